What follows belongs to an exercise in optimizing a design on an open flow for a short achievable clock period and few clock cycles; a production flow would make more cautious choices.
Only simulation tests tie the RTL to the original design; equivalence was not proved.
Order is by start time. A run may have started before the one above it ended, and the first run may already hold edits.
Some runs may be left out. An edit can pass the tests and still lose a function that they never use.
Power and IR drop assume default switching activity.

<file path="run.sh">
#!/bin/bash
# synth_recipe.tcl (not shown) runs the flow's synth.tcl, then flattens the netlist and writes it again
# the make line also repeats each setting of config.mk as NAME=value (left out here)
make -C /OpenROAD-flow-scripts/flow DESIGN_CONFIG=/design/flow/config.mk WORK_HOME=/design/flow/orfs CLKGATE_MAP_FILE= SYNTH_SCRIPT=/design/flow/synth_recipe.tcl finish
</file>
<file path="config.mk">
export PLATFORM = sky130hd
export DESIGN_NAME = z80
export DESIGN_NICKNAME = z80
export VERILOG_FILES = /design/flow/design.v
export SDC_FILE = /design/flow/constraint.sdc
export NUM_CORES = 4
export LEC_CHECK = 0
export CAP_MARGIN = 20
export CORE_MARGIN = 2
export CORE_UTILIZATION = 30
export GPL_ROUTABILITY_DRIVEN = 1
export SLEW_MARGIN = 20
export SYNTH_MEMORY_MAX_BITS = 1048576
</file>
<file path="constraint.sdc">
create_clock -name core_clock -period 16.0 [get_ports {clk}]
set_input_delay 3.2000 -clock core_clock [delete_from_list [all_inputs] [get_ports {clk}]]
set_output_delay 3.2000 -clock core_clock [all_outputs]
set_load 0.01 [all_outputs]
</file>
<file path="design.v">
`timescale 1ns / 1ps
module alu16(
    input wire [15:0] alu16_arg1,
    input wire [15:0] alu16_arg2,
    output reg [15:0] alu16_out,
    input wire [2:0]  alu16_op,
    input wire [7:0]  alu16_flags_in,
    output reg [7:0]  alu16_flags_out
    );
parameter UCODE_LENGTH = 80;
parameter UCODE_ADDR_LENGTH = 12;
parameter UC_RD = 4096;
parameter [79:0] UC_HALT = 1 << 13;
parameter VAL_HALT = 1;
parameter [79:0] UC_BDOS = 2 << 13;
parameter VAL_BDOS = 2;
parameter [79:0] UC_DECODE1 = 1 << 15;
parameter VAL_DECODE1 = 1;
parameter [79:0] UC_DECODE_CB = 2 << 15;
parameter VAL_DECODE_CB = 2;
parameter [79:0] UC_DECODE_XY = 3 << 15;
parameter VAL_DECODE_XY = 3;
parameter [79:0] UC_DECODE_XYBITS = 4 << 15;
parameter VAL_DECODE_XYBITS = 4;
parameter [79:0] UC_DECODE_ED = 5 << 15;
parameter VAL_DECODE_ED = 5;
parameter [79:0] UC_GOTO_NOW = 6 << 15;
parameter VAL_GOTO_NOW = 6;
parameter [79:0] UC_GOTO_NCC = 7 << 15;
parameter VAL_GOTO_NCC = 7;
parameter [79:0] UC_GOTO_NCCR = 8 << 15;
parameter VAL_GOTO_NCCR = 8;
parameter [79:0] UC_GOTO_Z = 9 << 15;
parameter VAL_GOTO_Z = 9;
parameter [79:0] UC_GOTO_LOOP = 10 << 15;
parameter VAL_GOTO_LOOP = 10;
parameter [79:0] UC_ADDR_SEL_IP = 1 << 19;
parameter VAL_ADDR_SEL_IP = 1;
parameter [79:0] UC_ADDR_SEL_DOUT16 = 2 << 19;
parameter VAL_ADDR_SEL_DOUT16 = 2;
parameter [79:0] UC_ADDR_SEL_ALU16 = 3 << 19;
parameter VAL_ADDR_SEL_ALU16 = 3;
parameter [79:0] UC_ADDR_SEL_TMP = 4 << 19;
parameter VAL_ADDR_SEL_TMP = 4;
parameter [79:0] UC_ADDR_SEL_TMP_P1 = 5 << 19;
parameter VAL_ADDR_SEL_TMP_P1 = 5;
parameter [79:0] UC_IO_ADDR_SEL_DOUT8 = 6 << 19;
parameter VAL_IO_ADDR_SEL_DOUT8 = 6;
parameter [79:0] UC_IO_ADDR_SEL_TMP_LO = 7 << 19;
parameter VAL_IO_ADDR_SEL_TMP_LO = 7;
parameter [79:0] UC_RD_IR = 1 << 22;
parameter VAL_RD_IR = 1;
parameter [79:0] UC_RD_TMP_LO = 2 << 22;
parameter VAL_RD_TMP_LO = 2;
parameter [79:0] UC_RD_TMP_HI = 3 << 22;
parameter VAL_RD_TMP_HI = 3;
parameter [79:0] UC_RD_TMP2_LO = 4 << 22;
parameter VAL_RD_TMP2_LO = 4;
parameter [79:0] UC_RD_TMP2_HI = 5 << 22;
parameter VAL_RD_TMP2_HI = 5;
parameter [79:0] UC_RD_TMP_FROM_DOUT16 = 6 << 22;
parameter VAL_RD_TMP_FROM_DOUT16 = 6;
parameter [79:0] UC_RD_TMP2_FROM_DOUT16 = 7 << 22;
parameter VAL_RD_TMP2_FROM_DOUT16 = 7;
parameter [79:0] UC_RD_XY_OFF = 8 << 22;
parameter VAL_RD_XY_OFF = 8;
parameter [79:0] UC_RD_TMP_LO_FROM_IO = 9 << 22;
parameter VAL_RD_TMP_LO_FROM_IO = 9;
parameter [79:0] UC_RAM_WR_DOUT8 = 1 << 26;
parameter VAL_RAM_WR_DOUT8 = 1;
parameter [79:0] UC_RAM_WR_TMP_LO = 2 << 26;
parameter VAL_RAM_WR_TMP_LO = 2;
parameter [79:0] UC_RAM_WR_TMP_HI = 3 << 26;
parameter VAL_RAM_WR_TMP_HI = 3;
parameter [79:0] UC_RAM_WR_TMP2_LO = 4 << 26;
parameter VAL_RAM_WR_TMP2_LO = 4;
parameter [79:0] UC_RAM_WR_TMP2_HI = 5 << 26;
parameter VAL_RAM_WR_TMP2_HI = 5;
parameter [79:0] UC_RAM_WR_IP_HI = 6 << 26;
parameter VAL_RAM_WR_IP_HI = 6;
parameter [79:0] UC_RAM_WR_IP_LO = 7 << 26;
parameter VAL_RAM_WR_IP_LO = 7;
parameter [79:0] UC_IO_WR_DOUT8 = 8 << 26;
parameter VAL_IO_WR_DOUT8 = 8;
parameter [79:0] UC_IO_WR_TMP_LO = 9 << 26;
parameter VAL_IO_WR_TMP_LO = 9;
parameter [79:0] UC_IO_WR_0 = 10 << 26;
parameter VAL_IO_WR_0 = 10;
parameter [79:0] UC_RAM_WR_ALU8 = 11 << 26;
parameter VAL_RAM_WR_ALU8 = 11;
parameter [79:0] UC_DIN8_DST_IR210 = 1 << 30;
parameter VAL_DIN8_DST_IR210 = 1;
parameter [79:0] UC_DIN8_DST_IR543 = 2 << 30;
parameter VAL_DIN8_DST_IR543 = 2;
parameter [79:0] UC_DIN8_DST_IR543_NO_XY = 3 << 30;
parameter VAL_DIN8_DST_IR543_NO_XY = 3;
parameter [79:0] UC_DIN8_DST_A = 4 << 30;
parameter VAL_DIN8_DST_A = 4;
parameter [79:0] UC_DIN8_DST_B = 5 << 30;
parameter VAL_DIN8_DST_B = 5;
parameter [79:0] UC_DIN8_DST_H = 6 << 30;
parameter VAL_DIN8_DST_H = 6;
parameter [79:0] UC_DIN8_DST_L = 7 << 30;
parameter VAL_DIN8_DST_L = 7;
parameter [79:0] UC_DIN8_DST_R = 8 << 30;
parameter VAL_DIN8_DST_R = 8;
parameter [79:0] UC_DIN8_DST_I = 9 << 30;
parameter VAL_DIN8_DST_I = 9;
parameter [79:0] UC_DIN8_SRC_DOUT8 = 1 << 34;
parameter VAL_DIN8_SRC_DOUT8 = 1;
parameter [79:0] UC_DIN8_SRC_RAM = 2 << 34;
parameter VAL_DIN8_SRC_RAM = 2;
parameter [79:0] UC_DIN8_SRC_ALU8 = 3 << 34;
parameter VAL_DIN8_SRC_ALU8 = 3;
parameter [79:0] UC_DIN8_SRC_IO = 4 << 34;
parameter VAL_DIN8_SRC_IO = 4;
parameter [79:0] UC_DOUT8_SEL_IR543 = 1 << 37;
parameter VAL_DOUT8_SEL_IR543 = 1;
parameter [79:0] UC_DOUT8_SEL_IR210_NO_XY = 2 << 37;
parameter VAL_DOUT8_SEL_IR210_NO_XY = 2;
parameter [79:0] UC_DOUT8_SEL_IR210 = 3 << 37;
parameter VAL_DOUT8_SEL_IR210 = 3;
parameter [79:0] UC_DOUT8_SEL_REGA = 4 << 37;
parameter VAL_DOUT8_SEL_REGA = 4;
parameter [79:0] UC_DOUT8_SEL_REGB = 5 << 37;
parameter VAL_DOUT8_SEL_REGB = 5;
parameter [79:0] UC_DOUT8_SEL_REGC = 6 << 37;
parameter VAL_DOUT8_SEL_REGC = 6;
parameter [79:0] UC_DOUT8_SEL_REG_H = 7 << 37;
parameter VAL_DOUT8_SEL_REG_H = 7;
parameter [79:0] UC_DOUT8_SEL_REG_L = 8 << 37;
parameter VAL_DOUT8_SEL_REG_L = 8;
parameter [79:0] UC_DOUT8_SEL_REG_R = 9 << 37;
parameter VAL_DOUT8_SEL_REG_R = 9;
parameter [79:0] UC_DOUT8_SEL_REG_I = 10 << 37;
parameter VAL_DOUT8_SEL_REG_I = 10;
parameter [79:0] UC_DIN16_SRC_TMP = 1 << 41;
parameter VAL_DIN16_SRC_TMP = 1;
parameter [79:0] UC_DIN16_SRC_TMP2 = 2 << 41;
parameter VAL_DIN16_SRC_TMP2 = 2;
parameter [79:0] UC_DIN16_SRC_DOUT16 = 3 << 41;
parameter VAL_DIN16_SRC_DOUT16 = 3;
parameter [79:0] UC_DIN16_SRC_ALU16 = 4 << 41;
parameter VAL_DIN16_SRC_ALU16 = 4;
parameter [79:0] UC_DIN16_SEL_IR54RP1 = 1 << 44;
parameter VAL_DIN16_SEL_IR54RP1 = 1;
parameter [79:0] UC_DIN16_SEL_IR54RP2 = 2 << 44;
parameter VAL_DIN16_SEL_IR54RP2 = 2;
parameter [79:0] UC_DIN16_SEL_SP = 3 << 44;
parameter VAL_DIN16_SEL_SP = 3;
parameter [79:0] UC_DIN16_SEL_HL = 4 << 44;
parameter VAL_DIN16_SEL_HL = 4;
parameter [79:0] UC_DIN16_SEL_DE = 5 << 44;
parameter VAL_DIN16_SEL_DE = 5;
parameter [79:0] UC_DIN16_SEL_BC = 6 << 44;
parameter VAL_DIN16_SEL_BC = 6;
parameter [79:0] UC_DOUT16_SEL_BC = 1 << 47;
parameter VAL_DOUT16_SEL_BC = 1;
parameter [79:0] UC_DOUT16_SEL_HL = 2 << 47;
parameter VAL_DOUT16_SEL_HL = 2;
parameter [79:0] UC_DOUT16_SEL_SP = 3 << 47;
parameter VAL_DOUT16_SEL_SP = 3;
parameter [79:0] UC_DOUT16_SEL_DE = 4 << 47;
parameter VAL_DOUT16_SEL_DE = 4;
parameter [79:0] UC_DOUT16_SEL_IR54RP = 5 << 47;
parameter VAL_DOUT16_SEL_IR54RP = 5;
parameter [79:0] UC_DOUT16_SEL_IR54RP2 = 6 << 47;
parameter VAL_DOUT16_SEL_IR54RP2 = 6;
parameter [79:0] UC_FLAGS_SOURCE_ALU8 = 1 << 50;
parameter VAL_FLAGS_SOURCE_ALU8 = 1;
parameter [79:0] UC_FLAGS_SOURCE_ALU16 = 2 << 50;
parameter VAL_FLAGS_SOURCE_ALU16 = 2;
parameter [79:0] UC_FLAGS_SOURCE_ALU_BLK = 3 << 50;
parameter VAL_FLAGS_SOURCE_ALU_BLK = 3;
parameter [79:0] UC_ALU8_SRC_RAM = 1 << 52;
parameter VAL_ALU8_SRC_RAM = 1;
parameter [79:0] UC_ALU8_SRC_DOUT8 = 2 << 52;
parameter VAL_ALU8_SRC_DOUT8 = 2;
parameter [79:0] UC_ALU8_SRC_TMP_LO = 3 << 52;
parameter VAL_ALU8_SRC_TMP_LO = 3;
parameter [79:0] UC_ALU8_SRC_IO = 4 << 52;
parameter VAL_ALU8_SRC_IO = 4;
parameter [79:0] UC_ALU8_SRC_RAM_ADDR = 5 << 52;
parameter VAL_ALU8_SRC_RAM_ADDR = 5;
parameter [79:0] UC_ALU8_OP_IP543 = 1 << 55;
parameter VAL_ALU8_OP_IP543 = 1;
parameter [79:0] UC_ALU8_OP_IP543B = 2 << 55;
parameter VAL_ALU8_OP_IP543B = 2;
parameter [79:0] UC_ALU8_OP_IP543_CBROT = 3 << 55;
parameter VAL_ALU8_OP_IP543_CBROT = 3;
parameter [79:0] UC_ALU8_OP_INC = 4 << 55;
parameter VAL_ALU8_OP_INC = 4;
parameter [79:0] UC_ALU8_OP_DEC = 5 << 55;
parameter VAL_ALU8_OP_DEC = 5;
parameter [79:0] UC_ALU8_OP_BIT = 6 << 55;
parameter VAL_ALU8_OP_BIT = 6;
parameter [79:0] UC_ALU8_OP_RES = 7 << 55;
parameter VAL_ALU8_OP_RES = 7;
parameter [79:0] UC_ALU8_OP_SET = 8 << 55;
parameter VAL_ALU8_OP_SET = 8;
parameter [79:0] UC_ALU8_OP_IN = 9 << 55;
parameter VAL_ALU8_OP_IN = 9;
parameter [79:0] UC_ALU8_OP_NEG = 10 << 55;
parameter VAL_ALU8_OP_NEG = 10;
parameter [79:0] UC_ALU8_OP_RRD_1 = 11 << 55;
parameter VAL_ALU8_OP_RRD_1 = 11;
parameter [79:0] UC_ALU8_OP_RRD_2 = 12 << 55;
parameter VAL_ALU8_OP_RRD_2 = 12;
parameter [79:0] UC_ALU8_OP_RLD_1 = 13 << 55;
parameter VAL_ALU8_OP_RLD_1 = 13;
parameter [79:0] UC_ALU8_OP_RLD_2 = 14 << 55;
parameter VAL_ALU8_OP_RLD_2 = 14;
parameter [79:0] UC_ALU8_OP_BIT_FIXUP = 15 << 55;
parameter VAL_ALU8_OP_BIT_FIXUP = 15;
parameter [79:0] UC_INC_IP = 1 << 59;
parameter VAL_INC_IP = 1;
parameter [79:0] UC_IP_FROM_TMP = 2 << 59;
parameter VAL_IP_FROM_TMP = 2;
parameter [79:0] UC_IP_FROM_REL_TMP = 3 << 59;
parameter VAL_IP_FROM_REL_TMP = 3;
parameter [79:0] UC_IP_FROM_RST = 4 << 59;
parameter VAL_IP_FROM_RST = 4;
parameter [79:0] UC_ALU16_OP_INC = 1 << 62;
parameter VAL_ALU16_OP_INC = 1;
parameter [79:0] UC_ALU16_OP_DEC = 2 << 62;
parameter VAL_ALU16_OP_DEC = 2;
parameter [79:0] UC_ALU16_OP_DEC_LD = 3 << 62;
parameter VAL_ALU16_OP_DEC_LD = 3;
parameter [79:0] UC_ALU16_OP_ADD = 4 << 62;
parameter VAL_ALU16_OP_ADD = 4;
parameter [79:0] UC_ALU16_OP_SBC = 5 << 62;
parameter VAL_ALU16_OP_SBC = 5;
parameter [79:0] UC_ALU16_OP_ADC = 6 << 62;
parameter VAL_ALU16_OP_ADC = 6;
parameter [79:0] UC_XY_SEL_CLEAR = 1 << 65;
parameter VAL_XY_SEL_CLEAR = 1;
parameter [79:0] UC_XY_SEL_IX = 2 << 65;
parameter VAL_XY_SEL_IX = 2;
parameter [79:0] UC_XY_SEL_IY = 3 << 65;
parameter VAL_XY_SEL_IY = 3;
parameter [79:0] UC_BLK_LATCH_DATA = 1 << 67;
parameter VAL_BLK_LATCH_DATA = 1;
parameter [79:0] UC_BLK_LATCH_IO = 2 << 67;
parameter VAL_BLK_LATCH_IO = 2;
parameter [79:0] UC_BLK_OP_LD = 1 << 69;
parameter VAL_BLK_OP_LD = 1;
parameter [79:0] UC_BLK_OP_CP = 2 << 69;
parameter VAL_BLK_OP_CP = 2;
parameter [79:0] UC_BLK_OP_OUT = 3 << 69;
parameter VAL_BLK_OP_OUT = 3;
parameter [79:0] UC_BLK_OP_INI = 4 << 69;
parameter VAL_BLK_OP_INI = 4;
parameter [79:0] UC_BLK_OP_IND = 5 << 69;
parameter VAL_BLK_OP_IND = 5;
parameter FLAG_S = 7;  
parameter FLAG_Z = 6;  
parameter FLAG_F5 = 5;  
parameter FLAG_H = 4;  
parameter FLAG_F3 = 3;  
parameter FLAG_PV = 2;  
parameter FLAG_N = 1;   
parameter FLAG_C = 0;  
wire flag_s, flag_z, flag_f5, flag_h, flag_f3, flag_pv, flag_n, flag_c;
assign flag_s = alu16_flags_in[FLAG_S];
assign flag_z = alu16_flags_in[FLAG_Z];
assign flag_f5 = alu16_flags_in[FLAG_F5];
assign flag_h = alu16_flags_in[FLAG_H];
assign flag_f3 = alu16_flags_in[FLAG_F3];
assign flag_pv = alu16_flags_in[FLAG_PV];
assign flag_n = alu16_flags_in[FLAG_N];
assign flag_c = alu16_flags_in[FLAG_C];
reg [12:0] tmp13;
reg [16:0] tmp17;
always @(*)
begin
  tmp13 = 0;
  tmp17 = 0;
  case (alu16_op)
    VAL_ALU16_OP_INC:  
      begin
        alu16_out = alu16_arg1 + 1;
        alu16_flags_out = alu16_flags_in;
      end
    VAL_ALU16_OP_DEC:  
      begin
        alu16_out = alu16_arg1 - 1;
        alu16_flags_out = alu16_flags_in;
      end    
    VAL_ALU16_OP_ADD:  
      begin 
        tmp17 = alu16_arg1 + alu16_arg2;
        tmp13 = alu16_arg1[11:0] + alu16_arg2[11:0];
        alu16_out = tmp17[15:0];
        alu16_flags_out = {flag_s, flag_z, alu16_out[8+5], tmp13[12], alu16_out[8+3], flag_pv, 1'b0, tmp17[16]};
      end
    VAL_ALU16_OP_DEC_LD:  
      begin
        alu16_out = alu16_arg1 - 1;
        alu16_flags_out = {flag_s, flag_z, flag_f5, 1'b0, flag_f3, alu16_out != 0, 1'b0, flag_c};
      end    
    VAL_ALU16_OP_SBC:  
      begin 
        tmp17 = alu16_arg1 - alu16_arg2 - flag_c;
        tmp13 = alu16_arg1[11:0] - alu16_arg2[11:0] - flag_c;
        alu16_out = tmp17[15:0];
        alu16_flags_out = {
          alu16_out[15], alu16_out == 0, alu16_out[13], tmp13[12], 
          alu16_out[11], (alu16_arg1[15] != alu16_arg2[15]) && (alu16_arg1[15] != alu16_out[15]) , 1'b1, tmp17[16]};
      end
    VAL_ALU16_OP_ADC:  
      begin 
        tmp17 = alu16_arg1 + alu16_arg2 + flag_c;
        tmp13 = alu16_arg1[11:0] + alu16_arg2[11:0] + flag_c;
        alu16_out = tmp17[15:0]; 
        alu16_flags_out = {
          alu16_out[15], alu16_out == 0, alu16_out[13], tmp13[12], 
          alu16_out[11], (alu16_arg1[15] == alu16_arg2[15]) && (alu16_arg1[15] != alu16_out[15]), 1'b0, tmp17[16]};
      end
    default:
      begin
        alu16_out = 16'bX;
        alu16_flags_out = 8'bX;
      end
  endcase
end
endmodule
`timescale 1ns / 1ps
module alu8(
    input wire [7:0] alu8_ain,
    output reg [7:0] alu8_out,
    input wire [5:0] alu8_op,
    input wire [7:0] alu8_arg,
    input wire [7:0] alu8_flags_in,
    output reg [7:0] alu8_flags_out,
    input wire [2:0] alu8_bit_sel
    );
parameter FLAG_S = 7;  
parameter FLAG_Z = 6;  
parameter FLAG_F5 = 5;  
parameter FLAG_H = 4;  
parameter FLAG_F3 = 3;  
parameter FLAG_PV = 2;  
parameter FLAG_N = 1;   
parameter FLAG_C = 0;  
wire flag_s, flag_z, flag_f5, flag_h, flag_f3, flag_pv, flag_n, flag_c;
assign flag_s = alu8_flags_in[FLAG_S];
assign flag_z = alu8_flags_in[FLAG_Z];
assign flag_f5 = alu8_flags_in[FLAG_F5];
assign flag_h = alu8_flags_in[FLAG_H];
assign flag_f3 = alu8_flags_in[FLAG_F3];
assign flag_pv = alu8_flags_in[FLAG_PV];
assign flag_n = alu8_flags_in[FLAG_N];
assign flag_c = alu8_flags_in[FLAG_C];
reg [4:0] tmp5;
reg [7:0] tmp8;
reg [8:0] tmp9;
reg cf_out, hf_out;
reg bit_set;
task daa_diff;
  input [7:0]a;
  input cf, hf, nf;
  output [7:0] daa_diff;
  output cf_out, hf_out;
  reg [3:0] hi;
  reg [3:0] lo;
  begin
    hi = a[7:4];
    lo = a[3:0];
    if (lo < 10) 
      begin
        if (cf)
          begin
            if (hf)
              begin
                cf_out = 1;
                daa_diff = 8'h66;
              end
            else
              begin
                cf_out = 1;
                daa_diff = 8'h60;
              end
          end
        else
          begin
            if (hf)
              begin
                if (hi < 10)
                  begin
                    cf_out = 0;
                    daa_diff = 8'h06;
                  end
                else 
                  begin
                    cf_out = 1;
                    daa_diff = 8'h66;
                  end
              end
            else
              begin
                if (hi < 10)
                  begin
                    cf_out = 0;
                    daa_diff = 8'h00;
                  end
                else 
                  begin
                    cf_out = 1;
                    daa_diff = 8'h60;
                  end
              end
          end
      end
    else
      begin
        if (cf)
          begin
            cf_out = 1;
            daa_diff = 8'h66;
          end
        else
          begin
            if (hi < 9)
              begin
                cf_out = 0;
                daa_diff = 8'h06;
              end  
            else
              begin
                cf_out = 1;
                daa_diff = 8'h66;
              end
          end
      end
    if (nf) 
        hf_out = hf && (lo < 6); 
    else
        hf_out = lo >= 10;
  end
endtask
always @(*)
begin
  tmp5 = 0;
  tmp8 = 0;
  tmp9 = 0;
  cf_out = 0;
  hf_out = 0;
  bit_set = 0;
  alu8_out = 8'bX;
  case (alu8_op)
  0:  
    begin
      tmp9 = alu8_ain + alu8_arg;
      tmp8 = alu8_ain[6:0] + alu8_arg[6:0];
      tmp5 = alu8_ain[3:0] + alu8_arg[3:0];
      alu8_out = tmp9[7:0];
      alu8_flags_out = {alu8_out[7], alu8_out == 0, alu8_out[5], tmp5[4], alu8_out[3], tmp9[8] ^ tmp8[7], 1'b0, tmp9[8]};
    end
  1:  
    begin
      tmp9 = alu8_ain + alu8_arg + flag_c;
      tmp8 = alu8_ain[6:0] + alu8_arg[6:0] + flag_c;
      tmp5 = alu8_ain[3:0] + alu8_arg[3:0] + flag_c;
      alu8_out = tmp9[7:0];
      alu8_flags_out = {alu8_out[7], alu8_out == 0, alu8_out[5], tmp5[4], alu8_out[3], tmp9[8] ^ tmp8[7], 1'b0, tmp9[8]};
    end
  2:  
    begin
      tmp9 = alu8_ain - alu8_arg;
      tmp8 = alu8_ain[6:0] - alu8_arg[6:0];
      tmp5 = alu8_ain[3:0] - alu8_arg[3:0];
      alu8_out = tmp9[7:0];
      alu8_flags_out = {alu8_out[7], alu8_out == 0, alu8_out[5], tmp5[4], alu8_out[3], tmp9[8] ^ tmp8[7], 1'b1, tmp9[8]};
    end
   3:  
    begin
      tmp9 = alu8_ain - alu8_arg - flag_c;
      tmp8 = alu8_ain[6:0] - alu8_arg[6:0] - flag_c;
      tmp5 = alu8_ain[3:0] - alu8_arg[3:0] - flag_c;
      alu8_out = tmp9[7:0];
      alu8_flags_out = {alu8_out[7], alu8_out == 0, alu8_out[5], tmp5[4], alu8_out[3], tmp9[8] ^ tmp8[7], 1'b1, tmp9[8]};
    end
   4:  
    begin
      alu8_out = alu8_ain & alu8_arg;
      alu8_flags_out = {alu8_out[7], alu8_out == 0, alu8_out[5], 1'b1, alu8_out[3], !(^alu8_out), 1'b0, 1'b0};
    end
   5:  
    begin
      alu8_out = alu8_ain ^ alu8_arg;
      alu8_flags_out = {alu8_out[7], alu8_out == 0, alu8_out[5], 1'b0, alu8_out[3], !(^alu8_out), 1'b0, 1'b0};
    end
   6:  
    begin
      alu8_out = alu8_ain | alu8_arg;
      alu8_flags_out = {alu8_out[7], alu8_out == 0, alu8_out[5], 1'b0, alu8_out[3], !(^alu8_out), 1'b0, 1'b0};
    end
  7:  
    begin
      tmp9 = alu8_ain - alu8_arg;
      tmp8 = alu8_ain[6:0] - alu8_arg[6:0];
      tmp5 = alu8_ain[3:0] - alu8_arg[3:0];
      alu8_out = alu8_ain;
      alu8_flags_out = {tmp9[7], tmp9[7:0] == 0, alu8_arg[5], tmp5[4], alu8_arg[3], tmp9[8] ^ tmp8[7], 1'b1, tmp9[8]};
    end
  8:  
    begin
      alu8_out = {alu8_ain[6:0], alu8_ain[7]};
      alu8_flags_out = {flag_s, flag_z, alu8_out[5], 1'b0, alu8_out[3], flag_pv, 1'b0, alu8_ain[7]};
    end
  9:  
    begin
      alu8_out = {alu8_ain[0], alu8_ain[7:1]};
      alu8_flags_out = {flag_s, flag_z, alu8_out[5], 1'b0, alu8_out[3], flag_pv, 1'b0, alu8_ain[0]};
    end
  10:  
    begin
      alu8_out = {alu8_ain[6:0], flag_c};
      alu8_flags_out = {flag_s, flag_z, alu8_out[5], 1'b0, alu8_out[3], flag_pv, 1'b0, alu8_ain[7]};
    end
  11:  
    begin
      alu8_out = {flag_c, alu8_ain[7:1]};
      alu8_flags_out = {flag_s, flag_z, alu8_out[5], 1'b0, alu8_out[3], flag_pv, 1'b0, alu8_ain[0]};
    end
  12:  
    begin
      daa_diff(alu8_ain, flag_c, flag_h, flag_n, tmp8, cf_out, hf_out);
      if (flag_n)
        alu8_out = alu8_ain - tmp8;
      else
        alu8_out = alu8_ain + tmp8;
      alu8_flags_out = {alu8_out[7], alu8_out == 0, alu8_out[5], hf_out, alu8_out[3], !(^alu8_out), flag_n, cf_out};
    end
  13:  
    begin
      alu8_out = ~alu8_ain;
      alu8_flags_out = {flag_s, flag_z, alu8_out[5], 1'b1, alu8_out[3], flag_pv, 1'b1, flag_c};
    end
  14:  
    begin
      alu8_out = alu8_ain;
      alu8_flags_out = {flag_s, flag_z, alu8_ain[5], 1'b0, alu8_ain[3], flag_pv, 1'b0, 1'b1};
    end
  15:  
    begin
      alu8_out = alu8_ain;
      alu8_flags_out = {flag_s, flag_z, alu8_ain[5], flag_c, alu8_ain[3], flag_pv, 1'b0, !flag_c};
    end
  16:  
    begin
      alu8_out = {alu8_arg[6:0], alu8_arg[7]};
      alu8_flags_out = {alu8_out[7], alu8_out == 0, alu8_out[5], 1'b0, alu8_out[3], !(^alu8_out), 1'b0, alu8_arg[7]};
    end
  17:  
    begin
      alu8_out = {alu8_arg[0], alu8_arg[7:1]};
      alu8_flags_out = {alu8_out[7], alu8_out == 0, alu8_out[5], 1'b0, alu8_out[3], !(^alu8_out), 1'b0, alu8_arg[0]};
    end
  18:  
    begin
      alu8_out = {alu8_arg[6:0], flag_c};
      alu8_flags_out = {alu8_out[7], alu8_out == 0, alu8_out[5], 1'b0, alu8_out[3], !(^alu8_out), 1'b0, alu8_arg[7]};
    end
  19:  
    begin
      alu8_out = {flag_c, alu8_arg[7:1]};
      alu8_flags_out = {alu8_out[7], alu8_out == 0, alu8_out[5], 1'b0, alu8_out[3], !(^alu8_out), 1'b0, alu8_arg[0]};
    end    
  20:  
    begin
      alu8_out = {alu8_arg[6:0], 1'b0};
      alu8_flags_out = {alu8_out[7], alu8_out == 0, alu8_out[5], 1'b0, alu8_out[3], !(^alu8_out), 1'b0, alu8_arg[7]};
    end
  21:  
    begin
      alu8_out = {alu8_arg[7], alu8_arg[7:1]};
      alu8_flags_out = {alu8_out[7], alu8_out == 0, alu8_out[5], 1'b0, alu8_out[3], !(^alu8_out), 1'b0, alu8_arg[0]};
    end
  22:  
    begin
      alu8_out = {alu8_arg[6:0], 1'b1};
      alu8_flags_out = {alu8_out[7], alu8_out == 0, alu8_out[5], 1'b0, alu8_out[3], !(^alu8_out), 1'b0, alu8_arg[7]};
    end
  23:  
    begin
      alu8_out = {1'b0, alu8_arg[7:1]};
      alu8_flags_out = {alu8_out[7], alu8_out == 0, alu8_out[5], 1'b0, alu8_out[3], !(^alu8_out), 1'b0, alu8_arg[0]};
    end
  24:  
    begin
      tmp9 = alu8_arg + 1;
      tmp8 = alu8_arg[6:0] + 1;
      tmp5 = alu8_arg[3:0] + 1;
      alu8_out = tmp9[7:0];
      alu8_flags_out = {alu8_out[7], alu8_out == 0, alu8_out[5], tmp5[4], alu8_out[3], alu8_arg == 8'h7f, 1'b0, flag_c};
    end
  25:  
    begin
      tmp9 = alu8_arg - 1;
      tmp8 = alu8_arg[6:0] - 1;
      tmp5 = alu8_arg[3:0] - 1;
      alu8_out = tmp9[7:0];
      alu8_flags_out = {alu8_out[7], alu8_out == 0, alu8_out[5], tmp5[4], alu8_out[3], alu8_arg == 8'h80, 1'b1, flag_c};
    end
  26:  
    begin
      bit_set = (alu8_arg & (1 << alu8_bit_sel)) != 0;
      alu8_out = alu8_arg;
      alu8_flags_out = {
        (alu8_bit_sel == 7) && bit_set,      
        !bit_set,                            
        alu8_arg[5],                         
        1'b1,                                
        alu8_arg[3],                         
        !bit_set,                            
        1'b0,                                
        flag_c                               
        };                            
    end
  27:  
    begin
      alu8_out = alu8_arg & ~(1 << alu8_bit_sel);
      alu8_flags_out = alu8_flags_in; 
    end
  28:  
    begin
      alu8_out = alu8_arg | (1 << alu8_bit_sel);
      alu8_flags_out = alu8_flags_in; 
    end
  29:  
    begin
      alu8_flags_out = {alu8_arg[7], alu8_arg == 0, alu8_arg[5], 1'b0, alu8_arg[3],!(^alu8_arg), 1'b0, flag_c};
    end
  30:  
    begin
      tmp9 = 0 - alu8_ain;
      tmp8 = 0 - alu8_ain[6:0];
      tmp5 = 0 - alu8_ain[3:0];
      alu8_out = tmp9[7:0];
      alu8_flags_out = {alu8_out[7], alu8_out == 0, alu8_out[5], tmp5[4], alu8_out[3], tmp9[8] ^ tmp8[7], 1'b1, tmp9[8]};
    end
  31:  
    begin
      alu8_out = {alu8_ain[3:0], alu8_arg[7:4]};
      alu8_flags_out = alu8_flags_in;
    end
  32:  
    begin
      alu8_out = {alu8_ain[7:4], alu8_arg[3:0]};
      alu8_flags_out = {alu8_out[7], alu8_out == 0, alu8_out[5], 1'b0, alu8_out[3], !(^alu8_out), 1'b0, flag_c};
    end
  33:  
    begin
      alu8_out = {alu8_arg[3:0], alu8_ain[3:0]};
      alu8_flags_out = alu8_flags_in;
    end
  34:  
    begin
      alu8_out = {alu8_ain[7:4], alu8_arg[7:4]};
      alu8_flags_out = {alu8_out[7], alu8_out == 0, alu8_out[5], 1'b0, alu8_out[3], !(^alu8_out), 1'b0, flag_c};
    end
  35:  
    begin
      alu8_out = 8'bX;
      alu8_flags_out = {flag_s, flag_z, alu8_arg[5], flag_h, alu8_arg[3], flag_pv, flag_n, flag_c};
    end
  default:
    begin
      alu8_out = 8'bX;
      alu8_flags_out = 8'bX;
    end
  endcase  
end
endmodule
`timescale 1ns / 1ps
module alu_blk(
    input wire clk,
    input wire reset,
    input wire [15:0] reg16,
    input wire [7:0] reg8,
    input wire [7:0] mem8,
    input wire [7:0] io8,
    input wire [2:0] op,
    input wire [1:0] latch_op,
    input wire [7:0] flags_in,
    output reg [7:0] flags_out,
    output reg do_loop
    );
parameter FLAG_S = 7;  
parameter FLAG_Z = 6;  
parameter FLAG_F5 = 5;  
parameter FLAG_H = 4;  
parameter FLAG_F3 = 3;  
parameter FLAG_PV = 2;  
parameter FLAG_N = 1;   
parameter FLAG_C = 0;  
wire flag_s, flag_z, flag_f5, flag_h, flag_f3, flag_pv, flag_n, flag_c;
assign flag_s = flags_in[FLAG_S];
assign flag_z = flags_in[FLAG_Z];
assign flag_f5 = flags_in[FLAG_F5];
assign flag_h = flags_in[FLAG_H];
assign flag_f3 = flags_in[FLAG_F3];
assign flag_pv = flags_in[FLAG_PV];
assign flag_n = flags_in[FLAG_N];
assign flag_c = flags_in[FLAG_C];
reg [7:0] data; 
reg [4:0] tmp5;
reg [7:0] tmp8;
reg [8:0] tmp9;
reg HF;
parameter UCODE_LENGTH = 80;
parameter UCODE_ADDR_LENGTH = 12;
parameter UC_RD = 4096;
parameter [79:0] UC_HALT = 1 << 13;
parameter VAL_HALT = 1;
parameter [79:0] UC_BDOS = 2 << 13;
parameter VAL_BDOS = 2;
parameter [79:0] UC_DECODE1 = 1 << 15;
parameter VAL_DECODE1 = 1;
parameter [79:0] UC_DECODE_CB = 2 << 15;
parameter VAL_DECODE_CB = 2;
parameter [79:0] UC_DECODE_XY = 3 << 15;
parameter VAL_DECODE_XY = 3;
parameter [79:0] UC_DECODE_XYBITS = 4 << 15;
parameter VAL_DECODE_XYBITS = 4;
parameter [79:0] UC_DECODE_ED = 5 << 15;
parameter VAL_DECODE_ED = 5;
parameter [79:0] UC_GOTO_NOW = 6 << 15;
parameter VAL_GOTO_NOW = 6;
parameter [79:0] UC_GOTO_NCC = 7 << 15;
parameter VAL_GOTO_NCC = 7;
parameter [79:0] UC_GOTO_NCCR = 8 << 15;
parameter VAL_GOTO_NCCR = 8;
parameter [79:0] UC_GOTO_Z = 9 << 15;
parameter VAL_GOTO_Z = 9;
parameter [79:0] UC_GOTO_LOOP = 10 << 15;
parameter VAL_GOTO_LOOP = 10;
parameter [79:0] UC_ADDR_SEL_IP = 1 << 19;
parameter VAL_ADDR_SEL_IP = 1;
parameter [79:0] UC_ADDR_SEL_DOUT16 = 2 << 19;
parameter VAL_ADDR_SEL_DOUT16 = 2;
parameter [79:0] UC_ADDR_SEL_ALU16 = 3 << 19;
parameter VAL_ADDR_SEL_ALU16 = 3;
parameter [79:0] UC_ADDR_SEL_TMP = 4 << 19;
parameter VAL_ADDR_SEL_TMP = 4;
parameter [79:0] UC_ADDR_SEL_TMP_P1 = 5 << 19;
parameter VAL_ADDR_SEL_TMP_P1 = 5;
parameter [79:0] UC_IO_ADDR_SEL_DOUT8 = 6 << 19;
parameter VAL_IO_ADDR_SEL_DOUT8 = 6;
parameter [79:0] UC_IO_ADDR_SEL_TMP_LO = 7 << 19;
parameter VAL_IO_ADDR_SEL_TMP_LO = 7;
parameter [79:0] UC_RD_IR = 1 << 22;
parameter VAL_RD_IR = 1;
parameter [79:0] UC_RD_TMP_LO = 2 << 22;
parameter VAL_RD_TMP_LO = 2;
parameter [79:0] UC_RD_TMP_HI = 3 << 22;
parameter VAL_RD_TMP_HI = 3;
parameter [79:0] UC_RD_TMP2_LO = 4 << 22;
parameter VAL_RD_TMP2_LO = 4;
parameter [79:0] UC_RD_TMP2_HI = 5 << 22;
parameter VAL_RD_TMP2_HI = 5;
parameter [79:0] UC_RD_TMP_FROM_DOUT16 = 6 << 22;
parameter VAL_RD_TMP_FROM_DOUT16 = 6;
parameter [79:0] UC_RD_TMP2_FROM_DOUT16 = 7 << 22;
parameter VAL_RD_TMP2_FROM_DOUT16 = 7;
parameter [79:0] UC_RD_XY_OFF = 8 << 22;
parameter VAL_RD_XY_OFF = 8;
parameter [79:0] UC_RD_TMP_LO_FROM_IO = 9 << 22;
parameter VAL_RD_TMP_LO_FROM_IO = 9;
parameter [79:0] UC_RAM_WR_DOUT8 = 1 << 26;
parameter VAL_RAM_WR_DOUT8 = 1;
parameter [79:0] UC_RAM_WR_TMP_LO = 2 << 26;
parameter VAL_RAM_WR_TMP_LO = 2;
parameter [79:0] UC_RAM_WR_TMP_HI = 3 << 26;
parameter VAL_RAM_WR_TMP_HI = 3;
parameter [79:0] UC_RAM_WR_TMP2_LO = 4 << 26;
parameter VAL_RAM_WR_TMP2_LO = 4;
parameter [79:0] UC_RAM_WR_TMP2_HI = 5 << 26;
parameter VAL_RAM_WR_TMP2_HI = 5;
parameter [79:0] UC_RAM_WR_IP_HI = 6 << 26;
parameter VAL_RAM_WR_IP_HI = 6;
parameter [79:0] UC_RAM_WR_IP_LO = 7 << 26;
parameter VAL_RAM_WR_IP_LO = 7;
parameter [79:0] UC_IO_WR_DOUT8 = 8 << 26;
parameter VAL_IO_WR_DOUT8 = 8;
parameter [79:0] UC_IO_WR_TMP_LO = 9 << 26;
parameter VAL_IO_WR_TMP_LO = 9;
parameter [79:0] UC_IO_WR_0 = 10 << 26;
parameter VAL_IO_WR_0 = 10;
parameter [79:0] UC_RAM_WR_ALU8 = 11 << 26;
parameter VAL_RAM_WR_ALU8 = 11;
parameter [79:0] UC_DIN8_DST_IR210 = 1 << 30;
parameter VAL_DIN8_DST_IR210 = 1;
parameter [79:0] UC_DIN8_DST_IR543 = 2 << 30;
parameter VAL_DIN8_DST_IR543 = 2;
parameter [79:0] UC_DIN8_DST_IR543_NO_XY = 3 << 30;
parameter VAL_DIN8_DST_IR543_NO_XY = 3;
parameter [79:0] UC_DIN8_DST_A = 4 << 30;
parameter VAL_DIN8_DST_A = 4;
parameter [79:0] UC_DIN8_DST_B = 5 << 30;
parameter VAL_DIN8_DST_B = 5;
parameter [79:0] UC_DIN8_DST_H = 6 << 30;
parameter VAL_DIN8_DST_H = 6;
parameter [79:0] UC_DIN8_DST_L = 7 << 30;
parameter VAL_DIN8_DST_L = 7;
parameter [79:0] UC_DIN8_DST_R = 8 << 30;
parameter VAL_DIN8_DST_R = 8;
parameter [79:0] UC_DIN8_DST_I = 9 << 30;
parameter VAL_DIN8_DST_I = 9;
parameter [79:0] UC_DIN8_SRC_DOUT8 = 1 << 34;
parameter VAL_DIN8_SRC_DOUT8 = 1;
parameter [79:0] UC_DIN8_SRC_RAM = 2 << 34;
parameter VAL_DIN8_SRC_RAM = 2;
parameter [79:0] UC_DIN8_SRC_ALU8 = 3 << 34;
parameter VAL_DIN8_SRC_ALU8 = 3;
parameter [79:0] UC_DIN8_SRC_IO = 4 << 34;
parameter VAL_DIN8_SRC_IO = 4;
parameter [79:0] UC_DOUT8_SEL_IR543 = 1 << 37;
parameter VAL_DOUT8_SEL_IR543 = 1;
parameter [79:0] UC_DOUT8_SEL_IR210_NO_XY = 2 << 37;
parameter VAL_DOUT8_SEL_IR210_NO_XY = 2;
parameter [79:0] UC_DOUT8_SEL_IR210 = 3 << 37;
parameter VAL_DOUT8_SEL_IR210 = 3;
parameter [79:0] UC_DOUT8_SEL_REGA = 4 << 37;
parameter VAL_DOUT8_SEL_REGA = 4;
parameter [79:0] UC_DOUT8_SEL_REGB = 5 << 37;
parameter VAL_DOUT8_SEL_REGB = 5;
parameter [79:0] UC_DOUT8_SEL_REGC = 6 << 37;
parameter VAL_DOUT8_SEL_REGC = 6;
parameter [79:0] UC_DOUT8_SEL_REG_H = 7 << 37;
parameter VAL_DOUT8_SEL_REG_H = 7;
parameter [79:0] UC_DOUT8_SEL_REG_L = 8 << 37;
parameter VAL_DOUT8_SEL_REG_L = 8;
parameter [79:0] UC_DOUT8_SEL_REG_R = 9 << 37;
parameter VAL_DOUT8_SEL_REG_R = 9;
parameter [79:0] UC_DOUT8_SEL_REG_I = 10 << 37;
parameter VAL_DOUT8_SEL_REG_I = 10;
parameter [79:0] UC_DIN16_SRC_TMP = 1 << 41;
parameter VAL_DIN16_SRC_TMP = 1;
parameter [79:0] UC_DIN16_SRC_TMP2 = 2 << 41;
parameter VAL_DIN16_SRC_TMP2 = 2;
parameter [79:0] UC_DIN16_SRC_DOUT16 = 3 << 41;
parameter VAL_DIN16_SRC_DOUT16 = 3;
parameter [79:0] UC_DIN16_SRC_ALU16 = 4 << 41;
parameter VAL_DIN16_SRC_ALU16 = 4;
parameter [79:0] UC_DIN16_SEL_IR54RP1 = 1 << 44;
parameter VAL_DIN16_SEL_IR54RP1 = 1;
parameter [79:0] UC_DIN16_SEL_IR54RP2 = 2 << 44;
parameter VAL_DIN16_SEL_IR54RP2 = 2;
parameter [79:0] UC_DIN16_SEL_SP = 3 << 44;
parameter VAL_DIN16_SEL_SP = 3;
parameter [79:0] UC_DIN16_SEL_HL = 4 << 44;
parameter VAL_DIN16_SEL_HL = 4;
parameter [79:0] UC_DIN16_SEL_DE = 5 << 44;
parameter VAL_DIN16_SEL_DE = 5;
parameter [79:0] UC_DIN16_SEL_BC = 6 << 44;
parameter VAL_DIN16_SEL_BC = 6;
parameter [79:0] UC_DOUT16_SEL_BC = 1 << 47;
parameter VAL_DOUT16_SEL_BC = 1;
parameter [79:0] UC_DOUT16_SEL_HL = 2 << 47;
parameter VAL_DOUT16_SEL_HL = 2;
parameter [79:0] UC_DOUT16_SEL_SP = 3 << 47;
parameter VAL_DOUT16_SEL_SP = 3;
parameter [79:0] UC_DOUT16_SEL_DE = 4 << 47;
parameter VAL_DOUT16_SEL_DE = 4;
parameter [79:0] UC_DOUT16_SEL_IR54RP = 5 << 47;
parameter VAL_DOUT16_SEL_IR54RP = 5;
parameter [79:0] UC_DOUT16_SEL_IR54RP2 = 6 << 47;
parameter VAL_DOUT16_SEL_IR54RP2 = 6;
parameter [79:0] UC_FLAGS_SOURCE_ALU8 = 1 << 50;
parameter VAL_FLAGS_SOURCE_ALU8 = 1;
parameter [79:0] UC_FLAGS_SOURCE_ALU16 = 2 << 50;
parameter VAL_FLAGS_SOURCE_ALU16 = 2;
parameter [79:0] UC_FLAGS_SOURCE_ALU_BLK = 3 << 50;
parameter VAL_FLAGS_SOURCE_ALU_BLK = 3;
parameter [79:0] UC_ALU8_SRC_RAM = 1 << 52;
parameter VAL_ALU8_SRC_RAM = 1;
parameter [79:0] UC_ALU8_SRC_DOUT8 = 2 << 52;
parameter VAL_ALU8_SRC_DOUT8 = 2;
parameter [79:0] UC_ALU8_SRC_TMP_LO = 3 << 52;
parameter VAL_ALU8_SRC_TMP_LO = 3;
parameter [79:0] UC_ALU8_SRC_IO = 4 << 52;
parameter VAL_ALU8_SRC_IO = 4;
parameter [79:0] UC_ALU8_SRC_RAM_ADDR = 5 << 52;
parameter VAL_ALU8_SRC_RAM_ADDR = 5;
parameter [79:0] UC_ALU8_OP_IP543 = 1 << 55;
parameter VAL_ALU8_OP_IP543 = 1;
parameter [79:0] UC_ALU8_OP_IP543B = 2 << 55;
parameter VAL_ALU8_OP_IP543B = 2;
parameter [79:0] UC_ALU8_OP_IP543_CBROT = 3 << 55;
parameter VAL_ALU8_OP_IP543_CBROT = 3;
parameter [79:0] UC_ALU8_OP_INC = 4 << 55;
parameter VAL_ALU8_OP_INC = 4;
parameter [79:0] UC_ALU8_OP_DEC = 5 << 55;
parameter VAL_ALU8_OP_DEC = 5;
parameter [79:0] UC_ALU8_OP_BIT = 6 << 55;
parameter VAL_ALU8_OP_BIT = 6;
parameter [79:0] UC_ALU8_OP_RES = 7 << 55;
parameter VAL_ALU8_OP_RES = 7;
parameter [79:0] UC_ALU8_OP_SET = 8 << 55;
parameter VAL_ALU8_OP_SET = 8;
parameter [79:0] UC_ALU8_OP_IN = 9 << 55;
parameter VAL_ALU8_OP_IN = 9;
parameter [79:0] UC_ALU8_OP_NEG = 10 << 55;
parameter VAL_ALU8_OP_NEG = 10;
parameter [79:0] UC_ALU8_OP_RRD_1 = 11 << 55;
parameter VAL_ALU8_OP_RRD_1 = 11;
parameter [79:0] UC_ALU8_OP_RRD_2 = 12 << 55;
parameter VAL_ALU8_OP_RRD_2 = 12;
parameter [79:0] UC_ALU8_OP_RLD_1 = 13 << 55;
parameter VAL_ALU8_OP_RLD_1 = 13;
parameter [79:0] UC_ALU8_OP_RLD_2 = 14 << 55;
parameter VAL_ALU8_OP_RLD_2 = 14;
parameter [79:0] UC_ALU8_OP_BIT_FIXUP = 15 << 55;
parameter VAL_ALU8_OP_BIT_FIXUP = 15;
parameter [79:0] UC_INC_IP = 1 << 59;
parameter VAL_INC_IP = 1;
parameter [79:0] UC_IP_FROM_TMP = 2 << 59;
parameter VAL_IP_FROM_TMP = 2;
parameter [79:0] UC_IP_FROM_REL_TMP = 3 << 59;
parameter VAL_IP_FROM_REL_TMP = 3;
parameter [79:0] UC_IP_FROM_RST = 4 << 59;
parameter VAL_IP_FROM_RST = 4;
parameter [79:0] UC_ALU16_OP_INC = 1 << 62;
parameter VAL_ALU16_OP_INC = 1;
parameter [79:0] UC_ALU16_OP_DEC = 2 << 62;
parameter VAL_ALU16_OP_DEC = 2;
parameter [79:0] UC_ALU16_OP_DEC_LD = 3 << 62;
parameter VAL_ALU16_OP_DEC_LD = 3;
parameter [79:0] UC_ALU16_OP_ADD = 4 << 62;
parameter VAL_ALU16_OP_ADD = 4;
parameter [79:0] UC_ALU16_OP_SBC = 5 << 62;
parameter VAL_ALU16_OP_SBC = 5;
parameter [79:0] UC_ALU16_OP_ADC = 6 << 62;
parameter VAL_ALU16_OP_ADC = 6;
parameter [79:0] UC_XY_SEL_CLEAR = 1 << 65;
parameter VAL_XY_SEL_CLEAR = 1;
parameter [79:0] UC_XY_SEL_IX = 2 << 65;
parameter VAL_XY_SEL_IX = 2;
parameter [79:0] UC_XY_SEL_IY = 3 << 65;
parameter VAL_XY_SEL_IY = 3;
parameter [79:0] UC_BLK_LATCH_DATA = 1 << 67;
parameter VAL_BLK_LATCH_DATA = 1;
parameter [79:0] UC_BLK_LATCH_IO = 2 << 67;
parameter VAL_BLK_LATCH_IO = 2;
parameter [79:0] UC_BLK_OP_LD = 1 << 69;
parameter VAL_BLK_OP_LD = 1;
parameter [79:0] UC_BLK_OP_CP = 2 << 69;
parameter VAL_BLK_OP_CP = 2;
parameter [79:0] UC_BLK_OP_OUT = 3 << 69;
parameter VAL_BLK_OP_OUT = 3;
parameter [79:0] UC_BLK_OP_INI = 4 << 69;
parameter VAL_BLK_OP_INI = 4;
parameter [79:0] UC_BLK_OP_IND = 5 << 69;
parameter VAL_BLK_OP_IND = 5;
always @(posedge clk)
begin
  if (reset)
      begin
        data <= 8'h00;
      end
  else
    begin     
      case (latch_op)
      VAL_BLK_LATCH_DATA:
        data <= mem8;
      VAL_BLK_LATCH_IO:
        data <= io8;
      endcase
    end
end
reg [7:0] n;    
reg [8:0] k;
reg p;    
always @(*)
begin
  tmp5 = 0;
  tmp8 = 0;
  tmp9 = 0;
  HF = 0;
  n = 0;
  k = 0;
  p = 0;
  do_loop = 1'bX;
  case (op)
  VAL_BLK_OP_LD: 
    begin
      n = data + reg8;
      flags_out = {flag_s, flag_z, n[1], 1'b0, n[3], reg16 != 0, 1'b0, flag_c};
      do_loop = flags_out[FLAG_PV];
    end
  VAL_BLK_OP_CP: 
    begin
      tmp9 = reg8 - data;
      tmp8 = reg8[6:0] - data[6:0];
      tmp5 = reg8[3:0] - data[3:0];
      HF = tmp5[4];
      n = reg8 - data - HF;
      flags_out = {tmp9[7], tmp9[7:0] == 0, n[1], HF, n[3], reg16 != 0, 1'b1, flag_c};
      do_loop = flags_out[FLAG_PV] && !flags_out[FLAG_Z];
    end
  VAL_BLK_OP_OUT: 
    begin
      k = data + reg8;
      p = !(^((k[7:0] & 8'b111) ^ reg16[15:8]));
      flags_out = {flag_s, flag_z, flag_f5, k[8], flag_f3, p, data[7], k[8]};
      do_loop = !flags_out[FLAG_Z];
    end
  VAL_BLK_OP_INI: 
    begin
      k = data + ((reg16[7:0] + 1) & 8'b11111111);
      p = !(^((k[7:0] & 8'b111) ^ reg16[15:8]));
      flags_out = {flag_s, flag_z, flag_f5, k[8], flag_f3, p, data[7], k[8]};
      do_loop = !flags_out[FLAG_Z];
    end
  VAL_BLK_OP_IND: 
    begin
      k = data + ((reg16[7:0] - 1) & 8'b11111111);
      p = !(^((k[7:0] & 8'b111) ^ reg16[15:8]));
      flags_out = {flag_s, flag_z, flag_f5, k[8], flag_f3, p, data[7], k[8]};
      do_loop = !flags_out[FLAG_Z];
    end
  default:
    begin
      flags_out = 8'bX;
    end
  endcase
end
endmodule
`timescale 1ns / 1ps
module registers(
    input wire clk,
    input wire reset,
    input wire [7:0] din8,
    output reg [7:0] dout8,
    input wire [3:0] din8sel,
    input wire [3:0] dout8sel,
    input wire [15:0] din16,
    output reg [15:0] dout16,
    input wire [3:0] din16sel,
    input wire [3:0] dout16sel,
    input wire [7:0] flags_in,
    output reg [7:0] flags_out,
    input wire din8we,
    input wire din16we,
    input wire flags_we,
    output reg [7:0] aout8,
    input wire [1:0] xy_sel
    );
parameter XY_SELECT_HL = 0;
parameter XY_SELECT_IX = 1;
parameter XY_SELECT_IY = 2;
reg [15:0] BC;
reg [15:0] DE;
reg [15:0] HL;
reg [15:0] AF;
reg [15:0] SP;
reg [15:0] IX;
reg [15:0] IY;
reg [15:0] IR;  
always @(*)
begin 
  aout8 = AF[15:8];
  flags_out = AF[7:0];
end    
always @(posedge clk)
begin
  if (reset)
      begin
        BC <= 16'hffff;
        DE <= 16'hffff;
        HL <= 16'hffff;
        AF <= 16'hffff;
        SP <= 16'hffff;
        IX <= 16'hffff;
        IY <= 16'hffff;
      end
  else
    begin 
      if (din8we)
      begin
        case (din8sel)
          0: BC[15:8] <= din8;
          1: BC[7:0] <= din8;
          2: DE[15:8] <= din8;
          3: DE[7:0] <= din8;
          4: 
            case (xy_sel)
              XY_SELECT_HL: HL[15:8] <= din8;
              XY_SELECT_IX: IX[15:8] <= din8;
              XY_SELECT_IY: IY[15:8] <= din8;
            endcase
          5: 
            case (xy_sel)
              XY_SELECT_HL: HL[7:0] <= din8;
              XY_SELECT_IX: IX[7:0] <= din8;
              XY_SELECT_IY: IY[7:0] <= din8;
            endcase
          7: AF[15:8] <= din8;
          8: BC[15:8] <= din8;
          9: BC[7:0] <= din8;
          10: DE[15:8] <= din8;
          11: DE[7:0] <= din8;
          12: HL[15:8] <= din8;
          13: HL[7:0] <= din8;
          15: AF[15:8] <= din8;
          16: IR[15:8] <= din8;
          17: IR[7:0] <= din8;
        endcase
      end
      else if (din16we)
          begin
            case (din16sel)
              0: BC <= din16;
              1: DE <= din16;
              2: 
                case (xy_sel)
                  XY_SELECT_HL: HL <= din16;
                  XY_SELECT_IX: IX <= din16;
                  XY_SELECT_IY: IY <= din16;
                endcase
              3: AF <= din16;
              4: BC <= din16;
              5: DE <= din16;
              6:
                case (xy_sel)
                  XY_SELECT_HL: HL <= din16;
                  XY_SELECT_IX: IX <= din16;
                  XY_SELECT_IY: IY <= din16;
                endcase
              7: SP <= din16;          
              8: IX <= din16;
              9: IY <= din16;
            endcase
          end
      if (flags_we)
        AF[7:0] <= flags_in;
    end  
end
always @(*)
begin
  dout8 = 8'bX;
  case (dout8sel)
    0: dout8 = BC[15:8];
    1: dout8 = BC[7:0];
    2: dout8 = DE[15:8];
    3: dout8 = DE[7:0];
    4: 
      case (xy_sel)
        XY_SELECT_HL: dout8 = HL[15:8];
        XY_SELECT_IX: dout8 = IX[15:8];
        XY_SELECT_IY: dout8 = IY[15:8];
      endcase
    5: 
      case (xy_sel)
        XY_SELECT_HL: dout8 = HL[7:0];    
        XY_SELECT_IX: dout8 = IX[7:0];
        XY_SELECT_IY: dout8 = IY[7:0];
      endcase
    7: dout8 = AF[15:8];
    8: dout8 = BC[15:8];
    9: dout8 = BC[7:0];
    10: dout8 = DE[15:8];
    11: dout8 = DE[7:0];
    12: dout8 = HL[15:8];
    13: dout8 = HL[7:0];    
    15: dout8 = AF[15:8];
    16: dout8 = IR[15:8];    
    17: dout8 = IR[7:0];   
    default: dout8 = 8'bX;
  endcase
end
always @(*)
begin
  dout16 = 16'bX;
  case (dout16sel)
    0: dout16 = BC;
    1: dout16 = DE;
    2: 
      case (xy_sel)
        XY_SELECT_HL: dout16 = HL;   
        XY_SELECT_IX: dout16 = IX;
        XY_SELECT_IY: dout16 = IY;
      endcase
    3: dout16 = AF;
    4: dout16 = BC;
    5: dout16 = DE;
    6: 
      case (xy_sel)
        XY_SELECT_HL: dout16 = HL;   
        XY_SELECT_IX: dout16 = IX;
        XY_SELECT_IY: dout16 = IY;
      endcase
    7: dout16 = SP;
    8: dout16 = IX;
    9: dout16 = IY;
    default: dout16 = 16'bX;
  endcase
end
always @(posedge clk)
begin
end
endmodule
`timescale 1ns / 1ps
module ucode_rom(
    clk,
    reset,
    ucode_addr,
    last_ucode_addr,
    ucode
    );
parameter UCODE_LENGTH = 80;
parameter UCODE_ADDR_LENGTH = 12;
parameter UC_RD = 4096;
parameter [79:0] UC_HALT = 1 << 13;
parameter VAL_HALT = 1;
parameter [79:0] UC_BDOS = 2 << 13;
parameter VAL_BDOS = 2;
parameter [79:0] UC_DECODE1 = 1 << 15;
parameter VAL_DECODE1 = 1;
parameter [79:0] UC_DECODE_CB = 2 << 15;
parameter VAL_DECODE_CB = 2;
parameter [79:0] UC_DECODE_XY = 3 << 15;
parameter VAL_DECODE_XY = 3;
parameter [79:0] UC_DECODE_XYBITS = 4 << 15;
parameter VAL_DECODE_XYBITS = 4;
parameter [79:0] UC_DECODE_ED = 5 << 15;
parameter VAL_DECODE_ED = 5;
parameter [79:0] UC_GOTO_NOW = 6 << 15;
parameter VAL_GOTO_NOW = 6;
parameter [79:0] UC_GOTO_NCC = 7 << 15;
parameter VAL_GOTO_NCC = 7;
parameter [79:0] UC_GOTO_NCCR = 8 << 15;
parameter VAL_GOTO_NCCR = 8;
parameter [79:0] UC_GOTO_Z = 9 << 15;
parameter VAL_GOTO_Z = 9;
parameter [79:0] UC_GOTO_LOOP = 10 << 15;
parameter VAL_GOTO_LOOP = 10;
parameter [79:0] UC_ADDR_SEL_IP = 1 << 19;
parameter VAL_ADDR_SEL_IP = 1;
parameter [79:0] UC_ADDR_SEL_DOUT16 = 2 << 19;
parameter VAL_ADDR_SEL_DOUT16 = 2;
parameter [79:0] UC_ADDR_SEL_ALU16 = 3 << 19;
parameter VAL_ADDR_SEL_ALU16 = 3;
parameter [79:0] UC_ADDR_SEL_TMP = 4 << 19;
parameter VAL_ADDR_SEL_TMP = 4;
parameter [79:0] UC_ADDR_SEL_TMP_P1 = 5 << 19;
parameter VAL_ADDR_SEL_TMP_P1 = 5;
parameter [79:0] UC_IO_ADDR_SEL_DOUT8 = 6 << 19;
parameter VAL_IO_ADDR_SEL_DOUT8 = 6;
parameter [79:0] UC_IO_ADDR_SEL_TMP_LO = 7 << 19;
parameter VAL_IO_ADDR_SEL_TMP_LO = 7;
parameter [79:0] UC_RD_IR = 1 << 22;
parameter VAL_RD_IR = 1;
parameter [79:0] UC_RD_TMP_LO = 2 << 22;
parameter VAL_RD_TMP_LO = 2;
parameter [79:0] UC_RD_TMP_HI = 3 << 22;
parameter VAL_RD_TMP_HI = 3;
parameter [79:0] UC_RD_TMP2_LO = 4 << 22;
parameter VAL_RD_TMP2_LO = 4;
parameter [79:0] UC_RD_TMP2_HI = 5 << 22;
parameter VAL_RD_TMP2_HI = 5;
parameter [79:0] UC_RD_TMP_FROM_DOUT16 = 6 << 22;
parameter VAL_RD_TMP_FROM_DOUT16 = 6;
parameter [79:0] UC_RD_TMP2_FROM_DOUT16 = 7 << 22;
parameter VAL_RD_TMP2_FROM_DOUT16 = 7;
parameter [79:0] UC_RD_XY_OFF = 8 << 22;
parameter VAL_RD_XY_OFF = 8;
parameter [79:0] UC_RD_TMP_LO_FROM_IO = 9 << 22;
parameter VAL_RD_TMP_LO_FROM_IO = 9;
parameter [79:0] UC_RAM_WR_DOUT8 = 1 << 26;
parameter VAL_RAM_WR_DOUT8 = 1;
parameter [79:0] UC_RAM_WR_TMP_LO = 2 << 26;
parameter VAL_RAM_WR_TMP_LO = 2;
parameter [79:0] UC_RAM_WR_TMP_HI = 3 << 26;
parameter VAL_RAM_WR_TMP_HI = 3;
parameter [79:0] UC_RAM_WR_TMP2_LO = 4 << 26;
parameter VAL_RAM_WR_TMP2_LO = 4;
parameter [79:0] UC_RAM_WR_TMP2_HI = 5 << 26;
parameter VAL_RAM_WR_TMP2_HI = 5;
parameter [79:0] UC_RAM_WR_IP_HI = 6 << 26;
parameter VAL_RAM_WR_IP_HI = 6;
parameter [79:0] UC_RAM_WR_IP_LO = 7 << 26;
parameter VAL_RAM_WR_IP_LO = 7;
parameter [79:0] UC_IO_WR_DOUT8 = 8 << 26;
parameter VAL_IO_WR_DOUT8 = 8;
parameter [79:0] UC_IO_WR_TMP_LO = 9 << 26;
parameter VAL_IO_WR_TMP_LO = 9;
parameter [79:0] UC_IO_WR_0 = 10 << 26;
parameter VAL_IO_WR_0 = 10;
parameter [79:0] UC_RAM_WR_ALU8 = 11 << 26;
parameter VAL_RAM_WR_ALU8 = 11;
parameter [79:0] UC_DIN8_DST_IR210 = 1 << 30;
parameter VAL_DIN8_DST_IR210 = 1;
parameter [79:0] UC_DIN8_DST_IR543 = 2 << 30;
parameter VAL_DIN8_DST_IR543 = 2;
parameter [79:0] UC_DIN8_DST_IR543_NO_XY = 3 << 30;
parameter VAL_DIN8_DST_IR543_NO_XY = 3;
parameter [79:0] UC_DIN8_DST_A = 4 << 30;
parameter VAL_DIN8_DST_A = 4;
parameter [79:0] UC_DIN8_DST_B = 5 << 30;
parameter VAL_DIN8_DST_B = 5;
parameter [79:0] UC_DIN8_DST_H = 6 << 30;
parameter VAL_DIN8_DST_H = 6;
parameter [79:0] UC_DIN8_DST_L = 7 << 30;
parameter VAL_DIN8_DST_L = 7;
parameter [79:0] UC_DIN8_DST_R = 8 << 30;
parameter VAL_DIN8_DST_R = 8;
parameter [79:0] UC_DIN8_DST_I = 9 << 30;
parameter VAL_DIN8_DST_I = 9;
parameter [79:0] UC_DIN8_SRC_DOUT8 = 1 << 34;
parameter VAL_DIN8_SRC_DOUT8 = 1;
parameter [79:0] UC_DIN8_SRC_RAM = 2 << 34;
parameter VAL_DIN8_SRC_RAM = 2;
parameter [79:0] UC_DIN8_SRC_ALU8 = 3 << 34;
parameter VAL_DIN8_SRC_ALU8 = 3;
parameter [79:0] UC_DIN8_SRC_IO = 4 << 34;
parameter VAL_DIN8_SRC_IO = 4;
parameter [79:0] UC_DOUT8_SEL_IR543 = 1 << 37;
parameter VAL_DOUT8_SEL_IR543 = 1;
parameter [79:0] UC_DOUT8_SEL_IR210_NO_XY = 2 << 37;
parameter VAL_DOUT8_SEL_IR210_NO_XY = 2;
parameter [79:0] UC_DOUT8_SEL_IR210 = 3 << 37;
parameter VAL_DOUT8_SEL_IR210 = 3;
parameter [79:0] UC_DOUT8_SEL_REGA = 4 << 37;
parameter VAL_DOUT8_SEL_REGA = 4;
parameter [79:0] UC_DOUT8_SEL_REGB = 5 << 37;
parameter VAL_DOUT8_SEL_REGB = 5;
parameter [79:0] UC_DOUT8_SEL_REGC = 6 << 37;
parameter VAL_DOUT8_SEL_REGC = 6;
parameter [79:0] UC_DOUT8_SEL_REG_H = 7 << 37;
parameter VAL_DOUT8_SEL_REG_H = 7;
parameter [79:0] UC_DOUT8_SEL_REG_L = 8 << 37;
parameter VAL_DOUT8_SEL_REG_L = 8;
parameter [79:0] UC_DOUT8_SEL_REG_R = 9 << 37;
parameter VAL_DOUT8_SEL_REG_R = 9;
parameter [79:0] UC_DOUT8_SEL_REG_I = 10 << 37;
parameter VAL_DOUT8_SEL_REG_I = 10;
parameter [79:0] UC_DIN16_SRC_TMP = 1 << 41;
parameter VAL_DIN16_SRC_TMP = 1;
parameter [79:0] UC_DIN16_SRC_TMP2 = 2 << 41;
parameter VAL_DIN16_SRC_TMP2 = 2;
parameter [79:0] UC_DIN16_SRC_DOUT16 = 3 << 41;
parameter VAL_DIN16_SRC_DOUT16 = 3;
parameter [79:0] UC_DIN16_SRC_ALU16 = 4 << 41;
parameter VAL_DIN16_SRC_ALU16 = 4;
parameter [79:0] UC_DIN16_SEL_IR54RP1 = 1 << 44;
parameter VAL_DIN16_SEL_IR54RP1 = 1;
parameter [79:0] UC_DIN16_SEL_IR54RP2 = 2 << 44;
parameter VAL_DIN16_SEL_IR54RP2 = 2;
parameter [79:0] UC_DIN16_SEL_SP = 3 << 44;
parameter VAL_DIN16_SEL_SP = 3;
parameter [79:0] UC_DIN16_SEL_HL = 4 << 44;
parameter VAL_DIN16_SEL_HL = 4;
parameter [79:0] UC_DIN16_SEL_DE = 5 << 44;
parameter VAL_DIN16_SEL_DE = 5;
parameter [79:0] UC_DIN16_SEL_BC = 6 << 44;
parameter VAL_DIN16_SEL_BC = 6;
parameter [79:0] UC_DOUT16_SEL_BC = 1 << 47;
parameter VAL_DOUT16_SEL_BC = 1;
parameter [79:0] UC_DOUT16_SEL_HL = 2 << 47;
parameter VAL_DOUT16_SEL_HL = 2;
parameter [79:0] UC_DOUT16_SEL_SP = 3 << 47;
parameter VAL_DOUT16_SEL_SP = 3;
parameter [79:0] UC_DOUT16_SEL_DE = 4 << 47;
parameter VAL_DOUT16_SEL_DE = 4;
parameter [79:0] UC_DOUT16_SEL_IR54RP = 5 << 47;
parameter VAL_DOUT16_SEL_IR54RP = 5;
parameter [79:0] UC_DOUT16_SEL_IR54RP2 = 6 << 47;
parameter VAL_DOUT16_SEL_IR54RP2 = 6;
parameter [79:0] UC_FLAGS_SOURCE_ALU8 = 1 << 50;
parameter VAL_FLAGS_SOURCE_ALU8 = 1;
parameter [79:0] UC_FLAGS_SOURCE_ALU16 = 2 << 50;
parameter VAL_FLAGS_SOURCE_ALU16 = 2;
parameter [79:0] UC_FLAGS_SOURCE_ALU_BLK = 3 << 50;
parameter VAL_FLAGS_SOURCE_ALU_BLK = 3;
parameter [79:0] UC_ALU8_SRC_RAM = 1 << 52;
parameter VAL_ALU8_SRC_RAM = 1;
parameter [79:0] UC_ALU8_SRC_DOUT8 = 2 << 52;
parameter VAL_ALU8_SRC_DOUT8 = 2;
parameter [79:0] UC_ALU8_SRC_TMP_LO = 3 << 52;
parameter VAL_ALU8_SRC_TMP_LO = 3;
parameter [79:0] UC_ALU8_SRC_IO = 4 << 52;
parameter VAL_ALU8_SRC_IO = 4;
parameter [79:0] UC_ALU8_SRC_RAM_ADDR = 5 << 52;
parameter VAL_ALU8_SRC_RAM_ADDR = 5;
parameter [79:0] UC_ALU8_OP_IP543 = 1 << 55;
parameter VAL_ALU8_OP_IP543 = 1;
parameter [79:0] UC_ALU8_OP_IP543B = 2 << 55;
parameter VAL_ALU8_OP_IP543B = 2;
parameter [79:0] UC_ALU8_OP_IP543_CBROT = 3 << 55;
parameter VAL_ALU8_OP_IP543_CBROT = 3;
parameter [79:0] UC_ALU8_OP_INC = 4 << 55;
parameter VAL_ALU8_OP_INC = 4;
parameter [79:0] UC_ALU8_OP_DEC = 5 << 55;
parameter VAL_ALU8_OP_DEC = 5;
parameter [79:0] UC_ALU8_OP_BIT = 6 << 55;
parameter VAL_ALU8_OP_BIT = 6;
parameter [79:0] UC_ALU8_OP_RES = 7 << 55;
parameter VAL_ALU8_OP_RES = 7;
parameter [79:0] UC_ALU8_OP_SET = 8 << 55;
parameter VAL_ALU8_OP_SET = 8;
parameter [79:0] UC_ALU8_OP_IN = 9 << 55;
parameter VAL_ALU8_OP_IN = 9;
parameter [79:0] UC_ALU8_OP_NEG = 10 << 55;
parameter VAL_ALU8_OP_NEG = 10;
parameter [79:0] UC_ALU8_OP_RRD_1 = 11 << 55;
parameter VAL_ALU8_OP_RRD_1 = 11;
parameter [79:0] UC_ALU8_OP_RRD_2 = 12 << 55;
parameter VAL_ALU8_OP_RRD_2 = 12;
parameter [79:0] UC_ALU8_OP_RLD_1 = 13 << 55;
parameter VAL_ALU8_OP_RLD_1 = 13;
parameter [79:0] UC_ALU8_OP_RLD_2 = 14 << 55;
parameter VAL_ALU8_OP_RLD_2 = 14;
parameter [79:0] UC_ALU8_OP_BIT_FIXUP = 15 << 55;
parameter VAL_ALU8_OP_BIT_FIXUP = 15;
parameter [79:0] UC_INC_IP = 1 << 59;
parameter VAL_INC_IP = 1;
parameter [79:0] UC_IP_FROM_TMP = 2 << 59;
parameter VAL_IP_FROM_TMP = 2;
parameter [79:0] UC_IP_FROM_REL_TMP = 3 << 59;
parameter VAL_IP_FROM_REL_TMP = 3;
parameter [79:0] UC_IP_FROM_RST = 4 << 59;
parameter VAL_IP_FROM_RST = 4;
parameter [79:0] UC_ALU16_OP_INC = 1 << 62;
parameter VAL_ALU16_OP_INC = 1;
parameter [79:0] UC_ALU16_OP_DEC = 2 << 62;
parameter VAL_ALU16_OP_DEC = 2;
parameter [79:0] UC_ALU16_OP_DEC_LD = 3 << 62;
parameter VAL_ALU16_OP_DEC_LD = 3;
parameter [79:0] UC_ALU16_OP_ADD = 4 << 62;
parameter VAL_ALU16_OP_ADD = 4;
parameter [79:0] UC_ALU16_OP_SBC = 5 << 62;
parameter VAL_ALU16_OP_SBC = 5;
parameter [79:0] UC_ALU16_OP_ADC = 6 << 62;
parameter VAL_ALU16_OP_ADC = 6;
parameter [79:0] UC_XY_SEL_CLEAR = 1 << 65;
parameter VAL_XY_SEL_CLEAR = 1;
parameter [79:0] UC_XY_SEL_IX = 2 << 65;
parameter VAL_XY_SEL_IX = 2;
parameter [79:0] UC_XY_SEL_IY = 3 << 65;
parameter VAL_XY_SEL_IY = 3;
parameter [79:0] UC_BLK_LATCH_DATA = 1 << 67;
parameter VAL_BLK_LATCH_DATA = 1;
parameter [79:0] UC_BLK_LATCH_IO = 2 << 67;
parameter VAL_BLK_LATCH_IO = 2;
parameter [79:0] UC_BLK_OP_LD = 1 << 69;
parameter VAL_BLK_OP_LD = 1;
parameter [79:0] UC_BLK_OP_CP = 2 << 69;
parameter VAL_BLK_OP_CP = 2;
parameter [79:0] UC_BLK_OP_OUT = 3 << 69;
parameter VAL_BLK_OP_OUT = 3;
parameter [79:0] UC_BLK_OP_INI = 4 << 69;
parameter VAL_BLK_OP_INI = 4;
parameter [79:0] UC_BLK_OP_IND = 5 << 69;
parameter VAL_BLK_OP_IND = 5;
input wire clk;
input wire reset;
input wire [UCODE_ADDR_LENGTH-1:0] ucode_addr;
output reg [UCODE_ADDR_LENGTH-1:0] last_ucode_addr;
output reg [UCODE_LENGTH-1:0] ucode;
always @(posedge clk)
begin
  if (reset)
    begin
      ucode <= 0;
      last_ucode_addr <= 0;
    end
  else
    begin
      last_ucode_addr <= ucode_addr;
      case (ucode_addr)
      0: ucode <= UC_ADDR_SEL_IP | UC_RD | UC_INC_IP | UC_RD_IR | UC_XY_SEL_CLEAR | UC_DECODE1 | 1;
      1: ucode <= UC_GOTO_NOW | 0;
      2: ucode <= UC_ADDR_SEL_IP | UC_RD | UC_INC_IP | UC_RD_TMP_LO | 3;
      3: ucode <= UC_DOUT8_SEL_REGB | UC_ALU8_SRC_DOUT8 | UC_ALU8_OP_DEC | UC_DIN8_SRC_ALU8 | UC_DIN8_DST_B | UC_GOTO_Z | 0;
      4: ucode <= UC_IP_FROM_REL_TMP | UC_GOTO_NOW | 0;
      5: ucode <= UC_ADDR_SEL_IP | UC_RD | UC_INC_IP | UC_RD_TMP_LO | UC_GOTO_NCCR | 0;
      6: ucode <= UC_IP_FROM_REL_TMP | UC_GOTO_NOW | 0;
      7: ucode <= UC_ADDR_SEL_IP | UC_RD | UC_INC_IP | UC_RD_TMP_LO | 8;
      8: ucode <= UC_ADDR_SEL_IP | UC_RD | UC_INC_IP | UC_RD_TMP_HI | 9;
      9: ucode <= UC_DIN16_SRC_TMP | UC_DIN16_SEL_IR54RP2 | UC_GOTO_NOW | 0;
      10: ucode <= UC_DOUT16_SEL_IR54RP | UC_ADDR_SEL_DOUT16 | UC_DOUT8_SEL_REGA | UC_RAM_WR_DOUT8 | UC_GOTO_NOW | 0;
      11: ucode <= UC_ADDR_SEL_IP | UC_RD | UC_INC_IP | UC_RD_TMP_LO | 12;
      12: ucode <= UC_ADDR_SEL_IP | UC_RD | UC_INC_IP | UC_RD_TMP_HI | 13;
      13: ucode <= UC_ADDR_SEL_TMP | UC_RAM_WR_DOUT8 | UC_DOUT8_SEL_REG_L | 14;
      14: ucode <= UC_ADDR_SEL_TMP_P1 | UC_RAM_WR_DOUT8 | UC_DOUT8_SEL_REG_H | UC_GOTO_NOW | 0;
      15: ucode <= UC_ADDR_SEL_IP | UC_RD | UC_INC_IP | UC_RD_TMP_LO | 16;
      16: ucode <= UC_ADDR_SEL_IP | UC_RD | UC_INC_IP | UC_RD_TMP_HI | 17;
      17: ucode <= UC_ADDR_SEL_TMP | UC_RAM_WR_DOUT8 | UC_DOUT8_SEL_REGA | UC_GOTO_NOW | 0;
      18: ucode <= UC_RD_TMP_FROM_DOUT16 | UC_DOUT16_SEL_IR54RP2 | 19;
      19: ucode <= UC_DOUT16_SEL_HL | UC_ALU16_OP_ADD | UC_DIN16_SRC_ALU16 | UC_DIN16_SEL_HL | UC_FLAGS_SOURCE_ALU16 | UC_GOTO_NOW | 0;
      20: ucode <= UC_DOUT8_SEL_IR543 | UC_ALU8_SRC_DOUT8 | UC_ALU8_OP_INC | UC_FLAGS_SOURCE_ALU8 | UC_DIN8_SRC_ALU8 | UC_DIN8_DST_IR543 | UC_GOTO_NOW | 0;
      21: ucode <= UC_DOUT16_SEL_HL | UC_ADDR_SEL_DOUT16 | UC_RD | UC_RD_TMP_LO | 22;
      22: ucode <= UC_ALU8_OP_INC | UC_DOUT16_SEL_HL | UC_ADDR_SEL_DOUT16 | UC_RAM_WR_ALU8 | UC_ALU8_SRC_TMP_LO | UC_FLAGS_SOURCE_ALU8 | UC_GOTO_NOW | 0;
      23: ucode <= UC_DOUT16_SEL_IR54RP2 | UC_ALU16_OP_INC | UC_DIN16_SRC_ALU16 | UC_DIN16_SEL_IR54RP2 | UC_GOTO_NOW | 0;
      24: ucode <= UC_ADDR_SEL_IP | UC_RD | UC_INC_IP | UC_RD_TMP_LO | 25;
      25: ucode <= UC_IP_FROM_REL_TMP | UC_GOTO_NOW | 0;
      26: ucode <= UC_DOUT16_SEL_IR54RP | UC_ADDR_SEL_DOUT16 | UC_DIN8_SRC_RAM | UC_DIN8_DST_A | UC_GOTO_NOW | 0;
      27: ucode <= UC_ADDR_SEL_IP | UC_RD | UC_INC_IP | UC_RD_TMP_LO | 28;
      28: ucode <= UC_ADDR_SEL_IP | UC_RD | UC_INC_IP | UC_RD_TMP_HI | 29;
      29: ucode <= UC_ADDR_SEL_TMP | UC_DIN8_SRC_RAM | UC_DIN8_DST_L | 30;
      30: ucode <= UC_ADDR_SEL_TMP_P1 | UC_DIN8_SRC_RAM | UC_DIN8_DST_H | UC_GOTO_NOW | 0;
      31: ucode <= UC_ADDR_SEL_IP | UC_RD | UC_INC_IP | UC_RD_TMP_LO | 32;
      32: ucode <= UC_ADDR_SEL_IP | UC_RD | UC_INC_IP | UC_RD_TMP_HI | 33;
      33: ucode <= UC_ADDR_SEL_TMP | UC_DIN8_SRC_RAM | UC_DIN8_DST_A | UC_GOTO_NOW | 0;
      34: ucode <= UC_DOUT16_SEL_IR54RP2 | UC_ALU16_OP_DEC | UC_DIN16_SRC_ALU16 | UC_DIN16_SEL_IR54RP2 | UC_GOTO_NOW | 0;
      35: ucode <= UC_DOUT8_SEL_IR543 | UC_ALU8_SRC_DOUT8 | UC_ALU8_OP_DEC | UC_FLAGS_SOURCE_ALU8 | UC_DIN8_SRC_ALU8 | UC_DIN8_DST_IR543 | UC_GOTO_NOW | 0;
      36: ucode <= UC_DOUT16_SEL_HL | UC_ADDR_SEL_DOUT16 | UC_RD | UC_RD_TMP_LO | 37;
      37: ucode <= UC_ALU8_OP_DEC | UC_DOUT16_SEL_HL | UC_ADDR_SEL_DOUT16 | UC_RAM_WR_ALU8 | UC_ALU8_SRC_TMP_LO | UC_FLAGS_SOURCE_ALU8 | UC_GOTO_NOW | 0;
      38: ucode <= UC_ADDR_SEL_IP | UC_RD | UC_INC_IP | UC_DIN8_SRC_RAM | UC_DIN8_DST_IR543 | UC_GOTO_NOW | 0;
      39: ucode <= UC_ADDR_SEL_IP | UC_RD | UC_INC_IP | UC_RD_TMP_LO | 40;
      40: ucode <= UC_DOUT16_SEL_HL | UC_ADDR_SEL_DOUT16 | UC_RAM_WR_TMP_LO | UC_GOTO_NOW | 0;
      41: ucode <= UC_ALU8_OP_IP543B | UC_FLAGS_SOURCE_ALU8 | UC_DIN8_SRC_ALU8 | UC_DIN8_DST_A | UC_GOTO_NOW | 0;
      42: ucode <= UC_DIN8_SRC_DOUT8 | UC_DIN8_DST_IR543 | UC_DOUT8_SEL_IR210 | UC_GOTO_NOW | 0;
      43: ucode <= UC_DOUT16_SEL_HL | UC_ADDR_SEL_DOUT16 | UC_RD | UC_DIN8_SRC_RAM | UC_DIN8_DST_IR543 | UC_GOTO_NOW | 0;
      44: ucode <= UC_DOUT16_SEL_HL | UC_ADDR_SEL_DOUT16 | UC_DOUT8_SEL_IR210 | UC_RAM_WR_DOUT8 | UC_GOTO_NOW | 0;
      45: ucode <= UC_HALT | UC_GOTO_NOW | 45;
      46: ucode <= UC_ALU8_OP_IP543 | UC_DOUT8_SEL_IR210 | UC_ALU8_SRC_DOUT8 | UC_FLAGS_SOURCE_ALU8 | UC_DIN8_SRC_ALU8 | UC_DIN8_DST_A | UC_GOTO_NOW | 0;
      47: ucode <= UC_ALU8_OP_IP543 | UC_DOUT16_SEL_HL | UC_ADDR_SEL_DOUT16 | UC_RD | UC_ALU8_SRC_RAM | UC_FLAGS_SOURCE_ALU8 | UC_DIN8_SRC_ALU8 | UC_DIN8_DST_A | UC_GOTO_NOW | 0;
      48: ucode <= UC_GOTO_NCC | 0;
      49: ucode <= UC_DOUT16_SEL_SP | UC_ADDR_SEL_DOUT16 | UC_ALU16_OP_INC | UC_RD_TMP_LO | UC_DIN16_SRC_ALU16 | UC_DIN16_SEL_SP | 50;
      50: ucode <= UC_DOUT16_SEL_SP | UC_ADDR_SEL_DOUT16 | UC_ALU16_OP_INC | UC_RD_TMP_HI | UC_DIN16_SRC_ALU16 | UC_DIN16_SEL_SP | 51;
      51: ucode <= UC_IP_FROM_TMP | UC_GOTO_NOW | 0;
      52: ucode <= UC_DOUT16_SEL_SP | UC_ADDR_SEL_DOUT16 | UC_ALU16_OP_INC | UC_RD_TMP_LO | UC_DIN16_SRC_ALU16 | UC_DIN16_SEL_SP | 53;
      53: ucode <= UC_DOUT16_SEL_SP | UC_ADDR_SEL_DOUT16 | UC_ALU16_OP_INC | UC_RD_TMP_HI | UC_DIN16_SRC_ALU16 | UC_DIN16_SEL_SP | 54;
      54: ucode <= UC_DIN16_SEL_IR54RP1 | UC_DIN16_SRC_TMP | UC_GOTO_NOW | 0;
      55: ucode <= UC_DOUT16_SEL_SP | UC_ADDR_SEL_DOUT16 | UC_ALU16_OP_INC | UC_RD_TMP_LO | UC_DIN16_SRC_ALU16 | UC_DIN16_SEL_SP | 56;
      56: ucode <= UC_DOUT16_SEL_SP | UC_ADDR_SEL_DOUT16 | UC_ALU16_OP_INC | UC_RD_TMP_HI | UC_DIN16_SRC_ALU16 | UC_DIN16_SEL_SP | 57;
      57: ucode <= UC_IP_FROM_TMP | UC_GOTO_NOW | 0;
      58: ucode <= UC_RD_TMP_FROM_DOUT16 | UC_DOUT16_SEL_HL | 59;
      59: ucode <= UC_IP_FROM_TMP | UC_GOTO_NOW | 0;
      60: ucode <= UC_DOUT16_SEL_HL | UC_DIN16_SRC_DOUT16 | UC_DIN16_SEL_SP | UC_GOTO_NOW | 0;
      61: ucode <= UC_ADDR_SEL_IP | UC_RD | UC_INC_IP | UC_RD_TMP_LO | 62;
      62: ucode <= UC_ADDR_SEL_IP | UC_RD | UC_INC_IP | UC_RD_TMP_HI | UC_GOTO_NCC | 0;
      63: ucode <= UC_IP_FROM_TMP | UC_GOTO_NOW | 0;
      64: ucode <= UC_ADDR_SEL_IP | UC_RD | UC_INC_IP | UC_RD_TMP_LO | 65;
      65: ucode <= UC_ADDR_SEL_IP | UC_RD | UC_RD_TMP_HI | 66;
      66: ucode <= UC_IP_FROM_TMP | UC_GOTO_NOW | 0;
      67: ucode <= UC_ADDR_SEL_IP | UC_RD | UC_INC_IP | UC_RD_TMP_LO | 68;
      68: ucode <= UC_DOUT8_SEL_REGA | UC_IO_WR_DOUT8 | UC_IO_ADDR_SEL_TMP_LO | UC_GOTO_NOW | 0;
      69: ucode <= UC_ADDR_SEL_IP | UC_RD | UC_INC_IP | UC_RD_IR | UC_DECODE_CB | 70;
      70: ucode <= UC_ADDR_SEL_IP | UC_RD | UC_INC_IP | UC_RD_TMP_LO | 71;
      71: ucode <= UC_IO_ADDR_SEL_TMP_LO | UC_DIN8_SRC_IO | UC_DIN8_DST_A | UC_GOTO_NOW | 0;
      72: ucode <= UC_DOUT16_SEL_SP | UC_ADDR_SEL_DOUT16 | UC_RD_TMP_LO | 73;
      73: ucode <= UC_DOUT16_SEL_SP | UC_ALU16_OP_INC | UC_ADDR_SEL_ALU16 | UC_RD_TMP_HI | 74;
      74: ucode <= UC_DOUT16_SEL_SP | UC_ADDR_SEL_DOUT16 | UC_RAM_WR_DOUT8 | UC_DOUT8_SEL_REG_L | 75;
      75: ucode <= UC_DOUT16_SEL_SP | UC_ALU16_OP_INC | UC_ADDR_SEL_ALU16 | UC_RAM_WR_DOUT8 | UC_DOUT8_SEL_REG_H | 76;
      76: ucode <= UC_DIN16_SRC_TMP | UC_DIN16_SEL_HL | UC_GOTO_NOW | 0;
      77: ucode <= UC_DOUT16_SEL_HL | UC_RD_TMP_FROM_DOUT16 | 78;
      78: ucode <= UC_DOUT16_SEL_DE | UC_DIN16_SRC_DOUT16 | UC_DIN16_SEL_HL | 79;
      79: ucode <= UC_DIN16_SRC_TMP | UC_DIN16_SEL_DE | UC_GOTO_NOW | 0;
      80: ucode <= UC_GOTO_NOW | 0;
      81: ucode <= UC_GOTO_NOW | 0;
      82: ucode <= UC_ADDR_SEL_IP | UC_RD | UC_INC_IP | UC_RD_TMP_LO | 83;
      83: ucode <= UC_ADDR_SEL_IP | UC_RD | UC_INC_IP | UC_RD_TMP_HI | UC_GOTO_NCC | 0;
      84: ucode <= UC_DOUT16_SEL_SP | UC_ADDR_SEL_ALU16 | UC_ALU16_OP_DEC | UC_RAM_WR_IP_HI | UC_DIN16_SRC_ALU16 | UC_DIN16_SEL_SP | 85;
      85: ucode <= UC_DOUT16_SEL_SP | UC_ADDR_SEL_ALU16 | UC_ALU16_OP_DEC | UC_RAM_WR_IP_LO | UC_DIN16_SRC_ALU16 | UC_DIN16_SEL_SP | UC_IP_FROM_TMP | UC_GOTO_NOW | 0;
      86: ucode <= UC_DOUT16_SEL_IR54RP | UC_RD_TMP_FROM_DOUT16 | 87;
      87: ucode <= UC_DOUT16_SEL_SP | UC_ADDR_SEL_ALU16 | UC_ALU16_OP_DEC | UC_RAM_WR_TMP_HI | UC_DIN16_SRC_ALU16 | UC_DIN16_SEL_SP | 88;
      88: ucode <= UC_DOUT16_SEL_SP | UC_ADDR_SEL_ALU16 | UC_ALU16_OP_DEC | UC_RAM_WR_TMP_LO | UC_DIN16_SRC_ALU16 | UC_DIN16_SEL_SP | UC_GOTO_NOW | 0;
      89: ucode <= UC_ADDR_SEL_IP | UC_RD | UC_INC_IP | UC_RD_TMP_LO | 90;
      90: ucode <= UC_ADDR_SEL_IP | UC_RD | UC_INC_IP | UC_RD_TMP_HI | 91;
      91: ucode <= UC_DOUT16_SEL_SP | UC_ADDR_SEL_ALU16 | UC_ALU16_OP_DEC | UC_RAM_WR_IP_HI | UC_DIN16_SRC_ALU16 | UC_DIN16_SEL_SP | 92;
      92: ucode <= UC_DOUT16_SEL_SP | UC_ADDR_SEL_ALU16 | UC_ALU16_OP_DEC | UC_RAM_WR_IP_LO | UC_DIN16_SRC_ALU16 | UC_DIN16_SEL_SP | UC_IP_FROM_TMP | UC_GOTO_NOW | 0;
      93: ucode <= UC_XY_SEL_IX | UC_ADDR_SEL_IP | UC_RD | UC_INC_IP | UC_RD_IR | UC_DECODE_XY | 94;
      94: ucode <= UC_ADDR_SEL_IP | UC_RD | UC_INC_IP | UC_RD_IR | UC_DECODE_ED | 95;
      95: ucode <= UC_XY_SEL_IY | UC_ADDR_SEL_IP | UC_RD | UC_INC_IP | UC_RD_IR | UC_DECODE_XY | 96;
      96: ucode <= UC_ADDR_SEL_IP | UC_RD | UC_INC_IP | UC_ALU8_OP_IP543 | UC_ALU8_SRC_RAM | UC_FLAGS_SOURCE_ALU8 | UC_DIN8_SRC_ALU8 | UC_DIN8_DST_A | UC_GOTO_NOW | 0;
      97: ucode <= UC_DOUT16_SEL_SP | UC_ADDR_SEL_ALU16 | UC_ALU16_OP_DEC | UC_RAM_WR_IP_HI | UC_DIN16_SRC_ALU16 | UC_DIN16_SEL_SP | 98;
      98: ucode <= UC_DOUT16_SEL_SP | UC_ADDR_SEL_ALU16 | UC_ALU16_OP_DEC | UC_RAM_WR_IP_LO | UC_DIN16_SRC_ALU16 | UC_DIN16_SEL_SP | UC_IP_FROM_RST | UC_GOTO_NOW | 0;
      99: ucode <= UC_BDOS | UC_GOTO_NOW | 0;
      100: ucode <= UC_ALU8_OP_IP543_CBROT | UC_DOUT8_SEL_IR210 | UC_ALU8_SRC_DOUT8 | UC_FLAGS_SOURCE_ALU8 | UC_DIN8_SRC_ALU8 | UC_DIN8_DST_IR210 | UC_GOTO_NOW | 0;
      101: ucode <= UC_DOUT16_SEL_HL | UC_ADDR_SEL_DOUT16 | UC_RD | UC_RD_TMP_LO | 102;
      102: ucode <= UC_ALU8_OP_IP543_CBROT | UC_DOUT16_SEL_HL | UC_ADDR_SEL_DOUT16 | UC_RAM_WR_ALU8 | UC_ALU8_SRC_TMP_LO | UC_FLAGS_SOURCE_ALU8 | UC_GOTO_NOW | 0;
      103: ucode <= UC_ALU8_SRC_DOUT8 | UC_DOUT8_SEL_IR210 | UC_ALU8_OP_BIT | UC_FLAGS_SOURCE_ALU8 | UC_GOTO_NOW | 0;
      104: ucode <= UC_DOUT16_SEL_HL | UC_ADDR_SEL_DOUT16 | UC_RD | UC_ALU8_SRC_RAM | UC_ALU8_OP_BIT | UC_FLAGS_SOURCE_ALU8 | 105;
      105: ucode <= UC_DOUT16_SEL_HL | UC_ADDR_SEL_DOUT16 | UC_ALU8_SRC_RAM_ADDR | UC_ALU8_OP_BIT_FIXUP | UC_FLAGS_SOURCE_ALU8 | UC_GOTO_NOW | 0;
      106: ucode <= UC_ALU8_SRC_DOUT8 | UC_DOUT8_SEL_IR210 | UC_ALU8_OP_RES | UC_FLAGS_SOURCE_ALU8 | UC_DIN8_SRC_ALU8 | UC_DIN8_DST_IR210 | UC_GOTO_NOW | 0;
      107: ucode <= UC_DOUT16_SEL_HL | UC_ADDR_SEL_DOUT16 | UC_RD | UC_RD_TMP_LO | 108;
      108: ucode <= UC_ALU8_OP_RES | UC_DOUT16_SEL_HL | UC_ADDR_SEL_DOUT16 | UC_RAM_WR_ALU8 | UC_ALU8_SRC_TMP_LO | UC_FLAGS_SOURCE_ALU8 | UC_GOTO_NOW | 0;
      109: ucode <= UC_ALU8_SRC_DOUT8 | UC_DOUT8_SEL_IR210 | UC_ALU8_OP_SET | UC_FLAGS_SOURCE_ALU8 | UC_DIN8_SRC_ALU8 | UC_DIN8_DST_IR210 | UC_GOTO_NOW | 0;
      110: ucode <= UC_DOUT16_SEL_HL | UC_ADDR_SEL_DOUT16 | UC_RD | UC_RD_TMP_LO | 111;
      111: ucode <= UC_ALU8_OP_SET | UC_DOUT16_SEL_HL | UC_ADDR_SEL_DOUT16 | UC_RAM_WR_ALU8 | UC_ALU8_SRC_TMP_LO | UC_FLAGS_SOURCE_ALU8 | UC_GOTO_NOW | 0;
      112: ucode <= UC_ADDR_SEL_IP | UC_RD | UC_INC_IP | UC_RD_XY_OFF | UC_GOTO_NOW | 21;
      113: ucode <= UC_ADDR_SEL_IP | UC_RD | UC_INC_IP | UC_RD_XY_OFF | UC_GOTO_NOW | 36;
      114: ucode <= UC_ADDR_SEL_IP | UC_RD | UC_INC_IP | UC_RD_XY_OFF | UC_GOTO_NOW | 39;
      115: ucode <= UC_ADDR_SEL_IP | UC_RD | UC_INC_IP | UC_RD_XY_OFF | 116;
      116: ucode <= UC_DOUT16_SEL_HL | UC_ADDR_SEL_DOUT16 | UC_RD | UC_DIN8_SRC_RAM | UC_DIN8_DST_IR543_NO_XY | UC_GOTO_NOW | 0;
      117: ucode <= UC_ADDR_SEL_IP | UC_RD | UC_INC_IP | UC_RD_XY_OFF | 118;
      118: ucode <= UC_DOUT16_SEL_HL | UC_ADDR_SEL_DOUT16 | UC_DOUT8_SEL_IR210_NO_XY | UC_RAM_WR_DOUT8 | UC_GOTO_NOW | 0;
      119: ucode <= UC_ADDR_SEL_IP | UC_RD | UC_INC_IP | UC_RD_XY_OFF | UC_GOTO_NOW | 47;
      120: ucode <= UC_ADDR_SEL_IP | UC_RD | UC_INC_IP | UC_RD_XY_OFF | 121;
      121: ucode <= UC_ADDR_SEL_IP | UC_RD | UC_INC_IP | UC_RD_IR | UC_DECODE_XYBITS | 122;
      122: ucode <= UC_DOUT16_SEL_HL | UC_ADDR_SEL_DOUT16 | UC_RD | UC_RD_TMP_LO | 123;
      123: ucode <= UC_ALU8_OP_IP543_CBROT | UC_DOUT16_SEL_HL | UC_ADDR_SEL_DOUT16 | UC_RAM_WR_ALU8 | UC_ALU8_SRC_TMP_LO | UC_FLAGS_SOURCE_ALU8 | UC_DIN8_SRC_ALU8 | UC_DIN8_DST_IR210 | UC_GOTO_NOW | 0;
      124: ucode <= UC_DOUT16_SEL_HL | UC_ADDR_SEL_DOUT16 | UC_RD | UC_RD_TMP_LO | 125;
      125: ucode <= UC_ALU8_OP_RES | UC_DOUT16_SEL_HL | UC_ADDR_SEL_DOUT16 | UC_RAM_WR_ALU8 | UC_ALU8_SRC_TMP_LO | UC_FLAGS_SOURCE_ALU8 | UC_DIN8_SRC_ALU8 | UC_DIN8_DST_IR210 | UC_GOTO_NOW | 0;
      126: ucode <= UC_DOUT16_SEL_HL | UC_ADDR_SEL_DOUT16 | UC_RD | UC_RD_TMP_LO | 127;
      127: ucode <= UC_ALU8_OP_SET | UC_DOUT16_SEL_HL | UC_ADDR_SEL_DOUT16 | UC_RAM_WR_ALU8 | UC_ALU8_SRC_TMP_LO | UC_FLAGS_SOURCE_ALU8 | UC_DIN8_SRC_ALU8 | UC_DIN8_DST_IR210 | UC_GOTO_NOW | 0;
      128: ucode <= UC_DOUT8_SEL_REGC | UC_IO_ADDR_SEL_DOUT8 | UC_DIN8_SRC_IO | UC_DIN8_DST_IR543 | UC_ALU8_OP_IN | UC_ALU8_SRC_IO | UC_FLAGS_SOURCE_ALU8 | UC_GOTO_NOW | 0;
      129: ucode <= UC_DOUT8_SEL_REGC | UC_IO_ADDR_SEL_DOUT8 | UC_ALU8_OP_IN | UC_ALU8_SRC_IO | UC_FLAGS_SOURCE_ALU8 | UC_GOTO_NOW | 0;
      130: ucode <= UC_DOUT16_SEL_BC | UC_RD_TMP_FROM_DOUT16 | 131;
      131: ucode <= UC_IO_ADDR_SEL_TMP_LO | UC_DOUT8_SEL_IR543 | UC_IO_WR_DOUT8 | UC_GOTO_NOW | 0;
      132: ucode <= UC_DOUT16_SEL_BC | UC_RD_TMP_FROM_DOUT16 | 133;
      133: ucode <= UC_IO_ADDR_SEL_TMP_LO | UC_IO_WR_0 | UC_GOTO_NOW | 0;
      134: ucode <= UC_RD_TMP_FROM_DOUT16 | UC_DOUT16_SEL_IR54RP2 | 135;
      135: ucode <= UC_DOUT16_SEL_HL | UC_ALU16_OP_SBC | UC_DIN16_SRC_ALU16 | UC_DIN16_SEL_HL | UC_FLAGS_SOURCE_ALU16 | UC_GOTO_NOW | 0;
      136: ucode <= UC_RD_TMP_FROM_DOUT16 | UC_DOUT16_SEL_IR54RP2 | 137;
      137: ucode <= UC_DOUT16_SEL_HL | UC_ALU16_OP_ADC | UC_DIN16_SRC_ALU16 | UC_DIN16_SEL_HL | UC_FLAGS_SOURCE_ALU16 | UC_GOTO_NOW | 0;
      138: ucode <= UC_ADDR_SEL_IP | UC_RD | UC_INC_IP | UC_RD_TMP_LO | 139;
      139: ucode <= UC_ADDR_SEL_IP | UC_RD | UC_INC_IP | UC_RD_TMP_HI | 140;
      140: ucode <= UC_DOUT16_SEL_IR54RP2 | UC_RD_TMP2_FROM_DOUT16 | 141;
      141: ucode <= UC_ADDR_SEL_TMP | UC_RAM_WR_TMP2_LO | 142;
      142: ucode <= UC_ADDR_SEL_TMP_P1 | UC_RAM_WR_TMP2_HI | UC_GOTO_NOW | 0;
      143: ucode <= UC_ALU8_OP_NEG | UC_DIN8_SRC_ALU8 | UC_DIN8_DST_A | UC_FLAGS_SOURCE_ALU8 | UC_GOTO_NOW | 0;
      144: ucode <= UC_ADDR_SEL_IP | UC_RD | UC_INC_IP | UC_RD_TMP_LO | 145;
      145: ucode <= UC_ADDR_SEL_IP | UC_RD | UC_INC_IP | UC_RD_TMP_HI | 146;
      146: ucode <= UC_ADDR_SEL_TMP | UC_RD_TMP2_LO | 147;
      147: ucode <= UC_ADDR_SEL_TMP_P1 | UC_RD_TMP2_HI | 148;
      148: ucode <= UC_DIN16_SRC_TMP2 | UC_DIN16_SEL_IR54RP2 | UC_GOTO_NOW | 0;
      149: ucode <= UC_GOTO_NOW | 0;
      150: ucode <= UC_DOUT8_SEL_REGA | UC_DIN8_SRC_DOUT8 | UC_DIN8_DST_I | UC_GOTO_NOW | 0;
      151: ucode <= UC_DOUT8_SEL_REGA | UC_DIN8_SRC_DOUT8 | UC_DIN8_DST_R | UC_GOTO_NOW | 0;
      152: ucode <= UC_DOUT8_SEL_REG_I | UC_DIN8_SRC_DOUT8 | UC_DIN8_DST_A | UC_GOTO_NOW | 0;
      153: ucode <= UC_DOUT8_SEL_REG_R | UC_DIN8_SRC_DOUT8 | UC_DIN8_DST_A | UC_GOTO_NOW | 0;
      154: ucode <= UC_DOUT16_SEL_HL | UC_ADDR_SEL_DOUT16 | UC_RD_TMP_LO | 155;
      155: ucode <= UC_ALU8_SRC_TMP_LO | UC_ALU8_OP_RRD_1 | UC_DOUT16_SEL_HL | UC_ADDR_SEL_DOUT16 | UC_RAM_WR_ALU8 | 156;
      156: ucode <= UC_ALU8_SRC_TMP_LO | UC_ALU8_OP_RRD_2 | UC_DIN8_SRC_ALU8 | UC_DIN8_DST_A | UC_FLAGS_SOURCE_ALU8 | UC_GOTO_NOW | 0;
      157: ucode <= UC_DOUT16_SEL_HL | UC_ADDR_SEL_DOUT16 | UC_RD_TMP_LO | 158;
      158: ucode <= UC_ALU8_SRC_TMP_LO | UC_ALU8_OP_RLD_1 | UC_DOUT16_SEL_HL | UC_ADDR_SEL_DOUT16 | UC_RAM_WR_ALU8 | 159;
      159: ucode <= UC_ALU8_SRC_TMP_LO | UC_ALU8_OP_RLD_2 | UC_DIN8_SRC_ALU8 | UC_DIN8_DST_A | UC_FLAGS_SOURCE_ALU8 | UC_GOTO_NOW | 0;
      160: ucode <= UC_ADDR_SEL_DOUT16 | UC_DOUT16_SEL_HL | UC_RD_TMP_LO | UC_ALU16_OP_INC | UC_DIN16_SRC_ALU16 | UC_DIN16_SEL_HL | UC_BLK_LATCH_DATA | 161;
      161: ucode <= UC_ADDR_SEL_DOUT16 | UC_DOUT16_SEL_DE | UC_RAM_WR_TMP_LO | UC_ALU16_OP_INC | UC_DIN16_SRC_ALU16 | UC_DIN16_SEL_DE | 162;
      162: ucode <= UC_DOUT16_SEL_BC | UC_ALU16_OP_DEC_LD | UC_DIN16_SRC_ALU16 | UC_DIN16_SEL_BC | 163;
      163: ucode <= UC_DOUT16_SEL_BC | UC_DOUT8_SEL_REGA | UC_BLK_OP_LD | UC_FLAGS_SOURCE_ALU_BLK | UC_GOTO_NOW | 0;
      164: ucode <= UC_ADDR_SEL_DOUT16 | UC_DOUT16_SEL_HL | UC_RD_TMP_LO | UC_ALU16_OP_INC | UC_DIN16_SRC_ALU16 | UC_DIN16_SEL_HL | UC_BLK_LATCH_DATA | 165;
      165: ucode <= UC_ADDR_SEL_DOUT16 | UC_DOUT16_SEL_DE | UC_RAM_WR_TMP_LO | UC_ALU16_OP_INC | UC_DIN16_SRC_ALU16 | UC_DIN16_SEL_DE | 166;
      166: ucode <= UC_DOUT16_SEL_BC | UC_ALU16_OP_DEC_LD | UC_DIN16_SRC_ALU16 | UC_DIN16_SEL_BC | 167;
      167: ucode <= UC_DOUT16_SEL_BC | UC_DOUT8_SEL_REGA | UC_BLK_OP_LD | UC_FLAGS_SOURCE_ALU_BLK | UC_GOTO_LOOP | 164;
      168: ucode <= UC_GOTO_NOW | 0;
      169: ucode <= UC_ADDR_SEL_DOUT16 | UC_DOUT16_SEL_HL | UC_RD_TMP_LO | UC_ALU16_OP_DEC | UC_DIN16_SRC_ALU16 | UC_DIN16_SEL_HL | UC_BLK_LATCH_DATA | 170;
      170: ucode <= UC_ADDR_SEL_DOUT16 | UC_DOUT16_SEL_DE | UC_RAM_WR_TMP_LO | UC_ALU16_OP_DEC | UC_DIN16_SRC_ALU16 | UC_DIN16_SEL_DE | 171;
      171: ucode <= UC_DOUT16_SEL_BC | UC_ALU16_OP_DEC_LD | UC_DIN16_SRC_ALU16 | UC_DIN16_SEL_BC | 172;
      172: ucode <= UC_DOUT16_SEL_BC | UC_DOUT8_SEL_REGA | UC_BLK_OP_LD | UC_FLAGS_SOURCE_ALU_BLK | UC_GOTO_NOW | 0;
      173: ucode <= UC_ADDR_SEL_DOUT16 | UC_DOUT16_SEL_HL | UC_RD_TMP_LO | UC_ALU16_OP_DEC | UC_DIN16_SRC_ALU16 | UC_DIN16_SEL_HL | UC_BLK_LATCH_DATA | 174;
      174: ucode <= UC_ADDR_SEL_DOUT16 | UC_DOUT16_SEL_DE | UC_RAM_WR_TMP_LO | UC_ALU16_OP_DEC | UC_DIN16_SRC_ALU16 | UC_DIN16_SEL_DE | 175;
      175: ucode <= UC_DOUT16_SEL_BC | UC_ALU16_OP_DEC_LD | UC_DIN16_SRC_ALU16 | UC_DIN16_SEL_BC | 176;
      176: ucode <= UC_DOUT16_SEL_BC | UC_DOUT8_SEL_REGA | UC_BLK_OP_LD | UC_FLAGS_SOURCE_ALU_BLK | UC_GOTO_LOOP | 173;
      177: ucode <= UC_GOTO_NOW | 0;
      178: ucode <= UC_ADDR_SEL_DOUT16 | UC_DOUT16_SEL_HL | UC_RD_TMP_LO | UC_ALU16_OP_INC | UC_DIN16_SRC_ALU16 | UC_DIN16_SEL_HL | UC_BLK_LATCH_DATA | 179;
      179: ucode <= UC_DOUT16_SEL_BC | UC_ALU16_OP_DEC_LD | UC_DIN16_SRC_ALU16 | UC_DIN16_SEL_BC | 180;
      180: ucode <= UC_DOUT16_SEL_BC | UC_DOUT8_SEL_REGA | UC_BLK_OP_CP | UC_FLAGS_SOURCE_ALU_BLK | UC_GOTO_NOW | 0;
      181: ucode <= UC_ADDR_SEL_DOUT16 | UC_DOUT16_SEL_HL | UC_RD_TMP_LO | UC_ALU16_OP_INC | UC_DIN16_SRC_ALU16 | UC_DIN16_SEL_HL | UC_BLK_LATCH_DATA | 182;
      182: ucode <= UC_DOUT16_SEL_BC | UC_ALU16_OP_DEC_LD | UC_DIN16_SRC_ALU16 | UC_DIN16_SEL_BC | 183;
      183: ucode <= UC_DOUT16_SEL_BC | UC_DOUT8_SEL_REGA | UC_BLK_OP_CP | UC_FLAGS_SOURCE_ALU_BLK | UC_GOTO_LOOP | 181;
      184: ucode <= UC_GOTO_NOW | 0;
      185: ucode <= UC_ADDR_SEL_DOUT16 | UC_DOUT16_SEL_HL | UC_RD_TMP_LO | UC_ALU16_OP_DEC | UC_DIN16_SRC_ALU16 | UC_DIN16_SEL_HL | UC_BLK_LATCH_DATA | 186;
      186: ucode <= UC_DOUT16_SEL_BC | UC_ALU16_OP_DEC_LD | UC_DIN16_SRC_ALU16 | UC_DIN16_SEL_BC | 187;
      187: ucode <= UC_DOUT16_SEL_BC | UC_DOUT8_SEL_REGA | UC_BLK_OP_CP | UC_FLAGS_SOURCE_ALU_BLK | UC_GOTO_NOW | 0;
      188: ucode <= UC_ADDR_SEL_DOUT16 | UC_DOUT16_SEL_HL | UC_RD_TMP_LO | UC_ALU16_OP_DEC | UC_DIN16_SRC_ALU16 | UC_DIN16_SEL_HL | UC_BLK_LATCH_DATA | 189;
      189: ucode <= UC_DOUT16_SEL_BC | UC_ALU16_OP_DEC_LD | UC_DIN16_SRC_ALU16 | UC_DIN16_SEL_BC | 190;
      190: ucode <= UC_DOUT16_SEL_BC | UC_DOUT8_SEL_REGA | UC_BLK_OP_CP | UC_FLAGS_SOURCE_ALU_BLK | UC_GOTO_LOOP | 188;
      191: ucode <= UC_GOTO_NOW | 0;
      192: ucode <= UC_ADDR_SEL_DOUT16 | UC_DOUT16_SEL_HL | UC_RD_TMP_LO | UC_ALU16_OP_INC | UC_DIN16_SRC_ALU16 | UC_DIN16_SEL_HL | UC_BLK_LATCH_DATA | 193;
      193: ucode <= UC_IO_WR_TMP_LO | UC_IO_ADDR_SEL_DOUT8 | UC_DOUT8_SEL_REGC | 194;
      194: ucode <= UC_DOUT8_SEL_REGB | UC_ALU8_SRC_DOUT8 | UC_ALU8_OP_DEC | UC_FLAGS_SOURCE_ALU8 | UC_DIN8_SRC_ALU8 | UC_DIN8_DST_B | 195;
      195: ucode <= UC_DOUT16_SEL_BC | UC_DOUT8_SEL_REG_L | UC_BLK_OP_OUT | UC_FLAGS_SOURCE_ALU_BLK | UC_GOTO_NOW | 0;
      196: ucode <= UC_ADDR_SEL_DOUT16 | UC_DOUT16_SEL_HL | UC_RD_TMP_LO | UC_ALU16_OP_INC | UC_DIN16_SRC_ALU16 | UC_DIN16_SEL_HL | UC_BLK_LATCH_DATA | 197;
      197: ucode <= UC_IO_WR_TMP_LO | UC_IO_ADDR_SEL_DOUT8 | UC_DOUT8_SEL_REGC | 198;
      198: ucode <= UC_DOUT8_SEL_REGB | UC_ALU8_SRC_DOUT8 | UC_ALU8_OP_DEC | UC_FLAGS_SOURCE_ALU8 | UC_DIN8_SRC_ALU8 | UC_DIN8_DST_B | 199;
      199: ucode <= UC_DOUT16_SEL_BC | UC_DOUT8_SEL_REG_L | UC_BLK_OP_OUT | UC_FLAGS_SOURCE_ALU_BLK | UC_GOTO_LOOP | 196;
      200: ucode <= UC_GOTO_NOW | 0;
      201: ucode <= UC_ADDR_SEL_DOUT16 | UC_DOUT16_SEL_HL | UC_RD_TMP_LO | UC_ALU16_OP_DEC | UC_DIN16_SRC_ALU16 | UC_DIN16_SEL_HL | UC_BLK_LATCH_DATA | 202;
      202: ucode <= UC_IO_WR_TMP_LO | UC_IO_ADDR_SEL_DOUT8 | UC_DOUT8_SEL_REGC | 203;
      203: ucode <= UC_DOUT8_SEL_REGB | UC_ALU8_SRC_DOUT8 | UC_ALU8_OP_DEC | UC_FLAGS_SOURCE_ALU8 | UC_DIN8_SRC_ALU8 | UC_DIN8_DST_B | 204;
      204: ucode <= UC_DOUT16_SEL_BC | UC_DOUT8_SEL_REG_L | UC_BLK_OP_OUT | UC_FLAGS_SOURCE_ALU_BLK | UC_GOTO_NOW | 0;
      205: ucode <= UC_ADDR_SEL_DOUT16 | UC_DOUT16_SEL_HL | UC_RD_TMP_LO | UC_ALU16_OP_DEC | UC_DIN16_SRC_ALU16 | UC_DIN16_SEL_HL | UC_BLK_LATCH_DATA | 206;
      206: ucode <= UC_IO_WR_TMP_LO | UC_IO_ADDR_SEL_DOUT8 | UC_DOUT8_SEL_REGC | 207;
      207: ucode <= UC_DOUT8_SEL_REGB | UC_ALU8_SRC_DOUT8 | UC_ALU8_OP_DEC | UC_FLAGS_SOURCE_ALU8 | UC_DIN8_SRC_ALU8 | UC_DIN8_DST_B | 208;
      208: ucode <= UC_DOUT16_SEL_BC | UC_DOUT8_SEL_REG_L | UC_BLK_OP_OUT | UC_FLAGS_SOURCE_ALU_BLK | UC_GOTO_LOOP | 205;
      209: ucode <= UC_GOTO_NOW | 0;
      210: ucode <= UC_DOUT8_SEL_REGC | UC_IO_ADDR_SEL_DOUT8 | UC_RD_TMP_LO_FROM_IO | UC_BLK_LATCH_IO | 211;
      211: ucode <= UC_ADDR_SEL_DOUT16 | UC_DOUT16_SEL_HL | UC_RAM_WR_TMP_LO | UC_ALU16_OP_INC | UC_DIN16_SRC_ALU16 | UC_DIN16_SEL_HL | 212;
      212: ucode <= UC_DOUT8_SEL_REGB | UC_ALU8_SRC_DOUT8 | UC_ALU8_OP_DEC | UC_FLAGS_SOURCE_ALU8 | UC_DIN8_SRC_ALU8 | UC_DIN8_DST_B | 213;
      213: ucode <= UC_DOUT16_SEL_BC | UC_DOUT8_SEL_REG_L | UC_BLK_OP_INI | UC_FLAGS_SOURCE_ALU_BLK | UC_GOTO_NOW | 0;
      214: ucode <= UC_DOUT8_SEL_REGC | UC_IO_ADDR_SEL_DOUT8 | UC_RD_TMP_LO_FROM_IO | UC_BLK_LATCH_IO | 215;
      215: ucode <= UC_ADDR_SEL_DOUT16 | UC_DOUT16_SEL_HL | UC_RAM_WR_TMP_LO | UC_ALU16_OP_INC | UC_DIN16_SRC_ALU16 | UC_DIN16_SEL_HL | 216;
      216: ucode <= UC_DOUT8_SEL_REGB | UC_ALU8_SRC_DOUT8 | UC_ALU8_OP_DEC | UC_FLAGS_SOURCE_ALU8 | UC_DIN8_SRC_ALU8 | UC_DIN8_DST_B | 217;
      217: ucode <= UC_DOUT16_SEL_BC | UC_DOUT8_SEL_REG_L | UC_BLK_OP_INI | UC_FLAGS_SOURCE_ALU_BLK | UC_GOTO_LOOP | 214;
      218: ucode <= UC_GOTO_NOW | 0;
      219: ucode <= UC_DOUT8_SEL_REGC | UC_IO_ADDR_SEL_DOUT8 | UC_RD_TMP_LO_FROM_IO | UC_BLK_LATCH_IO | 220;
      220: ucode <= UC_ADDR_SEL_DOUT16 | UC_DOUT16_SEL_HL | UC_RAM_WR_TMP_LO | UC_ALU16_OP_DEC | UC_DIN16_SRC_ALU16 | UC_DIN16_SEL_HL | 221;
      221: ucode <= UC_DOUT8_SEL_REGB | UC_ALU8_SRC_DOUT8 | UC_ALU8_OP_DEC | UC_FLAGS_SOURCE_ALU8 | UC_DIN8_SRC_ALU8 | UC_DIN8_DST_B | 222;
      222: ucode <= UC_DOUT16_SEL_BC | UC_DOUT8_SEL_REG_L | UC_BLK_OP_INI | UC_FLAGS_SOURCE_ALU_BLK | UC_GOTO_NOW | 0;
      223: ucode <= UC_DOUT8_SEL_REGC | UC_IO_ADDR_SEL_DOUT8 | UC_RD_TMP_LO_FROM_IO | UC_BLK_LATCH_IO | 224;
      224: ucode <= UC_ADDR_SEL_DOUT16 | UC_DOUT16_SEL_HL | UC_RAM_WR_TMP_LO | UC_ALU16_OP_DEC | UC_DIN16_SRC_ALU16 | UC_DIN16_SEL_HL | 225;
      225: ucode <= UC_DOUT8_SEL_REGB | UC_ALU8_SRC_DOUT8 | UC_ALU8_OP_DEC | UC_FLAGS_SOURCE_ALU8 | UC_DIN8_SRC_ALU8 | UC_DIN8_DST_B | 226;
      226: ucode <= UC_DOUT16_SEL_BC | UC_DOUT8_SEL_REG_L | UC_BLK_OP_INI | UC_FLAGS_SOURCE_ALU_BLK | UC_GOTO_LOOP | 223;
      227: ucode <= UC_GOTO_NOW | 0;
        default: ucode <= 7;
      endcase
    end
end
endmodule
`timescale 1ns / 1ps
module decode1_rom(
    opcode,
    uc_addr
    );
parameter UCODE_LENGTH = 80;
parameter UCODE_ADDR_LENGTH = 12;
parameter UC_RD = 4096;
parameter [79:0] UC_HALT = 1 << 13;
parameter VAL_HALT = 1;
parameter [79:0] UC_BDOS = 2 << 13;
parameter VAL_BDOS = 2;
parameter [79:0] UC_DECODE1 = 1 << 15;
parameter VAL_DECODE1 = 1;
parameter [79:0] UC_DECODE_CB = 2 << 15;
parameter VAL_DECODE_CB = 2;
parameter [79:0] UC_DECODE_XY = 3 << 15;
parameter VAL_DECODE_XY = 3;
parameter [79:0] UC_DECODE_XYBITS = 4 << 15;
parameter VAL_DECODE_XYBITS = 4;
parameter [79:0] UC_DECODE_ED = 5 << 15;
parameter VAL_DECODE_ED = 5;
parameter [79:0] UC_GOTO_NOW = 6 << 15;
parameter VAL_GOTO_NOW = 6;
parameter [79:0] UC_GOTO_NCC = 7 << 15;
parameter VAL_GOTO_NCC = 7;
parameter [79:0] UC_GOTO_NCCR = 8 << 15;
parameter VAL_GOTO_NCCR = 8;
parameter [79:0] UC_GOTO_Z = 9 << 15;
parameter VAL_GOTO_Z = 9;
parameter [79:0] UC_GOTO_LOOP = 10 << 15;
parameter VAL_GOTO_LOOP = 10;
parameter [79:0] UC_ADDR_SEL_IP = 1 << 19;
parameter VAL_ADDR_SEL_IP = 1;
parameter [79:0] UC_ADDR_SEL_DOUT16 = 2 << 19;
parameter VAL_ADDR_SEL_DOUT16 = 2;
parameter [79:0] UC_ADDR_SEL_ALU16 = 3 << 19;
parameter VAL_ADDR_SEL_ALU16 = 3;
parameter [79:0] UC_ADDR_SEL_TMP = 4 << 19;
parameter VAL_ADDR_SEL_TMP = 4;
parameter [79:0] UC_ADDR_SEL_TMP_P1 = 5 << 19;
parameter VAL_ADDR_SEL_TMP_P1 = 5;
parameter [79:0] UC_IO_ADDR_SEL_DOUT8 = 6 << 19;
parameter VAL_IO_ADDR_SEL_DOUT8 = 6;
parameter [79:0] UC_IO_ADDR_SEL_TMP_LO = 7 << 19;
parameter VAL_IO_ADDR_SEL_TMP_LO = 7;
parameter [79:0] UC_RD_IR = 1 << 22;
parameter VAL_RD_IR = 1;
parameter [79:0] UC_RD_TMP_LO = 2 << 22;
parameter VAL_RD_TMP_LO = 2;
parameter [79:0] UC_RD_TMP_HI = 3 << 22;
parameter VAL_RD_TMP_HI = 3;
parameter [79:0] UC_RD_TMP2_LO = 4 << 22;
parameter VAL_RD_TMP2_LO = 4;
parameter [79:0] UC_RD_TMP2_HI = 5 << 22;
parameter VAL_RD_TMP2_HI = 5;
parameter [79:0] UC_RD_TMP_FROM_DOUT16 = 6 << 22;
parameter VAL_RD_TMP_FROM_DOUT16 = 6;
parameter [79:0] UC_RD_TMP2_FROM_DOUT16 = 7 << 22;
parameter VAL_RD_TMP2_FROM_DOUT16 = 7;
parameter [79:0] UC_RD_XY_OFF = 8 << 22;
parameter VAL_RD_XY_OFF = 8;
parameter [79:0] UC_RD_TMP_LO_FROM_IO = 9 << 22;
parameter VAL_RD_TMP_LO_FROM_IO = 9;
parameter [79:0] UC_RAM_WR_DOUT8 = 1 << 26;
parameter VAL_RAM_WR_DOUT8 = 1;
parameter [79:0] UC_RAM_WR_TMP_LO = 2 << 26;
parameter VAL_RAM_WR_TMP_LO = 2;
parameter [79:0] UC_RAM_WR_TMP_HI = 3 << 26;
parameter VAL_RAM_WR_TMP_HI = 3;
parameter [79:0] UC_RAM_WR_TMP2_LO = 4 << 26;
parameter VAL_RAM_WR_TMP2_LO = 4;
parameter [79:0] UC_RAM_WR_TMP2_HI = 5 << 26;
parameter VAL_RAM_WR_TMP2_HI = 5;
parameter [79:0] UC_RAM_WR_IP_HI = 6 << 26;
parameter VAL_RAM_WR_IP_HI = 6;
parameter [79:0] UC_RAM_WR_IP_LO = 7 << 26;
parameter VAL_RAM_WR_IP_LO = 7;
parameter [79:0] UC_IO_WR_DOUT8 = 8 << 26;
parameter VAL_IO_WR_DOUT8 = 8;
parameter [79:0] UC_IO_WR_TMP_LO = 9 << 26;
parameter VAL_IO_WR_TMP_LO = 9;
parameter [79:0] UC_IO_WR_0 = 10 << 26;
parameter VAL_IO_WR_0 = 10;
parameter [79:0] UC_RAM_WR_ALU8 = 11 << 26;
parameter VAL_RAM_WR_ALU8 = 11;
parameter [79:0] UC_DIN8_DST_IR210 = 1 << 30;
parameter VAL_DIN8_DST_IR210 = 1;
parameter [79:0] UC_DIN8_DST_IR543 = 2 << 30;
parameter VAL_DIN8_DST_IR543 = 2;
parameter [79:0] UC_DIN8_DST_IR543_NO_XY = 3 << 30;
parameter VAL_DIN8_DST_IR543_NO_XY = 3;
parameter [79:0] UC_DIN8_DST_A = 4 << 30;
parameter VAL_DIN8_DST_A = 4;
parameter [79:0] UC_DIN8_DST_B = 5 << 30;
parameter VAL_DIN8_DST_B = 5;
parameter [79:0] UC_DIN8_DST_H = 6 << 30;
parameter VAL_DIN8_DST_H = 6;
parameter [79:0] UC_DIN8_DST_L = 7 << 30;
parameter VAL_DIN8_DST_L = 7;
parameter [79:0] UC_DIN8_DST_R = 8 << 30;
parameter VAL_DIN8_DST_R = 8;
parameter [79:0] UC_DIN8_DST_I = 9 << 30;
parameter VAL_DIN8_DST_I = 9;
parameter [79:0] UC_DIN8_SRC_DOUT8 = 1 << 34;
parameter VAL_DIN8_SRC_DOUT8 = 1;
parameter [79:0] UC_DIN8_SRC_RAM = 2 << 34;
parameter VAL_DIN8_SRC_RAM = 2;
parameter [79:0] UC_DIN8_SRC_ALU8 = 3 << 34;
parameter VAL_DIN8_SRC_ALU8 = 3;
parameter [79:0] UC_DIN8_SRC_IO = 4 << 34;
parameter VAL_DIN8_SRC_IO = 4;
parameter [79:0] UC_DOUT8_SEL_IR543 = 1 << 37;
parameter VAL_DOUT8_SEL_IR543 = 1;
parameter [79:0] UC_DOUT8_SEL_IR210_NO_XY = 2 << 37;
parameter VAL_DOUT8_SEL_IR210_NO_XY = 2;
parameter [79:0] UC_DOUT8_SEL_IR210 = 3 << 37;
parameter VAL_DOUT8_SEL_IR210 = 3;
parameter [79:0] UC_DOUT8_SEL_REGA = 4 << 37;
parameter VAL_DOUT8_SEL_REGA = 4;
parameter [79:0] UC_DOUT8_SEL_REGB = 5 << 37;
parameter VAL_DOUT8_SEL_REGB = 5;
parameter [79:0] UC_DOUT8_SEL_REGC = 6 << 37;
parameter VAL_DOUT8_SEL_REGC = 6;
parameter [79:0] UC_DOUT8_SEL_REG_H = 7 << 37;
parameter VAL_DOUT8_SEL_REG_H = 7;
parameter [79:0] UC_DOUT8_SEL_REG_L = 8 << 37;
parameter VAL_DOUT8_SEL_REG_L = 8;
parameter [79:0] UC_DOUT8_SEL_REG_R = 9 << 37;
parameter VAL_DOUT8_SEL_REG_R = 9;
parameter [79:0] UC_DOUT8_SEL_REG_I = 10 << 37;
parameter VAL_DOUT8_SEL_REG_I = 10;
parameter [79:0] UC_DIN16_SRC_TMP = 1 << 41;
parameter VAL_DIN16_SRC_TMP = 1;
parameter [79:0] UC_DIN16_SRC_TMP2 = 2 << 41;
parameter VAL_DIN16_SRC_TMP2 = 2;
parameter [79:0] UC_DIN16_SRC_DOUT16 = 3 << 41;
parameter VAL_DIN16_SRC_DOUT16 = 3;
parameter [79:0] UC_DIN16_SRC_ALU16 = 4 << 41;
parameter VAL_DIN16_SRC_ALU16 = 4;
parameter [79:0] UC_DIN16_SEL_IR54RP1 = 1 << 44;
parameter VAL_DIN16_SEL_IR54RP1 = 1;
parameter [79:0] UC_DIN16_SEL_IR54RP2 = 2 << 44;
parameter VAL_DIN16_SEL_IR54RP2 = 2;
parameter [79:0] UC_DIN16_SEL_SP = 3 << 44;
parameter VAL_DIN16_SEL_SP = 3;
parameter [79:0] UC_DIN16_SEL_HL = 4 << 44;
parameter VAL_DIN16_SEL_HL = 4;
parameter [79:0] UC_DIN16_SEL_DE = 5 << 44;
parameter VAL_DIN16_SEL_DE = 5;
parameter [79:0] UC_DIN16_SEL_BC = 6 << 44;
parameter VAL_DIN16_SEL_BC = 6;
parameter [79:0] UC_DOUT16_SEL_BC = 1 << 47;
parameter VAL_DOUT16_SEL_BC = 1;
parameter [79:0] UC_DOUT16_SEL_HL = 2 << 47;
parameter VAL_DOUT16_SEL_HL = 2;
parameter [79:0] UC_DOUT16_SEL_SP = 3 << 47;
parameter VAL_DOUT16_SEL_SP = 3;
parameter [79:0] UC_DOUT16_SEL_DE = 4 << 47;
parameter VAL_DOUT16_SEL_DE = 4;
parameter [79:0] UC_DOUT16_SEL_IR54RP = 5 << 47;
parameter VAL_DOUT16_SEL_IR54RP = 5;
parameter [79:0] UC_DOUT16_SEL_IR54RP2 = 6 << 47;
parameter VAL_DOUT16_SEL_IR54RP2 = 6;
parameter [79:0] UC_FLAGS_SOURCE_ALU8 = 1 << 50;
parameter VAL_FLAGS_SOURCE_ALU8 = 1;
parameter [79:0] UC_FLAGS_SOURCE_ALU16 = 2 << 50;
parameter VAL_FLAGS_SOURCE_ALU16 = 2;
parameter [79:0] UC_FLAGS_SOURCE_ALU_BLK = 3 << 50;
parameter VAL_FLAGS_SOURCE_ALU_BLK = 3;
parameter [79:0] UC_ALU8_SRC_RAM = 1 << 52;
parameter VAL_ALU8_SRC_RAM = 1;
parameter [79:0] UC_ALU8_SRC_DOUT8 = 2 << 52;
parameter VAL_ALU8_SRC_DOUT8 = 2;
parameter [79:0] UC_ALU8_SRC_TMP_LO = 3 << 52;
parameter VAL_ALU8_SRC_TMP_LO = 3;
parameter [79:0] UC_ALU8_SRC_IO = 4 << 52;
parameter VAL_ALU8_SRC_IO = 4;
parameter [79:0] UC_ALU8_SRC_RAM_ADDR = 5 << 52;
parameter VAL_ALU8_SRC_RAM_ADDR = 5;
parameter [79:0] UC_ALU8_OP_IP543 = 1 << 55;
parameter VAL_ALU8_OP_IP543 = 1;
parameter [79:0] UC_ALU8_OP_IP543B = 2 << 55;
parameter VAL_ALU8_OP_IP543B = 2;
parameter [79:0] UC_ALU8_OP_IP543_CBROT = 3 << 55;
parameter VAL_ALU8_OP_IP543_CBROT = 3;
parameter [79:0] UC_ALU8_OP_INC = 4 << 55;
parameter VAL_ALU8_OP_INC = 4;
parameter [79:0] UC_ALU8_OP_DEC = 5 << 55;
parameter VAL_ALU8_OP_DEC = 5;
parameter [79:0] UC_ALU8_OP_BIT = 6 << 55;
parameter VAL_ALU8_OP_BIT = 6;
parameter [79:0] UC_ALU8_OP_RES = 7 << 55;
parameter VAL_ALU8_OP_RES = 7;
parameter [79:0] UC_ALU8_OP_SET = 8 << 55;
parameter VAL_ALU8_OP_SET = 8;
parameter [79:0] UC_ALU8_OP_IN = 9 << 55;
parameter VAL_ALU8_OP_IN = 9;
parameter [79:0] UC_ALU8_OP_NEG = 10 << 55;
parameter VAL_ALU8_OP_NEG = 10;
parameter [79:0] UC_ALU8_OP_RRD_1 = 11 << 55;
parameter VAL_ALU8_OP_RRD_1 = 11;
parameter [79:0] UC_ALU8_OP_RRD_2 = 12 << 55;
parameter VAL_ALU8_OP_RRD_2 = 12;
parameter [79:0] UC_ALU8_OP_RLD_1 = 13 << 55;
parameter VAL_ALU8_OP_RLD_1 = 13;
parameter [79:0] UC_ALU8_OP_RLD_2 = 14 << 55;
parameter VAL_ALU8_OP_RLD_2 = 14;
parameter [79:0] UC_ALU8_OP_BIT_FIXUP = 15 << 55;
parameter VAL_ALU8_OP_BIT_FIXUP = 15;
parameter [79:0] UC_INC_IP = 1 << 59;
parameter VAL_INC_IP = 1;
parameter [79:0] UC_IP_FROM_TMP = 2 << 59;
parameter VAL_IP_FROM_TMP = 2;
parameter [79:0] UC_IP_FROM_REL_TMP = 3 << 59;
parameter VAL_IP_FROM_REL_TMP = 3;
parameter [79:0] UC_IP_FROM_RST = 4 << 59;
parameter VAL_IP_FROM_RST = 4;
parameter [79:0] UC_ALU16_OP_INC = 1 << 62;
parameter VAL_ALU16_OP_INC = 1;
parameter [79:0] UC_ALU16_OP_DEC = 2 << 62;
parameter VAL_ALU16_OP_DEC = 2;
parameter [79:0] UC_ALU16_OP_DEC_LD = 3 << 62;
parameter VAL_ALU16_OP_DEC_LD = 3;
parameter [79:0] UC_ALU16_OP_ADD = 4 << 62;
parameter VAL_ALU16_OP_ADD = 4;
parameter [79:0] UC_ALU16_OP_SBC = 5 << 62;
parameter VAL_ALU16_OP_SBC = 5;
parameter [79:0] UC_ALU16_OP_ADC = 6 << 62;
parameter VAL_ALU16_OP_ADC = 6;
parameter [79:0] UC_XY_SEL_CLEAR = 1 << 65;
parameter VAL_XY_SEL_CLEAR = 1;
parameter [79:0] UC_XY_SEL_IX = 2 << 65;
parameter VAL_XY_SEL_IX = 2;
parameter [79:0] UC_XY_SEL_IY = 3 << 65;
parameter VAL_XY_SEL_IY = 3;
parameter [79:0] UC_BLK_LATCH_DATA = 1 << 67;
parameter VAL_BLK_LATCH_DATA = 1;
parameter [79:0] UC_BLK_LATCH_IO = 2 << 67;
parameter VAL_BLK_LATCH_IO = 2;
parameter [79:0] UC_BLK_OP_LD = 1 << 69;
parameter VAL_BLK_OP_LD = 1;
parameter [79:0] UC_BLK_OP_CP = 2 << 69;
parameter VAL_BLK_OP_CP = 2;
parameter [79:0] UC_BLK_OP_OUT = 3 << 69;
parameter VAL_BLK_OP_OUT = 3;
parameter [79:0] UC_BLK_OP_INI = 4 << 69;
parameter VAL_BLK_OP_INI = 4;
parameter [79:0] UC_BLK_OP_IND = 5 << 69;
parameter VAL_BLK_OP_IND = 5;
input wire [7:0] opcode;
output reg [UCODE_ADDR_LENGTH-1:0] uc_addr;
always @(*)
begin
    case (opcode)
      0: uc_addr = 1;
      1: uc_addr = 7;
      2: uc_addr = 10;
      3: uc_addr = 23;
      4: uc_addr = 20;
      5: uc_addr = 35;
      6: uc_addr = 38;
      7: uc_addr = 41;
      9: uc_addr = 18;
      10: uc_addr = 26;
      11: uc_addr = 34;
      12: uc_addr = 20;
      13: uc_addr = 35;
      14: uc_addr = 38;
      15: uc_addr = 41;
      16: uc_addr = 2;
      17: uc_addr = 7;
      18: uc_addr = 10;
      19: uc_addr = 23;
      20: uc_addr = 20;
      21: uc_addr = 35;
      22: uc_addr = 38;
      23: uc_addr = 41;
      24: uc_addr = 24;
      25: uc_addr = 18;
      26: uc_addr = 26;
      27: uc_addr = 34;
      28: uc_addr = 20;
      29: uc_addr = 35;
      30: uc_addr = 38;
      31: uc_addr = 41;
      32: uc_addr = 5;
      33: uc_addr = 7;
      34: uc_addr = 11;
      35: uc_addr = 23;
      36: uc_addr = 20;
      37: uc_addr = 35;
      38: uc_addr = 38;
      39: uc_addr = 41;
      40: uc_addr = 5;
      41: uc_addr = 18;
      42: uc_addr = 27;
      43: uc_addr = 34;
      44: uc_addr = 20;
      45: uc_addr = 35;
      46: uc_addr = 38;
      47: uc_addr = 41;
      48: uc_addr = 5;
      49: uc_addr = 7;
      50: uc_addr = 15;
      51: uc_addr = 23;
      52: uc_addr = 21;
      53: uc_addr = 36;
      54: uc_addr = 39;
      55: uc_addr = 41;
      56: uc_addr = 5;
      57: uc_addr = 18;
      58: uc_addr = 31;
      59: uc_addr = 34;
      60: uc_addr = 20;
      61: uc_addr = 35;
      62: uc_addr = 38;
      63: uc_addr = 41;
      64: uc_addr = 42;
      65: uc_addr = 42;
      66: uc_addr = 42;
      67: uc_addr = 42;
      68: uc_addr = 42;
      69: uc_addr = 42;
      70: uc_addr = 43;
      71: uc_addr = 42;
      72: uc_addr = 42;
      73: uc_addr = 42;
      74: uc_addr = 42;
      75: uc_addr = 42;
      76: uc_addr = 42;
      77: uc_addr = 42;
      78: uc_addr = 43;
      79: uc_addr = 42;
      80: uc_addr = 42;
      81: uc_addr = 42;
      82: uc_addr = 42;
      83: uc_addr = 42;
      84: uc_addr = 42;
      85: uc_addr = 42;
      86: uc_addr = 43;
      87: uc_addr = 42;
      88: uc_addr = 42;
      89: uc_addr = 42;
      90: uc_addr = 42;
      91: uc_addr = 42;
      92: uc_addr = 42;
      93: uc_addr = 42;
      94: uc_addr = 43;
      95: uc_addr = 42;
      96: uc_addr = 42;
      97: uc_addr = 42;
      98: uc_addr = 42;
      99: uc_addr = 42;
      100: uc_addr = 42;
      101: uc_addr = 42;
      102: uc_addr = 43;
      103: uc_addr = 42;
      104: uc_addr = 42;
      105: uc_addr = 42;
      106: uc_addr = 42;
      107: uc_addr = 42;
      108: uc_addr = 42;
      109: uc_addr = 42;
      110: uc_addr = 43;
      111: uc_addr = 42;
      112: uc_addr = 44;
      113: uc_addr = 44;
      114: uc_addr = 44;
      115: uc_addr = 44;
      116: uc_addr = 44;
      117: uc_addr = 44;
      118: uc_addr = 45;
      119: uc_addr = 44;
      120: uc_addr = 42;
      121: uc_addr = 42;
      122: uc_addr = 42;
      123: uc_addr = 42;
      124: uc_addr = 42;
      125: uc_addr = 42;
      126: uc_addr = 43;
      127: uc_addr = 42;
      128: uc_addr = 46;
      129: uc_addr = 46;
      130: uc_addr = 46;
      131: uc_addr = 46;
      132: uc_addr = 46;
      133: uc_addr = 46;
      134: uc_addr = 47;
      135: uc_addr = 46;
      136: uc_addr = 46;
      137: uc_addr = 46;
      138: uc_addr = 46;
      139: uc_addr = 46;
      140: uc_addr = 46;
      141: uc_addr = 46;
      142: uc_addr = 47;
      143: uc_addr = 46;
      144: uc_addr = 46;
      145: uc_addr = 46;
      146: uc_addr = 46;
      147: uc_addr = 46;
      148: uc_addr = 46;
      149: uc_addr = 46;
      150: uc_addr = 47;
      151: uc_addr = 46;
      152: uc_addr = 46;
      153: uc_addr = 46;
      154: uc_addr = 46;
      155: uc_addr = 46;
      156: uc_addr = 46;
      157: uc_addr = 46;
      158: uc_addr = 47;
      159: uc_addr = 46;
      160: uc_addr = 46;
      161: uc_addr = 46;
      162: uc_addr = 46;
      163: uc_addr = 46;
      164: uc_addr = 46;
      165: uc_addr = 46;
      166: uc_addr = 47;
      167: uc_addr = 46;
      168: uc_addr = 46;
      169: uc_addr = 46;
      170: uc_addr = 46;
      171: uc_addr = 46;
      172: uc_addr = 46;
      173: uc_addr = 46;
      174: uc_addr = 47;
      175: uc_addr = 46;
      176: uc_addr = 46;
      177: uc_addr = 46;
      178: uc_addr = 46;
      179: uc_addr = 46;
      180: uc_addr = 46;
      181: uc_addr = 46;
      182: uc_addr = 47;
      183: uc_addr = 46;
      184: uc_addr = 46;
      185: uc_addr = 46;
      186: uc_addr = 46;
      187: uc_addr = 46;
      188: uc_addr = 46;
      189: uc_addr = 46;
      190: uc_addr = 47;
      191: uc_addr = 46;
      192: uc_addr = 48;
      193: uc_addr = 52;
      194: uc_addr = 61;
      195: uc_addr = 64;
      196: uc_addr = 82;
      197: uc_addr = 86;
      198: uc_addr = 96;
      199: uc_addr = 97;
      200: uc_addr = 48;
      201: uc_addr = 55;
      202: uc_addr = 61;
      203: uc_addr = 69;
      204: uc_addr = 82;
      205: uc_addr = 89;
      206: uc_addr = 96;
      207: uc_addr = 97;
      208: uc_addr = 48;
      209: uc_addr = 52;
      210: uc_addr = 61;
      211: uc_addr = 67;
      212: uc_addr = 82;
      213: uc_addr = 86;
      214: uc_addr = 96;
      215: uc_addr = 97;
      216: uc_addr = 48;
      218: uc_addr = 61;
      219: uc_addr = 70;
      220: uc_addr = 82;
      221: uc_addr = 93;
      222: uc_addr = 96;
      223: uc_addr = 97;
      224: uc_addr = 48;
      225: uc_addr = 52;
      226: uc_addr = 61;
      227: uc_addr = 72;
      228: uc_addr = 82;
      229: uc_addr = 86;
      230: uc_addr = 96;
      231: uc_addr = 97;
      232: uc_addr = 48;
      233: uc_addr = 58;
      234: uc_addr = 61;
      235: uc_addr = 77;
      236: uc_addr = 82;
      237: uc_addr = 94;
      238: uc_addr = 96;
      239: uc_addr = 97;
      240: uc_addr = 48;
      241: uc_addr = 52;
      242: uc_addr = 61;
      243: uc_addr = 80;
      244: uc_addr = 82;
      245: uc_addr = 86;
      246: uc_addr = 96;
      247: uc_addr = 97;
      248: uc_addr = 48;
      249: uc_addr = 60;
      250: uc_addr = 61;
      251: uc_addr = 81;
      252: uc_addr = 82;
      253: uc_addr = 95;
      254: uc_addr = 96;
      255: uc_addr = 99;
      default: uc_addr = 0;
    endcase
end
endmodule
`timescale 1ns / 1ps
module decode_cb_rom(
    opcode,
    uc_addr
    );
parameter UCODE_LENGTH = 80;
parameter UCODE_ADDR_LENGTH = 12;
parameter UC_RD = 4096;
parameter [79:0] UC_HALT = 1 << 13;
parameter VAL_HALT = 1;
parameter [79:0] UC_BDOS = 2 << 13;
parameter VAL_BDOS = 2;
parameter [79:0] UC_DECODE1 = 1 << 15;
parameter VAL_DECODE1 = 1;
parameter [79:0] UC_DECODE_CB = 2 << 15;
parameter VAL_DECODE_CB = 2;
parameter [79:0] UC_DECODE_XY = 3 << 15;
parameter VAL_DECODE_XY = 3;
parameter [79:0] UC_DECODE_XYBITS = 4 << 15;
parameter VAL_DECODE_XYBITS = 4;
parameter [79:0] UC_DECODE_ED = 5 << 15;
parameter VAL_DECODE_ED = 5;
parameter [79:0] UC_GOTO_NOW = 6 << 15;
parameter VAL_GOTO_NOW = 6;
parameter [79:0] UC_GOTO_NCC = 7 << 15;
parameter VAL_GOTO_NCC = 7;
parameter [79:0] UC_GOTO_NCCR = 8 << 15;
parameter VAL_GOTO_NCCR = 8;
parameter [79:0] UC_GOTO_Z = 9 << 15;
parameter VAL_GOTO_Z = 9;
parameter [79:0] UC_GOTO_LOOP = 10 << 15;
parameter VAL_GOTO_LOOP = 10;
parameter [79:0] UC_ADDR_SEL_IP = 1 << 19;
parameter VAL_ADDR_SEL_IP = 1;
parameter [79:0] UC_ADDR_SEL_DOUT16 = 2 << 19;
parameter VAL_ADDR_SEL_DOUT16 = 2;
parameter [79:0] UC_ADDR_SEL_ALU16 = 3 << 19;
parameter VAL_ADDR_SEL_ALU16 = 3;
parameter [79:0] UC_ADDR_SEL_TMP = 4 << 19;
parameter VAL_ADDR_SEL_TMP = 4;
parameter [79:0] UC_ADDR_SEL_TMP_P1 = 5 << 19;
parameter VAL_ADDR_SEL_TMP_P1 = 5;
parameter [79:0] UC_IO_ADDR_SEL_DOUT8 = 6 << 19;
parameter VAL_IO_ADDR_SEL_DOUT8 = 6;
parameter [79:0] UC_IO_ADDR_SEL_TMP_LO = 7 << 19;
parameter VAL_IO_ADDR_SEL_TMP_LO = 7;
parameter [79:0] UC_RD_IR = 1 << 22;
parameter VAL_RD_IR = 1;
parameter [79:0] UC_RD_TMP_LO = 2 << 22;
parameter VAL_RD_TMP_LO = 2;
parameter [79:0] UC_RD_TMP_HI = 3 << 22;
parameter VAL_RD_TMP_HI = 3;
parameter [79:0] UC_RD_TMP2_LO = 4 << 22;
parameter VAL_RD_TMP2_LO = 4;
parameter [79:0] UC_RD_TMP2_HI = 5 << 22;
parameter VAL_RD_TMP2_HI = 5;
parameter [79:0] UC_RD_TMP_FROM_DOUT16 = 6 << 22;
parameter VAL_RD_TMP_FROM_DOUT16 = 6;
parameter [79:0] UC_RD_TMP2_FROM_DOUT16 = 7 << 22;
parameter VAL_RD_TMP2_FROM_DOUT16 = 7;
parameter [79:0] UC_RD_XY_OFF = 8 << 22;
parameter VAL_RD_XY_OFF = 8;
parameter [79:0] UC_RD_TMP_LO_FROM_IO = 9 << 22;
parameter VAL_RD_TMP_LO_FROM_IO = 9;
parameter [79:0] UC_RAM_WR_DOUT8 = 1 << 26;
parameter VAL_RAM_WR_DOUT8 = 1;
parameter [79:0] UC_RAM_WR_TMP_LO = 2 << 26;
parameter VAL_RAM_WR_TMP_LO = 2;
parameter [79:0] UC_RAM_WR_TMP_HI = 3 << 26;
parameter VAL_RAM_WR_TMP_HI = 3;
parameter [79:0] UC_RAM_WR_TMP2_LO = 4 << 26;
parameter VAL_RAM_WR_TMP2_LO = 4;
parameter [79:0] UC_RAM_WR_TMP2_HI = 5 << 26;
parameter VAL_RAM_WR_TMP2_HI = 5;
parameter [79:0] UC_RAM_WR_IP_HI = 6 << 26;
parameter VAL_RAM_WR_IP_HI = 6;
parameter [79:0] UC_RAM_WR_IP_LO = 7 << 26;
parameter VAL_RAM_WR_IP_LO = 7;
parameter [79:0] UC_IO_WR_DOUT8 = 8 << 26;
parameter VAL_IO_WR_DOUT8 = 8;
parameter [79:0] UC_IO_WR_TMP_LO = 9 << 26;
parameter VAL_IO_WR_TMP_LO = 9;
parameter [79:0] UC_IO_WR_0 = 10 << 26;
parameter VAL_IO_WR_0 = 10;
parameter [79:0] UC_RAM_WR_ALU8 = 11 << 26;
parameter VAL_RAM_WR_ALU8 = 11;
parameter [79:0] UC_DIN8_DST_IR210 = 1 << 30;
parameter VAL_DIN8_DST_IR210 = 1;
parameter [79:0] UC_DIN8_DST_IR543 = 2 << 30;
parameter VAL_DIN8_DST_IR543 = 2;
parameter [79:0] UC_DIN8_DST_IR543_NO_XY = 3 << 30;
parameter VAL_DIN8_DST_IR543_NO_XY = 3;
parameter [79:0] UC_DIN8_DST_A = 4 << 30;
parameter VAL_DIN8_DST_A = 4;
parameter [79:0] UC_DIN8_DST_B = 5 << 30;
parameter VAL_DIN8_DST_B = 5;
parameter [79:0] UC_DIN8_DST_H = 6 << 30;
parameter VAL_DIN8_DST_H = 6;
parameter [79:0] UC_DIN8_DST_L = 7 << 30;
parameter VAL_DIN8_DST_L = 7;
parameter [79:0] UC_DIN8_DST_R = 8 << 30;
parameter VAL_DIN8_DST_R = 8;
parameter [79:0] UC_DIN8_DST_I = 9 << 30;
parameter VAL_DIN8_DST_I = 9;
parameter [79:0] UC_DIN8_SRC_DOUT8 = 1 << 34;
parameter VAL_DIN8_SRC_DOUT8 = 1;
parameter [79:0] UC_DIN8_SRC_RAM = 2 << 34;
parameter VAL_DIN8_SRC_RAM = 2;
parameter [79:0] UC_DIN8_SRC_ALU8 = 3 << 34;
parameter VAL_DIN8_SRC_ALU8 = 3;
parameter [79:0] UC_DIN8_SRC_IO = 4 << 34;
parameter VAL_DIN8_SRC_IO = 4;
parameter [79:0] UC_DOUT8_SEL_IR543 = 1 << 37;
parameter VAL_DOUT8_SEL_IR543 = 1;
parameter [79:0] UC_DOUT8_SEL_IR210_NO_XY = 2 << 37;
parameter VAL_DOUT8_SEL_IR210_NO_XY = 2;
parameter [79:0] UC_DOUT8_SEL_IR210 = 3 << 37;
parameter VAL_DOUT8_SEL_IR210 = 3;
parameter [79:0] UC_DOUT8_SEL_REGA = 4 << 37;
parameter VAL_DOUT8_SEL_REGA = 4;
parameter [79:0] UC_DOUT8_SEL_REGB = 5 << 37;
parameter VAL_DOUT8_SEL_REGB = 5;
parameter [79:0] UC_DOUT8_SEL_REGC = 6 << 37;
parameter VAL_DOUT8_SEL_REGC = 6;
parameter [79:0] UC_DOUT8_SEL_REG_H = 7 << 37;
parameter VAL_DOUT8_SEL_REG_H = 7;
parameter [79:0] UC_DOUT8_SEL_REG_L = 8 << 37;
parameter VAL_DOUT8_SEL_REG_L = 8;
parameter [79:0] UC_DOUT8_SEL_REG_R = 9 << 37;
parameter VAL_DOUT8_SEL_REG_R = 9;
parameter [79:0] UC_DOUT8_SEL_REG_I = 10 << 37;
parameter VAL_DOUT8_SEL_REG_I = 10;
parameter [79:0] UC_DIN16_SRC_TMP = 1 << 41;
parameter VAL_DIN16_SRC_TMP = 1;
parameter [79:0] UC_DIN16_SRC_TMP2 = 2 << 41;
parameter VAL_DIN16_SRC_TMP2 = 2;
parameter [79:0] UC_DIN16_SRC_DOUT16 = 3 << 41;
parameter VAL_DIN16_SRC_DOUT16 = 3;
parameter [79:0] UC_DIN16_SRC_ALU16 = 4 << 41;
parameter VAL_DIN16_SRC_ALU16 = 4;
parameter [79:0] UC_DIN16_SEL_IR54RP1 = 1 << 44;
parameter VAL_DIN16_SEL_IR54RP1 = 1;
parameter [79:0] UC_DIN16_SEL_IR54RP2 = 2 << 44;
parameter VAL_DIN16_SEL_IR54RP2 = 2;
parameter [79:0] UC_DIN16_SEL_SP = 3 << 44;
parameter VAL_DIN16_SEL_SP = 3;
parameter [79:0] UC_DIN16_SEL_HL = 4 << 44;
parameter VAL_DIN16_SEL_HL = 4;
parameter [79:0] UC_DIN16_SEL_DE = 5 << 44;
parameter VAL_DIN16_SEL_DE = 5;
parameter [79:0] UC_DIN16_SEL_BC = 6 << 44;
parameter VAL_DIN16_SEL_BC = 6;
parameter [79:0] UC_DOUT16_SEL_BC = 1 << 47;
parameter VAL_DOUT16_SEL_BC = 1;
parameter [79:0] UC_DOUT16_SEL_HL = 2 << 47;
parameter VAL_DOUT16_SEL_HL = 2;
parameter [79:0] UC_DOUT16_SEL_SP = 3 << 47;
parameter VAL_DOUT16_SEL_SP = 3;
parameter [79:0] UC_DOUT16_SEL_DE = 4 << 47;
parameter VAL_DOUT16_SEL_DE = 4;
parameter [79:0] UC_DOUT16_SEL_IR54RP = 5 << 47;
parameter VAL_DOUT16_SEL_IR54RP = 5;
parameter [79:0] UC_DOUT16_SEL_IR54RP2 = 6 << 47;
parameter VAL_DOUT16_SEL_IR54RP2 = 6;
parameter [79:0] UC_FLAGS_SOURCE_ALU8 = 1 << 50;
parameter VAL_FLAGS_SOURCE_ALU8 = 1;
parameter [79:0] UC_FLAGS_SOURCE_ALU16 = 2 << 50;
parameter VAL_FLAGS_SOURCE_ALU16 = 2;
parameter [79:0] UC_FLAGS_SOURCE_ALU_BLK = 3 << 50;
parameter VAL_FLAGS_SOURCE_ALU_BLK = 3;
parameter [79:0] UC_ALU8_SRC_RAM = 1 << 52;
parameter VAL_ALU8_SRC_RAM = 1;
parameter [79:0] UC_ALU8_SRC_DOUT8 = 2 << 52;
parameter VAL_ALU8_SRC_DOUT8 = 2;
parameter [79:0] UC_ALU8_SRC_TMP_LO = 3 << 52;
parameter VAL_ALU8_SRC_TMP_LO = 3;
parameter [79:0] UC_ALU8_SRC_IO = 4 << 52;
parameter VAL_ALU8_SRC_IO = 4;
parameter [79:0] UC_ALU8_SRC_RAM_ADDR = 5 << 52;
parameter VAL_ALU8_SRC_RAM_ADDR = 5;
parameter [79:0] UC_ALU8_OP_IP543 = 1 << 55;
parameter VAL_ALU8_OP_IP543 = 1;
parameter [79:0] UC_ALU8_OP_IP543B = 2 << 55;
parameter VAL_ALU8_OP_IP543B = 2;
parameter [79:0] UC_ALU8_OP_IP543_CBROT = 3 << 55;
parameter VAL_ALU8_OP_IP543_CBROT = 3;
parameter [79:0] UC_ALU8_OP_INC = 4 << 55;
parameter VAL_ALU8_OP_INC = 4;
parameter [79:0] UC_ALU8_OP_DEC = 5 << 55;
parameter VAL_ALU8_OP_DEC = 5;
parameter [79:0] UC_ALU8_OP_BIT = 6 << 55;
parameter VAL_ALU8_OP_BIT = 6;
parameter [79:0] UC_ALU8_OP_RES = 7 << 55;
parameter VAL_ALU8_OP_RES = 7;
parameter [79:0] UC_ALU8_OP_SET = 8 << 55;
parameter VAL_ALU8_OP_SET = 8;
parameter [79:0] UC_ALU8_OP_IN = 9 << 55;
parameter VAL_ALU8_OP_IN = 9;
parameter [79:0] UC_ALU8_OP_NEG = 10 << 55;
parameter VAL_ALU8_OP_NEG = 10;
parameter [79:0] UC_ALU8_OP_RRD_1 = 11 << 55;
parameter VAL_ALU8_OP_RRD_1 = 11;
parameter [79:0] UC_ALU8_OP_RRD_2 = 12 << 55;
parameter VAL_ALU8_OP_RRD_2 = 12;
parameter [79:0] UC_ALU8_OP_RLD_1 = 13 << 55;
parameter VAL_ALU8_OP_RLD_1 = 13;
parameter [79:0] UC_ALU8_OP_RLD_2 = 14 << 55;
parameter VAL_ALU8_OP_RLD_2 = 14;
parameter [79:0] UC_ALU8_OP_BIT_FIXUP = 15 << 55;
parameter VAL_ALU8_OP_BIT_FIXUP = 15;
parameter [79:0] UC_INC_IP = 1 << 59;
parameter VAL_INC_IP = 1;
parameter [79:0] UC_IP_FROM_TMP = 2 << 59;
parameter VAL_IP_FROM_TMP = 2;
parameter [79:0] UC_IP_FROM_REL_TMP = 3 << 59;
parameter VAL_IP_FROM_REL_TMP = 3;
parameter [79:0] UC_IP_FROM_RST = 4 << 59;
parameter VAL_IP_FROM_RST = 4;
parameter [79:0] UC_ALU16_OP_INC = 1 << 62;
parameter VAL_ALU16_OP_INC = 1;
parameter [79:0] UC_ALU16_OP_DEC = 2 << 62;
parameter VAL_ALU16_OP_DEC = 2;
parameter [79:0] UC_ALU16_OP_DEC_LD = 3 << 62;
parameter VAL_ALU16_OP_DEC_LD = 3;
parameter [79:0] UC_ALU16_OP_ADD = 4 << 62;
parameter VAL_ALU16_OP_ADD = 4;
parameter [79:0] UC_ALU16_OP_SBC = 5 << 62;
parameter VAL_ALU16_OP_SBC = 5;
parameter [79:0] UC_ALU16_OP_ADC = 6 << 62;
parameter VAL_ALU16_OP_ADC = 6;
parameter [79:0] UC_XY_SEL_CLEAR = 1 << 65;
parameter VAL_XY_SEL_CLEAR = 1;
parameter [79:0] UC_XY_SEL_IX = 2 << 65;
parameter VAL_XY_SEL_IX = 2;
parameter [79:0] UC_XY_SEL_IY = 3 << 65;
parameter VAL_XY_SEL_IY = 3;
parameter [79:0] UC_BLK_LATCH_DATA = 1 << 67;
parameter VAL_BLK_LATCH_DATA = 1;
parameter [79:0] UC_BLK_LATCH_IO = 2 << 67;
parameter VAL_BLK_LATCH_IO = 2;
parameter [79:0] UC_BLK_OP_LD = 1 << 69;
parameter VAL_BLK_OP_LD = 1;
parameter [79:0] UC_BLK_OP_CP = 2 << 69;
parameter VAL_BLK_OP_CP = 2;
parameter [79:0] UC_BLK_OP_OUT = 3 << 69;
parameter VAL_BLK_OP_OUT = 3;
parameter [79:0] UC_BLK_OP_INI = 4 << 69;
parameter VAL_BLK_OP_INI = 4;
parameter [79:0] UC_BLK_OP_IND = 5 << 69;
parameter VAL_BLK_OP_IND = 5;
input wire [7:0] opcode;
output reg [UCODE_ADDR_LENGTH-1:0] uc_addr;
always @(*)
begin
    case (opcode)
      0: uc_addr = 100;
      1: uc_addr = 100;
      2: uc_addr = 100;
      3: uc_addr = 100;
      4: uc_addr = 100;
      5: uc_addr = 100;
      6: uc_addr = 101;
      7: uc_addr = 100;
      8: uc_addr = 100;
      9: uc_addr = 100;
      10: uc_addr = 100;
      11: uc_addr = 100;
      12: uc_addr = 100;
      13: uc_addr = 100;
      14: uc_addr = 101;
      15: uc_addr = 100;
      16: uc_addr = 100;
      17: uc_addr = 100;
      18: uc_addr = 100;
      19: uc_addr = 100;
      20: uc_addr = 100;
      21: uc_addr = 100;
      22: uc_addr = 101;
      23: uc_addr = 100;
      24: uc_addr = 100;
      25: uc_addr = 100;
      26: uc_addr = 100;
      27: uc_addr = 100;
      28: uc_addr = 100;
      29: uc_addr = 100;
      30: uc_addr = 101;
      31: uc_addr = 100;
      32: uc_addr = 100;
      33: uc_addr = 100;
      34: uc_addr = 100;
      35: uc_addr = 100;
      36: uc_addr = 100;
      37: uc_addr = 100;
      38: uc_addr = 101;
      39: uc_addr = 100;
      40: uc_addr = 100;
      41: uc_addr = 100;
      42: uc_addr = 100;
      43: uc_addr = 100;
      44: uc_addr = 100;
      45: uc_addr = 100;
      46: uc_addr = 101;
      47: uc_addr = 100;
      48: uc_addr = 100;
      49: uc_addr = 100;
      50: uc_addr = 100;
      51: uc_addr = 100;
      52: uc_addr = 100;
      53: uc_addr = 100;
      54: uc_addr = 101;
      55: uc_addr = 100;
      56: uc_addr = 100;
      57: uc_addr = 100;
      58: uc_addr = 100;
      59: uc_addr = 100;
      60: uc_addr = 100;
      61: uc_addr = 100;
      62: uc_addr = 101;
      63: uc_addr = 100;
      64: uc_addr = 103;
      65: uc_addr = 103;
      66: uc_addr = 103;
      67: uc_addr = 103;
      68: uc_addr = 103;
      69: uc_addr = 103;
      70: uc_addr = 104;
      71: uc_addr = 103;
      72: uc_addr = 103;
      73: uc_addr = 103;
      74: uc_addr = 103;
      75: uc_addr = 103;
      76: uc_addr = 103;
      77: uc_addr = 103;
      78: uc_addr = 104;
      79: uc_addr = 103;
      80: uc_addr = 103;
      81: uc_addr = 103;
      82: uc_addr = 103;
      83: uc_addr = 103;
      84: uc_addr = 103;
      85: uc_addr = 103;
      86: uc_addr = 104;
      87: uc_addr = 103;
      88: uc_addr = 103;
      89: uc_addr = 103;
      90: uc_addr = 103;
      91: uc_addr = 103;
      92: uc_addr = 103;
      93: uc_addr = 103;
      94: uc_addr = 104;
      95: uc_addr = 103;
      96: uc_addr = 103;
      97: uc_addr = 103;
      98: uc_addr = 103;
      99: uc_addr = 103;
      100: uc_addr = 103;
      101: uc_addr = 103;
      102: uc_addr = 104;
      103: uc_addr = 103;
      104: uc_addr = 103;
      105: uc_addr = 103;
      106: uc_addr = 103;
      107: uc_addr = 103;
      108: uc_addr = 103;
      109: uc_addr = 103;
      110: uc_addr = 104;
      111: uc_addr = 103;
      112: uc_addr = 103;
      113: uc_addr = 103;
      114: uc_addr = 103;
      115: uc_addr = 103;
      116: uc_addr = 103;
      117: uc_addr = 103;
      118: uc_addr = 104;
      119: uc_addr = 103;
      120: uc_addr = 103;
      121: uc_addr = 103;
      122: uc_addr = 103;
      123: uc_addr = 103;
      124: uc_addr = 103;
      125: uc_addr = 103;
      126: uc_addr = 104;
      127: uc_addr = 103;
      128: uc_addr = 106;
      129: uc_addr = 106;
      130: uc_addr = 106;
      131: uc_addr = 106;
      132: uc_addr = 106;
      133: uc_addr = 106;
      134: uc_addr = 107;
      135: uc_addr = 106;
      136: uc_addr = 106;
      137: uc_addr = 106;
      138: uc_addr = 106;
      139: uc_addr = 106;
      140: uc_addr = 106;
      141: uc_addr = 106;
      142: uc_addr = 107;
      143: uc_addr = 106;
      144: uc_addr = 106;
      145: uc_addr = 106;
      146: uc_addr = 106;
      147: uc_addr = 106;
      148: uc_addr = 106;
      149: uc_addr = 106;
      150: uc_addr = 107;
      151: uc_addr = 106;
      152: uc_addr = 106;
      153: uc_addr = 106;
      154: uc_addr = 106;
      155: uc_addr = 106;
      156: uc_addr = 106;
      157: uc_addr = 106;
      158: uc_addr = 107;
      159: uc_addr = 106;
      160: uc_addr = 106;
      161: uc_addr = 106;
      162: uc_addr = 106;
      163: uc_addr = 106;
      164: uc_addr = 106;
      165: uc_addr = 106;
      166: uc_addr = 107;
      167: uc_addr = 106;
      168: uc_addr = 106;
      169: uc_addr = 106;
      170: uc_addr = 106;
      171: uc_addr = 106;
      172: uc_addr = 106;
      173: uc_addr = 106;
      174: uc_addr = 107;
      175: uc_addr = 106;
      176: uc_addr = 106;
      177: uc_addr = 106;
      178: uc_addr = 106;
      179: uc_addr = 106;
      180: uc_addr = 106;
      181: uc_addr = 106;
      182: uc_addr = 107;
      183: uc_addr = 106;
      184: uc_addr = 106;
      185: uc_addr = 106;
      186: uc_addr = 106;
      187: uc_addr = 106;
      188: uc_addr = 106;
      189: uc_addr = 106;
      190: uc_addr = 107;
      191: uc_addr = 106;
      192: uc_addr = 109;
      193: uc_addr = 109;
      194: uc_addr = 109;
      195: uc_addr = 109;
      196: uc_addr = 109;
      197: uc_addr = 109;
      198: uc_addr = 110;
      199: uc_addr = 109;
      200: uc_addr = 109;
      201: uc_addr = 109;
      202: uc_addr = 109;
      203: uc_addr = 109;
      204: uc_addr = 109;
      205: uc_addr = 109;
      206: uc_addr = 110;
      207: uc_addr = 109;
      208: uc_addr = 109;
      209: uc_addr = 109;
      210: uc_addr = 109;
      211: uc_addr = 109;
      212: uc_addr = 109;
      213: uc_addr = 109;
      214: uc_addr = 110;
      215: uc_addr = 109;
      216: uc_addr = 109;
      217: uc_addr = 109;
      218: uc_addr = 109;
      219: uc_addr = 109;
      220: uc_addr = 109;
      221: uc_addr = 109;
      222: uc_addr = 110;
      223: uc_addr = 109;
      224: uc_addr = 109;
      225: uc_addr = 109;
      226: uc_addr = 109;
      227: uc_addr = 109;
      228: uc_addr = 109;
      229: uc_addr = 109;
      230: uc_addr = 110;
      231: uc_addr = 109;
      232: uc_addr = 109;
      233: uc_addr = 109;
      234: uc_addr = 109;
      235: uc_addr = 109;
      236: uc_addr = 109;
      237: uc_addr = 109;
      238: uc_addr = 110;
      239: uc_addr = 109;
      240: uc_addr = 109;
      241: uc_addr = 109;
      242: uc_addr = 109;
      243: uc_addr = 109;
      244: uc_addr = 109;
      245: uc_addr = 109;
      246: uc_addr = 110;
      247: uc_addr = 109;
      248: uc_addr = 109;
      249: uc_addr = 109;
      250: uc_addr = 109;
      251: uc_addr = 109;
      252: uc_addr = 109;
      253: uc_addr = 109;
      254: uc_addr = 110;
      255: uc_addr = 109;
      default: uc_addr = 0;
    endcase
end
endmodule
`timescale 1ns / 1ps
module decode_ed_rom(
    opcode,
    uc_addr
    );
parameter UCODE_LENGTH = 80;
parameter UCODE_ADDR_LENGTH = 12;
parameter UC_RD = 4096;
parameter [79:0] UC_HALT = 1 << 13;
parameter VAL_HALT = 1;
parameter [79:0] UC_BDOS = 2 << 13;
parameter VAL_BDOS = 2;
parameter [79:0] UC_DECODE1 = 1 << 15;
parameter VAL_DECODE1 = 1;
parameter [79:0] UC_DECODE_CB = 2 << 15;
parameter VAL_DECODE_CB = 2;
parameter [79:0] UC_DECODE_XY = 3 << 15;
parameter VAL_DECODE_XY = 3;
parameter [79:0] UC_DECODE_XYBITS = 4 << 15;
parameter VAL_DECODE_XYBITS = 4;
parameter [79:0] UC_DECODE_ED = 5 << 15;
parameter VAL_DECODE_ED = 5;
parameter [79:0] UC_GOTO_NOW = 6 << 15;
parameter VAL_GOTO_NOW = 6;
parameter [79:0] UC_GOTO_NCC = 7 << 15;
parameter VAL_GOTO_NCC = 7;
parameter [79:0] UC_GOTO_NCCR = 8 << 15;
parameter VAL_GOTO_NCCR = 8;
parameter [79:0] UC_GOTO_Z = 9 << 15;
parameter VAL_GOTO_Z = 9;
parameter [79:0] UC_GOTO_LOOP = 10 << 15;
parameter VAL_GOTO_LOOP = 10;
parameter [79:0] UC_ADDR_SEL_IP = 1 << 19;
parameter VAL_ADDR_SEL_IP = 1;
parameter [79:0] UC_ADDR_SEL_DOUT16 = 2 << 19;
parameter VAL_ADDR_SEL_DOUT16 = 2;
parameter [79:0] UC_ADDR_SEL_ALU16 = 3 << 19;
parameter VAL_ADDR_SEL_ALU16 = 3;
parameter [79:0] UC_ADDR_SEL_TMP = 4 << 19;
parameter VAL_ADDR_SEL_TMP = 4;
parameter [79:0] UC_ADDR_SEL_TMP_P1 = 5 << 19;
parameter VAL_ADDR_SEL_TMP_P1 = 5;
parameter [79:0] UC_IO_ADDR_SEL_DOUT8 = 6 << 19;
parameter VAL_IO_ADDR_SEL_DOUT8 = 6;
parameter [79:0] UC_IO_ADDR_SEL_TMP_LO = 7 << 19;
parameter VAL_IO_ADDR_SEL_TMP_LO = 7;
parameter [79:0] UC_RD_IR = 1 << 22;
parameter VAL_RD_IR = 1;
parameter [79:0] UC_RD_TMP_LO = 2 << 22;
parameter VAL_RD_TMP_LO = 2;
parameter [79:0] UC_RD_TMP_HI = 3 << 22;
parameter VAL_RD_TMP_HI = 3;
parameter [79:0] UC_RD_TMP2_LO = 4 << 22;
parameter VAL_RD_TMP2_LO = 4;
parameter [79:0] UC_RD_TMP2_HI = 5 << 22;
parameter VAL_RD_TMP2_HI = 5;
parameter [79:0] UC_RD_TMP_FROM_DOUT16 = 6 << 22;
parameter VAL_RD_TMP_FROM_DOUT16 = 6;
parameter [79:0] UC_RD_TMP2_FROM_DOUT16 = 7 << 22;
parameter VAL_RD_TMP2_FROM_DOUT16 = 7;
parameter [79:0] UC_RD_XY_OFF = 8 << 22;
parameter VAL_RD_XY_OFF = 8;
parameter [79:0] UC_RD_TMP_LO_FROM_IO = 9 << 22;
parameter VAL_RD_TMP_LO_FROM_IO = 9;
parameter [79:0] UC_RAM_WR_DOUT8 = 1 << 26;
parameter VAL_RAM_WR_DOUT8 = 1;
parameter [79:0] UC_RAM_WR_TMP_LO = 2 << 26;
parameter VAL_RAM_WR_TMP_LO = 2;
parameter [79:0] UC_RAM_WR_TMP_HI = 3 << 26;
parameter VAL_RAM_WR_TMP_HI = 3;
parameter [79:0] UC_RAM_WR_TMP2_LO = 4 << 26;
parameter VAL_RAM_WR_TMP2_LO = 4;
parameter [79:0] UC_RAM_WR_TMP2_HI = 5 << 26;
parameter VAL_RAM_WR_TMP2_HI = 5;
parameter [79:0] UC_RAM_WR_IP_HI = 6 << 26;
parameter VAL_RAM_WR_IP_HI = 6;
parameter [79:0] UC_RAM_WR_IP_LO = 7 << 26;
parameter VAL_RAM_WR_IP_LO = 7;
parameter [79:0] UC_IO_WR_DOUT8 = 8 << 26;
parameter VAL_IO_WR_DOUT8 = 8;
parameter [79:0] UC_IO_WR_TMP_LO = 9 << 26;
parameter VAL_IO_WR_TMP_LO = 9;
parameter [79:0] UC_IO_WR_0 = 10 << 26;
parameter VAL_IO_WR_0 = 10;
parameter [79:0] UC_RAM_WR_ALU8 = 11 << 26;
parameter VAL_RAM_WR_ALU8 = 11;
parameter [79:0] UC_DIN8_DST_IR210 = 1 << 30;
parameter VAL_DIN8_DST_IR210 = 1;
parameter [79:0] UC_DIN8_DST_IR543 = 2 << 30;
parameter VAL_DIN8_DST_IR543 = 2;
parameter [79:0] UC_DIN8_DST_IR543_NO_XY = 3 << 30;
parameter VAL_DIN8_DST_IR543_NO_XY = 3;
parameter [79:0] UC_DIN8_DST_A = 4 << 30;
parameter VAL_DIN8_DST_A = 4;
parameter [79:0] UC_DIN8_DST_B = 5 << 30;
parameter VAL_DIN8_DST_B = 5;
parameter [79:0] UC_DIN8_DST_H = 6 << 30;
parameter VAL_DIN8_DST_H = 6;
parameter [79:0] UC_DIN8_DST_L = 7 << 30;
parameter VAL_DIN8_DST_L = 7;
parameter [79:0] UC_DIN8_DST_R = 8 << 30;
parameter VAL_DIN8_DST_R = 8;
parameter [79:0] UC_DIN8_DST_I = 9 << 30;
parameter VAL_DIN8_DST_I = 9;
parameter [79:0] UC_DIN8_SRC_DOUT8 = 1 << 34;
parameter VAL_DIN8_SRC_DOUT8 = 1;
parameter [79:0] UC_DIN8_SRC_RAM = 2 << 34;
parameter VAL_DIN8_SRC_RAM = 2;
parameter [79:0] UC_DIN8_SRC_ALU8 = 3 << 34;
parameter VAL_DIN8_SRC_ALU8 = 3;
parameter [79:0] UC_DIN8_SRC_IO = 4 << 34;
parameter VAL_DIN8_SRC_IO = 4;
parameter [79:0] UC_DOUT8_SEL_IR543 = 1 << 37;
parameter VAL_DOUT8_SEL_IR543 = 1;
parameter [79:0] UC_DOUT8_SEL_IR210_NO_XY = 2 << 37;
parameter VAL_DOUT8_SEL_IR210_NO_XY = 2;
parameter [79:0] UC_DOUT8_SEL_IR210 = 3 << 37;
parameter VAL_DOUT8_SEL_IR210 = 3;
parameter [79:0] UC_DOUT8_SEL_REGA = 4 << 37;
parameter VAL_DOUT8_SEL_REGA = 4;
parameter [79:0] UC_DOUT8_SEL_REGB = 5 << 37;
parameter VAL_DOUT8_SEL_REGB = 5;
parameter [79:0] UC_DOUT8_SEL_REGC = 6 << 37;
parameter VAL_DOUT8_SEL_REGC = 6;
parameter [79:0] UC_DOUT8_SEL_REG_H = 7 << 37;
parameter VAL_DOUT8_SEL_REG_H = 7;
parameter [79:0] UC_DOUT8_SEL_REG_L = 8 << 37;
parameter VAL_DOUT8_SEL_REG_L = 8;
parameter [79:0] UC_DOUT8_SEL_REG_R = 9 << 37;
parameter VAL_DOUT8_SEL_REG_R = 9;
parameter [79:0] UC_DOUT8_SEL_REG_I = 10 << 37;
parameter VAL_DOUT8_SEL_REG_I = 10;
parameter [79:0] UC_DIN16_SRC_TMP = 1 << 41;
parameter VAL_DIN16_SRC_TMP = 1;
parameter [79:0] UC_DIN16_SRC_TMP2 = 2 << 41;
parameter VAL_DIN16_SRC_TMP2 = 2;
parameter [79:0] UC_DIN16_SRC_DOUT16 = 3 << 41;
parameter VAL_DIN16_SRC_DOUT16 = 3;
parameter [79:0] UC_DIN16_SRC_ALU16 = 4 << 41;
parameter VAL_DIN16_SRC_ALU16 = 4;
parameter [79:0] UC_DIN16_SEL_IR54RP1 = 1 << 44;
parameter VAL_DIN16_SEL_IR54RP1 = 1;
parameter [79:0] UC_DIN16_SEL_IR54RP2 = 2 << 44;
parameter VAL_DIN16_SEL_IR54RP2 = 2;
parameter [79:0] UC_DIN16_SEL_SP = 3 << 44;
parameter VAL_DIN16_SEL_SP = 3;
parameter [79:0] UC_DIN16_SEL_HL = 4 << 44;
parameter VAL_DIN16_SEL_HL = 4;
parameter [79:0] UC_DIN16_SEL_DE = 5 << 44;
parameter VAL_DIN16_SEL_DE = 5;
parameter [79:0] UC_DIN16_SEL_BC = 6 << 44;
parameter VAL_DIN16_SEL_BC = 6;
parameter [79:0] UC_DOUT16_SEL_BC = 1 << 47;
parameter VAL_DOUT16_SEL_BC = 1;
parameter [79:0] UC_DOUT16_SEL_HL = 2 << 47;
parameter VAL_DOUT16_SEL_HL = 2;
parameter [79:0] UC_DOUT16_SEL_SP = 3 << 47;
parameter VAL_DOUT16_SEL_SP = 3;
parameter [79:0] UC_DOUT16_SEL_DE = 4 << 47;
parameter VAL_DOUT16_SEL_DE = 4;
parameter [79:0] UC_DOUT16_SEL_IR54RP = 5 << 47;
parameter VAL_DOUT16_SEL_IR54RP = 5;
parameter [79:0] UC_DOUT16_SEL_IR54RP2 = 6 << 47;
parameter VAL_DOUT16_SEL_IR54RP2 = 6;
parameter [79:0] UC_FLAGS_SOURCE_ALU8 = 1 << 50;
parameter VAL_FLAGS_SOURCE_ALU8 = 1;
parameter [79:0] UC_FLAGS_SOURCE_ALU16 = 2 << 50;
parameter VAL_FLAGS_SOURCE_ALU16 = 2;
parameter [79:0] UC_FLAGS_SOURCE_ALU_BLK = 3 << 50;
parameter VAL_FLAGS_SOURCE_ALU_BLK = 3;
parameter [79:0] UC_ALU8_SRC_RAM = 1 << 52;
parameter VAL_ALU8_SRC_RAM = 1;
parameter [79:0] UC_ALU8_SRC_DOUT8 = 2 << 52;
parameter VAL_ALU8_SRC_DOUT8 = 2;
parameter [79:0] UC_ALU8_SRC_TMP_LO = 3 << 52;
parameter VAL_ALU8_SRC_TMP_LO = 3;
parameter [79:0] UC_ALU8_SRC_IO = 4 << 52;
parameter VAL_ALU8_SRC_IO = 4;
parameter [79:0] UC_ALU8_SRC_RAM_ADDR = 5 << 52;
parameter VAL_ALU8_SRC_RAM_ADDR = 5;
parameter [79:0] UC_ALU8_OP_IP543 = 1 << 55;
parameter VAL_ALU8_OP_IP543 = 1;
parameter [79:0] UC_ALU8_OP_IP543B = 2 << 55;
parameter VAL_ALU8_OP_IP543B = 2;
parameter [79:0] UC_ALU8_OP_IP543_CBROT = 3 << 55;
parameter VAL_ALU8_OP_IP543_CBROT = 3;
parameter [79:0] UC_ALU8_OP_INC = 4 << 55;
parameter VAL_ALU8_OP_INC = 4;
parameter [79:0] UC_ALU8_OP_DEC = 5 << 55;
parameter VAL_ALU8_OP_DEC = 5;
parameter [79:0] UC_ALU8_OP_BIT = 6 << 55;
parameter VAL_ALU8_OP_BIT = 6;
parameter [79:0] UC_ALU8_OP_RES = 7 << 55;
parameter VAL_ALU8_OP_RES = 7;
parameter [79:0] UC_ALU8_OP_SET = 8 << 55;
parameter VAL_ALU8_OP_SET = 8;
parameter [79:0] UC_ALU8_OP_IN = 9 << 55;
parameter VAL_ALU8_OP_IN = 9;
parameter [79:0] UC_ALU8_OP_NEG = 10 << 55;
parameter VAL_ALU8_OP_NEG = 10;
parameter [79:0] UC_ALU8_OP_RRD_1 = 11 << 55;
parameter VAL_ALU8_OP_RRD_1 = 11;
parameter [79:0] UC_ALU8_OP_RRD_2 = 12 << 55;
parameter VAL_ALU8_OP_RRD_2 = 12;
parameter [79:0] UC_ALU8_OP_RLD_1 = 13 << 55;
parameter VAL_ALU8_OP_RLD_1 = 13;
parameter [79:0] UC_ALU8_OP_RLD_2 = 14 << 55;
parameter VAL_ALU8_OP_RLD_2 = 14;
parameter [79:0] UC_ALU8_OP_BIT_FIXUP = 15 << 55;
parameter VAL_ALU8_OP_BIT_FIXUP = 15;
parameter [79:0] UC_INC_IP = 1 << 59;
parameter VAL_INC_IP = 1;
parameter [79:0] UC_IP_FROM_TMP = 2 << 59;
parameter VAL_IP_FROM_TMP = 2;
parameter [79:0] UC_IP_FROM_REL_TMP = 3 << 59;
parameter VAL_IP_FROM_REL_TMP = 3;
parameter [79:0] UC_IP_FROM_RST = 4 << 59;
parameter VAL_IP_FROM_RST = 4;
parameter [79:0] UC_ALU16_OP_INC = 1 << 62;
parameter VAL_ALU16_OP_INC = 1;
parameter [79:0] UC_ALU16_OP_DEC = 2 << 62;
parameter VAL_ALU16_OP_DEC = 2;
parameter [79:0] UC_ALU16_OP_DEC_LD = 3 << 62;
parameter VAL_ALU16_OP_DEC_LD = 3;
parameter [79:0] UC_ALU16_OP_ADD = 4 << 62;
parameter VAL_ALU16_OP_ADD = 4;
parameter [79:0] UC_ALU16_OP_SBC = 5 << 62;
parameter VAL_ALU16_OP_SBC = 5;
parameter [79:0] UC_ALU16_OP_ADC = 6 << 62;
parameter VAL_ALU16_OP_ADC = 6;
parameter [79:0] UC_XY_SEL_CLEAR = 1 << 65;
parameter VAL_XY_SEL_CLEAR = 1;
parameter [79:0] UC_XY_SEL_IX = 2 << 65;
parameter VAL_XY_SEL_IX = 2;
parameter [79:0] UC_XY_SEL_IY = 3 << 65;
parameter VAL_XY_SEL_IY = 3;
parameter [79:0] UC_BLK_LATCH_DATA = 1 << 67;
parameter VAL_BLK_LATCH_DATA = 1;
parameter [79:0] UC_BLK_LATCH_IO = 2 << 67;
parameter VAL_BLK_LATCH_IO = 2;
parameter [79:0] UC_BLK_OP_LD = 1 << 69;
parameter VAL_BLK_OP_LD = 1;
parameter [79:0] UC_BLK_OP_CP = 2 << 69;
parameter VAL_BLK_OP_CP = 2;
parameter [79:0] UC_BLK_OP_OUT = 3 << 69;
parameter VAL_BLK_OP_OUT = 3;
parameter [79:0] UC_BLK_OP_INI = 4 << 69;
parameter VAL_BLK_OP_INI = 4;
parameter [79:0] UC_BLK_OP_IND = 5 << 69;
parameter VAL_BLK_OP_IND = 5;
input wire [7:0] opcode;
output reg [UCODE_ADDR_LENGTH-1:0] uc_addr;
always @(*)
begin
    case (opcode)
      64: uc_addr = 128;
      65: uc_addr = 130;
      66: uc_addr = 134;
      67: uc_addr = 138;
      68: uc_addr = 143;
      69: uc_addr = 55;
      70: uc_addr = 149;
      71: uc_addr = 150;
      72: uc_addr = 128;
      73: uc_addr = 130;
      74: uc_addr = 136;
      75: uc_addr = 144;
      76: uc_addr = 143;
      77: uc_addr = 55;
      78: uc_addr = 149;
      79: uc_addr = 151;
      80: uc_addr = 128;
      81: uc_addr = 130;
      82: uc_addr = 134;
      83: uc_addr = 138;
      84: uc_addr = 143;
      85: uc_addr = 55;
      86: uc_addr = 149;
      87: uc_addr = 152;
      88: uc_addr = 128;
      89: uc_addr = 130;
      90: uc_addr = 136;
      91: uc_addr = 144;
      92: uc_addr = 143;
      93: uc_addr = 55;
      94: uc_addr = 149;
      95: uc_addr = 153;
      96: uc_addr = 128;
      97: uc_addr = 130;
      98: uc_addr = 134;
      99: uc_addr = 138;
      100: uc_addr = 143;
      101: uc_addr = 55;
      102: uc_addr = 149;
      103: uc_addr = 154;
      104: uc_addr = 128;
      105: uc_addr = 130;
      106: uc_addr = 136;
      107: uc_addr = 144;
      108: uc_addr = 143;
      109: uc_addr = 55;
      110: uc_addr = 149;
      111: uc_addr = 157;
      112: uc_addr = 129;
      113: uc_addr = 132;
      114: uc_addr = 134;
      115: uc_addr = 138;
      116: uc_addr = 143;
      117: uc_addr = 55;
      118: uc_addr = 149;
      120: uc_addr = 128;
      121: uc_addr = 130;
      122: uc_addr = 136;
      123: uc_addr = 144;
      124: uc_addr = 143;
      125: uc_addr = 55;
      126: uc_addr = 149;
      160: uc_addr = 160;
      161: uc_addr = 178;
      162: uc_addr = 210;
      163: uc_addr = 192;
      168: uc_addr = 169;
      169: uc_addr = 185;
      170: uc_addr = 219;
      171: uc_addr = 201;
      176: uc_addr = 164;
      177: uc_addr = 181;
      178: uc_addr = 214;
      179: uc_addr = 196;
      184: uc_addr = 173;
      185: uc_addr = 188;
      186: uc_addr = 223;
      187: uc_addr = 205;
      default: uc_addr = 0;
    endcase
end
endmodule
`timescale 1ns / 1ps
module decode_xy_rom(
    opcode,
    uc_addr
    );
parameter UCODE_LENGTH = 80;
parameter UCODE_ADDR_LENGTH = 12;
parameter UC_RD = 4096;
parameter [79:0] UC_HALT = 1 << 13;
parameter VAL_HALT = 1;
parameter [79:0] UC_BDOS = 2 << 13;
parameter VAL_BDOS = 2;
parameter [79:0] UC_DECODE1 = 1 << 15;
parameter VAL_DECODE1 = 1;
parameter [79:0] UC_DECODE_CB = 2 << 15;
parameter VAL_DECODE_CB = 2;
parameter [79:0] UC_DECODE_XY = 3 << 15;
parameter VAL_DECODE_XY = 3;
parameter [79:0] UC_DECODE_XYBITS = 4 << 15;
parameter VAL_DECODE_XYBITS = 4;
parameter [79:0] UC_DECODE_ED = 5 << 15;
parameter VAL_DECODE_ED = 5;
parameter [79:0] UC_GOTO_NOW = 6 << 15;
parameter VAL_GOTO_NOW = 6;
parameter [79:0] UC_GOTO_NCC = 7 << 15;
parameter VAL_GOTO_NCC = 7;
parameter [79:0] UC_GOTO_NCCR = 8 << 15;
parameter VAL_GOTO_NCCR = 8;
parameter [79:0] UC_GOTO_Z = 9 << 15;
parameter VAL_GOTO_Z = 9;
parameter [79:0] UC_GOTO_LOOP = 10 << 15;
parameter VAL_GOTO_LOOP = 10;
parameter [79:0] UC_ADDR_SEL_IP = 1 << 19;
parameter VAL_ADDR_SEL_IP = 1;
parameter [79:0] UC_ADDR_SEL_DOUT16 = 2 << 19;
parameter VAL_ADDR_SEL_DOUT16 = 2;
parameter [79:0] UC_ADDR_SEL_ALU16 = 3 << 19;
parameter VAL_ADDR_SEL_ALU16 = 3;
parameter [79:0] UC_ADDR_SEL_TMP = 4 << 19;
parameter VAL_ADDR_SEL_TMP = 4;
parameter [79:0] UC_ADDR_SEL_TMP_P1 = 5 << 19;
parameter VAL_ADDR_SEL_TMP_P1 = 5;
parameter [79:0] UC_IO_ADDR_SEL_DOUT8 = 6 << 19;
parameter VAL_IO_ADDR_SEL_DOUT8 = 6;
parameter [79:0] UC_IO_ADDR_SEL_TMP_LO = 7 << 19;
parameter VAL_IO_ADDR_SEL_TMP_LO = 7;
parameter [79:0] UC_RD_IR = 1 << 22;
parameter VAL_RD_IR = 1;
parameter [79:0] UC_RD_TMP_LO = 2 << 22;
parameter VAL_RD_TMP_LO = 2;
parameter [79:0] UC_RD_TMP_HI = 3 << 22;
parameter VAL_RD_TMP_HI = 3;
parameter [79:0] UC_RD_TMP2_LO = 4 << 22;
parameter VAL_RD_TMP2_LO = 4;
parameter [79:0] UC_RD_TMP2_HI = 5 << 22;
parameter VAL_RD_TMP2_HI = 5;
parameter [79:0] UC_RD_TMP_FROM_DOUT16 = 6 << 22;
parameter VAL_RD_TMP_FROM_DOUT16 = 6;
parameter [79:0] UC_RD_TMP2_FROM_DOUT16 = 7 << 22;
parameter VAL_RD_TMP2_FROM_DOUT16 = 7;
parameter [79:0] UC_RD_XY_OFF = 8 << 22;
parameter VAL_RD_XY_OFF = 8;
parameter [79:0] UC_RD_TMP_LO_FROM_IO = 9 << 22;
parameter VAL_RD_TMP_LO_FROM_IO = 9;
parameter [79:0] UC_RAM_WR_DOUT8 = 1 << 26;
parameter VAL_RAM_WR_DOUT8 = 1;
parameter [79:0] UC_RAM_WR_TMP_LO = 2 << 26;
parameter VAL_RAM_WR_TMP_LO = 2;
parameter [79:0] UC_RAM_WR_TMP_HI = 3 << 26;
parameter VAL_RAM_WR_TMP_HI = 3;
parameter [79:0] UC_RAM_WR_TMP2_LO = 4 << 26;
parameter VAL_RAM_WR_TMP2_LO = 4;
parameter [79:0] UC_RAM_WR_TMP2_HI = 5 << 26;
parameter VAL_RAM_WR_TMP2_HI = 5;
parameter [79:0] UC_RAM_WR_IP_HI = 6 << 26;
parameter VAL_RAM_WR_IP_HI = 6;
parameter [79:0] UC_RAM_WR_IP_LO = 7 << 26;
parameter VAL_RAM_WR_IP_LO = 7;
parameter [79:0] UC_IO_WR_DOUT8 = 8 << 26;
parameter VAL_IO_WR_DOUT8 = 8;
parameter [79:0] UC_IO_WR_TMP_LO = 9 << 26;
parameter VAL_IO_WR_TMP_LO = 9;
parameter [79:0] UC_IO_WR_0 = 10 << 26;
parameter VAL_IO_WR_0 = 10;
parameter [79:0] UC_RAM_WR_ALU8 = 11 << 26;
parameter VAL_RAM_WR_ALU8 = 11;
parameter [79:0] UC_DIN8_DST_IR210 = 1 << 30;
parameter VAL_DIN8_DST_IR210 = 1;
parameter [79:0] UC_DIN8_DST_IR543 = 2 << 30;
parameter VAL_DIN8_DST_IR543 = 2;
parameter [79:0] UC_DIN8_DST_IR543_NO_XY = 3 << 30;
parameter VAL_DIN8_DST_IR543_NO_XY = 3;
parameter [79:0] UC_DIN8_DST_A = 4 << 30;
parameter VAL_DIN8_DST_A = 4;
parameter [79:0] UC_DIN8_DST_B = 5 << 30;
parameter VAL_DIN8_DST_B = 5;
parameter [79:0] UC_DIN8_DST_H = 6 << 30;
parameter VAL_DIN8_DST_H = 6;
parameter [79:0] UC_DIN8_DST_L = 7 << 30;
parameter VAL_DIN8_DST_L = 7;
parameter [79:0] UC_DIN8_DST_R = 8 << 30;
parameter VAL_DIN8_DST_R = 8;
parameter [79:0] UC_DIN8_DST_I = 9 << 30;
parameter VAL_DIN8_DST_I = 9;
parameter [79:0] UC_DIN8_SRC_DOUT8 = 1 << 34;
parameter VAL_DIN8_SRC_DOUT8 = 1;
parameter [79:0] UC_DIN8_SRC_RAM = 2 << 34;
parameter VAL_DIN8_SRC_RAM = 2;
parameter [79:0] UC_DIN8_SRC_ALU8 = 3 << 34;
parameter VAL_DIN8_SRC_ALU8 = 3;
parameter [79:0] UC_DIN8_SRC_IO = 4 << 34;
parameter VAL_DIN8_SRC_IO = 4;
parameter [79:0] UC_DOUT8_SEL_IR543 = 1 << 37;
parameter VAL_DOUT8_SEL_IR543 = 1;
parameter [79:0] UC_DOUT8_SEL_IR210_NO_XY = 2 << 37;
parameter VAL_DOUT8_SEL_IR210_NO_XY = 2;
parameter [79:0] UC_DOUT8_SEL_IR210 = 3 << 37;
parameter VAL_DOUT8_SEL_IR210 = 3;
parameter [79:0] UC_DOUT8_SEL_REGA = 4 << 37;
parameter VAL_DOUT8_SEL_REGA = 4;
parameter [79:0] UC_DOUT8_SEL_REGB = 5 << 37;
parameter VAL_DOUT8_SEL_REGB = 5;
parameter [79:0] UC_DOUT8_SEL_REGC = 6 << 37;
parameter VAL_DOUT8_SEL_REGC = 6;
parameter [79:0] UC_DOUT8_SEL_REG_H = 7 << 37;
parameter VAL_DOUT8_SEL_REG_H = 7;
parameter [79:0] UC_DOUT8_SEL_REG_L = 8 << 37;
parameter VAL_DOUT8_SEL_REG_L = 8;
parameter [79:0] UC_DOUT8_SEL_REG_R = 9 << 37;
parameter VAL_DOUT8_SEL_REG_R = 9;
parameter [79:0] UC_DOUT8_SEL_REG_I = 10 << 37;
parameter VAL_DOUT8_SEL_REG_I = 10;
parameter [79:0] UC_DIN16_SRC_TMP = 1 << 41;
parameter VAL_DIN16_SRC_TMP = 1;
parameter [79:0] UC_DIN16_SRC_TMP2 = 2 << 41;
parameter VAL_DIN16_SRC_TMP2 = 2;
parameter [79:0] UC_DIN16_SRC_DOUT16 = 3 << 41;
parameter VAL_DIN16_SRC_DOUT16 = 3;
parameter [79:0] UC_DIN16_SRC_ALU16 = 4 << 41;
parameter VAL_DIN16_SRC_ALU16 = 4;
parameter [79:0] UC_DIN16_SEL_IR54RP1 = 1 << 44;
parameter VAL_DIN16_SEL_IR54RP1 = 1;
parameter [79:0] UC_DIN16_SEL_IR54RP2 = 2 << 44;
parameter VAL_DIN16_SEL_IR54RP2 = 2;
parameter [79:0] UC_DIN16_SEL_SP = 3 << 44;
parameter VAL_DIN16_SEL_SP = 3;
parameter [79:0] UC_DIN16_SEL_HL = 4 << 44;
parameter VAL_DIN16_SEL_HL = 4;
parameter [79:0] UC_DIN16_SEL_DE = 5 << 44;
parameter VAL_DIN16_SEL_DE = 5;
parameter [79:0] UC_DIN16_SEL_BC = 6 << 44;
parameter VAL_DIN16_SEL_BC = 6;
parameter [79:0] UC_DOUT16_SEL_BC = 1 << 47;
parameter VAL_DOUT16_SEL_BC = 1;
parameter [79:0] UC_DOUT16_SEL_HL = 2 << 47;
parameter VAL_DOUT16_SEL_HL = 2;
parameter [79:0] UC_DOUT16_SEL_SP = 3 << 47;
parameter VAL_DOUT16_SEL_SP = 3;
parameter [79:0] UC_DOUT16_SEL_DE = 4 << 47;
parameter VAL_DOUT16_SEL_DE = 4;
parameter [79:0] UC_DOUT16_SEL_IR54RP = 5 << 47;
parameter VAL_DOUT16_SEL_IR54RP = 5;
parameter [79:0] UC_DOUT16_SEL_IR54RP2 = 6 << 47;
parameter VAL_DOUT16_SEL_IR54RP2 = 6;
parameter [79:0] UC_FLAGS_SOURCE_ALU8 = 1 << 50;
parameter VAL_FLAGS_SOURCE_ALU8 = 1;
parameter [79:0] UC_FLAGS_SOURCE_ALU16 = 2 << 50;
parameter VAL_FLAGS_SOURCE_ALU16 = 2;
parameter [79:0] UC_FLAGS_SOURCE_ALU_BLK = 3 << 50;
parameter VAL_FLAGS_SOURCE_ALU_BLK = 3;
parameter [79:0] UC_ALU8_SRC_RAM = 1 << 52;
parameter VAL_ALU8_SRC_RAM = 1;
parameter [79:0] UC_ALU8_SRC_DOUT8 = 2 << 52;
parameter VAL_ALU8_SRC_DOUT8 = 2;
parameter [79:0] UC_ALU8_SRC_TMP_LO = 3 << 52;
parameter VAL_ALU8_SRC_TMP_LO = 3;
parameter [79:0] UC_ALU8_SRC_IO = 4 << 52;
parameter VAL_ALU8_SRC_IO = 4;
parameter [79:0] UC_ALU8_SRC_RAM_ADDR = 5 << 52;
parameter VAL_ALU8_SRC_RAM_ADDR = 5;
parameter [79:0] UC_ALU8_OP_IP543 = 1 << 55;
parameter VAL_ALU8_OP_IP543 = 1;
parameter [79:0] UC_ALU8_OP_IP543B = 2 << 55;
parameter VAL_ALU8_OP_IP543B = 2;
parameter [79:0] UC_ALU8_OP_IP543_CBROT = 3 << 55;
parameter VAL_ALU8_OP_IP543_CBROT = 3;
parameter [79:0] UC_ALU8_OP_INC = 4 << 55;
parameter VAL_ALU8_OP_INC = 4;
parameter [79:0] UC_ALU8_OP_DEC = 5 << 55;
parameter VAL_ALU8_OP_DEC = 5;
parameter [79:0] UC_ALU8_OP_BIT = 6 << 55;
parameter VAL_ALU8_OP_BIT = 6;
parameter [79:0] UC_ALU8_OP_RES = 7 << 55;
parameter VAL_ALU8_OP_RES = 7;
parameter [79:0] UC_ALU8_OP_SET = 8 << 55;
parameter VAL_ALU8_OP_SET = 8;
parameter [79:0] UC_ALU8_OP_IN = 9 << 55;
parameter VAL_ALU8_OP_IN = 9;
parameter [79:0] UC_ALU8_OP_NEG = 10 << 55;
parameter VAL_ALU8_OP_NEG = 10;
parameter [79:0] UC_ALU8_OP_RRD_1 = 11 << 55;
parameter VAL_ALU8_OP_RRD_1 = 11;
parameter [79:0] UC_ALU8_OP_RRD_2 = 12 << 55;
parameter VAL_ALU8_OP_RRD_2 = 12;
parameter [79:0] UC_ALU8_OP_RLD_1 = 13 << 55;
parameter VAL_ALU8_OP_RLD_1 = 13;
parameter [79:0] UC_ALU8_OP_RLD_2 = 14 << 55;
parameter VAL_ALU8_OP_RLD_2 = 14;
parameter [79:0] UC_ALU8_OP_BIT_FIXUP = 15 << 55;
parameter VAL_ALU8_OP_BIT_FIXUP = 15;
parameter [79:0] UC_INC_IP = 1 << 59;
parameter VAL_INC_IP = 1;
parameter [79:0] UC_IP_FROM_TMP = 2 << 59;
parameter VAL_IP_FROM_TMP = 2;
parameter [79:0] UC_IP_FROM_REL_TMP = 3 << 59;
parameter VAL_IP_FROM_REL_TMP = 3;
parameter [79:0] UC_IP_FROM_RST = 4 << 59;
parameter VAL_IP_FROM_RST = 4;
parameter [79:0] UC_ALU16_OP_INC = 1 << 62;
parameter VAL_ALU16_OP_INC = 1;
parameter [79:0] UC_ALU16_OP_DEC = 2 << 62;
parameter VAL_ALU16_OP_DEC = 2;
parameter [79:0] UC_ALU16_OP_DEC_LD = 3 << 62;
parameter VAL_ALU16_OP_DEC_LD = 3;
parameter [79:0] UC_ALU16_OP_ADD = 4 << 62;
parameter VAL_ALU16_OP_ADD = 4;
parameter [79:0] UC_ALU16_OP_SBC = 5 << 62;
parameter VAL_ALU16_OP_SBC = 5;
parameter [79:0] UC_ALU16_OP_ADC = 6 << 62;
parameter VAL_ALU16_OP_ADC = 6;
parameter [79:0] UC_XY_SEL_CLEAR = 1 << 65;
parameter VAL_XY_SEL_CLEAR = 1;
parameter [79:0] UC_XY_SEL_IX = 2 << 65;
parameter VAL_XY_SEL_IX = 2;
parameter [79:0] UC_XY_SEL_IY = 3 << 65;
parameter VAL_XY_SEL_IY = 3;
parameter [79:0] UC_BLK_LATCH_DATA = 1 << 67;
parameter VAL_BLK_LATCH_DATA = 1;
parameter [79:0] UC_BLK_LATCH_IO = 2 << 67;
parameter VAL_BLK_LATCH_IO = 2;
parameter [79:0] UC_BLK_OP_LD = 1 << 69;
parameter VAL_BLK_OP_LD = 1;
parameter [79:0] UC_BLK_OP_CP = 2 << 69;
parameter VAL_BLK_OP_CP = 2;
parameter [79:0] UC_BLK_OP_OUT = 3 << 69;
parameter VAL_BLK_OP_OUT = 3;
parameter [79:0] UC_BLK_OP_INI = 4 << 69;
parameter VAL_BLK_OP_INI = 4;
parameter [79:0] UC_BLK_OP_IND = 5 << 69;
parameter VAL_BLK_OP_IND = 5;
input wire [7:0] opcode;
output reg [UCODE_ADDR_LENGTH-1:0] uc_addr;
always @(*)
begin
    case (opcode)
      9: uc_addr = 18;
      25: uc_addr = 18;
      33: uc_addr = 7;
      34: uc_addr = 11;
      35: uc_addr = 23;
      36: uc_addr = 20;
      37: uc_addr = 35;
      38: uc_addr = 38;
      41: uc_addr = 18;
      42: uc_addr = 27;
      43: uc_addr = 34;
      44: uc_addr = 20;
      45: uc_addr = 35;
      46: uc_addr = 38;
      52: uc_addr = 112;
      53: uc_addr = 113;
      54: uc_addr = 114;
      57: uc_addr = 18;
      64: uc_addr = 42;
      65: uc_addr = 42;
      66: uc_addr = 42;
      67: uc_addr = 42;
      68: uc_addr = 42;
      69: uc_addr = 42;
      70: uc_addr = 115;
      71: uc_addr = 42;
      72: uc_addr = 42;
      73: uc_addr = 42;
      74: uc_addr = 42;
      75: uc_addr = 42;
      76: uc_addr = 42;
      77: uc_addr = 42;
      78: uc_addr = 115;
      79: uc_addr = 42;
      80: uc_addr = 42;
      81: uc_addr = 42;
      82: uc_addr = 42;
      83: uc_addr = 42;
      84: uc_addr = 42;
      85: uc_addr = 42;
      86: uc_addr = 115;
      87: uc_addr = 42;
      88: uc_addr = 42;
      89: uc_addr = 42;
      90: uc_addr = 42;
      91: uc_addr = 42;
      92: uc_addr = 42;
      93: uc_addr = 42;
      94: uc_addr = 115;
      95: uc_addr = 42;
      96: uc_addr = 42;
      97: uc_addr = 42;
      98: uc_addr = 42;
      99: uc_addr = 42;
      100: uc_addr = 42;
      101: uc_addr = 42;
      102: uc_addr = 115;
      103: uc_addr = 42;
      104: uc_addr = 42;
      105: uc_addr = 42;
      106: uc_addr = 42;
      107: uc_addr = 42;
      108: uc_addr = 42;
      109: uc_addr = 42;
      110: uc_addr = 115;
      111: uc_addr = 42;
      112: uc_addr = 117;
      113: uc_addr = 117;
      114: uc_addr = 117;
      115: uc_addr = 117;
      116: uc_addr = 117;
      117: uc_addr = 117;
      118: uc_addr = 117;
      119: uc_addr = 117;
      120: uc_addr = 42;
      121: uc_addr = 42;
      122: uc_addr = 42;
      123: uc_addr = 42;
      124: uc_addr = 42;
      125: uc_addr = 42;
      126: uc_addr = 115;
      127: uc_addr = 42;
      128: uc_addr = 46;
      129: uc_addr = 46;
      130: uc_addr = 46;
      131: uc_addr = 46;
      132: uc_addr = 46;
      133: uc_addr = 46;
      134: uc_addr = 119;
      135: uc_addr = 46;
      136: uc_addr = 46;
      137: uc_addr = 46;
      138: uc_addr = 46;
      139: uc_addr = 46;
      140: uc_addr = 46;
      141: uc_addr = 46;
      142: uc_addr = 119;
      143: uc_addr = 46;
      144: uc_addr = 46;
      145: uc_addr = 46;
      146: uc_addr = 46;
      147: uc_addr = 46;
      148: uc_addr = 46;
      149: uc_addr = 46;
      150: uc_addr = 119;
      151: uc_addr = 46;
      152: uc_addr = 46;
      153: uc_addr = 46;
      154: uc_addr = 46;
      155: uc_addr = 46;
      156: uc_addr = 46;
      157: uc_addr = 46;
      158: uc_addr = 119;
      159: uc_addr = 46;
      160: uc_addr = 46;
      161: uc_addr = 46;
      162: uc_addr = 46;
      163: uc_addr = 46;
      164: uc_addr = 46;
      165: uc_addr = 46;
      166: uc_addr = 119;
      167: uc_addr = 46;
      168: uc_addr = 46;
      169: uc_addr = 46;
      170: uc_addr = 46;
      171: uc_addr = 46;
      172: uc_addr = 46;
      173: uc_addr = 46;
      174: uc_addr = 119;
      175: uc_addr = 46;
      176: uc_addr = 46;
      177: uc_addr = 46;
      178: uc_addr = 46;
      179: uc_addr = 46;
      180: uc_addr = 46;
      181: uc_addr = 46;
      182: uc_addr = 119;
      183: uc_addr = 46;
      184: uc_addr = 46;
      185: uc_addr = 46;
      186: uc_addr = 46;
      187: uc_addr = 46;
      188: uc_addr = 46;
      189: uc_addr = 46;
      190: uc_addr = 119;
      191: uc_addr = 46;
      203: uc_addr = 120;
      225: uc_addr = 52;
      227: uc_addr = 72;
      229: uc_addr = 86;
      233: uc_addr = 58;
      249: uc_addr = 60;
      default: uc_addr = 0;
    endcase
end
endmodule
`timescale 1ns / 1ps
module decode_xybits_rom(
    opcode,
    uc_addr
    );
parameter UCODE_LENGTH = 80;
parameter UCODE_ADDR_LENGTH = 12;
parameter UC_RD = 4096;
parameter [79:0] UC_HALT = 1 << 13;
parameter VAL_HALT = 1;
parameter [79:0] UC_BDOS = 2 << 13;
parameter VAL_BDOS = 2;
parameter [79:0] UC_DECODE1 = 1 << 15;
parameter VAL_DECODE1 = 1;
parameter [79:0] UC_DECODE_CB = 2 << 15;
parameter VAL_DECODE_CB = 2;
parameter [79:0] UC_DECODE_XY = 3 << 15;
parameter VAL_DECODE_XY = 3;
parameter [79:0] UC_DECODE_XYBITS = 4 << 15;
parameter VAL_DECODE_XYBITS = 4;
parameter [79:0] UC_DECODE_ED = 5 << 15;
parameter VAL_DECODE_ED = 5;
parameter [79:0] UC_GOTO_NOW = 6 << 15;
parameter VAL_GOTO_NOW = 6;
parameter [79:0] UC_GOTO_NCC = 7 << 15;
parameter VAL_GOTO_NCC = 7;
parameter [79:0] UC_GOTO_NCCR = 8 << 15;
parameter VAL_GOTO_NCCR = 8;
parameter [79:0] UC_GOTO_Z = 9 << 15;
parameter VAL_GOTO_Z = 9;
parameter [79:0] UC_GOTO_LOOP = 10 << 15;
parameter VAL_GOTO_LOOP = 10;
parameter [79:0] UC_ADDR_SEL_IP = 1 << 19;
parameter VAL_ADDR_SEL_IP = 1;
parameter [79:0] UC_ADDR_SEL_DOUT16 = 2 << 19;
parameter VAL_ADDR_SEL_DOUT16 = 2;
parameter [79:0] UC_ADDR_SEL_ALU16 = 3 << 19;
parameter VAL_ADDR_SEL_ALU16 = 3;
parameter [79:0] UC_ADDR_SEL_TMP = 4 << 19;
parameter VAL_ADDR_SEL_TMP = 4;
parameter [79:0] UC_ADDR_SEL_TMP_P1 = 5 << 19;
parameter VAL_ADDR_SEL_TMP_P1 = 5;
parameter [79:0] UC_IO_ADDR_SEL_DOUT8 = 6 << 19;
parameter VAL_IO_ADDR_SEL_DOUT8 = 6;
parameter [79:0] UC_IO_ADDR_SEL_TMP_LO = 7 << 19;
parameter VAL_IO_ADDR_SEL_TMP_LO = 7;
parameter [79:0] UC_RD_IR = 1 << 22;
parameter VAL_RD_IR = 1;
parameter [79:0] UC_RD_TMP_LO = 2 << 22;
parameter VAL_RD_TMP_LO = 2;
parameter [79:0] UC_RD_TMP_HI = 3 << 22;
parameter VAL_RD_TMP_HI = 3;
parameter [79:0] UC_RD_TMP2_LO = 4 << 22;
parameter VAL_RD_TMP2_LO = 4;
parameter [79:0] UC_RD_TMP2_HI = 5 << 22;
parameter VAL_RD_TMP2_HI = 5;
parameter [79:0] UC_RD_TMP_FROM_DOUT16 = 6 << 22;
parameter VAL_RD_TMP_FROM_DOUT16 = 6;
parameter [79:0] UC_RD_TMP2_FROM_DOUT16 = 7 << 22;
parameter VAL_RD_TMP2_FROM_DOUT16 = 7;
parameter [79:0] UC_RD_XY_OFF = 8 << 22;
parameter VAL_RD_XY_OFF = 8;
parameter [79:0] UC_RD_TMP_LO_FROM_IO = 9 << 22;
parameter VAL_RD_TMP_LO_FROM_IO = 9;
parameter [79:0] UC_RAM_WR_DOUT8 = 1 << 26;
parameter VAL_RAM_WR_DOUT8 = 1;
parameter [79:0] UC_RAM_WR_TMP_LO = 2 << 26;
parameter VAL_RAM_WR_TMP_LO = 2;
parameter [79:0] UC_RAM_WR_TMP_HI = 3 << 26;
parameter VAL_RAM_WR_TMP_HI = 3;
parameter [79:0] UC_RAM_WR_TMP2_LO = 4 << 26;
parameter VAL_RAM_WR_TMP2_LO = 4;
parameter [79:0] UC_RAM_WR_TMP2_HI = 5 << 26;
parameter VAL_RAM_WR_TMP2_HI = 5;
parameter [79:0] UC_RAM_WR_IP_HI = 6 << 26;
parameter VAL_RAM_WR_IP_HI = 6;
parameter [79:0] UC_RAM_WR_IP_LO = 7 << 26;
parameter VAL_RAM_WR_IP_LO = 7;
parameter [79:0] UC_IO_WR_DOUT8 = 8 << 26;
parameter VAL_IO_WR_DOUT8 = 8;
parameter [79:0] UC_IO_WR_TMP_LO = 9 << 26;
parameter VAL_IO_WR_TMP_LO = 9;
parameter [79:0] UC_IO_WR_0 = 10 << 26;
parameter VAL_IO_WR_0 = 10;
parameter [79:0] UC_RAM_WR_ALU8 = 11 << 26;
parameter VAL_RAM_WR_ALU8 = 11;
parameter [79:0] UC_DIN8_DST_IR210 = 1 << 30;
parameter VAL_DIN8_DST_IR210 = 1;
parameter [79:0] UC_DIN8_DST_IR543 = 2 << 30;
parameter VAL_DIN8_DST_IR543 = 2;
parameter [79:0] UC_DIN8_DST_IR543_NO_XY = 3 << 30;
parameter VAL_DIN8_DST_IR543_NO_XY = 3;
parameter [79:0] UC_DIN8_DST_A = 4 << 30;
parameter VAL_DIN8_DST_A = 4;
parameter [79:0] UC_DIN8_DST_B = 5 << 30;
parameter VAL_DIN8_DST_B = 5;
parameter [79:0] UC_DIN8_DST_H = 6 << 30;
parameter VAL_DIN8_DST_H = 6;
parameter [79:0] UC_DIN8_DST_L = 7 << 30;
parameter VAL_DIN8_DST_L = 7;
parameter [79:0] UC_DIN8_DST_R = 8 << 30;
parameter VAL_DIN8_DST_R = 8;
parameter [79:0] UC_DIN8_DST_I = 9 << 30;
parameter VAL_DIN8_DST_I = 9;
parameter [79:0] UC_DIN8_SRC_DOUT8 = 1 << 34;
parameter VAL_DIN8_SRC_DOUT8 = 1;
parameter [79:0] UC_DIN8_SRC_RAM = 2 << 34;
parameter VAL_DIN8_SRC_RAM = 2;
parameter [79:0] UC_DIN8_SRC_ALU8 = 3 << 34;
parameter VAL_DIN8_SRC_ALU8 = 3;
parameter [79:0] UC_DIN8_SRC_IO = 4 << 34;
parameter VAL_DIN8_SRC_IO = 4;
parameter [79:0] UC_DOUT8_SEL_IR543 = 1 << 37;
parameter VAL_DOUT8_SEL_IR543 = 1;
parameter [79:0] UC_DOUT8_SEL_IR210_NO_XY = 2 << 37;
parameter VAL_DOUT8_SEL_IR210_NO_XY = 2;
parameter [79:0] UC_DOUT8_SEL_IR210 = 3 << 37;
parameter VAL_DOUT8_SEL_IR210 = 3;
parameter [79:0] UC_DOUT8_SEL_REGA = 4 << 37;
parameter VAL_DOUT8_SEL_REGA = 4;
parameter [79:0] UC_DOUT8_SEL_REGB = 5 << 37;
parameter VAL_DOUT8_SEL_REGB = 5;
parameter [79:0] UC_DOUT8_SEL_REGC = 6 << 37;
parameter VAL_DOUT8_SEL_REGC = 6;
parameter [79:0] UC_DOUT8_SEL_REG_H = 7 << 37;
parameter VAL_DOUT8_SEL_REG_H = 7;
parameter [79:0] UC_DOUT8_SEL_REG_L = 8 << 37;
parameter VAL_DOUT8_SEL_REG_L = 8;
parameter [79:0] UC_DOUT8_SEL_REG_R = 9 << 37;
parameter VAL_DOUT8_SEL_REG_R = 9;
parameter [79:0] UC_DOUT8_SEL_REG_I = 10 << 37;
parameter VAL_DOUT8_SEL_REG_I = 10;
parameter [79:0] UC_DIN16_SRC_TMP = 1 << 41;
parameter VAL_DIN16_SRC_TMP = 1;
parameter [79:0] UC_DIN16_SRC_TMP2 = 2 << 41;
parameter VAL_DIN16_SRC_TMP2 = 2;
parameter [79:0] UC_DIN16_SRC_DOUT16 = 3 << 41;
parameter VAL_DIN16_SRC_DOUT16 = 3;
parameter [79:0] UC_DIN16_SRC_ALU16 = 4 << 41;
parameter VAL_DIN16_SRC_ALU16 = 4;
parameter [79:0] UC_DIN16_SEL_IR54RP1 = 1 << 44;
parameter VAL_DIN16_SEL_IR54RP1 = 1;
parameter [79:0] UC_DIN16_SEL_IR54RP2 = 2 << 44;
parameter VAL_DIN16_SEL_IR54RP2 = 2;
parameter [79:0] UC_DIN16_SEL_SP = 3 << 44;
parameter VAL_DIN16_SEL_SP = 3;
parameter [79:0] UC_DIN16_SEL_HL = 4 << 44;
parameter VAL_DIN16_SEL_HL = 4;
parameter [79:0] UC_DIN16_SEL_DE = 5 << 44;
parameter VAL_DIN16_SEL_DE = 5;
parameter [79:0] UC_DIN16_SEL_BC = 6 << 44;
parameter VAL_DIN16_SEL_BC = 6;
parameter [79:0] UC_DOUT16_SEL_BC = 1 << 47;
parameter VAL_DOUT16_SEL_BC = 1;
parameter [79:0] UC_DOUT16_SEL_HL = 2 << 47;
parameter VAL_DOUT16_SEL_HL = 2;
parameter [79:0] UC_DOUT16_SEL_SP = 3 << 47;
parameter VAL_DOUT16_SEL_SP = 3;
parameter [79:0] UC_DOUT16_SEL_DE = 4 << 47;
parameter VAL_DOUT16_SEL_DE = 4;
parameter [79:0] UC_DOUT16_SEL_IR54RP = 5 << 47;
parameter VAL_DOUT16_SEL_IR54RP = 5;
parameter [79:0] UC_DOUT16_SEL_IR54RP2 = 6 << 47;
parameter VAL_DOUT16_SEL_IR54RP2 = 6;
parameter [79:0] UC_FLAGS_SOURCE_ALU8 = 1 << 50;
parameter VAL_FLAGS_SOURCE_ALU8 = 1;
parameter [79:0] UC_FLAGS_SOURCE_ALU16 = 2 << 50;
parameter VAL_FLAGS_SOURCE_ALU16 = 2;
parameter [79:0] UC_FLAGS_SOURCE_ALU_BLK = 3 << 50;
parameter VAL_FLAGS_SOURCE_ALU_BLK = 3;
parameter [79:0] UC_ALU8_SRC_RAM = 1 << 52;
parameter VAL_ALU8_SRC_RAM = 1;
parameter [79:0] UC_ALU8_SRC_DOUT8 = 2 << 52;
parameter VAL_ALU8_SRC_DOUT8 = 2;
parameter [79:0] UC_ALU8_SRC_TMP_LO = 3 << 52;
parameter VAL_ALU8_SRC_TMP_LO = 3;
parameter [79:0] UC_ALU8_SRC_IO = 4 << 52;
parameter VAL_ALU8_SRC_IO = 4;
parameter [79:0] UC_ALU8_SRC_RAM_ADDR = 5 << 52;
parameter VAL_ALU8_SRC_RAM_ADDR = 5;
parameter [79:0] UC_ALU8_OP_IP543 = 1 << 55;
parameter VAL_ALU8_OP_IP543 = 1;
parameter [79:0] UC_ALU8_OP_IP543B = 2 << 55;
parameter VAL_ALU8_OP_IP543B = 2;
parameter [79:0] UC_ALU8_OP_IP543_CBROT = 3 << 55;
parameter VAL_ALU8_OP_IP543_CBROT = 3;
parameter [79:0] UC_ALU8_OP_INC = 4 << 55;
parameter VAL_ALU8_OP_INC = 4;
parameter [79:0] UC_ALU8_OP_DEC = 5 << 55;
parameter VAL_ALU8_OP_DEC = 5;
parameter [79:0] UC_ALU8_OP_BIT = 6 << 55;
parameter VAL_ALU8_OP_BIT = 6;
parameter [79:0] UC_ALU8_OP_RES = 7 << 55;
parameter VAL_ALU8_OP_RES = 7;
parameter [79:0] UC_ALU8_OP_SET = 8 << 55;
parameter VAL_ALU8_OP_SET = 8;
parameter [79:0] UC_ALU8_OP_IN = 9 << 55;
parameter VAL_ALU8_OP_IN = 9;
parameter [79:0] UC_ALU8_OP_NEG = 10 << 55;
parameter VAL_ALU8_OP_NEG = 10;
parameter [79:0] UC_ALU8_OP_RRD_1 = 11 << 55;
parameter VAL_ALU8_OP_RRD_1 = 11;
parameter [79:0] UC_ALU8_OP_RRD_2 = 12 << 55;
parameter VAL_ALU8_OP_RRD_2 = 12;
parameter [79:0] UC_ALU8_OP_RLD_1 = 13 << 55;
parameter VAL_ALU8_OP_RLD_1 = 13;
parameter [79:0] UC_ALU8_OP_RLD_2 = 14 << 55;
parameter VAL_ALU8_OP_RLD_2 = 14;
parameter [79:0] UC_ALU8_OP_BIT_FIXUP = 15 << 55;
parameter VAL_ALU8_OP_BIT_FIXUP = 15;
parameter [79:0] UC_INC_IP = 1 << 59;
parameter VAL_INC_IP = 1;
parameter [79:0] UC_IP_FROM_TMP = 2 << 59;
parameter VAL_IP_FROM_TMP = 2;
parameter [79:0] UC_IP_FROM_REL_TMP = 3 << 59;
parameter VAL_IP_FROM_REL_TMP = 3;
parameter [79:0] UC_IP_FROM_RST = 4 << 59;
parameter VAL_IP_FROM_RST = 4;
parameter [79:0] UC_ALU16_OP_INC = 1 << 62;
parameter VAL_ALU16_OP_INC = 1;
parameter [79:0] UC_ALU16_OP_DEC = 2 << 62;
parameter VAL_ALU16_OP_DEC = 2;
parameter [79:0] UC_ALU16_OP_DEC_LD = 3 << 62;
parameter VAL_ALU16_OP_DEC_LD = 3;
parameter [79:0] UC_ALU16_OP_ADD = 4 << 62;
parameter VAL_ALU16_OP_ADD = 4;
parameter [79:0] UC_ALU16_OP_SBC = 5 << 62;
parameter VAL_ALU16_OP_SBC = 5;
parameter [79:0] UC_ALU16_OP_ADC = 6 << 62;
parameter VAL_ALU16_OP_ADC = 6;
parameter [79:0] UC_XY_SEL_CLEAR = 1 << 65;
parameter VAL_XY_SEL_CLEAR = 1;
parameter [79:0] UC_XY_SEL_IX = 2 << 65;
parameter VAL_XY_SEL_IX = 2;
parameter [79:0] UC_XY_SEL_IY = 3 << 65;
parameter VAL_XY_SEL_IY = 3;
parameter [79:0] UC_BLK_LATCH_DATA = 1 << 67;
parameter VAL_BLK_LATCH_DATA = 1;
parameter [79:0] UC_BLK_LATCH_IO = 2 << 67;
parameter VAL_BLK_LATCH_IO = 2;
parameter [79:0] UC_BLK_OP_LD = 1 << 69;
parameter VAL_BLK_OP_LD = 1;
parameter [79:0] UC_BLK_OP_CP = 2 << 69;
parameter VAL_BLK_OP_CP = 2;
parameter [79:0] UC_BLK_OP_OUT = 3 << 69;
parameter VAL_BLK_OP_OUT = 3;
parameter [79:0] UC_BLK_OP_INI = 4 << 69;
parameter VAL_BLK_OP_INI = 4;
parameter [79:0] UC_BLK_OP_IND = 5 << 69;
parameter VAL_BLK_OP_IND = 5;
input wire [7:0] opcode;
output reg [UCODE_ADDR_LENGTH-1:0] uc_addr;
always @(*)
begin
    case (opcode)
      0: uc_addr = 122;
      1: uc_addr = 122;
      2: uc_addr = 122;
      3: uc_addr = 122;
      4: uc_addr = 122;
      5: uc_addr = 122;
      6: uc_addr = 122;
      7: uc_addr = 122;
      8: uc_addr = 122;
      9: uc_addr = 122;
      10: uc_addr = 122;
      11: uc_addr = 122;
      12: uc_addr = 122;
      13: uc_addr = 122;
      14: uc_addr = 122;
      15: uc_addr = 122;
      16: uc_addr = 122;
      17: uc_addr = 122;
      18: uc_addr = 122;
      19: uc_addr = 122;
      20: uc_addr = 122;
      21: uc_addr = 122;
      22: uc_addr = 122;
      23: uc_addr = 122;
      24: uc_addr = 122;
      25: uc_addr = 122;
      26: uc_addr = 122;
      27: uc_addr = 122;
      28: uc_addr = 122;
      29: uc_addr = 122;
      30: uc_addr = 122;
      31: uc_addr = 122;
      32: uc_addr = 122;
      33: uc_addr = 122;
      34: uc_addr = 122;
      35: uc_addr = 122;
      36: uc_addr = 122;
      37: uc_addr = 122;
      38: uc_addr = 122;
      39: uc_addr = 122;
      40: uc_addr = 122;
      41: uc_addr = 122;
      42: uc_addr = 122;
      43: uc_addr = 122;
      44: uc_addr = 122;
      45: uc_addr = 122;
      46: uc_addr = 122;
      47: uc_addr = 122;
      48: uc_addr = 122;
      49: uc_addr = 122;
      50: uc_addr = 122;
      51: uc_addr = 122;
      52: uc_addr = 122;
      53: uc_addr = 122;
      54: uc_addr = 122;
      55: uc_addr = 122;
      56: uc_addr = 122;
      57: uc_addr = 122;
      58: uc_addr = 122;
      59: uc_addr = 122;
      60: uc_addr = 122;
      61: uc_addr = 122;
      62: uc_addr = 122;
      63: uc_addr = 122;
      64: uc_addr = 104;
      65: uc_addr = 104;
      66: uc_addr = 104;
      67: uc_addr = 104;
      68: uc_addr = 104;
      69: uc_addr = 104;
      70: uc_addr = 104;
      71: uc_addr = 104;
      72: uc_addr = 104;
      73: uc_addr = 104;
      74: uc_addr = 104;
      75: uc_addr = 104;
      76: uc_addr = 104;
      77: uc_addr = 104;
      78: uc_addr = 104;
      79: uc_addr = 104;
      80: uc_addr = 104;
      81: uc_addr = 104;
      82: uc_addr = 104;
      83: uc_addr = 104;
      84: uc_addr = 104;
      85: uc_addr = 104;
      86: uc_addr = 104;
      87: uc_addr = 104;
      88: uc_addr = 104;
      89: uc_addr = 104;
      90: uc_addr = 104;
      91: uc_addr = 104;
      92: uc_addr = 104;
      93: uc_addr = 104;
      94: uc_addr = 104;
      95: uc_addr = 104;
      96: uc_addr = 104;
      97: uc_addr = 104;
      98: uc_addr = 104;
      99: uc_addr = 104;
      100: uc_addr = 104;
      101: uc_addr = 104;
      102: uc_addr = 104;
      103: uc_addr = 104;
      104: uc_addr = 104;
      105: uc_addr = 104;
      106: uc_addr = 104;
      107: uc_addr = 104;
      108: uc_addr = 104;
      109: uc_addr = 104;
      110: uc_addr = 104;
      111: uc_addr = 104;
      112: uc_addr = 104;
      113: uc_addr = 104;
      114: uc_addr = 104;
      115: uc_addr = 104;
      116: uc_addr = 104;
      117: uc_addr = 104;
      118: uc_addr = 104;
      119: uc_addr = 104;
      120: uc_addr = 104;
      121: uc_addr = 104;
      122: uc_addr = 104;
      123: uc_addr = 104;
      124: uc_addr = 104;
      125: uc_addr = 104;
      126: uc_addr = 104;
      127: uc_addr = 104;
      128: uc_addr = 124;
      129: uc_addr = 124;
      130: uc_addr = 124;
      131: uc_addr = 124;
      132: uc_addr = 124;
      133: uc_addr = 124;
      134: uc_addr = 124;
      135: uc_addr = 124;
      136: uc_addr = 124;
      137: uc_addr = 124;
      138: uc_addr = 124;
      139: uc_addr = 124;
      140: uc_addr = 124;
      141: uc_addr = 124;
      142: uc_addr = 124;
      143: uc_addr = 124;
      144: uc_addr = 124;
      145: uc_addr = 124;
      146: uc_addr = 124;
      147: uc_addr = 124;
      148: uc_addr = 124;
      149: uc_addr = 124;
      150: uc_addr = 124;
      151: uc_addr = 124;
      152: uc_addr = 124;
      153: uc_addr = 124;
      154: uc_addr = 124;
      155: uc_addr = 124;
      156: uc_addr = 124;
      157: uc_addr = 124;
      158: uc_addr = 124;
      159: uc_addr = 124;
      160: uc_addr = 124;
      161: uc_addr = 124;
      162: uc_addr = 124;
      163: uc_addr = 124;
      164: uc_addr = 124;
      165: uc_addr = 124;
      166: uc_addr = 124;
      167: uc_addr = 124;
      168: uc_addr = 124;
      169: uc_addr = 124;
      170: uc_addr = 124;
      171: uc_addr = 124;
      172: uc_addr = 124;
      173: uc_addr = 124;
      174: uc_addr = 124;
      175: uc_addr = 124;
      176: uc_addr = 124;
      177: uc_addr = 124;
      178: uc_addr = 124;
      179: uc_addr = 124;
      180: uc_addr = 124;
      181: uc_addr = 124;
      182: uc_addr = 124;
      183: uc_addr = 124;
      184: uc_addr = 124;
      185: uc_addr = 124;
      186: uc_addr = 124;
      187: uc_addr = 124;
      188: uc_addr = 124;
      189: uc_addr = 124;
      190: uc_addr = 124;
      191: uc_addr = 124;
      192: uc_addr = 126;
      193: uc_addr = 126;
      194: uc_addr = 126;
      195: uc_addr = 126;
      196: uc_addr = 126;
      197: uc_addr = 126;
      198: uc_addr = 126;
      199: uc_addr = 126;
      200: uc_addr = 126;
      201: uc_addr = 126;
      202: uc_addr = 126;
      203: uc_addr = 126;
      204: uc_addr = 126;
      205: uc_addr = 126;
      206: uc_addr = 126;
      207: uc_addr = 126;
      208: uc_addr = 126;
      209: uc_addr = 126;
      210: uc_addr = 126;
      211: uc_addr = 126;
      212: uc_addr = 126;
      213: uc_addr = 126;
      214: uc_addr = 126;
      215: uc_addr = 126;
      216: uc_addr = 126;
      217: uc_addr = 126;
      218: uc_addr = 126;
      219: uc_addr = 126;
      220: uc_addr = 126;
      221: uc_addr = 126;
      222: uc_addr = 126;
      223: uc_addr = 126;
      224: uc_addr = 126;
      225: uc_addr = 126;
      226: uc_addr = 126;
      227: uc_addr = 126;
      228: uc_addr = 126;
      229: uc_addr = 126;
      230: uc_addr = 126;
      231: uc_addr = 126;
      232: uc_addr = 126;
      233: uc_addr = 126;
      234: uc_addr = 126;
      235: uc_addr = 126;
      236: uc_addr = 126;
      237: uc_addr = 126;
      238: uc_addr = 126;
      239: uc_addr = 126;
      240: uc_addr = 126;
      241: uc_addr = 126;
      242: uc_addr = 126;
      243: uc_addr = 126;
      244: uc_addr = 126;
      245: uc_addr = 126;
      246: uc_addr = 126;
      247: uc_addr = 126;
      248: uc_addr = 126;
      249: uc_addr = 126;
      250: uc_addr = 126;
      251: uc_addr = 126;
      252: uc_addr = 126;
      253: uc_addr = 126;
      254: uc_addr = 126;
      255: uc_addr = 126;
      default: uc_addr = 0;
    endcase
end
endmodule
`timescale 1ns / 1ps
module sync_reset(
    input wire reset_external,
    input wire clk,
    output reg reset
    );
always @(posedge clk, posedge reset_external)
begin
  if (reset_external)
    reset <= 1;
  else
    reset <= reset_external;
end
endmodule
`timescale 1ns / 1ps
module z80(
    clk,
    reset_external,
    halt,
    bdos_trap,
    mem_addr,
    mem_we,
    mem_wdata,
    mem_rdata,
    io_addr,
    io_we,
    io_wdata,
    io_rdata
    );
parameter UCODE_LENGTH = 80;
parameter UCODE_ADDR_LENGTH = 12;
parameter UC_RD = 4096;
parameter [79:0] UC_HALT = 1 << 13;
parameter VAL_HALT = 1;
parameter [79:0] UC_BDOS = 2 << 13;
parameter VAL_BDOS = 2;
parameter [79:0] UC_DECODE1 = 1 << 15;
parameter VAL_DECODE1 = 1;
parameter [79:0] UC_DECODE_CB = 2 << 15;
parameter VAL_DECODE_CB = 2;
parameter [79:0] UC_DECODE_XY = 3 << 15;
parameter VAL_DECODE_XY = 3;
parameter [79:0] UC_DECODE_XYBITS = 4 << 15;
parameter VAL_DECODE_XYBITS = 4;
parameter [79:0] UC_DECODE_ED = 5 << 15;
parameter VAL_DECODE_ED = 5;
parameter [79:0] UC_GOTO_NOW = 6 << 15;
parameter VAL_GOTO_NOW = 6;
parameter [79:0] UC_GOTO_NCC = 7 << 15;
parameter VAL_GOTO_NCC = 7;
parameter [79:0] UC_GOTO_NCCR = 8 << 15;
parameter VAL_GOTO_NCCR = 8;
parameter [79:0] UC_GOTO_Z = 9 << 15;
parameter VAL_GOTO_Z = 9;
parameter [79:0] UC_GOTO_LOOP = 10 << 15;
parameter VAL_GOTO_LOOP = 10;
parameter [79:0] UC_ADDR_SEL_IP = 1 << 19;
parameter VAL_ADDR_SEL_IP = 1;
parameter [79:0] UC_ADDR_SEL_DOUT16 = 2 << 19;
parameter VAL_ADDR_SEL_DOUT16 = 2;
parameter [79:0] UC_ADDR_SEL_ALU16 = 3 << 19;
parameter VAL_ADDR_SEL_ALU16 = 3;
parameter [79:0] UC_ADDR_SEL_TMP = 4 << 19;
parameter VAL_ADDR_SEL_TMP = 4;
parameter [79:0] UC_ADDR_SEL_TMP_P1 = 5 << 19;
parameter VAL_ADDR_SEL_TMP_P1 = 5;
parameter [79:0] UC_IO_ADDR_SEL_DOUT8 = 6 << 19;
parameter VAL_IO_ADDR_SEL_DOUT8 = 6;
parameter [79:0] UC_IO_ADDR_SEL_TMP_LO = 7 << 19;
parameter VAL_IO_ADDR_SEL_TMP_LO = 7;
parameter [79:0] UC_RD_IR = 1 << 22;
parameter VAL_RD_IR = 1;
parameter [79:0] UC_RD_TMP_LO = 2 << 22;
parameter VAL_RD_TMP_LO = 2;
parameter [79:0] UC_RD_TMP_HI = 3 << 22;
parameter VAL_RD_TMP_HI = 3;
parameter [79:0] UC_RD_TMP2_LO = 4 << 22;
parameter VAL_RD_TMP2_LO = 4;
parameter [79:0] UC_RD_TMP2_HI = 5 << 22;
parameter VAL_RD_TMP2_HI = 5;
parameter [79:0] UC_RD_TMP_FROM_DOUT16 = 6 << 22;
parameter VAL_RD_TMP_FROM_DOUT16 = 6;
parameter [79:0] UC_RD_TMP2_FROM_DOUT16 = 7 << 22;
parameter VAL_RD_TMP2_FROM_DOUT16 = 7;
parameter [79:0] UC_RD_XY_OFF = 8 << 22;
parameter VAL_RD_XY_OFF = 8;
parameter [79:0] UC_RD_TMP_LO_FROM_IO = 9 << 22;
parameter VAL_RD_TMP_LO_FROM_IO = 9;
parameter [79:0] UC_RAM_WR_DOUT8 = 1 << 26;
parameter VAL_RAM_WR_DOUT8 = 1;
parameter [79:0] UC_RAM_WR_TMP_LO = 2 << 26;
parameter VAL_RAM_WR_TMP_LO = 2;
parameter [79:0] UC_RAM_WR_TMP_HI = 3 << 26;
parameter VAL_RAM_WR_TMP_HI = 3;
parameter [79:0] UC_RAM_WR_TMP2_LO = 4 << 26;
parameter VAL_RAM_WR_TMP2_LO = 4;
parameter [79:0] UC_RAM_WR_TMP2_HI = 5 << 26;
parameter VAL_RAM_WR_TMP2_HI = 5;
parameter [79:0] UC_RAM_WR_IP_HI = 6 << 26;
parameter VAL_RAM_WR_IP_HI = 6;
parameter [79:0] UC_RAM_WR_IP_LO = 7 << 26;
parameter VAL_RAM_WR_IP_LO = 7;
parameter [79:0] UC_IO_WR_DOUT8 = 8 << 26;
parameter VAL_IO_WR_DOUT8 = 8;
parameter [79:0] UC_IO_WR_TMP_LO = 9 << 26;
parameter VAL_IO_WR_TMP_LO = 9;
parameter [79:0] UC_IO_WR_0 = 10 << 26;
parameter VAL_IO_WR_0 = 10;
parameter [79:0] UC_RAM_WR_ALU8 = 11 << 26;
parameter VAL_RAM_WR_ALU8 = 11;
parameter [79:0] UC_DIN8_DST_IR210 = 1 << 30;
parameter VAL_DIN8_DST_IR210 = 1;
parameter [79:0] UC_DIN8_DST_IR543 = 2 << 30;
parameter VAL_DIN8_DST_IR543 = 2;
parameter [79:0] UC_DIN8_DST_IR543_NO_XY = 3 << 30;
parameter VAL_DIN8_DST_IR543_NO_XY = 3;
parameter [79:0] UC_DIN8_DST_A = 4 << 30;
parameter VAL_DIN8_DST_A = 4;
parameter [79:0] UC_DIN8_DST_B = 5 << 30;
parameter VAL_DIN8_DST_B = 5;
parameter [79:0] UC_DIN8_DST_H = 6 << 30;
parameter VAL_DIN8_DST_H = 6;
parameter [79:0] UC_DIN8_DST_L = 7 << 30;
parameter VAL_DIN8_DST_L = 7;
parameter [79:0] UC_DIN8_DST_R = 8 << 30;
parameter VAL_DIN8_DST_R = 8;
parameter [79:0] UC_DIN8_DST_I = 9 << 30;
parameter VAL_DIN8_DST_I = 9;
parameter [79:0] UC_DIN8_SRC_DOUT8 = 1 << 34;
parameter VAL_DIN8_SRC_DOUT8 = 1;
parameter [79:0] UC_DIN8_SRC_RAM = 2 << 34;
parameter VAL_DIN8_SRC_RAM = 2;
parameter [79:0] UC_DIN8_SRC_ALU8 = 3 << 34;
parameter VAL_DIN8_SRC_ALU8 = 3;
parameter [79:0] UC_DIN8_SRC_IO = 4 << 34;
parameter VAL_DIN8_SRC_IO = 4;
parameter [79:0] UC_DOUT8_SEL_IR543 = 1 << 37;
parameter VAL_DOUT8_SEL_IR543 = 1;
parameter [79:0] UC_DOUT8_SEL_IR210_NO_XY = 2 << 37;
parameter VAL_DOUT8_SEL_IR210_NO_XY = 2;
parameter [79:0] UC_DOUT8_SEL_IR210 = 3 << 37;
parameter VAL_DOUT8_SEL_IR210 = 3;
parameter [79:0] UC_DOUT8_SEL_REGA = 4 << 37;
parameter VAL_DOUT8_SEL_REGA = 4;
parameter [79:0] UC_DOUT8_SEL_REGB = 5 << 37;
parameter VAL_DOUT8_SEL_REGB = 5;
parameter [79:0] UC_DOUT8_SEL_REGC = 6 << 37;
parameter VAL_DOUT8_SEL_REGC = 6;
parameter [79:0] UC_DOUT8_SEL_REG_H = 7 << 37;
parameter VAL_DOUT8_SEL_REG_H = 7;
parameter [79:0] UC_DOUT8_SEL_REG_L = 8 << 37;
parameter VAL_DOUT8_SEL_REG_L = 8;
parameter [79:0] UC_DOUT8_SEL_REG_R = 9 << 37;
parameter VAL_DOUT8_SEL_REG_R = 9;
parameter [79:0] UC_DOUT8_SEL_REG_I = 10 << 37;
parameter VAL_DOUT8_SEL_REG_I = 10;
parameter [79:0] UC_DIN16_SRC_TMP = 1 << 41;
parameter VAL_DIN16_SRC_TMP = 1;
parameter [79:0] UC_DIN16_SRC_TMP2 = 2 << 41;
parameter VAL_DIN16_SRC_TMP2 = 2;
parameter [79:0] UC_DIN16_SRC_DOUT16 = 3 << 41;
parameter VAL_DIN16_SRC_DOUT16 = 3;
parameter [79:0] UC_DIN16_SRC_ALU16 = 4 << 41;
parameter VAL_DIN16_SRC_ALU16 = 4;
parameter [79:0] UC_DIN16_SEL_IR54RP1 = 1 << 44;
parameter VAL_DIN16_SEL_IR54RP1 = 1;
parameter [79:0] UC_DIN16_SEL_IR54RP2 = 2 << 44;
parameter VAL_DIN16_SEL_IR54RP2 = 2;
parameter [79:0] UC_DIN16_SEL_SP = 3 << 44;
parameter VAL_DIN16_SEL_SP = 3;
parameter [79:0] UC_DIN16_SEL_HL = 4 << 44;
parameter VAL_DIN16_SEL_HL = 4;
parameter [79:0] UC_DIN16_SEL_DE = 5 << 44;
parameter VAL_DIN16_SEL_DE = 5;
parameter [79:0] UC_DIN16_SEL_BC = 6 << 44;
parameter VAL_DIN16_SEL_BC = 6;
parameter [79:0] UC_DOUT16_SEL_BC = 1 << 47;
parameter VAL_DOUT16_SEL_BC = 1;
parameter [79:0] UC_DOUT16_SEL_HL = 2 << 47;
parameter VAL_DOUT16_SEL_HL = 2;
parameter [79:0] UC_DOUT16_SEL_SP = 3 << 47;
parameter VAL_DOUT16_SEL_SP = 3;
parameter [79:0] UC_DOUT16_SEL_DE = 4 << 47;
parameter VAL_DOUT16_SEL_DE = 4;
parameter [79:0] UC_DOUT16_SEL_IR54RP = 5 << 47;
parameter VAL_DOUT16_SEL_IR54RP = 5;
parameter [79:0] UC_DOUT16_SEL_IR54RP2 = 6 << 47;
parameter VAL_DOUT16_SEL_IR54RP2 = 6;
parameter [79:0] UC_FLAGS_SOURCE_ALU8 = 1 << 50;
parameter VAL_FLAGS_SOURCE_ALU8 = 1;
parameter [79:0] UC_FLAGS_SOURCE_ALU16 = 2 << 50;
parameter VAL_FLAGS_SOURCE_ALU16 = 2;
parameter [79:0] UC_FLAGS_SOURCE_ALU_BLK = 3 << 50;
parameter VAL_FLAGS_SOURCE_ALU_BLK = 3;
parameter [79:0] UC_ALU8_SRC_RAM = 1 << 52;
parameter VAL_ALU8_SRC_RAM = 1;
parameter [79:0] UC_ALU8_SRC_DOUT8 = 2 << 52;
parameter VAL_ALU8_SRC_DOUT8 = 2;
parameter [79:0] UC_ALU8_SRC_TMP_LO = 3 << 52;
parameter VAL_ALU8_SRC_TMP_LO = 3;
parameter [79:0] UC_ALU8_SRC_IO = 4 << 52;
parameter VAL_ALU8_SRC_IO = 4;
parameter [79:0] UC_ALU8_SRC_RAM_ADDR = 5 << 52;
parameter VAL_ALU8_SRC_RAM_ADDR = 5;
parameter [79:0] UC_ALU8_OP_IP543 = 1 << 55;
parameter VAL_ALU8_OP_IP543 = 1;
parameter [79:0] UC_ALU8_OP_IP543B = 2 << 55;
parameter VAL_ALU8_OP_IP543B = 2;
parameter [79:0] UC_ALU8_OP_IP543_CBROT = 3 << 55;
parameter VAL_ALU8_OP_IP543_CBROT = 3;
parameter [79:0] UC_ALU8_OP_INC = 4 << 55;
parameter VAL_ALU8_OP_INC = 4;
parameter [79:0] UC_ALU8_OP_DEC = 5 << 55;
parameter VAL_ALU8_OP_DEC = 5;
parameter [79:0] UC_ALU8_OP_BIT = 6 << 55;
parameter VAL_ALU8_OP_BIT = 6;
parameter [79:0] UC_ALU8_OP_RES = 7 << 55;
parameter VAL_ALU8_OP_RES = 7;
parameter [79:0] UC_ALU8_OP_SET = 8 << 55;
parameter VAL_ALU8_OP_SET = 8;
parameter [79:0] UC_ALU8_OP_IN = 9 << 55;
parameter VAL_ALU8_OP_IN = 9;
parameter [79:0] UC_ALU8_OP_NEG = 10 << 55;
parameter VAL_ALU8_OP_NEG = 10;
parameter [79:0] UC_ALU8_OP_RRD_1 = 11 << 55;
parameter VAL_ALU8_OP_RRD_1 = 11;
parameter [79:0] UC_ALU8_OP_RRD_2 = 12 << 55;
parameter VAL_ALU8_OP_RRD_2 = 12;
parameter [79:0] UC_ALU8_OP_RLD_1 = 13 << 55;
parameter VAL_ALU8_OP_RLD_1 = 13;
parameter [79:0] UC_ALU8_OP_RLD_2 = 14 << 55;
parameter VAL_ALU8_OP_RLD_2 = 14;
parameter [79:0] UC_ALU8_OP_BIT_FIXUP = 15 << 55;
parameter VAL_ALU8_OP_BIT_FIXUP = 15;
parameter [79:0] UC_INC_IP = 1 << 59;
parameter VAL_INC_IP = 1;
parameter [79:0] UC_IP_FROM_TMP = 2 << 59;
parameter VAL_IP_FROM_TMP = 2;
parameter [79:0] UC_IP_FROM_REL_TMP = 3 << 59;
parameter VAL_IP_FROM_REL_TMP = 3;
parameter [79:0] UC_IP_FROM_RST = 4 << 59;
parameter VAL_IP_FROM_RST = 4;
parameter [79:0] UC_ALU16_OP_INC = 1 << 62;
parameter VAL_ALU16_OP_INC = 1;
parameter [79:0] UC_ALU16_OP_DEC = 2 << 62;
parameter VAL_ALU16_OP_DEC = 2;
parameter [79:0] UC_ALU16_OP_DEC_LD = 3 << 62;
parameter VAL_ALU16_OP_DEC_LD = 3;
parameter [79:0] UC_ALU16_OP_ADD = 4 << 62;
parameter VAL_ALU16_OP_ADD = 4;
parameter [79:0] UC_ALU16_OP_SBC = 5 << 62;
parameter VAL_ALU16_OP_SBC = 5;
parameter [79:0] UC_ALU16_OP_ADC = 6 << 62;
parameter VAL_ALU16_OP_ADC = 6;
parameter [79:0] UC_XY_SEL_CLEAR = 1 << 65;
parameter VAL_XY_SEL_CLEAR = 1;
parameter [79:0] UC_XY_SEL_IX = 2 << 65;
parameter VAL_XY_SEL_IX = 2;
parameter [79:0] UC_XY_SEL_IY = 3 << 65;
parameter VAL_XY_SEL_IY = 3;
parameter [79:0] UC_BLK_LATCH_DATA = 1 << 67;
parameter VAL_BLK_LATCH_DATA = 1;
parameter [79:0] UC_BLK_LATCH_IO = 2 << 67;
parameter VAL_BLK_LATCH_IO = 2;
parameter [79:0] UC_BLK_OP_LD = 1 << 69;
parameter VAL_BLK_OP_LD = 1;
parameter [79:0] UC_BLK_OP_CP = 2 << 69;
parameter VAL_BLK_OP_CP = 2;
parameter [79:0] UC_BLK_OP_OUT = 3 << 69;
parameter VAL_BLK_OP_OUT = 3;
parameter [79:0] UC_BLK_OP_INI = 4 << 69;
parameter VAL_BLK_OP_INI = 4;
parameter [79:0] UC_BLK_OP_IND = 5 << 69;
parameter VAL_BLK_OP_IND = 5;
parameter XY_SELECT_HL = 0;
parameter XY_SELECT_IX = 1;
parameter XY_SELECT_IY = 2;
input wire clk;
input wire reset_external;
output reg halt;
output wire bdos_trap;
output wire [15:0] mem_addr;
output wire mem_we;
output wire [7:0] mem_wdata;
input wire [7:0] mem_rdata;
output wire [7:0] io_addr;
output wire io_we;
output wire [7:0] io_wdata;
input wire [7:0] io_rdata;
reg [15:0] TMP;
reg [15:0] TMP2;
reg [15:0] IP;
reg [1:0] xy_sel;
reg [7:0] xy_off;
assign bdos_trap = uc_command == VAL_BDOS;
wire reset;
sync_reset sync_reset(
  .reset_external(reset_external),
  .clk(clk),
  .reset(reset)
  );
reg [UCODE_ADDR_LENGTH-1:0] ucode_addr;
wire [UCODE_LENGTH-1:0] ucode;
wire [UCODE_ADDR_LENGTH-1:0] last_ucode_addr;
ucode_rom ucode_rom(
  .clk(clk),
  .reset(reset),
  .ucode_addr(ucode_addr),
  .last_ucode_addr(last_ucode_addr),
  .ucode(ucode)
  );
reg [15:0] ram_addr;
reg ram_we;
reg [7:0] ram_din;
wire [7:0] ram_dout;
assign mem_addr = ram_addr;
assign mem_we = ram_we;
assign mem_wdata = ram_din;
assign ram_dout = mem_rdata;
wire [UCODE_ADDR_LENGTH-1:0] decode1_out;
reg [7:0] IR1;
decode1_rom decode1_rom (
  .opcode(ram_dout),
  .uc_addr(decode1_out)
  );  
wire [UCODE_ADDR_LENGTH-1:0] decode_cb_out;
decode_cb_rom decode_cb_rom (
  .opcode(ram_dout),
  .uc_addr(decode_cb_out)
  );  
wire [UCODE_ADDR_LENGTH-1:0] decode_xy_out;
decode_xy_rom decode_xy_rom (
  .opcode(ram_dout),
  .uc_addr(decode_xy_out)
  );  
wire [UCODE_ADDR_LENGTH-1:0] decode_xybits_out;
decode_xybits_rom decode_xybits_rom (
  .opcode(ram_dout),
  .uc_addr(decode_xybits_out)
  );  
wire [UCODE_ADDR_LENGTH-1:0] decode_ed_out;
decode_ed_rom decode_ed_rom (
  .opcode(ram_dout),
  .uc_addr(decode_ed_out)
  );  
reg [7:0] reg_din8;
wire [7:0] reg_dout8;
reg [3:0] reg_din8sel;
reg [3:0] reg_dout8sel;
reg [15:0] reg_din16;
wire [15:0] reg_dout16;
reg [3:0] reg_din16sel;
reg [3:0] reg_dout16sel;
reg [7:0] reg_flags_in;
wire [7:0] reg_flags_out;
reg reg_din8we;
reg reg_din16we;
reg reg_flags_we;
wire [7:0] reg_aout8;
registers registers(
  .clk(clk),
  .reset(reset),
  .din8(reg_din8),
  .dout8(reg_dout8),
  .din8sel(reg_din8sel),
  .dout8sel(reg_dout8sel),
  .din16(reg_din16),
  .dout16(reg_dout16),
  .din16sel(reg_din16sel),
  .dout16sel(reg_dout16sel),
  .flags_in(reg_flags_in),
  .flags_out(reg_flags_out),
  .din8we(reg_din8we),
  .din16we(reg_din16we),
  .flags_we(reg_flags_we),
  .aout8(reg_aout8),
  .xy_sel(xy_sel)
  );  
wire [7:0] alu8_ain;
wire [7:0] alu8_out;
reg [5:0] alu8_op;
reg [7:0] alu8_arg;
wire [7:0] alu8_flags_in;
wire [7:0] alu8_flags_out;
wire [2:0] alu8_bit_sel;
alu8 alu8 (
  .alu8_ain(alu8_ain),
  .alu8_out(alu8_out),
  .alu8_op(alu8_op),
  .alu8_arg(alu8_arg),
  .alu8_flags_in(alu8_flags_in),
  .alu8_flags_out(alu8_flags_out),
  .alu8_bit_sel(alu8_bit_sel)
  );  
wire [15:0] alu16_out;
wire [7:0] alu16_flags_out;
wire [2:0] alu16_op;
alu16 alu16 (
  .alu16_arg1(reg_dout16),
  .alu16_arg2(TMP),
  .alu16_out(alu16_out),
  .alu16_op(alu16_op),
  .alu16_flags_in(reg_flags_out),
  .alu16_flags_out(alu16_flags_out)
);  
reg [7:0] io_addr_r;
wire [7:0] io_dout;
reg [7:0] io_din;
reg io_we_r;
assign io_addr = io_addr_r;
assign io_we = io_we_r;
assign io_wdata = io_din;
assign io_dout = io_rdata;
wire [7:0] alu_blk_flags_out;
wire blk_do_loop;
alu_blk alu_blk(
  .clk(clk),
  .reset(reset),
  .reg16(reg_dout16),
  .reg8(reg_dout8),
  .mem8(ram_dout),
  .io8(io_dout),
  .op(uc_blk_op),
  .latch_op(uc_blk_latch),
  .flags_in(reg_flags_out),
  .flags_out(alu_blk_flags_out),
  .do_loop(blk_do_loop)
  );
assign alu8_bit_sel = IR1[5:3];
wire uc_rd;
assign uc_rd = ucode[12];
wire [1:0] uc_command;
assign uc_command = ucode[14:13];
wire [3:0] uc_ucode_goto;
assign uc_ucode_goto = ucode[18:15];
wire [2:0] uc_ram_addr_sel;
assign uc_ram_addr_sel = ucode[21:19];
wire [3:0] uc_read_target;
assign uc_read_target = ucode[25:22];
wire [3:0] uc_ram_wr_sel;
assign uc_ram_wr_sel = ucode[29:26];
wire [3:0] uc_din8_target;
assign uc_din8_target = ucode[33:30];
wire [2:0] uc_din8_source;
assign uc_din8_source = ucode[36:34];
wire [3:0] uc_dout8_sel;
assign uc_dout8_sel = ucode[40:37];
wire [2:0] uc_din16_source;
assign uc_din16_source = ucode[43:41];
wire [2:0] uc_din16_sel;
assign uc_din16_sel = ucode[46:44];
wire [2:0] uc_dout16_sel;
assign uc_dout16_sel = ucode[49:47];
wire [1:0] uc_flags_source;
assign uc_flags_source = ucode[51:50];
wire [2:0] uc_alu8_source;
assign uc_alu8_source = ucode[54:52];
wire [3:0] uc_alu8_op;
assign uc_alu8_op = ucode[58:55];
wire [2:0] uc_ip_op;
assign uc_ip_op = ucode[61:59];
wire [2:0] uc_alu16_op;
assign uc_alu16_op = ucode[64:62];
wire [1:0] uc_xy_sel;
assign uc_xy_sel = ucode[66:65];
wire [1:0] uc_blk_latch;
assign uc_blk_latch = ucode[68:67];
wire [2:0] uc_blk_op;
assign uc_blk_op = ucode[71:69];
function check_condition;
input [2:0] cond;
input [7:0] flags;
begin
  case (cond)
    0: check_condition = flags[6] == 0;  
    1: check_condition = flags[6] == 1; 
    2: check_condition = flags[0] == 0; 
    3: check_condition = flags[0] == 1; 
    4: check_condition = flags[2] == 0; 
    5: check_condition = flags[2] == 1; 
    6: check_condition = flags[7] == 0; 
    7: check_condition = flags[7] == 1; 
  endcase
end
endfunction
always @(*)
begin
  case (uc_ucode_goto)
    VAL_DECODE1:
      ucode_addr = decode1_out;
    VAL_DECODE_CB: 
      ucode_addr = decode_cb_out;
    VAL_DECODE_XY: 
      ucode_addr = decode_xy_out;
    VAL_DECODE_XYBITS: 
      ucode_addr = decode_xybits_out;
    VAL_DECODE_ED: 
      ucode_addr = decode_ed_out;
    VAL_GOTO_NOW: 
      ucode_addr = ucode[UCODE_ADDR_LENGTH-1:0];
    VAL_GOTO_NCC:
      begin
        if (check_condition(IR1[5:3], reg_flags_out))
          ucode_addr = last_ucode_addr + 1;
        else
          ucode_addr = ucode[UCODE_ADDR_LENGTH-1:0];
      end
    VAL_GOTO_NCCR:
      begin
        if (check_condition(IR1[4:3], reg_flags_out))
          ucode_addr = last_ucode_addr + 1;
        else
          ucode_addr = ucode[UCODE_ADDR_LENGTH-1:0];
      end
    VAL_GOTO_Z:
      begin
        if (alu8_flags_out[6])
          ucode_addr = ucode[UCODE_ADDR_LENGTH-1:0];
        else
          ucode_addr = last_ucode_addr + 1;
      end
    VAL_GOTO_LOOP: 
      begin
        if (blk_do_loop)
          ucode_addr = ucode[UCODE_ADDR_LENGTH-1:0];
        else
          ucode_addr = last_ucode_addr + 1;
      end
    default:
      ucode_addr = last_ucode_addr + 1;
  endcase
end
always @(*)
begin
  case (uc_ram_wr_sel)
    VAL_RAM_WR_DOUT8:
      begin
        ram_din = reg_dout8;
        ram_we = 1;
      end
    VAL_RAM_WR_TMP_LO:
      begin
        ram_din = TMP[7:0];
        ram_we = 1;
      end
    VAL_RAM_WR_TMP_HI:
      begin
        ram_din = TMP[15:8];
        ram_we = 1;
      end
    VAL_RAM_WR_TMP2_LO:
      begin
        ram_din = TMP2[7:0];
        ram_we = 1;
      end
    VAL_RAM_WR_TMP2_HI:
      begin
        ram_din = TMP2[15:8];
        ram_we = 1;
      end
    VAL_RAM_WR_IP_HI:
      begin
        ram_din = IP[15:8];
        ram_we = 1;
      end
    VAL_RAM_WR_IP_LO:
      begin
        ram_din = IP[7:0];
        ram_we = 1;
      end
    VAL_RAM_WR_ALU8:
      begin
        ram_din = alu8_out;
        ram_we = 1;
      end
    default:
      begin
        ram_din = 8'bX;
        ram_we = 0;
      end
  endcase
end
always @(*)
begin
  case (uc_din8_source)
    VAL_DIN8_SRC_RAM: 
      begin
        reg_din8 = ram_dout;
        reg_din8we = 1;
      end
    VAL_DIN8_SRC_DOUT8:
      begin
        reg_din8 = reg_dout8;
        reg_din8we = 1;
      end
    VAL_DIN8_SRC_ALU8:
      begin
        reg_din8 = alu8_out;
        reg_din8we = 1;
      end    
    VAL_DIN8_SRC_IO:
      begin
        reg_din8 = io_dout;
        reg_din8we = 1;
      end    
    default:
      begin
        reg_din8 = 8'bX;
        reg_din8we = 0;
      end
  endcase
end
always @(*)
begin
  case (uc_din8_target)
    VAL_DIN8_DST_IR210: 
      reg_din8sel = IR1[2:0];
    VAL_DIN8_DST_IR543: 
      reg_din8sel = IR1[5:3];
    VAL_DIN8_DST_IR543_NO_XY: 
      reg_din8sel = 8 + IR1[5:3];
    VAL_DIN8_DST_A:
      reg_din8sel = 7;
    VAL_DIN8_DST_B:
      reg_din8sel = 0;
    VAL_DIN8_DST_H:
      reg_din8sel = 4;
    VAL_DIN8_DST_L:
      reg_din8sel = 5;
    VAL_DIN8_DST_I:
      reg_din8sel = 16;
    VAL_DIN8_DST_R:
      reg_din8sel = 17;
    default:
      reg_din8sel = 4'bX;
  endcase
end
always @(*)
begin
  case (uc_dout8_sel)
    VAL_DOUT8_SEL_IR543: reg_dout8sel = IR1[5:3];
    VAL_DOUT8_SEL_IR210: reg_dout8sel = IR1[2:0];
    VAL_DOUT8_SEL_IR210_NO_XY: reg_dout8sel = 8 + IR1[2:0];
    VAL_DOUT8_SEL_REGA: reg_dout8sel = 7;
    VAL_DOUT8_SEL_REGB: reg_dout8sel = 0;
    VAL_DOUT8_SEL_REGC: reg_dout8sel = 1;
    VAL_DOUT8_SEL_REG_H: reg_dout8sel = 4;
    VAL_DOUT8_SEL_REG_L: reg_dout8sel = 5;
    VAL_DOUT8_SEL_REG_I: reg_dout8sel = 16;
    VAL_DOUT8_SEL_REG_R: reg_dout8sel = 17;
    default:
      reg_dout8sel = 4'bX;
  endcase
end
always @(*)
begin
  case (uc_din16_source)
    VAL_DIN16_SRC_TMP: 
      begin
        reg_din16 = TMP;
        reg_din16we = 1;
      end
    VAL_DIN16_SRC_TMP2:  
      begin
        reg_din16 = TMP2;
        reg_din16we = 1;
      end
    VAL_DIN16_SRC_DOUT16:
      begin
        reg_din16 = reg_dout16;
        reg_din16we = 1;
      end
    VAL_DIN16_SRC_ALU16:
      begin
        reg_din16 = alu16_out;
        reg_din16we = 1;
      end
    default:
      begin
        reg_din16 = 16'bX;
        reg_din16we = 0;
      end
  endcase
end
always @(*)
begin
  case (uc_din16_sel)
    VAL_DIN16_SEL_IR54RP1:
      reg_din16sel = IR1[5:4];   
    VAL_DIN16_SEL_IR54RP2:
      reg_din16sel = 4 + IR1[5:4];   
    VAL_DIN16_SEL_SP:
      reg_din16sel = 7;
    VAL_DIN16_SEL_HL:
      reg_din16sel = 2;
    VAL_DIN16_SEL_DE:
      reg_din16sel = 1;
    VAL_DIN16_SEL_BC:
      reg_din16sel = 0;
    default:
      reg_din16sel = 4'bX;
  endcase
end
always @(*)
begin
  case (uc_dout16_sel)
    VAL_DOUT16_SEL_BC: reg_dout16sel = 0;
    VAL_DOUT16_SEL_DE: reg_dout16sel = 1;
    VAL_DOUT16_SEL_HL: reg_dout16sel = 2;
    VAL_DOUT16_SEL_SP: reg_dout16sel = 7;
    VAL_DOUT16_SEL_IR54RP: reg_dout16sel = IR1[5:4];
    VAL_DOUT16_SEL_IR54RP2: reg_dout16sel = 4 + IR1[5:4];
    default: reg_dout16sel = 3'bX;
  endcase
end
always @(*)
begin
  case (uc_flags_source)
    VAL_FLAGS_SOURCE_ALU8:
      begin
        reg_flags_in = alu8_flags_out;
        reg_flags_we = 1;      
      end
    VAL_FLAGS_SOURCE_ALU16:
      begin
        reg_flags_in = alu16_flags_out;
        reg_flags_we = 1;      
      end
    VAL_FLAGS_SOURCE_ALU_BLK:
      begin
        reg_flags_in = alu_blk_flags_out;
        reg_flags_we = 1;      
      end
    default:
      begin
        reg_flags_in = 8'bX;
        reg_flags_we = 0;
      end
  endcase
end
always @(*)
begin
  case (uc_ram_addr_sel)
    VAL_ADDR_SEL_IP: ram_addr = IP;
    VAL_ADDR_SEL_DOUT16: 
      if (xy_sel == XY_SELECT_HL || uc_dout16_sel != VAL_DOUT16_SEL_HL)
        ram_addr = reg_dout16;
      else
        ram_addr = $signed(reg_dout16) + $signed(xy_off);
    VAL_ADDR_SEL_ALU16: ram_addr = alu16_out;
    VAL_ADDR_SEL_TMP: ram_addr = TMP;
    VAL_ADDR_SEL_TMP_P1: ram_addr = TMP + 1;
    default: ram_addr = 16'h0000;
  endcase
end
always @(posedge clk)
begin
  if (reset)
    IP <= 0;
  else if (uc_ip_op == VAL_INC_IP)
    IP <= IP + 1;
  else if (uc_ip_op == VAL_IP_FROM_TMP)
    IP <= TMP;
  else if (uc_ip_op == VAL_IP_FROM_REL_TMP)
    IP <= $signed(IP) + $signed(TMP[7:0]);
  else if (uc_ip_op == VAL_IP_FROM_RST)
    IP <= IR1[5:3] * 8;
end
always @(posedge clk)
begin
  case (uc_read_target)
    VAL_RD_IR: IR1 <= ram_dout;
    VAL_RD_TMP_LO: TMP[7:0] = ram_dout;
    VAL_RD_TMP_HI: TMP[15:8] = ram_dout;
    VAL_RD_TMP2_LO: TMP2[7:0] = ram_dout;
    VAL_RD_TMP2_HI: TMP2[15:8] = ram_dout;
    VAL_RD_TMP_FROM_DOUT16: TMP = reg_dout16; 
    VAL_RD_TMP2_FROM_DOUT16: TMP2 = reg_dout16; 
    VAL_RD_XY_OFF: xy_off = ram_dout;
    VAL_RD_TMP_LO_FROM_IO: TMP[7:0] = io_dout;
  endcase
end
always @(posedge clk)
begin
  halt <= uc_command == VAL_HALT;
end
assign alu8_ain = reg_aout8;
assign alu8_flags_in = reg_flags_out;
always @(*)
begin
  case (uc_alu8_source)
    VAL_ALU8_SRC_RAM: alu8_arg = ram_dout;
    VAL_ALU8_SRC_DOUT8: alu8_arg = reg_dout8;
    VAL_ALU8_SRC_TMP_LO: alu8_arg = TMP[7:0];
    VAL_ALU8_SRC_IO: alu8_arg = io_dout;
    VAL_ALU8_SRC_RAM_ADDR: alu8_arg = ram_addr[7:0];
    default:
      alu8_arg = 8'bX;
  endcase
end
always @(*)
begin
  case (uc_alu8_op)
    VAL_ALU8_OP_IP543: alu8_op = {3'b0, IR1[5:3]};
    VAL_ALU8_OP_IP543B: alu8_op = 6'd8 + {3'b0, IR1[5:3]}; 
    VAL_ALU8_OP_IP543_CBROT: alu8_op = 6'd16 + {3'b0, IR1[5:3]}; 
    VAL_ALU8_OP_INC: alu8_op = 24;
    VAL_ALU8_OP_DEC: alu8_op = 25;
    VAL_ALU8_OP_BIT: alu8_op = 26;
    VAL_ALU8_OP_RES: alu8_op = 27;
    VAL_ALU8_OP_SET: alu8_op = 28;
    VAL_ALU8_OP_IN: alu8_op = 29;
    VAL_ALU8_OP_NEG: alu8_op = 30;
    VAL_ALU8_OP_RRD_1: alu8_op = 31;
    VAL_ALU8_OP_RRD_2: alu8_op = 32;
    VAL_ALU8_OP_RLD_1: alu8_op = 33;
    VAL_ALU8_OP_RLD_2: alu8_op = 34;
    VAL_ALU8_OP_BIT_FIXUP: alu8_op = 35;
    default:
      alu8_op = 6'bX;
  endcase
end
assign alu16_op = uc_alu16_op;
always @(*)
begin
  case (uc_ram_wr_sel)
    VAL_IO_WR_DOUT8:
      begin
        io_din = reg_dout8;
        io_we_r = 1;
      end
    VAL_IO_WR_TMP_LO:
      begin
        io_din = TMP[7:0];
        io_we_r = 1;
      end
    VAL_IO_WR_0:
      begin
        io_din = 0;
        io_we_r = 1;
      end
    default:
      begin
        io_din = 8'bX;
        io_we_r = 0;
      end
  endcase
end
always @(*)
begin
  case (uc_ram_addr_sel)
    VAL_IO_ADDR_SEL_DOUT8:
      io_addr_r = reg_dout8;
    VAL_IO_ADDR_SEL_TMP_LO:
      io_addr_r = TMP[7:0];
    default:
      io_addr_r = 8'h00;
  endcase
end
reg [1:0] xy_sel_q;
always @(posedge clk)
begin
  if (reset)
    xy_sel_q <= XY_SELECT_HL;
  else
    xy_sel_q <= xy_sel;
end
always @(*)
begin
  case (uc_xy_sel)
    VAL_XY_SEL_CLEAR:
      xy_sel = XY_SELECT_HL;
    VAL_XY_SEL_IX:
      xy_sel = XY_SELECT_IX;
    VAL_XY_SEL_IY:
      xy_sel = XY_SELECT_IY;
    default:
      xy_sel = xy_sel_q;
  endcase
end
endmodule
</file>
==> impl_metrics.yaml, run 1 <==
worst_setup_path:
  cp-end-kind: "primary output"
  reg2reg_to: "ucode_rom.ucode[48]"
  reg2regPathDepth: 42
  arrival_ps: 11460
  cp_max_fo: 17
  path_class: "reg2out"
  cp_slowest_cell: "a21oi_1"
  cp.required_ps: 12800
  rr_startpoint: "ucode_rom.ucode[66]"
  critPathLaunch: "ucode_rom.ucode[66]"
  r2r_setup_slack_ps: 1390
  timing.critical_path.mode_cell: "a21oi_1"
  slowest_delay_ps: 760
  critPathLaunchType: "register"
global_routing:
  grt_first_pass_wirelength_um: 304000
  overflow: 0
  antenna_found_initial: 15
  grt_max_degree: 63
  grt_pass1_vias: 39994
  grtUsageTotal: 0.342
die:
  die_h_um: 348
  die_area_sq_um: 121000
  start_util: 0.302
  core_sq_um: 118000
  fp.dieW_um: 348
  rows: 126
  io-pin-count: 62
drt:
  dr_total_vias: 44126
  route.detailed.drc: 0
  drt-total-wl_um: 218000
  antenna_left: 0
  first_pass_iters: 9
  viasPerCell: 6.81
  drtIter0Drc: 7753
  routedWlPerCell_um: 33.7
clock_tree:
  path_clk_slew_ps: 70
  post_cts_resized: 0
  hold_buffers: 0
  clock-root-buffer: "clkbuf_16"
  h-tree-depth: 2
  cts_tree: "done"
  postCtsSetupBuffers: 0
  numCtsBuffers: 37
  clock_path_buffers: 3
  clkLatencyLatePin_ps: 610
  cts.sinks: 265
sta:
  max_freq_mhz: 68.2
  relSlewSlack: 0.0880
  finalHoldViolCount: 0
  rsz0062_at_grt: "false"
  fin_skew_ps: 30.5
  post-route-period-util: 0.916
  finalSetupViolCount: 0
  finalMaxSlewViolations: 0
  period_needed_ps: 14660
  tightest_slew_ps: 1360
  tns_ps: 0
job:
  cap_violations: 0
synth:
  ys_ff_latch: 265
  synth_flop_cell: "dfxtp_1"
  synth_fp_nets: 5284
  avgSynthCellArea_sq_um: 7.10
  syn_area_sq_um: 35600
  syn_inst: 5014
  ys_types: 133
  synth_edf_count: 46
  synthArstFlopShare: 0.00377
  ys_warn_count: 12
  yosysSeqAreaShare: 0.162
finish:
  nNetsFinal: 5174
  final_cell_mix: "584 x nand2_1, 499 x nor2_1, 368 x o21ai_0, 366 x a21oi_1, 240 x ha_1"
  layout_commonest_cell: "nand2_1"
  drive_above_1_share: 0.0803
  syn_to_final_growth_pct: 9.82
  largest_reg_flops: 67
  fillers: 12833
  regMostFlops: "ucode_rom.ucode"
place:
  port-buffer-count: 61
  dp_hpwl_um: 164000
  place_congestion: 1.13
run_status:
  status: "timing/DRC/antenna clean"
worst_hold_path:
  min_from: "ucode_rom.ucode[14]"
  hold_path.class: "reg2reg"
  hold_depth: 1
  hold_end: "halt"
## area by class of cell
type	count	area, sq um	area share
multi-input combinational	4204	27600	0.706
sequential	265	5770	0.148
tap	1536	1920	0.0492
timing repair buffer	224	1830	0.0469
clock buffer	46	1040	0.0267
inverter	172	654	0.0167
clock inverter	21	249	0.00637
antenna	11	27.5	0.000704
## cell usage after synthesis (30+ instances only)
cell type / instances / area, sq um
a211oi_1: 80 / 601
a21o_1: 62 / 465
a21oi_1: 366 / 1830
a221oi_1: 38 / 333
a22oi_1: 69 / 518
a31oi_1: 64 / 400
and3_1: 43 / 269
buf_1: 47 / 176
buf_2: 78 / 390
clkbuf_1: 219 / 822
dfxtp_1: 218 / 4360
edfxtp_1: 46 / 1380
ha_1: 241 / 3020
inv_1: 153 / 574
mux2i_1: 78 / 781
nand2_1: 584 / 2190
nand2b_1: 59 / 369
nand3_1: 147 / 736
nand4_1: 47 / 294
nor2_1: 504 / 1890
nor2b_1: 65 / 407
nor3_1: 114 / 571
nor4_1: 41 / 257
o211ai_1: 151 / 1130
o21a_1: 36 / 270
o21ai_0: 368 / 1840
o221ai_1: 45 / 394
o22ai_1: 95 / 594
o31ai_1: 30 / 225
xnor2_1: 171 / 1500
xor2_1: 62 / 543
## stage by stage
stage          cells  setup WS (ps)   util  area (sq um)  hold slack [ps]
2_1_floorplan   5014           5580      -         35600              384
3_3_place_gp    6400           2120  0.320         37800              394
3_5_place_dp    6400           2210  0.320         37800              413
4_1_cts         6467           1750  0.331         39100              437
5_1_grt         6468            957  0.331         39100              458
6_report        6479           1340  0.332         39100              424
## cell families (layout without fill, tap and decap cells)
family / after synthesis / in the layout / share of synthesized area
AOI/OAI and AO/OA: 1822 / 1822 / 0.351
xor gates and xnor gates: 235 / 235 / 0.0582
adders and majority gates: 252 / 252 / 0.0909
buffers and inverters: 545 / 463 / 0.0646
DFF: 265 / 265 / 0.162
muxes: 104 / 104 / 0.0337
other: 0 / 11 / 0
and+or+nand+nor: 1791 / 1791 / 0.240
## worst max path at each step
| stage | end | cells after the start |
|---|---|---|
| 2_1_floorplan | mem_wdata[7] | 22 |
| 3_3_place_gp | ucode_rom.ucode[48] | 42 |
| 3_5_place_dp | ucode_rom.ucode[48] | 42 |
| 4_1_cts | mem_wdata[7] | 37 |
| 5_1_grt | mem_wdata[7] | 37 |
| 6_report | mem_wdata[5] | 36 |
## routing by layer
metal / vias to the layer above / share of wire / global-route usage
met3: 922 / 0.14 / 0.117
met4: 18 / 0.079 / 0.214
met5: - / 0.0011 / 0.00920
met1: 20973 / 0.38 / 0.432
met2: 3589 / 0.40 / 0.494
li1: 18624 / - / -
## critical path: cells and delay by family (launching register included)
kind	cells	cell delay, ps
xor+xnor	2	780
buf+inv	5	1380
mux	1	460
flops	1	360
compound gates	19	5620
fa+ha+maj	5	1850
simple gates	4	370
Testbench counts, summed over its fixed seeds: cycles 222,736.
Power of run 1 is not shown: default switching activity piles up to over one toggle a cycle in this logic, so the estimate is an artifact.
==> run 2: changes to the inputs <==
==> design.v (replaced) <==
`timescale 1ns / 1ps
module alu16(
    input wire [15:0] alu16_arg1,
    input wire [15:0] alu16_arg2,
    output reg [15:0] alu16_out,
    input wire [2:0]  alu16_op,
    input wire [7:0]  alu16_flags_in,
    output reg [7:0]  alu16_flags_out
    );
parameter UCODE_LENGTH = 80;
parameter UCODE_ADDR_LENGTH = 12;
parameter UC_RD = 4096;
parameter [79:0] UC_HALT = 1 << 13;
parameter VAL_HALT = 1;
parameter [79:0] UC_BDOS = 2 << 13;
parameter VAL_BDOS = 2;
parameter [79:0] UC_DECODE1 = 1 << 15;
parameter VAL_DECODE1 = 1;
parameter [79:0] UC_DECODE_CB = 2 << 15;
parameter VAL_DECODE_CB = 2;
parameter [79:0] UC_DECODE_XY = 3 << 15;
parameter VAL_DECODE_XY = 3;
parameter [79:0] UC_DECODE_XYBITS = 4 << 15;
parameter VAL_DECODE_XYBITS = 4;
parameter [79:0] UC_DECODE_ED = 5 << 15;
parameter VAL_DECODE_ED = 5;
parameter [79:0] UC_GOTO_NOW = 6 << 15;
parameter VAL_GOTO_NOW = 6;
parameter [79:0] UC_GOTO_NCC = 7 << 15;
parameter VAL_GOTO_NCC = 7;
parameter [79:0] UC_GOTO_NCCR = 8 << 15;
parameter VAL_GOTO_NCCR = 8;
parameter [79:0] UC_GOTO_Z = 9 << 15;
parameter VAL_GOTO_Z = 9;
parameter [79:0] UC_GOTO_LOOP = 10 << 15;
parameter VAL_GOTO_LOOP = 10;
parameter [79:0] UC_ADDR_SEL_IP = 1 << 19;
parameter VAL_ADDR_SEL_IP = 1;
parameter [79:0] UC_ADDR_SEL_DOUT16 = 2 << 19;
parameter VAL_ADDR_SEL_DOUT16 = 2;
parameter [79:0] UC_ADDR_SEL_ALU16 = 3 << 19;
parameter VAL_ADDR_SEL_ALU16 = 3;
parameter [79:0] UC_ADDR_SEL_TMP = 4 << 19;
parameter VAL_ADDR_SEL_TMP = 4;
parameter [79:0] UC_ADDR_SEL_TMP_P1 = 5 << 19;
parameter VAL_ADDR_SEL_TMP_P1 = 5;
parameter [79:0] UC_IO_ADDR_SEL_DOUT8 = 6 << 19;
parameter VAL_IO_ADDR_SEL_DOUT8 = 6;
parameter [79:0] UC_IO_ADDR_SEL_TMP_LO = 7 << 19;
parameter VAL_IO_ADDR_SEL_TMP_LO = 7;
parameter [79:0] UC_RD_IR = 1 << 22;
parameter VAL_RD_IR = 1;
parameter [79:0] UC_RD_TMP_LO = 2 << 22;
parameter VAL_RD_TMP_LO = 2;
parameter [79:0] UC_RD_TMP_HI = 3 << 22;
parameter VAL_RD_TMP_HI = 3;
parameter [79:0] UC_RD_TMP2_LO = 4 << 22;
parameter VAL_RD_TMP2_LO = 4;
parameter [79:0] UC_RD_TMP2_HI = 5 << 22;
parameter VAL_RD_TMP2_HI = 5;
parameter [79:0] UC_RD_TMP_FROM_DOUT16 = 6 << 22;
parameter VAL_RD_TMP_FROM_DOUT16 = 6;
parameter [79:0] UC_RD_TMP2_FROM_DOUT16 = 7 << 22;
parameter VAL_RD_TMP2_FROM_DOUT16 = 7;
parameter [79:0] UC_RD_XY_OFF = 8 << 22;
parameter VAL_RD_XY_OFF = 8;
parameter [79:0] UC_RD_TMP_LO_FROM_IO = 9 << 22;
parameter VAL_RD_TMP_LO_FROM_IO = 9;
parameter [79:0] UC_RAM_WR_DOUT8 = 1 << 26;
parameter VAL_RAM_WR_DOUT8 = 1;
parameter [79:0] UC_RAM_WR_TMP_LO = 2 << 26;
parameter VAL_RAM_WR_TMP_LO = 2;
parameter [79:0] UC_RAM_WR_TMP_HI = 3 << 26;
parameter VAL_RAM_WR_TMP_HI = 3;
parameter [79:0] UC_RAM_WR_TMP2_LO = 4 << 26;
parameter VAL_RAM_WR_TMP2_LO = 4;
parameter [79:0] UC_RAM_WR_TMP2_HI = 5 << 26;
parameter VAL_RAM_WR_TMP2_HI = 5;
parameter [79:0] UC_RAM_WR_IP_HI = 6 << 26;
parameter VAL_RAM_WR_IP_HI = 6;
parameter [79:0] UC_RAM_WR_IP_LO = 7 << 26;
parameter VAL_RAM_WR_IP_LO = 7;
parameter [79:0] UC_IO_WR_DOUT8 = 8 << 26;
parameter VAL_IO_WR_DOUT8 = 8;
parameter [79:0] UC_IO_WR_TMP_LO = 9 << 26;
parameter VAL_IO_WR_TMP_LO = 9;
parameter [79:0] UC_IO_WR_0 = 10 << 26;
parameter VAL_IO_WR_0 = 10;
parameter [79:0] UC_RAM_WR_ALU8 = 11 << 26;
parameter VAL_RAM_WR_ALU8 = 11;
parameter [79:0] UC_DIN8_DST_IR210 = 1 << 30;
parameter VAL_DIN8_DST_IR210 = 1;
parameter [79:0] UC_DIN8_DST_IR543 = 2 << 30;
parameter VAL_DIN8_DST_IR543 = 2;
parameter [79:0] UC_DIN8_DST_IR543_NO_XY = 3 << 30;
parameter VAL_DIN8_DST_IR543_NO_XY = 3;
parameter [79:0] UC_DIN8_DST_A = 4 << 30;
parameter VAL_DIN8_DST_A = 4;
parameter [79:0] UC_DIN8_DST_B = 5 << 30;
parameter VAL_DIN8_DST_B = 5;
parameter [79:0] UC_DIN8_DST_H = 6 << 30;
parameter VAL_DIN8_DST_H = 6;
parameter [79:0] UC_DIN8_DST_L = 7 << 30;
parameter VAL_DIN8_DST_L = 7;
parameter [79:0] UC_DIN8_DST_R = 8 << 30;
parameter VAL_DIN8_DST_R = 8;
parameter [79:0] UC_DIN8_DST_I = 9 << 30;
parameter VAL_DIN8_DST_I = 9;
parameter [79:0] UC_DIN8_SRC_DOUT8 = 1 << 34;
parameter VAL_DIN8_SRC_DOUT8 = 1;
parameter [79:0] UC_DIN8_SRC_RAM = 2 << 34;
parameter VAL_DIN8_SRC_RAM = 2;
parameter [79:0] UC_DIN8_SRC_ALU8 = 3 << 34;
parameter VAL_DIN8_SRC_ALU8 = 3;
parameter [79:0] UC_DIN8_SRC_IO = 4 << 34;
parameter VAL_DIN8_SRC_IO = 4;
parameter [79:0] UC_DOUT8_SEL_IR543 = 1 << 37;
parameter VAL_DOUT8_SEL_IR543 = 1;
parameter [79:0] UC_DOUT8_SEL_IR210_NO_XY = 2 << 37;
parameter VAL_DOUT8_SEL_IR210_NO_XY = 2;
parameter [79:0] UC_DOUT8_SEL_IR210 = 3 << 37;
parameter VAL_DOUT8_SEL_IR210 = 3;
parameter [79:0] UC_DOUT8_SEL_REGA = 4 << 37;
parameter VAL_DOUT8_SEL_REGA = 4;
parameter [79:0] UC_DOUT8_SEL_REGB = 5 << 37;
parameter VAL_DOUT8_SEL_REGB = 5;
parameter [79:0] UC_DOUT8_SEL_REGC = 6 << 37;
parameter VAL_DOUT8_SEL_REGC = 6;
parameter [79:0] UC_DOUT8_SEL_REG_H = 7 << 37;
parameter VAL_DOUT8_SEL_REG_H = 7;
parameter [79:0] UC_DOUT8_SEL_REG_L = 8 << 37;
parameter VAL_DOUT8_SEL_REG_L = 8;
parameter [79:0] UC_DOUT8_SEL_REG_R = 9 << 37;
parameter VAL_DOUT8_SEL_REG_R = 9;
parameter [79:0] UC_DOUT8_SEL_REG_I = 10 << 37;
parameter VAL_DOUT8_SEL_REG_I = 10;
parameter [79:0] UC_DIN16_SRC_TMP = 1 << 41;
parameter VAL_DIN16_SRC_TMP = 1;
parameter [79:0] UC_DIN16_SRC_TMP2 = 2 << 41;
parameter VAL_DIN16_SRC_TMP2 = 2;
parameter [79:0] UC_DIN16_SRC_DOUT16 = 3 << 41;
parameter VAL_DIN16_SRC_DOUT16 = 3;
parameter [79:0] UC_DIN16_SRC_ALU16 = 4 << 41;
parameter VAL_DIN16_SRC_ALU16 = 4;
parameter [79:0] UC_DIN16_SEL_IR54RP1 = 1 << 44;
parameter VAL_DIN16_SEL_IR54RP1 = 1;
parameter [79:0] UC_DIN16_SEL_IR54RP2 = 2 << 44;
parameter VAL_DIN16_SEL_IR54RP2 = 2;
parameter [79:0] UC_DIN16_SEL_SP = 3 << 44;
parameter VAL_DIN16_SEL_SP = 3;
parameter [79:0] UC_DIN16_SEL_HL = 4 << 44;
parameter VAL_DIN16_SEL_HL = 4;
parameter [79:0] UC_DIN16_SEL_DE = 5 << 44;
parameter VAL_DIN16_SEL_DE = 5;
parameter [79:0] UC_DIN16_SEL_BC = 6 << 44;
parameter VAL_DIN16_SEL_BC = 6;
parameter [79:0] UC_DOUT16_SEL_BC = 1 << 47;
parameter VAL_DOUT16_SEL_BC = 1;
parameter [79:0] UC_DOUT16_SEL_HL = 2 << 47;
parameter VAL_DOUT16_SEL_HL = 2;
parameter [79:0] UC_DOUT16_SEL_SP = 3 << 47;
parameter VAL_DOUT16_SEL_SP = 3;
parameter [79:0] UC_DOUT16_SEL_DE = 4 << 47;
parameter VAL_DOUT16_SEL_DE = 4;
parameter [79:0] UC_DOUT16_SEL_IR54RP = 5 << 47;
parameter VAL_DOUT16_SEL_IR54RP = 5;
parameter [79:0] UC_DOUT16_SEL_IR54RP2 = 6 << 47;
parameter VAL_DOUT16_SEL_IR54RP2 = 6;
parameter [79:0] UC_FLAGS_SOURCE_ALU8 = 1 << 50;
parameter VAL_FLAGS_SOURCE_ALU8 = 1;
parameter [79:0] UC_FLAGS_SOURCE_ALU16 = 2 << 50;
parameter VAL_FLAGS_SOURCE_ALU16 = 2;
parameter [79:0] UC_FLAGS_SOURCE_ALU_BLK = 3 << 50;
parameter VAL_FLAGS_SOURCE_ALU_BLK = 3;
parameter [79:0] UC_ALU8_SRC_RAM = 1 << 52;
parameter VAL_ALU8_SRC_RAM = 1;
parameter [79:0] UC_ALU8_SRC_DOUT8 = 2 << 52;
parameter VAL_ALU8_SRC_DOUT8 = 2;
parameter [79:0] UC_ALU8_SRC_TMP_LO = 3 << 52;
parameter VAL_ALU8_SRC_TMP_LO = 3;
parameter [79:0] UC_ALU8_SRC_IO = 4 << 52;
parameter VAL_ALU8_SRC_IO = 4;
parameter [79:0] UC_ALU8_SRC_RAM_ADDR = 5 << 52;
parameter VAL_ALU8_SRC_RAM_ADDR = 5;
parameter [79:0] UC_ALU8_OP_IP543 = 1 << 55;
parameter VAL_ALU8_OP_IP543 = 1;
parameter [79:0] UC_ALU8_OP_IP543B = 2 << 55;
parameter VAL_ALU8_OP_IP543B = 2;
parameter [79:0] UC_ALU8_OP_IP543_CBROT = 3 << 55;
parameter VAL_ALU8_OP_IP543_CBROT = 3;
parameter [79:0] UC_ALU8_OP_INC = 4 << 55;
parameter VAL_ALU8_OP_INC = 4;
parameter [79:0] UC_ALU8_OP_DEC = 5 << 55;
parameter VAL_ALU8_OP_DEC = 5;
parameter [79:0] UC_ALU8_OP_BIT = 6 << 55;
parameter VAL_ALU8_OP_BIT = 6;
parameter [79:0] UC_ALU8_OP_RES = 7 << 55;
parameter VAL_ALU8_OP_RES = 7;
parameter [79:0] UC_ALU8_OP_SET = 8 << 55;
parameter VAL_ALU8_OP_SET = 8;
parameter [79:0] UC_ALU8_OP_IN = 9 << 55;
parameter VAL_ALU8_OP_IN = 9;
parameter [79:0] UC_ALU8_OP_NEG = 10 << 55;
parameter VAL_ALU8_OP_NEG = 10;
parameter [79:0] UC_ALU8_OP_RRD_1 = 11 << 55;
parameter VAL_ALU8_OP_RRD_1 = 11;
parameter [79:0] UC_ALU8_OP_RRD_2 = 12 << 55;
parameter VAL_ALU8_OP_RRD_2 = 12;
parameter [79:0] UC_ALU8_OP_RLD_1 = 13 << 55;
parameter VAL_ALU8_OP_RLD_1 = 13;
parameter [79:0] UC_ALU8_OP_RLD_2 = 14 << 55;
parameter VAL_ALU8_OP_RLD_2 = 14;
parameter [79:0] UC_ALU8_OP_BIT_FIXUP = 15 << 55;
parameter VAL_ALU8_OP_BIT_FIXUP = 15;
parameter [79:0] UC_INC_IP = 1 << 59;
parameter VAL_INC_IP = 1;
parameter [79:0] UC_IP_FROM_TMP = 2 << 59;
parameter VAL_IP_FROM_TMP = 2;
parameter [79:0] UC_IP_FROM_REL_TMP = 3 << 59;
parameter VAL_IP_FROM_REL_TMP = 3;
parameter [79:0] UC_IP_FROM_RST = 4 << 59;
parameter VAL_IP_FROM_RST = 4;
parameter [79:0] UC_ALU16_OP_INC = 1 << 62;
parameter VAL_ALU16_OP_INC = 1;
parameter [79:0] UC_ALU16_OP_DEC = 2 << 62;
parameter VAL_ALU16_OP_DEC = 2;
parameter [79:0] UC_ALU16_OP_DEC_LD = 3 << 62;
parameter VAL_ALU16_OP_DEC_LD = 3;
parameter [79:0] UC_ALU16_OP_ADD = 4 << 62;
parameter VAL_ALU16_OP_ADD = 4;
parameter [79:0] UC_ALU16_OP_SBC = 5 << 62;
parameter VAL_ALU16_OP_SBC = 5;
parameter [79:0] UC_ALU16_OP_ADC = 6 << 62;
parameter VAL_ALU16_OP_ADC = 6;
parameter [79:0] UC_XY_SEL_CLEAR = 1 << 65;
parameter VAL_XY_SEL_CLEAR = 1;
parameter [79:0] UC_XY_SEL_IX = 2 << 65;
parameter VAL_XY_SEL_IX = 2;
parameter [79:0] UC_XY_SEL_IY = 3 << 65;
parameter VAL_XY_SEL_IY = 3;
parameter [79:0] UC_BLK_LATCH_DATA = 1 << 67;
parameter VAL_BLK_LATCH_DATA = 1;
parameter [79:0] UC_BLK_LATCH_IO = 2 << 67;
parameter VAL_BLK_LATCH_IO = 2;
parameter [79:0] UC_BLK_OP_LD = 1 << 69;
parameter VAL_BLK_OP_LD = 1;
parameter [79:0] UC_BLK_OP_CP = 2 << 69;
parameter VAL_BLK_OP_CP = 2;
parameter [79:0] UC_BLK_OP_OUT = 3 << 69;
parameter VAL_BLK_OP_OUT = 3;
parameter [79:0] UC_BLK_OP_INI = 4 << 69;
parameter VAL_BLK_OP_INI = 4;
parameter [79:0] UC_BLK_OP_IND = 5 << 69;
parameter VAL_BLK_OP_IND = 5;
parameter FLAG_S = 7;  
parameter FLAG_Z = 6;  
parameter FLAG_F5 = 5;  
parameter FLAG_H = 4;  
parameter FLAG_F3 = 3;  
parameter FLAG_PV = 2;  
parameter FLAG_N = 1;   
parameter FLAG_C = 0;  
wire flag_s, flag_z, flag_f5, flag_h, flag_f3, flag_pv, flag_n, flag_c;
assign flag_s = alu16_flags_in[FLAG_S];
assign flag_z = alu16_flags_in[FLAG_Z];
assign flag_f5 = alu16_flags_in[FLAG_F5];
assign flag_h = alu16_flags_in[FLAG_H];
assign flag_f3 = alu16_flags_in[FLAG_F3];
assign flag_pv = alu16_flags_in[FLAG_PV];
assign flag_n = alu16_flags_in[FLAG_N];
assign flag_c = alu16_flags_in[FLAG_C];
reg [12:0] tmp13;
reg [16:0] tmp17;
always @(*)
begin
  tmp13 = 0;
  tmp17 = 0;
  case (alu16_op)
    VAL_ALU16_OP_INC:  
      begin
        alu16_out = alu16_arg1 + 1;
        alu16_flags_out = alu16_flags_in;
      end
    VAL_ALU16_OP_DEC:  
      begin
        alu16_out = alu16_arg1 - 1;
        alu16_flags_out = alu16_flags_in;
      end    
    VAL_ALU16_OP_ADD:  
      begin 
        tmp17 = alu16_arg1 + alu16_arg2;
        tmp13 = alu16_arg1[11:0] + alu16_arg2[11:0];
        alu16_out = tmp17[15:0];
        alu16_flags_out = {flag_s, flag_z, alu16_out[8+5], tmp13[12], alu16_out[8+3], flag_pv, 1'b0, tmp17[16]};
      end
    VAL_ALU16_OP_DEC_LD:  
      begin
        alu16_out = alu16_arg1 - 1;
        alu16_flags_out = {flag_s, flag_z, flag_f5, 1'b0, flag_f3, alu16_out != 0, 1'b0, flag_c};
      end    
    VAL_ALU16_OP_SBC:  
      begin 
        tmp17 = alu16_arg1 - alu16_arg2 - flag_c;
        tmp13 = alu16_arg1[11:0] - alu16_arg2[11:0] - flag_c;
        alu16_out = tmp17[15:0];
        alu16_flags_out = {
          alu16_out[15], alu16_out == 0, alu16_out[13], tmp13[12], 
          alu16_out[11], (alu16_arg1[15] != alu16_arg2[15]) && (alu16_arg1[15] != alu16_out[15]) , 1'b1, tmp17[16]};
      end
    VAL_ALU16_OP_ADC:  
      begin 
        tmp17 = alu16_arg1 + alu16_arg2 + flag_c;
        tmp13 = alu16_arg1[11:0] + alu16_arg2[11:0] + flag_c;
        alu16_out = tmp17[15:0]; 
        alu16_flags_out = {
          alu16_out[15], alu16_out == 0, alu16_out[13], tmp13[12], 
          alu16_out[11], (alu16_arg1[15] == alu16_arg2[15]) && (alu16_arg1[15] != alu16_out[15]), 1'b0, tmp17[16]};
      end
    default:
      begin
        alu16_out = 16'bX;
        alu16_flags_out = 8'bX;
      end
  endcase
end
endmodule
`timescale 1ns / 1ps
module alu8(
    input wire [7:0] alu8_ain,
    output reg [7:0] alu8_out,
    input wire [5:0] alu8_op,
    input wire [7:0] alu8_arg,
    input wire [7:0] alu8_flags_in,
    output reg [7:0] alu8_flags_out,
    input wire [2:0] alu8_bit_sel
    );
parameter FLAG_S = 7;  
parameter FLAG_Z = 6;  
parameter FLAG_F5 = 5;  
parameter FLAG_H = 4;  
parameter FLAG_F3 = 3;  
parameter FLAG_PV = 2;  
parameter FLAG_N = 1;   
parameter FLAG_C = 0;  
wire flag_s, flag_z, flag_f5, flag_h, flag_f3, flag_pv, flag_n, flag_c;
assign flag_s = alu8_flags_in[FLAG_S];
assign flag_z = alu8_flags_in[FLAG_Z];
assign flag_f5 = alu8_flags_in[FLAG_F5];
assign flag_h = alu8_flags_in[FLAG_H];
assign flag_f3 = alu8_flags_in[FLAG_F3];
assign flag_pv = alu8_flags_in[FLAG_PV];
assign flag_n = alu8_flags_in[FLAG_N];
assign flag_c = alu8_flags_in[FLAG_C];
reg [4:0] tmp5;
reg [7:0] tmp8;
reg [8:0] tmp9;
reg cf_out, hf_out;
reg bit_set;
task daa_diff;
  input [7:0]a;
  input cf, hf, nf;
  output [7:0] daa_diff;
  output cf_out, hf_out;
  reg [3:0] hi;
  reg [3:0] lo;
  begin
    hi = a[7:4];
    lo = a[3:0];
    if (lo < 10) 
      begin
        if (cf)
          begin
            if (hf)
              begin
                cf_out = 1;
                daa_diff = 8'h66;
              end
            else
              begin
                cf_out = 1;
                daa_diff = 8'h60;
              end
          end
        else
          begin
            if (hf)
              begin
                if (hi < 10)
                  begin
                    cf_out = 0;
                    daa_diff = 8'h06;
                  end
                else 
                  begin
                    cf_out = 1;
                    daa_diff = 8'h66;
                  end
              end
            else
              begin
                if (hi < 10)
                  begin
                    cf_out = 0;
                    daa_diff = 8'h00;
                  end
                else 
                  begin
                    cf_out = 1;
                    daa_diff = 8'h60;
                  end
              end
          end
      end
    else
      begin
        if (cf)
          begin
            cf_out = 1;
            daa_diff = 8'h66;
          end
        else
          begin
            if (hi < 9)
              begin
                cf_out = 0;
                daa_diff = 8'h06;
              end  
            else
              begin
                cf_out = 1;
                daa_diff = 8'h66;
              end
          end
      end
    if (nf) 
        hf_out = hf && (lo < 6); 
    else
        hf_out = lo >= 10;
  end
endtask
always @(*)
begin
  tmp5 = 0;
  tmp8 = 0;
  tmp9 = 0;
  cf_out = 0;
  hf_out = 0;
  bit_set = 0;
  alu8_out = 8'bX;
  case (alu8_op)
  0:  
    begin
      tmp9 = alu8_ain + alu8_arg;
      tmp8 = alu8_ain[6:0] + alu8_arg[6:0];
      tmp5 = alu8_ain[3:0] + alu8_arg[3:0];
      alu8_out = tmp9[7:0];
      alu8_flags_out = {alu8_out[7], alu8_out == 0, alu8_out[5], tmp5[4], alu8_out[3], tmp9[8] ^ tmp8[7], 1'b0, tmp9[8]};
    end
  1:  
    begin
      tmp9 = alu8_ain + alu8_arg + flag_c;
      tmp8 = alu8_ain[6:0] + alu8_arg[6:0] + flag_c;
      tmp5 = alu8_ain[3:0] + alu8_arg[3:0] + flag_c;
      alu8_out = tmp9[7:0];
      alu8_flags_out = {alu8_out[7], alu8_out == 0, alu8_out[5], tmp5[4], alu8_out[3], tmp9[8] ^ tmp8[7], 1'b0, tmp9[8]};
    end
  2:  
    begin
      tmp9 = alu8_ain - alu8_arg;
      tmp8 = alu8_ain[6:0] - alu8_arg[6:0];
      tmp5 = alu8_ain[3:0] - alu8_arg[3:0];
      alu8_out = tmp9[7:0];
      alu8_flags_out = {alu8_out[7], alu8_out == 0, alu8_out[5], tmp5[4], alu8_out[3], tmp9[8] ^ tmp8[7], 1'b1, tmp9[8]};
    end
   3:  
    begin
      tmp9 = alu8_ain - alu8_arg - flag_c;
      tmp8 = alu8_ain[6:0] - alu8_arg[6:0] - flag_c;
      tmp5 = alu8_ain[3:0] - alu8_arg[3:0] - flag_c;
      alu8_out = tmp9[7:0];
      alu8_flags_out = {alu8_out[7], alu8_out == 0, alu8_out[5], tmp5[4], alu8_out[3], tmp9[8] ^ tmp8[7], 1'b1, tmp9[8]};
    end
   4:  
    begin
      alu8_out = alu8_ain & alu8_arg;
      alu8_flags_out = {alu8_out[7], alu8_out == 0, alu8_out[5], 1'b1, alu8_out[3], !(^alu8_out), 1'b0, 1'b0};
    end
   5:  
    begin
      alu8_out = alu8_ain ^ alu8_arg;
      alu8_flags_out = {alu8_out[7], alu8_out == 0, alu8_out[5], 1'b0, alu8_out[3], !(^alu8_out), 1'b0, 1'b0};
    end
   6:  
    begin
      alu8_out = alu8_ain | alu8_arg;
      alu8_flags_out = {alu8_out[7], alu8_out == 0, alu8_out[5], 1'b0, alu8_out[3], !(^alu8_out), 1'b0, 1'b0};
    end
  7:  
    begin
      tmp9 = alu8_ain - alu8_arg;
      tmp8 = alu8_ain[6:0] - alu8_arg[6:0];
      tmp5 = alu8_ain[3:0] - alu8_arg[3:0];
      alu8_out = alu8_ain;
      alu8_flags_out = {tmp9[7], tmp9[7:0] == 0, alu8_arg[5], tmp5[4], alu8_arg[3], tmp9[8] ^ tmp8[7], 1'b1, tmp9[8]};
    end
  8:  
    begin
      alu8_out = {alu8_ain[6:0], alu8_ain[7]};
      alu8_flags_out = {flag_s, flag_z, alu8_out[5], 1'b0, alu8_out[3], flag_pv, 1'b0, alu8_ain[7]};
    end
  9:  
    begin
      alu8_out = {alu8_ain[0], alu8_ain[7:1]};
      alu8_flags_out = {flag_s, flag_z, alu8_out[5], 1'b0, alu8_out[3], flag_pv, 1'b0, alu8_ain[0]};
    end
  10:  
    begin
      alu8_out = {alu8_ain[6:0], flag_c};
      alu8_flags_out = {flag_s, flag_z, alu8_out[5], 1'b0, alu8_out[3], flag_pv, 1'b0, alu8_ain[7]};
    end
  11:  
    begin
      alu8_out = {flag_c, alu8_ain[7:1]};
      alu8_flags_out = {flag_s, flag_z, alu8_out[5], 1'b0, alu8_out[3], flag_pv, 1'b0, alu8_ain[0]};
    end
  12:  
    begin
      daa_diff(alu8_ain, flag_c, flag_h, flag_n, tmp8, cf_out, hf_out);
      if (flag_n)
        alu8_out = alu8_ain - tmp8;
      else
        alu8_out = alu8_ain + tmp8;
      alu8_flags_out = {alu8_out[7], alu8_out == 0, alu8_out[5], hf_out, alu8_out[3], !(^alu8_out), flag_n, cf_out};
    end
  13:  
    begin
      alu8_out = ~alu8_ain;
      alu8_flags_out = {flag_s, flag_z, alu8_out[5], 1'b1, alu8_out[3], flag_pv, 1'b1, flag_c};
    end
  14:  
    begin
      alu8_out = alu8_ain;
      alu8_flags_out = {flag_s, flag_z, alu8_ain[5], 1'b0, alu8_ain[3], flag_pv, 1'b0, 1'b1};
    end
  15:  
    begin
      alu8_out = alu8_ain;
      alu8_flags_out = {flag_s, flag_z, alu8_ain[5], flag_c, alu8_ain[3], flag_pv, 1'b0, !flag_c};
    end
  16:  
    begin
      alu8_out = {alu8_arg[6:0], alu8_arg[7]};
      alu8_flags_out = {alu8_out[7], alu8_out == 0, alu8_out[5], 1'b0, alu8_out[3], !(^alu8_out), 1'b0, alu8_arg[7]};
    end
  17:  
    begin
      alu8_out = {alu8_arg[0], alu8_arg[7:1]};
      alu8_flags_out = {alu8_out[7], alu8_out == 0, alu8_out[5], 1'b0, alu8_out[3], !(^alu8_out), 1'b0, alu8_arg[0]};
    end
  18:  
    begin
      alu8_out = {alu8_arg[6:0], flag_c};
      alu8_flags_out = {alu8_out[7], alu8_out == 0, alu8_out[5], 1'b0, alu8_out[3], !(^alu8_out), 1'b0, alu8_arg[7]};
    end
  19:  
    begin
      alu8_out = {flag_c, alu8_arg[7:1]};
      alu8_flags_out = {alu8_out[7], alu8_out == 0, alu8_out[5], 1'b0, alu8_out[3], !(^alu8_out), 1'b0, alu8_arg[0]};
    end    
  20:  
    begin
      alu8_out = {alu8_arg[6:0], 1'b0};
      alu8_flags_out = {alu8_out[7], alu8_out == 0, alu8_out[5], 1'b0, alu8_out[3], !(^alu8_out), 1'b0, alu8_arg[7]};
    end
  21:  
    begin
      alu8_out = {alu8_arg[7], alu8_arg[7:1]};
      alu8_flags_out = {alu8_out[7], alu8_out == 0, alu8_out[5], 1'b0, alu8_out[3], !(^alu8_out), 1'b0, alu8_arg[0]};
    end
  22:  
    begin
      alu8_out = {alu8_arg[6:0], 1'b1};
      alu8_flags_out = {alu8_out[7], alu8_out == 0, alu8_out[5], 1'b0, alu8_out[3], !(^alu8_out), 1'b0, alu8_arg[7]};
    end
  23:  
    begin
      alu8_out = {1'b0, alu8_arg[7:1]};
      alu8_flags_out = {alu8_out[7], alu8_out == 0, alu8_out[5], 1'b0, alu8_out[3], !(^alu8_out), 1'b0, alu8_arg[0]};
    end
  24:  
    begin
      tmp9 = alu8_arg + 1;
      tmp8 = alu8_arg[6:0] + 1;
      tmp5 = alu8_arg[3:0] + 1;
      alu8_out = tmp9[7:0];
      alu8_flags_out = {alu8_out[7], alu8_out == 0, alu8_out[5], tmp5[4], alu8_out[3], alu8_arg == 8'h7f, 1'b0, flag_c};
    end
  25:  
    begin
      tmp9 = alu8_arg - 1;
      tmp8 = alu8_arg[6:0] - 1;
      tmp5 = alu8_arg[3:0] - 1;
      alu8_out = tmp9[7:0];
      alu8_flags_out = {alu8_out[7], alu8_out == 0, alu8_out[5], tmp5[4], alu8_out[3], alu8_arg == 8'h80, 1'b1, flag_c};
    end
  26:  
    begin
      bit_set = (alu8_arg & (1 << alu8_bit_sel)) != 0;
      alu8_out = alu8_arg;
      alu8_flags_out = {
        (alu8_bit_sel == 7) && bit_set,      
        !bit_set,                            
        alu8_arg[5],                         
        1'b1,                                
        alu8_arg[3],                         
        !bit_set,                            
        1'b0,                                
        flag_c                               
        };                            
    end
  27:  
    begin
      alu8_out = alu8_arg & ~(1 << alu8_bit_sel);
      alu8_flags_out = alu8_flags_in; 
    end
  28:  
    begin
      alu8_out = alu8_arg | (1 << alu8_bit_sel);
      alu8_flags_out = alu8_flags_in; 
    end
  29:  
    begin
      alu8_flags_out = {alu8_arg[7], alu8_arg == 0, alu8_arg[5], 1'b0, alu8_arg[3],!(^alu8_arg), 1'b0, flag_c};
    end
  30:  
    begin
      tmp9 = 0 - alu8_ain;
      tmp8 = 0 - alu8_ain[6:0];
      tmp5 = 0 - alu8_ain[3:0];
      alu8_out = tmp9[7:0];
      alu8_flags_out = {alu8_out[7], alu8_out == 0, alu8_out[5], tmp5[4], alu8_out[3], tmp9[8] ^ tmp8[7], 1'b1, tmp9[8]};
    end
  31:  
    begin
      alu8_out = {alu8_ain[3:0], alu8_arg[7:4]};
      alu8_flags_out = alu8_flags_in;
    end
  32:  
    begin
      alu8_out = {alu8_ain[7:4], alu8_arg[3:0]};
      alu8_flags_out = {alu8_out[7], alu8_out == 0, alu8_out[5], 1'b0, alu8_out[3], !(^alu8_out), 1'b0, flag_c};
    end
  33:  
    begin
      alu8_out = {alu8_arg[3:0], alu8_ain[3:0]};
      alu8_flags_out = alu8_flags_in;
    end
  34:  
    begin
      alu8_out = {alu8_ain[7:4], alu8_arg[7:4]};
      alu8_flags_out = {alu8_out[7], alu8_out == 0, alu8_out[5], 1'b0, alu8_out[3], !(^alu8_out), 1'b0, flag_c};
    end
  35:  
    begin
      alu8_out = 8'bX;
      alu8_flags_out = {flag_s, flag_z, alu8_arg[5], flag_h, alu8_arg[3], flag_pv, flag_n, flag_c};
    end
  default:
    begin
      alu8_out = 8'bX;
      alu8_flags_out = 8'bX;
    end
  endcase  
end
endmodule
`timescale 1ns / 1ps
module sync_reset(
    input wire reset_external,
    input wire clk,
    output reg reset
    );
always @(posedge clk, posedge reset_external)
begin
  if (reset_external)
    reset <= 1;
  else
    reset <= reset_external;
end
endmodule
`timescale 1ns / 1ps
module z80(
    clk,
    reset_external,
    halt,
    bdos_trap,
    mem_addr,
    mem_we,
    mem_wdata,
    mem_rdata,
    io_addr,
    io_we,
    io_wdata,
    io_rdata
    );
input wire clk;
input wire reset_external;
output reg halt;
output reg bdos_trap;
output reg [15:0] mem_addr;
output reg mem_we;
output reg [7:0] mem_wdata;
input wire [7:0] mem_rdata;
output reg [7:0] io_addr;
output reg io_we;
output reg [7:0] io_wdata;
input wire [7:0] io_rdata;
wire reset;
sync_reset sync_reset(
  .reset_external(reset_external),
  .clk(clk),
  .reset(reset)
  );
reg [7:0] A, F, B, C, D, E, H, L;
reg [15:0] IX, IY, SP, PC, TMP, EA;
reg [7:0] ir;
reg [1:0] pfx, xy;
reg xycb, ddone, tk;
reg [2:0] st;
reg [5:0] alu_op_q;
reg [11:0] asel_q;
reg [2:0] a16_op_q;
wire [5:0] alu_op_a, alu_op_b;
wire [11:0] asel_a, asel_b;
wire [2:0] a16_op_a, a16_op_b;
wire [7:0] A_n, F_n, B_n, C_n, D_n, E_n, H_n, L_n;
wire [15:0] IX_n, IY_n, SP_n, PC_n, TMP_n, EA_n;
wire [7:0] ir_n;
wire [1:0] pfx_n, xy_n;
wire xycb_n, ddone_n, tk_n, halt_n, bdos_n, ldir_n;
wire [15:0] TMPx_n, EAx_n, rel_o, ea_o;
wire jrb_n, eab_n;
wire [2:0] st_n;
z80_step #(.USEQ(1)) cur (
  .alu_op_q(alu_op_q), .asel_q(asel_q), .a16_op_q(a16_op_q), .alu_op_d(), .asel_d(), .a16_op_d(),
  .TMPx_n(TMPx_n), .EAx_n(EAx_n), .jrb_n(jrb_n), .eab_n(eab_n), .rel_o(rel_o), .ea_o(ea_o),
  .A(A), .F(F), .B(B), .C(C), .D(D), .E(E), .H(H), .L(L),
  .IX(IX), .IY(IY), .SP(SP), .PC(PC), .TMP(TMP), .EA(EA),
  .ir(ir), .ir_rmw(ir), .pfx(pfx), .xy(xy), .xycb(xycb), .ddone(ddone), .tk(tk), .st(st), .halt(halt),
  .din(mem_rdata), .iodin(io_rdata), .ma_cur(mem_addr),
  .A_n(A_n), .F_n(F_n), .B_n(B_n), .C_n(C_n), .D_n(D_n), .E_n(E_n), .H_n(H_n), .L_n(L_n),
  .IX_n(IX_n), .IY_n(IY_n), .SP_n(SP_n), .PC_n(PC_n), .TMP_n(TMP_n), .EA_n(EA_n),
  .ir_n(ir_n), .pfx_n(pfx_n), .xy_n(xy_n), .xycb_n(xycb_n), .ddone_n(ddone_n), .tk_n(tk_n),
  .st_n(st_n), .halt_n(halt_n), .bdos_n(bdos_n), .ldir_n(ldir_n),
  .mem_addr(), .mem_we(), .mem_wdata(), .io_addr(), .io_we(), .io_wdata()
  );
wire [15:0] ma_a, ma_b;
wire we_a, we_b, iowe_a, iowe_b;
wire [7:0] wd_a, wd_b, ioa_a, ioa_b, iowd_a, iowd_b;
z80_step nxa (
  .TMPx_n(), .EAx_n(), .jrb_n(), .eab_n(), .rel_o(), .ea_o(),
  .alu_op_q(6'd0), .asel_q(12'd0), .a16_op_q(3'd0), .alu_op_d(alu_op_a), .asel_d(asel_a), .a16_op_d(a16_op_a),
  .A(A_n), .F(F_n), .B(B_n), .C(C_n), .D(D_n), .E(E_n), .H(H_n), .L(L_n),
  .IX(IX_n), .IY(IY_n), .SP(SP_n), .PC(PC_n), .TMP(TMPx_n), .EA(EAx_n),
  .ir(ir), .ir_rmw(ir), .pfx(pfx), .xy(xy), .xycb(xycb), .ddone(ddone_n), .tk(tk_n), .st(st_n), .halt(halt),
  .din(8'h00), .iodin(8'h00), .ma_cur(16'h0000),
  .A_n(), .F_n(), .B_n(), .C_n(), .D_n(), .E_n(), .H_n(), .L_n(),
  .IX_n(), .IY_n(), .SP_n(), .PC_n(), .TMP_n(), .EA_n(),
  .ir_n(), .pfx_n(), .xy_n(), .xycb_n(), .ddone_n(), .tk_n(),
  .st_n(), .halt_n(), .bdos_n(), .ldir_n(),
  .mem_addr(ma_a), .mem_we(we_a), .mem_wdata(wd_a), .io_addr(ioa_a), .io_we(iowe_a), .io_wdata(iowd_a)
  );
z80_step nxb (
  .TMPx_n(), .EAx_n(), .jrb_n(), .eab_n(), .rel_o(), .ea_o(),
  .alu_op_q(6'd0), .asel_q(12'd0), .a16_op_q(3'd0), .alu_op_d(alu_op_b), .asel_d(asel_b), .a16_op_d(a16_op_b),
  .A(A_n), .F(F_n), .B(B_n), .C(C_n), .D(D_n), .E(E_n), .H(H_n), .L(L_n),
  .IX(IX_n), .IY(IY_n), .SP(SP_n), .PC(PC_n), .TMP(TMPx_n), .EA(EAx_n),
  .ir(mem_rdata), .ir_rmw(ir), .pfx(pfx_n), .xy(xy_n), .xycb(xycb_n), .ddone(1'b0), .tk(tk_n), .st(3'd0), .halt(1'b0),
  .din(8'h00), .iodin(8'h00), .ma_cur(16'h0000),
  .A_n(), .F_n(), .B_n(), .C_n(), .D_n(), .E_n(), .H_n(), .L_n(),
  .IX_n(), .IY_n(), .SP_n(), .PC_n(), .TMP_n(), .EA_n(),
  .ir_n(), .pfx_n(), .xy_n(), .xycb_n(), .ddone_n(), .tk_n(),
  .st_n(), .halt_n(), .bdos_n(), .ldir_n(),
  .mem_addr(ma_b), .mem_we(we_b), .mem_wdata(wd_b), .io_addr(ioa_b), .io_we(iowe_b), .io_wdata(iowd_b)
  );
always @(posedge clk)
begin
  if (reset)
    begin
      A <= 8'hff; F <= 8'hff; B <= 8'hff; C <= 8'hff; D <= 8'hff; E <= 8'hff; H <= 8'hff; L <= 8'hff;
      IX <= 16'hffff; IY <= 16'hffff; SP <= 16'hffff; PC <= 16'h0000;
      TMP <= 16'h0000; EA <= 16'h0000;
      ir <= 8'h00; pfx <= 2'd0; xy <= 2'd0; xycb <= 1'b0; ddone <= 1'b0; tk <= 1'b0;
      st <= 3'd0; halt <= 1'b0; bdos_trap <= 1'b0;
      mem_addr <= 16'h0000; mem_we <= 1'b0; mem_wdata <= 8'h00;
      io_addr <= 8'h00; io_we <= 1'b0; io_wdata <= 8'h00;
      alu_op_q <= 6'd0; asel_q <= 12'd1; a16_op_q <= 3'd4;
    end
  else
    begin
      A <= A_n; F <= F_n; B <= B_n; C <= C_n; D <= D_n; E <= E_n; H <= H_n; L <= L_n;
      IX <= IX_n; IY <= IY_n; SP <= SP_n; PC <= PC_n;
      TMP <= TMP_n; EA <= EA_n;
      ir <= ir_n; pfx <= pfx_n; xy <= xy_n; xycb <= xycb_n; ddone <= ddone_n; tk <= tk_n;
      st <= st_n; halt <= halt_n; bdos_trap <= bdos_n;
      mem_addr <= jrb_n ? rel_o : eab_n ? ea_o : ldir_n ? ma_b : ma_a;
      mem_we <= ldir_n ? we_b : we_a;
      mem_wdata <= ldir_n ? wd_b : wd_a;
      io_addr <= ldir_n ? ioa_b : ioa_a;
      io_we <= ldir_n ? iowe_b : iowe_a;
      io_wdata <= ldir_n ? iowd_b : iowd_a;
      alu_op_q <= ldir_n ? alu_op_b : alu_op_a;
      asel_q <= ldir_n ? asel_b : asel_a;
      a16_op_q <= ldir_n ? a16_op_b : a16_op_a;
    end
end
endmodule
module add_rel(
    input wire [15:0] base,
    input wire [7:0] d,
    output wire [15:0] sum
    );
wire [8:0] lo = {1'b0, base[7:0]} + {1'b0, d};
wire [7:0] hp = base[15:8] + 8'd1;
wire [7:0] hm = base[15:8] - 8'd1;
assign sum[7:0] = lo[7:0];
assign sum[15:8] = (lo[8] == d[7]) ? base[15:8] : (lo[8] ? hp : hm);
endmodule
module z80_step #(parameter USEQ = 0) (
    input wire [5:0] alu_op_q,
    input wire [11:0] asel_q,
    input wire [2:0] a16_op_q,
    output wire [5:0] alu_op_d,
    output reg [11:0] asel_d,
    output wire [2:0] a16_op_d,
    output reg [15:0] TMPx_n, EAx_n,    
    output reg jrb_n, eab_n,            
    output wire [15:0] rel_o, ea_o,
    input wire [7:0] A, F, B, C, D, E, H, L,
    input wire [15:0] IX, IY, SP, PC, TMP, EA,
    input wire [7:0] ir,
    input wire [7:0] ir_rmw,
    input wire [1:0] pfx,
    input wire [1:0] xy,
    input wire xycb, ddone, tk,
    input wire [2:0] st,
    input wire halt,
    input wire [7:0] din,
    input wire [7:0] iodin,
    input wire [15:0] ma_cur,
    output reg [7:0] A_n, F_n, B_n, C_n, D_n, E_n, H_n, L_n,
    output reg [15:0] IX_n, IY_n, SP_n, PC_n, TMP_n, EA_n,
    output reg [7:0] ir_n,
    output reg [1:0] pfx_n, xy_n,
    output reg xycb_n, ddone_n, tk_n, halt_n, bdos_n, ldir_n,
    output reg [2:0] st_n,
    output reg [15:0] mem_addr,
    output reg mem_we,
    output reg [7:0] mem_wdata,
    output reg [7:0] io_addr,
    output reg io_we,
    output reg [7:0] io_wdata
    );
wire [2:0] y = ir[5:3];
wire [2:0] z = ir[2:0];
wire [1:0] p = ir[5:4];
function uses_mhl;
  input [7:0] o;
  begin
    uses_mhl = (o == 8'h34) || (o == 8'h35) || (o == 8'h36) ||
               (o[7:6] == 2'b01 && (o[2:0] == 3'd6 || o[5:3] == 3'd6) && o != 8'h76) ||
               (o[7:6] == 2'b10 && o[2:0] == 3'd6);
  end
endfunction
function cond;
  input [2:0] cc;
  input [7:0] f;
  begin
    case (cc)
      3'd0: cond = !f[6];
      3'd1: cond = f[6];
      3'd2: cond = !f[0];
      3'd3: cond = f[0];
      3'd4: cond = !f[2];
      3'd5: cond = f[2];
      3'd6: cond = !f[7];
      default: cond = f[7];
    endcase
  end
endfunction
wire mhl = (pfx == 2'd0) && uses_mhl(ir);
wire xyr = (xy != 2'd0) && !mhl;
wire [15:0] BC = {B, C};
wire [15:0] DE = {D, E};
wire [15:0] HL = {H, L};
wire [15:0] IXY = (xy == 2'd1) ? IX : IY;
wire [15:0] HLx = (xy == 2'd0) ? HL : IXY;
wire [7:0] Hx = xyr ? IXY[15:8] : H;
wire [7:0] Lx = xyr ? IXY[7:0] : L;
wire [15:0] MHL = (xy == 2'd0) ? HL : EA;
reg [7:0] r8z, r8y;
always @(*)
begin
  case (z)
    3'd0: r8z = B;
    3'd1: r8z = C;
    3'd2: r8z = D;
    3'd3: r8z = E;
    3'd4: r8z = Hx;
    3'd5: r8z = Lx;
    3'd6: r8z = 8'h00;
    default: r8z = A;
  endcase
  case (y)
    3'd0: r8y = B;
    3'd1: r8y = C;
    3'd2: r8y = D;
    3'd3: r8y = E;
    3'd4: r8y = Hx;
    3'd5: r8y = Lx;
    3'd6: r8y = 8'h00;
    default: r8y = A;
  endcase
end
reg [15:0] rrp, rrq;
always @(*)
begin
  case (p)
    2'd0: begin rrp = BC; rrq = BC; end
    2'd1: begin rrp = DE; rrq = DE; end
    2'd2: begin rrp = HLx; rrq = HLx; end
    default: begin rrp = SP; rrq = {A, F}; end
  endcase
end
reg [5:0] alu_op;
reg [1:0] argc;      
wire [7:0] alu_out, alu_f;
assign alu_op_d = alu_op;
wire [2:0] argr = (argc == 2'd1) ? y : z;
always @(*)
begin
  asel_d = 12'd0;
  if (argc == 2'd2) asel_d[11] = 1'b1;
  else
    case (argr)
      3'd0: asel_d[0] = 1'b1;
      3'd1: asel_d[1] = 1'b1;
      3'd2: asel_d[2] = 1'b1;
      3'd3: asel_d[3] = 1'b1;
      3'd4: if (!xyr) asel_d[4] = 1'b1; else if (xy == 2'd1) asel_d[6] = 1'b1; else asel_d[8] = 1'b1;
      3'd5: if (!xyr) asel_d[5] = 1'b1; else if (xy == 2'd1) asel_d[7] = 1'b1; else asel_d[9] = 1'b1;
      3'd7: asel_d[10] = 1'b1;
      default: ;
    endcase
end
wire [11:0] asel_u = USEQ ? asel_q : asel_d;
wire [7:0] alu_arg =
    ({8{asel_u[0]}} & B) | ({8{asel_u[1]}} & C) | ({8{asel_u[2]}} & D) | ({8{asel_u[3]}} & E) |
    ({8{asel_u[4]}} & H) | ({8{asel_u[5]}} & L) | ({8{asel_u[6]}} & IX[15:8]) | ({8{asel_u[7]}} & IX[7:0]) |
    ({8{asel_u[8]}} & IY[15:8]) | ({8{asel_u[9]}} & IY[7:0]) | ({8{asel_u[10]}} & A) | ({8{asel_u[11]}} & TMP[7:0]);
alu8 alu8 (
  .alu8_ain(A),
  .alu8_out(alu_out),
  .alu8_op(USEQ ? alu_op_q : alu_op),
  .alu8_arg(alu_arg),
  .alu8_flags_in(F),
  .alu8_flags_out(alu_f),
  .alu8_bit_sel(y)
  );
reg [5:0] rmw_op;
wire [7:0] rmw_out;
wire [7:0] rmw_f_unused;
always @(*)
begin
  if (pfx == 2'd1)
    case (ir_rmw[7:6])
      2'b00: rmw_op = {3'b010, ir_rmw[5:3]};
      2'b10: rmw_op = 6'd27;
      default: rmw_op = 6'd28;
    endcase
  else if (pfx == 2'd2)
    rmw_op = ir_rmw[3] ? 6'd33 : 6'd31;
  else
    rmw_op = ir_rmw[0] ? 6'd25 : 6'd24;
end
alu8 alu8_rmw (
  .alu8_ain(A),
  .alu8_out(rmw_out),
  .alu8_op(rmw_op),
  .alu8_arg(TMP[7:0]),
  .alu8_flags_in(F),
  .alu8_flags_out(rmw_f_unused),
  .alu8_bit_sel(ir_rmw[5:3])
  );
reg [2:0] a16_op;
assign a16_op_d = a16_op;
wire [15:0] a16_out;
wire [7:0] a16_f;
alu16 alu16 (
  .alu16_arg1(HLx),
  .alu16_arg2(rrp),
  .alu16_out(a16_out),
  .alu16_op(USEQ ? a16_op_q : a16_op),
  .alu16_flags_in(F),
  .alu16_flags_out(a16_f)
);
wire [15:0] pc1 = PC + 16'd1;
wire [15:0] sp1 = SP + 16'd1;
wire [15:0] spm1 = SP - 16'd1;
wire [15:0] rel_tgt, ea_in;
add_rel add_jr (.base(pc1), .d(din), .sum(rel_tgt));
add_rel add_ea (.base(IXY), .d(din), .sum(ea_in));
wire [7:0] tl = TMP[7:0];
assign rel_o = rel_tgt;
assign ea_o = ea_in;
wire [15:0] bcm1 = BC - 16'd1;
wire [7:0] bm1 = B - 8'd1;
wire [15:0] hl_step = ir[3] ? HL - 16'd1 : HL + 16'd1;
wire [15:0] de_step = ir[3] ? DE - 16'd1 : DE + 16'd1;
wire [7:0] ld_n = tl + A;
wire [8:0] cp_t9 = {1'b0, A} - {1'b0, tl};
wire [4:0] cp_t5 = {1'b0, A[3:0]} - {1'b0, tl[3:0]};
wire [7:0] cp_n = A - tl - {7'b0, cp_t5[4]};
wire [7:0] ini_c = C + 8'd1;    
wire [8:0] ini_k = {1'b0, tl} + {1'b0, ini_c};
wire [8:0] out_k = {1'b0, tl} + {1'b0, L};
wire [7:0] decb_f = {bm1[7], bm1 == 8'd0, bm1[5], B[3:0] == 4'd0, bm1[3], B == 8'h80, 1'b1, F[0]};
reg fe;
reg [15:0] fa;
reg [1:0] npfx, nxy;
reg w8;  reg [2:0] w8i;  reg [7:0] w8v;
reg w16; reg [1:0] w16i; reg w16af; reg [15:0] w16v;
always @(*)
begin
  A_n = A; F_n = F; B_n = B; C_n = C; D_n = D; E_n = E; H_n = H; L_n = L;
  IX_n = IX; IY_n = IY; SP_n = SP; PC_n = PC; TMP_n = TMP; EA_n = EA;
  ir_n = ir; pfx_n = pfx; xy_n = xy; xycb_n = xycb; ddone_n = ddone; tk_n = tk;
  halt_n = halt; bdos_n = 1'b0; ldir_n = 1'b0;
  jrb_n = 1'b0; eab_n = 1'b0; TMPx_n = TMP; EAx_n = EA;
  st_n = st + 3'd1;
  mem_addr = PC; mem_we = 1'b0; mem_wdata = 8'h00;
  io_addr = 8'h00; io_we = 1'b0; io_wdata = 8'h00;
  fe = 1'b0; fa = PC; npfx = 2'd0; nxy = 2'd0;
  w8 = 1'b0; w8i = 3'd0; w8v = alu_out;
  w16 = 1'b0; w16i = p; w16af = 1'b0; w16v = TMP;
  alu_op = {3'b0, y}; argc = 2'd0;
  a16_op = 3'd4;
  if (pfx == 2'd0 && xy != 2'd0 && mhl && !ddone)
    begin
      mem_addr = PC; PC_n = pc1; EA_n = ea_in; ddone_n = 1'b1; st_n = st;
      eab_n = (ir != 8'h36);
    end
  else
  case (pfx)
  2'd0:
    casez (ir)
      8'b00_000_000, 8'b00_001_000: fe = 1'b1;             
      8'b00_010_000:                                       
        if (st == 3'd0)
          begin
            mem_addr = PC; PC_n = pc1; TMP_n = rel_tgt; B_n = bm1; tk_n = (B != 8'd1); jrb_n = (B != 8'd1);
          end
        else
          begin fe = 1'b1; fa = tk ? TMP : PC; end
      8'b00_011_000, 8'b00_1??_000:                        
        if (st == 3'd0)
          begin
            mem_addr = PC; PC_n = pc1; TMP_n = rel_tgt;
            tk_n = ir[5] ? cond({1'b0, ir[4:3]}, F) : 1'b1;
            jrb_n = ir[5] ? cond({1'b0, ir[4:3]}, F) : 1'b1;
          end
        else
          begin fe = 1'b1; fa = tk ? TMP : PC; end
      8'b00_??0_001:                                       
        case (st)
          3'd0: begin mem_addr = PC; PC_n = pc1; TMP_n[7:0] = din; end
          3'd1: begin mem_addr = PC; PC_n = pc1; TMP_n[15:8] = din; end
          default: begin w16 = 1'b1; w16v = TMP; fe = 1'b1; end
        endcase
      8'b00_??1_001:                                       
        begin a16_op = 3'd4; w16 = 1'b1; w16i = 2'd2; w16v = a16_out; F_n = a16_f; fe = 1'b1; end
      8'b00_0?0_010:                                       
        if (st == 3'd0)
          begin mem_addr = ir[4] ? DE : BC; mem_we = 1'b1; mem_wdata = A; end
        else fe = 1'b1;
      8'b00_0?1_010:                                       
        if (st == 3'd0)
          begin mem_addr = ir[4] ? DE : BC; A_n = din; end
        else fe = 1'b1;
      8'b00_1??_010:                                       
        case (st)
          3'd0: begin mem_addr = PC; PC_n = pc1; TMP_n[7:0] = din; end
          3'd1: begin mem_addr = PC; PC_n = pc1; TMP_n[15:8] = din; end
          3'd2:
            begin
              mem_addr = TMP;
              case (ir[4:3])
                2'b00: begin mem_we = 1'b1; mem_wdata = HLx[7:0]; TMP_n = TMP + 16'd1; end
                2'b01: begin EA_n[7:0] = din; TMP_n = TMP + 16'd1; end
                2'b10: begin mem_we = 1'b1; mem_wdata = A; st_n = 3'd4; end
                default: begin A_n = din; st_n = 3'd4; end
              endcase
            end
          3'd3:
            begin
              mem_addr = TMP;
              if (ir[3] == 1'b0)
                begin mem_we = 1'b1; mem_wdata = HLx[15:8]; end
              else
                EA_n[15:8] = din;
            end
          default:
            begin
              if (ir[4:3] == 2'b01) begin w16 = 1'b1; w16i = 2'd2; w16v = EA; end
              fe = 1'b1;
            end
        endcase
      8'b00_??0_011:                                       
        begin w16 = 1'b1; w16v = rrp + 16'd1; fe = 1'b1; end
      8'b00_??1_011:                                       
        begin w16 = 1'b1; w16v = rrp - 16'd1; fe = 1'b1; end
      8'b00_???_10?:                                       
        begin
          alu_op = ir[0] ? 6'd25 : 6'd24;
          if (y == 3'd6)
            case (st)
              3'd0: begin mem_addr = MHL; TMP_n[7:0] = din; end
              3'd1: begin argc = 2'd2; mem_addr = MHL; mem_we = 1'b1; mem_wdata = rmw_out; F_n = alu_f; end
              default: fe = 1'b1;
            endcase
          else
            begin argc = 2'd1; w8 = 1'b1; w8i = y; F_n = alu_f; fe = 1'b1; end
        end
      8'b00_???_110:                                       
        if (y == 3'd6)
          case (st)
            3'd0: begin mem_addr = PC; PC_n = pc1; TMP_n[7:0] = din; end
            3'd1: begin mem_addr = MHL; mem_we = 1'b1; mem_wdata = tl; end
            default: fe = 1'b1;
          endcase
        else
          if (st == 3'd0)
            begin mem_addr = PC; PC_n = pc1; w8 = 1'b1; w8i = y; w8v = din; end
          else fe = 1'b1;
      8'b00_???_111:                                       
        begin alu_op = {3'b001, y}; w8 = 1'b1; w8i = 3'd7; F_n = alu_f; fe = 1'b1; end
      8'b01_110_110:                                       
        st_n = st;
      8'b01_???_???:                                       
        if (z == 3'd6)
          if (st == 3'd0)
            begin mem_addr = MHL; w8 = 1'b1; w8i = y; w8v = din; end
          else fe = 1'b1;
        else if (y == 3'd6)
          if (st == 3'd0)
            begin mem_addr = MHL; mem_we = 1'b1; mem_wdata = r8z; end
          else fe = 1'b1;
        else
          begin w8 = 1'b1; w8i = y; w8v = r8z; fe = 1'b1; end
      8'b10_???_???:                                       
        if (z == 3'd6)
          if (st == 3'd0)
            begin mem_addr = MHL; TMP_n[7:0] = din; end
          else
            begin argc = 2'd2; w8 = 1'b1; w8i = 3'd7; F_n = alu_f; fe = 1'b1; end
        else
          begin w8 = 1'b1; w8i = 3'd7; F_n = alu_f; fe = 1'b1; end
      8'b11_???_000, 8'b11_001_001:                        
        case (st)
          3'd0:
            begin
              mem_addr = SP; TMP_n[7:0] = din;
              tk_n = ir[0] || cond(y, F);
              if (ir[0] || cond(y, F)) SP_n = sp1;
            end
          3'd1:
            if (tk)
              begin mem_addr = SP; TMP_n[15:8] = din; SP_n = sp1; end
            else fe = 1'b1;
          default: begin fe = 1'b1; fa = TMP; end
        endcase
      8'b11_??0_001:                                       
        case (st)
          3'd0: begin mem_addr = SP; TMP_n[7:0] = din; SP_n = sp1; end
          3'd1: begin mem_addr = SP; TMP_n[15:8] = din; SP_n = sp1; end
          default: begin w16 = 1'b1; w16af = 1'b1; w16v = TMP; fe = 1'b1; end
        endcase
      8'b11_011_001: fe = 1'b1;                            
      8'b11_101_001: begin fe = 1'b1; fa = HLx; end        
      8'b11_111_001: begin SP_n = HLx; fe = 1'b1; end      
      8'b11_???_010, 8'b11_000_011:                        
        case (st)
          3'd0: begin mem_addr = PC; PC_n = pc1; TMP_n[7:0] = din; end
          3'd1: begin mem_addr = PC; PC_n = pc1; TMP_n[15:8] = din; tk_n = ir[0] || cond(y, F); end
          default: begin fe = 1'b1; fa = tk ? TMP : PC; end
        endcase
      8'b11_001_011:                                       
        if (xy == 2'd0)
          begin fe = 1'b1; npfx = 2'd1; end
        else if (st == 3'd0)
          begin mem_addr = PC; PC_n = pc1; EA_n = ea_in; end
        else
          begin
            mem_addr = PC; PC_n = pc1; ir_n = din; pfx_n = 2'd1; xycb_n = 1'b1; st_n = 3'd0; ldir_n = 1'b1;
          end
      8'b11_010_011:                                       
        if (st == 3'd0)
          begin mem_addr = PC; PC_n = pc1; TMP_n[7:0] = din; end
        else
          begin io_addr = tl; io_we = 1'b1; io_wdata = A; fe = 1'b1; end
      8'b11_011_011:                                       
        if (st == 3'd0)
          begin mem_addr = PC; PC_n = pc1; TMP_n[7:0] = din; end
        else
          begin io_addr = tl; A_n = iodin; fe = 1'b1; end
      8'b11_100_011:                                       
        case (st)
          3'd0: begin mem_addr = SP; TMP_n[7:0] = din; SP_n = sp1; end
          3'd1: begin mem_addr = SP; TMP_n[15:8] = din; SP_n = spm1; end
          3'd2: begin mem_addr = SP; mem_we = 1'b1; mem_wdata = HLx[7:0]; SP_n = sp1; end
          3'd3: begin mem_addr = SP; mem_we = 1'b1; mem_wdata = HLx[15:8]; SP_n = spm1;
                      w16 = 1'b1; w16i = 2'd2; w16v = TMP; end
          default: fe = 1'b1;
        endcase
      8'b11_101_011:                                       
        begin D_n = HLx[15:8]; E_n = HLx[7:0]; w16 = 1'b1; w16i = 2'd2; w16v = DE; fe = 1'b1; end
      8'b11_11?_011: fe = 1'b1;                            
      8'b11_???_100, 8'b11_001_101:                        
        case (st)
          3'd0: begin mem_addr = PC; PC_n = pc1; TMP_n[7:0] = din; end
          3'd1: begin mem_addr = PC; PC_n = pc1; TMP_n[15:8] = din; tk_n = ir[0] || cond(y, F); end
          3'd2:
            if (tk)
              begin mem_addr = spm1; mem_we = 1'b1; mem_wdata = PC[15:8]; SP_n = spm1; end
            else fe = 1'b1;
          3'd3: begin mem_addr = spm1; mem_we = 1'b1; mem_wdata = PC[7:0]; SP_n = spm1; end
          default: begin fe = 1'b1; fa = TMP; end
        endcase
      8'b11_??0_101:                                       
        case (st)
          3'd0: begin mem_addr = spm1; mem_we = 1'b1; mem_wdata = rrq[15:8]; SP_n = spm1; end
          3'd1: begin mem_addr = spm1; mem_we = 1'b1; mem_wdata = rrq[7:0]; SP_n = spm1; end
          default: fe = 1'b1;
        endcase
      8'b11_011_101: begin fe = 1'b1; nxy = 2'd1; end      
      8'b11_111_101: begin fe = 1'b1; nxy = 2'd2; end      
      8'b11_101_101: begin fe = 1'b1; npfx = 2'd2; end     
      8'b11_???_110:                                       
        if (st == 3'd0)
          begin mem_addr = PC; PC_n = pc1; TMP_n[7:0] = din; end
        else
          begin argc = 2'd2; w8 = 1'b1; w8i = 3'd7; F_n = alu_f; fe = 1'b1; end
      8'b11_111_111: fe = 1'b1;                            
      8'b11_???_111:                                       
        case (st)
          3'd0: begin mem_addr = spm1; mem_we = 1'b1; mem_wdata = PC[15:8]; SP_n = spm1; end
          3'd1: begin mem_addr = spm1; mem_we = 1'b1; mem_wdata = PC[7:0]; SP_n = spm1; end
          default: begin fe = 1'b1; fa = {10'b0, y, 3'b0}; end
        endcase
      default: fe = 1'b1;
    endcase
  2'd1:                                                    
    begin
      case (ir[7:6])
        2'b00: alu_op = {3'b010, y};
        2'b01: alu_op = 6'd26;
        2'b10: alu_op = 6'd27;
        default: alu_op = 6'd28;
      endcase
      if (xycb || z == 3'd6)
        begin
          if (ir[7:6] == 2'b01)
            if (st == 3'd0)
              begin
                mem_addr = xycb ? EA : HL;
                F_n = {y == 3'd7 && din[y], !din[y], ma_cur[5], 1'b1, ma_cur[3], !din[y], 1'b0, F[0]};
              end
            else fe = 1'b1;
          else
            case (st)
              3'd0: begin mem_addr = xycb ? EA : HL; TMP_n[7:0] = din; end
              3'd1:
                begin
                  argc = 2'd2; mem_addr = xycb ? EA : HL; mem_we = 1'b1; mem_wdata = rmw_out; F_n = alu_f;
                  if (z != 3'd6) begin w8 = 1'b1; w8i = z; end
                end
              default: fe = 1'b1;
            endcase
        end
      else
        begin
          F_n = alu_f;
          if (ir[7:6] != 2'b01) begin w8 = 1'b1; w8i = z; end
          fe = 1'b1;
        end
    end
  default:                                                 
    casez (ir)
      8'b01_???_000:                                       
        begin
          io_addr = C; F_n = {iodin[7], iodin == 8'd0, iodin[5], 1'b0, iodin[3], ~^iodin, 1'b0, F[0]};
          if (y != 3'd6) begin w8 = 1'b1; w8i = y; w8v = iodin; end
          fe = 1'b1;
        end
      8'b01_???_001:                                       
        begin io_addr = C; io_we = 1'b1; io_wdata = r8y; fe = 1'b1; end
      8'b01_??0_010:                                       
        begin a16_op = 3'd5; w16 = 1'b1; w16i = 2'd2; w16v = a16_out; F_n = a16_f; fe = 1'b1; end
      8'b01_??1_010:                                       
        begin a16_op = 3'd6; w16 = 1'b1; w16i = 2'd2; w16v = a16_out; F_n = a16_f; fe = 1'b1; end
      8'b01_???_011:                                       
        case (st)
          3'd0: begin mem_addr = PC; PC_n = pc1; TMP_n[7:0] = din; end
          3'd1: begin mem_addr = PC; PC_n = pc1; TMP_n[15:8] = din; end
          3'd2:
            begin
              mem_addr = TMP; TMP_n = TMP + 16'd1;
              if (ir[3] == 1'b0) begin mem_we = 1'b1; mem_wdata = rrp[7:0]; end
              else EA_n[7:0] = din;
            end
          3'd3:
            begin
              mem_addr = TMP;
              if (ir[3] == 1'b0) begin mem_we = 1'b1; mem_wdata = rrp[15:8]; end
              else EA_n[15:8] = din;
            end
          default:
            begin
              if (ir[3]) begin w16 = 1'b1; w16v = EA; end
              fe = 1'b1;
            end
        endcase
      8'b01_???_100:                                       
        begin alu_op = 6'd30; w8 = 1'b1; w8i = 3'd7; F_n = alu_f; fe = 1'b1; end
      8'b01_???_101:                                       
        case (st)
          3'd0: begin mem_addr = SP; TMP_n[7:0] = din; SP_n = sp1; tk_n = 1'b1; end
          3'd1: begin mem_addr = SP; TMP_n[15:8] = din; SP_n = sp1; end
          default: begin fe = 1'b1; fa = TMP; end
        endcase
      8'b01_000_111: begin B_n = A; fe = 1'b1; end         
      8'b01_001_111: begin C_n = A; fe = 1'b1; end         
      8'b01_010_111: begin A_n = B; fe = 1'b1; end         
      8'b01_011_111: begin A_n = C; fe = 1'b1; end         
      8'b01_10?_111:                                       
        case (st)
          3'd0: begin mem_addr = HL; TMP_n[7:0] = din; end
          3'd1: begin mem_addr = HL; mem_we = 1'b1; mem_wdata = rmw_out; end
          default: begin argc = 2'd2; alu_op = ir[3] ? 6'd34 : 6'd32; w8 = 1'b1; w8i = 3'd7; F_n = alu_f; fe = 1'b1; end
        endcase
      8'b10_1??_000:                                       
        case (st)
          3'd0: begin mem_addr = HL; TMP_n[7:0] = din; H_n = hl_step[15:8]; L_n = hl_step[7:0]; end
          3'd1:
            begin
              mem_addr = DE; mem_we = 1'b1; mem_wdata = tl;
              D_n = de_step[15:8]; E_n = de_step[7:0]; B_n = bcm1[15:8]; C_n = bcm1[7:0];
              F_n = {F[7], F[6], ld_n[1], 1'b0, ld_n[3], bcm1 != 16'd0, 1'b0, F[0]};
              st_n = (ir[4] && bcm1 != 16'd0) ? 3'd0 : 3'd2;
            end
          default: fe = 1'b1;
        endcase
      8'b10_1??_001:                                       
        case (st)
          3'd0:
            begin
              mem_addr = HL; TMP_n[7:0] = din; H_n = hl_step[15:8]; L_n = hl_step[7:0];
              B_n = bcm1[15:8]; C_n = bcm1[7:0];
            end
          3'd1:
            begin
              F_n = {cp_t9[7], cp_t9[7:0] == 8'd0, cp_n[1], cp_t5[4], cp_n[3], BC != 16'd0, 1'b1, F[0]};
              mem_addr = HL;
              if (ir[4] && BC != 16'd0 && cp_t9[7:0] != 8'd0)
                begin
                  TMP_n[7:0] = din; H_n = hl_step[15:8]; L_n = hl_step[7:0];
                  B_n = bcm1[15:8]; C_n = bcm1[7:0]; st_n = 3'd1;
                end
              else st_n = 3'd2;
            end
          default: fe = 1'b1;
        endcase
      8'b10_1??_010:                                       
        case (st)
          3'd0: begin io_addr = C; TMP_n[7:0] = iodin; end
          3'd1:
            begin
              mem_addr = HL; mem_we = 1'b1; mem_wdata = tl; H_n = hl_step[15:8]; L_n = hl_step[7:0];
              B_n = bm1; io_addr = C;
              F_n = {decb_f[7:5], ini_k[8], decb_f[3], ~^((ini_k[7:0] & 8'h07) ^ bm1), tl[7], ini_k[8]};
              if (ir[4] && bm1 != 8'd0)
                begin TMP_n[7:0] = iodin; st_n = 3'd1; end
              else st_n = 3'd2;
            end
          default: fe = 1'b1;
        endcase
      8'b10_1??_011:                                       
        case (st)
          3'd0:
            begin
              mem_addr = HL; TMP_n[7:0] = din; H_n = hl_step[15:8]; L_n = hl_step[7:0];
              tk_n = ir[4] && (B != 8'd1);
            end
          default:
            begin
              io_addr = C; io_we = 1'b1; io_wdata = tl; B_n = bm1;
              F_n = {decb_f[7:5], out_k[8], decb_f[3], ~^((out_k[7:0] & 8'h07) ^ bm1), tl[7], out_k[8]};
              if (tk)
                begin
                  mem_addr = HL; TMP_n[7:0] = din; H_n = hl_step[15:8]; L_n = hl_step[7:0]; st_n = 3'd1;
                  tk_n = (B != 8'd2);
                end
              else fe = 1'b1;
            end
        endcase
      default: fe = 1'b1;
    endcase
  endcase
  if (w8)
    case (w8i)
      3'd0: B_n = w8v;
      3'd1: C_n = w8v;
      3'd2: D_n = w8v;
      3'd3: E_n = w8v;
      3'd4: if (!xyr) H_n = w8v; else if (xy == 2'd1) IX_n[15:8] = w8v; else IY_n[15:8] = w8v;
      3'd5: if (!xyr) L_n = w8v; else if (xy == 2'd1) IX_n[7:0] = w8v; else IY_n[7:0] = w8v;
      3'd7: A_n = w8v;
      default: ;
    endcase
  if (w16)
    case (w16i)
      2'd0: begin B_n = w16v[15:8]; C_n = w16v[7:0]; end
      2'd1: begin D_n = w16v[15:8]; E_n = w16v[7:0]; end
      2'd2:
        if (xy == 2'd0) begin H_n = w16v[15:8]; L_n = w16v[7:0]; end
        else if (xy == 2'd1) IX_n = w16v;
        else IY_n = w16v;
      default:
        if (w16af) begin A_n = w16v[15:8]; F_n = w16v[7:0]; end
        else SP_n = w16v;
    endcase
  if (!(pfx == 2'd0 && (ir == 8'h10 || ir == 8'h18 || ir[7:5] == 3'b001) && ir[2:0] == 3'd0 && st == 3'd0))
    TMPx_n = TMP_n;
  if (!(pfx == 2'd0 && ((xy != 2'd0 && mhl && !ddone) || (ir == 8'hcb && xy != 2'd0 && st == 3'd0))))
    EAx_n = EA_n;
  if (fe)
    begin
      mem_addr = fa;
      ir_n = din;
      ldir_n = 1'b1;
      PC_n = ma_cur + 16'd1;
      st_n = 3'd0;
      pfx_n = npfx;
      xy_n = nxy;
      xycb_n = 1'b0;
      ddone_n = 1'b0;
      if (npfx == 2'd0)
        begin
          if (din == 8'h76) halt_n = 1'b1;
          if (din == 8'hff) bdos_n = 1'b1;
        end
    end
end
endmodule
==> flow/run.sh (new file) <==
#!/bin/bash
set -euo pipefail
MARGIN=${SETUP_MARGIN:-11}
sed "s/\"\\\${@:-finish}\"/SETUP_SLACK_MARGIN=$MARGIN \"\${@:-finish}\"/" standard.sh > standard_margin.sh
grep -q "SETUP_SLACK_MARGIN=$MARGIN" standard_margin.sh
bash standard_margin.sh > flow_make.log 2>&1
test -f out/final.def
==> standard.sh (new file) <==
#!/bin/bash
# synth_recipe.tcl (not shown) runs the flow's synth.tcl, then flattens the netlist and writes it again
# the make line also repeats each setting of config.mk as NAME=value (left out here)
make -C /OpenROAD-flow-scripts/flow DESIGN_CONFIG=/design/flow/config.mk WORK_HOME=/design/flow/orfs CLKGATE_MAP_FILE= SYNTH_SCRIPT=/design/flow/synth_recipe.tcl "${@:-finish}"
removed: run.sh
==> run 2 against run 1 <==
Effect of this change: the flow now stops in 5_1_grt; synthesized cell count grew 97%; area after synthesis grew 80%.
==> impl_metrics.yaml, run 2 <==
run_status:
  stop_stage: "5_1_grt"
  status: "did not finish"
  firstError: "[ERROR GRT-0232] Routing congestion too high. Check the congestion heatmap in the GUI."
die:
  start_util: 0.302
  io-pin-count: 62
  die_h_um: 466
  rows: 169
  fp.dieW_um: 466
synth:
  yosysSeqAreaShare: 0.0761
  synth_compound_area_frac: 0.436
  yosysTopAreaCell: "dfxtp_1"
  synth.most_common_cell: "nand2_1"
  synth_flop_cell: "dfxtp_1"
  syn_area_sq_um: 64000
  synth.area.top_cells: "dfxtp_1 7.6%, nand2_1 6.5%, a21oi_1 6.3%"
  avgSynthCellArea_sq_um: 6.48
  synthAdderAreaFrac: 0.0588
  synth-simple-area-share: 0.275
  ys_ff_latch: 243
  ys_warn_count: 6
  synthDominantCellAreaShare: 0.0757
  ys_types: 143
  synth_fp_nets: 10187
  synth_xor_area_frac: 0.0385
  syn_inst: 9878
  synth_top_family_by_area: "compound AO/OA/AOI/OAI gates"
  synth_commonest_cells: "1100 x nand2_1, 929 x nor2_1, 809 x a21oi_1"
  synth_edf_count: 0
  synthArstFlopShare: 0.00412
  synthMuxAreaShare: 0.0437
place:
  dp_hpwl_um: 523000
  place_congestion: 1.23
  port-buffer-count: 61
clock_tree:
  numCtsBuffers: 43
  h-tree-depth: 2
  clock-root-buffer: "clkbuf_16"
  clock_path_buffers: 3
  cts.sinks: 243
global_routing:
  overflow: 1
  grt_max_degree: 53
  grtUsageTotal: 0.658
## run 2: what timing repair did
action                                  in CTS
setup buffers                              500
hold buffers                                 0
endpoints found under the setup margin     251
cloned                                      30
pin swaps                                  331
gates resized for setup                   1507
## run 2: worst max-delay path by stage
stage / slack [ps] / from / cells past startpoint / to
4_1_cts: 8720 / mem_rdata[0] / 24 / mem_addr[15]
3_5_place_dp: 6710 / xy[1] / 23 / mem_addr[11]
3_3_place_gp: 6550 / xy[1] / 22 / mem_addr[11]
2_1_floorplan: 8650 / mem_rdata[1] / 27 / mem_wdata[6]
## run 2: metal layers
metal	GRT overflow	track usage
met1	1	0.679
met2	0	0.778
met3	0	0.530
met4	0	0.625
met5	0	0.313
## run 2: per-stage QoR
stage	utilization	setup WS, ps	instances	hold slack [ps]	cell area, sq um
after floorplan	-	8650	9878	495	65200
after global placement	0.335	6550	12532	491	71100
after detailed placement	0.336	6710	12536	486	71200
after CTS	0.399	8720	13144	508	84700
## run 2: kinds of logic after synthesis
logic type      after synthesis
xor+xnor                    275
compound gates             4048
flops                       243
fa+ha+maj                   291
buf+inv                    1142
mux                         248
simple gates               3631
Testbench counts for the RTL of run 2, summed over its fixed seeds: cycles 150,602.
==> run 3: changes to the inputs <==
--- a/design.v
+++ b/design.v
@@ -706,13 +706,13 @@
 input wire reset_external;
 output reg halt;
 output reg bdos_trap;
-output reg [15:0] mem_addr;
+output wire [15:0] mem_addr;
 output reg mem_we;
-output reg [7:0] mem_wdata;
+output wire [7:0] mem_wdata;
 input wire [7:0] mem_rdata;
-output reg [7:0] io_addr;
+output wire [7:0] io_addr;
 output reg io_we;
-output reg [7:0] io_wdata;
+output wire [7:0] io_wdata;
 input wire [7:0] io_rdata;
 wire reset;
 sync_reset sync_reset(
@@ -720,8 +720,8 @@
   .clk(clk),
   .reset(reset)
   );
-reg [7:0] A, F, B, C, D, E, H, L;
-reg [15:0] IX, IY, SP, PC, TMP, EA;
+reg [7:0] A, F, B, C, D, E, H, L, RMW;
+reg [15:0] IX, IY, SP, SPM, PC, TMP, EA;
 reg [7:0] ir;
 reg [1:0] pfx, xy;
 reg xycb, ddone, tk;
@@ -729,20 +729,37 @@
 reg [5:0] alu_op_q;
 reg [11:0] asel_q;
 reg [2:0] a16_op_q;
-wire [5:0] alu_op_a, alu_op_b;
-wire [11:0] asel_a, asel_b;
-wire [2:0] a16_op_a, a16_op_b;
-wire [7:0] A_n, F_n, B_n, C_n, D_n, E_n, H_n, L_n;
+reg [11:0] as_q;
+reg [15:0] JT;
+reg [17:0] ws_q;
+reg [1:0] ias_q;
+reg [11:0] iws_q;
+wire [7:0] A_n, F_n, B_n, C_n, D_n, E_n, H_n, L_n, RMW_n;
 wire [15:0] IX_n, IY_n, SP_n, PC_n, TMP_n, EA_n;
 wire [7:0] ir_n;
 wire [1:0] pfx_n, xy_n;
 wire xycb_n, ddone_n, tk_n, halt_n, bdos_n, ldir_n;
-wire [15:0] TMPx_n, EAx_n, rel_o, ea_o;
-wire jrb_n, eab_n;
 wire [2:0] st_n;
+assign mem_addr =
+    ({16{as_q[0]}} & PC) | ({16{as_q[1]}} & {H, L}) | ({16{as_q[2]}} & {B, C}) | ({16{as_q[3]}} & {D, E}) |
+    ({16{as_q[4]}} & SP) | ({16{as_q[5]}} & SPM) | ({16{as_q[6]}} & TMP) | ({16{as_q[7]}} & EA) |
+    ({16{as_q[8]}} & IX) | ({16{as_q[9]}} & IY) | ({16{as_q[10]}} & {10'b0, ir[5:3], 3'b0}) |
+    ({16{as_q[11]}} & JT);
+assign mem_wdata =
+    ({8{ws_q[0]}} & A) | ({8{ws_q[1]}} & B) | ({8{ws_q[2]}} & C) | ({8{ws_q[3]}} & D) |
+    ({8{ws_q[4]}} & E) | ({8{ws_q[5]}} & H) | ({8{ws_q[6]}} & L) | ({8{ws_q[7]}} & IX[15:8]) |
+    ({8{ws_q[8]}} & IX[7:0]) | ({8{ws_q[9]}} & IY[15:8]) | ({8{ws_q[10]}} & IY[7:0]) | ({8{ws_q[11]}} & F) |
+    ({8{ws_q[12]}} & TMP[7:0]) | ({8{ws_q[13]}} & PC[15:8]) | ({8{ws_q[14]}} & PC[7:0]) |
+    ({8{ws_q[15]}} & SP[15:8]) | ({8{ws_q[16]}} & SP[7:0]) | ({8{ws_q[17]}} & RMW);
+assign io_addr = ({8{ias_q[0]}} & C) | ({8{ias_q[1]}} & TMP[7:0]);
+assign io_wdata =
+    ({8{iws_q[0]}} & A) | ({8{iws_q[1]}} & B) | ({8{iws_q[2]}} & C) | ({8{iws_q[3]}} & D) |
+    ({8{iws_q[4]}} & E) | ({8{iws_q[5]}} & H) | ({8{iws_q[6]}} & L) | ({8{iws_q[7]}} & IX[15:8]) |
+    ({8{iws_q[8]}} & IX[7:0]) | ({8{iws_q[9]}} & IY[15:8]) | ({8{iws_q[10]}} & IY[7:0]) | ({8{iws_q[11]}} & TMP[7:0]);
 z80_step #(.USEQ(1)) cur (
   .alu_op_q(alu_op_q), .asel_q(asel_q), .a16_op_q(a16_op_q), .alu_op_d(), .asel_d(), .a16_op_d(),
-  .TMPx_n(TMPx_n), .EAx_n(EAx_n), .jrb_n(jrb_n), .eab_n(eab_n), .rel_o(rel_o), .ea_o(ea_o),
+  .TMPx_n(), .EAx_n(), .jrb_n(), .eab_n(), .rel_o(rel_o), .ea_o(),
+  .as_(), .JT(JT), .ws_(), .ias_(), .iws_(), .RMW(RMW), .RMW_n(RMW_n),
   .A(A), .F(F), .B(B), .C(C), .D(D), .E(E), .H(H), .L(L),
   .IX(IX), .IY(IY), .SP(SP), .PC(PC), .TMP(TMP), .EA(EA),
   .ir(ir), .ir_rmw(ir), .pfx(pfx), .xy(xy), .xycb(xycb), .ddone(ddone), .tk(tk), .st(st), .halt(halt),
@@ -753,64 +770,73 @@
   .st_n(st_n), .halt_n(halt_n), .bdos_n(bdos_n), .ldir_n(ldir_n),
   .mem_addr(), .mem_we(), .mem_wdata(), .io_addr(), .io_we(), .io_wdata()
   );
-wire [15:0] ma_a, ma_b;
+wire [5:0] alu_op_a, alu_op_b;
+wire [11:0] asel_a, asel_b;
+wire [2:0] a16_op_a, a16_op_b;
+wire [11:0] as_a, as_b;
+wire [15:0] rel_o;
+wire [17:0] ws_a, ws_b;
+wire [1:0] ias_a, ias_b;
+wire [11:0] iws_a, iws_b;
 wire we_a, we_b, iowe_a, iowe_b;
-wire [7:0] wd_a, wd_b, ioa_a, ioa_b, iowd_a, iowd_b;
 z80_step nxa (
-  .TMPx_n(), .EAx_n(), .jrb_n(), .eab_n(), .rel_o(), .ea_o(),
   .alu_op_q(6'd0), .asel_q(12'd0), .a16_op_q(3'd0), .alu_op_d(alu_op_a), .asel_d(asel_a), .a16_op_d(a16_op_a),
-  .A(A_n), .F(F_n), .B(B_n), .C(C_n), .D(D_n), .E(E_n), .H(H_n), .L(L_n),
-  .IX(IX_n), .IY(IY_n), .SP(SP_n), .PC(PC_n), .TMP(TMPx_n), .EA(EAx_n),
+  .TMPx_n(), .EAx_n(), .jrb_n(), .eab_n(), .rel_o(), .ea_o(),
+  .as_(as_a), .JT(16'h0000), .ws_(ws_a), .ias_(ias_a), .iws_(iws_a), .RMW(8'h00), .RMW_n(),
+  .A(8'h00), .F(8'h00), .B(8'h00), .C(8'h00), .D(8'h00), .E(8'h00), .H(8'h00), .L(8'h00),
+  .IX(16'h0000), .IY(16'h0000), .SP(16'h0000), .PC(16'h0000), .TMP(16'h0000), .EA(16'h0000),
   .ir(ir), .ir_rmw(ir), .pfx(pfx), .xy(xy), .xycb(xycb), .ddone(ddone_n), .tk(tk_n), .st(st_n), .halt(halt),
   .din(8'h00), .iodin(8'h00), .ma_cur(16'h0000),
   .A_n(), .F_n(), .B_n(), .C_n(), .D_n(), .E_n(), .H_n(), .L_n(),
   .IX_n(), .IY_n(), .SP_n(), .PC_n(), .TMP_n(), .EA_n(),
   .ir_n(), .pfx_n(), .xy_n(), .xycb_n(), .ddone_n(), .tk_n(),
   .st_n(), .halt_n(), .bdos_n(), .ldir_n(),
-  .mem_addr(ma_a), .mem_we(we_a), .mem_wdata(wd_a), .io_addr(ioa_a), .io_we(iowe_a), .io_wdata(iowd_a)
+  .mem_addr(), .mem_we(we_a), .mem_wdata(), .io_addr(), .io_we(iowe_a), .io_wdata()
   );
 z80_step nxb (
-  .TMPx_n(), .EAx_n(), .jrb_n(), .eab_n(), .rel_o(), .ea_o(),
   .alu_op_q(6'd0), .asel_q(12'd0), .a16_op_q(3'd0), .alu_op_d(alu_op_b), .asel_d(asel_b), .a16_op_d(a16_op_b),
-  .A(A_n), .F(F_n), .B(B_n), .C(C_n), .D(D_n), .E(E_n), .H(H_n), .L(L_n),
-  .IX(IX_n), .IY(IY_n), .SP(SP_n), .PC(PC_n), .TMP(TMPx_n), .EA(EAx_n),
+  .TMPx_n(), .EAx_n(), .jrb_n(), .eab_n(), .rel_o(), .ea_o(),
+  .as_(as_b), .JT(16'h0000), .ws_(ws_b), .ias_(ias_b), .iws_(iws_b), .RMW(8'h00), .RMW_n(),
+  .A(8'h00), .F(8'h00), .B(8'h00), .C(8'h00), .D(8'h00), .E(8'h00), .H(8'h00), .L(8'h00),
+  .IX(16'h0000), .IY(16'h0000), .SP(16'h0000), .PC(16'h0000), .TMP(16'h0000), .EA(16'h0000),
   .ir(mem_rdata), .ir_rmw(ir), .pfx(pfx_n), .xy(xy_n), .xycb(xycb_n), .ddone(1'b0), .tk(tk_n), .st(3'd0), .halt(1'b0),
   .din(8'h00), .iodin(8'h00), .ma_cur(16'h0000),
   .A_n(), .F_n(), .B_n(), .C_n(), .D_n(), .E_n(), .H_n(), .L_n(),
   .IX_n(), .IY_n(), .SP_n(), .PC_n(), .TMP_n(), .EA_n(),
   .ir_n(), .pfx_n(), .xy_n(), .xycb_n(), .ddone_n(), .tk_n(),
   .st_n(), .halt_n(), .bdos_n(), .ldir_n(),
-  .mem_addr(ma_b), .mem_we(we_b), .mem_wdata(wd_b), .io_addr(ioa_b), .io_we(iowe_b), .io_wdata(iowd_b)
+  .mem_addr(), .mem_we(we_b), .mem_wdata(), .io_addr(), .io_we(iowe_b), .io_wdata()
   );
 always @(posedge clk)
 begin
   if (reset)
     begin
       A <= 8'hff; F <= 8'hff; B <= 8'hff; C <= 8'hff; D <= 8'hff; E <= 8'hff; H <= 8'hff; L <= 8'hff;
-      IX <= 16'hffff; IY <= 16'hffff; SP <= 16'hffff; PC <= 16'h0000;
-      TMP <= 16'h0000; EA <= 16'h0000;
+      IX <= 16'hffff; IY <= 16'hffff; SP <= 16'hffff; SPM <= 16'hfffe; PC <= 16'h0000;
+      TMP <= 16'h0000; EA <= 16'h0000; RMW <= 8'h00;
       ir <= 8'h00; pfx <= 2'd0; xy <= 2'd0; xycb <= 1'b0; ddone <= 1'b0; tk <= 1'b0;
       st <= 3'd0; halt <= 1'b0; bdos_trap <= 1'b0;
-      mem_addr <= 16'h0000; mem_we <= 1'b0; mem_wdata <= 8'h00;
-      io_addr <= 8'h00; io_we <= 1'b0; io_wdata <= 8'h00;
+      mem_we <= 1'b0; io_we <= 1'b0;
       alu_op_q <= 6'd0; asel_q <= 12'd1; a16_op_q <= 3'd4;
+      as_q <= 12'd1; JT <= 16'h0000; ws_q <= 18'd0; ias_q <= 2'd0; iws_q <= 12'd0;
     end
   else
     begin
       A <= A_n; F <= F_n; B <= B_n; C <= C_n; D <= D_n; E <= E_n; H <= H_n; L <= L_n;
-      IX <= IX_n; IY <= IY_n; SP <= SP_n; PC <= PC_n;
-      TMP <= TMP_n; EA <= EA_n;
+      IX <= IX_n; IY <= IY_n; SP <= SP_n; SPM <= SP_n - 16'd1; PC <= PC_n;
+      TMP <= TMP_n; EA <= EA_n; RMW <= RMW_n;
       ir <= ir_n; pfx <= pfx_n; xy <= xy_n; xycb <= xycb_n; ddone <= ddone_n; tk <= tk_n;
       st <= st_n; halt <= halt_n; bdos_trap <= bdos_n;
-      mem_addr <= jrb_n ? rel_o : eab_n ? ea_o : ldir_n ? ma_b : ma_a;
       mem_we <= ldir_n ? we_b : we_a;
-      mem_wdata <= ldir_n ? wd_b : wd_a;
-      io_addr <= ldir_n ? ioa_b : ioa_a;
       io_we <= ldir_n ? iowe_b : iowe_a;
-      io_wdata <= ldir_n ? iowd_b : iowd_a;
       alu_op_q <= ldir_n ? alu_op_b : alu_op_a;
       asel_q <= ldir_n ? asel_b : asel_a;
       a16_op_q <= ldir_n ? a16_op_b : a16_op_a;
+      as_q <= ldir_n ? as_b : as_a;
+      JT <= rel_o;
+      ws_q <= ldir_n ? ws_b : ws_a;
+      ias_q <= ldir_n ? ias_b : ias_a;
+      iws_q <= ldir_n ? iws_b : iws_a;
     end
 end
 endmodule
@@ -819,11 +845,48 @@
     input wire [7:0] d,
     output wire [15:0] sum
     );
-wire [8:0] lo = {1'b0, base[7:0]} + {1'b0, d};
-wire [7:0] hp = base[15:8] + 8'd1;
-wire [7:0] hm = base[15:8] - 8'd1;
+wire [8:0] lo = fast_add8(base[7:0], d);
+wire [7:0] hp = fast_inc8(base[15:8]);
+wire [7:0] hm = fast_dec8(base[15:8]);
+wire up = lo[8] & ~d[7];
+wire dn = ~lo[8] & d[7];
 assign sum[7:0] = lo[7:0];
-assign sum[15:8] = (lo[8] == d[7]) ? base[15:8] : (lo[8] ? hp : hm);
+assign sum[15:8] = ({8{up}} & hp) | ({8{dn}} & hm) | ({8{~(up | dn)}} & base[15:8]);
+function [8:0] fast_add8;     
+  input [7:0] a, b;
+  reg [7:0] g, p, gg, pp;
+  integer i, k;
+  begin
+    g = a & b; p = a ^ b; gg = g; pp = p;
+    for (k = 1; k < 8; k = k * 2)
+      for (i = 7; i >= k; i = i - 1)
+        begin
+          gg[i] = gg[i] | (pp[i] & gg[i - k]);
+          pp[i] = pp[i] & pp[i - k];
+        end
+    fast_add8[0] = p[0];
+    for (i = 1; i < 8; i = i + 1) fast_add8[i] = p[i] ^ gg[i - 1];
+    fast_add8[8] = gg[7];
+  end
+endfunction
+function [7:0] fast_inc8;
+  input [7:0] a;
+  integer i;
+  reg c;
+  begin
+    c = 1'b1;
+    for (i = 0; i < 8; i = i + 1) begin fast_inc8[i] = a[i] ^ c; c = c & a[i]; end
+  end
+endfunction
+function [7:0] fast_dec8;
+  input [7:0] a;
+  integer i;
+  reg c;
+  begin
+    c = 1'b1;
+    for (i = 0; i < 8; i = i + 1) begin fast_dec8[i] = a[i] ^ c; c = c & ~a[i]; end
+  end
+endfunction
 endmodule
 module z80_step #(parameter USEQ = 0) (
     input wire [5:0] alu_op_q,
@@ -835,6 +898,13 @@
     output reg [15:0] TMPx_n, EAx_n,    
     output reg jrb_n, eab_n,            
     output wire [15:0] rel_o, ea_o,
+    output reg [11:0] as_,         
+    input wire [15:0] JT,
+    output reg [17:0] ws_,         
+    output reg [1:0] ias_,         
+    output reg [11:0] iws_,        
+    input wire [7:0] RMW,
+    output reg [7:0] RMW_n,
     input wire [7:0] A, F, B, C, D, E, H, L,
     input wire [15:0] IX, IY, SP, PC, TMP, EA,
     input wire [7:0] ir,
@@ -897,6 +967,76 @@
 wire [7:0] Hx = xyr ? IXY[15:8] : H;
 wire [7:0] Lx = xyr ? IXY[7:0] : L;
 wire [15:0] MHL = (xy == 2'd0) ? HL : EA;
+localparam [11:0] ASPC = 12'd1, ASHL = 12'd2, ASBC = 12'd4, ASDE = 12'd8, ASSP = 12'd16, ASSPM = 12'd32,
+                  ASTMP = 12'd64, ASEA = 12'd128, ASIX = 12'd256, ASIY = 12'd512, ASVEC = 12'd1024, ASJT = 12'd2048;
+localparam [17:0] WSA = 18'd1, WSB = 18'd2, WSC = 18'd4, WSD = 18'd8, WSE = 18'd16, WSH = 18'd32, WSL = 18'd64,
+                  WSXH = 18'd128, WSXL = 18'd256, WSYH = 18'd512, WSYL = 18'd1024, WSF = 18'd2048,
+                  WSTL = 18'd4096, WSPCH = 18'd8192, WSPCL = 18'd16384, WSSPH = 18'd32768, WSSPL = 18'd65536,
+                  WSRMW = 18'd131072;
+localparam [1:0] IAC = 2'd1, IATL = 2'd2;
+localparam [11:0] IWA = 12'd1, IWB = 12'd2, IWC = 12'd4, IWD = 12'd8, IWE = 12'd16, IWH = 12'd32, IWL = 12'd64,
+                  IWXH = 12'd128, IWXL = 12'd256, IWYH = 12'd512, IWYL = 12'd1024, IWTL = 12'd2048;
+reg [11:0] fas;
+wire [11:0] ASMHL = (xy == 2'd0) ? ASHL : ASEA;
+wire [11:0] ASHLX = (xy == 2'd0) ? ASHL : (xy == 2'd1) ? ASIX : ASIY;
+wire [17:0] WSHLXL = (xy == 2'd0) ? WSL : (xy == 2'd1) ? WSXL : WSYL;
+wire [17:0] WSHLXH = (xy == 2'd0) ? WSH : (xy == 2'd1) ? WSXH : WSYH;
+reg [17:0] wsr8z, wsrrqh, wsrrql, wsrrph, wsrrpl;
+reg [11:0] iwr8y;
+always @(*)
+begin
+  case (z)
+    3'd0: wsr8z = WSB;
+    3'd1: wsr8z = WSC;
+    3'd2: wsr8z = WSD;
+    3'd3: wsr8z = WSE;
+    3'd4: wsr8z = !xyr ? WSH : (xy == 2'd1) ? WSXH : WSYH;
+    3'd5: wsr8z = !xyr ? WSL : (xy == 2'd1) ? WSXL : WSYL;
+    3'd6: wsr8z = 18'd0;
+    default: wsr8z = WSA;
+  endcase
+  case (y)
+    3'd0: iwr8y = IWB;
+    3'd1: iwr8y = IWC;
+    3'd2: iwr8y = IWD;
+    3'd3: iwr8y = IWE;
+    3'd4: iwr8y = !xyr ? IWH : (xy == 2'd1) ? IWXH : IWYH;
+    3'd5: iwr8y = !xyr ? IWL : (xy == 2'd1) ? IWXL : IWYL;
+    3'd6: iwr8y = 12'd0;
+    default: iwr8y = IWA;
+  endcase
+  case (p)
+    2'd0: begin wsrrqh = WSB; wsrrql = WSC; wsrrph = WSB; wsrrpl = WSC; end
+    2'd1: begin wsrrqh = WSD; wsrrql = WSE; wsrrph = WSD; wsrrpl = WSE; end
+    2'd2: begin wsrrqh = WSHLXH; wsrrql = WSHLXL; wsrrph = WSHLXH; wsrrpl = WSHLXL; end
+    default: begin wsrrqh = WSA; wsrrql = WSF; wsrrph = WSSPH; wsrrpl = WSSPL; end
+  endcase
+end
+reg [7:0] rmw_din;
+always @(*)
+begin
+  if (pfx == 2'd1)
+    case (ir[7:6])
+      2'b00:
+        case (y)
+          3'd0: rmw_din = {din[6:0], din[7]};
+          3'd1: rmw_din = {din[0], din[7:1]};
+          3'd2: rmw_din = {din[6:0], F[0]};
+          3'd3: rmw_din = {F[0], din[7:1]};
+          3'd4: rmw_din = {din[6:0], 1'b0};
+          3'd5: rmw_din = {din[7], din[7:1]};
+          3'd6: rmw_din = {din[6:0], 1'b1};
+          default: rmw_din = {1'b0, din[7:1]};
+        endcase
+      2'b10: rmw_din = din & ~(8'd1 << y);
+      2'b11: rmw_din = din | (8'd1 << y);
+      default: rmw_din = din;
+    endcase
+  else if (pfx == 2'd2)
+    rmw_din = ir[3] ? {din[3:0], A[3:0]} : {A[3:0], din[7:4]};
+  else
+    rmw_din = ir[0] ? din - 8'd1 : din + 8'd1;
+end
 reg [7:0] r8z, r8y;
 always @(*)
 begin
@@ -966,31 +1106,6 @@
   .alu8_flags_out(alu_f),
   .alu8_bit_sel(y)
   );
-reg [5:0] rmw_op;
-wire [7:0] rmw_out;
-wire [7:0] rmw_f_unused;
-always @(*)
-begin
-  if (pfx == 2'd1)
-    case (ir_rmw[7:6])
-      2'b00: rmw_op = {3'b010, ir_rmw[5:3]};
-      2'b10: rmw_op = 6'd27;
-      default: rmw_op = 6'd28;
-    endcase
-  else if (pfx == 2'd2)
-    rmw_op = ir_rmw[3] ? 6'd33 : 6'd31;
-  else
-    rmw_op = ir_rmw[0] ? 6'd25 : 6'd24;
-end
-alu8 alu8_rmw (
-  .alu8_ain(A),
-  .alu8_out(rmw_out),
-  .alu8_op(rmw_op),
-  .alu8_arg(TMP[7:0]),
-  .alu8_flags_in(F),
-  .alu8_flags_out(rmw_f_unused),
-  .alu8_bit_sel(ir_rmw[5:3])
-  );
 reg [2:0] a16_op;
 assign a16_op_d = a16_op;
 wire [15:0] a16_out;
@@ -1035,18 +1150,18 @@
   IX_n = IX; IY_n = IY; SP_n = SP; PC_n = PC; TMP_n = TMP; EA_n = EA;
   ir_n = ir; pfx_n = pfx; xy_n = xy; xycb_n = xycb; ddone_n = ddone; tk_n = tk;
   halt_n = halt; bdos_n = 1'b0; ldir_n = 1'b0;
-  jrb_n = 1'b0; eab_n = 1'b0; TMPx_n = TMP; EAx_n = EA;
+  jrb_n = 1'b0; eab_n = 1'b0; TMPx_n = TMP; EAx_n = EA; RMW_n = RMW;
   st_n = st + 3'd1;
-  mem_addr = PC; mem_we = 1'b0; mem_wdata = 8'h00;
-  io_addr = 8'h00; io_we = 1'b0; io_wdata = 8'h00;
-  fe = 1'b0; fa = PC; npfx = 2'd0; nxy = 2'd0;
+  mem_addr = PC; as_ = ASPC; mem_we = 1'b0; mem_wdata = 8'h00; ws_ = 18'd0;
+  io_addr = 8'h00; ias_ = 2'd0; io_we = 1'b0; io_wdata = 8'h00; iws_ = 12'd0;
+  fe = 1'b0; fa = PC; fas = ASPC; npfx = 2'd0; nxy = 2'd0;
   w8 = 1'b0; w8i = 3'd0; w8v = alu_out;
   w16 = 1'b0; w16i = p; w16af = 1'b0; w16v = TMP;
   alu_op = {3'b0, y}; argc = 2'd0;
   a16_op = 3'd4;
   if (pfx == 2'd0 && xy != 2'd0 && mhl && !ddone)
     begin
-      mem_addr = PC; PC_n = pc1; EA_n = ea_in; ddone_n = 1'b1; st_n = st;
+      mem_addr = PC; as_ = ASPC; PC_n = pc1; EA_n = ea_in; ddone_n = 1'b1; st_n = st;
       eab_n = (ir != 8'h36);
     end
   else
@@ -1057,60 +1172,60 @@
       8'b00_010_000:                                       
         if (st == 3'd0)
           begin
-            mem_addr = PC; PC_n = pc1; TMP_n = rel_tgt; B_n = bm1; tk_n = (B != 8'd1); jrb_n = (B != 8'd1);
+            mem_addr = PC; as_ = ASPC; PC_n = pc1; B_n = bm1; tk_n = (B != 8'd1); jrb_n = (B != 8'd1);
           end
         else
-          begin fe = 1'b1; fa = tk ? TMP : PC; end
+          begin fe = 1'b1; fa = tk ? JT : PC; fas = (tk ? ASJT : ASPC); end
       8'b00_011_000, 8'b00_1??_000:                        
         if (st == 3'd0)
           begin
-            mem_addr = PC; PC_n = pc1; TMP_n = rel_tgt;
+            mem_addr = PC; as_ = ASPC; PC_n = pc1;
             tk_n = ir[5] ? cond({1'b0, ir[4:3]}, F) : 1'b1;
             jrb_n = ir[5] ? cond({1'b0, ir[4:3]}, F) : 1'b1;
           end
         else
-          begin fe = 1'b1; fa = tk ? TMP : PC; end
+          begin fe = 1'b1; fa = tk ? JT : PC; fas = (tk ? ASJT : ASPC); end
       8'b00_??0_001:                                       
         case (st)
-          3'd0: begin mem_addr = PC; PC_n = pc1; TMP_n[7:0] = din; end
-          3'd1: begin mem_addr = PC; PC_n = pc1; TMP_n[15:8] = din; end
+          3'd0: begin mem_addr = PC; as_ = ASPC; PC_n = pc1; TMP_n[7:0] = din; end
+          3'd1: begin mem_addr = PC; as_ = ASPC; PC_n = pc1; TMP_n[15:8] = din; end
           default: begin w16 = 1'b1; w16v = TMP; fe = 1'b1; end
         endcase
       8'b00_??1_001:                                       
         begin a16_op = 3'd4; w16 = 1'b1; w16i = 2'd2; w16v = a16_out; F_n = a16_f; fe = 1'b1; end
       8'b00_0?0_010:                                       
         if (st == 3'd0)
-          begin mem_addr = ir[4] ? DE : BC; mem_we = 1'b1; mem_wdata = A; end
+          begin mem_addr = ir[4] ? DE : BC; as_ = (ir[4] ? ASDE : ASBC); mem_we = 1'b1; mem_wdata = A; ws_ = WSA; end
         else fe = 1'b1;
       8'b00_0?1_010:                                       
         if (st == 3'd0)
-          begin mem_addr = ir[4] ? DE : BC; A_n = din; end
+          begin mem_addr = ir[4] ? DE : BC; as_ = (ir[4] ? ASDE : ASBC); A_n = din; end
         else fe = 1'b1;
       8'b00_1??_010:                                       
         case (st)
-          3'd0: begin mem_addr = PC; PC_n = pc1; TMP_n[7:0] = din; end
-          3'd1: begin mem_addr = PC; PC_n = pc1; TMP_n[15:8] = din; end
+          3'd0: begin mem_addr = PC; as_ = ASPC; PC_n = pc1; TMP_n[7:0] = din; end
+          3'd1: begin mem_addr = PC; as_ = ASPC; PC_n = pc1; TMP_n[15:8] = din; end
           3'd2:
             begin
-              mem_addr = TMP;
+              mem_addr = TMP; as_ = ASTMP;
               case (ir[4:3])
-                2'b00: begin mem_we = 1'b1; mem_wdata = HLx[7:0]; TMP_n = TMP + 16'd1; end
-                2'b01: begin EA_n[7:0] = din; TMP_n = TMP + 16'd1; end
-                2'b10: begin mem_we = 1'b1; mem_wdata = A; st_n = 3'd4; end
+                2'b00: begin mem_we = 1'b1; mem_wdata = HLx[7:0]; ws_ = WSHLXL; TMP_n = TMP + 16'd1; end
+                2'b01: begin RMW_n = din; TMP_n = TMP + 16'd1; end
+                2'b10: begin mem_we = 1'b1; mem_wdata = A; ws_ = WSA; st_n = 3'd4; end
                 default: begin A_n = din; st_n = 3'd4; end
               endcase
             end
           3'd3:
             begin
-              mem_addr = TMP;
+              mem_addr = TMP; as_ = ASTMP;
               if (ir[3] == 1'b0)
-                begin mem_we = 1'b1; mem_wdata = HLx[15:8]; end
+                begin mem_we = 1'b1; mem_wdata = HLx[15:8]; ws_ = WSHLXH; end
               else
-                EA_n[15:8] = din;
+                TMP_n = {din, RMW};
             end
           default:
             begin
-              if (ir[4:3] == 2'b01) begin w16 = 1'b1; w16i = 2'd2; w16v = EA; end
+              if (ir[4:3] == 2'b01) begin w16 = 1'b1; w16i = 2'd2; w16v = TMP; end
               fe = 1'b1;
             end
         endcase
@@ -1123,8 +1238,8 @@
           alu_op = ir[0] ? 6'd25 : 6'd24;
           if (y == 3'd6)
             case (st)
-              3'd0: begin mem_addr = MHL; TMP_n[7:0] = din; end
-              3'd1: begin argc = 2'd2; mem_addr = MHL; mem_we = 1'b1; mem_wdata = rmw_out; F_n = alu_f; end
+              3'd0: begin mem_addr = MHL; as_ = ASMHL; TMP_n[7:0] = din; RMW_n = rmw_din; end
+              3'd1: begin argc = 2'd2; mem_addr = MHL; as_ = ASMHL; mem_we = 1'b1; mem_wdata = RMW; ws_ = WSRMW; F_n = alu_f; end
               default: fe = 1'b1;
             endcase
           else
@@ -1133,13 +1248,13 @@
       8'b00_???_110:                                       
         if (y == 3'd6)
           case (st)
-            3'd0: begin mem_addr = PC; PC_n = pc1; TMP_n[7:0] = din; end
-            3'd1: begin mem_addr = MHL; mem_we = 1'b1; mem_wdata = tl; end
+            3'd0: begin mem_addr = PC; as_ = ASPC; PC_n = pc1; TMP_n[7:0] = din; end
+            3'd1: begin mem_addr = MHL; as_ = ASMHL; mem_we = 1'b1; mem_wdata = tl; ws_ = WSTL; end
             default: fe = 1'b1;
           endcase
         else
           if (st == 3'd0)
-            begin mem_addr = PC; PC_n = pc1; w8 = 1'b1; w8i = y; w8v = din; end
+            begin mem_addr = PC; as_ = ASPC; PC_n = pc1; w8 = 1'b1; w8i = y; w8v = din; end
           else fe = 1'b1;
       8'b00_???_111:                                       
         begin alu_op = {3'b001, y}; w8 = 1'b1; w8i = 3'd7; F_n = alu_f; fe = 1'b1; end
@@ -1148,18 +1263,18 @@
       8'b01_???_???:                                       
         if (z == 3'd6)
           if (st == 3'd0)
-            begin mem_addr = MHL; w8 = 1'b1; w8i = y; w8v = din; end
+            begin mem_addr = MHL; as_ = ASMHL; w8 = 1'b1; w8i = y; w8v = din; end
           else fe = 1'b1;
         else if (y == 3'd6)
           if (st == 3'd0)
-            begin mem_addr = MHL; mem_we = 1'b1; mem_wdata = r8z; end
+            begin mem_addr = MHL; as_ = ASMHL; mem_we = 1'b1; mem_wdata = r8z; ws_ = wsr8z; end
           else fe = 1'b1;
         else
           begin w8 = 1'b1; w8i = y; w8v = r8z; fe = 1'b1; end
       8'b10_???_???:                                       
         if (z == 3'd6)
           if (st == 3'd0)
-            begin mem_addr = MHL; TMP_n[7:0] = din; end
+            begin mem_addr = MHL; as_ = ASMHL; TMP_n[7:0] = din; end
           else
             begin argc = 2'd2; w8 = 1'b1; w8i = 3'd7; F_n = alu_f; fe = 1'b1; end
         else
@@ -1168,56 +1283,56 @@
         case (st)
           3'd0:
             begin
-              mem_addr = SP; TMP_n[7:0] = din;
+              mem_addr = SP; as_ = ASSP; TMP_n[7:0] = din;
               tk_n = ir[0] || cond(y, F);
               if (ir[0] || cond(y, F)) SP_n = sp1;
             end
           3'd1:
             if (tk)
-              begin mem_addr = SP; TMP_n[15:8] = din; SP_n = sp1; end
+              begin mem_addr = SP; as_ = ASSP; TMP_n[15:8] = din; SP_n = sp1; end
             else fe = 1'b1;
-          default: begin fe = 1'b1; fa = TMP; end
+          default: begin fe = 1'b1; fa = TMP; fas = ASTMP; end
         endcase
       8'b11_??0_001:                                       
         case (st)
-          3'd0: begin mem_addr = SP; TMP_n[7:0] = din; SP_n = sp1; end
-          3'd1: begin mem_addr = SP; TMP_n[15:8] = din; SP_n = sp1; end
+          3'd0: begin mem_addr = SP; as_ = ASSP; TMP_n[7:0] = din; SP_n = sp1; end
+          3'd1: begin mem_addr = SP; as_ = ASSP; TMP_n[15:8] = din; SP_n = sp1; end
           default: begin w16 = 1'b1; w16af = 1'b1; w16v = TMP; fe = 1'b1; end
         endcase
       8'b11_011_001: fe = 1'b1;                            
-      8'b11_101_001: begin fe = 1'b1; fa = HLx; end        
+      8'b11_101_001: begin fe = 1'b1; fa = HLx; fas = ASHLX; end        
       8'b11_111_001: begin SP_n = HLx; fe = 1'b1; end      
       8'b11_???_010, 8'b11_000_011:                        
         case (st)
-          3'd0: begin mem_addr = PC; PC_n = pc1; TMP_n[7:0] = din; end
-          3'd1: begin mem_addr = PC; PC_n = pc1; TMP_n[15:8] = din; tk_n = ir[0] || cond(y, F); end
-          default: begin fe = 1'b1; fa = tk ? TMP : PC; end
+          3'd0: begin mem_addr = PC; as_ = ASPC; PC_n = pc1; TMP_n[7:0] = din; end
+          3'd1: begin mem_addr = PC; as_ = ASPC; PC_n = pc1; TMP_n[15:8] = din; tk_n = ir[0] || cond(y, F); end
+          default: begin fe = 1'b1; fa = tk ? TMP : PC; fas = (tk ? ASTMP : ASPC); end
         endcase
       8'b11_001_011:                                       
         if (xy == 2'd0)
           begin fe = 1'b1; npfx = 2'd1; end
         else if (st == 3'd0)
-          begin mem_addr = PC; PC_n = pc1; EA_n = ea_in; end
+          begin mem_addr = PC; as_ = ASPC; PC_n = pc1; EA_n = ea_in; end
         else
           begin
-            mem_addr = PC; PC_n = pc1; ir_n = din; pfx_n = 2'd1; xycb_n = 1'b1; st_n = 3'd0; ldir_n = 1'b1;
+            mem_addr = PC; as_ = ASPC; PC_n = pc1; ir_n = din; pfx_n = 2'd1; xycb_n = 1'b1; st_n = 3'd0; ldir_n = 1'b1;
           end
       8'b11_010_011:                                       
         if (st == 3'd0)
-          begin mem_addr = PC; PC_n = pc1; TMP_n[7:0] = din; end
+          begin mem_addr = PC; as_ = ASPC; PC_n = pc1; TMP_n[7:0] = din; end
         else
-          begin io_addr = tl; io_we = 1'b1; io_wdata = A; fe = 1'b1; end
+          begin io_addr = tl; ias_ = IATL; io_we = 1'b1; io_wdata = A; iws_ = IWA; fe = 1'b1; end
       8'b11_011_011:                                       
         if (st == 3'd0)
-          begin mem_addr = PC; PC_n = pc1; TMP_n[7:0] = din; end
+          begin mem_addr = PC; as_ = ASPC; PC_n = pc1; TMP_n[7:0] = din; end
         else
-          begin io_addr = tl; A_n = iodin; fe = 1'b1; end
+          begin io_addr = tl; ias_ = IATL; A_n = iodin; fe = 1'b1; end
       8'b11_100_011:                                       
         case (st)
-          3'd0: begin mem_addr = SP; TMP_n[7:0] = din; SP_n = sp1; end
-          3'd1: begin mem_addr = SP; TMP_n[15:8] = din; SP_n = spm1; end
-          3'd2: begin mem_addr = SP; mem_we = 1'b1; mem_wdata = HLx[7:0]; SP_n = sp1; end
-          3'd3: begin mem_addr = SP; mem_we = 1'b1; mem_wdata = HLx[15:8]; SP_n = spm1;
+          3'd0: begin mem_addr = SP; as_ = ASSP; TMP_n[7:0] = din; SP_n = sp1; end
+          3'd1: begin mem_addr = SP; as_ = ASSP; TMP_n[15:8] = din; SP_n = spm1; end
+          3'd2: begin mem_addr = SP; as_ = ASSP; mem_we = 1'b1; mem_wdata = HLx[7:0]; ws_ = WSHLXL; SP_n = sp1; end
+          3'd3: begin mem_addr = SP; as_ = ASSP; mem_we = 1'b1; mem_wdata = HLx[15:8]; ws_ = WSHLXH; SP_n = spm1;
                       w16 = 1'b1; w16i = 2'd2; w16v = TMP; end
           default: fe = 1'b1;
         endcase
@@ -1226,19 +1341,19 @@
       8'b11_11?_011: fe = 1'b1;                            
       8'b11_???_100, 8'b11_001_101:                        
         case (st)
-          3'd0: begin mem_addr = PC; PC_n = pc1; TMP_n[7:0] = din; end
-          3'd1: begin mem_addr = PC; PC_n = pc1; TMP_n[15:8] = din; tk_n = ir[0] || cond(y, F); end
+          3'd0: begin mem_addr = PC; as_ = ASPC; PC_n = pc1; TMP_n[7:0] = din; end
+          3'd1: begin mem_addr = PC; as_ = ASPC; PC_n = pc1; TMP_n[15:8] = din; tk_n = ir[0] || cond(y, F); end
           3'd2:
             if (tk)
-              begin mem_addr = spm1; mem_we = 1'b1; mem_wdata = PC[15:8]; SP_n = spm1; end
+              begin mem_addr = spm1; as_ = ASSPM; mem_we = 1'b1; mem_wdata = PC[15:8]; ws_ = WSPCH; SP_n = spm1; end
             else fe = 1'b1;
-          3'd3: begin mem_addr = spm1; mem_we = 1'b1; mem_wdata = PC[7:0]; SP_n = spm1; end
-          default: begin fe = 1'b1; fa = TMP; end
+          3'd3: begin mem_addr = spm1; as_ = ASSPM; mem_we = 1'b1; mem_wdata = PC[7:0]; ws_ = WSPCL; SP_n = spm1; end
+          default: begin fe = 1'b1; fa = TMP; fas = ASTMP; end
         endcase
       8'b11_??0_101:                                       
         case (st)
-          3'd0: begin mem_addr = spm1; mem_we = 1'b1; mem_wdata = rrq[15:8]; SP_n = spm1; end
-          3'd1: begin mem_addr = spm1; mem_we = 1'b1; mem_wdata = rrq[7:0]; SP_n = spm1; end
+          3'd0: begin mem_addr = spm1; as_ = ASSPM; mem_we = 1'b1; mem_wdata = rrq[15:8]; ws_ = wsrrqh; SP_n = spm1; end
+          3'd1: begin mem_addr = spm1; as_ = ASSPM; mem_we = 1'b1; mem_wdata = rrq[7:0]; ws_ = wsrrql; SP_n = spm1; end
           default: fe = 1'b1;
         endcase
       8'b11_011_101: begin fe = 1'b1; nxy = 2'd1; end      
@@ -1246,15 +1361,15 @@
       8'b11_101_101: begin fe = 1'b1; npfx = 2'd2; end     
       8'b11_???_110:                                       
         if (st == 3'd0)
-          begin mem_addr = PC; PC_n = pc1; TMP_n[7:0] = din; end
+          begin mem_addr = PC; as_ = ASPC; PC_n = pc1; TMP_n[7:0] = din; end
         else
           begin argc = 2'd2; w8 = 1'b1; w8i = 3'd7; F_n = alu_f; fe = 1'b1; end
       8'b11_111_111: fe = 1'b1;                            
       8'b11_???_111:                                       
         case (st)
-          3'd0: begin mem_addr = spm1; mem_we = 1'b1; mem_wdata = PC[15:8]; SP_n = spm1; end
-          3'd1: begin mem_addr = spm1; mem_we = 1'b1; mem_wdata = PC[7:0]; SP_n = spm1; end
-          default: begin fe = 1'b1; fa = {10'b0, y, 3'b0}; end
+          3'd0: begin mem_addr = spm1; as_ = ASSPM; mem_we = 1'b1; mem_wdata = PC[15:8]; ws_ = WSPCH; SP_n = spm1; end
+          3'd1: begin mem_addr = spm1; as_ = ASSPM; mem_we = 1'b1; mem_wdata = PC[7:0]; ws_ = WSPCL; SP_n = spm1; end
+          default: begin fe = 1'b1; fa = {10'b0, y, 3'b0}; fas = ASVEC; end
         endcase
       default: fe = 1'b1;
     endcase
@@ -1271,16 +1386,16 @@
           if (ir[7:6] == 2'b01)
             if (st == 3'd0)
               begin
-                mem_addr = xycb ? EA : HL;
+                mem_addr = xycb ? EA : HL; as_ = (xycb ? ASEA : ASHL);
                 F_n = {y == 3'd7 && din[y], !din[y], ma_cur[5], 1'b1, ma_cur[3], !din[y], 1'b0, F[0]};
               end
             else fe = 1'b1;
           else
             case (st)
-              3'd0: begin mem_addr = xycb ? EA : HL; TMP_n[7:0] = din; end
+              3'd0: begin mem_addr = xycb ? EA : HL; as_ = (xycb ? ASEA : ASHL); TMP_n[7:0] = din; RMW_n = rmw_din; end
               3'd1:
                 begin
-                  argc = 2'd2; mem_addr = xycb ? EA : HL; mem_we = 1'b1; mem_wdata = rmw_out; F_n = alu_f;
+                  argc = 2'd2; mem_addr = xycb ? EA : HL; as_ = (xycb ? ASEA : ASHL); mem_we = 1'b1; mem_wdata = RMW; ws_ = WSRMW; F_n = alu_f;
                   if (z != 3'd6) begin w8 = 1'b1; w8i = z; end
                 end
               default: fe = 1'b1;
@@ -1297,35 +1412,35 @@
     casez (ir)
       8'b01_???_000:                                       
         begin
-          io_addr = C; F_n = {iodin[7], iodin == 8'd0, iodin[5], 1'b0, iodin[3], ~^iodin, 1'b0, F[0]};
+          io_addr = C; ias_ = IAC; F_n = {iodin[7], iodin == 8'd0, iodin[5], 1'b0, iodin[3], ~^iodin, 1'b0, F[0]};
           if (y != 3'd6) begin w8 = 1'b1; w8i = y; w8v = iodin; end
           fe = 1'b1;
         end
       8'b01_???_001:                                       
-        begin io_addr = C; io_we = 1'b1; io_wdata = r8y; fe = 1'b1; end
+        begin io_addr = C; ias_ = IAC; io_we = 1'b1; io_wdata = r8y; iws_ = iwr8y; fe = 1'b1; end
       8'b01_??0_010:                                       
         begin a16_op = 3'd5; w16 = 1'b1; w16i = 2'd2; w16v = a16_out; F_n = a16_f; fe = 1'b1; end
       8'b01_??1_010:                                       
         begin a16_op = 3'd6; w16 = 1'b1; w16i = 2'd2; w16v = a16_out; F_n = a16_f; fe = 1'b1; end
       8'b01_???_011:                                       
         case (st)
-          3'd0: begin mem_addr = PC; PC_n = pc1; TMP_n[7:0] = din; end
-          3'd1: begin mem_addr = PC; PC_n = pc1; TMP_n[15:8] = din; end
+          3'd0: begin mem_addr = PC; as_ = ASPC; PC_n = pc1; TMP_n[7:0] = din; end
+          3'd1: begin mem_addr = PC; as_ = ASPC; PC_n = pc1; TMP_n[15:8] = din; end
           3'd2:
             begin
-              mem_addr = TMP; TMP_n = TMP + 16'd1;
-              if (ir[3] == 1'b0) begin mem_we = 1'b1; mem_wdata = rrp[7:0]; end
-              else EA_n[7:0] = din;
+              mem_addr = TMP; as_ = ASTMP; TMP_n = TMP + 16'd1;
+              if (ir[3] == 1'b0) begin mem_we = 1'b1; mem_wdata = rrp[7:0]; ws_ = wsrrpl; end
+              else RMW_n = din;
             end
           3'd3:
             begin
-              mem_addr = TMP;
-              if (ir[3] == 1'b0) begin mem_we = 1'b1; mem_wdata = rrp[15:8]; end
-              else EA_n[15:8] = din;
+              mem_addr = TMP; as_ = ASTMP;
+              if (ir[3] == 1'b0) begin mem_we = 1'b1; mem_wdata = rrp[15:8]; ws_ = wsrrph; end
+              else TMP_n = {din, RMW};
             end
           default:
             begin
-              if (ir[3]) begin w16 = 1'b1; w16v = EA; end
+              if (ir[3]) begin w16 = 1'b1; w16v = TMP; end
               fe = 1'b1;
             end
         endcase
@@ -1333,9 +1448,9 @@
         begin alu_op = 6'd30; w8 = 1'b1; w8i = 3'd7; F_n = alu_f; fe = 1'b1; end
       8'b01_???_101:                                       
         case (st)
-          3'd0: begin mem_addr = SP; TMP_n[7:0] = din; SP_n = sp1; tk_n = 1'b1; end
-          3'd1: begin mem_addr = SP; TMP_n[15:8] = din; SP_n = sp1; end
-          default: begin fe = 1'b1; fa = TMP; end
+          3'd0: begin mem_addr = SP; as_ = ASSP; TMP_n[7:0] = din; SP_n = sp1; tk_n = 1'b1; end
+          3'd1: begin mem_addr = SP; as_ = ASSP; TMP_n[15:8] = din; SP_n = sp1; end
+          default: begin fe = 1'b1; fa = TMP; fas = ASTMP; end
         endcase
       8'b01_000_111: begin B_n = A; fe = 1'b1; end         
       8'b01_001_111: begin C_n = A; fe = 1'b1; end         
@@ -1343,16 +1458,16 @@
       8'b01_011_111: begin A_n = C; fe = 1'b1; end         
       8'b01_10?_111:                                       
         case (st)
-          3'd0: begin mem_addr = HL; TMP_n[7:0] = din; end
-          3'd1: begin mem_addr = HL; mem_we = 1'b1; mem_wdata = rmw_out; end
+          3'd0: begin mem_addr = HL; as_ = ASHL; TMP_n[7:0] = din; RMW_n = rmw_din; end
+          3'd1: begin mem_addr = HL; as_ = ASHL; mem_we = 1'b1; mem_wdata = RMW; ws_ = WSRMW; end
           default: begin argc = 2'd2; alu_op = ir[3] ? 6'd34 : 6'd32; w8 = 1'b1; w8i = 3'd7; F_n = alu_f; fe = 1'b1; end
         endcase
       8'b10_1??_000:                                       
         case (st)
-          3'd0: begin mem_addr = HL; TMP_n[7:0] = din; H_n = hl_step[15:8]; L_n = hl_step[7:0]; end
+          3'd0: begin mem_addr = HL; as_ = ASHL; TMP_n[7:0] = din; H_n = hl_step[15:8]; L_n = hl_step[7:0]; end
           3'd1:
             begin
-              mem_addr = DE; mem_we = 1'b1; mem_wdata = tl;
+              mem_addr = DE; as_ = ASDE; mem_we = 1'b1; mem_wdata = tl; ws_ = WSTL;
               D_n = de_step[15:8]; E_n = de_step[7:0]; B_n = bcm1[15:8]; C_n = bcm1[7:0];
               F_n = {F[7], F[6], ld_n[1], 1'b0, ld_n[3], bcm1 != 16'd0, 1'b0, F[0]};
               st_n = (ir[4] && bcm1 != 16'd0) ? 3'd0 : 3'd2;
@@ -1363,13 +1478,13 @@
         case (st)
           3'd0:
             begin
-              mem_addr = HL; TMP_n[7:0] = din; H_n = hl_step[15:8]; L_n = hl_step[7:0];
+              mem_addr = HL; as_ = ASHL; TMP_n[7:0] = din; H_n = hl_step[15:8]; L_n = hl_step[7:0];
               B_n = bcm1[15:8]; C_n = bcm1[7:0];
             end
           3'd1:
             begin
               F_n = {cp_t9[7], cp_t9[7:0] == 8'd0, cp_n[1], cp_t5[4], cp_n[3], BC != 16'd0, 1'b1, F[0]};
-              mem_addr = HL;
+              mem_addr = HL; as_ = ASHL;
               if (ir[4] && BC != 16'd0 && cp_t9[7:0] != 8'd0)
                 begin
                   TMP_n[7:0] = din; H_n = hl_step[15:8]; L_n = hl_step[7:0];
@@ -1381,11 +1496,11 @@
         endcase
       8'b10_1??_010:                                       
         case (st)
-          3'd0: begin io_addr = C; TMP_n[7:0] = iodin; end
+          3'd0: begin io_addr = C; ias_ = IAC; TMP_n[7:0] = iodin; end
           3'd1:
             begin
-              mem_addr = HL; mem_we = 1'b1; mem_wdata = tl; H_n = hl_step[15:8]; L_n = hl_step[7:0];
-              B_n = bm1; io_addr = C;
+              mem_addr = HL; as_ = ASHL; mem_we = 1'b1; mem_wdata = tl; ws_ = WSTL; H_n = hl_step[15:8]; L_n = hl_step[7:0];
+              B_n = bm1; io_addr = C; ias_ = IAC;
               F_n = {decb_f[7:5], ini_k[8], decb_f[3], ~^((ini_k[7:0] & 8'h07) ^ bm1), tl[7], ini_k[8]};
               if (ir[4] && bm1 != 8'd0)
                 begin TMP_n[7:0] = iodin; st_n = 3'd1; end
@@ -1397,16 +1512,16 @@
         case (st)
           3'd0:
             begin
-              mem_addr = HL; TMP_n[7:0] = din; H_n = hl_step[15:8]; L_n = hl_step[7:0];
+              mem_addr = HL; as_ = ASHL; TMP_n[7:0] = din; H_n = hl_step[15:8]; L_n = hl_step[7:0];
               tk_n = ir[4] && (B != 8'd1);
             end
           default:
             begin
-              io_addr = C; io_we = 1'b1; io_wdata = tl; B_n = bm1;
+              io_addr = C; ias_ = IAC; io_we = 1'b1; io_wdata = tl; iws_ = IWTL; B_n = bm1;
               F_n = {decb_f[7:5], out_k[8], decb_f[3], ~^((out_k[7:0] & 8'h07) ^ bm1), tl[7], out_k[8]};
               if (tk)
                 begin
-                  mem_addr = HL; TMP_n[7:0] = din; H_n = hl_step[15:8]; L_n = hl_step[7:0]; st_n = 3'd1;
+                  mem_addr = HL; as_ = ASHL; TMP_n[7:0] = din; H_n = hl_step[15:8]; L_n = hl_step[7:0]; st_n = 3'd1;
                   tk_n = (B != 8'd2);
                 end
               else fe = 1'b1;
@@ -1444,7 +1559,7 @@
     EAx_n = EA_n;
   if (fe)
     begin
-      mem_addr = fa;
+      mem_addr = fa; as_ = fas;
       ir_n = din;
       ldir_n = 1'b1;
       PC_n = ma_cur + 16'd1;
--- a/config.mk
+++ b/config.mk
@@ -7,7 +7,9 @@
 export LEC_CHECK = 0
 export CAP_MARGIN = 20
 export CORE_MARGIN = 2
-export CORE_UTILIZATION = 30
+export CORE_UTILIZATION = 25
+export CTS_CLUSTER_DIAMETER = 60
+export CTS_CLUSTER_SIZE = 12
 export GPL_ROUTABILITY_DRIVEN = 1
 export SLEW_MARGIN = 20
 export SYNTH_MEMORY_MAX_BITS = 1048576
==> run 3 against run 2 <==
Effect of this change: area after synthesis fell by 27%; synthesized cell count fell by 32%; the run now finishes clean.
==> impl_metrics.yaml, run 3 <==
run_status:
  status: "timing/DRC/antenna clean"
drt:
  drt-total-wl_um: 426000
  drtIter0Drc: 13072
  route.detailed.drc: 0
  first_pass_iters: 13
  dr_total_vias: 69562
  antenna_left: 0
  routedWlPerCell_um: 43.6
  viasPerCell: 7.12
sta:
  hold_ws_ps: 467
  period_needed_ps: 5710
  finalMaxSlewViolations: 0
  finalSetupViolCount: 0
  tightest_slew_ps: 1310
  finalHoldViolCount: 0
  tns_ps: 0
  fin_skew_ps: 48.9
  max_freq_mhz: 175
  rsz0062_at_grt: "true"
  post-route-period-util: 0.357
  relSlewSlack: 0.120
clock_tree:
  clock_path_buffers: 3
  cts.sinks: 287
  h-tree-depth: 2
  hold_buffers: 0
  clock-root-buffer: "clkbuf_16"
  clkLatencyLatePin_ps: 730
  path_clk_slew_ps: 60
  numCtsBuffers: 54
  cts_tree: "done"
synth:
  synth.most_common_cell: "nand2_1"
  yosysTopAreaCell: "dfxtp_1"
  synth_fp_nets: 7080
  synth_edf_count: 0
  synthDominantCellAreaShare: 0.122
  syn_inst: 6759
  synth_flop_cell: "dfxtp_1"
  syn_area_sq_um: 46800
  ys_warn_count: 7
  synth.area.top_cells: "dfxtp_1 12%, ha_1 7.7%, nand2_1 5.2%"
  yosysSeqAreaShare: 0.123
  synth_commonest_cells: "643 x nand2_1, 600 x nor2_1, 488 x clkbuf_1"
  avgSynthCellArea_sq_um: 6.92
  ys_types: 134
  ys_ff_latch: 287
  synthArstFlopShare: 0.00348
worst_setup_path:
  r2r_setup_slack_ps: 10290
  critical_path.cell_chain: "buf_12, clkinv_4, mux2i_4, inv_4, mux4_2, fa_2, buf_6, xor2_4, o2111ai_4, or4_4, nor2_4, nand2_1, or3_4, nor3_4, buf_6, xor2_4, o211ai_1, a221o_1, nand3_2, o2111ai_1"
  path_class: "reg2reg"
  arrival_ps: 6340
  reg2regPathDepth: 20
  cp-end-kind: "register"
  cp.required_ps: 16630
  reg2reg_to: "F[7]"
  cp_slowest_cell: "o211ai_1"
  cp_max_fo: 11
  slowest_delay_ps: 740
  rr_startpoint: "xy[1]"
  critPathLaunchType: "register"
  critPathLaunch: "xy[1]"
place:
  place_congestion: 1.12
  dp_hpwl_um: 298000
  port-buffer-count: 61
  placed_cell_area_sq_um: 51200
die:
  fp.dieW_um: 437
  start_util: 0.252
  die_h_um: 437
  die_area_sq_um: 191000
  rows: 158
  io-pin-count: 62
  core_sq_um: 186000
finish:
  largest_reg_flops: 18
  layout_commonest_cell: "buf_4"
  syn_to_final_growth_pct: 39.6
  final_util: 0.352
  nNetsFinal: 7520
  drive_above_1_share: 0.295
  final_cell_mix: "678 x buf_4, 600 x nand2_1, 561 x nor2_1, 408 x a21oi_1, 390 x o21ai_0"
  regMostFlops: "ws_q"
  fillers: 19476
  stdcell_area_sq_um: 65300
global_routing:
  grt_first_pass_wirelength_um: 558000
  grtUsageTotal: 0.419
  antenna_found_initial: 53
  grt_pass1_vias: 62543
  overflow: 0
  grt_max_degree: 57
worst_hold_path:
  min_from: "TMP[8]"
  hold_end: "TMP[8]"
  hold_depth: 2
  hold_path.class: "reg2reg"
job:
  cap_violations: 0
==> run 3: cell count changes after synthesis, moves of 117 or more <==
cell / delta
nand2_1: -457
nor2_1: -329
clkbuf_1: -145
o21ai_0: -334
a31oi_1: -117
a21oi_1: -353
nor3_1: -145
==> run 3: per-stage QoR <==
| step | cells | worst slack [ps] |
|---|---|---|
| floorplan | 6759 | 10000 |
| global placement | 9025 | 8750 |
| detailed placement | 9027 | 8700 |
| CTS | 9553 | 10430 |
| global route | 9729 | 10350 |
| finish | 9768 | 10290 |
==> run 3: worst max path at each step <==
stage / endpoint / slack, ps / cells after the start
floorplan: as_q[3] / 10000 / 15
global placement: SPM[14] / 8750 / 18
detailed placement: SPM[14] / 8700 / 18
CTS: mem_wdata[4] / 10430 / 6
global route: SPM[15] / 10350 / 20
finish: F[7] / 10290 / 20
==> run 3: per-layer routing <==
| layer | up-vias | track usage | wire [um] |
|---|---|---|---|
| met5 | - | 0.00504 | 386 |
| met3 | 2304 | 0.216 | 67800 |
| met1 | 33452 | 0.488 | 151000 |
| met4 | 34 | 0.372 | 49900 |
| met2 | 6913 | 0.550 | 156000 |
| li1 | 26859 | - | - |
==> run 3: timing repair <==
action	in CTS	in global routing
resized for setup	1275	414
endpoints found under the setup margin	297	235
buffers inserted	407	164
gates cloned	18	7
pin swaps	222	233
==> run 3: final cells by class <==
type	count	area [sq um]	share of cell area
Timing Repair Buffer	1021	10500	0.161
Inverter	236	1010	0.0155
Tap cell	2480	3100	0.0475
Multi-Input combinational cell	5599	42500	0.651
Antenna cell	44	110	0.00169
Clock inverter	36	495	0.00759
Clock buffer	65	1490	0.0227
Sequential cell	287	6080	0.0931
==> run 3: worst max-delay path: cells and delay by family, from the launching register on <==
| kind | cells | cell delay, ps |
|---|---|---|
| flip-flops | 1 | 420 |
| buffers and inverters | 5 | 720 |
| XOR/XNOR | 2 | 260 |
| multiplexers | 2 | 800 |
| adder cells (fa/ha/maj) | 1 | 440 |
| AND/OR/NAND/NOR | 6 | 1600 |
| AO/OA/AOI/OAI | 4 | 1340 |
==> run 3: cells by family after synthesis <==
family	count (synthesis)	synth area share
flops	287	0.123
mux	160	0.0408
simple gates	2325	0.246
compound gates	2538	0.381
buf+inv	873	0.0743
xor+xnor	273	0.0517
fa+ha+maj	303	0.0833
Testbench counts for the RTL of run 3, summed over its fixed seeds: cycles 150,602.
Power of run 3 is not shown: the default activity estimate is doubtful for this run.
==> run 4: changes to the inputs <==
--- a/design.v
+++ b/design.v
@@ -1,676 +1,231 @@
 `timescale 1ns / 1ps
 module alu16(
-    input wire [15:0] alu16_arg1,
-    input wire [15:0] alu16_arg2,
-    output reg [15:0] alu16_out,
-    input wire [2:0]  alu16_op,
-    input wire [7:0]  alu16_flags_in,
-    output reg [7:0]  alu16_flags_out
+    alu16_arg1,
+    alu16_arg2,
+    alu16_out,
+    alu16_op,
+    alu16_flags_in,
+    alu16_flags_out
     );
-parameter UCODE_LENGTH = 80;
-parameter UCODE_ADDR_LENGTH = 12;
-parameter UC_RD = 4096;
-parameter [79:0] UC_HALT = 1 << 13;
-parameter VAL_HALT = 1;
-parameter [79:0] UC_BDOS = 2 << 13;
-parameter VAL_BDOS = 2;
-parameter [79:0] UC_DECODE1 = 1 << 15;
-parameter VAL_DECODE1 = 1;
-parameter [79:0] UC_DECODE_CB = 2 << 15;
-parameter VAL_DECODE_CB = 2;
-parameter [79:0] UC_DECODE_XY = 3 << 15;
-parameter VAL_DECODE_XY = 3;
-parameter [79:0] UC_DECODE_XYBITS = 4 << 15;
-parameter VAL_DECODE_XYBITS = 4;
-parameter [79:0] UC_DECODE_ED = 5 << 15;
-parameter VAL_DECODE_ED = 5;
-parameter [79:0] UC_GOTO_NOW = 6 << 15;
-parameter VAL_GOTO_NOW = 6;
-parameter [79:0] UC_GOTO_NCC = 7 << 15;
-parameter VAL_GOTO_NCC = 7;
-parameter [79:0] UC_GOTO_NCCR = 8 << 15;
-parameter VAL_GOTO_NCCR = 8;
-parameter [79:0] UC_GOTO_Z = 9 << 15;
-parameter VAL_GOTO_Z = 9;
-parameter [79:0] UC_GOTO_LOOP = 10 << 15;
-parameter VAL_GOTO_LOOP = 10;
-parameter [79:0] UC_ADDR_SEL_IP = 1 << 19;
-parameter VAL_ADDR_SEL_IP = 1;
-parameter [79:0] UC_ADDR_SEL_DOUT16 = 2 << 19;
-parameter VAL_ADDR_SEL_DOUT16 = 2;
-parameter [79:0] UC_ADDR_SEL_ALU16 = 3 << 19;
-parameter VAL_ADDR_SEL_ALU16 = 3;
-parameter [79:0] UC_ADDR_SEL_TMP = 4 << 19;
-parameter VAL_ADDR_SEL_TMP = 4;
-parameter [79:0] UC_ADDR_SEL_TMP_P1 = 5 << 19;
-parameter VAL_ADDR_SEL_TMP_P1 = 5;
-parameter [79:0] UC_IO_ADDR_SEL_DOUT8 = 6 << 19;
-parameter VAL_IO_ADDR_SEL_DOUT8 = 6;
-parameter [79:0] UC_IO_ADDR_SEL_TMP_LO = 7 << 19;
-parameter VAL_IO_ADDR_SEL_TMP_LO = 7;
-parameter [79:0] UC_RD_IR = 1 << 22;
-parameter VAL_RD_IR = 1;
-parameter [79:0] UC_RD_TMP_LO = 2 << 22;
-parameter VAL_RD_TMP_LO = 2;
-parameter [79:0] UC_RD_TMP_HI = 3 << 22;
-parameter VAL_RD_TMP_HI = 3;
-parameter [79:0] UC_RD_TMP2_LO = 4 << 22;
-parameter VAL_RD_TMP2_LO = 4;
-parameter [79:0] UC_RD_TMP2_HI = 5 << 22;
-parameter VAL_RD_TMP2_HI = 5;
-parameter [79:0] UC_RD_TMP_FROM_DOUT16 = 6 << 22;
-parameter VAL_RD_TMP_FROM_DOUT16 = 6;
-parameter [79:0] UC_RD_TMP2_FROM_DOUT16 = 7 << 22;
-parameter VAL_RD_TMP2_FROM_DOUT16 = 7;
-parameter [79:0] UC_RD_XY_OFF = 8 << 22;
-parameter VAL_RD_XY_OFF = 8;
-parameter [79:0] UC_RD_TMP_LO_FROM_IO = 9 << 22;
-parameter VAL_RD_TMP_LO_FROM_IO = 9;
-parameter [79:0] UC_RAM_WR_DOUT8 = 1 << 26;
-parameter VAL_RAM_WR_DOUT8 = 1;
-parameter [79:0] UC_RAM_WR_TMP_LO = 2 << 26;
-parameter VAL_RAM_WR_TMP_LO = 2;
-parameter [79:0] UC_RAM_WR_TMP_HI = 3 << 26;
-parameter VAL_RAM_WR_TMP_HI = 3;
-parameter [79:0] UC_RAM_WR_TMP2_LO = 4 << 26;
-parameter VAL_RAM_WR_TMP2_LO = 4;
-parameter [79:0] UC_RAM_WR_TMP2_HI = 5 << 26;
-parameter VAL_RAM_WR_TMP2_HI = 5;
-parameter [79:0] UC_RAM_WR_IP_HI = 6 << 26;
-parameter VAL_RAM_WR_IP_HI = 6;
-parameter [79:0] UC_RAM_WR_IP_LO = 7 << 26;
-parameter VAL_RAM_WR_IP_LO = 7;
-parameter [79:0] UC_IO_WR_DOUT8 = 8 << 26;
-parameter VAL_IO_WR_DOUT8 = 8;
-parameter [79:0] UC_IO_WR_TMP_LO = 9 << 26;
-parameter VAL_IO_WR_TMP_LO = 9;
-parameter [79:0] UC_IO_WR_0 = 10 << 26;
-parameter VAL_IO_WR_0 = 10;
-parameter [79:0] UC_RAM_WR_ALU8 = 11 << 26;
-parameter VAL_RAM_WR_ALU8 = 11;
-parameter [79:0] UC_DIN8_DST_IR210 = 1 << 30;
-parameter VAL_DIN8_DST_IR210 = 1;
-parameter [79:0] UC_DIN8_DST_IR543 = 2 << 30;
-parameter VAL_DIN8_DST_IR543 = 2;
-parameter [79:0] UC_DIN8_DST_IR543_NO_XY = 3 << 30;
-parameter VAL_DIN8_DST_IR543_NO_XY = 3;
-parameter [79:0] UC_DIN8_DST_A = 4 << 30;
-parameter VAL_DIN8_DST_A = 4;
-parameter [79:0] UC_DIN8_DST_B = 5 << 30;
-parameter VAL_DIN8_DST_B = 5;
-parameter [79:0] UC_DIN8_DST_H = 6 << 30;
-parameter VAL_DIN8_DST_H = 6;
-parameter [79:0] UC_DIN8_DST_L = 7 << 30;
-parameter VAL_DIN8_DST_L = 7;
-parameter [79:0] UC_DIN8_DST_R = 8 << 30;
-parameter VAL_DIN8_DST_R = 8;
-parameter [79:0] UC_DIN8_DST_I = 9 << 30;
-parameter VAL_DIN8_DST_I = 9;
-parameter [79:0] UC_DIN8_SRC_DOUT8 = 1 << 34;
-parameter VAL_DIN8_SRC_DOUT8 = 1;
-parameter [79:0] UC_DIN8_SRC_RAM = 2 << 34;
-parameter VAL_DIN8_SRC_RAM = 2;
-parameter [79:0] UC_DIN8_SRC_ALU8 = 3 << 34;
-parameter VAL_DIN8_SRC_ALU8 = 3;
-parameter [79:0] UC_DIN8_SRC_IO = 4 << 34;
-parameter VAL_DIN8_SRC_IO = 4;
-parameter [79:0] UC_DOUT8_SEL_IR543 = 1 << 37;
-parameter VAL_DOUT8_SEL_IR543 = 1;
-parameter [79:0] UC_DOUT8_SEL_IR210_NO_XY = 2 << 37;
-parameter VAL_DOUT8_SEL_IR210_NO_XY = 2;
-parameter [79:0] UC_DOUT8_SEL_IR210 = 3 << 37;
-parameter VAL_DOUT8_SEL_IR210 = 3;
-parameter [79:0] UC_DOUT8_SEL_REGA = 4 << 37;
-parameter VAL_DOUT8_SEL_REGA = 4;
-parameter [79:0] UC_DOUT8_SEL_REGB = 5 << 37;
-parameter VAL_DOUT8_SEL_REGB = 5;
-parameter [79:0] UC_DOUT8_SEL_REGC = 6 << 37;
-parameter VAL_DOUT8_SEL_REGC = 6;
-parameter [79:0] UC_DOUT8_SEL_REG_H = 7 << 37;
-parameter VAL_DOUT8_SEL_REG_H = 7;
-parameter [79:0] UC_DOUT8_SEL_REG_L = 8 << 37;
-parameter VAL_DOUT8_SEL_REG_L = 8;
-parameter [79:0] UC_DOUT8_SEL_REG_R = 9 << 37;
-parameter VAL_DOUT8_SEL_REG_R = 9;
-parameter [79:0] UC_DOUT8_SEL_REG_I = 10 << 37;
-parameter VAL_DOUT8_SEL_REG_I = 10;
-parameter [79:0] UC_DIN16_SRC_TMP = 1 << 41;
-parameter VAL_DIN16_SRC_TMP = 1;
-parameter [79:0] UC_DIN16_SRC_TMP2 = 2 << 41;
-parameter VAL_DIN16_SRC_TMP2 = 2;
-parameter [79:0] UC_DIN16_SRC_DOUT16 = 3 << 41;
-parameter VAL_DIN16_SRC_DOUT16 = 3;
-parameter [79:0] UC_DIN16_SRC_ALU16 = 4 << 41;
-parameter VAL_DIN16_SRC_ALU16 = 4;
-parameter [79:0] UC_DIN16_SEL_IR54RP1 = 1 << 44;
-parameter VAL_DIN16_SEL_IR54RP1 = 1;
-parameter [79:0] UC_DIN16_SEL_IR54RP2 = 2 << 44;
-parameter VAL_DIN16_SEL_IR54RP2 = 2;
-parameter [79:0] UC_DIN16_SEL_SP = 3 << 44;
-parameter VAL_DIN16_SEL_SP = 3;
-parameter [79:0] UC_DIN16_SEL_HL = 4 << 44;
-parameter VAL_DIN16_SEL_HL = 4;
-parameter [79:0] UC_DIN16_SEL_DE = 5 << 44;
-parameter VAL_DIN16_SEL_DE = 5;
-parameter [79:0] UC_DIN16_SEL_BC = 6 << 44;
-parameter VAL_DIN16_SEL_BC = 6;
-parameter [79:0] UC_DOUT16_SEL_BC = 1 << 47;
-parameter VAL_DOUT16_SEL_BC = 1;
-parameter [79:0] UC_DOUT16_SEL_HL = 2 << 47;
-parameter VAL_DOUT16_SEL_HL = 2;
-parameter [79:0] UC_DOUT16_SEL_SP = 3 << 47;
-parameter VAL_DOUT16_SEL_SP = 3;
-parameter [79:0] UC_DOUT16_SEL_DE = 4 << 47;
-parameter VAL_DOUT16_SEL_DE = 4;
-parameter [79:0] UC_DOUT16_SEL_IR54RP = 5 << 47;
-parameter VAL_DOUT16_SEL_IR54RP = 5;
-parameter [79:0] UC_DOUT16_SEL_IR54RP2 = 6 << 47;
-parameter VAL_DOUT16_SEL_IR54RP2 = 6;
-parameter [79:0] UC_FLAGS_SOURCE_ALU8 = 1 << 50;
-parameter VAL_FLAGS_SOURCE_ALU8 = 1;
-parameter [79:0] UC_FLAGS_SOURCE_ALU16 = 2 << 50;
-parameter VAL_FLAGS_SOURCE_ALU16 = 2;
-parameter [79:0] UC_FLAGS_SOURCE_ALU_BLK = 3 << 50;
-parameter VAL_FLAGS_SOURCE_ALU_BLK = 3;
-parameter [79:0] UC_ALU8_SRC_RAM = 1 << 52;
-parameter VAL_ALU8_SRC_RAM = 1;
-parameter [79:0] UC_ALU8_SRC_DOUT8 = 2 << 52;
-parameter VAL_ALU8_SRC_DOUT8 = 2;
-parameter [79:0] UC_ALU8_SRC_TMP_LO = 3 << 52;
-parameter VAL_ALU8_SRC_TMP_LO = 3;
-parameter [79:0] UC_ALU8_SRC_IO = 4 << 52;
-parameter VAL_ALU8_SRC_IO = 4;
-parameter [79:0] UC_ALU8_SRC_RAM_ADDR = 5 << 52;
-parameter VAL_ALU8_SRC_RAM_ADDR = 5;
-parameter [79:0] UC_ALU8_OP_IP543 = 1 << 55;
-parameter VAL_ALU8_OP_IP543 = 1;
-parameter [79:0] UC_ALU8_OP_IP543B = 2 << 55;
-parameter VAL_ALU8_OP_IP543B = 2;
-parameter [79:0] UC_ALU8_OP_IP543_CBROT = 3 << 55;
-parameter VAL_ALU8_OP_IP543_CBROT = 3;
-parameter [79:0] UC_ALU8_OP_INC = 4 << 55;
-parameter VAL_ALU8_OP_INC = 4;
-parameter [79:0] UC_ALU8_OP_DEC = 5 << 55;
-parameter VAL_ALU8_OP_DEC = 5;
-parameter [79:0] UC_ALU8_OP_BIT = 6 << 55;
-parameter VAL_ALU8_OP_BIT = 6;
-parameter [79:0] UC_ALU8_OP_RES = 7 << 55;
-parameter VAL_ALU8_OP_RES = 7;
-parameter [79:0] UC_ALU8_OP_SET = 8 << 55;
-parameter VAL_ALU8_OP_SET = 8;
-parameter [79:0] UC_ALU8_OP_IN = 9 << 55;
-parameter VAL_ALU8_OP_IN = 9;
-parameter [79:0] UC_ALU8_OP_NEG = 10 << 55;
-parameter VAL_ALU8_OP_NEG = 10;
-parameter [79:0] UC_ALU8_OP_RRD_1 = 11 << 55;
-parameter VAL_ALU8_OP_RRD_1 = 11;
-parameter [79:0] UC_ALU8_OP_RRD_2 = 12 << 55;
-parameter VAL_ALU8_OP_RRD_2 = 12;
-parameter [79:0] UC_ALU8_OP_RLD_1 = 13 << 55;
-parameter VAL_ALU8_OP_RLD_1 = 13;
-parameter [79:0] UC_ALU8_OP_RLD_2 = 14 << 55;
-parameter VAL_ALU8_OP_RLD_2 = 14;
-parameter [79:0] UC_ALU8_OP_BIT_FIXUP = 15 << 55;
-parameter VAL_ALU8_OP_BIT_FIXUP = 15;
-parameter [79:0] UC_INC_IP = 1 << 59;
-parameter VAL_INC_IP = 1;
-parameter [79:0] UC_IP_FROM_TMP = 2 << 59;
-parameter VAL_IP_FROM_TMP = 2;
-parameter [79:0] UC_IP_FROM_REL_TMP = 3 << 59;
-parameter VAL_IP_FROM_REL_TMP = 3;
-parameter [79:0] UC_IP_FROM_RST = 4 << 59;
-parameter VAL_IP_FROM_RST = 4;
-parameter [79:0] UC_ALU16_OP_INC = 1 << 62;
-parameter VAL_ALU16_OP_INC = 1;
-parameter [79:0] UC_ALU16_OP_DEC = 2 << 62;
-parameter VAL_ALU16_OP_DEC = 2;
-parameter [79:0] UC_ALU16_OP_DEC_LD = 3 << 62;
-parameter VAL_ALU16_OP_DEC_LD = 3;
-parameter [79:0] UC_ALU16_OP_ADD = 4 << 62;
-parameter VAL_ALU16_OP_ADD = 4;
-parameter [79:0] UC_ALU16_OP_SBC = 5 << 62;
-parameter VAL_ALU16_OP_SBC = 5;
-parameter [79:0] UC_ALU16_OP_ADC = 6 << 62;
-parameter VAL_ALU16_OP_ADC = 6;
-parameter [79:0] UC_XY_SEL_CLEAR = 1 << 65;
-parameter VAL_XY_SEL_CLEAR = 1;
-parameter [79:0] UC_XY_SEL_IX = 2 << 65;
-parameter VAL_XY_SEL_IX = 2;
-parameter [79:0] UC_XY_SEL_IY = 3 << 65;
-parameter VAL_XY_SEL_IY = 3;
-parameter [79:0] UC_BLK_LATCH_DATA = 1 << 67;
-parameter VAL_BLK_LATCH_DATA = 1;
-parameter [79:0] UC_BLK_LATCH_IO = 2 << 67;
-parameter VAL_BLK_LATCH_IO = 2;
-parameter [79:0] UC_BLK_OP_LD = 1 << 69;
-parameter VAL_BLK_OP_LD = 1;
-parameter [79:0] UC_BLK_OP_CP = 2 << 69;
-parameter VAL_BLK_OP_CP = 2;
-parameter [79:0] UC_BLK_OP_OUT = 3 << 69;
-parameter VAL_BLK_OP_OUT = 3;
-parameter [79:0] UC_BLK_OP_INI = 4 << 69;
-parameter VAL_BLK_OP_INI = 4;
-parameter [79:0] UC_BLK_OP_IND = 5 << 69;
-parameter VAL_BLK_OP_IND = 5;
-parameter FLAG_S = 7;  
-parameter FLAG_Z = 6;  
-parameter FLAG_F5 = 5;  
-parameter FLAG_H = 4;  
-parameter FLAG_F3 = 3;  
-parameter FLAG_PV = 2;  
-parameter FLAG_N = 1;   
-parameter FLAG_C = 0;  
-wire flag_s, flag_z, flag_f5, flag_h, flag_f3, flag_pv, flag_n, flag_c;
-assign flag_s = alu16_flags_in[FLAG_S];
-assign flag_z = alu16_flags_in[FLAG_Z];
-assign flag_f5 = alu16_flags_in[FLAG_F5];
-assign flag_h = alu16_flags_in[FLAG_H];
-assign flag_f3 = alu16_flags_in[FLAG_F3];
-assign flag_pv = alu16_flags_in[FLAG_PV];
-assign flag_n = alu16_flags_in[FLAG_N];
-assign flag_c = alu16_flags_in[FLAG_C];
-reg [12:0] tmp13;
-reg [16:0] tmp17;
+input wire [15:0] alu16_arg1;
+input wire [15:0] alu16_arg2;
+output reg [15:0] alu16_out;
+input wire [2:0] alu16_op;
+input wire [7:0] alu16_flags_in;
+output reg [7:0] alu16_flags_out;
+wire [15:0] a = alu16_arg1;
+wire [15:0] b = alu16_arg2;
+wire [7:0] fi = alu16_flags_in;
+wire cf = fi[0];
+function [17:0] add16;
+  input [15:0] x, y;
+  input ci;
+  reg [15:0] g, p, gg, pp;
+  reg [16:0] c;
+  integer i, k;
+  begin
+    g = x & y; p = x ^ y; gg = g; pp = p;
+    for (k = 1; k < 16; k = k * 2)
+      for (i = 15; i >= k; i = i - 1)
+        begin
+          gg[i] = gg[i] | (pp[i] & gg[i - k]);
+          pp[i] = pp[i] & pp[i - k];
+        end
+    c[0] = ci;
+    for (i = 0; i < 16; i = i + 1) c[i + 1] = gg[i] | (pp[i] & ci);
+    add16 = {c[16], c[12], p ^ c[15:0]};
+  end
+endfunction
+wire [17:0] r_add = add16(a, b, 1'b0);
+wire [17:0] r_adc = add16(a, b, cf);
+wire [17:0] r_sbc = add16(a, ~b, ~cf);
 always @(*)
 begin
-  tmp13 = 0;
-  tmp17 = 0;
   case (alu16_op)
-    VAL_ALU16_OP_INC:  
-      begin
-        alu16_out = alu16_arg1 + 1;
-        alu16_flags_out = alu16_flags_in;
-      end
-    VAL_ALU16_OP_DEC:  
+    3'd4:
       begin
-        alu16_out = alu16_arg1 - 1;
-        alu16_flags_out = alu16_flags_in;
-      end    
-    VAL_ALU16_OP_ADD:  
-      begin 
-        tmp17 = alu16_arg1 + alu16_arg2;
-        tmp13 = alu16_arg1[11:0] + alu16_arg2[11:0];
-        alu16_out = tmp17[15:0];
-        alu16_flags_out = {flag_s, flag_z, alu16_out[8+5], tmp13[12], alu16_out[8+3], flag_pv, 1'b0, tmp17[16]};
+        alu16_out = r_add[15:0];
+        alu16_flags_out = {fi[7:6], r_add[13], r_add[16], r_add[11], fi[2], 1'b0, r_add[17]};
       end
-    VAL_ALU16_OP_DEC_LD:  
+    3'd5:
       begin
-        alu16_out = alu16_arg1 - 1;
-        alu16_flags_out = {flag_s, flag_z, flag_f5, 1'b0, flag_f3, alu16_out != 0, 1'b0, flag_c};
-      end    
-    VAL_ALU16_OP_SBC:  
-      begin 
-        tmp17 = alu16_arg1 - alu16_arg2 - flag_c;
-        tmp13 = alu16_arg1[11:0] - alu16_arg2[11:0] - flag_c;
-        alu16_out = tmp17[15:0];
-        alu16_flags_out = {
-          alu16_out[15], alu16_out == 0, alu16_out[13], tmp13[12], 
-          alu16_out[11], (alu16_arg1[15] != alu16_arg2[15]) && (alu16_arg1[15] != alu16_out[15]) , 1'b1, tmp17[16]};
-      end
-    VAL_ALU16_OP_ADC:  
-      begin 
-        tmp17 = alu16_arg1 + alu16_arg2 + flag_c;
-        tmp13 = alu16_arg1[11:0] + alu16_arg2[11:0] + flag_c;
-        alu16_out = tmp17[15:0]; 
-        alu16_flags_out = {
-          alu16_out[15], alu16_out == 0, alu16_out[13], tmp13[12], 
-          alu16_out[11], (alu16_arg1[15] == alu16_arg2[15]) && (alu16_arg1[15] != alu16_out[15]), 1'b0, tmp17[16]};
+        alu16_out = r_sbc[15:0];
+        alu16_flags_out = {r_sbc[15], r_sbc[15:0] == 16'd0, r_sbc[13], ~r_sbc[16], r_sbc[11],
+                           (a[15] != b[15]) && (a[15] != r_sbc[15]), 1'b1, ~r_sbc[17]};
       end
     default:
       begin
-        alu16_out = 16'bX;
-        alu16_flags_out = 8'bX;
+        alu16_out = r_adc[15:0];
+        alu16_flags_out = {r_adc[15], r_adc[15:0] == 16'd0, r_adc[13], r_adc[16], r_adc[11],
+                           (a[15] == b[15]) && (a[15] != r_adc[15]), 1'b0, r_adc[17]};
       end
   endcase
 end
 endmodule
 `timescale 1ns / 1ps
 module alu8(
-    input wire [7:0] alu8_ain,
-    output reg [7:0] alu8_out,
-    input wire [5:0] alu8_op,
-    input wire [7:0] alu8_arg,
-    input wire [7:0] alu8_flags_in,
-    output reg [7:0] alu8_flags_out,
-    input wire [2:0] alu8_bit_sel
+    alu8_ain,
+    alu8_out,
+    alu8_op,
+    alu8_arg,
+    alu8_flags_in,
+    alu8_flags_out,
+    alu8_bit_sel
     );
-parameter FLAG_S = 7;  
-parameter FLAG_Z = 6;  
-parameter FLAG_F5 = 5;  
-parameter FLAG_H = 4;  
-parameter FLAG_F3 = 3;  
-parameter FLAG_PV = 2;  
-parameter FLAG_N = 1;   
-parameter FLAG_C = 0;  
-wire flag_s, flag_z, flag_f5, flag_h, flag_f3, flag_pv, flag_n, flag_c;
-assign flag_s = alu8_flags_in[FLAG_S];
-assign flag_z = alu8_flags_in[FLAG_Z];
-assign flag_f5 = alu8_flags_in[FLAG_F5];
-assign flag_h = alu8_flags_in[FLAG_H];
-assign flag_f3 = alu8_flags_in[FLAG_F3];
-assign flag_pv = alu8_flags_in[FLAG_PV];
-assign flag_n = alu8_flags_in[FLAG_N];
-assign flag_c = alu8_flags_in[FLAG_C];
-reg [4:0] tmp5;
-reg [7:0] tmp8;
-reg [8:0] tmp9;
-reg cf_out, hf_out;
-reg bit_set;
-task daa_diff;
-  input [7:0]a;
-  input cf, hf, nf;
-  output [7:0] daa_diff;
-  output cf_out, hf_out;
-  reg [3:0] hi;
-  reg [3:0] lo;
+input wire [7:0] alu8_ain;
+output reg [7:0] alu8_out;
+input wire [5:0] alu8_op;
+input wire [7:0] alu8_arg;
+input wire [7:0] alu8_flags_in;
+output reg [7:0] alu8_flags_out;
+input wire [2:0] alu8_bit_sel;
+wire [7:0] a = alu8_ain;
+wire [7:0] b = alu8_arg;
+wire [7:0] fi = alu8_flags_in;
+wire cf = fi[0];
+function [10:0] addc;
+  input [7:0] x, y;
+  input ci;
+  reg [7:0] g, p, gg, pp;
+  reg [8:0] c;
+  integer i, k;
   begin
-    hi = a[7:4];
-    lo = a[3:0];
-    if (lo < 10) 
-      begin
-        if (cf)
-          begin
-            if (hf)
-              begin
-                cf_out = 1;
-                daa_diff = 8'h66;
-              end
-            else
-              begin
-                cf_out = 1;
-                daa_diff = 8'h60;
-              end
-          end
-        else
-          begin
-            if (hf)
-              begin
-                if (hi < 10)
-                  begin
-                    cf_out = 0;
-                    daa_diff = 8'h06;
-                  end
-                else 
-                  begin
-                    cf_out = 1;
-                    daa_diff = 8'h66;
-                  end
-              end
-            else
-              begin
-                if (hi < 10)
-                  begin
-                    cf_out = 0;
-                    daa_diff = 8'h00;
-                  end
-                else 
-                  begin
-                    cf_out = 1;
-                    daa_diff = 8'h60;
-                  end
-              end
-          end
-      end
-    else
-      begin
-        if (cf)
-          begin
-            cf_out = 1;
-            daa_diff = 8'h66;
-          end
-        else
-          begin
-            if (hi < 9)
-              begin
-                cf_out = 0;
-                daa_diff = 8'h06;
-              end  
-            else
-              begin
-                cf_out = 1;
-                daa_diff = 8'h66;
-              end
-          end
-      end
-    if (nf) 
-        hf_out = hf && (lo < 6); 
-    else
-        hf_out = lo >= 10;
+    g = x & y; p = x ^ y; gg = g; pp = p;
+    for (k = 1; k < 8; k = k * 2)
+      for (i = 7; i >= k; i = i - 1)
+        begin
+          gg[i] = gg[i] | (pp[i] & gg[i - k]);
+          pp[i] = pp[i] & pp[i - k];
+        end
+    c[0] = ci;
+    for (i = 0; i < 8; i = i + 1) c[i + 1] = gg[i] | (pp[i] & ci);
+    addc = {c[8], c[7], c[4], p ^ c[7:0]};
   end
-endtask
+endfunction
+function par;     
+  input [7:0] v;
+  par = ~^v;
+endfunction
+function [7:0] szf;    
+  input [7:0] v;
+  szf = {v[7], v == 8'd0, v[5], 1'b0, v[3], 3'b000};
+endfunction
+wire [10:0] r_add = addc(a, b, 1'b0);
+wire [10:0] r_adc = addc(a, b, cf);
+wire [10:0] r_sub = addc(a, ~b, 1'b1);
+wire [10:0] r_sbc = addc(a, ~b, ~cf);
+wire [10:0] r_inc = addc(b, 8'h00, 1'b1);
+wire [10:0] r_dec = addc(b, 8'hff, 1'b0);
+wire [10:0] r_neg = addc(8'h00, ~a, 1'b1);
+wire [7:0] s_add = r_add[7:0], s_adc = r_adc[7:0], s_sub = r_sub[7:0], s_sbc = r_sbc[7:0];
+wire [7:0] s_inc = r_inc[7:0], s_dec = r_dec[7:0], s_neg = r_neg[7:0];
+reg [7:0] daa_d;
+reg daa_c, daa_h;
 always @(*)
 begin
-  tmp5 = 0;
-  tmp8 = 0;
-  tmp9 = 0;
-  cf_out = 0;
-  hf_out = 0;
-  bit_set = 0;
-  alu8_out = 8'bX;
-  case (alu8_op)
-  0:  
-    begin
-      tmp9 = alu8_ain + alu8_arg;
-      tmp8 = alu8_ain[6:0] + alu8_arg[6:0];
-      tmp5 = alu8_ain[3:0] + alu8_arg[3:0];
-      alu8_out = tmp9[7:0];
-      alu8_flags_out = {alu8_out[7], alu8_out == 0, alu8_out[5], tmp5[4], alu8_out[3], tmp9[8] ^ tmp8[7], 1'b0, tmp9[8]};
-    end
-  1:  
-    begin
-      tmp9 = alu8_ain + alu8_arg + flag_c;
-      tmp8 = alu8_ain[6:0] + alu8_arg[6:0] + flag_c;
-      tmp5 = alu8_ain[3:0] + alu8_arg[3:0] + flag_c;
-      alu8_out = tmp9[7:0];
-      alu8_flags_out = {alu8_out[7], alu8_out == 0, alu8_out[5], tmp5[4], alu8_out[3], tmp9[8] ^ tmp8[7], 1'b0, tmp9[8]};
-    end
-  2:  
-    begin
-      tmp9 = alu8_ain - alu8_arg;
-      tmp8 = alu8_ain[6:0] - alu8_arg[6:0];
-      tmp5 = alu8_ain[3:0] - alu8_arg[3:0];
-      alu8_out = tmp9[7:0];
-      alu8_flags_out = {alu8_out[7], alu8_out == 0, alu8_out[5], tmp5[4], alu8_out[3], tmp9[8] ^ tmp8[7], 1'b1, tmp9[8]};
-    end
-   3:  
-    begin
-      tmp9 = alu8_ain - alu8_arg - flag_c;
-      tmp8 = alu8_ain[6:0] - alu8_arg[6:0] - flag_c;
-      tmp5 = alu8_ain[3:0] - alu8_arg[3:0] - flag_c;
-      alu8_out = tmp9[7:0];
-      alu8_flags_out = {alu8_out[7], alu8_out == 0, alu8_out[5], tmp5[4], alu8_out[3], tmp9[8] ^ tmp8[7], 1'b1, tmp9[8]};
-    end
-   4:  
-    begin
-      alu8_out = alu8_ain & alu8_arg;
-      alu8_flags_out = {alu8_out[7], alu8_out == 0, alu8_out[5], 1'b1, alu8_out[3], !(^alu8_out), 1'b0, 1'b0};
-    end
-   5:  
-    begin
-      alu8_out = alu8_ain ^ alu8_arg;
-      alu8_flags_out = {alu8_out[7], alu8_out == 0, alu8_out[5], 1'b0, alu8_out[3], !(^alu8_out), 1'b0, 1'b0};
-    end
-   6:  
-    begin
-      alu8_out = alu8_ain | alu8_arg;
-      alu8_flags_out = {alu8_out[7], alu8_out == 0, alu8_out[5], 1'b0, alu8_out[3], !(^alu8_out), 1'b0, 1'b0};
-    end
-  7:  
-    begin
-      tmp9 = alu8_ain - alu8_arg;
-      tmp8 = alu8_ain[6:0] - alu8_arg[6:0];
-      tmp5 = alu8_ain[3:0] - alu8_arg[3:0];
-      alu8_out = alu8_ain;
-      alu8_flags_out = {tmp9[7], tmp9[7:0] == 0, alu8_arg[5], tmp5[4], alu8_arg[3], tmp9[8] ^ tmp8[7], 1'b1, tmp9[8]};
-    end
-  8:  
+  if (a[3:0] < 4'd10)
     begin
-      alu8_out = {alu8_ain[6:0], alu8_ain[7]};
-      alu8_flags_out = {flag_s, flag_z, alu8_out[5], 1'b0, alu8_out[3], flag_pv, 1'b0, alu8_ain[7]};
-    end
-  9:  
-    begin
-      alu8_out = {alu8_ain[0], alu8_ain[7:1]};
-      alu8_flags_out = {flag_s, flag_z, alu8_out[5], 1'b0, alu8_out[3], flag_pv, 1'b0, alu8_ain[0]};
-    end
-  10:  
-    begin
-      alu8_out = {alu8_ain[6:0], flag_c};
-      alu8_flags_out = {flag_s, flag_z, alu8_out[5], 1'b0, alu8_out[3], flag_pv, 1'b0, alu8_ain[7]};
-    end
-  11:  
-    begin
-      alu8_out = {flag_c, alu8_ain[7:1]};
-      alu8_flags_out = {flag_s, flag_z, alu8_out[5], 1'b0, alu8_out[3], flag_pv, 1'b0, alu8_ain[0]};
-    end
-  12:  
-    begin
-      daa_diff(alu8_ain, flag_c, flag_h, flag_n, tmp8, cf_out, hf_out);
-      if (flag_n)
-        alu8_out = alu8_ain - tmp8;
+      if (cf)
+        begin daa_c = 1'b1; daa_d = fi[4] ? 8'h66 : 8'h60; end
+      else if (fi[4])
+        begin
+          if (a[7:4] < 4'd10) begin daa_c = 1'b0; daa_d = 8'h06; end
+          else begin daa_c = 1'b1; daa_d = 8'h66; end
+        end
       else
-        alu8_out = alu8_ain + tmp8;
-      alu8_flags_out = {alu8_out[7], alu8_out == 0, alu8_out[5], hf_out, alu8_out[3], !(^alu8_out), flag_n, cf_out};
-    end
-  13:  
-    begin
-      alu8_out = ~alu8_ain;
-      alu8_flags_out = {flag_s, flag_z, alu8_out[5], 1'b1, alu8_out[3], flag_pv, 1'b1, flag_c};
-    end
-  14:  
-    begin
-      alu8_out = alu8_ain;
-      alu8_flags_out = {flag_s, flag_z, alu8_ain[5], 1'b0, alu8_ain[3], flag_pv, 1'b0, 1'b1};
-    end
-  15:  
-    begin
-      alu8_out = alu8_ain;
-      alu8_flags_out = {flag_s, flag_z, alu8_ain[5], flag_c, alu8_ain[3], flag_pv, 1'b0, !flag_c};
-    end
-  16:  
-    begin
-      alu8_out = {alu8_arg[6:0], alu8_arg[7]};
-      alu8_flags_out = {alu8_out[7], alu8_out == 0, alu8_out[5], 1'b0, alu8_out[3], !(^alu8_out), 1'b0, alu8_arg[7]};
-    end
-  17:  
-    begin
-      alu8_out = {alu8_arg[0], alu8_arg[7:1]};
-      alu8_flags_out = {alu8_out[7], alu8_out == 0, alu8_out[5], 1'b0, alu8_out[3], !(^alu8_out), 1'b0, alu8_arg[0]};
-    end
-  18:  
-    begin
-      alu8_out = {alu8_arg[6:0], flag_c};
-      alu8_flags_out = {alu8_out[7], alu8_out == 0, alu8_out[5], 1'b0, alu8_out[3], !(^alu8_out), 1'b0, alu8_arg[7]};
-    end
-  19:  
-    begin
-      alu8_out = {flag_c, alu8_arg[7:1]};
-      alu8_flags_out = {alu8_out[7], alu8_out == 0, alu8_out[5], 1'b0, alu8_out[3], !(^alu8_out), 1'b0, alu8_arg[0]};
-    end    
-  20:  
-    begin
-      alu8_out = {alu8_arg[6:0], 1'b0};
-      alu8_flags_out = {alu8_out[7], alu8_out == 0, alu8_out[5], 1'b0, alu8_out[3], !(^alu8_out), 1'b0, alu8_arg[7]};
-    end
-  21:  
-    begin
-      alu8_out = {alu8_arg[7], alu8_arg[7:1]};
-      alu8_flags_out = {alu8_out[7], alu8_out == 0, alu8_out[5], 1'b0, alu8_out[3], !(^alu8_out), 1'b0, alu8_arg[0]};
-    end
-  22:  
-    begin
-      alu8_out = {alu8_arg[6:0], 1'b1};
-      alu8_flags_out = {alu8_out[7], alu8_out == 0, alu8_out[5], 1'b0, alu8_out[3], !(^alu8_out), 1'b0, alu8_arg[7]};
-    end
-  23:  
-    begin
-      alu8_out = {1'b0, alu8_arg[7:1]};
-      alu8_flags_out = {alu8_out[7], alu8_out == 0, alu8_out[5], 1'b0, alu8_out[3], !(^alu8_out), 1'b0, alu8_arg[0]};
-    end
-  24:  
-    begin
-      tmp9 = alu8_arg + 1;
-      tmp8 = alu8_arg[6:0] + 1;
-      tmp5 = alu8_arg[3:0] + 1;
-      alu8_out = tmp9[7:0];
-      alu8_flags_out = {alu8_out[7], alu8_out == 0, alu8_out[5], tmp5[4], alu8_out[3], alu8_arg == 8'h7f, 1'b0, flag_c};
-    end
-  25:  
-    begin
-      tmp9 = alu8_arg - 1;
-      tmp8 = alu8_arg[6:0] - 1;
-      tmp5 = alu8_arg[3:0] - 1;
-      alu8_out = tmp9[7:0];
-      alu8_flags_out = {alu8_out[7], alu8_out == 0, alu8_out[5], tmp5[4], alu8_out[3], alu8_arg == 8'h80, 1'b1, flag_c};
-    end
-  26:  
-    begin
-      bit_set = (alu8_arg & (1 << alu8_bit_sel)) != 0;
-      alu8_out = alu8_arg;
-      alu8_flags_out = {
-        (alu8_bit_sel == 7) && bit_set,      
-        !bit_set,                            
-        alu8_arg[5],                         
-        1'b1,                                
-        alu8_arg[3],                         
-        !bit_set,                            
-        1'b0,                                
-        flag_c                               
-        };                            
-    end
-  27:  
-    begin
-      alu8_out = alu8_arg & ~(1 << alu8_bit_sel);
-      alu8_flags_out = alu8_flags_in; 
-    end
-  28:  
-    begin
-      alu8_out = alu8_arg | (1 << alu8_bit_sel);
-      alu8_flags_out = alu8_flags_in; 
-    end
-  29:  
-    begin
-      alu8_flags_out = {alu8_arg[7], alu8_arg == 0, alu8_arg[5], 1'b0, alu8_arg[3],!(^alu8_arg), 1'b0, flag_c};
-    end
-  30:  
-    begin
-      tmp9 = 0 - alu8_ain;
-      tmp8 = 0 - alu8_ain[6:0];
-      tmp5 = 0 - alu8_ain[3:0];
-      alu8_out = tmp9[7:0];
-      alu8_flags_out = {alu8_out[7], alu8_out == 0, alu8_out[5], tmp5[4], alu8_out[3], tmp9[8] ^ tmp8[7], 1'b1, tmp9[8]};
-    end
-  31:  
-    begin
-      alu8_out = {alu8_ain[3:0], alu8_arg[7:4]};
-      alu8_flags_out = alu8_flags_in;
-    end
-  32:  
-    begin
-      alu8_out = {alu8_ain[7:4], alu8_arg[3:0]};
-      alu8_flags_out = {alu8_out[7], alu8_out == 0, alu8_out[5], 1'b0, alu8_out[3], !(^alu8_out), 1'b0, flag_c};
-    end
-  33:  
-    begin
-      alu8_out = {alu8_arg[3:0], alu8_ain[3:0]};
-      alu8_flags_out = alu8_flags_in;
-    end
-  34:  
-    begin
-      alu8_out = {alu8_ain[7:4], alu8_arg[7:4]};
-      alu8_flags_out = {alu8_out[7], alu8_out == 0, alu8_out[5], 1'b0, alu8_out[3], !(^alu8_out), 1'b0, flag_c};
-    end
-  35:  
-    begin
-      alu8_out = 8'bX;
-      alu8_flags_out = {flag_s, flag_z, alu8_arg[5], flag_h, alu8_arg[3], flag_pv, flag_n, flag_c};
+        begin
+          if (a[7:4] < 4'd10) begin daa_c = 1'b0; daa_d = 8'h00; end
+          else begin daa_c = 1'b1; daa_d = 8'h60; end
+        end
     end
-  default:
+  else
     begin
-      alu8_out = 8'bX;
-      alu8_flags_out = 8'bX;
+      if (cf) begin daa_c = 1'b1; daa_d = 8'h66; end
+      else if (a[7:4] < 4'd9) begin daa_c = 1'b0; daa_d = 8'h06; end
+      else begin daa_c = 1'b1; daa_d = 8'h66; end
     end
-  endcase  
+  if (fi[1]) daa_h = fi[4] && (a[3:0] < 4'd6);
+  else daa_h = a[3:0] >= 4'd10;
+end
+wire [10:0] r_daa = fi[1] ? addc(a, ~daa_d, 1'b1) : addc(a, daa_d, 1'b0);
+wire [7:0] s_daa = r_daa[7:0];
+wire [7:0] bitmask = 8'd1 << alu8_bit_sel;
+wire bit_set = (b & bitmask) != 8'd0;
+wire [35:0] oh = 36'd1 << alu8_op;
+always @(*)
+begin
+  alu8_out =
+    ({8{oh[0]}} & (s_add)) |
+    ({8{oh[1]}} & (s_adc)) |
+    ({8{oh[2]}} & (s_sub)) |
+    ({8{oh[3]}} & (s_sbc)) |
+    ({8{oh[4]}} & ((a & b))) |
+    ({8{oh[5]}} & ((a ^ b))) |
+    ({8{oh[6]}} & ((a | b))) |
+    ({8{oh[7]}} & (a)) |
+    ({8{oh[8]}} & ({a[6:0], a[7]})) |
+    ({8{oh[9]}} & ({a[0], a[7:1]})) |
+    ({8{oh[10]}} & ({a[6:0], cf})) |
+    ({8{oh[11]}} & ({cf, a[7:1]})) |
+    ({8{oh[12]}} & (s_daa)) |
+    ({8{oh[13]}} & (~a)) |
+    ({8{oh[14]}} & (a)) |
+    ({8{oh[15]}} & (a)) |
+    ({8{oh[16]}} & ({b[6:0], b[7]})) |
+    ({8{oh[17]}} & ({b[0], b[7:1]})) |
+    ({8{oh[18]}} & ({b[6:0], cf})) |
+    ({8{oh[19]}} & ({cf, b[7:1]})) |
+    ({8{oh[20]}} & ({b[6:0], 1'b0})) |
+    ({8{oh[21]}} & ({b[7], b[7:1]})) |
+    ({8{oh[22]}} & ({b[6:0], 1'b1})) |
+    ({8{oh[23]}} & ({1'b0, b[7:1]})) |
+    ({8{oh[24]}} & (s_inc)) |
+    ({8{oh[25]}} & (s_dec)) |
+    ({8{oh[26]}} & (b)) |
+    ({8{oh[27]}} & ((b & ~bitmask))) |
+    ({8{oh[28]}} & ((b | bitmask))) |
+    ({8{oh[30]}} & (s_neg)) |
+    ({8{oh[31]}} & ({a[3:0], b[7:4]})) |
+    ({8{oh[32]}} & ({a[7:4], b[3:0]})) |
+    ({8{oh[33]}} & ({b[3:0], a[3:0]})) |
+    ({8{oh[34]}} & ({a[7:4], b[7:4]}));
+  alu8_flags_out =
+    ({8{oh[0]}} & (szf(s_add) | {3'b000, r_add[8], 1'b0, r_add[10] ^ r_add[9], 1'b0, r_add[10]})) |
+    ({8{oh[1]}} & (szf(s_adc) | {3'b000, r_adc[8], 1'b0, r_adc[10] ^ r_adc[9], 1'b0, r_adc[10]})) |
+    ({8{oh[2]}} & (szf(s_sub) | {3'b000, ~r_sub[8], 1'b0, r_sub[10] ^ r_sub[9], 1'b1, ~r_sub[10]})) |
+    ({8{oh[3]}} & (szf(s_sbc) | {3'b000, ~r_sbc[8], 1'b0, r_sbc[10] ^ r_sbc[9], 1'b1, ~r_sbc[10]})) |
+    ({8{oh[4]}} & (szf(a & b) | {3'b000, 1'b1, 1'b0, par(a & b), 2'b00})) |
+    ({8{oh[5]}} & (szf(a ^ b) | {5'b00000, par(a ^ b), 2'b00})) |
+    ({8{oh[6]}} & (szf(a | b) | {5'b00000, par(a | b), 2'b00})) |
+    ({8{oh[7]}} & ({s_sub[7], s_sub == 8'd0, b[5], ~r_sub[8], b[3], r_sub[10] ^ r_sub[9], 1'b1, ~r_sub[10]})) |
+    ({8{oh[8]}} & ({fi[7:6], a[4], 1'b0, a[2], fi[2], 1'b0, a[7]})) |
+    ({8{oh[9]}} & ({fi[7:6], a[6], 1'b0, a[4], fi[2], 1'b0, a[0]})) |
+    ({8{oh[10]}} & ({fi[7:6], a[4], 1'b0, a[2], fi[2], 1'b0, a[7]})) |
+    ({8{oh[11]}} & ({fi[7:6], a[6], 1'b0, a[4], fi[2], 1'b0, a[0]})) |
+    ({8{oh[12]}} & (szf(s_daa) | {3'b000, daa_h, 1'b0, par(s_daa), fi[1], daa_c})) |
+    ({8{oh[13]}} & ({fi[7:6], ~a[5], 1'b1, ~a[3], fi[2], 1'b1, cf})) |
+    ({8{oh[14]}} & ({fi[7:6], a[5], 1'b0, a[3], fi[2], 1'b0, 1'b1})) |
+    ({8{oh[15]}} & ({fi[7:6], a[5], cf, a[3], fi[2], 1'b0, ~cf})) |
+    ({8{oh[16]}} & (szf({b[6:0], b[7]}) | {5'b00000, par({b[6:0], b[7]}), 1'b0, b[7]})) |
+    ({8{oh[17]}} & (szf({b[0], b[7:1]}) | {5'b00000, par({b[0], b[7:1]}), 1'b0, b[0]})) |
+    ({8{oh[18]}} & (szf({b[6:0], cf}) | {5'b00000, par({b[6:0], cf}), 1'b0, b[7]})) |
+    ({8{oh[19]}} & (szf({cf, b[7:1]}) | {5'b00000, par({cf, b[7:1]}), 1'b0, b[0]})) |
+    ({8{oh[20]}} & (szf({b[6:0], 1'b0}) | {5'b00000, par({b[6:0], 1'b0}), 1'b0, b[7]})) |
+    ({8{oh[21]}} & (szf({b[7], b[7:1]}) | {5'b00000, par({b[7], b[7:1]}), 1'b0, b[0]})) |
+    ({8{oh[22]}} & (szf({b[6:0], 1'b1}) | {5'b00000, par({b[6:0], 1'b1}), 1'b0, b[7]})) |
+    ({8{oh[23]}} & (szf({1'b0, b[7:1]}) | {5'b00000, par({1'b0, b[7:1]}), 1'b0, b[0]})) |
+    ({8{oh[24]}} & (szf(s_inc) | {3'b000, r_inc[8], 1'b0, b == 8'h7f, 1'b0, cf})) |
+    ({8{oh[25]}} & (szf(s_dec) | {3'b000, ~r_dec[8], 1'b0, b == 8'h80, 1'b1, cf})) |
+    ({8{oh[26]}} & ({alu8_bit_sel == 3'd7 && bit_set, ~bit_set, b[5], 1'b1, b[3], ~bit_set, 1'b0, cf})) |
+    ({8{oh[27]}} & (fi)) |
+    ({8{oh[28]}} & (fi)) |
+    ({8{oh[29]}} & (szf(b) | {5'b00000, par(b), 1'b0, cf})) |
+    ({8{oh[30]}} & (szf(s_neg) | {3'b000, ~r_neg[8], 1'b0, r_neg[10] ^ r_neg[9], 1'b1, ~r_neg[10]})) |
+    ({8{oh[31]}} & (fi)) |
+    ({8{oh[32]}} & (szf({a[7:4], b[3:0]}) | {5'b00000, par({a[7:4], b[3:0]}), 1'b0, cf})) |
+    ({8{oh[33]}} & (fi)) |
+    ({8{oh[34]}} & (szf({a[7:4], b[7:4]}) | {5'b00000, par({a[7:4], b[7:4]}), 1'b0, cf})) |
+    ({8{oh[35]}} & ({fi[7:6], b[5], fi[4], b[3], fi[2:0]}));
 end
 endmodule
 `timescale 1ns / 1ps
@@ -740,6 +295,7 @@
 wire [1:0] pfx_n, xy_n;
 wire xycb_n, ddone_n, tk_n, halt_n, bdos_n, ldir_n;
 wire [2:0] st_n;
+wire [15:0] spm_n;
 assign mem_addr =
     ({16{as_q[0]}} & PC) | ({16{as_q[1]}} & {H, L}) | ({16{as_q[2]}} & {B, C}) | ({16{as_q[3]}} & {D, E}) |
     ({16{as_q[4]}} & SP) | ({16{as_q[5]}} & SPM) | ({16{as_q[6]}} & TMP) | ({16{as_q[7]}} & EA) |
@@ -759,7 +315,7 @@
 z80_step #(.USEQ(1)) cur (
   .alu_op_q(alu_op_q), .asel_q(asel_q), .a16_op_q(a16_op_q), .alu_op_d(), .asel_d(), .a16_op_d(),
   .TMPx_n(), .EAx_n(), .jrb_n(), .eab_n(), .rel_o(rel_o), .ea_o(),
-  .as_(), .JT(JT), .ws_(), .ias_(), .iws_(), .RMW(RMW), .RMW_n(RMW_n),
+  .as_(), .JT(JT), .ws_(), .ias_(), .iws_(), .RMW(RMW), .RMW_n(RMW_n), .SPM_n(spm_n),
   .A(A), .F(F), .B(B), .C(C), .D(D), .E(E), .H(H), .L(L),
   .IX(IX), .IY(IY), .SP(SP), .PC(PC), .TMP(TMP), .EA(EA),
   .ir(ir), .ir_rmw(ir), .pfx(pfx), .xy(xy), .xycb(xycb), .ddone(ddone), .tk(tk), .st(st), .halt(halt),
@@ -782,7 +338,7 @@
 z80_step nxa (
   .alu_op_q(6'd0), .asel_q(12'd0), .a16_op_q(3'd0), .alu_op_d(alu_op_a), .asel_d(asel_a), .a16_op_d(a16_op_a),
   .TMPx_n(), .EAx_n(), .jrb_n(), .eab_n(), .rel_o(), .ea_o(),
-  .as_(as_a), .JT(16'h0000), .ws_(ws_a), .ias_(ias_a), .iws_(iws_a), .RMW(8'h00), .RMW_n(),
+  .as_(as_a), .JT(16'h0000), .ws_(ws_a), .ias_(ias_a), .iws_(iws_a), .RMW(8'h00), .RMW_n(), .SPM_n(),
   .A(8'h00), .F(8'h00), .B(8'h00), .C(8'h00), .D(8'h00), .E(8'h00), .H(8'h00), .L(8'h00),
   .IX(16'h0000), .IY(16'h0000), .SP(16'h0000), .PC(16'h0000), .TMP(16'h0000), .EA(16'h0000),
   .ir(ir), .ir_rmw(ir), .pfx(pfx), .xy(xy), .xycb(xycb), .ddone(ddone_n), .tk(tk_n), .st(st_n), .halt(halt),
@@ -796,7 +352,7 @@
 z80_step nxb (
   .alu_op_q(6'd0), .asel_q(12'd0), .a16_op_q(3'd0), .alu_op_d(alu_op_b), .asel_d(asel_b), .a16_op_d(a16_op_b),
   .TMPx_n(), .EAx_n(), .jrb_n(), .eab_n(), .rel_o(), .ea_o(),
-  .as_(as_b), .JT(16'h0000), .ws_(ws_b), .ias_(ias_b), .iws_(iws_b), .RMW(8'h00), .RMW_n(),
+  .as_(as_b), .JT(16'h0000), .ws_(ws_b), .ias_(ias_b), .iws_(iws_b), .RMW(8'h00), .RMW_n(), .SPM_n(),
   .A(8'h00), .F(8'h00), .B(8'h00), .C(8'h00), .D(8'h00), .E(8'h00), .H(8'h00), .L(8'h00),
   .IX(16'h0000), .IY(16'h0000), .SP(16'h0000), .PC(16'h0000), .TMP(16'h0000), .EA(16'h0000),
   .ir(mem_rdata), .ir_rmw(ir), .pfx(pfx_n), .xy(xy_n), .xycb(xycb_n), .ddone(1'b0), .tk(tk_n), .st(3'd0), .halt(1'b0),
@@ -823,7 +379,7 @@
   else
     begin
       A <= A_n; F <= F_n; B <= B_n; C <= C_n; D <= D_n; E <= E_n; H <= H_n; L <= L_n;
-      IX <= IX_n; IY <= IY_n; SP <= SP_n; SPM <= SP_n - 16'd1; PC <= PC_n;
+      IX <= IX_n; IY <= IY_n; SP <= SP_n; SPM <= spm_n; PC <= PC_n;
       TMP <= TMP_n; EA <= EA_n; RMW <= RMW_n;
       ir <= ir_n; pfx <= pfx_n; xy <= xy_n; xycb <= xycb_n; ddone <= ddone_n; tk <= tk_n;
       st <= st_n; halt <= halt_n; bdos_trap <= bdos_n;
@@ -905,6 +461,7 @@
     output reg [11:0] iws_,        
     input wire [7:0] RMW,
     output reg [7:0] RMW_n,
+    output wire [15:0] SPM_n,
     input wire [7:0] A, F, B, C, D, E, H, L,
     input wire [15:0] IX, IY, SP, PC, TMP, EA,
     input wire [7:0] ir,
@@ -930,6 +487,39 @@
     output reg io_we,
     output reg [7:0] io_wdata
     );
+function [15:0] inc16;     
+  input [15:0] x;
+  integer i;
+  begin
+    for (i = 0; i < 16; i = i + 1) inc16[i] = x[i] ^ (&(x | ~((16'd1 << i) - 16'd1)));
+  end
+endfunction
+function [15:0] dec16;
+  input [15:0] x;
+  integer i;
+  begin
+    for (i = 0; i < 16; i = i + 1) dec16[i] = x[i] ^ (&(~x | ~((16'd1 << i) - 16'd1)));
+  end
+endfunction
+function [8:0] kadd8;     
+  input [7:0] x, y;
+  input ci;
+  reg [7:0] g, p, gg, pp;
+  reg [8:0] c;
+  integer i, k;
+  begin
+    g = x & y; p = x ^ y; gg = g; pp = p;
+    for (k = 1; k < 8; k = k * 2)
+      for (i = 7; i >= k; i = i - 1)
+        begin
+          gg[i] = gg[i] | (pp[i] & gg[i - k]);
+          pp[i] = pp[i] & pp[i - k];
+        end
+    c[0] = ci;
+    for (i = 0; i < 8; i = i + 1) c[i + 1] = gg[i] | (pp[i] & ci);
+    kadd8 = {c[8], p ^ c[7:0]};
+  end
+endfunction
 wire [2:0] y = ir[5:3];
 wire [2:0] z = ir[2:0];
 wire [1:0] p = ir[5:4];
@@ -1118,26 +708,32 @@
   .alu16_flags_in(F),
   .alu16_flags_out(a16_f)
 );
-wire [15:0] pc1 = PC + 16'd1;
-wire [15:0] sp1 = SP + 16'd1;
-wire [15:0] spm1 = SP - 16'd1;
+wire [15:0] pc1 = inc16(PC);
+assign SPM_n = dec16(SP_n);
+wire [15:0] sp1 = inc16(SP);
+wire [15:0] spm1 = dec16(SP);
 wire [15:0] rel_tgt, ea_in;
 add_rel add_jr (.base(pc1), .d(din), .sum(rel_tgt));
 add_rel add_ea (.base(IXY), .d(din), .sum(ea_in));
 wire [7:0] tl = TMP[7:0];
 assign rel_o = rel_tgt;
 assign ea_o = ea_in;
-wire [15:0] bcm1 = BC - 16'd1;
-wire [7:0] bm1 = B - 8'd1;
-wire [15:0] hl_step = ir[3] ? HL - 16'd1 : HL + 16'd1;
-wire [15:0] de_step = ir[3] ? DE - 16'd1 : DE + 16'd1;
-wire [7:0] ld_n = tl + A;
-wire [8:0] cp_t9 = {1'b0, A} - {1'b0, tl};
+wire [15:0] bcm1 = dec16(BC);
+wire [8:0] bm1_9 = kadd8(B, 8'hff, 1'b0);
+wire [7:0] bm1 = bm1_9[7:0];
+wire [15:0] hl_step = ir[3] ? dec16(HL) : inc16(HL);
+wire [15:0] de_step = ir[3] ? dec16(DE) : inc16(DE);
+wire [8:0] ld_n9 = kadd8(tl, A, 1'b0);
+wire [7:0] ld_n = ld_n9[7:0];
+wire [8:0] cp_r9 = kadd8(A, ~tl, 1'b1);
+wire [8:0] cp_t9 = {~cp_r9[8], cp_r9[7:0]};
 wire [4:0] cp_t5 = {1'b0, A[3:0]} - {1'b0, tl[3:0]};
-wire [7:0] cp_n = A - tl - {7'b0, cp_t5[4]};
-wire [7:0] ini_c = C + 8'd1;    
-wire [8:0] ini_k = {1'b0, tl} + {1'b0, ini_c};
-wire [8:0] out_k = {1'b0, tl} + {1'b0, L};
+wire [8:0] cp_n9 = kadd8(A, ~tl, ~cp_t5[4]);
+wire [7:0] cp_n = cp_n9[7:0];
+wire [8:0] ini_c9 = kadd8(C, 8'h00, 1'b1);
+wire [7:0] ini_c = ini_c9[7:0];    
+wire [8:0] ini_k = kadd8(tl, ini_c, 1'b0);
+wire [8:0] out_k = kadd8(tl, L, 1'b0);
 wire [7:0] decb_f = {bm1[7], bm1 == 8'd0, bm1[5], B[3:0] == 4'd0, bm1[3], B == 8'h80, 1'b1, F[0]};
 reg fe;
 reg [15:0] fa;
@@ -1209,8 +805,8 @@
             begin
               mem_addr = TMP; as_ = ASTMP;
               case (ir[4:3])
-                2'b00: begin mem_we = 1'b1; mem_wdata = HLx[7:0]; ws_ = WSHLXL; TMP_n = TMP + 16'd1; end
-                2'b01: begin RMW_n = din; TMP_n = TMP + 16'd1; end
+                2'b00: begin mem_we = 1'b1; mem_wdata = HLx[7:0]; ws_ = WSHLXL; TMP_n = inc16(TMP); end
+                2'b01: begin RMW_n = din; TMP_n = inc16(TMP); end
                 2'b10: begin mem_we = 1'b1; mem_wdata = A; ws_ = WSA; st_n = 3'd4; end
                 default: begin A_n = din; st_n = 3'd4; end
               endcase
@@ -1230,9 +826,9 @@
             end
         endcase
       8'b00_??0_011:                                       
-        begin w16 = 1'b1; w16v = rrp + 16'd1; fe = 1'b1; end
+        begin w16 = 1'b1; w16v = inc16(rrp); fe = 1'b1; end
       8'b00_??1_011:                                       
-        begin w16 = 1'b1; w16v = rrp - 16'd1; fe = 1'b1; end
+        begin w16 = 1'b1; w16v = dec16(rrp); fe = 1'b1; end
       8'b00_???_10?:                                       
         begin
           alu_op = ir[0] ? 6'd25 : 6'd24;
@@ -1428,7 +1024,7 @@
           3'd1: begin mem_addr = PC; as_ = ASPC; PC_n = pc1; TMP_n[15:8] = din; end
           3'd2:
             begin
-              mem_addr = TMP; as_ = ASTMP; TMP_n = TMP + 16'd1;
+              mem_addr = TMP; as_ = ASTMP; TMP_n = inc16(TMP);
               if (ir[3] == 1'b0) begin mem_we = 1'b1; mem_wdata = rrp[7:0]; ws_ = wsrrpl; end
               else RMW_n = din;
             end
@@ -1562,7 +1158,7 @@
       mem_addr = fa; as_ = fas;
       ir_n = din;
       ldir_n = 1'b1;
-      PC_n = ma_cur + 16'd1;
+      PC_n = inc16(ma_cur);
       st_n = 3'd0;
       pfx_n = npfx;
       xy_n = nxy;
==> run 4 against run 3 <==
Effect of this change: area after synthesis shrank 6.6%; via count shrank 4.6%; register-to-register slack gained 230 ps; sequential cell count is the same; core utilization is essentially flat; sequential share of layout area grew 0.62 points; final cell count shrank 5.2%; design area shrank 6.4%; die area shrank 6.6%; global-route usage is essentially flat.
==> impl_metrics.yaml, run 4 <==
run_status:
  status: "timing/DRC/antenna clean"
global_routing:
  overflow: 0
  grtUsageTotal: 0.419
  antenna_found_initial: 54
  grt_max_degree: 60
  grt_first_pass_wirelength_um: 522000
  grt_pass1_vias: 58761
finish:
  final_cell_mix: "676 x buf_4, 557 x nand2_1, 531 x nor2_1, 453 x a21oi_1, 372 x o21ai_0"
  register_area_sq_um: 6060
  syn_to_final_growth_pct: 39.9
  nNetsFinal: 7127
  drive_above_1_share: 0.293
  largest_reg_flops: 18
  final_util: 0.351
  regMostFlops: "ws_q"
  layout_commonest_cell: "buf_4"
  multi_input_area_sq_um: 39400
  fillers: 18393
sta:
  finalSetupViolCount: 0
  fin_skew_ps: 87.4
  hold_ws_ps: 480
  tightest_slew_ps: 1330
  period_needed_ps: 5500
  finalWorstSetupSlack_ps: 10500
  relSlewSlack: 0.111
  rsz0062_at_grt: "true"
  tns_ps: 0
  finalHoldViolCount: 0
  finalMaxSlewViolations: 0
  max_freq_mhz: 182
  post-route-period-util: 0.343
die:
  io-pin-count: 62
  fp.dieW_um: 422
  core_sq_um: 174000
  die_h_um: 422
  start_util: 0.251
  rows: 153
  die_area_sq_um: 178000
clock_tree:
  clkLatencyLatePin_ps: 760
  clock-root-buffer: "clkbuf_16"
  path_clk_slew_ps: 60
  cts_tree: "done"
  numCtsBuffers: 52
  clock_path_buffers: 3
  h-tree-depth: 2
  hold_buffers: 0
  cts.sinks: 287
drt:
  first_pass_iters: 14
  dr_total_vias: 66373
  viasPerCell: 7.17
  antenna_left: 0
  routedWlPerCell_um: 43.1
  drt-total-wl_um: 399000
  route.detailed.drc: 0
  drtIter0Drc: 12531
worst_setup_path:
  cp_slowest_cell: "dfxtp_4"
  arrival_ps: 2300
  critPathLaunchType: "register"
  cp.required_ps: 12800
  cp_top_family: "buffers and inverters"
  cp-end-kind: "primary output"
  cp_max_fo: 4
  timing.critical_path.mode_cell: "buf_6"
  path_class: "reg2out"
  critical_path.cell_chain: "buf_12, buf_16, a22oi_2, and3_1, nand4_1, buf_6, buf_6"
  slowest_delay_ps: 370
  crit_buf_inv: 4
synth:
  synthArstFlopShare: 0.00348
  synth_commonest_cells: "610 x nand2_1, 580 x nor2_1, 523 x a21oi_1"
  synth.most_common_cell: "nand2_1"
  synth_edf_count: 0
  yosysTopAreaCell: "dfxtp_1"
  syn_inst: 6426
  ys_warn_count: 7
  synth_flop_cell: "dfxtp_1"
  synth_fp_nets: 6702
  avgSynthCellArea_sq_um: 6.80
  synthDominantCellAreaShare: 0.131
  synth.area.top_cells: "dfxtp_1 13%, ha_1 7.0%, a21oi_1 6.0%"
  ys_ff_latch: 287
  syn_area_sq_um: 43700
  ys_types: 110
  yosysSeqAreaShare: 0.132
place:
  port-buffer-count: 61
  dp_hpwl_um: 274000
  place_congestion: 1.14
  place_ws_ps: 9090
worst_hold_path:
  hold_path.class: "reg2reg"
job:
  cap_violations: 0
## run 4: final timing paths
kind                                 from          endpoint  slack, ps  cells past startpoint
hold / removal                       halt              halt        480                      2
setup / recovery                    ir[4]       mem_addr[4]      10500                      7
max in group asynchronous  reset_external  sync_reset.reset      13120                      2
hold reg to reg                      halt              halt        480                      2
setup reg to reg                    st[1]           SPM[11]      10520                     16
min in group asynchronous  reset_external  sync_reset.reset       2860                      2
## run 4: worst reg2reg max path: cells and delay by family, from the launching register on
kind	cells	cell delay [ps]
buffers and inverters	3	1030
flip-flops	1	380
AND/OR/NAND/NOR	6	2040
AO/OA/AOI/OAI	5	1440
XOR/XNOR	1	270
adder cells (fa/ha/maj)	1	160
## run 4: logic make-up after synthesis
kind of cell | count (synthesis) | share of synthesized area
flip-flops | 287 | 0.132
AND/OR/NAND/NOR | 2245 | 0.252
buffers and inverters | 826 | 0.0732
multiplexers | 145 | 0.0362
XOR/XNOR | 234 | 0.0469
AO/OA/AOI/OAI | 2431 | 0.384
adder cells (fa/ha/maj) | 258 | 0.0760
## run 4: what timing repair did
item	CTS	global route
pin swaps	166	285
cloned	16	9
resized for setup	1111	566
setup buffers	355	208
endpoints found under the setup margin	310	229
## run 4: layout make-up
cell class | count | share of cell area
Antenna cell | 43 | 0.00176
Inverter | 207 | 0.0151
Sequential cell | 287 | 0.0993
Tap cell | 2325 | 0.0476
Timing Repair inverter | 1 | 0.000143
Clock inverter | 38 | 0.00713
Clock buffer | 60 | 0.0226
Multi-Input combinational cell | 5313 | 0.644
Timing Repair Buffer | 989 | 0.162
## run 4: metrics by stage
step           std cells  instance area, sq um
2_1_floorplan       6426                 44000
3_3_place_gp        8529                 47700
4_1_cts             9003                 56600
6_report            9263                 61100
5_1_grt             9226                 61000
3_5_place_dp        8534                 47800
## run 4: per-layer routing
| layer | share of wire | wire length (um) | GRT usage |
|---|---|---|---|
| met5 | 0.0021 | 836 | 0.0132 |
| met3 | 0.17 | 67600 | 0.234 |
| met2 | 0.36 | 145000 | 0.545 |
| met4 | 0.12 | 49700 | 0.387 |
| met1 | 0.34 | 136000 | 0.476 |
Testbench counts for the RTL of run 4, summed over its fixed seeds: cycles 150,602.
Power of run 4 is not shown: the default activity estimate is doubtful for this run.
==> run 5: changes to the inputs <==
--- a/design.v
+++ b/design.v
@@ -299,14 +299,12 @@
 assign mem_addr =
     ({16{as_q[0]}} & PC) | ({16{as_q[1]}} & {H, L}) | ({16{as_q[2]}} & {B, C}) | ({16{as_q[3]}} & {D, E}) |
     ({16{as_q[4]}} & SP) | ({16{as_q[5]}} & SPM) | ({16{as_q[6]}} & TMP) | ({16{as_q[7]}} & EA) |
-    ({16{as_q[8]}} & IX) | ({16{as_q[9]}} & IY) | ({16{as_q[10]}} & {10'b0, ir[5:3], 3'b0}) |
     ({16{as_q[11]}} & JT);
 assign mem_wdata =
     ({8{ws_q[0]}} & A) | ({8{ws_q[1]}} & B) | ({8{ws_q[2]}} & C) | ({8{ws_q[3]}} & D) |
     ({8{ws_q[4]}} & E) | ({8{ws_q[5]}} & H) | ({8{ws_q[6]}} & L) | ({8{ws_q[7]}} & IX[15:8]) |
-    ({8{ws_q[8]}} & IX[7:0]) | ({8{ws_q[9]}} & IY[15:8]) | ({8{ws_q[10]}} & IY[7:0]) | ({8{ws_q[11]}} & F) |
-    ({8{ws_q[12]}} & TMP[7:0]) | ({8{ws_q[13]}} & PC[15:8]) | ({8{ws_q[14]}} & PC[7:0]) |
-    ({8{ws_q[15]}} & SP[15:8]) | ({8{ws_q[16]}} & SP[7:0]) | ({8{ws_q[17]}} & RMW);
+    ({8{ws_q[8]}} & IX[7:0]) | ({8{ws_q[9]}} & IY[15:8]) | ({8{ws_q[10]}} & IY[7:0]) |
+    ({8{ws_q[12]}} & TMP[7:0]) | ({8{ws_q[17]}} & RMW);
 assign io_addr = ({8{ias_q[0]}} & C) | ({8{ias_q[1]}} & TMP[7:0]);
 assign io_wdata =
     ({8{iws_q[0]}} & A) | ({8{iws_q[1]}} & B) | ({8{iws_q[2]}} & C) | ({8{iws_q[3]}} & D) |
@@ -896,7 +894,13 @@
           default: begin w16 = 1'b1; w16af = 1'b1; w16v = TMP; fe = 1'b1; end
         endcase
       8'b11_011_001: fe = 1'b1;                            
-      8'b11_101_001: begin fe = 1'b1; fa = HLx; fas = ASHLX; end        
+      8'b11_101_001:                                       
+        if (xy == 2'd0)
+          begin fe = 1'b1; fa = HL; fas = ASHL; end
+        else if (st == 3'd0)
+          TMP_n = IXY;
+        else
+          begin fe = 1'b1; fa = TMP; fas = ASTMP; end
       8'b11_111_001: begin SP_n = HLx; fe = 1'b1; end      
       8'b11_???_010, 8'b11_000_011:                        
         case (st)
@@ -938,18 +942,18 @@
       8'b11_???_100, 8'b11_001_101:                        
         case (st)
           3'd0: begin mem_addr = PC; as_ = ASPC; PC_n = pc1; TMP_n[7:0] = din; end
-          3'd1: begin mem_addr = PC; as_ = ASPC; PC_n = pc1; TMP_n[15:8] = din; tk_n = ir[0] || cond(y, F); end
+          3'd1: begin mem_addr = PC; as_ = ASPC; PC_n = pc1; TMP_n[15:8] = din; tk_n = ir[0] || cond(y, F); RMW_n = pc1[15:8]; end
           3'd2:
             if (tk)
-              begin mem_addr = spm1; as_ = ASSPM; mem_we = 1'b1; mem_wdata = PC[15:8]; ws_ = WSPCH; SP_n = spm1; end
+              begin mem_addr = spm1; as_ = ASSPM; mem_we = 1'b1; mem_wdata = RMW; ws_ = WSRMW; SP_n = spm1; RMW_n = PC[7:0]; end
             else fe = 1'b1;
-          3'd3: begin mem_addr = spm1; as_ = ASSPM; mem_we = 1'b1; mem_wdata = PC[7:0]; ws_ = WSPCL; SP_n = spm1; end
+          3'd3: begin mem_addr = spm1; as_ = ASSPM; mem_we = 1'b1; mem_wdata = RMW; ws_ = WSRMW; SP_n = spm1; end
           default: begin fe = 1'b1; fa = TMP; fas = ASTMP; end
         endcase
       8'b11_??0_101:                                       
         case (st)
-          3'd0: begin mem_addr = spm1; as_ = ASSPM; mem_we = 1'b1; mem_wdata = rrq[15:8]; ws_ = wsrrqh; SP_n = spm1; end
-          3'd1: begin mem_addr = spm1; as_ = ASSPM; mem_we = 1'b1; mem_wdata = rrq[7:0]; ws_ = wsrrql; SP_n = spm1; end
+          3'd0: begin mem_addr = spm1; as_ = ASSPM; mem_we = 1'b1; mem_wdata = rrq[15:8]; ws_ = wsrrqh; SP_n = spm1; TMP_n[7:0] = F; end
+          3'd1: begin mem_addr = spm1; as_ = ASSPM; mem_we = 1'b1; mem_wdata = rrq[7:0]; ws_ = (p == 2'd3) ? WSTL : wsrrql; SP_n = spm1; end
           default: fe = 1'b1;
         endcase
       8'b11_011_101: begin fe = 1'b1; nxy = 2'd1; end      
@@ -963,9 +967,10 @@
       8'b11_111_111: fe = 1'b1;                            
       8'b11_???_111:                                       
         case (st)
-          3'd0: begin mem_addr = spm1; as_ = ASSPM; mem_we = 1'b1; mem_wdata = PC[15:8]; ws_ = WSPCH; SP_n = spm1; end
-          3'd1: begin mem_addr = spm1; as_ = ASSPM; mem_we = 1'b1; mem_wdata = PC[7:0]; ws_ = WSPCL; SP_n = spm1; end
-          default: begin fe = 1'b1; fa = {10'b0, y, 3'b0}; fas = ASVEC; end
+          3'd0: begin mem_addr = spm1; as_ = ASSPM; mem_we = 1'b1; mem_wdata = RMW; ws_ = WSRMW; SP_n = spm1;
+                      RMW_n = PC[7:0]; TMP_n = {10'b0, y, 3'b0}; end
+          3'd1: begin mem_addr = spm1; as_ = ASSPM; mem_we = 1'b1; mem_wdata = RMW; ws_ = WSRMW; SP_n = spm1; end
+          default: begin fe = 1'b1; fa = TMP; fas = ASTMP; end
         endcase
       default: fe = 1'b1;
     endcase
@@ -1021,17 +1026,17 @@
       8'b01_???_011:                                       
         case (st)
           3'd0: begin mem_addr = PC; as_ = ASPC; PC_n = pc1; TMP_n[7:0] = din; end
-          3'd1: begin mem_addr = PC; as_ = ASPC; PC_n = pc1; TMP_n[15:8] = din; end
+          3'd1: begin mem_addr = PC; as_ = ASPC; PC_n = pc1; TMP_n[15:8] = din; RMW_n = rrp[7:0]; end
           3'd2:
             begin
               mem_addr = TMP; as_ = ASTMP; TMP_n = inc16(TMP);
-              if (ir[3] == 1'b0) begin mem_we = 1'b1; mem_wdata = rrp[7:0]; ws_ = wsrrpl; end
+              if (ir[3] == 1'b0) begin mem_we = 1'b1; mem_wdata = RMW; ws_ = WSRMW; RMW_n = rrp[15:8]; end
               else RMW_n = din;
             end
           3'd3:
             begin
               mem_addr = TMP; as_ = ASTMP;
-              if (ir[3] == 1'b0) begin mem_we = 1'b1; mem_wdata = rrp[15:8]; ws_ = wsrrph; end
+              if (ir[3] == 1'b0) begin mem_we = 1'b1; mem_wdata = RMW; ws_ = WSRMW; end
               else TMP_n = {din, RMW};
             end
           default:
@@ -1159,6 +1164,7 @@
       ir_n = din;
       ldir_n = 1'b1;
       PC_n = inc16(ma_cur);
+      RMW_n = PC_n[15:8];        
       st_n = 3'd0;
       pfx_n = npfx;
       xy_n = nxy;
==> run 5 against run 4 <==
Effect of this change: critical endpoint is now mem_wdata[6]; final cell count up 0.54%; routed wire length up 3.0%; synthesized cell count down 0.12%; worst hold slack better by 25 ps; still clean.
==> impl_metrics.yaml, run 5 <==
die:
  core_sq_um: 173000
  start_util: 0.251
  die_area_sq_um: 177000
  rows: 153
  fp.dieW_um: 421
  io-pin-count: 62
  die_h_um: 421
finish:
  final_cell_mix: "700 x buf_4, 622 x nand2_1, 525 x nor2_1, 447 x a21oi_1, 407 x o21ai_0"
  stdcell_area_sq_um: 61200
  final_util: 0.353
  nNetsFinal: 7177
  fin_cells: 9313
  syn_to_final_growth_pct: 40.6
  layout_commonest_cell: "buf_4"
  drive_above_1_share: 0.294
global_routing:
  grtUsageTotal: 0.432
  grt_max_degree: 58
  grt_pass1_vias: 57940
  grt_first_pass_wirelength_um: 534000
  overflow: 0
  antenna_found_initial: 50
synth:
  synth.area.top_cells: "dfxtp_1 13%, ha_1 7.0%, a21oi_1 5.6%"
  synth.most_common_cell: "nand2_1"
  syn_area_sq_um: 43500
  synth_fp_nets: 6692
  syn_inst: 6418
  synthDominantCellAreaShare: 0.128
  ys_warn_count: 7
  ys_types: 126
  synth_commonest_cells: "652 x nand2_1, 563 x nor2_1, 490 x a21oi_1"
  synthArstFlopShare: 0.00358
  yosysSeqAreaShare: 0.129
  avgSynthCellArea_sq_um: 6.78
  synth_edf_count: 0
  ys_ff_latch: 279
  synth_flop_cell: "dfxtp_1"
  yosysTopAreaCell: "dfxtp_1"
sta:
  finalSetupViolCount: 0
  max_freq_mhz: 176
  fin_skew_ps: 67.9
  finalHoldViolCount: 0
  finalMaxSlewViolations: 0
  period_needed_ps: 5690
  hold_ws_ps: 505
  post-route-period-util: 0.356
  relSlewSlack: 0.159
  rsz0062_at_grt: "true"
  finalWorstSetupSlack_ps: 10310
  tns_ps: 0
  tightest_slew_ps: 1250
clock_tree:
  path_clk_slew_ps: 70
  numCtsBuffers: 53
  clock-root-buffer: "clkbuf_16"
  cts.sinks: 279
  h-tree-depth: 2
  cts_tree: "done"
  hold_buffers: 0
  clock_path_buffers: 3
  clkLatencyLatePin_ps: 730
pwr:
  p_total_mw: 16.7
  ir_worst_vdd_v: 0.000201
  p_sw_frac: 0.594
  powerDensity_nw_per_um2: 272
  power_frac_seq: 0.073
  p_switching_mw: 9.90
  p_clk_frac: 0.077
  pwr-share-comb: 0.850
  p_leak_nw: 23.2
  power.internal_mw: 6.77
drt:
  wl_met2_um: 155000
  viasPerCell: 7.12
  dr_total_vias: 66264
  routedWlPerCell_um: 44.1
  drt-total-wl_um: 411000
  route.detailed.drc: 0
  drtIter0Drc: 12520
  antenna_left: 0
  first_pass_iters: 14
  wl_met3_um: 63800
  top_layer: "met5"
  wl_met1_um: 147000
worst_setup_path:
  path_class: "reg2out"
  cp.required_ps: 12800
  cp_max_fo: 8
  cp-end-kind: "primary output"
  arrival_ps: 2490
  critPathLaunchType: "register"
place:
  place_ws_ps: 8340
  port-buffer-count: 61
  place_congestion: 1.08
  placed_cells: 8545
  dp_hpwl_um: 284000
  placed_cell_area_sq_um: 47600
worst_hold_path:
  hold_path.class: "reg2reg"
job:
  cap_violations: 0
run_status:
  status: "timing/DRC/antenna clean"
==> run 5: cell types whose count changed after synthesis, sizes merged, moves of 19 or more <==
cell    change
a21oi      -32
a22o       -23
and3       -19
buf        +24
clkbuf     -29
nand2      +45
nand2b     +20
nand3      +26
nor3b      -21
nor4       -28
o211ai     +38
o21ai      +45
==> run 5: area by class of cell <==
cell class | count | area, sq um
fill | 18459 | 112000
multi-input combinational | 5308 | 39100
timing repair buffer | 1042 | 10400
sequential | 279 | 5870
tap | 2325 | 2910
clock buffer | 56 | 1340
inverter | 219 | 992
clock inverter | 41 | 532
antenna | 43 | 108
==> run 5: power groups by stage <==
stage / Combinational, mW / Clock [mW] / Sequential, mW
finish: 14.2 / 1.28 / 1.21
global route: 14.2 / 1.30 / 1.19
CTS: 11.8 / 1.27 / 1.17
detailed placement: 9.94 / 0 / 1.20
global placement: 9.96 / 0 / 1.20
floorplan: 5.87 / 0 / 0.948
==> run 5: final timing paths <==
kind                            slack (ps)          endpoint  cells after the start      startpoint
worst max-delay path                 10310      mem_wdata[6]                      3         ws_q[4]
worst min-delay path                   500            EA[12]                      2          EA[12]
worst max register to register       10360             PC[7]                     41         as_q[3]
worst min register to register         500            EA[12]                      2          EA[12]
max in group asynchronous            13120  sync_reset.reset                      2  reset_external
min in group asynchronous             2860  sync_reset.reset                      2  reset_external
==> run 5: repair_timing <==
item,4_1_cts,5_1_grt
cloned,13,7
setup endpoints to repair,297,230
resized for setup,1083,549
endpoints found under the hold margin,0,0
buffers inserted,367,238
pin swaps,175,267
==> run 5: layer usage <==
layer | GRT usage | up-vias
met4 | 0.347 | 39
met5 | 0.00753 | -
met3 | 0.211 | 2131
met1 | 0.511 | 31977
met2 | 0.584 | 6658
li1 | - | 25459
==> run 5: logic make-up (layout without fill, tap and decap cells) <==
| logic type | after synthesis | count (layout) | synth area share |
|---|---|---|---|
| flip-flops | 279 | 279 | 0.129 |
| adder cells (fa/ha/maj) | 256 | 256 | 0.0755 |
| buffers and inverters | 833 | 1358 | 0.0757 |
| multiplexers | 147 | 147 | 0.0362 |
| other | 0 | 43 | 0 |
| XOR/XNOR | 242 | 242 | 0.0487 |
| AO/OA/AOI/OAI | 2421 | 2422 | 0.386 |
| AND/OR/NAND/NOR | 2240 | 2241 | 0.250 |
==> run 5: critical path: stages (launching register included) <==
cell,delay (ps)
dfxtp_4,430
a222oi_1,880
nand3_1,250
buf_6,200
Testbench counts for the RTL of run 5, summed over its fixed seeds: cycles 150,838.
==> run 6: changes to the inputs <==
--- a/design.v
+++ b/design.v
@@ -299,12 +299,14 @@
 assign mem_addr =
     ({16{as_q[0]}} & PC) | ({16{as_q[1]}} & {H, L}) | ({16{as_q[2]}} & {B, C}) | ({16{as_q[3]}} & {D, E}) |
     ({16{as_q[4]}} & SP) | ({16{as_q[5]}} & SPM) | ({16{as_q[6]}} & TMP) | ({16{as_q[7]}} & EA) |
+    ({16{as_q[8]}} & IX) | ({16{as_q[9]}} & IY) | ({16{as_q[10]}} & {10'b0, ir[5:3], 3'b0}) |
     ({16{as_q[11]}} & JT);
 assign mem_wdata =
     ({8{ws_q[0]}} & A) | ({8{ws_q[1]}} & B) | ({8{ws_q[2]}} & C) | ({8{ws_q[3]}} & D) |
     ({8{ws_q[4]}} & E) | ({8{ws_q[5]}} & H) | ({8{ws_q[6]}} & L) | ({8{ws_q[7]}} & IX[15:8]) |
-    ({8{ws_q[8]}} & IX[7:0]) | ({8{ws_q[9]}} & IY[15:8]) | ({8{ws_q[10]}} & IY[7:0]) |
-    ({8{ws_q[12]}} & TMP[7:0]) | ({8{ws_q[17]}} & RMW);
+    ({8{ws_q[8]}} & IX[7:0]) | ({8{ws_q[9]}} & IY[15:8]) | ({8{ws_q[10]}} & IY[7:0]) | ({8{ws_q[11]}} & F) |
+    ({8{ws_q[12]}} & TMP[7:0]) | ({8{ws_q[13]}} & PC[15:8]) | ({8{ws_q[14]}} & PC[7:0]) |
+    ({8{ws_q[15]}} & SP[15:8]) | ({8{ws_q[16]}} & SP[7:0]) | ({8{ws_q[17]}} & RMW);
 assign io_addr = ({8{ias_q[0]}} & C) | ({8{ias_q[1]}} & TMP[7:0]);
 assign io_wdata =
     ({8{iws_q[0]}} & A) | ({8{iws_q[1]}} & B) | ({8{iws_q[2]}} & C) | ({8{iws_q[3]}} & D) |
@@ -313,7 +315,7 @@
 z80_step #(.USEQ(1)) cur (
   .alu_op_q(alu_op_q), .asel_q(asel_q), .a16_op_q(a16_op_q), .alu_op_d(), .asel_d(), .a16_op_d(),
   .TMPx_n(), .EAx_n(), .jrb_n(), .eab_n(), .rel_o(rel_o), .ea_o(),
-  .as_(), .JT(JT), .ws_(), .ias_(), .iws_(), .RMW(RMW), .RMW_n(RMW_n), .SPM_n(spm_n),
+  .as_(), .JT(JT), .ws_(), .ias_(), .iws_(), .RMW(RMW), .RMW_n(RMW_n), .SPM_n(spm_n), .SPM(SPM),
   .A(A), .F(F), .B(B), .C(C), .D(D), .E(E), .H(H), .L(L),
   .IX(IX), .IY(IY), .SP(SP), .PC(PC), .TMP(TMP), .EA(EA),
   .ir(ir), .ir_rmw(ir), .pfx(pfx), .xy(xy), .xycb(xycb), .ddone(ddone), .tk(tk), .st(st), .halt(halt),
@@ -336,7 +338,7 @@
 z80_step nxa (
   .alu_op_q(6'd0), .asel_q(12'd0), .a16_op_q(3'd0), .alu_op_d(alu_op_a), .asel_d(asel_a), .a16_op_d(a16_op_a),
   .TMPx_n(), .EAx_n(), .jrb_n(), .eab_n(), .rel_o(), .ea_o(),
-  .as_(as_a), .JT(16'h0000), .ws_(ws_a), .ias_(ias_a), .iws_(iws_a), .RMW(8'h00), .RMW_n(), .SPM_n(),
+  .as_(as_a), .JT(16'h0000), .ws_(ws_a), .ias_(ias_a), .iws_(iws_a), .RMW(8'h00), .RMW_n(), .SPM_n(), .SPM(16'h0000),
   .A(8'h00), .F(8'h00), .B(8'h00), .C(8'h00), .D(8'h00), .E(8'h00), .H(8'h00), .L(8'h00),
   .IX(16'h0000), .IY(16'h0000), .SP(16'h0000), .PC(16'h0000), .TMP(16'h0000), .EA(16'h0000),
   .ir(ir), .ir_rmw(ir), .pfx(pfx), .xy(xy), .xycb(xycb), .ddone(ddone_n), .tk(tk_n), .st(st_n), .halt(halt),
@@ -350,7 +352,7 @@
 z80_step nxb (
   .alu_op_q(6'd0), .asel_q(12'd0), .a16_op_q(3'd0), .alu_op_d(alu_op_b), .asel_d(asel_b), .a16_op_d(a16_op_b),
   .TMPx_n(), .EAx_n(), .jrb_n(), .eab_n(), .rel_o(), .ea_o(),
-  .as_(as_b), .JT(16'h0000), .ws_(ws_b), .ias_(ias_b), .iws_(iws_b), .RMW(8'h00), .RMW_n(), .SPM_n(),
+  .as_(as_b), .JT(16'h0000), .ws_(ws_b), .ias_(ias_b), .iws_(iws_b), .RMW(8'h00), .RMW_n(), .SPM_n(), .SPM(16'h0000),
   .A(8'h00), .F(8'h00), .B(8'h00), .C(8'h00), .D(8'h00), .E(8'h00), .H(8'h00), .L(8'h00),
   .IX(16'h0000), .IY(16'h0000), .SP(16'h0000), .PC(16'h0000), .TMP(16'h0000), .EA(16'h0000),
   .ir(mem_rdata), .ir_rmw(ir), .pfx(pfx_n), .xy(xy_n), .xycb(xycb_n), .ddone(1'b0), .tk(tk_n), .st(3'd0), .halt(1'b0),
@@ -460,6 +462,7 @@
     input wire [7:0] RMW,
     output reg [7:0] RMW_n,
     output wire [15:0] SPM_n,
+    input wire [15:0] SPM,
     input wire [7:0] A, F, B, C, D, E, H, L,
     input wire [15:0] IX, IY, SP, PC, TMP, EA,
     input wire [7:0] ir,
@@ -707,7 +710,11 @@
   .alu16_flags_out(a16_f)
 );
 wire [15:0] pc1 = inc16(PC);
-assign SPM_n = dec16(SP_n);
+reg [2:0] spk, w16spk;    
+wire [15:0] spm2 = dec16(SPM);
+wire [15:0] hlm1 = dec16(HLx);
+wire [15:0] tmpm1 = dec16(TMP);
+assign SPM_n = (spk == 3'd1) ? SP : (spk == 3'd2) ? spm2 : (spk == 3'd3) ? hlm1 : (spk == 3'd4) ? tmpm1 : SPM;
 wire [15:0] sp1 = inc16(SP);
 wire [15:0] spm1 = dec16(SP);
 wire [15:0] rel_tgt, ea_in;
@@ -750,7 +757,7 @@
   io_addr = 8'h00; ias_ = 2'd0; io_we = 1'b0; io_wdata = 8'h00; iws_ = 12'd0;
   fe = 1'b0; fa = PC; fas = ASPC; npfx = 2'd0; nxy = 2'd0;
   w8 = 1'b0; w8i = 3'd0; w8v = alu_out;
-  w16 = 1'b0; w16i = p; w16af = 1'b0; w16v = TMP;
+  w16 = 1'b0; w16i = p; w16af = 1'b0; w16v = TMP; w16spk = 3'd4; spk = 3'd0;
   alu_op = {3'b0, y}; argc = 2'd0;
   a16_op = 3'd4;
   if (pfx == 2'd0 && xy != 2'd0 && mhl && !ddone)
@@ -824,9 +831,9 @@
             end
         endcase
       8'b00_??0_011:                                       
-        begin w16 = 1'b1; w16v = inc16(rrp); fe = 1'b1; end
+        begin w16 = 1'b1; w16v = inc16(rrp); w16spk = 3'd1; fe = 1'b1; end
       8'b00_??1_011:                                       
-        begin w16 = 1'b1; w16v = dec16(rrp); fe = 1'b1; end
+        begin w16 = 1'b1; w16v = dec16(rrp); w16spk = 3'd2; fe = 1'b1; end
       8'b00_???_10?:                                       
         begin
           alu_op = ir[0] ? 6'd25 : 6'd24;
@@ -879,29 +886,23 @@
             begin
               mem_addr = SP; as_ = ASSP; TMP_n[7:0] = din;
               tk_n = ir[0] || cond(y, F);
-              if (ir[0] || cond(y, F)) SP_n = sp1;
+              if (ir[0] || cond(y, F)) begin SP_n = sp1; spk = 3'd1; end
             end
           3'd1:
             if (tk)
-              begin mem_addr = SP; as_ = ASSP; TMP_n[15:8] = din; SP_n = sp1; end
+              begin mem_addr = SP; as_ = ASSP; TMP_n[15:8] = din; begin SP_n = sp1; spk = 3'd1; end end
             else fe = 1'b1;
           default: begin fe = 1'b1; fa = TMP; fas = ASTMP; end
         endcase
       8'b11_??0_001:                                       
         case (st)
-          3'd0: begin mem_addr = SP; as_ = ASSP; TMP_n[7:0] = din; SP_n = sp1; end
-          3'd1: begin mem_addr = SP; as_ = ASSP; TMP_n[15:8] = din; SP_n = sp1; end
+          3'd0: begin mem_addr = SP; as_ = ASSP; TMP_n[7:0] = din; begin SP_n = sp1; spk = 3'd1; end end
+          3'd1: begin mem_addr = SP; as_ = ASSP; TMP_n[15:8] = din; begin SP_n = sp1; spk = 3'd1; end end
           default: begin w16 = 1'b1; w16af = 1'b1; w16v = TMP; fe = 1'b1; end
         endcase
       8'b11_011_001: fe = 1'b1;                            
-      8'b11_101_001:                                       
-        if (xy == 2'd0)
-          begin fe = 1'b1; fa = HL; fas = ASHL; end
-        else if (st == 3'd0)
-          TMP_n = IXY;
-        else
-          begin fe = 1'b1; fa = TMP; fas = ASTMP; end
-      8'b11_111_001: begin SP_n = HLx; fe = 1'b1; end      
+      8'b11_101_001: begin fe = 1'b1; fa = HLx; fas = ASHLX; end        
+      8'b11_111_001: begin begin SP_n = HLx; spk = 3'd3; end fe = 1'b1; end      
       8'b11_???_010, 8'b11_000_011:                        
         case (st)
           3'd0: begin mem_addr = PC; as_ = ASPC; PC_n = pc1; TMP_n[7:0] = din; end
@@ -929,10 +930,10 @@
           begin io_addr = tl; ias_ = IATL; A_n = iodin; fe = 1'b1; end
       8'b11_100_011:                                       
         case (st)
-          3'd0: begin mem_addr = SP; as_ = ASSP; TMP_n[7:0] = din; SP_n = sp1; end
-          3'd1: begin mem_addr = SP; as_ = ASSP; TMP_n[15:8] = din; SP_n = spm1; end
-          3'd2: begin mem_addr = SP; as_ = ASSP; mem_we = 1'b1; mem_wdata = HLx[7:0]; ws_ = WSHLXL; SP_n = sp1; end
-          3'd3: begin mem_addr = SP; as_ = ASSP; mem_we = 1'b1; mem_wdata = HLx[15:8]; ws_ = WSHLXH; SP_n = spm1;
+          3'd0: begin mem_addr = SP; as_ = ASSP; TMP_n[7:0] = din; begin SP_n = sp1; spk = 3'd1; end end
+          3'd1: begin mem_addr = SP; as_ = ASSP; TMP_n[15:8] = din; begin SP_n = spm1; spk = 3'd2; end end
+          3'd2: begin mem_addr = SP; as_ = ASSP; mem_we = 1'b1; mem_wdata = HLx[7:0]; ws_ = WSHLXL; begin SP_n = sp1; spk = 3'd1; end end
+          3'd3: begin mem_addr = SP; as_ = ASSP; mem_we = 1'b1; mem_wdata = HLx[15:8]; ws_ = WSHLXH; begin SP_n = spm1; spk = 3'd2; end
                       w16 = 1'b1; w16i = 2'd2; w16v = TMP; end
           default: fe = 1'b1;
         endcase
@@ -942,18 +943,18 @@
       8'b11_???_100, 8'b11_001_101:                        
         case (st)
           3'd0: begin mem_addr = PC; as_ = ASPC; PC_n = pc1; TMP_n[7:0] = din; end
-          3'd1: begin mem_addr = PC; as_ = ASPC; PC_n = pc1; TMP_n[15:8] = din; tk_n = ir[0] || cond(y, F); RMW_n = pc1[15:8]; end
+          3'd1: begin mem_addr = PC; as_ = ASPC; PC_n = pc1; TMP_n[15:8] = din; tk_n = ir[0] || cond(y, F); end
           3'd2:
             if (tk)
-              begin mem_addr = spm1; as_ = ASSPM; mem_we = 1'b1; mem_wdata = RMW; ws_ = WSRMW; SP_n = spm1; RMW_n = PC[7:0]; end
+              begin mem_addr = spm1; as_ = ASSPM; mem_we = 1'b1; mem_wdata = PC[15:8]; ws_ = WSPCH; begin SP_n = spm1; spk = 3'd2; end end
             else fe = 1'b1;
-          3'd3: begin mem_addr = spm1; as_ = ASSPM; mem_we = 1'b1; mem_wdata = RMW; ws_ = WSRMW; SP_n = spm1; end
+          3'd3: begin mem_addr = spm1; as_ = ASSPM; mem_we = 1'b1; mem_wdata = PC[7:0]; ws_ = WSPCL; begin SP_n = spm1; spk = 3'd2; end end
           default: begin fe = 1'b1; fa = TMP; fas = ASTMP; end
         endcase
       8'b11_??0_101:                                       
         case (st)
-          3'd0: begin mem_addr = spm1; as_ = ASSPM; mem_we = 1'b1; mem_wdata = rrq[15:8]; ws_ = wsrrqh; SP_n = spm1; TMP_n[7:0] = F; end
-          3'd1: begin mem_addr = spm1; as_ = ASSPM; mem_we = 1'b1; mem_wdata = rrq[7:0]; ws_ = (p == 2'd3) ? WSTL : wsrrql; SP_n = spm1; end
+          3'd0: begin mem_addr = spm1; as_ = ASSPM; mem_we = 1'b1; mem_wdata = rrq[15:8]; ws_ = wsrrqh; begin SP_n = spm1; spk = 3'd2; end end
+          3'd1: begin mem_addr = spm1; as_ = ASSPM; mem_we = 1'b1; mem_wdata = rrq[7:0]; ws_ = wsrrql; begin SP_n = spm1; spk = 3'd2; end end
           default: fe = 1'b1;
         endcase
       8'b11_011_101: begin fe = 1'b1; nxy = 2'd1; end      
@@ -967,10 +968,9 @@
       8'b11_111_111: fe = 1'b1;                            
       8'b11_???_111:                                       
         case (st)
-          3'd0: begin mem_addr = spm1; as_ = ASSPM; mem_we = 1'b1; mem_wdata = RMW; ws_ = WSRMW; SP_n = spm1;
-                      RMW_n = PC[7:0]; TMP_n = {10'b0, y, 3'b0}; end
-          3'd1: begin mem_addr = spm1; as_ = ASSPM; mem_we = 1'b1; mem_wdata = RMW; ws_ = WSRMW; SP_n = spm1; end
-          default: begin fe = 1'b1; fa = TMP; fas = ASTMP; end
+          3'd0: begin mem_addr = spm1; as_ = ASSPM; mem_we = 1'b1; mem_wdata = PC[15:8]; ws_ = WSPCH; begin SP_n = spm1; spk = 3'd2; end end
+          3'd1: begin mem_addr = spm1; as_ = ASSPM; mem_we = 1'b1; mem_wdata = PC[7:0]; ws_ = WSPCL; begin SP_n = spm1; spk = 3'd2; end end
+          default: begin fe = 1'b1; fa = {10'b0, y, 3'b0}; fas = ASVEC; end
         endcase
       default: fe = 1'b1;
     endcase
@@ -1026,17 +1026,17 @@
       8'b01_???_011:                                       
         case (st)
           3'd0: begin mem_addr = PC; as_ = ASPC; PC_n = pc1; TMP_n[7:0] = din; end
-          3'd1: begin mem_addr = PC; as_ = ASPC; PC_n = pc1; TMP_n[15:8] = din; RMW_n = rrp[7:0]; end
+          3'd1: begin mem_addr = PC; as_ = ASPC; PC_n = pc1; TMP_n[15:8] = din; end
           3'd2:
             begin
               mem_addr = TMP; as_ = ASTMP; TMP_n = inc16(TMP);
-              if (ir[3] == 1'b0) begin mem_we = 1'b1; mem_wdata = RMW; ws_ = WSRMW; RMW_n = rrp[15:8]; end
+              if (ir[3] == 1'b0) begin mem_we = 1'b1; mem_wdata = rrp[7:0]; ws_ = wsrrpl; end
               else RMW_n = din;
             end
           3'd3:
             begin
               mem_addr = TMP; as_ = ASTMP;
-              if (ir[3] == 1'b0) begin mem_we = 1'b1; mem_wdata = RMW; ws_ = WSRMW; end
+              if (ir[3] == 1'b0) begin mem_we = 1'b1; mem_wdata = rrp[15:8]; ws_ = wsrrph; end
               else TMP_n = {din, RMW};
             end
           default:
@@ -1049,8 +1049,8 @@
         begin alu_op = 6'd30; w8 = 1'b1; w8i = 3'd7; F_n = alu_f; fe = 1'b1; end
       8'b01_???_101:                                       
         case (st)
-          3'd0: begin mem_addr = SP; as_ = ASSP; TMP_n[7:0] = din; SP_n = sp1; tk_n = 1'b1; end
-          3'd1: begin mem_addr = SP; as_ = ASSP; TMP_n[15:8] = din; SP_n = sp1; end
+          3'd0: begin mem_addr = SP; as_ = ASSP; TMP_n[7:0] = din; begin SP_n = sp1; spk = 3'd1; end tk_n = 1'b1; end
+          3'd1: begin mem_addr = SP; as_ = ASSP; TMP_n[15:8] = din; begin SP_n = sp1; spk = 3'd1; end end
           default: begin fe = 1'b1; fa = TMP; fas = ASTMP; end
         endcase
       8'b01_000_111: begin B_n = A; fe = 1'b1; end         
@@ -1152,7 +1152,7 @@
         else IY_n = w16v;
       default:
         if (w16af) begin A_n = w16v[15:8]; F_n = w16v[7:0]; end
-        else SP_n = w16v;
+        else begin SP_n = w16v; spk = w16spk; end
     endcase
   if (!(pfx == 2'd0 && (ir == 8'h10 || ir == 8'h18 || ir[7:5] == 3'b001) && ir[2:0] == 3'd0 && st == 3'd0))
     TMPx_n = TMP_n;
@@ -1164,7 +1164,6 @@
       ir_n = din;
       ldir_n = 1'b1;
       PC_n = inc16(ma_cur);
-      RMW_n = PC_n[15:8];        
       st_n = 3'd0;
       pfx_n = npfx;
       xy_n = nxy;
==> run 6 against run 5 <==
Effect of this change: register-to-register slack better by 150 ps; sequential cell count increased by 8; first-iteration DRC count is 5.4% lower; count of clock-buffer cells in the layout grew 8; critical endpoint is now mem_wdata[5]; core utilization fell by 0.77 points; sequential share of layout area is 0.49 points higher; fmax up 0.95%; synthesized cell count grew 1.3%; worst hold slack got worse by 4.4 ps; largest cell class unchanged; global-route usage down 0.94 points; still clean.
==> impl_metrics.yaml, run 6 <==
run_status:
  status: "timing/DRC/antenna clean"
finish:
  syn_to_final_growth_pct: 36.8
  drive_above_1_share: 0.272
  final_cell_mix: "601 x nor2_1, 597 x nand2_1, 575 x buf_4, 473 x a21oi_1, 404 x o21ai_0"
  nNetsFinal: 7097
  final_util: 0.345
  stdcell_area_sq_um: 60200
  largest_reg_flops: 18
  layout_commonest_cell: "nor2_1"
  regMostFlops: "ws_q"
worst_hold_path:
  hold_path.class: "reg2reg"
die:
  core_sq_um: 174000
  fp.dieW_um: 424
  io-pin-count: 62
  die_area_sq_um: 179000
  rows: 153
  die_h_um: 424
  start_util: 0.252
synth:
  yosysTopAreaCell: "dfxtp_1"
  synth.area.top_cells: "dfxtp_1 13%, ha_1 7.2%, a21oi_1 6.0%"
  avgSynthCellArea_sq_um: 6.77
  synth_fp_nets: 6785
  synth_commonest_cells: "647 x nor2_1, 643 x nand2_1, 526 x a21oi_1"
  synth_edf_count: 0
  synth_flop_cell: "dfxtp_1"
  syn_inst: 6501
  syn_area_sq_um: 44000
  synthArstFlopShare: 0.00348
  synthDominantCellAreaShare: 0.130
  ys_types: 118
  synth.most_common_cell: "nor2_1"
  ys_warn_count: 7
  yosysSeqAreaShare: 0.131
  ys_ff_latch: 287
place:
  dp_hpwl_um: 282000
  port-buffer-count: 61
  placed_cell_area_sq_um: 48300
  place_congestion: 1.09
drt:
  route.detailed.drc: 0
  dr_total_vias: 64900
  drtIter0Drc: 11848
  routedWlPerCell_um: 43.6
  first_pass_iters: 13
  drt-total-wl_um: 402000
  antenna_left: 0
  viasPerCell: 7.05
global_routing:
  grt_max_degree: 99
  grtUsageTotal: 0.422
  grt_first_pass_wirelength_um: 526000
  antenna_found_initial: 42
  grt_pass1_vias: 58140
  overflow: 0
clock_tree:
  path_clk_slew_ps: 50
  numCtsBuffers: 58
  clock-root-buffer: "clkbuf_16"
  hold_buffers: 0
  clock_path_buffers: 3
  cts.sinks: 287
  h-tree-depth: 2
  cts_tree: "done"
  clkLatencyLatePin_ps: 770
sta:
  tns_ps: 0
  finalHoldViolCount: 0
  post-route-period-util: 0.352
  tightest_slew_ps: 1350
  period_needed_ps: 5640
  hold_ws_ps: 501
  finalMaxSlewViolations: 0
  fin_skew_ps: 88.7
  relSlewSlack: 0.0976
  finalSetupViolCount: 0
  rsz0062_at_grt: "true"
  max_freq_mhz: 177
worst_setup_path:
  arrival_ps: 2440
  critical_path.cell_chain: "buf_8, a22o_1, a221oi_2, and3_1, nand4_1, buf_2"
  cp.required_ps: 12800
  cp_top_family: "simple AND/OR/NAND/NOR gates"
  cp_slowest_cell: "dfxtp_1"
  slowest_delay_ps: 310
  cp-end-kind: "primary output"
  crit_buf_inv: 2
  path_class: "reg2out"
  r2r_setup_slack_ps: 10510
  critPathLaunchType: "register"
  cp_max_fo: 17
job:
  cap_violations: 0
## run 6: cells by family (layout without fill, tap and decap cells)
logic type	after synthesis	count (layout)	synth area share
DFF	287	287	0.131
muxes	129	129	0.0355
AOI/OAI and AO/OA	2490	2490	0.389
and+or+nand+nor	2241	2242	0.242
adders and majority gates	266	266	0.0777
buffers and inverters	839	1198	0.0747
other	0	24	0
xor gates and xnor gates	249	249	0.0496
## run 6: what timing repair did
item                       in CTS  in global routing
pin swaps                     175                230
gates resized for setup      1089                433
setup endpoints to repair     299                228
setup buffers                 316                139
gates cloned                   12                  1
## run 6: layout make-up
class / count / area [sq um]
Clock inverter: 44 / 552
Timing Repair Buffer: 880 / 8890
Tap cell: 2325 / 2910
Sequential cell: 287 / 6070
Inverter: 210 / 936
Antenna cell: 24 / 60.1
Multi-Input combinational cell: 5376 / 39300
Fill cell: 18513 / 114000
Clock buffer: 64 / 1510
## run 6: per-layer routing
layer  wire length, um  global-route usage
met5               496             0.00188
met4             42600               0.337
met3             61800               0.191
met2            151000               0.567
met1            146000               0.514
## run 6: final timing paths
kind                           startpoint          endpoint  depth (start not counted)
setup / recovery                     B[5]      mem_wdata[5]                          6
hold / removal                      EA[5]             EA[5]                          2
setup reg to reg                     A[2]              F[2]                         23
hold reg to reg                     EA[5]             EA[5]                          2
max in group asynchronous  reset_external  sync_reset.reset                          2
min in group asynchronous  reset_external  sync_reset.reset                          2
## run 6: metrics by stage
stage,setup slack [ps],cells
after floorplan,10450,6501
after global placement,8880,8606
after detailed placement,8840,8610
after CTS,10390,9046
after global routing,10370,9189
final,10360,9210
## run 6: worst reg2reg max path: stages (launching register included)
cell and delay, ps:
dfxtp_4 370, buf_12 140, buf_4 150, o21ai_4 150, nand2b_1 130, ha_2 400, nor2b_1 250, o211ai_1 160
a21oi_1 260, o21ai_0 130, xor2_1 230, ha_1 280, xor2_1 160, xnor2_1 180, a32oi_2 260, nand3_2 170
a221o_1 320, nor4_2 280, nor4bb_4 240, buf_4 200, a211oi_1 80, o221ai_1 210, nand4b_1 290, a31o_2 340
Testbench counts for the RTL of run 6, summed over its fixed seeds: cycles 150,602.
Power of run 6 is not shown: the default activity estimate is doubtful for this run.
==> run 7: changes to the inputs <==
--- a/design.v
+++ b/design.v
@@ -739,7 +739,7 @@
 wire [7:0] ini_c = ini_c9[7:0];    
 wire [8:0] ini_k = kadd8(tl, ini_c, 1'b0);
 wire [8:0] out_k = kadd8(tl, L, 1'b0);
-wire [7:0] decb_f = {bm1[7], bm1 == 8'd0, bm1[5], B[3:0] == 4'd0, bm1[3], B == 8'h80, 1'b1, F[0]};
+wire [7:0] decb_f = {bm1[7], B == 8'd1, bm1[5], B[3:0] == 4'd0, bm1[3], B == 8'h80, 1'b1, F[0]};
 reg fe;
 reg [15:0] fa;
 reg [1:0] npfx, nxy;
@@ -1070,8 +1070,8 @@
             begin
               mem_addr = DE; as_ = ASDE; mem_we = 1'b1; mem_wdata = tl; ws_ = WSTL;
               D_n = de_step[15:8]; E_n = de_step[7:0]; B_n = bcm1[15:8]; C_n = bcm1[7:0];
-              F_n = {F[7], F[6], ld_n[1], 1'b0, ld_n[3], bcm1 != 16'd0, 1'b0, F[0]};
-              st_n = (ir[4] && bcm1 != 16'd0) ? 3'd0 : 3'd2;
+              F_n = {F[7], F[6], ld_n[1], 1'b0, ld_n[3], BC != 16'd1, 1'b0, F[0]};
+              st_n = (ir[4] && BC != 16'd1) ? 3'd0 : 3'd2;
             end
           default: fe = 1'b1;
         endcase
@@ -1084,9 +1084,9 @@
             end
           3'd1:
             begin
-              F_n = {cp_t9[7], cp_t9[7:0] == 8'd0, cp_n[1], cp_t5[4], cp_n[3], BC != 16'd0, 1'b1, F[0]};
+              F_n = {cp_t9[7], A == tl, cp_n[1], cp_t5[4], cp_n[3], BC != 16'd0, 1'b1, F[0]};
               mem_addr = HL; as_ = ASHL;
-              if (ir[4] && BC != 16'd0 && cp_t9[7:0] != 8'd0)
+              if (ir[4] && BC != 16'd0 && A != tl)
                 begin
                   TMP_n[7:0] = din; H_n = hl_step[15:8]; L_n = hl_step[7:0];
                   B_n = bcm1[15:8]; C_n = bcm1[7:0]; st_n = 3'd1;
@@ -1103,7 +1103,7 @@
               mem_addr = HL; as_ = ASHL; mem_we = 1'b1; mem_wdata = tl; ws_ = WSTL; H_n = hl_step[15:8]; L_n = hl_step[7:0];
               B_n = bm1; io_addr = C; ias_ = IAC;
               F_n = {decb_f[7:5], ini_k[8], decb_f[3], ~^((ini_k[7:0] & 8'h07) ^ bm1), tl[7], ini_k[8]};
-              if (ir[4] && bm1 != 8'd0)
+              if (ir[4] && B != 8'd1)
                 begin TMP_n[7:0] = iodin; st_n = 3'd1; end
               else st_n = 3'd2;
             end
==> run 7 against run 6 <==
Effect of this change: worst hold slack better by 5.1 ps; highest routed layer unchanged; die area up 2.0%; still clean on timing, DRC and antenna; core utilization up 0.34 points; non-clock buffer count up 69; design area up 3.3%; sequential cell count unchanged; global-route usage up 1.6 points.
==> impl_metrics.yaml, run 7 <==
run_status:
  status: "timing/DRC/antenna clean"
clock_tree:
  hold_buffers: 0
  cts_tree: "done"
  cts.sinks: 287
  numCtsBuffers: 57
  clock_path_buffers: 3
  clkLatencyLatePin_ps: 750
  clock-root-buffer: "clkbuf_16"
  path_clk_slew_ps: 60
  h-tree-depth: 2
worst_setup_path:
  r2r_setup_slack_ps: 10570
  critPathLaunchType: "register"
  cp-end-kind: "primary output"
  path_class: "reg2out"
  cp.required_ps: 12800
  reg2regPathDepth: 15
  rr_startpoint: "ir[2]"
  critPathLaunch: "ws_q[14]"
  arrival_ps: 2560
  cp_max_fo: 8
  reg2reg_to: "D[2]"
synth:
  synthDominantCellAreaShare: 0.128
  synth_flop_cell: "dfxtp_1"
  syn_inst: 6653
  synthArstFlopShare: 0.00348
  yosysSeqAreaShare: 0.128
  yosysTopAreaCell: "dfxtp_1"
  synth_fp_nets: 6933
  ys_types: 107
  synth.most_common_cell: "nand2_1"
  avgSynthCellArea_sq_um: 6.74
  synth.area.top_cells: "dfxtp_1 13%, ha_1 7.0%, a21oi_1 6.2%"
  ys_ff_latch: 287
  synth_edf_count: 0
  ys_warn_count: 7
  synth_commonest_cells: "644 x nand2_1, 623 x nor2_1, 558 x a21oi_1"
  syn_area_sq_um: 44900
sta:
  period_needed_ps: 5760
  fin_skew_ps: 50.7
  rsz0062_at_grt: "true"
  tightest_slew_ps: 1350
  finalMaxSlewViolations: 0
  finalHoldViolCount: 0
  post-route-period-util: 0.360
  finalWorstSetupSlack_ps: 10240
  tns_ps: 0
  finalSetupViolCount: 0
  max_freq_mhz: 174
  relSlewSlack: 0.0946
global_routing:
  antenna_found_initial: 60
  met1_usage: 0.520
  grtUsageMet3: 0.231
  grt_busiest_layer: "met2"
  grt_first_pass_wirelength_um: 551000
  use_met2: 0.573
  grt_pass1_vias: 60137
  grtUsageTotal: 0.438
  overflow: 0
  grt_max_degree: 69
finish:
  layout_commonest_cell: "buf_4"
  multi_input_area_sq_um: 40200
  drive_above_1_share: 0.272
  final_cell_mix: "608 x buf_4, 602 x nand2_1, 584 x nor2_1, 506 x a21oi_1, 441 x o21ai_0"
  fillers: 18842
  register_area_sq_um: 6060
  regMostFlops: "ws_q"
  largest_reg_flops: 18
  nNetsFinal: 7313
  final_util: 0.348
  stdcell_area_sq_um: 62200
  syn_to_final_growth_pct: 38.6
drt:
  route.detailed.drc: 0
  routedWlPerCell_um: 45.1
  drt-total-wl_um: 427000
  viasPerCell: 7.24
  dr_total_vias: 68613
  antenna_left: 0
  drtIter0Drc: 14005
  first_pass_iters: 14
place:
  place_ws_ps: 9250
  placed_cell_area_sq_um: 49300
  port-buffer-count: 61
  place_congestion: 1.13
  dp_hpwl_um: 291000
die:
  core_sq_um: 178000
  die_area_sq_um: 183000
  die_h_um: 428
  start_util: 0.251
  fp.dieW_um: 428
  rows: 155
  io-pin-count: 62
worst_hold_path:
  hold_path.class: "reg2reg"
  hold_depth: 2
  hold_end: "SPM[1]"
  min_from: "SPM[1]"
job:
  cap_violations: 0
## run 7: cell count changes after synthesis, sizes merged, moves of 16 or more
| cell | change |
|---|---|
| a211o | +16 |
| a211oi | +18 |
| a21oi | +29 |
| buf | -28 |
| clkbuf | +30 |
| inv | +44 |
| nor2 | -25 |
| nor2b | -17 |
| nor3 | -28 |
| o211ai | -16 |
| o21ai | +25 |
| o221ai | -31 |
| o31ai | +16 |
## run 7: worst max path at each step
stage	to	slack, ps
2_1_floorplan	EA[15]	10450
3_3_place_gp	F[7]	8940
3_5_place_dp	F[7]	9250
4_1_cts	mem_wdata[5]	10380
5_1_grt	mem_wdata[5]	10310
6_report	mem_wdata[5]	10240
## run 7: kinds of logic after synthesis
group / count (synthesis) / synth area share
multiplexers: 145 / 0.0382
AND/OR/NAND/NOR: 2238 / 0.239
adder cells (fa/ha/maj): 262 / 0.0751
AO/OA/AOI/OAI: 2596 / 0.396
XOR/XNOR: 245 / 0.0484
buffers and inverters: 880 / 0.0752
flip-flops: 287 / 0.128
## run 7: repair_timing
item | CTS | global route
endpoints found under the setup margin | 294 | 236
pin swaps | 188 | 239
setup buffers | 292 | 213
gates resized for setup | 1076 | 517
cloned | 15 | 9
## run 7: critical path, cell delays in order, from the launching register on
cell and delay, ps:
dfxtp_4 440, a22o_4 300, a221oi_4 290, and3_1 210, nand4_1 280, buf_2 270
## run 7: per-stage QoR
step	hold slack, ps	instances
detailed placement	487	8800
global placement	478	8798
finish	506	9479
CTS	501	9213
global route	527	9440
floorplan	449	6653
## run 7: layout make-up
| type | count | share of cell area |
|---|---|---|
| antenna | 44 | 0.00177 |
| clock buffer | 65 | 0.0239 |
| clock inverter | 41 | 0.00759 |
| inverter | 249 | 0.0169 |
| multi-input combinational | 5489 | 0.646 |
| sequential | 287 | 0.0974 |
| tap | 2355 | 0.0474 |
| timing repair buffer | 949 | 0.159 |
## run 7: layer usage
layer  up-vias  share of wire  routed length (um)
li1      26164              -                   -
met1     33034           0.36              152000
met2      7090           0.36              156000
met3      2271           0.17               71400
met4        54           0.11               47200
met5         -         0.0020                 841
Testbench counts for the RTL of run 7, summed over its fixed seeds: cycles 150,602.
Power of run 7 is not shown: the default activity estimate is doubtful for this run.

## static timing again, ports no longer ideal
In the flow no input, the clock included, has a driving cell. The finished layouts below were timed again as built, in two steps. Step 1 (the two cells are an assumption about what drives the block):
set clk [get_ports {clk}]
set_driving_cell -lib_cell sky130_fd_sc_hd__clkbuf_16 $clk
set_driving_cell -lib_cell sky130_fd_sc_hd__buf_2 [delete_from_list [all_inputs] $clk]
Step 2 moves the port delays by t, midway between the first and last clock arrival at a register: inputs arrive t later, outputs are due t later. That takes back most of the time a late clock gives input paths. Slacks: ideal ports / drivers / drivers and shift; pairs: ideal ports / drivers.
| run | t, ns | setup WS [ns] | hold slack, ns | worst setup path at the end | clock arrival spread, ns |
|---|---|---|---|---|---|
| run 1 | 0.678 | 1.340 / 1.260 / 1.388 | 0.424 / 0.424 / 0.424 | register to register | 0.031 / 0.031 |
| run 3 | 0.782 | 10.292 / 10.241 / 9.853 | 0.467 / 0.467 / 0.467 | input to register | 0.055 / 0.054 |
| run 4 | 0.787 | 10.504 / 10.429 / 10.024 | 0.480 / 0.480 / 0.480 | input to register | 0.088 / 0.087 |
| run 5 | 0.782 | 10.308 / 10.222 / 9.909 | 0.505 / 0.505 / 0.505 | input to register | 0.069 / 0.069 |
| run 6 | 0.808 | 10.362 / 10.282 / 9.923 | 0.501 / 0.501 / 0.501 | input to register | 0.093 / 0.092 |
| run 7 | 0.806 | 10.237 / 10.151 / 9.966 | 0.506 / 0.506 / 0.506 | input to register | 0.051 / 0.050 |
After both steps every run listed still meets setup and hold. For run 4, which loses most, drivers alone change the setup slack by -0.075 ns; drivers and shift together by -0.480 ns.
